This is an optimization exercise on Yosys and OpenROAD, whose aim is small area and a short achievable clock period, not a production implementation.
At most, simulation tests tie the RTL to the original design; equivalence was not proved.
The runs stand in the order in which they began. Some may have run side by side, so a run need not build on the results above it, and the first need not be the original design.
The series may have gaps, and a smaller design here may also do less where the tests do not look.
Function not checked in runs 12, 14 to 16, 20 and 22: the RTL went through the layout flow alone.

===== flow/design.v =====
module counter #( parameter DATA_WIDTH = 10, 
                  parameter MAX_VAL    = {DATA_WIDTH{1'b0}} )
                ( clk, rst, out );
    input wire                      clk, rst;
    output reg [ DATA_WIDTH - 1:0 ] out;
    always @( posedge clk or posedge rst ) begin
        if ( ( rst ) )
            out <= {DATA_WIDTH{1'b0}};  
        else
            if ( out == MAX_VAL )
                out <= {DATA_WIDTH{1'b0}};  
            else
                out <= out + 1'b1;  
    end
endmodule
module counter_stop #( parameter DATA_WIDTH = 10, 
                       parameter MAX_VAL    = 8 )
                     ( clk, rst, out );
    input wire clk, rst;
    output reg [ DATA_WIDTH - 1:0 ] out;
    always @( posedge clk or posedge rst ) begin
        if ( rst )
            out <= {DATA_WIDTH{1'b0}};  
        else if ( out < MAX_VAL )
            out <= out + 1'b1;  
    end
endmodule
module decoder #( parameter DATA_WIDTH = 4,
                  parameter PORTS      = 14 )
                  ( count, out );
    input  wire [ DATA_WIDTH-1:0] count;
    output wire [ PORTS-1:0 ] out;
    genvar i;
    generate
        for (i = 0; i < PORTS; i = i + 1) begin : gen_decode
            assign out[i] = (count == i[ DATA_WIDTH-1:0 ] );
        end
    endgenerate
endmodule
module dff  #( parameter DATA_WIDTH = 12,
               parameter RESET_VAL  = {DATA_WIDTH{1'b0}} )
             ( clk, rst, en, d, q );
    input                           clk, rst, en;
    input      [ DATA_WIDTH-1:0 ]   d; 
    output reg [ DATA_WIDTH-1:0 ]   q;
    always @ ( posedge clk or posedge rst ) begin
        if ( rst )
            q <= RESET_VAL;
        else if (en)
            q <= d;
    end
endmodule
module mux2_1 #( parameter DATA_WIDTH = 10 )
               ( d0, d1, s, q );
    input                         s;
    input      [ DATA_WIDTH-1:0 ] d0, d1; 
    output reg [ DATA_WIDTH-1:0 ] q;
    always @( d0, d1, s )
        if( s == 0 )
            q = d0;
        else
            q = d1;
endmodule
module register #( parameter DATA_WIDTH = 12,
                   parameter N          = 14 )
                  ( clk, rst, enables, in_smpl, out_smpls );
    input wire                      clk, rst;
    input wire  [ N-1:0 ]           enables;
    input wire  [ DATA_WIDTH-1:0 ]  in_smpl; 
    output reg [ N*DATA_WIDTH-1:0 ]  out_smpls;
    genvar i;
    generate
        for ( i = 0; i < N; i = i + 1 ) begin : sample_regs
            always @(posedge clk or posedge rst ) begin
                if ( rst )
                    out_smpls[ i * DATA_WIDTH +: DATA_WIDTH ] 
                        <= {DATA_WIDTH{1'b0}};  
                else if ( enables[ i ] )
                    out_smpls[ i * DATA_WIDTH +: DATA_WIDTH ] 
                        <= in_smpl;
            end
        end
endgenerate
endmodule
module NOAA_Module( CLK, RESET, MODE, TN, SAMPLE, DONE, AVG_SD );
    input CLK, RESET, MODE;
    input [ 11:0 ] TN;
    output SAMPLE, DONE;
    output [ 11:0 ] AVG_SD;
    localparam TEMP_WIDTH       = 12;
    localparam N_SAMPLES        = 14;
    localparam MAX_IDX          = 4'b1101;
    localparam SUM_SQRD_WIDTH   = 28;
    localparam INIT_STDEV = 12'b010000000000;
    wire                                mode;
    wire [ 3:0 ]                        idx_reg;
    wire [ 3:0 ]                        num_smpls;
    wire [ N_SAMPLES-1:0 ]              temp_reg_ENs;
    wire [ N_SAMPLES*TEMP_WIDTH-1:0 ]   temps;
    reg  [ 15:0 ]                       sum;  
    wire [ TEMP_WIDTH-1:0 ]             avg;
    reg  [ SUM_SQRD_WIDTH-1:0 ]         sum_sqrd;  
    wire [ SUM_SQRD_WIDTH-1:0 ]         variance;
    wire [ TEMP_WIDTH-1:0 ]             stdev;
    wire [ TEMP_WIDTH-1:0 ]             stdev_q;
    wire [ TEMP_WIDTH-1:0 ]             avg_sd;
    integer                             i;
    dff     #( .DATA_WIDTH( 1 ), .RESET_VAL( 0 ) )
     mode_ff ( .clk( CLK    ),
               .rst( RESET  ),
               .en(  1'b1   ),
               .d(   MODE   ),
               .q(   mode   ) );
    counter_stop #( .DATA_WIDTH( 4 ), .MAX_VAL( N_SAMPLES ) )
        smpl_cntr ( .clk( CLK       ),
                    .rst( RESET     ),
                    .out( num_smpls ) );
    counter     #(  .DATA_WIDTH( 4 ), .MAX_VAL( MAX_IDX ) )
        idx_cntr (  .clk( CLK        ),
                    .rst( RESET      ),
                    .out( idx_reg    ) );
    decoder #( .DATA_WIDTH( 4 ), .PORTS( N_SAMPLES ) )
        dcdr ( .count( idx_reg      ),
               .out(   temp_reg_ENs ) );
    register #( .DATA_WIDTH( TEMP_WIDTH ), .N( N_SAMPLES ) )
        rgstr ( .clk(       CLK             ),
                .rst(       RESET           ),
                .enables(   temp_reg_ENs    ),
                .in_smpl(   TN              ),
                .out_smpls( temps           ) );
    always @(*) begin
        sum = 0;
        for (i = 0; i < N_SAMPLES; i = i + 1)
            sum = sum + temps[ i*TEMP_WIDTH +: TEMP_WIDTH ];
    end
    assign avg = ( num_smpls == 0 ) ? 0 : ( sum / num_smpls );
    always @(*) begin
        sum_sqrd = 0;
        for (i = 0; i < N_SAMPLES; i = i + 1)
            sum_sqrd = sum_sqrd 
                     + temps[ i*TEMP_WIDTH +: TEMP_WIDTH ] 
                     * temps[ i*TEMP_WIDTH +: TEMP_WIDTH ];
    end
    assign variance = ( num_smpls == 0 ) ? 0 : sum_sqrd / num_smpls - avg * avg;
    assign stdev = ( stdev_q == 0 ) ? 0 : ( ( variance / stdev_q ) + stdev_q ) / 2;
    dff     #( .DATA_WIDTH( TEMP_WIDTH ), .RESET_VAL( INIT_STDEV ) )
     stdev_ff( .clk( CLK        ),
               .rst( RESET      ),
               .en(  mode       ),
               .d(   stdev      ),
               .q(   stdev_q    ) );
    mux2_1 #( TEMP_WIDTH )
     out_mux( .s(  mode     ),
              .d0( avg      ),
              .d1( stdev    ),
              .q(  avg_sd   ) );
    assign SAMPLE = DONE;
    dff     #( .DATA_WIDTH( 1 ) )
     done_ff ( .clk( CLK            ),
               .rst( RESET          ),
               .en(  1'b1           ),
               .d(   num_smpls >= 1 ),
               .q(   DONE           ) );
    dff    #( .DATA_WIDTH( TEMP_WIDTH ) )
     out_ff ( .clk( CLK    ),
              .rst( RESET  ),
              .en(  1'b1   ),
              .d(   avg_sd ),
              .q(   AVG_SD ) );
endmodule

===== flow/run.sh =====
#!/bin/bash
# synth_recipe.tcl (not shown) runs the flow's synth.tcl, then flattens the netlist and writes it again
# the make line also repeats each setting of config.mk as NAME=value (left out here)
make -C /OpenROAD-flow-scripts/flow DESIGN_CONFIG=/design/flow/config.mk WORK_HOME=/design/flow/orfs CLKGATE_MAP_FILE= SYNTH_SCRIPT=/design/flow/synth_recipe.tcl finish

===== flow/config.mk =====
export PLATFORM = sky130hd
export DESIGN_NAME = NOAA_Module
export DESIGN_NICKNAME = NOAA_Module
export VERILOG_FILES = /design/flow/design.v
export SDC_FILE = /design/flow/constraint.sdc
export NUM_CORES = 4
export LEC_CHECK = 0
export CAP_MARGIN = 20
export CORE_MARGIN = 2
export CORE_UTILIZATION = 40
export SLEW_MARGIN = 20

===== flow/constraint.sdc =====
create_clock -name core_clock -period 250.0 [get_ports {CLK}]
set_input_delay 50.0000 -clock core_clock [delete_from_list [all_inputs] [get_ports {CLK}]]
set_output_delay 50.0000 -clock core_clock [all_outputs]
set_load 0.01 [all_outputs]

==> results of run 1 <==
cell type report:
type                    instances  area (sq um)  area share (%)
clock inverters                22           213           0.161
clock buffers                  38           886           0.670
inverters                    2714         10200            7.72
multi-input cells           12000        110000            82.8
well taps                    4160          5200            3.94
repair buffers                146          1140           0.863
flip-flops and latches        202          5060            3.82
diodes                          2          5.00         0.00378
layer usage:
| layer | track usage, % | part of all wire [%] |
|---|---|---|
| met1 | 34.0 | 44 |
| met2 | 40.9 | 46 |
| met3 | 3.70 | 6.5 |
| met4 | 6.48 | 3.0 |
| met5 | 0 | 0 |
registers in the layout, summed over array words and instances, names as in the netlist:
name,flops
rgstr.out_smpls,168
idx_cntr.out,4
smpl_cntr.out,4
mode_ff.q,1
done_ff.q,1
stdev_ff.q,12
out_ff.q,12
per-stage QoR:
stage          utilization [%]  instances
6_report                  42.0      19300
5_1_grt                   42.0      19300
4_1_cts                   42.0      19300
3_5_place_dp              41.7      19200
3_3_place_gp              41.7      19200
2_1_floorplan                -      15400
synthesized netlist by cell type, drive strengths merged (94+ instances only):
master,instances
o21ai,580
nand2b,167
nor4,124
inv,2710
nand4,125
clkbuf,386
and3,96
mux2i,105
o31ai,132
a21o,184
nor3,487
xor2,268
mux2,233
a31oi,127
nand2,1230
a21oi,755
or3,133
o21a,324
o211ai,94
nor2,1031
ha,1320
nand3,243
dfrtp,201
and2,546
xnor2,398
fa,1920
nor2b,147
or2,156
cell families (layout without fill, tap and decap cells):
logic type | count (synthesis) | count (layout) | synth area share (%)
multiplexers | 338 | 338 | 2.94
XOR/XNOR | 667 | 667 | 4.64
AO/OA/AOI/OAI | 3018 | 3018 | 16.3
buffers and inverters | 3172 | 2920 | 9.50
flip-flops | 202 | 202 | 4.00
AND/OR/NAND/NOR | 4729 | 4729 | 19.1
adder cells (fa/ha/maj) | 3248 | 3248 | 43.5
other | 1 | 25 | 0.00297
==> flow_summary_export.csv, run 1 <==
group,metric,value,unit
finish,drive_gt1_share,5.31,%
synthesis,post-synth-top-area-fraction,30.4,%
finish,fin_area,0.132,sq mm
grt,grt_max_degree,67,
placed_design,place_area,0.131,sq mm
hold_path,min_to,"smpl_cntr.out[2]",
hold_path,min-delay-start,"smpl_cntr.out[2]",
worst_setup_path,crit_top_cell,"o21a_1",
cts,cts.sinks,202,
worst_setup_path,reg2regPathDepth,942,
grt,grt_usage,24.9,%
grt,grt_overflow,0,
sta,fin_crit,204.40,ns
cts,postCtsHoldBufs,0,
job,max_cap_viol_count,0,
cts,htreeDepth,2,
worst_setup_path,critical-path-top-delay-family,"compound AO/OA/AOI/OAI gates",
synthesis,synthCells,15400,
worst_setup_path,cp_max_fo,39,
sta,finalHoldViolations,0,
sta,rsz0062_at_grt,"false",
cts,cts_made_buffers,34,
synthesis,synth_area,0.126,sq mm
die,rows,206,
routing,drt_iter0_markers,8394,
die,core,0.315,sq mm
sta,worst_slack,45.60,ns
synthesis,ys_seq_elements,202,
routing,drtAntennaViolNets,0,
placed_design,place_ws,48.58,ns
grt,antenna_found_initial,13,
synthesis,synth_top_cell_by_area,"fa_1",
die,die_h,566,um
cts,clock_latency,0.65,ns
worst_setup_path,path_class,"flip-flop to flip-flop",
synthesis,synthArstFlopShare,100,%
sta,setup_viol,0,
worst_setup_path,startpoint,"rgstr.out_smpls[19]",
finish,layout.nets,18400,
die,num_io_pins,29,
die,dieArea,0.321,sq mm
cts,postCtsSetupBuffers,0,
run_status,outcome,"complete, no violations",
worst_setup_path,r2r_slack,45.60,ns
worst_setup_path,required,250.53,ns
grt,grt_pass1_wl,629000,um
worst_setup_path,critPathBufInv,101,
synthesis,synth_edf_count,0,
worst_setup_path,crit_cells,863,
synthesis,synth_area_leaders,"fa_1 30%, ha_1 13%, inv_1 8.0%, dfrtp_1 4.0%, nand2_1 3.6%",
finish,nFillCells,31800,
cts,cts_root_buf,"clkbuf_16",
worst_setup_path,timing.rr.end,"out_ff.q[11]",
hold_path,hold_path_class,"flip-flop to flip-flop",
synthesis,syn_area_per_cell,8.22,sq um
routing,viasPerCell,5.57,
synthesis,yosysSeqAreaShare,4.00,%
synthesis,ys_types,155,
routing,drtPass1Iterations,6,
worst_setup_path,endpoint_kind,"flip-flop",
worst_setup_path,cp_data_arrival_time,204.92,ns
sta,drv_slew,0,
worst_setup_path,slowest_delay,0.82,ns
synthesis,ys.flop_type,"dfrtp_1",
cts,cts_tree,"built",
sta,max_slew_margin,21.8,%
sta,fmax,4.89,MHz
hold_path,hold-path-cell-count,2,
sta,tightestPinTransition,1.14,ns
routing,drc,0,
cts,path_clk_slew,0.06,ns
routing,wirelength,401000,um
finish,final_common_cell,"inv_1",
die,start_util,40.2,%
sta,tns,0,ns
sta,hold_slack,0.617,ns
sta,fin_crit_sh,81.8,%
sta,fin_worst_skew,0.0529,ns
cts,ctsResizeCount,0,
worst_setup_path,start_kind,"flip-flop",
grt,grt_pass1_vias,107000,
placed_design,hpwlAfterDp,341000,um
finish,areaGrowthSynthToFinish,4.62,%
finish,mostFrequentLayoutCells,"2686 x inv_1, 1920 x fa_1, 1320 x ha_1",
placed_design,gp_congestion,0.991,
worst_setup_path,cp-endpoint,"out_ff.q[11]",
synthesis,yosys_warnings,9,
placed_design,port-buffer-count,28,
cts,clockBufferDepth,3,
die,die_x,566,um
worst_setup_path,crit_slowest_cell,"dfrtp_1",
worst_setup_path,r2r_start,"rgstr.out_smpls[19]",
routing,avgRoutedWirePerCell,20.8,um
routing,vias,107000,
Power of run 1 is not shown: the default activity estimate is doubtful for this run.
==> inputs of run 2 (changes only) <==
==> flow/design.v (replaced) <==
module noaa_udiv #( parameter NW = 16, parameter DW = 4, parameter QW = 12 )
                  ( input [NW-1:0] num, input [DW-1:0] den, output [QW-1:0] quo );
    wire [DW-1:0] rem [0:QW];
    assign rem[QW] = num[NW-1:QW];
    genvar i;
    generate
        for (i = QW-1; i >= 0; i = i - 1) begin : row
            wire [DW:0] t = {rem[i+1], num[i]};
            wire [DW+1:0] d = {1'b0, t} - {2'b0, den};
            assign quo[i] = ~d[DW+1];
            assign rem[i] = d[DW+1] ? t[DW-1:0] : d[DW-1:0];
        end
    endgenerate
endmodule
module NOAA_Module( CLK, RESET, MODE, TN, SAMPLE, DONE, AVG_SD );
    input CLK, RESET, MODE;
    input [ 11:0 ] TN;
    output SAMPLE, DONE;
    output [ 11:0 ] AVG_SD;
    reg  [ 11:0 ] win [ 0:13 ];    
    reg  [ 3:0 ]  n;               
    reg  [ 15:0 ] s;               
    reg  [ 27:0 ] ss;              
    reg  [ 11:0 ] avg_r;           
    reg  [ 22:0 ] var_r;           
    reg           m;
    reg  [ 11:0 ] q;
    reg           done_r;
    reg  [ 11:0 ] out_r;
    integer i;
    wire          full  = ( n == 4'd14 );
    wire [ 3:0 ]  n_nx  = full ? 4'd14 : n + 4'd1;
    wire [ 11:0 ] old   = full ? win[13] : 12'd0;
    wire [ 15:0 ] s_nx  = s + TN - old;
    wire [ 27:0 ] ss_nx = ss + TN * TN - old * old;
    wire [ 11:0 ] avg_nx;
    wire [ 23:0 ] ssq_nx;
    noaa_udiv #( .NW( 16 ), .DW( 4 ), .QW( 12 ) ) div_s  ( .num( s_nx  ), .den( n_nx ), .quo( avg_nx ) );
    noaa_udiv #( .NW( 28 ), .DW( 4 ), .QW( 24 ) ) div_ss ( .num( ss_nx ), .den( n_nx ), .quo( ssq_nx ) );
    wire [ 23:0 ] var_nx = ssq_nx - avg_nx * avg_nx;
    wire [ 12:0 ] quo;
    wire [ 9:0 ]  dummy_hi;
    noaa_udiv #( .NW( 35 ), .DW( 12 ), .QW( 23 ) ) div_q ( .num( { 12'd0, var_r } ), .den( q ), .quo( {dummy_hi, quo} ) );
    wire [ 12:0 ] nsum = quo + { 1'b0, q };
    wire [ 11:0 ] sd   = ( q == 12'd0 ) ? 12'd0 : nsum[ 12:1 ];
    always @( posedge CLK ) begin
        win[0] <= TN;
        for ( i = 1; i < 14; i = i + 1 )
            win[i] <= win[i-1];
        avg_r <= avg_nx;
        var_r <= var_nx[ 22:0 ];
        out_r <= m ? sd : avg_r;
    end
    always @( posedge CLK or posedge RESET ) begin
        if ( RESET ) begin
            n      <= 4'd0;
            s      <= 16'd0;
            ss     <= 28'd0;
            m      <= 1'b0;
            q      <= 12'd1024;
            done_r <= 1'b0;
        end else begin
            n      <= n_nx;
            s      <= s_nx;
            ss     <= ss_nx;
            m      <= MODE;
            if ( m ) q <= sd;
            done_r <= ( n != 4'd0 );
        end
    end
    assign DONE   = done_r;
    assign SAMPLE = done_r;
    assign AVG_SD = out_r;
endmodule
==> flow_summary_export.csv, run 2 <==
group,metric,value,unit
run_status,outcome,"complete, no violations",
finish,mostFrequentLayoutCells,"835 x inv_1, 620 x ha_1, 393 x fa_1",
synthesis,ys_types,109,
sta,setup_viol,0,
placed_design,dp.cells,6235,
cts,cts.sinks,277,
synthesis,post_synth_and_or_nand_nor_area_fraction,12.4,%
routing,vias,32700,
finish,top_register,"win",
grt,antenna_found_initial,1,
grt,grt_usage,19.6,%
synthesis,synth_top_cell_by_area,"fa_1",
cts,postCtsHoldBufs,0,
finish,drive_gt1_share,5.33,%
finish,final-instance-count-excl-fill,6294,
sta,finalHoldViolations,0,
synthesis,syn_area_per_cell,8.63,sq um
sta,tightestPinTransition,1.09,ns
placed_design,port-buffer-count,28,
die,dieArea,0.107,sq mm
die,core,0.104,sq mm
finish,top_regs,"win: 168 flops, ss: 28 flops, var_r: 23 flops",
die,start_util,40.4,%
sta,drv_slew,0,
routing,drc,0,
synthesis,synth_edf_count,0,
sta,rsz0062_at_grt,"false",
grt,grt_max_degree,63,
cts,ctsResizeCount,0,
synthesis,ys.flop_type,"dfxtp_1",
synthesis,synthArstFlopShare,22.4,%
die,die_h,328,um
sta,hold_slack,0.322,ns
worst_setup_path,required,250.49,ns
worst_setup_path,crit_top_cell,"a21o_1",
placed_design,hpwlAfterDp,83000,um
worst_setup_path,cp_data_arrival_time,104.46,ns
cts,cts_root_buf,"clkbuf_16",
synthesis,ys_top_cells_by_count,"838 x inv_1, 620 x ha_1, 393 x fa_1",
sta,fmax,9.62,MHz
cts,clockBufferDepth,3,
grt,grt_pass1_vias,33100,
job,max_cap_viol_count,0,
sta,fin_crit_sh,41.6,%
placed_design,gp_congestion,0.894,
synthesis,synth-adder-area-share,37.3,%
synthesis,muxShareOfSynthArea,4.82,%
finish,n_antenna_cell,0,
synthesis,yosys.area_share.xor_xnor,6.41,%
finish,final_common_cell,"inv_1",
cts,cts_tree,"built",
synthesis,yosysSeqAreaShare,14.0,%
synthesis,synth_top_family_by_area,"adder cells",
synthesis,synth_area_leaders,"fa_1 19%, ha_1 18%, dfxtp_1 10%, inv_1 7.5%, a21o_1 4.1%",
cts,clock_latency,0.57,ns
synthesis,synthCells,4859,
finish,largest_reg_flops,168,
synthesis,synth_most_common_cell,"inv_1",
routing,drtAntennaViolNets,0,
die,num_io_pins,29,
die,die_x,328,um
routing,drt_iter0_markers,1713,
sta,fin_crit,103.96,ns
sta,max_slew_margin,27.0,%
synthesis,ys_seq_elements,277,
worst_setup_path,endpoint_kind,"flip-flop",
grt,grt_pass1_wl,172000,um
synthesis,post-synth-top-area-fraction,18.8,%
routing,avgRoutedWirePerCell,16.3,um
worst_setup_path,path_class,"input port to flip-flop",
routing,viasPerCell,5.19,
worst_setup_path,slowest_delay,0.83,ns
finish,layout.nets,5919,
grt,grt_overflow,0,
synthesis,synth_area,0.0419,sq mm
finish,areaGrowthSynthToFinish,7.62,%
routing,drtPass1Iterations,5,
synthesis,synth_compound_area_share,16.6,%
die,rows,118,
sta,fin_worst_skew,0.0266,ns
cts,path_clk_slew,0.06,ns
cts,cts_made_buffers,34,
finish,nFillCells,10200,
worst_setup_path,crit_slowest_cell,"clkdlybuf4s50_1",
cts,postCtsSetupBuffers,0,
routing,wirelength,103000,um
synthesis,yosys_warnings,5,
cts,htreeDepth,2,
worst_setup_path,start_kind,"input port",
sta,tns,0,ns
hold_path,hold_path_class,"flip-flop to flip-flop",
worst_setup_path,cp_max_fo,13,
==> run 2: cell count changes after synthesis, sizes merged, moves of 500 or more <==
| cell | before | now |
|---|---|---|
| fa | 1920 | 393 |
| ha | 1320 | 620 |
| nor2 | 1031 | 322 |
| a21oi | 755 | 255 |
| inv | 2710 | 848 |
| nand2 | 1230 | 307 |
==> run 2: worst max-delay path, delay by kind of cell <==
kind,cells,cell delay (ns)
adder cells (fa/ha/maj),36,12.41
multiplexers,13,4.55
buffers and inverters,20,3.45
AO/OA/AOI/OAI,111,24.76
AND/OR/NAND/NOR,36,8.90
XOR/XNOR,2,0.31
==> run 2: cell families (layout without fill, tap and decap cells) <==
group / count (synthesis) / in the layout
compound gates: 1057 / 1057
xor+xnor: 307 / 307
other cells: 1 / 5
simple gates: 1082 / 1082
buf+inv: 934 / 985
fa+ha+maj: 1013 / 1013
mux: 188 / 188
flops: 277 / 277
==> run 2: final cells by class <==
cell class              instances  area, sq um  area share, %
inverters                     856         3210           7.12
clock buffers                  40          925           2.05
flip-flops and latches        277         5860           13.0
repair buffers                 70          596           1.32
clock inverters                19          255          0.565
multi-input cells            3652        32600           72.1
well taps                    1380         1730           3.83
==> run 2: final timing paths <==
kind | cells after the start | slack (ns) | to | start
hold reg to reg | 0 | 0.32 | win[12][10] | win[11][10]
hold / removal | 0 | 0.32 | win[12][10] | win[11][10]
setup / recovery | 218 | 146.04 | var_r[21] | TN[4]
min in group asynchronous | 3 | 50.05 | s[0] | RESET
max in group asynchronous | 3 | 199.26 | s[15] | RESET
setup reg to reg | 363 | 171.37 | q[11] | q[1]
==> run 2: metrics by stage <==
stage	cell area [sq um]	setup slack, ns	utilization [%]
final	45100	146.04	43.5
after global routing	45100	140.92	43.5
after CTS	45100	146.18	43.5
after detailed placement	44000	145.66	42.4
after global placement	44000	147.11	42.4
after floorplan	42000	152.80	-
==> run 2: metal layers <==
layer  wire [um]  track usage [%]  vias up
met5           0                0        -
met4        2140             4.47        0
met3        3960             1.78      106
met2       46500             32.5      521
met1       50200             27.7    15700
li1            -                -    16300
Power of run 2 is left out: the tool's default activity adds up to more than one toggle a clock period on the data nets, which glitch-free logic cannot reach.
## Run 3: large edit since run 2, in outline
flow/design.v: 74 -> 4368 lines; modules unchanged: 0
  NOAA_Module: edited, 60 -> 4368 lines, shown in part
  removed: noaa_udiv
==> module NOAA_Module, changes in run 3, first 69 of 4352 lines <==
@@ -9,24 +9,4332 @@
     reg  [ 27:0 ] ss;              
     reg  [ 11:0 ] avg_r;           
     reg  [ 22:0 ] var_r;           
-    reg           m;
-    reg  [ 11:0 ] q;
+    reg           m;               
+    reg  [ 11:0 ] q;               
     reg           done_r;
     reg  [ 11:0 ] out_r;
     integer i;
     wire          full  = ( n == 4'd14 );
     wire [ 3:0 ]  n_nx  = full ? 4'd14 : n + 4'd1;
-    wire [ 11:0 ] old   = full ? win[13] : 12'd0;
-    wire [ 15:0 ] s_nx  = s + TN - old;
-    wire [ 27:0 ] ss_nx = ss + TN * TN - old * old;
+    wire [ 11:0 ] old   = full ? win[13] : 12'd0;    
+    wire [ 15:0 ] s_nx;
+    wire [ 27:0 ] ss_nx;
     wire [ 11:0 ] avg_nx;
     wire [ 23:0 ] ssq_nx;
-    noaa_udiv #( .NW( 16 ), .DW( 4 ), .QW( 12 ) ) div_s  ( .num( s_nx  ), .den( n_nx ), .quo( avg_nx ) );
-    noaa_udiv #( .NW( 28 ), .DW( 4 ), .QW( 24 ) ) div_ss ( .num( ss_nx ), .den( n_nx ), .quo( ssq_nx ) );
-    wire [ 23:0 ] var_nx = ssq_nx - avg_nx * avg_nx;
+    wire [ 22:0 ] var_nx;
     wire [ 12:0 ] quo;
-    wire [ 9:0 ]  dummy_hi;
-    noaa_udiv #( .NW( 35 ), .DW( 12 ), .QW( 23 ) ) div_q ( .num( { 12'd0, var_r } ), .den( q ), .quo( {dummy_hi, quo} ) );
+    wire g1;
+    wire g2;
+    wire g3;
+    wire g4;
+    wire g5;
+    wire g6;
+    wire g7;
+    wire g8;
+    wire g9;
+    wire g10;
+    wire g11;
+    wire g12;
+    wire g13;
+    wire g14;
+    wire s15;
+    wire c16;
+    wire s17;
+    wire c18;
+    wire s19;
+    wire c20;
+    wire s21;
+    wire c22;
+    wire s23;
+    wire c24;
+    wire s25;
+    wire c26;
+    wire s27;
+    wire c28;
+    wire s29;
+    wire c30;
+    wire s31;
+    wire c32;
+    wire s33;
+    wire c34;
+    wire s35;
+    wire c36;
+    wire s37;
+    wire c38;
+    wire s39;
+    wire c40;
+    wire s41;
==> flow_summary_export.csv, run 3 <==
group,metric,value,unit
cts,cts_tree,"built",
sta,tns,0,ns
routing,drtPass1Iterations,5,
routing,drtAntennaViolNets,0,
grt,grt_pass1_wl,109000,um
synthesis,ys_seq_elements,277,
cts,clock_latency,0.61,ns
die,num_io_pins,29,
die,core,0.0683,sq mm
finish,largest_reg_flops,168,
worst_setup_path,slowest_delay,0.84,ns
grt,grt_usage,19.2,%
worst_setup_path,startpoint,"TN[1]",
finish,drive_gt1_share,9.88,%
cts,clockBufferDepth,3,
cts,cts_made_buffers,29,
worst_setup_path,cp_max_fo,14,
sta,drv_slew,0,
die,dieArea,0.0709,sq mm
sta,rsz0062_at_grt,"false",
finish,mostFrequentLayoutCells,"529 x fa_1, 432 x inv_1, 249 x nand2_1",
routing,viasPerCell,5.24,
placed_design,port-buffer-count,28,
finish,final_common_cell,"fa_1",
grt,grt_overflow,0,
synthesis,syn_area_per_cell,10.5,sq um
job,max_cap_viol_count,0,
routing,drc,0,
die,start_util,40.3,%
finish,top_regs,"win: 168 flops, ss: 28 flops, var_r: 23 flops",
worst_setup_path,start_kind,"input port",
hold_path,min-delay-start,"win[5][1]",
routing,vias,18600,
worst_setup_path,cp_data_arrival_time,115.89,ns
sta,fin_worst_skew,0.0337,ns
routing,wirelength,64100,um
cts,path_clk_slew,0.06,ns
synthesis,yosysSeqAreaShare,21.3,%
grt,antenna_found_initial,2,
synthesis,synth_area_leaders,"fa_1 38%, dfxtp_1 16%, ha_1 6.4%, inv_1 5.9%, dfrtp_1 5.5%",
synthesis,synth_area,0.0275,sq mm
die,die_x,266,um
finish,top_register,"win",
sta,fmax,8.67,MHz
cts,postCtsHoldBufs,0,
synthesis,synth_edf_count,0,
die,rows,96,
grt,grt_pass1_vias,20400,
synthesis,synthCells,2632,
worst_setup_path,crit_top_cell,"fa_1",
sta,fin_crit_sh,46.1,%
cts,htreeDepth,1,
synthesis,post-synth-top-area-fraction,38.5,%
run_status,outcome,"complete, no violations",
synthesis,synth_top_cell_by_area,"fa_1",
synthesis,synthArstFlopShare,22.4,%
die,die_h,266,um
sta,tightestPinTransition,0.983,ns
placed_design,gp_congestion,0.871,
hold_path,hold_path_class,"flip-flop to flip-flop",
finish,areaGrowthSynthToFinish,8.51,%
synthesis,ys_types,114,
synthesis,ys_top_cells_by_count,"529 x fa_1, 433 x inv_1, 249 x nand2_1",
grt,grt_max_degree,63,
worst_setup_path,endpoint_kind,"flip-flop",
sta,setup_viol,0,
synthesis,yosys_warnings,2,
synthesis,ys.flop_type,"dfxtp_1",
cts,postCtsSetupBuffers,0,
sta,finalHoldViolations,0,
cts,ctsResizeCount,0,
cts,cts_root_buf,"clkbuf_16",
worst_setup_path,required,250.51,ns
sta,max_slew_margin,34.5,%
finish,nFillCells,6360,
worst_setup_path,r2r_start,"q[8]",
routing,avgRoutedWirePerCell,18.0,um
worst_setup_path,crit_slowest_cell,"clkdlybuf4s50_1",
routing,drt_iter0_markers,1229,
finish,layout.nets,3332,
cts,cts.sinks,277,
worst_setup_path,path_class,"input port to flip-flop",
sta,fin_crit,115.37,ns
placed_design,hpwlAfterDp,50500,um
synthesis,synth_most_common_cell,"fa_1",
## run 3: layout make-up
cell class                 instances  area, sq um  share of cell area (%)
clock inverter                    10          106                   0.356
sequential                       277         5860                    19.6
tap                              882         1100                    3.69
multi-input combinational       1831        19700                    65.9
inverter                         442         1670                    5.58
timing repair buffer              67          573                    1.92
clock buffer                      44          872                    2.92
antenna                            1         2.50                 0.00838
## run 3: critical path, delay by kind of cell
| family | cells | cell delay, ns |
|---|---|---|
| adders and majority gates | 116 | 42.25 |
| AOI/OAI and AO/OA | 46 | 9.22 |
| and+or+nand+nor | 34 | 6.59 |
| buffers and inverters | 35 | 3.61 |
| muxes | 12 | 3.58 |
| xor gates and xnor gates | 3 | 0.48 |
## run 3: cells by family after synthesis
family	share of synthesized area (%)
AO/OA/AOI/OAI	8.96
XOR/XNOR	0.614
adder cells (fa/ha/maj)	44.8
buffers and inverters	7.26
flip-flops	21.3
multiplexers	5.57
AND/OR/NAND/NOR	11.5
## run 3: worst paths after layout
kind / to / slack, ns / cells after the start
min: win[6][1] / 0.32 / 0
max: var_r[22] / 134.63 / 246
max in group asynchronous: q[1] / 199.28 / 3
max reg2reg: out_r[11] / 155.63 / 294
min reg2reg: win[6][1] / 0.32 / 0
min in group asynchronous: done_r / 50.01 / 3
## run 3: routing by layer
| layer | GRT usage [%] | share of wire [%] | up-vias |
|---|---|---|---|
| li1 | - | - | 8499 |
| met1 | 26.4 | 44 | 9544 |
| met2 | 31.6 | 48 | 455 |
| met3 | 2.33 | 4.7 | 111 |
| met4 | 6.39 | 3.5 | 0 |
| met5 | 0 | 0 | - |
## run 3: stage by stage
stage | hold WS [ns] | area (sq um) | utilization (%) | setup slack, ns | std cells
floorplan | 0.310 | 27500 | - | 139.32 | 2632
global placement | 0.310 | 28900 | 42.3 | 135.75 | 3499
detailed placement | 0.312 | 28900 | 42.3 | 133.80 | 3499
CTS | 0.325 | 29900 | 43.7 | 134.45 | 3553
global route | 0.326 | 29900 | 43.7 | 130.57 | 3553
finish | 0.323 | 29900 | 43.7 | 134.63 | 3554
Power of run 3 is left out for the same reason.
--- run 4: outline of the changes from run 3 ---
flow/design.v: 4368 -> 4446 lines; modules unchanged: 0
  NOAA_Module: edited, 4368 -> 4446 lines, shown in part
==> module NOAA_Module, changes in run 4, first 97 of 5156 lines <==
@@ -8,7 +8,7 @@
     reg  [ 15:0 ] s;               
     reg  [ 27:0 ] ss;              
     reg  [ 11:0 ] avg_r;           
-    reg  [ 22:0 ] var_r;           
+    reg  [ 23:0 ] ssq_r;           
     reg           m;               
     reg  [ 11:0 ] q;               
     reg           done_r;
@@ -21,7 +21,7 @@
     wire [ 27:0 ] ss_nx;
     wire [ 11:0 ] avg_nx;
     wire [ 23:0 ] ssq_nx;
-    wire [ 22:0 ] var_nx;
+    wire [ 22:0 ] var_c;           
     wire [ 12:0 ] quo;
     wire g1;
     wire g2;
@@ -659,18 +659,18 @@
     wire c634;
     wire s635;
     wire c636;
-    wire s637;
-    wire c638;
-    wire s639;
-    wire c640;
-    wire s641;
-    wire c642;
-    wire s643;
-    wire c644;
-    wire s645;
-    wire c646;
-    wire s647;
-    wire c648;
+    wire g637;
+    wire s638;
+    wire c639;
+    wire s640;
+    wire c641;
+    wire s642;
+    wire c643;
+    wire g644;
+    wire g645;
+    wire g646;
+    wire g647;
+    wire g648;
     wire s649;
     wire c650;
     wire s651;
@@ -679,525 +679,525 @@
     wire c654;
     wire s655;
     wire c656;
-    wire s657;
-    wire c658;
+    wire g657;
+    wire g658;
     wire s659;
     wire c660;
     wire s661;
     wire c662;
-    wire g663;
-    wire g664;
+    wire s663;
+    wire c664;
     wire g665;
     wire g666;
     wire g667;
     wire g668;
-    wire s669;
-    wire c670;
-    wire s671;
-    wire c672;
-    wire s673;
-    wire c674;
-    wire g675;
-    wire g676;
-    wire g677;
+    wire g669;
+    wire s670;
+    wire c671;
+    wire s672;
+    wire c673;
+    wire s674;
+    wire c675;
+    wire s676;
+    wire c677;
     wire g678;
     wire g679;
-    wire g680;
-    wire g681;
-    wire g682;
-    wire s683;
-    wire c684;
-    wire s685;
-    wire c686;
-    wire s687;
==> flow_summary_export.csv, run 4 <==
group,metric,value,unit
synthesis,synth_area,0.0276,sq mm
die,dieArea,0.0710,sq mm
cts,cts.sinks,277,
sta,fin_worst_skew,0.0159,ns
sta,fin_crit,109.45,ns
routing,drc,0,
finish,seq_area,0.00586,sq mm
cts,ctsResizeCount,0,
routing,wirelength,63800,um
sta,rsz0062_at_grt,"false",
hold_path,hold_path_class,"flip-flop to flip-flop",
worst_setup_path,cp-endpoint,"ssq_r[0]",
worst_setup_path,r2r_slack,147.89,ns
cts,cts_tree,"built",
sta,max_slew_margin,33.7,%
hold_path,hold-path-cell-count,0,
synthesis,synth_most_common_cell,"fa_1",
die,die_x,266,um
placed_design,place_ws,140.18,ns
synthesis,syn_area_per_cell,10.5,sq um
synthesis,synth_edf_count,0,
worst_setup_path,r2r_start,"avg_r[0]",
worst_setup_path,slowest_delay,0.89,ns
finish,layout.nets,3333,
job,max_cap_viol_count,0,
synthesis,yosys_warnings,2,
finish,mostFrequentLayoutCells,"527 x fa_1, 429 x inv_1, 323 x nand2_1",
cts,postCtsHoldBufs,0,
die,core,0.0683,sq mm
finish,top_register,"win",
cts,clock_latency,0.57,ns
cts,clockBufferDepth,3,
worst_setup_path,critical-path-top-delay-family,"adder cells",
grt,antenna_found_initial,0,
sta,tightestPinTransition,0.989,ns
sta,finalHoldViolations,0,
synthesis,ys_top_cells_by_count,"527 x fa_1, 433 x inv_1, 323 x nand2_1",
finish,multi_input_area,0.0197,sq mm
finish,top_regs,"win: 168 flops, ss: 28 flops, ssq_r: 23 flops",
synthesis,synth_top_cell_by_area,"fa_1",
sta,worst_slack,140.55,ns
die,rows,96,
synthesis,yosysSeqAreaShare,21.3,%
worst_setup_path,crit_cells,204,
cts,cts_root_buf,"clkbuf_16",
worst_setup_path,critPathBufInv,22,
finish,largest_reg_flops,168,
worst_setup_path,cp_max_fo,14,
sta,tns,0,ns
worst_setup_path,timing.rr.end,"q[11]",
placed_design,port-buffer-count,28,
grt,grt_pass1_wl,108000,um
worst_setup_path,reg2regPathDepth,327,
worst_setup_path,required,250.46,ns
sta,setup_viol,0,
worst_setup_path,startpoint,"TN[1]",
sta,fin_crit_sh,43.8,%
cts,postCtsSetupBuffers,0,
die,start_util,40.3,%
worst_setup_path,crit_slowest_cell,"clkdlybuf4s50_1",
routing,drtAntennaViolNets,0,
worst_setup_path,endpoint_kind,"flip-flop",
synthesis,synthArstFlopShare,22.4,%
worst_setup_path,cp_data_arrival_time,109.91,ns
finish,drive_gt1_share,9.70,%
placed_design,hpwlAfterDp,50500,um
routing,viasPerCell,5.19,
cts,htreeDepth,1,
routing,drt_iter0_markers,1048,
worst_setup_path,start_kind,"input port",
worst_setup_path,crit_top_cell,"fa_1",
die,num_io_pins,29,
cts,cts_made_buffers,30,
cts,path_clk_slew,0.07,ns
finish,nFillCells,6459,
routing,drtPass1Iterations,5,
worst_setup_path,path_class,"input port to flip-flop",
finish,final_common_cell,"fa_1",
synthesis,synth_area_leaders,"fa_1 38%, dfxtp_1 16%, ha_1 6.5%, inv_1 5.9%, dfrtp_1 5.5%",
placed_design,gp_congestion,0.858,
routing,avgRoutedWirePerCell,18.0,um
synthesis,synthCells,2628,
synthesis,ys.flop_type,"dfxtp_1",
synthesis,ys_types,122,
run_status,outcome,"complete, no violations",
die,die_h,266,um
synthesis,ys_seq_elements,277,
routing,vias,18400,
grt,grt_usage,18.9,%
grt,grt_max_degree,50,
finish,n_antenna_cell,0,
finish,areaGrowthSynthToFinish,8.72,%
sta,drv_slew,0,
grt,grt_pass1_vias,20300,
grt,grt_overflow,0,
sta,fmax,9.14,MHz
synthesis,post-synth-top-area-fraction,38.3,%
-- run 4: cell count changes after synthesis, moves of 6 or more --
| cell | previous run | this run |
|---|---|---|
| o21ai_0 | 79 | 72 |
| o31ai_1 | 12 | 6 |
| or3_1 | 15 | 8 |
| nor2_1 | 203 | 133 |
| or4_1 | 12 | 6 |
| o221a_2 | 8 | 1 |
| nand3_1 | 29 | 17 |
| mux2i_1 | 37 | 54 |
| nor3_1 | 13 | 22 |
| mux2_2 | 101 | 94 |
| nand2_1 | 249 | 323 |
-- run 4: layer usage --
layer | global-route usage, % | up-vias | part of all wire (%)
li1 | - | 8450 | -
met1 | 24.8 | 9467 | 43
met2 | 33.8 | 406 | 51
met3 | 1.61 | 116 | 3.3
met4 | 4.66 | 0 | 2.7
met5 | 0 | - | 0
-- run 4: cells by family after synthesis --
| group | after synthesis | synth area share (%) |
|---|---|---|
| buffers and inverters | 518 | 7.24 |
| AOI/OAI and AO/OA | 332 | 9.01 |
| xor gates and xnor gates | 21 | 0.745 |
| DFF | 277 | 21.3 |
| adders and majority gates | 670 | 44.8 |
| muxes | 153 | 6.07 |
| and+or+nand+nor | 657 | 10.9 |
-- run 4: layout make-up --
type | count | area share, %
clock inverters | 20 | 0.831
clock buffers | 35 | 2.81
inverters | 446 | 5.60
flip-flops and latches | 277 | 19.5
repair buffers | 60 | 1.74
well taps | 882 | 3.68
multi-input cells | 1833 | 65.8
-- run 4: how the worst min path moves through the flow --
stage               start    endpoint  slack, ns
6_report       win[12][9]  win[13][9]       0.32
4_1_cts         win[3][7]   win[4][7]       0.32
5_1_grt         win[9][9]  win[10][9]       0.33
3_5_place_dp    win[8][6]   win[9][6]       0.31
2_1_floorplan   win[9][0]  win[10][0]       0.31
3_3_place_gp   win[12][7]  win[13][7]       0.31
-- run 4: stage by stage --
step | cell area (sq um) | std cells | util (%) | hold slack [ns]
CTS | 30000 | 3553 | 43.8 | 0.322
finish | 30000 | 3553 | 43.8 | 0.321
global route | 30000 | 3553 | 43.8 | 0.328
detailed placement | 28900 | 3498 | 42.2 | 0.312
global placement | 28900 | 3498 | 42.2 | 0.310
floorplan | 27600 | 2628 | - | 0.310
-- run 4: worst register-to-register path: cells and delay by family, from the launching register on --
family	cells	cell delay [ns]
AOI/OAI and AO/OA	51	8.86
xor gates and xnor gates	2	0.57
adders and majority gates	201	79.28
buffers and inverters	31	4.48
DFF	1	0.54
muxes	1	0.22
and+or+nand+nor	41	8.11
Power of run 4 is left out for the same reason.
==> run 5: too many edits to list; what changed since run 4 <==
flow/design.v: 4446 -> 4969 lines; modules unchanged: 0
  NOAA_Module: edited, 4446 -> 4969 lines, shown in part
==> module NOAA_Module, changes in run 5, first 85 of 5151 lines <==
@@ -8,7 +8,7 @@
     reg  [ 15:0 ] s;               
     reg  [ 27:0 ] ss;              
     reg  [ 11:0 ] avg_r;           
-    reg  [ 23:0 ] ssq_r;           
+    reg  [ 25:0 ] e_r;             
     reg           m;               
     reg  [ 11:0 ] q;               
     reg           done_r;
@@ -20,9 +20,13 @@
     wire [ 15:0 ] s_nx;
     wire [ 27:0 ] ss_nx;
     wire [ 11:0 ] avg_nx;
-    wire [ 23:0 ] ssq_nx;
+    wire [ 3:0 ]  rs_nx;           
+    wire [ 25:0 ] e_nx;
     wire [ 22:0 ] var_c;           
     wire [ 12:0 ] quo;
+    wire [ 4:0 ]  m_lo  = { 1'b0, s_nx[ 3:0 ] } - { 1'b0, rs_nx };
+    wire [ 11:0 ] m_hi1 = s_nx[ 15:4 ] - 12'd1;
+    wire [ 15:0 ] m_nx  = { m_lo[4] ? m_hi1 : s_nx[ 15:4 ], m_lo[ 3:0 ] };
     wire g1;
     wire g2;
     wire g3;
@@ -898,12 +902,12 @@
     wire g873;
     wire g874;
     wire g875;
-    wire s876;
-    wire c877;
-    wire s878;
-    wire c879;
-    wire s880;
-    wire c881;
+    wire g876;
+    wire g877;
+    wire g878;
+    wire g879;
+    wire g880;
+    wire g881;
     wire g882;
     wire g883;
     wire g884;
@@ -912,12 +916,12 @@
     wire g887;
     wire g888;
     wire g889;
-    wire s890;
-    wire c891;
-    wire s892;
-    wire c893;
-    wire s894;
-    wire c895;
+    wire g890;
+    wire g891;
+    wire g892;
+    wire g893;
+    wire g894;
+    wire g895;
     wire g896;
     wire g897;
     wire g898;
@@ -926,12 +930,12 @@
     wire g901;
     wire g902;
     wire g903;
-    wire s904;
-    wire c905;
-    wire s906;
-    wire c907;
-    wire s908;
-    wire c909;
+    wire g904;
+    wire g905;
+    wire g906;
+    wire g907;
+    wire g908;
+    wire g909;
     wire g910;
     wire g911;
     wire g912;
@@ -940,12 +944,12 @@
     wire g915;
     wire g916;
     wire g917;
==> flow_summary_export.csv, run 5 <==
group,metric,value,unit
worst_setup_path,reg2regPathDepth,303,
routing,top_layer,"met5",
synthesis,synth_top_cell_by_area,"fa_1",
synthesis,yosysSeqAreaShare,19.2,%
sta,tightestPinTransition,1.00,ns
routing,drtPass1Iterations,7,
sta,drv_slew,0,
worst_setup_path,path_class,"flip-flop to flip-flop",
finish,nFillCells,7229,
cts,htreeDepth,1,
sta,fin_crit,94.00,ns
routing,drtAntennaViolNets,0,
cts,path_clk_slew,0.07,ns
synthesis,synthArstFlopShare,21.6,%
cts,ctsResizeCount,0,
die,rows,101,
placed_design,hpwlAfterDp,60000,um
worst_setup_path,crit_slowest_cell,"or4_1",
routing,vias,20500,
synthesis,synth_area_leaders,"fa_1 42%, dfxtp_1 14%, ha_1 5.8%, inv_1 5.6%, dfrtp_1 4.8%",
worst_setup_path,startpoint,"n[2]",
grt,grt_pass1_wl,124000,um
sta,tns,0,ns
synthesis,synthCells,2918,
routing,drt_iter0_markers,1374,
worst_setup_path,cp_data_arrival_time,94.49,ns
cts,cts_root_buf,"clkbuf_16",
die,dieArea,0.0788,sq mm
synthesis,syn_area_per_cell,10.5,sq um
worst_setup_path,slowest_delay,0.76,ns
die,die_h,281,um
grt,grt_overflow,0,
die,die_x,281,um
synthesis,post-synth-top-area-fraction,41.8,%
placed_design,port-buffer-count,28,
die,num_io_pins,29,
sta,fin_crit_sh,37.6,%
placed_design,gp_congestion,0.888,
routing,viasPerCell,5.21,
synthesis,synth_edf_count,0,
worst_setup_path,crit_top_cell,"fa_1",
synthesis,yosys_warnings,2,
worst_setup_path,r2r_start,"n[2]",
grt,antenna_found_initial,5,
hold_path,hold_path_class,"flip-flop to flip-flop",
job,max_cap_viol_count,0,
finish,top_register,"win",
finish,top_regs,"win: 168 flops, e_r: 26 flops, ss: 26 flops",
routing,drc,0,
worst_setup_path,cp_max_fo,24,
sta,fmax,10.6,MHz
sta,rsz0062_at_grt,"false",
routing,wirelength,74900,um
synthesis,synth_area,0.0306,sq mm
synthesis,ys_top_cells_by_count,"639 x fa_1, 459 x inv_1, 304 x nor2_1",
finish,largest_reg_flops,168,
finish,areaGrowthSynthToFinish,8.22,%
worst_setup_path,required,250.49,ns
finish,layout.nets,3734,
worst_setup_path,r2r_slack,156.01,ns
synthesis,synth_most_common_cell,"fa_1",
worst_setup_path,endpoint_kind,"flip-flop",
sta,finalHoldViolations,0,
finish,final_common_cell,"fa_1",
routing,avgRoutedWirePerCell,19.0,um
run_status,outcome,"complete, no violations",
grt,grt_max_degree,61,
cts,cts_made_buffers,28,
sta,fin_worst_skew,0.0213,ns
worst_setup_path,timing.rr.end,"q[11]",
routing,wl_met3,4510,um
cts,clock_latency,0.57,ns
finish,n_antenna_cell,0,
worst_setup_path,start_kind,"flip-flop",
cts,clockBufferDepth,3,
sta,max_slew_margin,33.2,%
die,core,0.0758,sq mm
finish,drive_gt1_share,10.3,%
grt,grt_pass1_vias,22100,
synthesis,ys_seq_elements,278,
routing,met2WireLength,34400,um
finish,mostFrequentLayoutCells,"639 x fa_1, 458 x inv_1, 304 x nor2_1",
die,start_util,40.4,%
cts,postCtsHoldBufs,0,
sta,setup_viol,0,
routing,wl_met1,34300,um
cts,cts_tree,"built",
sta,worst_slack,156.01,ns
placed_design,place_ws,156.17,ns
synthesis,ys.flop_type,"dfxtp_1",
cts,cts.sinks,278,
worst_setup_path,cp-endpoint,"q[11]",
cts,postCtsSetupBuffers,0,
grt,grt_usage,20.2,%
synthesis,ys_types,110,
run 5: cell count changes after synthesis, moves of 9 or more:
| cell | delta |
|---|---|
| fa_1 | +112 |
| nand3_1 | +9 |
| and2_1 | +11 |
| nor2_1 | +171 |
| nand2_1 | -87 |
| o31ai_1 | +10 |
| buf_2 | +14 |
| inv_1 | +26 |
| clkbuf_1 | +10 |
| o21ai_0 | -11 |
| mux2_2 | +12 |
| xnor2_1 | +15 |
run 5: stage by stage:
step                      util (%)  instances  hold slack (ns)  area [sq um]
after global placement        42.5       3887            0.310         32200
after CTS                     43.7       3939            0.322         33100
after detailed placement      42.5       3887            0.312         32200
after global routing          43.7       3939            0.326         33100
after floorplan                  -       2918            0.310         30600
final                         43.7       3939            0.318         33100
run 5: area by class of cell:
| type | instances | area (sq um) | share of cell area, % |
|---|---|---|---|
| Clock inverter | 19 | 159 | 0.480 |
| Sequential cell | 278 | 5870 | 17.7 |
| Tap cell | 978 | 1220 | 3.69 |
| Clock buffer | 33 | 772 | 2.33 |
| Timing Repair Buffer | 92 | 761 | 2.30 |
| Multi-Input combinational cell | 2068 | 22600 | 68.1 |
| Inverter | 471 | 1770 | 5.34 |
run 5: critical path, delay by kind of cell, from the launching register on:
kind                       cells  cell delay (ns)
adders and majority gates    187            72.39
and+or+nand+nor               39             7.99
AOI/OAI and AO/OA             40             6.91
buffers and inverters         32             4.47
muxes                          4             1.54
DFF                            1             0.34
xor gates and xnor gates       1             0.13
run 5: worst min path at each step:
stage | start | to | slack, ns | cells past startpoint
after floorplan | win[9][0] | win[10][0] | 0.31 | 0
after global placement | win[0][3] | win[1][3] | 0.31 | 0
after detailed placement | win[0][6] | win[1][6] | 0.31 | 0
after CTS | win[3][2] | win[4][2] | 0.32 | 0
after global routing | win[3][6] | win[4][6] | 0.33 | 0
final | win[3][2] | win[4][2] | 0.32 | 0
run 5: per-layer routing:
metal	track usage (%)	up-vias
met4	4.35	2
met2	32.2	581
met1	28.9	10600
li1	-	9291
met3	3.37	95
met5	0	-
run 5: kinds of logic (layout without fill, tap and decap cells):
group / Yosys count / count (layout) / share of synthesized area [%]
DFF: 278 / 278 / 19.2
muxes: 156 / 156 / 5.59
adders and majority gates: 780 / 780 / 47.6
and+or+nand+nor: 778 / 778 / 11.6
buffers and inverters: 572 / 615 / 7.19
xor gates and xnor gates: 36 / 36 / 1.03
AOI/OAI and AO/OA: 318 / 318 / 7.90
Power of run 5 is left out for the same reason.
## Run 6: large edit since run 5, in outline
flow/design.v: 4969 -> 5369 lines; modules unchanged: 0
  NOAA_Module: edited, 4969 -> 5369 lines, shown in part
==> module NOAA_Module, changes in run 6, first 105 of 2398 lines <==
@@ -1937,8 +1937,8 @@
     wire c1908;
     wire s1909;
     wire c1910;
-    wire s1911;
-    wire c1912;
+    wire g1911;
+    wire g1912;
     wire s1913;
     wire c1914;
     wire s1915;
@@ -1947,94 +1947,94 @@
     wire c1918;
     wire g1919;
     wire g1920;
-    wire g1921;
-    wire g1922;
-    wire g1923;
-    wire g1924;
-    wire g1925;
-    wire g1926;
+    wire s1921;
+    wire c1922;
+    wire s1923;
+    wire c1924;
+    wire s1925;
+    wire c1926;
     wire g1927;
     wire g1928;
     wire g1929;
-    wire s1930;
-    wire c1931;
-    wire s1932;
-    wire c1933;
-    wire s1934;
-    wire c1935;
-    wire s1936;
-    wire c1937;
-    wire s1938;
-    wire c1939;
-    wire s1940;
-    wire c1941;
-    wire s1942;
-    wire c1943;
-    wire s1944;
-    wire c1945;
+    wire g1930;
+    wire g1931;
+    wire g1932;
+    wire g1933;
+    wire g1934;
+    wire g1935;
+    wire g1936;
+    wire g1937;
+    wire g1938;
+    wire s1939;
+    wire c1940;
+    wire s1941;
+    wire c1942;
+    wire s1943;
+    wire c1944;
+    wire g1945;
     wire g1946;
-    wire g1947;
-    wire g1948;
-    wire g1949;
-    wire g1950;
-    wire g1951;
-    wire g1952;
-    wire g1953;
-    wire g1954;
+    wire s1947;
+    wire c1948;
+    wire s1949;
+    wire c1950;
+    wire s1951;
+    wire c1952;
+    wire s1953;
+    wire c1954;
     wire g1955;
     wire g1956;
-    wire g1957;
-    wire s1958;
-    wire c1959;
-    wire s1960;
-    wire c1961;
-    wire s1962;
-    wire c1963;
-    wire s1964;
-    wire c1965;
-    wire s1966;
-    wire c1967;
-    wire s1968;
-    wire c1969;
-    wire s1970;
-    wire c1971;
-    wire s1972;
-    wire c1973;
-    wire s1974;
-    wire c1975;
+    wire s1957;
+    wire c1958;
+    wire s1959;
+    wire c1960;
+    wire s1961;
==> flow_summary_export.csv, run 6 <==
group,metric,value,unit
sta,fin_crit_sh,36.2,%
sta,finalHoldViolations,0,
grt,grt_overflow,0,
worst_setup_path,r2r_start,"n[1]",
synthesis,synth_area_leaders,"fa_1 40%, dfxtp_1 14%, ha_1 6.8%, inv_1 6.0%, dfrtp_1 4.7%",
die,core,0.0775,sq mm
routing,viasPerCell,5.09,
cts,postCtsHoldBufs,0,
finish,top_register,"win",
synthesis,synth_top_cell_by_area,"fa_1",
sta,max_slew_margin,33.9,%
run_status,outcome,"complete, no violations",
placed_design,port-buffer-count,28,
synthesis,synthArstFlopShare,21.6,%
placed_design,place_ws,158.73,ns
sta,fin_crit,90.53,ns
sta,rsz0062_at_grt,"false",
die,start_util,40.4,%
synthesis,synth_most_common_cell,"fa_1",
hold_path,hold_path_class,"flip-flop to flip-flop",
finish,mostFrequentLayoutCells,"624 x fa_1, 503 x inv_1, 328 x nand2_1",
worst_setup_path,slowest_delay,0.81,ns
cts,clockBufferDepth,3,
worst_setup_path,critical-path-top-delay-family,"adder cells",
routing,vias,21300,
worst_setup_path,r2r_slack,160.91,ns
synthesis,ys_top_cells_by_count,"624 x fa_1, 504 x inv_1, 328 x nand2_1",
hold_path,hold-path-cell-count,0,
finish,drive_gt1_share,9.37,%
worst_setup_path,crit_slowest_cell,"clkdlybuf4s50_1",
worst_setup_path,reg2regPathDepth,316,
finish,nFillCells,7433,
grt,grt_pass1_vias,23100,
die,die_h,284,um
finish,final_common_cell,"fa_1",
die,rows,102,
finish,top_regs,"win: 168 flops, e_r: 26 flops, ss: 26 flops",
finish,largest_reg_flops,168,
grt,grt_pass1_wl,127000,um
synthesis,synthCells,3089,
worst_setup_path,cp_data_arrival_time,91.00,ns
sta,drv_slew,0,
worst_setup_path,critPathBufInv,29,
die,dieArea,0.0805,sq mm
worst_setup_path,crit_cells,142,
routing,avgRoutedWirePerCell,18.0,um
cts,postCtsSetupBuffers,0,
worst_setup_path,timing.rr.end,"out_r[11]",
cts,cts_root_buf,"clkbuf_16",
synthesis,ys_types,107,
sta,tns,0,ns
grt,antenna_found_initial,2,
finish,areaGrowthSynthToFinish,9.07,%
finish,layout.nets,3920,
sta,worst_slack,159.47,ns
cts,htreeDepth,2,
worst_setup_path,start_kind,"input port",
hold_path,min_to,"win[2][5]",
placed_design,hpwlAfterDp,61000,um
hold_path,min-delay-start,"win[1][5]",
die,die_x,284,um
routing,drtPass1Iterations,5,
synthesis,syn_area_per_cell,10.1,sq um
sta,setup_viol,0,
cts,cts_made_buffers,34,
worst_setup_path,cp_max_fo,23,
synthesis,synth_edf_count,0,
synthesis,post-synth-top-area-fraction,39.9,%
synthesis,yosys_warnings,2,
sta,tightestPinTransition,0.988,ns
cts,cts.sinks,278,
grt,grt_max_degree,61,
synthesis,yosysSeqAreaShare,18.8,%
cts,ctsResizeCount,0,
sta,fmax,11.0,MHz
cts,path_clk_slew,0.06,ns
placed_design,gp_congestion,0.876,
cts,cts_tree,"built",
routing,drc,0,
sta,fin_worst_skew,0.0193,ns
routing,drtAntennaViolNets,0,
synthesis,ys.flop_type,"dfxtp_1",
worst_setup_path,endpoint_kind,"flip-flop",
worst_setup_path,crit_top_cell,"fa_1",
job,max_cap_viol_count,0,
synthesis,ys_seq_elements,278,
synthesis,synth_area,0.0313,sq mm
routing,drt_iter0_markers,1308,
worst_setup_path,path_class,"input port to flip-flop",
cts,clock_latency,0.55,ns
routing,wirelength,75200,um
die,num_io_pins,29,
grt,grt_usage,19.8,%
worst_setup_path,required,250.47,ns
[run 6: cell count changes after synthesis, moves of 9 or more]
cell      before  now
nand2_1      236  328
inv_1        459  504
mux2_2       106   62
ha_1         141  170
o21ai_0       61   85
nor2_1       304  286
fa_1         639  624
mux2i_1       48   59
xnor2_1       24   34
clkbuf_1      72   81
nand3_1       26   17
[run 6: per-layer routing]
| layer | vias up | wire length (um) | GRT usage (%) |
|---|---|---|---|
| li1 | 9817 | - | - |
| met1 | 10900 | 33500 | 27.1 |
| met2 | 440 | 36800 | 33.5 |
| met3 | 110 | 2840 | 1.99 |
| met4 | 0 | 2110 | 5.41 |
| met5 | - | 0 | 0 |
[run 6: worst max path at each step]
stage / start / to
after CTS: TN[1] / e_r[25]
final: TN[1] / e_r[25]
after floorplan: TN[2] / e_r[25]
after global routing: n[1] / out_r[11]
after detailed placement: TN[1] / e_r[25]
after global placement: TN[1] / e_r[25]
[run 6: logic make-up (layout without fill, tap and decap cells)]
group           after synthesis  in the layout  share of synthesized area [%]
mux                         128            128                           4.47
buf+inv                     626            674                           7.71
xor+xnor                     52             52                           1.46
other cells                   0              1                              0
flops                       278            278                           18.8
compound gates              370            370                           8.70
fa+ha+maj                   794            794                           46.7
simple gates                841            841                           12.2
[run 6: layout make-up]
class | count | area [sq um] | share of cell area (%)
clock inverter | 15 | 176 | 0.517
timing repair buffer | 88 | 731 | 2.14
sequential | 278 | 5870 | 17.2
multi-input combinational | 2185 | 23000 | 67.5
antenna | 1 | 2.50 | 0.00733
tap | 1040 | 1300 | 3.81
inverter | 524 | 1970 | 5.79
clock buffer | 47 | 1030 | 3.03
[run 6: stage by stage]
| stage | util, % | area (sq um) | hold slack, ns | std cells |
|---|---|---|---|---|
| 2_1_floorplan | - | 31300 | 0.310 | 3089 |
| 3_3_place_gp | 42.5 | 32900 | 0.310 | 4115 |
| 3_5_place_dp | 42.5 | 32900 | 0.312 | 4115 |
| 4_1_cts | 44.0 | 34100 | 0.324 | 4177 |
| 5_1_grt | 44.0 | 34100 | 0.324 | 4177 |
| 6_report | 44.1 | 34100 | 0.323 | 4178 |
Power of run 6 is left out for the same reason.
==> inputs of run 7 (changes only) <==
==> flow/design.v: back to that of run 5 <==
==> flow/config.mk (replaced) <==
export PLATFORM = sky130hd
export DESIGN_NAME = NOAA_Module
export DESIGN_NICKNAME = NOAA_Module
export VERILOG_FILES = /design/flow/design.v
export SDC_FILE = /design/flow/constraint.sdc
export NUM_CORES = 4
export LEC_CHECK = 0
export CAP_MARGIN = 10
export CORE_MARGIN = 2
export CORE_UTILIZATION = 65
export PLACE_DENSITY = 0.75
export SLEW_MARGIN = 10
==> flow_summary_export.csv, run 7 <==
group,metric,value,unit
run_status,outcome,"complete, no violations",
synthesis,synth_edf_count,0,
grt,grt_max_degree,61,
cts,clock_latency,0.58,ns
routing,drt_iter0_markers,1543,
sta,fin_worst_skew,0.0149,ns
finish,top_register,"win",
cts,cts_made_buffers,29,
synthesis,syn_area_per_cell,10.5,sq um
routing,vias,21100,
cts,postCtsSetupBuffers,0,
finish,n_antenna_cell,0,
worst_setup_path,crit_top_cell,"fa_1",
worst_setup_path,slowest_delay,0.74,ns
routing,viasPerCell,5.94,
hold_path,hold_path_class,"flip-flop to flip-flop",
finish,final_common_cell,"fa_1",
job,max_cap_viol_count,0,
placed_design,port-buffer-count,28,
worst_setup_path,cp_max_fo,23,
sta,finalHoldViolations,0,
sta,fin_crit,94.66,ns
grt,grt_pass1_wl,124000,um
die,rows,79,
worst_setup_path,path_class,"flip-flop to flip-flop",
cts,clockBufferDepth,3,
synthesis,ys_top_cells_by_count,"639 x fa_1, 459 x inv_1, 304 x nor2_1",
finish,largest_reg_flops,168,
worst_setup_path,cp_data_arrival_time,95.14,ns
cts,cts.sinks,278,
synthesis,ys_seq_elements,278,
synthesis,ys_types,110,
placed_design,gp_congestion,0.960,
cts,cts_root_buf,"clkbuf_16",
grt,grt_pass1_vias,23200,
finish,nFillCells,3380,
worst_setup_path,required,250.48,ns
die,die_x,221,um
synthesis,ys.flop_type,"dfxtp_1",
finish,drive_gt1_share,9.93,%
cts,cts_tree,"built",
sta,fmax,10.6,MHz
routing,drtAntennaViolNets,0,
synthesis,yosysSeqAreaShare,19.2,%
finish,layout.nets,3722,
placed_design,hpwlAfterDp,60300,um
synthesis,synth_top_cell_by_area,"fa_1",
die,core,0.0466,sq mm
worst_setup_path,start_kind,"flip-flop",
finish,areaGrowthSynthToFinish,6.65,%
sta,tns,0,ns
die,num_io_pins,29,
finish,mostFrequentLayoutCells,"639 x fa_1, 458 x inv_1, 304 x nor2_1",
synthesis,synth_area,0.0306,sq mm
synthesis,synthCells,2918,
cts,ctsResizeCount,0,
sta,tightestPinTransition,1.22,ns
synthesis,post-synth-top-area-fraction,41.8,%
sta,drv_slew,0,
sta,max_slew_margin,18.4,%
worst_setup_path,crit_slowest_cell,"or4_1",
die,die_h,221,um
sta,rsz0062_at_grt,"false",
grt,grt_overflow,0,
routing,wirelength,75500,um
die,start_util,65.7,%
sta,setup_viol,0,
routing,avgRoutedWirePerCell,21.2,um
synthesis,synth_area_leaders,"fa_1 42%, dfxtp_1 14%, ha_1 5.8%, inv_1 5.6%, dfrtp_1 4.8%",
die,dieArea,0.0488,sq mm
finish,top_regs,"win: 168 flops, e_r: 26 flops, ss: 26 flops",
sta,fin_crit_sh,37.9,%
cts,htreeDepth,1,
routing,drc,0,
cts,path_clk_slew,0.07,ns
synthesis,synthArstFlopShare,21.6,%
grt,grt_usage,32.2,%
synthesis,yosys_warnings,2,
synthesis,synth_most_common_cell,"fa_1",
cts,postCtsHoldBufs,0,
grt,antenna_found_initial,1,
worst_setup_path,endpoint_kind,"flip-flop",
routing,drtPass1Iterations,5,
[run 7: worst max-delay path: cells and delay by family (launching register included)]
| kind | cells | cell delay [ns] |
|---|---|---|
| fa+ha+maj | 188 | 73.48 |
| simple gates | 39 | 8.16 |
| compound gates | 40 | 7.09 |
| buf+inv | 30 | 3.73 |
| mux | 4 | 1.53 |
| flops | 1 | 0.41 |
| xor+xnor | 1 | 0.14 |
[run 7: path summary, 6_finish.rpt]
kind,startpoint,endpoint,slack (ns),cells after the start
max in group asynchronous,RESET,q[1],199.34,3
worst max register to register,n[1],q[11],155.34,302
min in group asynchronous,RESET,s[2],50.00,3
worst min register to register,win[2][0],win[3][0],0.32,0
worst min-delay path,win[2][0],win[3][0],0.32,0
worst max-delay path,n[1],q[11],155.34,302
[run 7: metal layers]
metal | vias to the layer above | share of wire (%) | track usage [%]
li1 | 9262 | - | -
met1 | 10900 | 40 | 42.7
met2 | 761 | 50 | 54.7
met3 | 200 | 6.0 | 4.13
met4 | 2 | 4.4 | 12.3
met5 | - | 0.017 | 0
[run 7: kinds of logic (layout without fill, tap and decap cells)]
kind of cell,Yosys count,count (layout),share of synthesized area [%]
AOI/OAI and AO/OA,318,318,7.90
xor gates and xnor gates,36,36,1.03
adders and majority gates,780,780,47.6
buffers and inverters,572,604,7.19
DFF,278,278,19.2
muxes,156,156,5.59
and+or+nand+nor,778,778,11.6
[run 7: final cells by class]
cell class,count,area (sq um),share of cell area [%]
timing repair buffer,79,663,2.03
inverter,471,1770,5.42
clock buffer,36,825,2.53
sequential,278,5870,18.0
multi-input combinational,2068,22600,69.1
tap,607,759,2.33
clock inverter,18,196,0.602
[run 7: stage by stage]
| stage | setup WS, ns | hold WS, ns | instances | instance area, sq um | util, % |
|---|---|---|---|---|---|
| finish | 155.34 | 0.324 | 3557 | 32600 | 70.1 |
| floorplan | 157.95 | 0.310 | 2918 | 30600 | - |
| global placement | 158.46 | 0.310 | 3502 | 31600 | 67.9 |
| CTS | 155.71 | 0.324 | 3556 | 32600 | 70.1 |
| global route | 151.28 | 0.327 | 3557 | 32600 | 70.1 |
| detailed placement | 155.77 | 0.312 | 3502 | 31600 | 67.9 |
Power of run 7 is left out for the same reason.
--- run 8: outline of the changes from run 7 ---
flow/design.v: 4969 -> 5244 lines; modules unchanged: 0
  NOAA_Module: edited, 4969 -> 5244 lines, shown in part
==> module NOAA_Module, changes in run 8, first 47 of 6910 lines <==
@@ -3,12 +3,13 @@
     input [ 11:0 ] TN;
     output SAMPLE, DONE;
     output [ 11:0 ] AVG_SD;
+    localparam K = 9;
     reg  [ 11:0 ] win [ 0:13 ];    
     reg  [ 3:0 ]  n;               
     reg  [ 15:0 ] s;               
     reg  [ 27:0 ] ss;              
-    reg  [ 11:0 ] avg_r;           
-    reg  [ 25:0 ] e_r;             
+    reg  [ K-1:0 ] aq_r;           
+    reg  [ 3:0 ]  ar_r;            
     reg           m;               
     reg  [ 11:0 ] q;               
     reg           done_r;
@@ -19,14 +20,27 @@
     wire [ 11:0 ] old   = full ? win[13] : 12'd0;    
     wire [ 15:0 ] s_nx;
     wire [ 27:0 ] ss_nx;
-    wire [ 11:0 ] avg_nx;
-    wire [ 3:0 ]  rs_nx;           
-    wire [ 25:0 ] e_nx;
-    wire [ 22:0 ] var_c;           
-    wire [ 12:0 ] quo;
-    wire [ 4:0 ]  m_lo  = { 1'b0, s_nx[ 3:0 ] } - { 1'b0, rs_nx };
-    wire [ 11:0 ] m_hi1 = s_nx[ 15:4 ] - 12'd1;
-    wire [ 15:0 ] m_nx  = { m_lo[4] ? m_hi1 : s_nx[ 15:4 ], m_lo[ 3:0 ] };
+    wire [ K-1:0 ] aq_nx;
+    wire [ 3:0 ]  ar_nx;
+    wire [ 11:0 ] avg_c;
+    wire [ 23:0 ] a2_c;
+    wire [ 23:0 ] ssq_c;
+    reg  [ 3:0 ]  sh;
+    always @(*) begin
+        sh = 4'd0;
+        for ( i = 0; i < 12; i = i + 1 )
+            if ( q[i] ) sh = 4'd11 - i[3:0];
+    end
+    wire [ 11:0 ] d1   = sh[3] ? { q[3:0], 8'd0 } : sh[2] ? { q[7:0], 4'd0 } : q;
+    wire [ 11:0 ] d    = d1 << sh[1:0];
+    wire [ 14:0 ] dpos = { 3'b000, d };
+    wire [ 14:0 ] negd = -dpos;
+    wire [ 34:0 ] xs1  = sh[3] ? { 3'd0, ssq_c, 8'd0 } : sh[2] ? { 7'd0, ssq_c, 4'd0 } : { 11'd0, ssq_c };
+    wire [ 34:0 ] ys1  = sh[3] ? { 3'd0, a2_c, 8'd0 } : sh[2] ? { 7'd0, a2_c, 4'd0 } : { 11'd0, a2_c };
+    wire [ 34:0 ] xs   = xs1 << sh[1:0];
+    wire [ 34:0 ] ys   = ys1 << sh[1:0];
==> flow/config.mk (replaced) <==
export PLATFORM = sky130hd
export DESIGN_NAME = NOAA_Module
export DESIGN_NICKNAME = NOAA_Module
export VERILOG_FILES = /design/flow/design.v
export SDC_FILE = /design/flow/constraint.sdc
export NUM_CORES = 4
export LEC_CHECK = 0
export CAP_MARGIN = 20
export CORE_MARGIN = 2
export CORE_UTILIZATION = 40
export SLEW_MARGIN = 20
==> flow_summary_export.csv, run 8 <==
group,metric,value,unit
grt,grt_pass1_wl,175000,um
cts,clock_latency,0.56,ns
grt,grt_max_degree,75,
synthesis,yosys.area_share.xor_xnor,3.51,%
synthesis,synth_most_common_cell,"inv_1",
finish,layout.nets,4790,
synthesis,synthArstFlopShare,24.3,%
finish,drive_gt1_share,5.63,%
worst_setup_path,start_kind,"flip-flop",
worst_setup_path,required,250.46,ns
worst_setup_path,endpoint_kind,"flip-flop",
finish,final_util,42.9,%
worst_setup_path,cp_data_arrival_time,82.97,ns
grt,grt_overflow,0,
routing,viasPerCell,5.66,
die,start_util,40.2,%
grt,grt_usage,24.0,%
grt,met1_usage,32.0,%
grt,antenna_found_initial,0,
cts,cts_root_buf,"clkbuf_16",
grt,met2_usage,40.0,%
sta,tightestPinTransition,1.08,ns
grt,met3_usage,3.62,%
worst_setup_path,critPathBufInv,34,
sta,drv_slew,0,
die,die_h,304,um
synthesis,synth-adder-area-share,41.8,%
cts,clockBufferDepth,3,
worst_setup_path,cp_max_fo,23,
sta,fin_crit_sh,33.0,%
sta,setup_viol,0,
synthesis,synth_compound_area_share,15.5,%
placed_design,place_area,0.0376,sq mm
die,rows,110,
synthesis,synth_area,0.0361,sq mm
synthesis,synth_top_cell_by_area,"fa_1",
grt,grt_pass1_vias,29700,
placed_design,gp_congestion,0.979,
worst_setup_path,slowest_delay,0.80,ns
synthesis,ys_seq_elements,255,
sta,max_slew_margin,27.9,%
die,core,0.0897,sq mm
worst_setup_path,reg2regPathDepth,296,
finish,largest_reg_flops,168,
synthesis,syn_area_per_cell,8.94,sq um
finish,final_common_cell,"inv_1",
sta,hold_slack,0.320,ns
die,die_x,304,um
finish,fin_area,0.0385,sq mm
cts,postCtsHoldBufs,0,
synthesis,yosys_warnings,2,
sta,finalHoldViolations,0,
routing,drtAntennaViolNets,0,
hold_path,hold-path-cell-count,0,
routing,drc,0,
routing,wirelength,111000,um
sta,tns,0,ns
routing,drtPass1Iterations,6,
cts,htreeDepth,1,
synthesis,post_synth_and_or_nand_nor_area_fraction,11.8,%
cts,cts.sinks,255,
synthesis,ys_top_cells_by_count,"640 x inv_1, 617 x fa_1, 336 x a21oi_1",
synthesis,post-synth-top-area-fraction,34.2,%
cts,ctsResizeCount,0,
finish,areaGrowthSynthToFinish,6.67,%
die,dieArea,0.0926,sq mm
finish,top_register,"win",
sta,fmax,12.1,MHz
routing,avgRoutedWirePerCell,21.6,um
finish,top_regs,"win: 168 flops, ss: 28 flops, s: 16 flops",
routing,vias,29100,
finish,mostFrequentLayoutCells,"639 x inv_1, 617 x fa_1, 333 x a21oi_1",
worst_setup_path,critical-path-top-delay-family,"adder cells",
synthesis,synth_edf_count,0,
routing,drt_iter0_markers,2934,
finish,nFillCells,8910,
synthesis,synth_area_leaders,"fa_1 34%, dfxtp_1 11%, ha_1 7.5%, inv_1 6.7%, a21oi_1 4.7%",
grt,grt-busiest-layer,"met2",
worst_setup_path,path_class,"flip-flop to flip-flop",
cts,cts_tree,"built",
job,max_cap_viol_count,0,
synthesis,muxShareOfSynthArea,3.25,%
finish,seq_area,0.00542,sq mm
sta,fin_crit,82.51,ns
cts,path_clk_slew,0.07,ns
synthesis,ys.flop_type,"dfxtp_1",
sta,rsz0062_at_grt,"false",
finish,multi_input_area,0.0275,sq mm
synthesis,synthCells,4037,
worst_setup_path,crit_cells,296,
synthesis,yosysSeqAreaShare,15.0,%
synthesis,synth_top_family_by_area,"adder cells",
sta,fin_worst_skew,0.0165,ns
synthesis,ys_types,97,
die,num_io_pins,29,
cts,cts_made_buffers,25,
hold_path,hold_path_class,"flip-flop to flip-flop",
run_status,outcome,"complete, no violations",
worst_setup_path,crit_slowest_cell,"xnor2_1",
placed_design,hpwlAfterDp,85900,um
cts,postCtsSetupBuffers,0,
worst_setup_path,crit_top_cell,"fa_1",
placed_design,port-buffer-count,28,
-- run 8: worst paths after layout --
path	start	endpoint	slack, ns
max	n[1]	q[11]	167.49
min	win[2][2]	win[3][2]	0.32
max reg2reg	n[1]	q[11]	167.49
min reg2reg	win[2][2]	win[3][2]	0.32
max in group asynchronous	RESET	n[2]	199.33
min in group asynchronous	RESET	ss[21]	50.01
-- run 8: layout make-up --
cell class                 count  share of cell area [%]
clock inverter                16                   0.429
sequential                   255                    14.1
inverter                     643                    6.27
timing repair buffer         108                    2.29
antenna                        1                 0.00650
tap                         1176                    3.82
clock buffer                  30                    1.78
multi-input combinational   2908                    71.3
-- run 8: per-layer routing --
layer	wire length [um]	vias up	part of all wire, %
li1	-	13000	-
met1	45200	14400	41
met2	52000	1356	47
met3	9400	303	8.5
met4	4290	0	3.9
met5	0	-	0
-- run 8: cells by family (layout without fill, tap and decap cells) --
kind of cell             count (synthesis)  in the layout
adder cells (fa/ha/maj)                834            834
XOR/XNOR                               135            135
flip-flops                             255            255
buffers and inverters                  874            797
AND/OR/NAND/NOR                        912            912
multiplexers                           108            108
AO/OA/AOI/OAI                          919            919
other                                    0              1
-- run 8: stage by stage --
| step | setup WS (ns) | instances |
|---|---|---|
| after floorplan | 180.09 | 4037 |
| after global placement | 171.62 | 5090 |
| after detailed placement | 168.58 | 5090 |
| after CTS | 168.42 | 5136 |
| after global routing | 161.07 | 5136 |
| final | 167.49 | 5137 |
Power of run 8 is left out for the same reason.
--- run 9: outline of the changes from run 8 ---
flow/design.v: 5244 -> 5371 lines; modules unchanged: 0
  NOAA_Module: edited, 5244 -> 5371 lines, shown in part
==> module NOAA_Module, changes in run 9, first 55 of 9003 lines <==
@@ -3,13 +3,16 @@
     input [ 11:0 ] TN;
     output SAMPLE, DONE;
     output [ 11:0 ] AVG_SD;
-    localparam K = 9;
+    localparam K = 10;
+    localparam J = 4;
     reg  [ 11:0 ] win [ 0:13 ];    
     reg  [ 3:0 ]  n;               
     reg  [ 15:0 ] s;               
     reg  [ 27:0 ] ss;              
     reg  [ K-1:0 ] aq_r;           
     reg  [ 3:0 ]  ar_r;            
+    reg  [ J-1:0 ] sq_r;           
+    reg  [ 3:0 ]  sr_r;            
     reg           m;               
     reg  [ 11:0 ] q;               
     reg           done_r;
@@ -18,10 +21,13 @@
     wire          full  = ( n == 4'd14 );
     wire [ 3:0 ]  n_nx  = full ? 4'd14 : n + 4'd1;
     wire [ 11:0 ] old   = full ? win[13] : 12'd0;    
+    wire [ 15:0 ] s_m = s - old;   
     wire [ 15:0 ] s_nx;
     wire [ 27:0 ] ss_nx;
     wire [ K-1:0 ] aq_nx;
     wire [ 3:0 ]  ar_nx;
+    wire [ J-1:0 ] sq_nx;
+    wire [ 3:0 ]  sr_nx;
     wire [ 11:0 ] avg_c;
     wire [ 23:0 ] a2_c;
     wire [ 23:0 ] ssq_c;
@@ -41,6 +47,267 @@
     wire [ 34:0 ] ys   = ys1 << sh[1:0];
     wire [ 22:0 ] dp, dm;          
     wire [ 14:0 ] rs, rc;          
+    function [1:0] qsel( input [7:0] sc );
+        case ( sc )
+            8'd0: qsel = 2'b10;
+            8'd1: qsel = 2'b10;
+            8'd2: qsel = 2'b10;
+            8'd3: qsel = 2'b10;
+            8'd4: qsel = 2'b10;
+            8'd5: qsel = 2'b10;
+            8'd6: qsel = 2'b10;
+            8'd7: qsel = 2'b10;
+            8'd8: qsel = 2'b01;
+            8'd9: qsel = 2'b01;
+            8'd10: qsel = 2'b01;
+            8'd11: qsel = 2'b01;
+            8'd12: qsel = 2'b01;
+            8'd13: qsel = 2'b01;
+            8'd14: qsel = 2'b01;
+            8'd15: qsel = 2'b00;
+            8'd16: qsel = 2'b10;
removed: flow/run.sh
==> flow/flow/run.sh (new file) <==
#!/bin/bash
# Standard synthesis and layout; the layout's timing repair aims at a setup
# slack of 175 ns at the design's clock period (250 ns), i.e. it sizes and
# buffers the slowest paths towards an achieved period of 75 ns.
set -euo pipefail
bash standard.sh synth > synth.log 2>&1
bash standard.sh SETUP_SLACK_MARGIN=175 finish > layout.log 2>&1
==> flow/standard.sh (new file) <==
#!/bin/bash
# synth_recipe.tcl (not shown) runs the flow's synth.tcl, then flattens the netlist and writes it again
# the make line also repeats each setting of config.mk as NAME=value (left out here)
make -C /OpenROAD-flow-scripts/flow DESIGN_CONFIG=/design/flow/config.mk WORK_HOME=/design/flow/orfs CLKGATE_MAP_FILE= SYNTH_SCRIPT=/design/flow/synth_recipe.tcl "${@:-finish}"
==> flow_summary_export.csv, run 9 <==
group,metric,value,unit
run_status,outcome,"complete, no violations",
sta,max_slew_margin,28.6,%
worst_setup_path,required,250.46,ns
synthesis,post-synth-top-area-fraction,33.6,%
sta,fin_worst_skew,0.0267,ns
worst_setup_path,r2r_slack,179.82,ns
worst_setup_path,start_kind,"input port",
finish,top_register,"win",
synthesis,post_synth_and_or_nand_nor_area_fraction,11.1,%
sta,finalHoldViolations,0,
routing,avgRoutedWirePerCell,21.6,um
finish,final_common_cell,"inv_1",
finish,nFillCells,8807,
worst_setup_path,startpoint,"TN[1]",
finish,seq_area,0.00560,sq mm
die,die_h,305,um
synthesis,synthArstFlopShare,23.5,%
worst_setup_path,slowest_delay,0.88,ns
routing,wirelength,112000,um
worst_setup_path,crit_top_cell,"fa_1",
routing,drtAntennaViolNets,0,
cts,path_clk_slew,0.06,ns
synthesis,ys_types,103,
grt,grt_overflow,0,
cts,cts_root_buf,"clkbuf_16",
cts,htreeDepth,1,
sta,drv_slew,0,
job,max_cap_viol_count,0,
routing,drt_iter0_markers,2515,
grt,antenna_found_initial,1,
routing,drtPass1Iterations,8,
sta,fin_crit_sh,28.9,%
worst_setup_path,crit_slowest_cell,"clkdlybuf4s50_1",
worst_setup_path,cp_data_arrival_time,72.71,ns
finish,layout.nets,4832,
hold_path,min-delay-start,"win[12][9]",
synthesis,synth_top_cell_by_area,"fa_1",
sta,tightestPinTransition,1.06,ns
cts,clock_latency,0.58,ns
cts,cts_made_buffers,27,
worst_setup_path,path_class,"input port to flip-flop",
grt,grt_usage,24.2,%
synthesis,yosysSeqAreaShare,15.5,%
finish,areaGrowthSynthToFinish,8.06,%
finish,fin_area,0.0391,sq mm
synthesis,synthCells,4053,
synthesis,synth_compound_area_share,15.5,%
cts,cts_tree,"built",
finish,drive_gt1_share,6.57,%
placed_design,gp_congestion,0.995,
grt,grt_pass1_vias,29400,
placed_design,dp.cells,5127,
synthesis,synth_top_family_by_area,"adder cells",
finish,largest_reg_flops,168,
cts,clockBufferDepth,3,
placed_design,port-buffer-count,28,
synthesis,synth_most_common_cell,"inv_1",
cts,cts.sinks,264,
sta,tns,0,ns
synthesis,yosys_warnings,2,
sta,setup_viol,0,
finish,multi_input_area,0.0276,sq mm
hold_path,hold_path_class,"flip-flop to flip-flop",
synthesis,synth_edf_count,0,
sta,rsz0062_at_grt,"false",
worst_setup_path,endpoint_kind,"flip-flop",
die,rows,110,
synthesis,ys_seq_elements,264,
die,dieArea,0.0929,sq mm
die,die_x,305,um
routing,viasPerCell,5.57,
grt,grt_max_degree,90,
placed_design,hpwlAfterDp,86900,um
synthesis,syn_area_per_cell,8.93,sq um
sta,fin_crit,72.25,ns
synthesis,ys_top_cells_by_count,"687 x inv_1, 608 x fa_1, 360 x a21oi_1",
sta,hold_slack,0.310,ns
finish,top_regs,"win: 168 flops, ss: 28 flops, s: 16 flops",
sta,fmax,13.8,MHz
die,core,0.0899,sq mm
die,num_io_pins,29,
worst_setup_path,cp_max_fo,8,
synthesis,synth_area_leaders,"fa_1 34%, dfxtp_1 11%, ha_1 7.7%, inv_1 7.1%, a21oi_1 5.0%",
synthesis,synth-adder-area-share,41.4,%
finish,final-instance-count-excl-fill,5182,
synthesis,yosys.area_share.xor_xnor,3.80,%
routing,vias,28800,
synthesis,synth_area,0.0362,sq mm
die,start_util,40.3,%
synthesis,muxShareOfSynthArea,3.26,%
finish,mostFrequentLayoutCells,"685 x inv_1, 608 x fa_1, 357 x a21oi_1",
worst_setup_path,r2r_start,"n[1]",
grt,grt_pass1_wl,175000,um
placed_design,place_area,0.0378,sq mm
routing,drc,0,
synthesis,ys.flop_type,"dfxtp_1",
## run 9: final cells by class
cell class,count,share of cell area [%]
clock inverters,14,0.419
inverters,693,6.66
diodes,1,0.00640
well taps,1176,3.76
multi-input cells,2888,70.6
flip-flops and latches,264,14.3
clock buffers,35,1.94
repair buffers,111,2.31
## run 9: final timing paths
path                              end  cells after the start
max                           ar_r[3]                     79
min                        win[13][9]                      0
max reg2reg                     q[11]                    283
min reg2reg                win[13][9]                      0
max in group asynchronous      ss[10]                      3
min in group asynchronous       s[14]                      3
## run 9: per-layer routing
layer | track usage, % | wire [um] | vias up
li1 | - | - | 13100
met1 | 32.3 | 46100 | 14100
met2 | 38.7 | 50900 | 1284
met3 | 4.42 | 9560 | 317
met4 | 9.75 | 5190 | 2
met5 | 0.672 | 85 | -
## run 9: worst max-delay path: cells and delay by family
family | cells | cell delay, ns
adders and majority gates | 31 | 11.76
muxes | 9 | 2.38
and+or+nand+nor | 11 | 2.26
buffers and inverters | 10 | 1.77
AOI/OAI and AO/OA | 18 | 4.51
## run 9: logic make-up (layout without fill, tap and decap cells)
group                    count (synthesis)  count (layout)
AO/OA/AOI/OAI                          914             914
XOR/XNOR                               146             147
adder cells (fa/ha/maj)                832             832
buffers and inverters                  902             853
flip-flops                             264             264
multiplexers                           112             112
other                                    0               1
AND/OR/NAND/NOR                        883             883
## run 9: repair_timing
item,4_1_cts,5_1_grt
gates cloned,0,1
setup endpoints to repair,14,24
resized for setup,6,39
hold buffers,0,0
pin swaps,0,3
buffers inserted,0,4
## run 9: through the flow
step                      util, %  setup WS (ns)
after floorplan                 -         180.61
final                        43.5         177.75
after global placement       42.1         175.82
after detailed placement     42.1         173.76
after global routing         43.5         174.86
after CTS                    43.1         175.19
Power of run 9 is left out for the same reason.
==> inputs of run 10 (changes only) <==
==> flow/flow/run.sh (replaced) <==
#!/bin/bash
# Standard synthesis and layout; the layout's timing repair aims at a setup
# slack of 185 ns at the design's clock period (250 ns), i.e. it sizes and
# buffers the slowest paths towards an achieved period of 65 ns.
set -euo pipefail
bash standard.sh synth > synth.log 2>&1
bash standard.sh SETUP_SLACK_MARGIN=185 finish > layout.log 2>&1
==> flow_summary_export.csv, run 10 <==
group,metric,value,unit
synthesis,synth_area_leaders,"fa_1 34%, dfxtp_1 11%, ha_1 7.7%, inv_1 7.1%, a21oi_1 5.0%",
cts,path_clk_slew,0.09,ns
finish,drive_gt1_share,14.2,%
worst_setup_path,startpoint,"TN[5]",
grt,met3_usage,4.57,%
synthesis,yosysSeqAreaShare,15.5,%
worst_setup_path,slowest_delay,0.54,ns
worst_setup_path,cp_max_fo,5,
routing,drt_iter0_markers,2737,
grt,met1_usage,32.7,%
finish,final_common_cell,"inv_1",
cts,cts.sinks,264,
finish,final-instance-count-excl-fill,5316,
die,start_util,40.3,%
routing,wirelength,116000,um
grt,met2_usage,41.1,%
cts,cts_root_buf,"clkbuf_16",
sta,fmax,14.8,MHz
cts,cts_made_buffers,26,
sta,rsz0062_at_grt,"true",
grt,antenna_found_initial,3,
synthesis,ys.flop_type,"dfxtp_1",
synthesis,synthArstFlopShare,23.5,%
die,die_x,305,um
die,core,0.0899,sq mm
grt,grt_pass1_vias,29800,
placed_design,port-buffer-count,28,
routing,drtPass1Iterations,9,
placed_design,dp.cells,5122,
finish,mostFrequentLayoutCells,"655 x inv_1, 563 x fa_1, 330 x a21oi_1",
die,dieArea,0.0929,sq mm
job,max_cap_viol_count,0,
routing,vias,29500,
routing,drc,0,
synthesis,yosys_warnings,2,
die,die_h,305,um
sta,fin_crit_sh,26.9,%
sta,tightestPinTransition,1.28,ns
routing,avgRoutedWirePerCell,21.9,um
worst_setup_path,crit_top_cell,"fa_2",
sta,drv_slew,0,
finish,nFillCells,8652,
placed_design,place_ws,173.06,ns
synthesis,synthCells,4053,
run_status,outcome,"complete, no violations",
finish,areaGrowthSynthToFinish,14.1,%
cts,htreeDepth,1,
placed_design,gp_congestion,1.03,
finish,top_regs,"win: 168 flops, ss: 28 flops, s: 16 flops",
worst_setup_path,required,250.45,ns
worst_setup_path,endpoint_kind,"flip-flop",
grt,grt_usage,24.8,%
hold_path,min_to,"win[13][2]",
grt,grt_overflow,0,
worst_setup_path,reg2regPathDepth,292,
synthesis,synth_area,0.0362,sq mm
worst_setup_path,cp_data_arrival_time,67.81,ns
grt,grt_max_degree,74,
grt,grt-busiest-layer,"met2",
synthesis,synth_top_cell_by_area,"fa_1",
worst_setup_path,r2r_slack,188.09,ns
cts,cts_tree,"built",
sta,finalHoldViolations,0,
synthesis,synth_edf_count,0,
die,rows,110,
worst_setup_path,r2r_start,"s[1]",
sta,tns,0,ns
sta,setup_viol,0,
worst_setup_path,crit_slowest_cell,"fa_1",
synthesis,ys_types,103,
cts,clock_latency,0.58,ns
synthesis,ys_top_cells_by_count,"687 x inv_1, 608 x fa_1, 360 x a21oi_1",
routing,viasPerCell,5.56,
sta,fin_crit,67.36,ns
worst_setup_path,start_kind,"input port",
cts,postCtsHoldBufs,0,
hold_path,hold_path_class,"flip-flop to flip-flop",
cts,clockBufferDepth,3,
sta,worst_slack,182.64,ns
worst_setup_path,timing.rr.end,"q[11]",
grt,grt_pass1_wl,179000,um
hold_path,min-delay-start,"win[12][2]",
placed_design,hpwlAfterDp,87200,um
hold_path,hold-path-cell-count,0,
synthesis,synth_most_common_cell,"inv_1",
die,num_io_pins,29,
finish,layout.nets,4968,
routing,drtAntennaViolNets,0,
sta,max_slew_margin,13.6,%
synthesis,ys_seq_elements,264,
sta,fin_worst_skew,0.0328,ns
finish,largest_reg_flops,168,
synthesis,post-synth-top-area-fraction,33.6,%
worst_setup_path,path_class,"input port to flip-flop",
finish,top_register,"win",
synthesis,syn_area_per_cell,8.93,sq um
-- run 10: critical path: cells and delay by family --
kind	cells	cell delay (ns)
AOI/OAI and AO/OA	13	2.36
and+or+nand+nor	10	1.27
buffers and inverters	13	1.22
muxes	9	1.61
xor gates and xnor gates	1	0.16
adders and majority gates	33	11.16
-- run 10: logic make-up after synthesis --
group / count (synthesis) / synth area share, %
buffers and inverters: 902 / 9.53
adders and majority gates: 832 / 41.4
DFF: 264 / 15.5
AOI/OAI and AO/OA: 914 / 15.5
xor gates and xnor gates: 146 / 3.80
muxes: 112 / 3.26
and+or+nand+nor: 883 / 11.1
-- run 10: metal layers --
layer,part of all wire [%],vias to the layer above
li1,-,13400
met1,40,14600
met2,47,1297
met3,8.5,281
met4,4.1,4
met5,0.023,-
-- run 10: through the flow --
stage | hold slack (ns) | cell area (sq um) | util [%]
2_1_floorplan | 0.310 | 36500 | -
3_3_place_gp | 0.310 | 38100 | 42.4
3_5_place_dp | 0.312 | 38100 | 42.4
4_1_cts | 0.287 | 40200 | 44.8
5_1_grt | 0.322 | 41300 | 45.9
6_report | 0.300 | 41300 | 45.9
-- run 10: how the worst max path moves through the flow --
stage,end,cells past startpoint
after floorplan,ar_r[1],81
after global placement,q[11],283
after detailed placement,q[11],283
after CTS,ar_r[3],81
after global routing,ar_r[1],79
final,ar_r[3],79
-- run 10: timing repair --
action                                  4_1_cts  5_1_grt
endpoints found under the setup margin       37       36
cloned                                        1        4
buffers inserted                             75       67
pin swaps                                    50       59
resized for setup                           160      107
-- run 10: cell type report --
class / count / area, sq um / share of cell area (%)
Tap cell: 1176 / 1470 / 3.56
Antenna cell: 1 / 2.50 / 0.00606
Inverter: 693 / 2670 / 6.47
Timing Repair inverter: 1 / 5.00 / 0.0121
Sequential cell: 264 / 5600 / 13.6
Timing Repair Buffer: 247 / 2010 / 4.86
Clock buffer: 35 / 746 / 1.81
Multi-Input combinational cell: 2888 / 28700 / 69.4
Clock inverter: 11 / 131 / 0.318
Power of run 10 is left out for the same reason.
==> inputs of run 11 (changes only) <==
==> flow/run.sh (new file) <==
#!/bin/bash
# synth_recipe.tcl (not shown) runs the flow's synth.tcl, then flattens the netlist and writes it again
# the make line also repeats each setting of config.mk as NAME=value (left out here)
make -C /OpenROAD-flow-scripts/flow DESIGN_CONFIG=/design/flow/config.mk WORK_HOME=/design/flow/orfs CLKGATE_MAP_FILE= SYNTH_SCRIPT=/design/flow/synth_recipe.tcl finish
removed: flow/flow/run.sh
removed: flow/standard.sh
==> flow_summary_export.csv, run 11 <==
group,metric,value,unit
cts,postCtsSetupBuffers,0,
synthesis,ys_top_cells_by_count,"687 x inv_1, 608 x fa_1, 360 x a21oi_1",
worst_setup_path,crit_cells,283,
worst_setup_path,crit_top_cell,"a21oi_1",
cts,cts_root_buf,"clkbuf_16",
cts,ctsResizeCount,0,
finish,fin_area,0.0387,sq mm
worst_setup_path,crit_slowest_cell,"xnor2_2",
run_status,outcome,"complete, no violations",
routing,avgRoutedWirePerCell,21.5,um
worst_setup_path,cp-endpoint,"q[11]",
worst_setup_path,r2r_start,"n[1]",
worst_setup_path,timing.rr.end,"q[11]",
synthesis,ys_types,103,
finish,final-instance-count-excl-fill,5179,
worst_setup_path,critical-path-top-delay-family,"adder cells",
synthesis,synth_most_common_cell,"inv_1",
die,num_io_pins,29,
die,die_x,305,um
sta,tns,0,ns
cts,clock_latency,0.58,ns
sta,fin_crit,77.14,ns
synthesis,synth_top_cell_by_area,"fa_1",
die,rows,110,
cts,cts_made_buffers,27,
cts,clockBufferDepth,3,
sta,max_slew_margin,27.7,%
routing,wirelength,112000,um
finish,final_common_cell,"inv_1",
placed_design,hpwlAfterDp,86900,um
synthesis,synthCells,4053,
finish,seq_area,0.00560,sq mm
finish,nFillCells,8844,
worst_setup_path,slowest_delay,0.86,ns
synthesis,syn_area_per_cell,8.93,sq um
worst_setup_path,critPathBufInv,41,
job,max_cap_viol_count,0,
synthesis,yosysSeqAreaShare,15.5,%
die,start_util,40.3,%
worst_setup_path,start_kind,"flip-flop",
routing,drc,0,
grt,grt_usage,24.2,%
worst_setup_path,endpoint_kind,"flip-flop",
worst_setup_path,cp_max_fo,26,
sta,drv_slew,0,
sta,rsz0062_at_grt,"false",
synthesis,synth_edf_count,0,
sta,finalHoldViolations,0,
synthesis,post-synth-top-area-fraction,33.6,%
cts,htreeDepth,1,
hold_path,hold_path_class,"flip-flop to flip-flop",
sta,setup_viol,0,
finish,mostFrequentLayoutCells,"686 x inv_1, 608 x fa_1, 360 x a21oi_1",
synthesis,synth_area_leaders,"fa_1 34%, dfxtp_1 11%, ha_1 7.7%, inv_1 7.1%, a21oi_1 5.0%",
cts,cts.sinks,264,
synthesis,ys.flop_type,"dfxtp_1",
worst_setup_path,startpoint,"n[1]",
die,core,0.0899,sq mm
worst_setup_path,r2r_slack,172.86,ns
synthesis,ys_seq_elements,264,
finish,drive_gt1_share,5.65,%
cts,path_clk_slew,0.07,ns
finish,multi_input_area,0.0273,sq mm
synthesis,synthArstFlopShare,23.5,%
placed_design,gp_congestion,0.995,
routing,vias,28700,
placed_design,dp.cells,5127,
cts,postCtsHoldBufs,0,
finish,top_regs,"win: 168 flops, ss: 28 flops, s: 16 flops",
routing,viasPerCell,5.53,
grt,grt_overflow,0,
routing,drtPass1Iterations,6,
sta,fin_worst_skew,0.0285,ns
finish,largest_reg_flops,168,
sta,fin_crit_sh,30.9,%
grt,grt_pass1_wl,175000,um
worst_setup_path,cp_data_arrival_time,77.55,ns
synthesis,yosys_warnings,2,
routing,drt_iter0_markers,2796,
sta,fmax,13.0,MHz
cts,cts_tree,"built",
grt,antenna_found_initial,2,
grt,grt_max_degree,90,
worst_setup_path,path_class,"flip-flop to flip-flop",
die,dieArea,0.0929,sq mm
worst_setup_path,reg2regPathDepth,283,
finish,areaGrowthSynthToFinish,7.03,%
die,die_h,305,um
placed_design,port-buffer-count,28,
finish,top_register,"win",
finish,layout.nets,4827,
placed_design,place_area,0.0378,sq mm
grt,grt_pass1_vias,29300,
synthesis,synth_area,0.0362,sq mm
routing,drtAntennaViolNets,0,
worst_setup_path,required,250.41,ns
sta,tightestPinTransition,1.08,ns
[run 11: layer usage]
layer / GRT usage [%] / vias to the layer above / routed length, um
met2: 38.7 / 1204 / 50300
li1: - / 13100 / -
met5: 0.672 / - / 98
met4: 9.71 / 4 / 5210
met3: 4.52 / 293 / 8860
met1: 32.2 / 14100 / 47000
[run 11: how the worst min path moves through the flow]
stage                          start          to  slack, ns  cells after the start
after floorplan            win[9][0]  win[10][0]       0.31                      0
final                     win[12][9]  win[13][9]       0.31                      0
after global placement     win[1][5]   win[2][5]       0.31                      0
after detailed placement   win[3][9]   win[4][9]       0.31                      0
after global routing      win[6][10]  win[7][10]       0.33                      0
after CTS                 win[10][6]  win[11][6]       0.32                      0
[run 11: cells by family (layout without fill, tap and decap cells)]
kind of cell / count (synthesis) / count (layout) / share of synthesized area (%)
mux: 112 / 112 / 3.26
simple gates: 883 / 883 / 11.1
compound gates: 914 / 914 / 15.5
fa+ha+maj: 832 / 832 / 41.4
flops: 264 / 264 / 15.5
other cells: 0 / 3 / 0
xor+xnor: 146 / 146 / 3.80
buf+inv: 902 / 849 / 9.53
[run 11: layout make-up]
| cell class | count | share of cell area (%) |
|---|---|---|
| antenna | 3 | 0.0194 |
| clock buffer | 35 | 1.95 |
| clock inverter | 14 | 0.423 |
| inverter | 693 | 6.72 |
| multi-input combinational | 2887 | 70.4 |
| sequential | 264 | 14.5 |
| tap | 1176 | 3.80 |
| timing repair buffer | 107 | 2.26 |
[run 11: per-stage QoR]
step           util [%]  setup WS [ns]  hold slack (ns)
2_1_floorplan         -         180.61            0.310
4_1_cts            43.1         173.55            0.319
6_report           43.1         172.86            0.308
3_5_place_dp       42.1         173.76            0.312
5_1_grt            43.1         166.55            0.327
3_3_place_gp       42.1         175.82            0.310
Power of run 11 is left out for the same reason.
## Run 12: large edit since run 11, in outline
flow/design.v: 5371 -> 5553 lines; modules unchanged: 0
  NOAA_Module: edited, 5371 -> 5553 lines, shown in part
==> module NOAA_Module as of run 12, first 82 of 5553 lines <==
module NOAA_Module( CLK, RESET, MODE, TN, SAMPLE, DONE, AVG_SD );
    input CLK, RESET, MODE;
    input [ 11:0 ] TN;
    output SAMPLE, DONE;
    output [ 11:0 ] AVG_SD;
    reg  [ 11:0 ] win [ 0:13 ];    
    reg  [ 3:0 ]  n;               
    reg  [ 15:0 ] s;               
    reg  [ 27:0 ] ss;              
    reg  [ 11:0 ] avg_r;           
    reg  [ 25:0 ] e_r;             
    reg           m;               
    reg  [ 11:0 ] q;               
    reg           done_r;
    reg  [ 11:0 ] out_r;
    integer i;
    wire          full  = ( n == 4'd14 );
    wire [ 3:0 ]  n_nx  = full ? 4'd14 : n + 4'd1;
    wire [ 11:0 ] old   = full ? win[13] : 12'd0;    
    wire [ 15:0 ] s_nx;
    wire [ 27:0 ] ss_nx;
    wire [ 11:0 ] avg_nx;
    wire [ 3:0 ]  rs_nx;           
    wire [ 25:0 ] e_nx;
    wire [ 22:0 ] var_c;           
    wire [ 12:0 ] quo;
    wire [ 4:0 ]  m_lo  = { 1'b0, s_nx[ 3:0 ] } - { 1'b0, rs_nx };
    wire [ 11:0 ] m_hi1 = s_nx[ 15:4 ] - 12'd1;
    wire [ 15:0 ] m_nx  = { m_lo[4] ? m_hi1 : s_nx[ 15:4 ], m_lo[ 3:0 ] };
    wire g1;
    wire g2;
    wire g3;
    wire g4;
    wire g5;
    wire g6;
    wire g7;
    wire g8;
    wire g9;
    wire g10;
    wire g11;
    wire g12;
    wire g13;
    wire g14;
    wire s15;
    wire c16;
    wire s17;
    wire c18;
    wire s19;
    wire c20;
    wire s21;
    wire c22;
    wire s23;
    wire c24;
    wire s25;
    wire c26;
    wire s27;
    wire c28;
    wire s29;
    wire c30;
    wire s31;
    wire c32;
    wire s33;
    wire c34;
    wire s35;
    wire c36;
    wire s37;
    wire c38;
    wire s39;
    wire c40;
    wire s41;
    wire c42;
    wire s43;
    wire c44;
    wire s45;
    wire c46;
    wire s47;
    wire c48;
    wire s49;
    wire c50;
    wire s51;
    wire c52;
    wire s53;
removed: flow/run.sh
==> flow/flow/run.sh (new file) <==
#!/bin/bash
# Standard synthesis and layout; the layout's timing repair aims at a setup
# slack of 170 ns at the design's clock period (250 ns), i.e. it sizes and
# buffers the slowest paths towards an achieved period of 80 ns.
set -euo pipefail
bash standard.sh synth > synth.log 2>&1
bash standard.sh SETUP_SLACK_MARGIN=170 finish > layout.log 2>&1
==> flow/standard.sh (new file) <==
#!/bin/bash
# synth_recipe.tcl (not shown) runs the flow's synth.tcl, then flattens the netlist and writes it again
# the make line also repeats each setting of config.mk as NAME=value (left out here)
make -C /OpenROAD-flow-scripts/flow DESIGN_CONFIG=/design/flow/config.mk WORK_HOME=/design/flow/orfs CLKGATE_MAP_FILE= SYNTH_SCRIPT=/design/flow/synth_recipe.tcl "${@:-finish}"
==> flow_summary_export.csv, run 12 <==
group,metric,value,unit
die,rows,102,
worst_setup_path,start_kind,"input port",
finish,layout.nets,4087,
sta,fin_crit_sh,33.1,%
synthesis,syn_area_per_cell,10.1,sq um
synthesis,yosysSeqAreaShare,18.6,%
worst_setup_path,cp_data_arrival_time,83.27,ns
cts,path_clk_slew,0.07,ns
cts,cts.sinks,278,
worst_setup_path,crit_top_cell,"fa_2",
cts,cts_root_buf,"clkbuf_16",
sta,tightestPinTransition,1.05,ns
synthesis,post-synth-top-area-fraction,39.6,%
sta,hold_slack,0.322,ns
job,max_cap_viol_count,0,
run_status,outcome,"complete, no violations",
synthesis,synth_edf_count,0,
die,core,0.0777,sq mm
hold_path,hold_path_class,"flip-flop to flip-flop",
finish,top_regs,"win: 168 flops, e_r: 26 flops, ss: 26 flops",
grt,grt_overflow,0,
hold_path,min-delay-start,"win[6][2]",
synthesis,synthCells,3134,
finish,areaGrowthSynthToFinish,15.6,%
sta,finalHoldViolations,0,
grt,grt_max_degree,61,
die,dieArea,0.0810,sq mm
cts,cts_tree,"built",
sta,fin_crit,82.77,ns
worst_setup_path,cp_max_fo,6,
die,die_x,285,um
cts,htreeDepth,1,
die,die_h,285,um
worst_setup_path,startpoint,"TN[1]",
cts,clockBufferDepth,3,
routing,drtAntennaViolNets,0,
sta,max_slew_margin,30.1,%
worst_setup_path,required,250.50,ns
synthesis,synth_top_cell_by_area,"fa_1",
sta,drv_slew,0,
sta,fmax,12.1,MHz
synthesis,ys_seq_elements,278,
synthesis,synth_area_leaders,"fa_1 40%, dfxtp_1 14%, ha_1 6.7%, inv_1 5.9%, dfrtp_1 4.7%",
placed_design,gp_congestion,0.901,
synthesis,ys_types,108,
die,start_util,40.5,%
grt,antenna_found_initial,0,
grt,grt_pass1_vias,23700,
synthesis,ys_top_cells_by_count,"624 x fa_1, 499 x inv_1, 316 x nor2_1",
worst_setup_path,crit_slowest_cell,"fa_1",
grt,grt_pass1_wl,133000,um
cts,clock_latency,0.59,ns
sta,fin_worst_skew,0.0280,ns
placed_design,port-buffer-count,28,
routing,vias,22200,
sta,rsz0062_at_grt,"true",
routing,viasPerCell,5.11,
worst_setup_path,endpoint_kind,"flip-flop",
routing,drc,0,
finish,drive_gt1_share,22.7,%
worst_setup_path,r2r_start,"e_r[22]",
sta,tns,0,ns
worst_setup_path,slowest_delay,0.49,ns
worst_setup_path,path_class,"input port to flip-flop",
routing,drtPass1Iterations,5,
placed_design,hpwlAfterDp,62400,um
cts,cts_made_buffers,28,
synthesis,synth_area,0.0315,sq mm
finish,top_register,"win",
die,num_io_pins,29,
finish,nFillCells,7241,
synthesis,synth_most_common_cell,"fa_1",
routing,drt_iter0_markers,1058,
finish,mostFrequentLayoutCells,"456 x inv_1, 418 x fa_1, 295 x nor2_1",
synthesis,yosys_warnings,2,
finish,largest_reg_flops,168,
routing,avgRoutedWirePerCell,18.6,um
synthesis,ys.flop_type,"dfxtp_1",
sta,setup_viol,0,
routing,wirelength,80800,um
synthesis,synthArstFlopShare,21.6,%
finish,n_antenna_cell,0,
finish,final_common_cell,"inv_1",
grt,grt_usage,20.7,%
==> run 12: worst paths after layout <==
check / endpoint / slack [ns] / cells after the start
worst max register to register: out_r[11] / 172.71 / 321
min in group asynchronous: ss[5] / 50.01 / 3
worst max-delay path: e_r[25] / 167.23 / 143
max in group asynchronous: n[3] / 199.21 / 3
worst min-delay path: win[7][2] / 0.32 / 0
worst min register to register: win[7][2] / 0.32 / 0
==> run 12: final cells by class <==
cell class / instances / area, sq um / area share (%)
clock inverter: 19 / 158 / 0.433
sequential: 278 / 5880 / 16.1
multi-input combinational: 2241 / 24600 / 67.5
timing repair buffer: 215 / 1750 / 4.81
clock buffer: 33 / 739 / 2.03
tap: 1040 / 1300 / 3.57
inverter: 514 / 2010 / 5.51
==> run 12: worst max-delay path, delay by kind of cell <==
kind,cells,cell delay [ns]
buffers and inverters,28,1.91
adders and majority gates,75,25.46
xor gates and xnor gates,6,0.91
AOI/OAI and AO/OA,14,1.89
muxes,4,1.14
and+or+nand+nor,16,1.92
==> run 12: timing repair <==
action                     in CTS  in global routing
gates resized for setup       127                105
setup endpoints to repair      43                 35
setup buffers                 102                 38
hold buffers                    0                  0
pin swaps                      80                 97
gates cloned                    6                  1
==> run 12: per-layer routing <==
| metal | track usage [%] | part of all wire (%) |
|---|---|---|
| met1 | 28.5 | 44 |
| met2 | 35.0 | 49 |
| met3 | 1.93 | 3.8 |
| met4 | 5.41 | 3.0 |
| met5 | 0 | 0 |
==> run 12: through the flow <==
stage / worst slack, ns / util [%] / cell area, sq um / cells
2_1_floorplan: 166.00 / - / 32500 / 3134
3_3_place_gp: 163.32 / 43.4 / 33700 / 4141
3_5_place_dp: 162.69 / 43.4 / 33700 / 4141
4_1_cts: 167.22 / 46.1 / 35800 / 4301
5_1_grt: 166.07 / 46.9 / 36400 / 4340
6_report: 167.23 / 46.9 / 36400 / 4340
==> run 12: logic make-up (layout without fill, tap and decap cells) <==
logic type,Yosys count,in the layout,share of synthesized area (%)
AOI/OAI and AO/OA,403,403,9.53
xor gates and xnor gates,50,50,1.39
adders and majority gates,795,795,46.4
buffers and inverters,620,781,7.52
DFF,278,278,18.6
muxes,130,130,4.45
and+or+nand+nor,858,863,12.1
Power of run 12 is left out for the same reason.
==> inputs of run 13 (changes only) <==
==> flow/design.v: back to that of run 9 <==
==> flow/flow/run.sh (replaced) <==
#!/bin/bash
# Standard synthesis and layout; the layout's timing repair aims at a setup
# slack of 195 ns at the design's clock period (250 ns), i.e. it sizes and
# buffers the slowest paths towards an achieved period of 55 ns.
set -euo pipefail
bash standard.sh synth > synth.log 2>&1
bash standard.sh SETUP_SLACK_MARGIN=195 finish > layout.log 2>&1
==> flow_summary_export.csv, run 13 <==
group,metric,value,unit
synthesis,synth_area_leaders,"fa_1 34%, dfxtp_1 11%, ha_1 7.7%, inv_1 7.1%, a21oi_1 5.0%",
finish,n_antenna_cell,0,
finish,final_common_cell,"inv_1",
placed_design,hpwlAfterDp,89200,um
sta,hold_slack,0.314,ns
finish,top_register,"win",
finish,multi_input_area,0.0309,sq mm
synthesis,synth_area,0.0362,sq mm
die,rows,110,
synthesis,post-synth-top-area-fraction,33.6,%
finish,top_regs,"win: 168 flops, ss: 28 flops, s: 16 flops",
sta,rsz0062_at_grt,"true",
synthesis,yosysSeqAreaShare,15.5,%
placed_design,gp_congestion,1.01,
worst_setup_path,start_kind,"input port",
synthesis,ys_seq_elements,264,
cts,clock_latency,0.57,ns
routing,viasPerCell,5.61,
synthesis,ys_types,103,
sta,fmax,14.9,MHz
worst_setup_path,crit_slowest_cell,"fa_2",
cts,cts.sinks,264,
grt,grt_max_degree,74,
synthesis,syn_area_per_cell,8.93,sq um
routing,drt_iter0_markers,2897,
cts,clockBufferDepth,3,
sta,drv_slew,0,
finish,layout.nets,5228,
placed_design,port-buffer-count,28,
sta,max_slew_margin,19.0,%
finish,final_util,50.9,%
cts,htreeDepth,1,
routing,drtPass1Iterations,6,
die,start_util,40.3,%
worst_setup_path,cp_data_arrival_time,67.71,ns
finish,seq_area,0.00561,sq mm
cts,path_clk_slew,0.07,ns
sta,tns,0,ns
routing,wirelength,124000,um
finish,areaGrowthSynthToFinish,26.4,%
grt,grt_pass1_wl,190000,um
die,die_h,305,um
finish,nFillCells,8127,
sta,finalHoldViolations,0,
cts,cts_made_buffers,26,
grt,grt_pass1_vias,32000,
grt,antenna_found_initial,0,
sta,fin_crit_sh,26.9,%
worst_setup_path,critical-path-top-delay-family,"adder cells",
synthesis,synth_edf_count,0,
finish,fin_area,0.0457,sq mm
run_status,outcome,"complete, no violations",
synthesis,synth_most_common_cell,"inv_1",
worst_setup_path,required,250.45,ns
routing,vias,31300,
worst_setup_path,endpoint_kind,"flip-flop",
synthesis,synth_top_cell_by_area,"fa_1",
grt,grt_usage,26.3,%
worst_setup_path,path_class,"input port to flip-flop",
worst_setup_path,slowest_delay,0.54,ns
hold_path,hold_path_class,"flip-flop to flip-flop",
finish,largest_reg_flops,168,
grt,grt_overflow,0,
job,max_cap_viol_count,0,
synthesis,synthCells,4053,
sta,fin_crit,67.26,ns
routing,drtAntennaViolNets,0,
finish,drive_gt1_share,28.5,%
sta,tightestPinTransition,1.21,ns
synthesis,yosys_warnings,2,
worst_setup_path,cp_max_fo,6,
cts,cts_root_buf,"clkbuf_16",
synthesis,ys_top_cells_by_count,"687 x inv_1, 608 x fa_1, 360 x a21oi_1",
die,core,0.0899,sq mm
sta,fin_worst_skew,0.0188,ns
placed_design,place_area,0.0389,sq mm
routing,avgRoutedWirePerCell,22.3,um
synthesis,synthArstFlopShare,23.5,%
finish,mostFrequentLayoutCells,"609 x inv_1, 462 x fa_1, 411 x buf_4",
die,num_io_pins,29,
worst_setup_path,critPathBufInv,44,
worst_setup_path,r2r_slack,195.55,ns
sta,setup_viol,0,
die,die_x,305,um
worst_setup_path,crit_top_cell,"fa_2",
synthesis,ys.flop_type,"dfxtp_1",
cts,cts_tree,"built",
die,dieArea,0.0929,sq mm
routing,drc,0,
run 13: changes by cell type after synthesis, sizes merged, moves of 37 or more:
cell and delta:
inv +178, clkbuf +97, o22ai +97, xnor2 +74, ha +54, nor2 -68, a21oi +288, o21ai +111
nand3 +62, mux2 -37
run 13: area by class of cell:
type	instances	share of cell area, %
repair buffers	505	9.19
flip-flops and latches	264	12.3
multi-input cells	2891	67.5
inverters	693	5.87
clock buffers	31	1.58
clock inverters	16	0.350
well taps	1176	3.22
run 13: worst paths after layout:
kind                            cells past startpoint       from   endpoint
worst min register to register                      0  win[7][6]  win[8][6]
worst max-delay path                               88      TN[1]    sr_r[1]
worst min-delay path                                0  win[7][6]  win[8][6]
worst max register to register                    285       n[1]      q[11]
min in group asynchronous                           3      RESET      q[11]
max in group asynchronous                           3      RESET       n[2]
run 13: logic make-up after synthesis:
family                     Yosys count  synth area share [%]
AOI/OAI and AO/OA                  914                  15.5
DFF                                264                  15.5
buffers and inverters              902                  9.53
xor gates and xnor gates           146                  3.80
and+or+nand+nor                    883                  11.1
muxes                              112                  3.26
adders and majority gates          832                  41.4
run 13: through the flow:
step | instances | setup WS [ns]
floorplan | 4053 | 182.57
global placement | 5110 | 180.20
detailed placement | 5110 | 180.11
CTS | 5467 | 182.80
global route | 5576 | 182.20
finish | 5576 | 182.74
run 13: repair_timing:
item / 4_1_cts / 5_1_grt
cloned: 7 / 0
pin swaps: 240 / 237
endpoints found under the setup margin: 62 / 68
hold buffers: 0 / 0
gates resized for setup: 390 / 247
buffers inserted: 303 / 109
run 13: per-layer routing:
layer  GRT usage (%)  part of all wire (%)  vias to the layer above
met4            11.6                   5.5                        0
met1            34.7                    40                    15400
met5               0                     0                        -
met2            41.9                    45                     1595
met3            5.35                   9.9                      383
li1                -                     -                    13900
Power of run 13 is left out for the same reason.
==> inputs of run 14 (changes only) <==
--- a/flow/design.v
+++ b/flow/design.v
@@ -3,7 +3,7 @@
     input [ 11:0 ] TN;
     output SAMPLE, DONE;
     output [ 11:0 ] AVG_SD;
-    localparam K = 10;
+    localparam K = 9;
     localparam J = 4;
     reg  [ 11:0 ] win [ 0:13 ];    
     reg  [ 3:0 ]  n;               
@@ -1026,16 +1026,16 @@
     wire g716;
     wire g717;
     wire g718;
-    wire s719;
-    wire c720;
-    wire s721;
-    wire c722;
+    wire g719;
+    wire g720;
+    wire g721;
+    wire g722;
     wire s723;
     wire c724;
-    wire g725;
-    wire g726;
-    wire g727;
-    wire g728;
+    wire s725;
+    wire c726;
+    wire s727;
+    wire c728;
     wire g729;
     wire g730;
     wire g731;
@@ -1086,16 +1086,16 @@
     wire g776;
     wire g777;
     wire g778;
-    wire s779;
-    wire c780;
-    wire s781;
-    wire c782;
+    wire g779;
+    wire g780;
+    wire g781;
+    wire g782;
     wire s783;
     wire c784;
-    wire g785;
-    wire g786;
-    wire g787;
-    wire g788;
+    wire s785;
+    wire c786;
+    wire s787;
+    wire c788;
     wire g789;
     wire g790;
     wire g791;
@@ -3476,215 +3476,215 @@
     assign g714 = g712 ? s705 : g699;
     assign g715 = g712 ? s707 : g700;
     assign g716 = g712 ? s709 : g701;
-    assign g717 = ~(s_nx[2] ^ g587);
-    assign g718 = s_nx[2] | g587;
-    assign s719 = g713 ^ g588 ^ g718;
-    assign c720 = (g713 & g588) | (g718 & (g713 ^ g588));
-    assign s721 = g714 ^ g589 ^ c720;
-    assign c722 = (g714 & g589) | (c720 & (g714 ^ g589));
-    assign s723 = g715 ^ g590 ^ c722;
-    assign c724 = (g715 & g590) | (c722 & (g715 ^ g590));
-    assign g725 = ~(g716 ^ c724);
-    assign g726 = g716 | c724;
-    assign g727 = g726 ? g717 : s_nx[2];
-    assign g728 = g726 ? s719 : g713;
-    assign g729 = g726 ? s721 : g714;
-    assign g730 = g726 ? s723 : g715;
-    assign aq_nx = {g600, g614, g628, g642, g656, g670, g684, g698, g712, g726};
-    assign ar_nx = {g730, g729, g728, g727};
-    assign g731 = ~n_nx[0];
-    assign g732 = ~n_nx[1];
-    assign g733 = ~n_nx[2];
-    assign g734 = ~n_nx[3];
-    assign g735 = ~(ss_nx[23] ^ g731);
-    assign g736 = ss_nx[23] | g731;
-    assign s737 = ss_nx[24] ^ g732 ^ g736;
-    assign c738 = (ss_nx[24] & g732) | (g736 & (ss_nx[24] ^ g732));
-    assign s739 = ss_nx[25] ^ g733 ^ c738;
-    assign c740 = (ss_nx[25] & g733) | (c738 & (ss_nx[25] ^ g733));
-    assign s741 = ss_nx[26] ^ g734 ^ c740;
-    assign c742 = (ss_nx[26] & g734) | (c740 & (ss_nx[26] ^ g734));
-    assign g743 = ~(ss_nx[27] ^ c742);
-    assign g744 = ss_nx[27] | c742;
-    assign g745 = g744 ? g735 : ss_nx[23];
-    assign g746 = g744 ? s737 : ss_nx[24];
-    assign g747 = g744 ? s739 : ss_nx[25];
-    assign g748 = g744 ? s741 : ss_nx[26];
-    assign g749 = ~(ss_nx[22] ^ g731);
-    assign g750 = ss_nx[22] | g731;
-    assign s751 = g745 ^ g732 ^ g750;
-    assign c752 = (g745 & g732) | (g750 & (g745 ^ g732));
-    assign s753 = g746 ^ g733 ^ c752;
-    assign c754 = (g746 & g733) | (c752 & (g746 ^ g733));
-    assign s755 = g747 ^ g734 ^ c754;
-    assign c756 = (g747 & g734) | (c754 & (g747 ^ g734));
+    assign aq_nx = {g600, g614, g628, g642, g656, g670, g684, g698, g712};
+    assign ar_nx = {g716, g715, g714, g713};
+    assign g717 = ~n_nx[0];
+    assign g718 = ~n_nx[1];
+    assign g719 = ~n_nx[2];
+    assign g720 = ~n_nx[3];
+    assign g721 = ~(ss_nx[23] ^ g717);
+    assign g722 = ss_nx[23] | g717;
+    assign s723 = ss_nx[24] ^ g718 ^ g722;
+    assign c724 = (ss_nx[24] & g718) | (g722 & (ss_nx[24] ^ g718));
+    assign s725 = ss_nx[25] ^ g719 ^ c724;
+    assign c726 = (ss_nx[25] & g719) | (c724 & (ss_nx[25] ^ g719));
+    assign s727 = ss_nx[26] ^ g720 ^ c726;
+    assign c728 = (ss_nx[26] & g720) | (c726 & (ss_nx[26] ^ g720));
+    assign g729 = ~(ss_nx[27] ^ c728);
+    assign g730 = ss_nx[27] | c728;
+    assign g731 = g730 ? g721 : ss_nx[23];
+    assign g732 = g730 ? s723 : ss_nx[24];
+    assign g733 = g730 ? s725 : ss_nx[25];
+    assign g734 = g730 ? s727 : ss_nx[26];
+    assign g735 = ~(ss_nx[22] ^ g717);
+    assign g736 = ss_nx[22] | g717;
+    assign s737 = g731 ^ g718 ^ g736;
+    assign c738 = (g731 & g718) | (g736 & (g731 ^ g718));
+    assign s739 = g732 ^ g719 ^ c738;
+    assign c740 = (g732 & g719) | (c738 & (g732 ^ g719));
+    assign s741 = g733 ^ g720 ^ c740;
+    assign c742 = (g733 & g720) | (c740 & (g733 ^ g720));
+    assign g743 = ~(g734 ^ c742);
+    assign g744 = g734 | c742;
+    assign g745 = g744 ? g735 : ss_nx[22];
+    assign g746 = g744 ? s737 : g731;
+    assign g747 = g744 ? s739 : g732;
+    assign g748 = g744 ? s741 : g733;
+    assign g749 = ~(ss_nx[21] ^ g717);
+    assign g750 = ss_nx[21] | g717;
+    assign s751 = g745 ^ g718 ^ g750;
+    assign c752 = (g745 & g718) | (g750 & (g745 ^ g718));
+    assign s753 = g746 ^ g719 ^ c752;
+    assign c754 = (g746 & g719) | (c752 & (g746 ^ g719));
+    assign s755 = g747 ^ g720 ^ c754;
+    assign c756 = (g747 & g720) | (c754 & (g747 ^ g720));
     assign g757 = ~(g748 ^ c756);
     assign g758 = g748 | c756;
-    assign g759 = g758 ? g749 : ss_nx[22];
+    assign g759 = g758 ? g749 : ss_nx[21];
     assign g760 = g758 ? s751 : g745;
     assign g761 = g758 ? s753 : g746;
     assign g762 = g758 ? s755 : g747;
-    assign g763 = ~(ss_nx[21] ^ g731);
-    assign g764 = ss_nx[21] | g731;
-    assign s765 = g759 ^ g732 ^ g764;
-    assign c766 = (g759 & g732) | (g764 & (g759 ^ g732));
-    assign s767 = g760 ^ g733 ^ c766;
-    assign c768 = (g760 & g733) | (c766 & (g760 ^ g733));
-    assign s769 = g761 ^ g734 ^ c768;
-    assign c770 = (g761 & g734) | (c768 & (g761 ^ g734));
+    assign g763 = ~(ss_nx[20] ^ g717);
+    assign g764 = ss_nx[20] | g717;
+    assign s765 = g759 ^ g718 ^ g764;
+    assign c766 = (g759 & g718) | (g764 & (g759 ^ g718));
+    assign s767 = g760 ^ g719 ^ c766;
+    assign c768 = (g760 & g719) | (c766 & (g760 ^ g719));
+    assign s769 = g761 ^ g720 ^ c768;
+    assign c770 = (g761 & g720) | (c768 & (g761 ^ g720));
     assign g771 = ~(g762 ^ c770);
     assign g772 = g762 | c770;
-    assign g773 = g772 ? g763 : ss_nx[21];
+    assign g773 = g772 ? g763 : ss_nx[20];
     assign g774 = g772 ? s765 : g759;
     assign g775 = g772 ? s767 : g760;
     assign g776 = g772 ? s769 : g761;
-    assign g777 = ~(ss_nx[20] ^ g731);
-    assign g778 = ss_nx[20] | g731;
-    assign s779 = g773 ^ g732 ^ g778;
-    assign c780 = (g773 & g732) | (g778 & (g773 ^ g732));
-    assign s781 = g774 ^ g733 ^ c780;
-    assign c782 = (g774 & g733) | (c780 & (g774 ^ g733));
-    assign s783 = g775 ^ g734 ^ c782;
-    assign c784 = (g775 & g734) | (c782 & (g775 ^ g734));
-    assign g785 = ~(g776 ^ c784);
-    assign g786 = g776 | c784;
-    assign g787 = g786 ? g777 : ss_nx[20];
-    assign g788 = g786 ? s779 : g773;
-    assign g789 = g786 ? s781 : g774;
-    assign g790 = g786 ? s783 : g775;
-    assign sq_nx = {g744, g758, g772, g786};
-    assign sr_nx = {g790, g789, g788, g787};
-    assign g791 = ~n[0];
-    assign g792 = ~n[1];
-    assign g793 = ~n[2];
-    assign g794 = ~n[3];
-    assign g795 = ~(s[1] ^ g791);
-    assign g796 = s[1] | g791;
-    assign s797 = ar_r[0] ^ g792 ^ g796;
-    assign c798 = (ar_r[0] & g792) | (g796 & (ar_r[0] ^ g792));
-    assign s799 = ar_r[1] ^ g793 ^ c798;
-    assign c800 = (ar_r[1] & g793) | (c798 & (ar_r[1] ^ g793));
-    assign s801 = ar_r[2] ^ g794 ^ c800;
-    assign c802 = (ar_r[2] & g794) | (c800 & (ar_r[2] ^ g794));
-    assign g803 = ~(ar_r[3] ^ c802);
-    assign g804 = ar_r[3] | c802;
+    assign sq_nx = {g730, g744, g758, g772};
+    assign sr_nx = {g776, g775, g774, g773};
+    assign g777 = ~n[0];
+    assign g778 = ~n[1];
+    assign g779 = ~n[2];
+    assign g780 = ~n[3];
+    assign g781 = ~(s[2] ^ g777);
+    assign g782 = s[2] | g777;
+    assign s783 = ar_r[0] ^ g778 ^ g782;
+    assign c784 = (ar_r[0] & g778) | (g782 & (ar_r[0] ^ g778));
+    assign s785 = ar_r[1] ^ g779 ^ c784;
+    assign c786 = (ar_r[1] & g779) | (c784 & (ar_r[1] ^ g779));
+    assign s787 = ar_r[2] ^ g780 ^ c786;
+    assign c788 = (ar_r[2] & g780) | (c786 & (ar_r[2] ^ g780));
+    assign g789 = ~(ar_r[3] ^ c788);
+    assign g790 = ar_r[3] | c788;
+    assign g791 = g790 ? g781 : s[2];
+    assign g792 = g790 ? s783 : ar_r[0];
+    assign g793 = g790 ? s785 : ar_r[1];
+    assign g794 = g790 ? s787 : ar_r[2];
+    assign g795 = ~(s[1] ^ g777);
+    assign g796 = s[1] | g777;
+    assign s797 = g791 ^ g778 ^ g796;
+    assign c798 = (g791 & g778) | (g796 & (g791 ^ g778));
+    assign s799 = g792 ^ g779 ^ c798;
+    assign c800 = (g792 & g779) | (c798 & (g792 ^ g779));
+    assign s801 = g793 ^ g780 ^ c800;
+    assign c802 = (g793 & g780) | (c800 & (g793 ^ g780));
+    assign g803 = ~(g794 ^ c802);
+    assign g804 = g794 | c802;
     assign g805 = g804 ? g795 : s[1];
-    assign g806 = g804 ? s797 : ar_r[0];
-    assign g807 = g804 ? s799 : ar_r[1];
-    assign g808 = g804 ? s801 : ar_r[2];
-    assign g809 = ~(s[0] ^ g791);
-    assign g810 = s[0] | g791;
-    assign s811 = g805 ^ g792 ^ g810;
-    assign c812 = (g805 & g792) | (g810 & (g805 ^ g792));
-    assign s813 = g806 ^ g793 ^ c812;
-    assign c814 = (g806 & g793) | (c812 & (g806 ^ g793));
-    assign s815 = g807 ^ g794 ^ c814;
-    assign c816 = (g807 & g794) | (c814 & (g807 ^ g794));
+    assign g806 = g804 ? s797 : g791;
+    assign g807 = g804 ? s799 : g792;
+    assign g808 = g804 ? s801 : g793;
+    assign g809 = ~(s[0] ^ g777);
+    assign g810 = s[0] | g777;
+    assign s811 = g805 ^ g778 ^ g810;
+    assign c812 = (g805 & g778) | (g810 & (g805 ^ g778));
+    assign s813 = g806 ^ g779 ^ c812;
+    assign c814 = (g806 & g779) | (c812 & (g806 ^ g779));
+    assign s815 = g807 ^ g780 ^ c814;
+    assign c816 = (g807 & g780) | (c814 & (g807 ^ g780));
     assign g817 = ~(g808 ^ c816);
     assign g818 = g808 | c816;
-    assign avg_c = {aq_r[9], aq_r[8], aq_r[7], aq_r[6], aq_r[5], aq_r[4], aq_r[3], aq_r[2], aq_r[1], aq_r[0], g804, g818};
+    assign avg_c = {aq_r[8], aq_r[7], aq_r[6], aq_r[5], aq_r[4], aq_r[3], aq_r[2], aq_r[1], aq_r[0], g790, g804, g818};
     assign g819 = g818 & g804;
-    assign g820 = g818 & aq_r[0];
-    assign g821 = g818 & aq_r[1];
-    assign g822 = g818 & aq_r[2];
-    assign g823 = g818 & aq_r[3];
-    assign g824 = g818 & aq_r[4];
-    assign g825 = g818 & aq_r[5];
-    assign g826 = g818 & aq_r[6];
-    assign g827 = g818 & aq_r[7];
-    assign g828 = g818 & aq_r[8];
-    assign g829 = g818 & aq_r[9];
-    assign g830 = g804 & aq_r[0];
-    assign g831 = g804 & aq_r[1];
-    assign g832 = g804 & aq_r[2];
-    assign g833 = g804 & aq_r[3];
-    assign g834 = g804 & aq_r[4];
-    assign g835 = g804 & aq_r[5];
-    assign g836 = g804 & aq_r[6];
-    assign g837 = g804 & aq_r[7];
-    assign g838 = g804 & aq_r[8];
-    assign g839 = g804 & aq_r[9];
-    assign g840 = aq_r[0] & aq_r[1];
-    assign g841 = aq_r[0] & aq_r[2];
-    assign g842 = aq_r[0] & aq_r[3];
-    assign g843 = aq_r[0] & aq_r[4];
-    assign g844 = aq_r[0] & aq_r[5];
-    assign g845 = aq_r[0] & aq_r[6];
-    assign g846 = aq_r[0] & aq_r[7];
-    assign g847 = aq_r[0] & aq_r[8];
-    assign g848 = aq_r[0] & aq_r[9];
-    assign g849 = aq_r[1] & aq_r[2];
-    assign g850 = aq_r[1] & aq_r[3];
-    assign g851 = aq_r[1] & aq_r[4];
-    assign g852 = aq_r[1] & aq_r[5];
-    assign g853 = aq_r[1] & aq_r[6];
-    assign g854 = aq_r[1] & aq_r[7];
-    assign g855 = aq_r[1] & aq_r[8];
-    assign g856 = aq_r[1] & aq_r[9];
-    assign g857 = aq_r[2] & aq_r[3];
-    assign g858 = aq_r[2] & aq_r[4];
-    assign g859 = aq_r[2] & aq_r[5];
-    assign g860 = aq_r[2] & aq_r[6];
-    assign g861 = aq_r[2] & aq_r[7];
-    assign g862 = aq_r[2] & aq_r[8];
-    assign g863 = aq_r[2] & aq_r[9];
-    assign g864 = aq_r[3] & aq_r[4];
-    assign g865 = aq_r[3] & aq_r[5];
-    assign g866 = aq_r[3] & aq_r[6];
-    assign g867 = aq_r[3] & aq_r[7];
-    assign g868 = aq_r[3] & aq_r[8];
-    assign g869 = aq_r[3] & aq_r[9];
-    assign g870 = aq_r[4] & aq_r[5];
-    assign g871 = aq_r[4] & aq_r[6];
-    assign g872 = aq_r[4] & aq_r[7];
-    assign g873 = aq_r[4] & aq_r[8];
-    assign g874 = aq_r[4] & aq_r[9];
-    assign g875 = aq_r[5] & aq_r[6];
-    assign g876 = aq_r[5] & aq_r[7];
-    assign g877 = aq_r[5] & aq_r[8];
-    assign g878 = aq_r[5] & aq_r[9];
-    assign g879 = aq_r[6] & aq_r[7];
-    assign g880 = aq_r[6] & aq_r[8];
-    assign g881 = aq_r[6] & aq_r[9];
-    assign g882 = aq_r[7] & aq_r[8];
-    assign g883 = aq_r[7] & aq_r[9];
-    assign g884 = aq_r[8] & aq_r[9];
-    assign s885 = aq_r[0] ^ g830 ^ g821;
-    assign c886 = (aq_r[0] & g830) | (g821 & (aq_r[0] ^ g830));
-    assign s887 = aq_r[1] ^ g840 ^ g832;
-    assign c888 = (aq_r[1] & g840) | (g832 & (aq_r[1] ^ g840));
+    assign g820 = g818 & g790;
+    assign g821 = g818 & aq_r[0];
+    assign g822 = g818 & aq_r[1];
+    assign g823 = g818 & aq_r[2];
+    assign g824 = g818 & aq_r[3];
+    assign g825 = g818 & aq_r[4];
+    assign g826 = g818 & aq_r[5];
+    assign g827 = g818 & aq_r[6];
+    assign g828 = g818 & aq_r[7];
+    assign g829 = g818 & aq_r[8];
+    assign g830 = g804 & g790;
+    assign g831 = g804 & aq_r[0];
+    assign g832 = g804 & aq_r[1];
+    assign g833 = g804 & aq_r[2];
+    assign g834 = g804 & aq_r[3];
+    assign g835 = g804 & aq_r[4];
+    assign g836 = g804 & aq_r[5];
+    assign g837 = g804 & aq_r[6];
+    assign g838 = g804 & aq_r[7];
+    assign g839 = g804 & aq_r[8];
+    assign g840 = g790 & aq_r[0];
+    assign g841 = g790 & aq_r[1];
+    assign g842 = g790 & aq_r[2];
+    assign g843 = g790 & aq_r[3];
+    assign g844 = g790 & aq_r[4];
+    assign g845 = g790 & aq_r[5];
+    assign g846 = g790 & aq_r[6];
+    assign g847 = g790 & aq_r[7];
+    assign g848 = g790 & aq_r[8];
+    assign g849 = aq_r[0] & aq_r[1];
+    assign g850 = aq_r[0] & aq_r[2];
+    assign g851 = aq_r[0] & aq_r[3];
+    assign g852 = aq_r[0] & aq_r[4];
+    assign g853 = aq_r[0] & aq_r[5];
+    assign g854 = aq_r[0] & aq_r[6];
+    assign g855 = aq_r[0] & aq_r[7];
+    assign g856 = aq_r[0] & aq_r[8];
+    assign g857 = aq_r[1] & aq_r[2];
+    assign g858 = aq_r[1] & aq_r[3];
+    assign g859 = aq_r[1] & aq_r[4];
+    assign g860 = aq_r[1] & aq_r[5];
+    assign g861 = aq_r[1] & aq_r[6];
+    assign g862 = aq_r[1] & aq_r[7];
+    assign g863 = aq_r[1] & aq_r[8];
+    assign g864 = aq_r[2] & aq_r[3];
+    assign g865 = aq_r[2] & aq_r[4];
+    assign g866 = aq_r[2] & aq_r[5];
+    assign g867 = aq_r[2] & aq_r[6];
+    assign g868 = aq_r[2] & aq_r[7];
+    assign g869 = aq_r[2] & aq_r[8];
+    assign g870 = aq_r[3] & aq_r[4];
+    assign g871 = aq_r[3] & aq_r[5];
+    assign g872 = aq_r[3] & aq_r[6];
+    assign g873 = aq_r[3] & aq_r[7];
+    assign g874 = aq_r[3] & aq_r[8];
+    assign g875 = aq_r[4] & aq_r[5];
+    assign g876 = aq_r[4] & aq_r[6];
+    assign g877 = aq_r[4] & aq_r[7];
+    assign g878 = aq_r[4] & aq_r[8];
+    assign g879 = aq_r[5] & aq_r[6];
+    assign g880 = aq_r[5] & aq_r[7];
+    assign g881 = aq_r[5] & aq_r[8];
+    assign g882 = aq_r[6] & aq_r[7];
+    assign g883 = aq_r[6] & aq_r[8];
+    assign g884 = aq_r[7] & aq_r[8];
+    assign s885 = g790 ^ g830 ^ g821;
+    assign c886 = (g790 & g830) | (g821 & (g790 ^ g830));
+    assign s887 = aq_r[0] ^ g840 ^ g832;
+    assign c888 = (aq_r[0] & g840) | (g832 & (aq_r[0] ^ g840));
     assign s889 = g841 ^ g833 ^ g824;
     assign c890 = (g841 & g833) | (g824 & (g841 ^ g833));
-    assign s891 = aq_r[2] ^ g842 ^ g849;
-    assign c892 = (aq_r[2] & g842) | (g849 & (aq_r[2] ^ g842));
-    assign s893 = g843 ^ g850 ^ g835;
-    assign c894 = (g843 & g850) | (g835 & (g843 ^ g850));
-    assign s895 = aq_r[3] ^ g844 ^ g851;
-    assign c896 = (aq_r[3] & g844) | (g851 & (aq_r[3] ^ g844));
-    assign s897 = g857 ^ g836 ^ g827;
-    assign c898 = (g857 & g836) | (g827 & (g857 ^ g836));
-    assign s899 = g845 ^ g852 ^ g858;
-    assign c900 = (g845 & g852) | (g858 & (g845 ^ g852));
-    assign s901 = aq_r[4] ^ g846 ^ g853;
-    assign c902 = (aq_r[4] & g846) | (g853 & (aq_r[4] ^ g846));
-    assign s903 = g859 ^ g864 ^ g838;
-    assign c904 = (g859 & g864) | (g838 & (g859 ^ g864));
-    assign s905 = g847 ^ g854 ^ g860;
-    assign c906 = (g847 & g854) | (g860 & (g847 ^ g854));
-    assign s907 = aq_r[5] ^ g848 ^ g855;
-    assign c908 = (aq_r[5] & g848) | (g855 & (aq_r[5] ^ g848));
-    assign s909 = g861 ^ g866 ^ g870;
-    assign c910 = (g861 & g866) | (g870 & (g861 ^ g866));
+    assign s891 = aq_r[1] ^ g849 ^ g842;
+    assign c892 = (aq_r[1] & g849) | (g842 & (aq_r[1] ^ g849));
+    assign s893 = g850 ^ g843 ^ g835;
+    assign c894 = (g850 & g843) | (g835 & (g850 ^ g843));
+    assign s895 = aq_r[2] ^ g851 ^ g857;
+    assign c896 = (aq_r[2] & g851) | (g857 & (aq_r[2] ^ g851));
+    assign s897 = g844 ^ g836 ^ g827;
+    assign c898 = (g844 & g836) | (g827 & (g844 ^ g836));
+    assign s899 = g852 ^ g858 ^ g845;
+    assign c900 = (g852 & g858) | (g845 & (g852 ^ g858));
+    assign s901 = aq_r[3] ^ g853 ^ g859;
+    assign c902 = (aq_r[3] & g853) | (g859 & (aq_r[3] ^ g853));
+    assign s903 = g864 ^ g846 ^ g838;
+    assign c904 = (g864 & g846) | (g838 & (g864 ^ g846));
+    assign s905 = g854 ^ g860 ^ g865;
+    assign c906 = (g854 & g860) | (g865 & (g854 ^ g860));
+    assign s907 = aq_r[4] ^ g855 ^ g861;
+    assign c908 = (aq_r[4] & g855) | (g861 & (aq_r[4] ^ g855));
+    assign s909 = g866 ^ g870 ^ g848;
+    assign c910 = (g866 & g870) | (g848 & (g866 ^ g870));
     assign s911 = g856 ^ g862 ^ g867;
     assign c912 = (g856 & g862) | (g867 & (g856 ^ g862));
-    assign s913 = aq_r[6] ^ g863 ^ g868;
-    assign c914 = (aq_r[6] & g863) | (g868 & (aq_r[6] ^ g863));
+    assign s913 = aq_r[5] ^ g863 ^ g868;
+    assign c914 = (aq_r[5] & g863) | (g868 & (aq_r[5] ^ g863));
     assign s915 = g869 ^ g873 ^ g876;
     assign c916 = (g869 & g873) | (g876 & (g869 ^ g873));
-    assign s917 = aq_r[7] ^ g874 ^ g877;
-    assign c918 = (aq_r[7] & g874) | (g877 & (aq_r[7] ^ g874));
-    assign s919 = aq_r[8] ^ g881 ^ g882;
-    assign c920 = (aq_r[8] & g881) | (g882 & (aq_r[8] ^ g881));
+    assign s917 = aq_r[6] ^ g874 ^ g877;
+    assign c918 = (aq_r[6] & g874) | (g877 & (aq_r[6] ^ g874));
+    assign s919 = aq_r[7] ^ g881 ^ g882;
+    assign c920 = (aq_r[7] & g881) | (g882 & (aq_r[7] ^ g881));
     assign s921 = g831 ^ g822 ^ c886;
     assign c922 = (g831 & g822) | (c886 & (g831 ^ g822));
     assign s923 = s891 ^ g834 ^ g825;
@@ -3695,14 +3695,14 @@
     assign c928 = (s895 & c894) | (s897 & (s895 ^ c894));
     assign s929 = c896 ^ s899 ^ g837;
     assign c930 = (c896 & s899) | (g837 & (c896 ^ s899));
-    assign s931 = c900 ^ s901 ^ s903;
-    assign c932 = (c900 & s901) | (s903 & (c900 ^ s901));
-    assign s933 = g865 ^ c902 ^ s905;
-    assign c934 = (g865 & c902) | (s905 & (g865 ^ c902));
+    assign s931 = s901 ^ c900 ^ s903;
+    assign c932 = (s901 & c900) | (s903 & (s901 ^ c900));
+    assign s933 = c902 ^ s905 ^ g847;
+    assign c934 = (c902 & s905) | (g847 & (c902 ^ s905));
     assign s935 = c906 ^ s907 ^ s909;
     assign c936 = (c906 & s907) | (s909 & (c906 ^ s907));
-    assign s937 = g871 ^ c908 ^ c910;
-    assign c938 = (g871 & c908) | (c910 & (g871 ^ c908));
+    assign s937 = g871 ^ c908 ^ s911;
+    assign c938 = (g871 & c908) | (s911 & (g871 ^ c908));
     assign s939 = g872 ^ g875 ^ c912;
     assign c940 = (g872 & g875) | (c912 & (g872 ^ g875));
     assign s941 = g879 ^ c916 ^ s917;
@@ -3717,8 +3717,8 @@
     assign c950 = (c930 & s931) | (g829 & (c930 ^ s931));
     assign s951 = s933 ^ g839 ^ c904;
     assign c952 = (s933 & g839) | (c904 & (s933 ^ g839));
-    assign s953 = s911 ^ c936 ^ s937;
-    assign c954 = (s911 & c936) | (s937 & (s911 ^ c936));
+    assign s953 = s937 ^ c910 ^ c936;
+    assign c954 = (s937 & c910) | (c936 & (s937 ^ c910));
     assign s955 = s913 ^ c938 ^ s939;
     assign c956 = (s913 & c938) | (s939 & (s913 ^ c938));
     assign s957 = c914 ^ s915 ^ c940;
@@ -3777,16 +3777,16 @@
     assign c1010 = s963 & c962;
     assign s1011 = s953 ^ c964 ^ c1010;
     assign c1012 = (s953 & c964) | (c1010 & (s953 ^ c964));
-    assign s1013 = c954 ^ s955 ^ c1012;
-    assign c1014 = (c954 & s955) | (c1012 & (c954 ^ s955));
+    assign s1013 = s955 ^ c954 ^ c1012;
+    assign c1014 = (s955 & c954) | (c1012 & (s955 ^ c954));
     assign s1015 = c956 ^ s957 ^ c1014;
     assign c1016 = (c956 & s957) | (c1014 & (c956 ^ s957));
     assign g1017 = ~(s963 ^ c962);
     assign g1018 = s963 | c962;
     assign s1019 = s953 ^ c964 ^ g1018;
     assign c1020 = (s953 & c964) | (g1018 & (s953 ^ c964));
-    assign s1021 = c954 ^ s955 ^ c1020;
-    assign c1022 = (c954 & s955) | (c1020 & (c954 ^ s955));
+    assign s1021 = s955 ^ c954 ^ c1020;
+    assign c1022 = (s955 & c954) | (c1020 & (s955 ^ c954));
     assign s1023 = c956 ^ s957 ^ c1022;
     assign c1024 = (c956 & s957) | (c1022 & (c956 ^ s957));
     assign g1025 = g1008 ? g1017 : s1009;
@@ -3812,12 +3812,12 @@
     assign g1045 = g1029 ? c1041 : c1035;
     assign s1046 = g883 ^ c920;
     assign c1047 = g883 & c920;
-    assign s1048 = aq_r[9] ^ g884 ^ c1047;
-    assign c1049 = (aq_r[9] & g884) | (c1047 & (aq_r[9] ^ g884));
+    assign s1048 = aq_r[8] ^ g884 ^ c1047;
+    assign c1049 = (aq_r[8] & g884) | (c1047 & (aq_r[8] ^ g884));
     assign g1050 = ~(g883 ^ c920);
     assign g1051 = g883 | c920;
-    assign s1052 = aq_r[9] ^ g884 ^ g1051;
-    assign c1053 = (aq_r[9] & g884) | (g1051 & (aq_r[9] ^ g884));
+    assign s1052 = aq_r[8] ^ g884 ^ g1051;
+    assign c1053 = (aq_r[8] & g884) | (g1051 & (aq_r[8] ^ g884));
     assign g1054 = g1045 ? g1050 : s1046;
     assign g1055 = g1045 ? s1052 : s1048;
     assign g1056 = g1045 ? c1053 : c1049;
==> flow/flow/run.sh (replaced) <==
#!/bin/bash
# Standard synthesis and layout; the layout's timing repair aims at a setup
# slack of 187 ns at the design's clock period (250 ns), i.e. it sizes and
# buffers the slowest paths towards an achieved period of 63 ns.
set -euo pipefail
bash standard.sh synth > synth.log 2>&1
bash standard.sh SETUP_SLACK_MARGIN=187 finish > layout.log 2>&1
==> flow_summary_export.csv, run 14 <==
group,metric,value,unit
run_status,outcome,"complete, no violations",
synthesis,post-synth-top-area-fraction,34.0,%
worst_setup_path,path_class,"input port to flip-flop",
sta,finalHoldViolations,0,
worst_setup_path,slowest_delay,0.54,ns
finish,top_regs,"win: 168 flops, ss: 28 flops, s: 16 flops",
routing,vias,29000,
finish,mostFrequentLayoutCells,"634 x inv_1, 522 x fa_1, 341 x nand2_1",
cts,postCtsHoldBufs,0,
synthesis,synth_top_cell_by_area,"fa_1",
routing,drtAntennaViolNets,0,
worst_setup_path,crit_top_cell,"fa_2",
synthesis,ys_top_cells_by_count,"677 x inv_1, 607 x fa_1, 349 x nand2_1",
routing,wirelength,115000,um
finish,multi_input_area,0.0287,sq mm
die,num_io_pins,29,
finish,seq_area,0.00558,sq mm
finish,final_common_cell,"inv_1",
grt,grt_pass1_wl,177000,um
synthesis,ys_seq_elements,263,
routing,viasPerCell,5.52,
worst_setup_path,cp_data_arrival_time,66.74,ns
sta,rsz0062_at_grt,"true",
cts,clockBufferDepth,3,
synthesis,syn_area_per_cell,8.97,sq um
synthesis,synth_most_common_cell,"inv_1",
synthesis,yosys_warnings,2,
die,start_util,40.4,%
cts,cts_root_buf,"clkbuf_16",
finish,drive_gt1_share,17.0,%
synthesis,yosysSeqAreaShare,15.6,%
sta,drv_slew,0,
cts,htreeDepth,1,
synthesis,synthCells,3982,
grt,antenna_found_initial,1,
worst_setup_path,endpoint_kind,"flip-flop",
synthesis,ys.flop_type,"dfxtp_1",
grt,grt_overflow,0,
worst_setup_path,start_kind,"input port",
cts,cts.sinks,263,
synthesis,synth_edf_count,0,
cts,path_clk_slew,0.07,ns
sta,fin_worst_skew,0.0113,ns
cts,cts_made_buffers,27,
worst_setup_path,crit_slowest_cell,"fa_1",
synthesis,synthArstFlopShare,23.6,%
sta,fin_crit,66.28,ns
worst_setup_path,cp_max_fo,5,
synthesis,synth_area_leaders,"fa_1 34%, dfxtp_1 11%, ha_1 7.9%, inv_1 7.1%, a21oi_1 4.8%",
routing,drt_iter0_markers,2552,
finish,top_register,"win",
sta,setup_viol,0,
placed_design,hpwlAfterDp,85900,um
sta,tns,0,ns
synthesis,synth_area,0.0357,sq mm
sta,tightestPinTransition,1.04,ns
cts,clock_latency,0.57,ns
routing,drc,0,
routing,avgRoutedWirePerCell,21.8,um
die,dieArea,0.0917,sq mm
placed_design,port-buffer-count,28,
grt,grt_usage,25.2,%
finish,layout.nets,4914,
hold_path,hold_path_class,"flip-flop to flip-flop",
synthesis,ys_types,94,
placed_design,gp_congestion,1.03,
sta,max_slew_margin,30.8,%
routing,drtPass1Iterations,6,
die,rows,109,
grt,grt_pass1_vias,29300,
job,max_cap_viol_count,0,
worst_setup_path,required,250.45,ns
sta,fin_crit_sh,26.5,%
finish,largest_reg_flops,168,
cts,cts_tree,"built",
sta,fmax,15.1,MHz
die,die_h,303,um
die,core,0.0885,sq mm
finish,nFillCells,8405,
grt,grt_max_degree,83,
die,die_x,303,um
finish,areaGrowthSynthToFinish,15.8,%
run 14: cell count changes after synthesis, sizes merged, moves of 16 or more:
| cell | delta |
|---|---|
| nand3 | -22 |
| o21ai | -18 |
| and3 | +17 |
| nand2 | +20 |
| a21oi | -16 |
run 14: timing repair:
action | in CTS | in global routing
gates resized for setup | 157 | 159
hold endpoints to repair | 0 | 0
setup endpoints to repair | 38 | 36
setup buffers | 80 | 77
pin swaps | 69 | 106
gates cloned | 3 | 5
run 14: cell type report:
type | count | area share [%]
diodes | 2 | 0.0121
multi-input cells | 2837 | 69.3
inverters | 688 | 6.42
repair buffers | 250 | 5.04
well taps | 1165 | 3.52
clock inverters | 18 | 0.550
clock buffers | 32 | 1.70
flip-flops and latches | 263 | 13.5
run 14: metal layers:
layer  vias to the layer above  track usage [%]  routed length (um)  part of all wire, %
li1                      13100                -                   -                    -
met4                         0             9.35                5210                  4.5
met3                       300             4.53                9660                  8.4
met5                         -                0                   0                    0
met2                      1254             40.9               52900                   46
met1                     14300             33.8               47000                   41
run 14: worst max-delay path, delay by kind of cell:
family	cells	cell delay (ns)
buffers and inverters	11	1.21
and+or+nand+nor	10	1.52
adders and majority gates	29	9.89
xor gates and xnor gates	1	0.16
AOI/OAI and AO/OA	16	2.59
muxes	7	1.31
run 14: cell families (layout without fill, tap and decap cells):
group	count (synthesis)	in the layout	synth area share [%]
muxes	106	106	3.24
AOI/OAI and AO/OA	871	871	14.8
xor gates and xnor gates	148	154	3.94
and+or+nand+nor	874	874	11.0
buffers and inverters	888	988	9.43
adders and majority gates	832	832	41.9
DFF	263	263	15.6
other	0	2	0
run 14: worst paths after layout:
path	cells after the start	endpoint	slack, ns	startpoint
setup reg to reg	284	q[11]	189.96	n[0]
min in group asynchronous	3	m	50.03	RESET
setup / recovery	74	ar_r[3]	183.72	TN[6]
hold / removal	0	win[2][9]	0.32	win[1][9]
hold reg to reg	0	win[2][9]	0.32	win[1][9]
max in group asynchronous	3	n[2]	199.26	RESET
run 14: per-stage QoR:
stage	instance area [sq um]	worst slack [ns]	utilization (%)	hold slack (ns)	cells
after floorplan	36400	183.41	-	0.310	3982
after global placement	37900	180.42	42.8	0.310	5038
after detailed placement	37900	178.37	42.8	0.312	5038
after CTS	40200	183.66	45.4	0.323	5171
after global routing	41400	182.94	46.8	0.328	5253
final	41400	183.72	46.8	0.322	5255
Power of run 14 is left out for the same reason.
==> inputs of run 15 (changes only) <==
--- a/flow/design.v
+++ b/flow/design.v
@@ -3,8 +3,8 @@
     input [ 11:0 ] TN;
     output SAMPLE, DONE;
     output [ 11:0 ] AVG_SD;
-    localparam K = 9;
-    localparam J = 4;
+    localparam K = 7;
+    localparam J = 2;
     reg  [ 11:0 ] win [ 0:13 ];    
     reg  [ 3:0 ]  n;               
     reg  [ 15:0 ] s;               
@@ -998,30 +998,30 @@
     wire g688;
     wire g689;
     wire g690;
-    wire s691;
-    wire c692;
-    wire s693;
-    wire c694;
+    wire g691;
+    wire g692;
+    wire g693;
+    wire g694;
     wire s695;
     wire c696;
-    wire g697;
-    wire g698;
-    wire g699;
-    wire g700;
+    wire s697;
+    wire c698;
+    wire s699;
+    wire c700;
     wire g701;
     wire g702;
     wire g703;
     wire g704;
-    wire s705;
-    wire c706;
-    wire s707;
-    wire c708;
+    wire g705;
+    wire g706;
+    wire g707;
+    wire g708;
     wire s709;
     wire c710;
-    wire g711;
-    wire g712;
-    wire g713;
-    wire g714;
+    wire s711;
+    wire c712;
+    wire s713;
+    wire c714;
     wire g715;
     wire g716;
     wire g717;
@@ -1030,58 +1030,58 @@
     wire g720;
     wire g721;
     wire g722;
-    wire s723;
-    wire c724;
-    wire s725;
-    wire c726;
+    wire g723;
+    wire g724;
+    wire g725;
+    wire g726;
     wire s727;
     wire c728;
-    wire g729;
-    wire g730;
-    wire g731;
-    wire g732;
+    wire s729;
+    wire c730;
+    wire s731;
+    wire c732;
     wire g733;
     wire g734;
     wire g735;
     wire g736;
-    wire s737;
-    wire c738;
-    wire s739;
-    wire c740;
+    wire g737;
+    wire g738;
+    wire g739;
+    wire g740;
     wire s741;
     wire c742;
-    wire g743;
-    wire g744;
-    wire g745;
-    wire g746;
+    wire s743;
+    wire c744;
+    wire s745;
+    wire c746;
     wire g747;
     wire g748;
     wire g749;
     wire g750;
-    wire s751;
-    wire c752;
-    wire s753;
-    wire c754;
+    wire g751;
+    wire g752;
+    wire g753;
+    wire g754;
     wire s755;
     wire c756;
-    wire g757;
-    wire g758;
-    wire g759;
-    wire g760;
+    wire s757;
+    wire c758;
+    wire s759;
+    wire c760;
     wire g761;
     wire g762;
     wire g763;
     wire g764;
-    wire s765;
-    wire c766;
-    wire s767;
-    wire c768;
+    wire g765;
+    wire g766;
+    wire g767;
+    wire g768;
     wire s769;
     wire c770;
-    wire g771;
-    wire g772;
-    wire g773;
-    wire g774;
+    wire s771;
+    wire c772;
+    wire s773;
+    wire c774;
     wire g775;
     wire g776;
     wire g777;
@@ -1104,12 +1104,12 @@
     wire g794;
     wire g795;
     wire g796;
-    wire s797;
-    wire c798;
-    wire s799;
-    wire c800;
-    wire s801;
-    wire c802;
+    wire g797;
+    wire g798;
+    wire g799;
+    wire g800;
+    wire g801;
+    wire g802;
     wire g803;
     wire g804;
     wire g805;
@@ -1118,12 +1118,12 @@
     wire g808;
     wire g809;
     wire g810;
-    wire s811;
-    wire c812;
-    wire s813;
-    wire c814;
-    wire s815;
-    wire c816;
+    wire g811;
+    wire g812;
+    wire g813;
+    wire g814;
+    wire g815;
+    wire g816;
     wire g817;
     wire g818;
     wire g819;
@@ -1164,34 +1164,34 @@
     wire g854;
     wire g855;
     wire g856;
-    wire g857;
-    wire g858;
-    wire g859;
-    wire g860;
-    wire g861;
-    wire g862;
-    wire g863;
-    wire g864;
-    wire g865;
-    wire g866;
-    wire g867;
-    wire g868;
-    wire g869;
-    wire g870;
-    wire g871;
-    wire g872;
-    wire g873;
-    wire g874;
-    wire g875;
-    wire g876;
-    wire g877;
-    wire g878;
-    wire g879;
-    wire g880;
-    wire g881;
-    wire g882;
-    wire g883;
-    wire g884;
+    wire s857;
+    wire c858;
+    wire s859;
+    wire c860;
+    wire s861;
+    wire c862;
+    wire s863;
+    wire c864;
+    wire s865;
+    wire c866;
+    wire s867;
+    wire c868;
+    wire s869;
+    wire c870;
+    wire s871;
+    wire c872;
+    wire s873;
+    wire c874;
+    wire s875;
+    wire c876;
+    wire s877;
+    wire c878;
+    wire s879;
+    wire c880;
+    wire s881;
+    wire c882;
+    wire s883;
+    wire c884;
     wire s885;
     wire c886;
     wire s887;
@@ -1262,106 +1262,106 @@
     wire c952;
     wire s953;
     wire c954;
-    wire s955;
-    wire c956;
-    wire s957;
-    wire c958;
-    wire s959;
-    wire c960;
-    wire s961;
-    wire c962;
-    wire s963;
-    wire c964;
-    wire s965;
-    wire c966;
+    wire g955;
+    wire s956;
+    wire c957;
+    wire s958;
+    wire c959;
+    wire s960;
+    wire c961;
+    wire g962;
+    wire g963;
+    wire g964;
+    wire g965;
+    wire g966;
     wire s967;
     wire c968;
-    wire s969;
-    wire c970;
-    wire s971;
-    wire c972;
-    wire s973;
-    wire c974;
-    wire s975;
-    wire c976;
-    wire s977;
-    wire c978;
-    wire s979;
-    wire c980;
+    wire g969;
+    wire s970;
+    wire c971;
+    wire s972;
+    wire c973;
+    wire s974;
+    wire c975;
+    wire g976;
+    wire g977;
+    wire g978;
+    wire g979;
+    wire g980;
     wire s981;
     wire c982;
-    wire g983;
-    wire s984;
-    wire c985;
-    wire s986;
-    wire c987;
-    wire s988;
-    wire c989;
+    wire s983;
+    wire c984;
+    wire s985;
+    wire c986;
+    wire s987;
+    wire c988;
+    wire g989;
     wire g990;
-    wire g991;
-    wire g992;
-    wire g993;
-    wire g994;
+    wire s991;
+    wire c992;
+    wire s993;
+    wire c994;
     wire s995;
     wire c996;
     wire g997;
-    wire s998;
-    wire c999;
-    wire s1000;
-    wire c1001;
+    wire g998;
+    wire g999;
+    wire g1000;
+    wire g1001;
     wire s1002;
     wire c1003;
-    wire g1004;
-    wire g1005;
-    wire g1006;
-    wire g1007;
+    wire s1004;
+    wire c1005;
+    wire s1006;
+    wire c1007;
     wire g1008;
-    wire s1009;
-    wire c1010;
-    wire s1011;
-    wire c1012;
-    wire s1013;
-    wire c1014;
-    wire s1015;
-    wire c1016;
+    wire g1009;
+    wire s1010;
+    wire c1011;
+    wire s1012;
+    wire c1013;
+    wire g1014;
+    wire g1015;
+    wire g1016;
     wire g1017;
-    wire g1018;
-    wire s1019;
-    wire c1020;
-    wire s1021;
-    wire c1022;
-    wire s1023;
-    wire c1024;
-    wire g1025;
+    wire s1018;
+    wire c1019;
+    wire s1020;
+    wire c1021;
+    wire g1022;
+    wire g1023;
+    wire s1024;
+    wire c1025;
     wire g1026;
     wire g1027;
     wire g1028;
     wire g1029;
-    wire s1030;
-    wire c1031;
-    wire s1032;
-    wire c1033;
-    wire s1034;
-    wire c1035;
-    wire g1036;
-    wire g1037;
-    wire s1038;
-    wire c1039;
-    wire s1040;
-    wire c1041;
+    wire g1030;
+    wire g1031;
+    wire g1032;
+    wire g1033;
+    wire g1034;
+    wire s1035;
+    wire c1036;
+    wire s1037;
+    wire c1038;
+    wire s1039;
+    wire c1040;
+    wire g1041;
     wire g1042;
     wire g1043;
     wire g1044;
     wire g1045;
-    wire s1046;
-    wire c1047;
-    wire s1048;
-    wire c1049;
-    wire g1050;
-    wire g1051;
-    wire s1052;
-    wire c1053;
-    wire g1054;
+    wire g1046;
+    wire g1047;
+    wire g1048;
+    wire s1049;
+    wire c1050;
+    wire s1051;
+    wire c1052;
+    wire s1053;
+    wire c1054;
     wire g1055;
     wire g1056;
     wire g1057;
@@ -3448,661 +3448,661 @@
     assign g686 = g684 ? s677 : g671;
     assign g687 = g684 ? s679 : g672;
     assign g688 = g684 ? s681 : g673;
-    assign g689 = ~(s_nx[4] ^ g587);
-    assign g690 = s_nx[4] | g587;
-    assign s691 = g685 ^ g588 ^ g690;
-    assign c692 = (g685 & g588) | (g690 & (g685 ^ g588));
-    assign s693 = g686 ^ g589 ^ c692;
-    assign c694 = (g686 & g589) | (c692 & (g686 ^ g589));
-    assign s695 = g687 ^ g590 ^ c694;
-    assign c696 = (g687 & g590) | (c694 & (g687 ^ g590));
-    assign g697 = ~(g688 ^ c696);
-    assign g698 = g688 | c696;
-    assign g699 = g698 ? g689 : s_nx[4];
-    assign g700 = g698 ? s691 : g685;
-    assign g701 = g698 ? s693 : g686;
-    assign g702 = g698 ? s695 : g687;
-    assign g703 = ~(s_nx[3] ^ g587);
-    assign g704 = s_nx[3] | g587;
-    assign s705 = g699 ^ g588 ^ g704;
-    assign c706 = (g699 & g588) | (g704 & (g699 ^ g588));
-    assign s707 = g700 ^ g589 ^ c706;
-    assign c708 = (g700 & g589) | (c706 & (g700 ^ g589));
-    assign s709 = g701 ^ g590 ^ c708;
-    assign c710 = (g701 & g590) | (c708 & (g701 ^ g590));
-    assign g711 = ~(g702 ^ c710);
-    assign g712 = g702 | c710;
-    assign g713 = g712 ? g703 : s_nx[3];
-    assign g714 = g712 ? s705 : g699;
-    assign g715 = g712 ? s707 : g700;
-    assign g716 = g712 ? s709 : g701;
-    assign aq_nx = {g600, g614, g628, g642, g656, g670, g684, g698, g712};
-    assign ar_nx = {g716, g715, g714, g713};
-    assign g717 = ~n_nx[0];
-    assign g718 = ~n_nx[1];
-    assign g719 = ~n_nx[2];
-    assign g720 = ~n_nx[3];
-    assign g721 = ~(ss_nx[23] ^ g717);
-    assign g722 = ss_nx[23] | g717;
-    assign s723 = ss_nx[24] ^ g718 ^ g722;
-    assign c724 = (ss_nx[24] & g718) | (g722 & (ss_nx[24] ^ g718));
-    assign s725 = ss_nx[25] ^ g719 ^ c724;
-    assign c726 = (ss_nx[25] & g719) | (c724 & (ss_nx[25] ^ g719));
-    assign s727 = ss_nx[26] ^ g720 ^ c726;
-    assign c728 = (ss_nx[26] & g720) | (c726 & (ss_nx[26] ^ g720));
-    assign g729 = ~(ss_nx[27] ^ c728);
-    assign g730 = ss_nx[27] | c728;
-    assign g731 = g730 ? g721 : ss_nx[23];
-    assign g732 = g730 ? s723 : ss_nx[24];
-    assign g733 = g730 ? s725 : ss_nx[25];
-    assign g734 = g730 ? s727 : ss_nx[26];
-    assign g735 = ~(ss_nx[22] ^ g717);
-    assign g736 = ss_nx[22] | g717;
-    assign s737 = g731 ^ g718 ^ g736;
-    assign c738 = (g731 & g718) | (g736 & (g731 ^ g718));
-    assign s739 = g732 ^ g719 ^ c738;
-    assign c740 = (g732 & g719) | (c738 & (g732 ^ g719));
-    assign s741 = g733 ^ g720 ^ c740;
-    assign c742 = (g733 & g720) | (c740 & (g733 ^ g720));
-    assign g743 = ~(g734 ^ c742);
-    assign g744 = g734 | c742;
-    assign g745 = g744 ? g735 : ss_nx[22];
-    assign g746 = g744 ? s737 : g731;
-    assign g747 = g744 ? s739 : g732;
-    assign g748 = g744 ? s741 : g733;
-    assign g749 = ~(ss_nx[21] ^ g717);
-    assign g750 = ss_nx[21] | g717;
-    assign s751 = g745 ^ g718 ^ g750;
-    assign c752 = (g745 & g718) | (g750 & (g745 ^ g718));
-    assign s753 = g746 ^ g719 ^ c752;
-    assign c754 = (g746 & g719) | (c752 & (g746 ^ g719));
-    assign s755 = g747 ^ g720 ^ c754;
-    assign c756 = (g747 & g720) | (c754 & (g747 ^ g720));
-    assign g757 = ~(g748 ^ c756);
-    assign g758 = g748 | c756;
-    assign g759 = g758 ? g749 : ss_nx[21];
-    assign g760 = g758 ? s751 : g745;
-    assign g761 = g758 ? s753 : g746;
-    assign g762 = g758 ? s755 : g747;
-    assign g763 = ~(ss_nx[20] ^ g717);
-    assign g764 = ss_nx[20] | g717;
-    assign s765 = g759 ^ g718 ^ g764;
-    assign c766 = (g759 & g718) | (g764 & (g759 ^ g718));
-    assign s767 = g760 ^ g719 ^ c766;
-    assign c768 = (g760 & g719) | (c766 & (g760 ^ g719));
-    assign s769 = g761 ^ g720 ^ c768;
-    assign c770 = (g761 & g720) | (c768 & (g761 ^ g720));
-    assign g771 = ~(g762 ^ c770);
-    assign g772 = g762 | c770;
-    assign g773 = g772 ? g763 : ss_nx[20];
-    assign g774 = g772 ? s765 : g759;
-    assign g775 = g772 ? s767 : g760;
-    assign g776 = g772 ? s769 : g761;
-    assign sq_nx = {g730, g744, g758, g772};
-    assign sr_nx = {g776, g775, g774, g773};
-    assign g777 = ~n[0];
-    assign g778 = ~n[1];
-    assign g779 = ~n[2];
-    assign g780 = ~n[3];
-    assign g781 = ~(s[2] ^ g777);
-    assign g782 = s[2] | g777;
-    assign s783 = ar_r[0] ^ g778 ^ g782;
-    assign c784 = (ar_r[0] & g778) | (g782 & (ar_r[0] ^ g778));
-    assign s785 = ar_r[1] ^ g779 ^ c784;
-    assign c786 = (ar_r[1] & g779) | (c784 & (ar_r[1] ^ g779));
-    assign s787 = ar_r[2] ^ g780 ^ c786;
-    assign c788 = (ar_r[2] & g780) | (c786 & (ar_r[2] ^ g780));
-    assign g789 = ~(ar_r[3] ^ c788);
-    assign g790 = ar_r[3] | c788;
-    assign g791 = g790 ? g781 : s[2];
-    assign g792 = g790 ? s783 : ar_r[0];
-    assign g793 = g790 ? s785 : ar_r[1];
-    assign g794 = g790 ? s787 : ar_r[2];
-    assign g795 = ~(s[1] ^ g777);
-    assign g796 = s[1] | g777;
-    assign s797 = g791 ^ g778 ^ g796;
-    assign c798 = (g791 & g778) | (g796 & (g791 ^ g778));
-    assign s799 = g792 ^ g779 ^ c798;
-    assign c800 = (g792 & g779) | (c798 & (g792 ^ g779));
-    assign s801 = g793 ^ g780 ^ c800;
-    assign c802 = (g793 & g780) | (c800 & (g793 ^ g780));
-    assign g803 = ~(g794 ^ c802);
-    assign g804 = g794 | c802;
-    assign g805 = g804 ? g795 : s[1];
-    assign g806 = g804 ? s797 : g791;
-    assign g807 = g804 ? s799 : g792;
-    assign g808 = g804 ? s801 : g793;
-    assign g809 = ~(s[0] ^ g777);
-    assign g810 = s[0] | g777;
-    assign s811 = g805 ^ g778 ^ g810;
-    assign c812 = (g805 & g778) | (g810 & (g805 ^ g778));
-    assign s813 = g806 ^ g779 ^ c812;
-    assign c814 = (g806 & g779) | (c812 & (g806 ^ g779));
-    assign s815 = g807 ^ g780 ^ c814;
-    assign c816 = (g807 & g780) | (c814 & (g807 ^ g780));
-    assign g817 = ~(g808 ^ c816);
-    assign g818 = g808 | c816;
-    assign avg_c = {aq_r[8], aq_r[7], aq_r[6], aq_r[5], aq_r[4], aq_r[3], aq_r[2], aq_r[1], aq_r[0], g790, g804, g818};
-    assign g819 = g818 & g804;
-    assign g820 = g818 & g790;
-    assign g821 = g818 & aq_r[0];
-    assign g822 = g818 & aq_r[1];
-    assign g823 = g818 & aq_r[2];
-    assign g824 = g818 & aq_r[3];
-    assign g825 = g818 & aq_r[4];
-    assign g826 = g818 & aq_r[5];
-    assign g827 = g818 & aq_r[6];
-    assign g828 = g818 & aq_r[7];
-    assign g829 = g818 & aq_r[8];
-    assign g830 = g804 & g790;
-    assign g831 = g804 & aq_r[0];
-    assign g832 = g804 & aq_r[1];
-    assign g833 = g804 & aq_r[2];
-    assign g834 = g804 & aq_r[3];
-    assign g835 = g804 & aq_r[4];
-    assign g836 = g804 & aq_r[5];
-    assign g837 = g804 & aq_r[6];
-    assign g838 = g804 & aq_r[7];
-    assign g839 = g804 & aq_r[8];
-    assign g840 = g790 & aq_r[0];
-    assign g841 = g790 & aq_r[1];
-    assign g842 = g790 & aq_r[2];
-    assign g843 = g790 & aq_r[3];
-    assign g844 = g790 & aq_r[4];
-    assign g845 = g790 & aq_r[5];
-    assign g846 = g790 & aq_r[6];
-    assign g847 = g790 & aq_r[7];
-    assign g848 = g790 & aq_r[8];
-    assign g849 = aq_r[0] & aq_r[1];
-    assign g850 = aq_r[0] & aq_r[2];
-    assign g851 = aq_r[0] & aq_r[3];
-    assign g852 = aq_r[0] & aq_r[4];
-    assign g853 = aq_r[0] & aq_r[5];
-    assign g854 = aq_r[0] & aq_r[6];
-    assign g855 = aq_r[0] & aq_r[7];
-    assign g856 = aq_r[0] & aq_r[8];
-    assign g857 = aq_r[1] & aq_r[2];
-    assign g858 = aq_r[1] & aq_r[3];
-    assign g859 = aq_r[1] & aq_r[4];
-    assign g860 = aq_r[1] & aq_r[5];
-    assign g861 = aq_r[1] & aq_r[6];
-    assign g862 = aq_r[1] & aq_r[7];
-    assign g863 = aq_r[1] & aq_r[8];
-    assign g864 = aq_r[2] & aq_r[3];
-    assign g865 = aq_r[2] & aq_r[4];
-    assign g866 = aq_r[2] & aq_r[5];
-    assign g867 = aq_r[2] & aq_r[6];
-    assign g868 = aq_r[2] & aq_r[7];
-    assign g869 = aq_r[2] & aq_r[8];
-    assign g870 = aq_r[3] & aq_r[4];
-    assign g871 = aq_r[3] & aq_r[5];
-    assign g872 = aq_r[3] & aq_r[6];
-    assign g873 = aq_r[3] & aq_r[7];
-    assign g874 = aq_r[3] & aq_r[8];
-    assign g875 = aq_r[4] & aq_r[5];
-    assign g876 = aq_r[4] & aq_r[6];
-    assign g877 = aq_r[4] & aq_r[7];
-    assign g878 = aq_r[4] & aq_r[8];
-    assign g879 = aq_r[5] & aq_r[6];
-    assign g880 = aq_r[5] & aq_r[7];
-    assign g881 = aq_r[5] & aq_r[8];
-    assign g882 = aq_r[6] & aq_r[7];
-    assign g883 = aq_r[6] & aq_r[8];
-    assign g884 = aq_r[7] & aq_r[8];
-    assign s885 = g790 ^ g830 ^ g821;
-    assign c886 = (g790 & g830) | (g821 & (g790 ^ g830));
-    assign s887 = aq_r[0] ^ g840 ^ g832;
-    assign c888 = (aq_r[0] & g840) | (g832 & (aq_r[0] ^ g840));
-    assign s889 = g841 ^ g833 ^ g824;
-    assign c890 = (g841 & g833) | (g824 & (g841 ^ g833));
-    assign s891 = aq_r[1] ^ g849 ^ g842;
-    assign c892 = (aq_r[1] & g849) | (g842 & (aq_r[1] ^ g849));
-    assign s893 = g850 ^ g843 ^ g835;
-    assign c894 = (g850 & g843) | (g835 & (g850 ^ g843));
-    assign s895 = aq_r[2] ^ g851 ^ g857;
-    assign c896 = (aq_r[2] & g851) | (g857 & (aq_r[2] ^ g851));
-    assign s897 = g844 ^ g836 ^ g827;
-    assign c898 = (g844 & g836) | (g827 & (g844 ^ g836));
-    assign s899 = g852 ^ g858 ^ g845;
-    assign c900 = (g852 & g858) | (g845 & (g852 ^ g858));
-    assign s901 = aq_r[3] ^ g853 ^ g859;
-    assign c902 = (aq_r[3] & g853) | (g859 & (aq_r[3] ^ g853));
-    assign s903 = g864 ^ g846 ^ g838;
-    assign c904 = (g864 & g846) | (g838 & (g864 ^ g846));
-    assign s905 = g854 ^ g860 ^ g865;
-    assign c906 = (g854 & g860) | (g865 & (g854 ^ g860));
-    assign s907 = aq_r[4] ^ g855 ^ g861;
-    assign c908 = (aq_r[4] & g855) | (g861 & (aq_r[4] ^ g855));
-    assign s909 = g866 ^ g870 ^ g848;
-    assign c910 = (g866 & g870) | (g848 & (g866 ^ g870));
-    assign s911 = g856 ^ g862 ^ g867;
-    assign c912 = (g856 & g862) | (g867 & (g856 ^ g862));
-    assign s913 = aq_r[5] ^ g863 ^ g868;
-    assign c914 = (aq_r[5] & g863) | (g868 & (aq_r[5] ^ g863));
-    assign s915 = g869 ^ g873 ^ g876;
-    assign c916 = (g869 & g873) | (g876 & (g869 ^ g873));
-    assign s917 = aq_r[6] ^ g874 ^ g877;
-    assign c918 = (aq_r[6] & g874) | (g877 & (aq_r[6] ^ g874));
-    assign s919 = aq_r[7] ^ g881 ^ g882;
-    assign c920 = (aq_r[7] & g881) | (g882 & (aq_r[7] ^ g881));
-    assign s921 = g831 ^ g822 ^ c886;
-    assign c922 = (g831 & g822) | (c886 & (g831 ^ g822));
-    assign s923 = s891 ^ g834 ^ g825;
-    assign c924 = (s891 & g834) | (g825 & (s891 ^ g834));
-    assign s925 = c892 ^ s893 ^ g826;
-    assign c926 = (c892 & s893) | (g826 & (c892 ^ s893));
-    assign s927 = s895 ^ c894 ^ s897;
-    assign c928 = (s895 & c894) | (s897 & (s895 ^ c894));
-    assign s929 = c896 ^ s899 ^ g837;
-    assign c930 = (c896 & s899) | (g837 & (c896 ^ s899));
-    assign s931 = s901 ^ c900 ^ s903;
-    assign c932 = (s901 & c900) | (s903 & (s901 ^ c900));
-    assign s933 = c902 ^ s905 ^ g847;
-    assign c934 = (c902 & s905) | (g847 & (c902 ^ s905));
-    assign s935 = c906 ^ s907 ^ s909;
-    assign c936 = (c906 & s907) | (s909 & (c906 ^ s907));
-    assign s937 = g871 ^ c908 ^ s911;
-    assign c938 = (g871 & c908) | (s911 & (g871 ^ c908));
-    assign s939 = g872 ^ g875 ^ c912;
-    assign c940 = (g872 & g875) | (c912 & (g872 ^ g875));
-    assign s941 = g879 ^ c916 ^ s917;
-    assign c942 = (g879 & c916) | (s917 & (g879 ^ c916));
-    assign s943 = g878 ^ g880 ^ c918;
-    assign c944 = (g878 & g880) | (c918 & (g878 ^ g880));
-    assign s945 = s887 ^ g823 ^ c922;
-    assign c946 = (s887 & g823) | (c922 & (s887 ^ g823));
-    assign s947 = s929 ^ g828 ^ c898;
-    assign c948 = (s929 & g828) | (c898 & (s929 ^ g828));
-    assign s949 = c930 ^ s931 ^ g829;
-    assign c950 = (c930 & s931) | (g829 & (c930 ^ s931));
-    assign s951 = s933 ^ g839 ^ c904;
-    assign c952 = (s933 & g839) | (c904 & (s933 ^ g839));
-    assign s953 = s937 ^ c910 ^ c936;
-    assign c954 = (s937 & c910) | (c936 & (s937 ^ c910));
-    assign s955 = s913 ^ c938 ^ s939;
-    assign c956 = (s913 & c938) | (s939 & (s913 ^ c938));
-    assign s957 = c914 ^ s915 ^ c940;
-    assign c958 = (c914 & s915) | (c940 & (c914 ^ s915));
-    assign s959 = c888 ^ s889 ^ c946;
-    assign c960 = (c888 & s889) | (c946 & (c888 ^ s889));
-    assign s961 = s951 ^ c932 ^ c950;
-    assign c962 = (s951 & c932) | (c950 & (s951 ^ c932));
-    assign s963 = c934 ^ s935 ^ c952;
-    assign c964 = (c934 & s935) | (c952 & (c934 ^ s935));
-    assign s965 = c890 ^ s923 ^ c960;
-    assign c966 = (c890 & s923) | (c960 & (c890 ^ s923));
-    assign s967 = c924 ^ s925 ^ c966;
-    assign c968 = (c924 & s925) | (c966 & (c924 ^ s925));
-    assign s969 = c926 ^ s927 ^ c968;
-    assign c970 = (c926 & s927) | (c968 & (c926 ^ s927));
-    assign s971 = s947 ^ c928 ^ c970;
-    assign c972 = (s947 & c928) | (c970 & (s947 ^ c928));
-    assign s973 = s949 ^ c948 ^ c972;
-    assign c974 = (s949 & c948) | (c972 & (s949 ^ c948));
-    assign s975 = g804 ^ g819;
-    assign c976 = g804 & g819;
-    assign s977 = g820 ^ c976;
-    assign c978 = g820 & c976;
-    assign s979 = s885 ^ c978;
-    assign c980 = s885 & c978;
-    assign s981 = s921 ^ c980;
-    assign c982 = s921 & c980;
-    assign g983 = ~s945;
-    assign s984 = s959 ^ s945;
-    assign c985 = s959 & s945;
-    assign s986 = s965 ^ c985;
-    assign c987 = s965 & c985;
-    assign s988 = s967 ^ c987;
-    assign c989 = s967 & c987;
-    assign g990 = c982 ? g983 : s945;
-    assign g991 = c982 ? s984 : s959;
-    assign g992 = c982 ? s986 : s965;
-    assign g993 = c982 ? s988 : s967;
-    assign g994 = c982 ? c989 : 1'b0;
-    assign s995 = c974 ^ s961;
-    assign c996 = c974 & s961;
-    assign g997 = ~s969;
-    assign s998 = s971 ^ s969;
-    assign c999 = s971 & s969;
-    assign s1000 = s973 ^ c999;
-    assign c1001 = s973 & c999;
-    assign s1002 = c974 ^ s961 ^ c1001;
-    assign c1003 = (c974 & s961) | (c1001 & (c974 ^ s961));
-    assign g1004 = g994 ? g997 : s969;
-    assign g1005 = g994 ? s998 : s971;
-    assign g1006 = g994 ? s1000 : s973;
-    assign g1007 = g994 ? s1002 : s995;
-    assign g1008 = g994 ? c1003 : c996;
-    assign s1009 = s963 ^ c962;
-    assign c1010 = s963 & c962;
-    assign s1011 = s953 ^ c964 ^ c1010;
-    assign c1012 = (s953 & c964) | (c1010 & (s953 ^ c964));
-    assign s1013 = s955 ^ c954 ^ c1012;
-    assign c1014 = (s955 & c954) | (c1012 & (s955 ^ c954));
-    assign s1015 = c956 ^ s957 ^ c1014;
-    assign c1016 = (c956 & s957) | (c1014 & (c956 ^ s957));
-    assign g1017 = ~(s963 ^ c962);
-    assign g1018 = s963 | c962;
-    assign s1019 = s953 ^ c964 ^ g1018;
-    assign c1020 = (s953 & c964) | (g1018 & (s953 ^ c964));
-    assign s1021 = s955 ^ c954 ^ c1020;
-    assign c1022 = (s955 & c954) | (c1020 & (s955 ^ c954));
-    assign s1023 = c956 ^ s957 ^ c1022;
-    assign c1024 = (c956 & s957) | (c1022 & (c956 ^ s957));
-    assign g1025 = g1008 ? g1017 : s1009;
-    assign g1026 = g1008 ? s1019 : s1011;
-    assign g1027 = g1008 ? s1021 : s1013;
-    assign g1028 = g1008 ? s1023 : s1015;
-    assign g1029 = g1008 ? c1024 : c1016;
-    assign s1030 = s941 ^ c958;
-    assign c1031 = s941 & c958;
-    assign s1032 = c942 ^ s943 ^ c1031;
-    assign c1033 = (c942 & s943) | (c1031 & (c942 ^ s943));
-    assign s1034 = s919 ^ c944 ^ c1033;
-    assign c1035 = (s919 & c944) | (c1033 & (s919 ^ c944));
-    assign g1036 = ~(s941 ^ c958);
-    assign g1037 = s941 | c958;
-    assign s1038 = c942 ^ s943 ^ g1037;
-    assign c1039 = (c942 & s943) | (g1037 & (c942 ^ s943));
-    assign s1040 = s919 ^ c944 ^ c1039;
-    assign c1041 = (s919 & c944) | (c1039 & (s919 ^ c944));
-    assign g1042 = g1029 ? g1036 : s1030;
-    assign g1043 = g1029 ? s1038 : s1032;
-    assign g1044 = g1029 ? s1040 : s1034;
-    assign g1045 = g1029 ? c1041 : c1035;
-    assign s1046 = g883 ^ c920;
-    assign c1047 = g883 & c920;
-    assign s1048 = aq_r[8] ^ g884 ^ c1047;
-    assign c1049 = (aq_r[8] & g884) | (c1047 & (aq_r[8] ^ g884));
-    assign g1050 = ~(g883 ^ c920);
-    assign g1051 = g883 | c920;
-    assign s1052 = aq_r[8] ^ g884 ^ g1051;
-    assign c1053 = (aq_r[8] & g884) | (g1051 & (aq_r[8] ^ g884));
-    assign g1054 = g1045 ? g1050 : s1046;
-    assign g1055 = g1045 ? s1052 : s1048;
-    assign g1056 = g1045 ? c1053 : c1049;
-    assign a2_c = {g1056, g1055, g1054, g1044, g1043, g1042, g1028, g1027, g1026, g1025, g1007, g1006, g1005, g1004, g993, g992, g991, g990, s981, s979, s977, s975, 1'b0, g818};
-    assign g1057 = ~n[0];
-    assign g1058 = ~n[1];
-    assign g1059 = ~n[2];
-    assign g1060 = ~n[3];
-    assign g1061 = ~(ss[19] ^ g1057);
-    assign g1062 = ss[19] | g1057;
-    assign s1063 = sr_r[0] ^ g1058 ^ g1062;
-    assign c1064 = (sr_r[0] & g1058) | (g1062 & (sr_r[0] ^ g1058));
-    assign s1065 = sr_r[1] ^ g1059 ^ c1064;
-    assign c1066 = (sr_r[1] & g1059) | (c1064 & (sr_r[1] ^ g1059));
-    assign s1067 = sr_r[2] ^ g1060 ^ c1066;
-    assign c1068 = (sr_r[2] & g1060) | (c1066 & (sr_r[2] ^ g1060));
-    assign g1069 = ~(sr_r[3] ^ c1068);
-    assign g1070 = sr_r[3] | c1068;
+    assign aq_nx = {g600, g614, g628, g642, g656, g670, g684};
+    assign ar_nx = {g688, g687, g686, g685};
+    assign g689 = ~n_nx[0];
+    assign g690 = ~n_nx[1];
+    assign g691 = ~n_nx[2];
+    assign g692 = ~n_nx[3];
+    assign g693 = ~(ss_nx[23] ^ g689);
+    assign g694 = ss_nx[23] | g689;
+    assign s695 = ss_nx[24] ^ g690 ^ g694;
+    assign c696 = (ss_nx[24] & g690) | (g694 & (ss_nx[24] ^ g690));
+    assign s697 = ss_nx[25] ^ g691 ^ c696;
+    assign c698 = (ss_nx[25] & g691) | (c696 & (ss_nx[25] ^ g691));
+    assign s699 = ss_nx[26] ^ g692 ^ c698;
+    assign c700 = (ss_nx[26] & g692) | (c698 & (ss_nx[26] ^ g692));
+    assign g701 = ~(ss_nx[27] ^ c700);
+    assign g702 = ss_nx[27] | c700;
+    assign g703 = g702 ? g693 : ss_nx[23];
+    assign g704 = g702 ? s695 : ss_nx[24];
+    assign g705 = g702 ? s697 : ss_nx[25];
+    assign g706 = g702 ? s699 : ss_nx[26];
+    assign g707 = ~(ss_nx[22] ^ g689);
+    assign g708 = ss_nx[22] | g689;
+    assign s709 = g703 ^ g690 ^ g708;
+    assign c710 = (g703 & g690) | (g708 & (g703 ^ g690));
+    assign s711 = g704 ^ g691 ^ c710;
+    assign c712 = (g704 & g691) | (c710 & (g704 ^ g691));
+    assign s713 = g705 ^ g692 ^ c712;
+    assign c714 = (g705 & g692) | (c712 & (g705 ^ g692));
+    assign g715 = ~(g706 ^ c714);
+    assign g716 = g706 | c714;
+    assign g717 = g716 ? g707 : ss_nx[22];
+    assign g718 = g716 ? s709 : g703;
+    assign g719 = g716 ? s711 : g704;
+    assign g720 = g716 ? s713 : g705;
+    assign sq_nx = {g702, g716};
+    assign sr_nx = {g720, g719, g718, g717};
+    assign g721 = ~n[0];
+    assign g722 = ~n[1];
+    assign g723 = ~n[2];
+    assign g724 = ~n[3];
+    assign g725 = ~(s[4] ^ g721);
+    assign g726 = s[4] | g721;
+    assign s727 = ar_r[0] ^ g722 ^ g726;
+    assign c728 = (ar_r[0] & g722) | (g726 & (ar_r[0] ^ g722));
+    assign s729 = ar_r[1] ^ g723 ^ c728;
+    assign c730 = (ar_r[1] & g723) | (c728 & (ar_r[1] ^ g723));
+    assign s731 = ar_r[2] ^ g724 ^ c730;
+    assign c732 = (ar_r[2] & g724) | (c730 & (ar_r[2] ^ g724));
+    assign g733 = ~(ar_r[3] ^ c732);
+    assign g734 = ar_r[3] | c732;
+    assign g735 = g734 ? g725 : s[4];
+    assign g736 = g734 ? s727 : ar_r[0];
+    assign g737 = g734 ? s729 : ar_r[1];
+    assign g738 = g734 ? s731 : ar_r[2];
+    assign g739 = ~(s[3] ^ g721);
+    assign g740 = s[3] | g721;
+    assign s741 = g735 ^ g722 ^ g740;
+    assign c742 = (g735 & g722) | (g740 & (g735 ^ g722));
+    assign s743 = g736 ^ g723 ^ c742;
+    assign c744 = (g736 & g723) | (c742 & (g736 ^ g723));
+    assign s745 = g737 ^ g724 ^ c744;
+    assign c746 = (g737 & g724) | (c744 & (g737 ^ g724));
+    assign g747 = ~(g738 ^ c746);
+    assign g748 = g738 | c746;
+    assign g749 = g748 ? g739 : s[3];
+    assign g750 = g748 ? s741 : g735;
+    assign g751 = g748 ? s743 : g736;
+    assign g752 = g748 ? s745 : g737;
+    assign g753 = ~(s[2] ^ g721);
+    assign g754 = s[2] | g721;
+    assign s755 = g749 ^ g722 ^ g754;
+    assign c756 = (g749 & g722) | (g754 & (g749 ^ g722));
+    assign s757 = g750 ^ g723 ^ c756;
+    assign c758 = (g750 & g723) | (c756 & (g750 ^ g723));
+    assign s759 = g751 ^ g724 ^ c758;
+    assign c760 = (g751 & g724) | (c758 & (g751 ^ g724));
+    assign g761 = ~(g752 ^ c760);
+    assign g762 = g752 | c760;
+    assign g763 = g762 ? g753 : s[2];
+    assign g764 = g762 ? s755 : g749;
+    assign g765 = g762 ? s757 : g750;
+    assign g766 = g762 ? s759 : g751;
+    assign g767 = ~(s[1] ^ g721);
+    assign g768 = s[1] | g721;
+    assign s769 = g763 ^ g722 ^ g768;
+    assign c770 = (g763 & g722) | (g768 & (g763 ^ g722));
+    assign s771 = g764 ^ g723 ^ c770;
+    assign c772 = (g764 & g723) | (c770 & (g764 ^ g723));
+    assign s773 = g765 ^ g724 ^ c772;
+    assign c774 = (g765 & g724) | (c772 & (g765 ^ g724));
+    assign g775 = ~(g766 ^ c774);
+    assign g776 = g766 | c774;
+    assign g777 = g776 ? g767 : s[1];
+    assign g778 = g776 ? s769 : g763;
+    assign g779 = g776 ? s771 : g764;
+    assign g780 = g776 ? s773 : g765;
+    assign g781 = ~(s[0] ^ g721);
+    assign g782 = s[0] | g721;
+    assign s783 = g777 ^ g722 ^ g782;
+    assign c784 = (g777 & g722) | (g782 & (g777 ^ g722));
+    assign s785 = g778 ^ g723 ^ c784;
+    assign c786 = (g778 & g723) | (c784 & (g778 ^ g723));
+    assign s787 = g779 ^ g724 ^ c786;
+    assign c788 = (g779 & g724) | (c786 & (g779 ^ g724));
+    assign g789 = ~(g780 ^ c788);
+    assign g790 = g780 | c788;
+    assign avg_c = {aq_r[6], aq_r[5], aq_r[4], aq_r[3], aq_r[2], aq_r[1], aq_r[0], g734, g748, g762, g776, g790};
+    assign g791 = g790 & g776;
+    assign g792 = g790 & g762;
+    assign g793 = g790 & g748;
+    assign g794 = g790 & g734;
+    assign g795 = g790 & aq_r[0];
+    assign g796 = g790 & aq_r[1];
+    assign g797 = g790 & aq_r[2];
+    assign g798 = g790 & aq_r[3];
+    assign g799 = g790 & aq_r[4];
+    assign g800 = g790 & aq_r[5];
+    assign g801 = g790 & aq_r[6];
+    assign g802 = g776 & g762;
+    assign g803 = g776 & g748;
+    assign g804 = g776 & g734;
+    assign g805 = g776 & aq_r[0];
+    assign g806 = g776 & aq_r[1];
+    assign g807 = g776 & aq_r[2];
+    assign g808 = g776 & aq_r[3];
+    assign g809 = g776 & aq_r[4];
+    assign g810 = g776 & aq_r[5];
+    assign g811 = g776 & aq_r[6];
+    assign g812 = g762 & g748;
+    assign g813 = g762 & g734;
+    assign g814 = g762 & aq_r[0];
+    assign g815 = g762 & aq_r[1];
+    assign g816 = g762 & aq_r[2];
+    assign g817 = g762 & aq_r[3];
+    assign g818 = g762 & aq_r[4];
+    assign g819 = g762 & aq_r[5];
+    assign g820 = g762 & aq_r[6];
+    assign g821 = g748 & g734;
+    assign g822 = g748 & aq_r[0];
+    assign g823 = g748 & aq_r[1];
+    assign g824 = g748 & aq_r[2];
+    assign g825 = g748 & aq_r[3];
+    assign g826 = g748 & aq_r[4];
+    assign g827 = g748 & aq_r[5];
+    assign g828 = g748 & aq_r[6];
+    assign g829 = g734 & aq_r[0];
+    assign g830 = g734 & aq_r[1];
+    assign g831 = g734 & aq_r[2];
+    assign g832 = g734 & aq_r[3];
+    assign g833 = g734 & aq_r[4];
+    assign g834 = g734 & aq_r[5];
+    assign g835 = g734 & aq_r[6];
+    assign g836 = aq_r[0] & aq_r[1];
+    assign g837 = aq_r[0] & aq_r[2];
+    assign g838 = aq_r[0] & aq_r[3];
+    assign g839 = aq_r[0] & aq_r[4];
+    assign g840 = aq_r[0] & aq_r[5];
+    assign g841 = aq_r[0] & aq_r[6];
+    assign g842 = aq_r[1] & aq_r[2];
+    assign g843 = aq_r[1] & aq_r[3];
+    assign g844 = aq_r[1] & aq_r[4];
+    assign g845 = aq_r[1] & aq_r[5];
+    assign g846 = aq_r[1] & aq_r[6];
+    assign g847 = aq_r[2] & aq_r[3];
+    assign g848 = aq_r[2] & aq_r[4];
+    assign g849 = aq_r[2] & aq_r[5];
+    assign g850 = aq_r[2] & aq_r[6];
+    assign g851 = aq_r[3] & aq_r[4];
+    assign g852 = aq_r[3] & aq_r[5];
+    assign g853 = aq_r[3] & aq_r[6];
+    assign g854 = aq_r[4] & aq_r[5];
+    assign g855 = aq_r[4] & aq_r[6];
+    assign g856 = aq_r[5] & aq_r[6];
+    assign s857 = g762 ^ g802 ^ g793;
+    assign c858 = (g762 & g802) | (g793 & (g762 ^ g802));
+    assign s859 = g748 ^ g812 ^ g804;
+    assign c860 = (g748 & g812) | (g804 & (g748 ^ g812));
+    assign s861 = g813 ^ g805 ^ g796;
+    assign c862 = (g813 & g805) | (g796 & (g813 ^ g805));
+    assign s863 = g734 ^ g821 ^ g814;
+    assign c864 = (g734 & g821) | (g814 & (g734 ^ g821));
+    assign s865 = g822 ^ g815 ^ g807;
+    assign c866 = (g822 & g815) | (g807 & (g822 ^ g815));
+    assign s867 = aq_r[0] ^ g829 ^ g823;
+    assign c868 = (aq_r[0] & g829) | (g823 & (aq_r[0] ^ g829));
+    assign s869 = g816 ^ g808 ^ g799;
+    assign c870 = (g816 & g808) | (g799 & (g816 ^ g808));
+    assign s871 = g830 ^ g824 ^ g817;
+    assign c872 = (g830 & g824) | (g817 & (g830 ^ g824));
+    assign s873 = aq_r[1] ^ g836 ^ g831;
+    assign c874 = (aq_r[1] & g836) | (g831 & (aq_r[1] ^ g836));
+    assign s875 = g825 ^ g818 ^ g810;
+    assign c876 = (g825 & g818) | (g810 & (g825 ^ g818));
+    assign s877 = g837 ^ g832 ^ g826;
+    assign c878 = (g837 & g832) | (g826 & (g837 ^ g832));
+    assign s879 = aq_r[2] ^ g838 ^ g842;
+    assign c880 = (aq_r[2] & g838) | (g842 & (aq_r[2] ^ g838));
+    assign s881 = g833 ^ g827 ^ g820;
+    assign c882 = (g833 & g827) | (g820 & (g833 ^ g827));
+    assign s883 = g839 ^ g843 ^ g834;
+    assign c884 = (g839 & g843) | (g834 & (g839 ^ g843));
+    assign s885 = aq_r[3] ^ g840 ^ g844;
+    assign c886 = (aq_r[3] & g840) | (g844 & (aq_r[3] ^ g840));
+    assign s887 = g841 ^ g845 ^ g848;
+    assign c888 = (g841 & g845) | (g848 & (g841 ^ g845));
+    assign s889 = aq_r[4] ^ g846 ^ g849;
+    assign c890 = (aq_r[4] & g846) | (g849 & (aq_r[4] ^ g846));
+    assign s891 = aq_r[5] ^ g853 ^ g854;
+    assign c892 = (aq_r[5] & g853) | (g854 & (aq_r[5] ^ g853));
+    assign s893 = g803 ^ g794 ^ c858;
+    assign c894 = (g803 & g794) | (c858 & (g803 ^ g794));
+    assign s895 = s863 ^ g806 ^ g797;
+    assign c896 = (s863 & g806) | (g797 & (s863 ^ g806));
+    assign s897 = c864 ^ s865 ^ g798;
+    assign c898 = (c864 & s865) | (g798 & (c864 ^ s865));
+    assign s899 = s867 ^ c866 ^ s869;
+    assign c900 = (s867 & c866) | (s869 & (s867 ^ c866));
+    assign s901 = c868 ^ s871 ^ g809;
+    assign c902 = (c868 & s871) | (g809 & (c868 ^ s871));
+    assign s903 = s873 ^ c872 ^ s875;
+    assign c904 = (s873 & c872) | (s875 & (s873 ^ c872));
+    assign s905 = c874 ^ s877 ^ g819;
+    assign c906 = (c874 & s877) | (g819 & (c874 ^ s877));
+    assign s907 = s879 ^ c878 ^ s881;
+    assign c908 = (s879 & c878) | (s881 & (s879 ^ c878));
+    assign s909 = c880 ^ s883 ^ g828;
+    assign c910 = (c880 & s883) | (g828 & (c880 ^ s883));
+    assign s911 = g847 ^ s885 ^ g835;
+    assign c912 = (g847 & s885) | (g835 & (g847 ^ s885));
+    assign s913 = g851 ^ c888 ^ s889;
+    assign c914 = (g851 & c888) | (s889 & (g851 ^ c888));
+    assign s915 = g850 ^ g852 ^ c890;
+    assign c916 = (g850 & g852) | (c890 & (g850 ^ g852));
+    assign s917 = s859 ^ g795 ^ c894;
+    assign c918 = (s859 & g795) | (c894 & (s859 ^ g795));
+    assign s919 = s901 ^ g800 ^ c870;
+    assign c920 = (s901 & g800) | (c870 & (s901 ^ g800));
+    assign s921 = c902 ^ s903 ^ g801;
+    assign c922 = (c902 & s903) | (g801 & (c902 ^ s903));
+    assign s923 = s905 ^ g811 ^ c876;
+    assign c924 = (s905 & g811) | (c876 & (s905 ^ g811));
+    assign s925 = s909 ^ c882 ^ c908;
+    assign c926 = (s909 & c882) | (c908 & (s909 ^ c882));
+    assign s927 = c884 ^ s911 ^ c910;
+    assign c928 = (c884 & s911) | (c910 & (c884 ^ s911));
+    assign s929 = c886 ^ s887 ^ c912;
+    assign c930 = (c886 & s887) | (c912 & (c886 ^ s887));
+    assign s931 = c860 ^ s861 ^ c918;
+    assign c932 = (c860 & s861) | (c918 & (c860 ^ s861));
+    assign s933 = s923 ^ c904 ^ c922;
+    assign c934 = (s923 & c904) | (c922 & (s923 ^ c904));
+    assign s935 = c906 ^ s907 ^ c924;
+    assign c936 = (c906 & s907) | (c924 & (c906 ^ s907));
+    assign s937 = c862 ^ s895 ^ c932;
+    assign c938 = (c862 & s895) | (c932 & (c862 ^ s895));
+    assign s939 = c896 ^ s897 ^ c938;
+    assign c940 = (c896 & s897) | (c938 & (c896 ^ s897));
+    assign s941 = c898 ^ s899 ^ c940;
+    assign c942 = (c898 & s899) | (c940 & (c898 ^ s899));
+    assign s943 = s919 ^ c900 ^ c942;
+    assign c944 = (s919 & c900) | (c942 & (s919 ^ c900));
+    assign s945 = s921 ^ c920 ^ c944;
+    assign c946 = (s921 & c920) | (c944 & (s921 ^ c920));
+    assign s947 = g776 ^ g791;
+    assign c948 = g776 & g791;
+    assign s949 = g792 ^ c948;
+    assign c950 = g792 & c948;
+    assign s951 = s857 ^ c950;
+    assign c952 = s857 & c950;
+    assign s953 = s893 ^ c952;
+    assign c954 = s893 & c952;
+    assign g955 = ~s917;
+    assign s956 = s931 ^ s917;
+    assign c957 = s931 & s917;
+    assign s958 = s937 ^ c957;
+    assign c959 = s937 & c957;
+    assign s960 = s939 ^ c959;
+    assign c961 = s939 & c959;
+    assign g962 = c954 ? g955 : s917;
+    assign g963 = c954 ? s956 : s931;
+    assign g964 = c954 ? s958 : s937;
+    assign g965 = c954 ? s960 : s939;
+    assign g966 = c954 ? c961 : 1'b0;
+    assign s967 = c946 ^ s933;
+    assign c968 = c946 & s933;
+    assign g969 = ~s941;
+    assign s970 = s943 ^ s941;
+    assign c971 = s943 & s941;
+    assign s972 = s945 ^ c971;
+    assign c973 = s945 & c971;
+    assign s974 = c946 ^ s933 ^ c973;
+    assign c975 = (c946 & s933) | (c973 & (c946 ^ s933));
+    assign g976 = g966 ? g969 : s941;
+    assign g977 = g966 ? s970 : s943;
+    assign g978 = g966 ? s972 : s945;
+    assign g979 = g966 ? s974 : s967;
+    assign g980 = g966 ? c975 : c968;
+    assign s981 = s935 ^ c934;
+    assign c982 = s935 & c934;
+    assign s983 = s925 ^ c936 ^ c982;
+    assign c984 = (s925 & c936) | (c982 & (s925 ^ c936));
+    assign s985 = s927 ^ c926 ^ c984;
+    assign c986 = (s927 & c926) | (c984 & (s927 ^ c926));
+    assign s987 = s929 ^ c928 ^ c986;
+    assign c988 = (s929 & c928) | (c986 & (s929 ^ c928));
+    assign g989 = ~(s935 ^ c934);
+    assign g990 = s935 | c934;
+    assign s991 = s925 ^ c936 ^ g990;
+    assign c992 = (s925 & c936) | (g990 & (s925 ^ c936));
+    assign s993 = s927 ^ c926 ^ c992;
+    assign c994 = (s927 & c926) | (c992 & (s927 ^ c926));
+    assign s995 = s929 ^ c928 ^ c994;
+    assign c996 = (s929 & c928) | (c994 & (s929 ^ c928));
+    assign g997 = g980 ? g989 : s981;
+    assign g998 = g980 ? s991 : s983;
+    assign g999 = g980 ? s993 : s985;
+    assign g1000 = g980 ? s995 : s987;
+    assign g1001 = g980 ? c996 : c988;
+    assign s1002 = s913 ^ c930;
+    assign c1003 = s913 & c930;
+    assign s1004 = c914 ^ s915 ^ c1003;
+    assign c1005 = (c914 & s915) | (c1003 & (c914 ^ s915));
+    assign s1006 = s891 ^ c916 ^ c1005;
+    assign c1007 = (s891 & c916) | (c1005 & (s891 ^ c916));
+    assign g1008 = ~(s913 ^ c930);
+    assign g1009 = s913 | c930;
+    assign s1010 = c914 ^ s915 ^ g1009;
+    assign c1011 = (c914 & s915) | (g1009 & (c914 ^ s915));
+    assign s1012 = s891 ^ c916 ^ c1011;
+    assign c1013 = (s891 & c916) | (c1011 & (s891 ^ c916));
+    assign g1014 = g1001 ? g1008 : s1002;
+    assign g1015 = g1001 ? s1010 : s1004;
+    assign g1016 = g1001 ? s1012 : s1006;
+    assign g1017 = g1001 ? c1013 : c1007;
+    assign s1018 = g855 ^ c892;
+    assign c1019 = g855 & c892;
+    assign s1020 = aq_r[6] ^ g856 ^ c1019;
+    assign c1021 = (aq_r[6] & g856) | (c1019 & (aq_r[6] ^ g856));
+    assign g1022 = ~(g855 ^ c892);
+    assign g1023 = g855 | c892;
+    assign s1024 = aq_r[6] ^ g856 ^ g1023;
+    assign c1025 = (aq_r[6] & g856) | (g1023 & (aq_r[6] ^ g856));
+    assign g1026 = g1017 ? g1022 : s1018;
+    assign g1027 = g1017 ? s1024 : s1020;
+    assign g1028 = g1017 ? c1025 : c1021;
+    assign a2_c = {g1028, g1027, g1026, g1016, g1015, g1014, g1000, g999, g998, g997, g979, g978, g977, g976, g965, g964, g963, g962, s953, s951, s949, s947, 1'b0, g790};
+    assign g1029 = ~n[0];
+    assign g1030 = ~n[1];
+    assign g1031 = ~n[2];
+    assign g1032 = ~n[3];
+    assign g1033 = ~(ss[21] ^ g1029);
+    assign g1034 = ss[21] | g1029;
+    assign s1035 = sr_r[0] ^ g1030 ^ g1034;
+    assign c1036 = (sr_r[0] & g1030) | (g1034 & (sr_r[0] ^ g1030));
+    assign s1037 = sr_r[1] ^ g1031 ^ c1036;
+    assign c1038 = (sr_r[1] & g1031) | (c1036 & (sr_r[1] ^ g1031));
+    assign s1039 = sr_r[2] ^ g1032 ^ c1038;
+    assign c1040 = (sr_r[2] & g1032) | (c1038 & (sr_r[2] ^ g1032));
+    assign g1041 = ~(sr_r[3] ^ c1040);
+    assign g1042 = sr_r[3] | c1040;
+    assign g1043 = g1042 ? g1033 : ss[21];
+    assign g1044 = g1042 ? s1035 : sr_r[0];
+    assign g1045 = g1042 ? s1037 : sr_r[1];
+    assign g1046 = g1042 ? s1039 : sr_r[2];
+    assign g1047 = ~(ss[20] ^ g1029);
+    assign g1048 = ss[20] | g1029;
+    assign s1049 = g1043 ^ g1030 ^ g1048;
+    assign c1050 = (g1043 & g1030) | (g1048 & (g1043 ^ g1030));
+    assign s1051 = g1044 ^ g1031 ^ c1050;
+    assign c1052 = (g1044 & g1031) | (c1050 & (g1044 ^ g1031));
+    assign s1053 = g1045 ^ g1032 ^ c1052;
+    assign c1054 = (g1045 & g1032) | (c1052 & (g1045 ^ g1032));
+    assign g1055 = ~(g1046 ^ c1054);
+    assign g1056 = g1046 | c1054;
+    assign g1057 = g1056 ? g1047 : ss[20];
+    assign g1058 = g1056 ? s1049 : g1043;
+    assign g1059 = g1056 ? s1051 : g1044;
+    assign g1060 = g1056 ? s1053 : g1045;
+    assign g1061 = ~(ss[19] ^ g1029);
+    assign g1062 = ss[19] | g1029;
+    assign s1063 = g1057 ^ g1030 ^ g1062;
+    assign c1064 = (g1057 & g1030) | (g1062 & (g1057 ^ g1030));
+    assign s1065 = g1058 ^ g1031 ^ c1064;
+    assign c1066 = (g1058 & g1031) | (c1064 & (g1058 ^ g1031));
+    assign s1067 = g1059 ^ g1032 ^ c1066;
+    assign c1068 = (g1059 & g1032) | (c1066 & (g1059 ^ g1032));
+    assign g1069 = ~(g1060 ^ c1068);
+    assign g1070 = g1060 | c1068;
     assign g1071 = g1070 ? g1061 : ss[19];
-    assign g1072 = g1070 ? s1063 : sr_r[0];
-    assign g1073 = g1070 ? s1065 : sr_r[1];
-    assign g1074 = g1070 ? s1067 : sr_r[2];
-    assign g1075 = ~(ss[18] ^ g1057);
-    assign g1076 = ss[18] | g1057;
-    assign s1077 = g1071 ^ g1058 ^ g1076;
-    assign c1078 = (g1071 & g1058) | (g1076 & (g1071 ^ g1058));
-    assign s1079 = g1072 ^ g1059 ^ c1078;
-    assign c1080 = (g1072 & g1059) | (c1078 & (g1072 ^ g1059));
-    assign s1081 = g1073 ^ g1060 ^ c1080;
-    assign c1082 = (g1073 & g1060) | (c1080 & (g1073 ^ g1060));
+    assign g1072 = g1070 ? s1063 : g1057;
+    assign g1073 = g1070 ? s1065 : g1058;
+    assign g1074 = g1070 ? s1067 : g1059;
+    assign g1075 = ~(ss[18] ^ g1029);
+    assign g1076 = ss[18] | g1029;
+    assign s1077 = g1071 ^ g1030 ^ g1076;
+    assign c1078 = (g1071 & g1030) | (g1076 & (g1071 ^ g1030));
+    assign s1079 = g1072 ^ g1031 ^ c1078;
+    assign c1080 = (g1072 & g1031) | (c1078 & (g1072 ^ g1031));
+    assign s1081 = g1073 ^ g1032 ^ c1080;
+    assign c1082 = (g1073 & g1032) | (c1080 & (g1073 ^ g1032));
     assign g1083 = ~(g1074 ^ c1082);
     assign g1084 = g1074 | c1082;
     assign g1085 = g1084 ? g1075 : ss[18];
     assign g1086 = g1084 ? s1077 : g1071;
     assign g1087 = g1084 ? s1079 : g1072;
     assign g1088 = g1084 ? s1081 : g1073;
-    assign g1089 = ~(ss[17] ^ g1057);
-    assign g1090 = ss[17] | g1057;
-    assign s1091 = g1085 ^ g1058 ^ g1090;
-    assign c1092 = (g1085 & g1058) | (g1090 & (g1085 ^ g1058));
-    assign s1093 = g1086 ^ g1059 ^ c1092;
-    assign c1094 = (g1086 & g1059) | (c1092 & (g1086 ^ g1059));
-    assign s1095 = g1087 ^ g1060 ^ c1094;
-    assign c1096 = (g1087 & g1060) | (c1094 & (g1087 ^ g1060));
+    assign g1089 = ~(ss[17] ^ g1029);
+    assign g1090 = ss[17] | g1029;
+    assign s1091 = g1085 ^ g1030 ^ g1090;
+    assign c1092 = (g1085 & g1030) | (g1090 & (g1085 ^ g1030));
+    assign s1093 = g1086 ^ g1031 ^ c1092;
+    assign c1094 = (g1086 & g1031) | (c1092 & (g1086 ^ g1031));
+    assign s1095 = g1087 ^ g1032 ^ c1094;
+    assign c1096 = (g1087 & g1032) | (c1094 & (g1087 ^ g1032));
     assign g1097 = ~(g1088 ^ c1096);
     assign g1098 = g1088 | c1096;
     assign g1099 = g1098 ? g1089 : ss[17];
     assign g1100 = g1098 ? s1091 : g1085;
     assign g1101 = g1098 ? s1093 : g1086;
     assign g1102 = g1098 ? s1095 : g1087;
-    assign g1103 = ~(ss[16] ^ g1057);
-    assign g1104 = ss[16] | g1057;
-    assign s1105 = g1099 ^ g1058 ^ g1104;
-    assign c1106 = (g1099 & g1058) | (g1104 & (g1099 ^ g1058));
-    assign s1107 = g1100 ^ g1059 ^ c1106;
-    assign c1108 = (g1100 & g1059) | (c1106 & (g1100 ^ g1059));
-    assign s1109 = g1101 ^ g1060 ^ c1108;
-    assign c1110 = (g1101 & g1060) | (c1108 & (g1101 ^ g1060));
+    assign g1103 = ~(ss[16] ^ g1029);
+    assign g1104 = ss[16] | g1029;
+    assign s1105 = g1099 ^ g1030 ^ g1104;
+    assign c1106 = (g1099 & g1030) | (g1104 & (g1099 ^ g1030));
+    assign s1107 = g1100 ^ g1031 ^ c1106;
+    assign c1108 = (g1100 & g1031) | (c1106 & (g1100 ^ g1031));
+    assign s1109 = g1101 ^ g1032 ^ c1108;
+    assign c1110 = (g1101 & g1032) | (c1108 & (g1101 ^ g1032));
     assign g1111 = ~(g1102 ^ c1110);
     assign g1112 = g1102 | c1110;
     assign g1113 = g1112 ? g1103 : ss[16];
     assign g1114 = g1112 ? s1105 : g1099;
     assign g1115 = g1112 ? s1107 : g1100;
     assign g1116 = g1112 ? s1109 : g1101;
-    assign g1117 = ~(ss[15] ^ g1057);
-    assign g1118 = ss[15] | g1057;
-    assign s1119 = g1113 ^ g1058 ^ g1118;
-    assign c1120 = (g1113 & g1058) | (g1118 & (g1113 ^ g1058));
-    assign s1121 = g1114 ^ g1059 ^ c1120;
-    assign c1122 = (g1114 & g1059) | (c1120 & (g1114 ^ g1059));
-    assign s1123 = g1115 ^ g1060 ^ c1122;
-    assign c1124 = (g1115 & g1060) | (c1122 & (g1115 ^ g1060));
+    assign g1117 = ~(ss[15] ^ g1029);
+    assign g1118 = ss[15] | g1029;
+    assign s1119 = g1113 ^ g1030 ^ g1118;
+    assign c1120 = (g1113 & g1030) | (g1118 & (g1113 ^ g1030));
+    assign s1121 = g1114 ^ g1031 ^ c1120;
+    assign c1122 = (g1114 & g1031) | (c1120 & (g1114 ^ g1031));
+    assign s1123 = g1115 ^ g1032 ^ c1122;
+    assign c1124 = (g1115 & g1032) | (c1122 & (g1115 ^ g1032));
     assign g1125 = ~(g1116 ^ c1124);
     assign g1126 = g1116 | c1124;
     assign g1127 = g1126 ? g1117 : ss[15];
     assign g1128 = g1126 ? s1119 : g1113;
     assign g1129 = g1126 ? s1121 : g1114;
     assign g1130 = g1126 ? s1123 : g1115;
-    assign g1131 = ~(ss[14] ^ g1057);
-    assign g1132 = ss[14] | g1057;
-    assign s1133 = g1127 ^ g1058 ^ g1132;
-    assign c1134 = (g1127 & g1058) | (g1132 & (g1127 ^ g1058));
-    assign s1135 = g1128 ^ g1059 ^ c1134;
-    assign c1136 = (g1128 & g1059) | (c1134 & (g1128 ^ g1059));
-    assign s1137 = g1129 ^ g1060 ^ c1136;
-    assign c1138 = (g1129 & g1060) | (c1136 & (g1129 ^ g1060));
+    assign g1131 = ~(ss[14] ^ g1029);
+    assign g1132 = ss[14] | g1029;
+    assign s1133 = g1127 ^ g1030 ^ g1132;
+    assign c1134 = (g1127 & g1030) | (g1132 & (g1127 ^ g1030));
+    assign s1135 = g1128 ^ g1031 ^ c1134;
+    assign c1136 = (g1128 & g1031) | (c1134 & (g1128 ^ g1031));
+    assign s1137 = g1129 ^ g1032 ^ c1136;
+    assign c1138 = (g1129 & g1032) | (c1136 & (g1129 ^ g1032));
     assign g1139 = ~(g1130 ^ c1138);
     assign g1140 = g1130 | c1138;
     assign g1141 = g1140 ? g1131 : ss[14];
     assign g1142 = g1140 ? s1133 : g1127;
     assign g1143 = g1140 ? s1135 : g1128;
     assign g1144 = g1140 ? s1137 : g1129;
-    assign g1145 = ~(ss[13] ^ g1057);
-    assign g1146 = ss[13] | g1057;
-    assign s1147 = g1141 ^ g1058 ^ g1146;
-    assign c1148 = (g1141 & g1058) | (g1146 & (g1141 ^ g1058));
-    assign s1149 = g1142 ^ g1059 ^ c1148;
-    assign c1150 = (g1142 & g1059) | (c1148 & (g1142 ^ g1059));
-    assign s1151 = g1143 ^ g1060 ^ c1150;
-    assign c1152 = (g1143 & g1060) | (c1150 & (g1143 ^ g1060));
+    assign g1145 = ~(ss[13] ^ g1029);
+    assign g1146 = ss[13] | g1029;
+    assign s1147 = g1141 ^ g1030 ^ g1146;
+    assign c1148 = (g1141 & g1030) | (g1146 & (g1141 ^ g1030));
+    assign s1149 = g1142 ^ g1031 ^ c1148;
+    assign c1150 = (g1142 & g1031) | (c1148 & (g1142 ^ g1031));
+    assign s1151 = g1143 ^ g1032 ^ c1150;
+    assign c1152 = (g1143 & g1032) | (c1150 & (g1143 ^ g1032));
     assign g1153 = ~(g1144 ^ c1152);
     assign g1154 = g1144 | c1152;
     assign g1155 = g1154 ? g1145 : ss[13];
     assign g1156 = g1154 ? s1147 : g1141;
     assign g1157 = g1154 ? s1149 : g1142;
     assign g1158 = g1154 ? s1151 : g1143;
-    assign g1159 = ~(ss[12] ^ g1057);
-    assign g1160 = ss[12] | g1057;
-    assign s1161 = g1155 ^ g1058 ^ g1160;
-    assign c1162 = (g1155 & g1058) | (g1160 & (g1155 ^ g1058));
-    assign s1163 = g1156 ^ g1059 ^ c1162;
-    assign c1164 = (g1156 & g1059) | (c1162 & (g1156 ^ g1059));
-    assign s1165 = g1157 ^ g1060 ^ c1164;
-    assign c1166 = (g1157 & g1060) | (c1164 & (g1157 ^ g1060));
+    assign g1159 = ~(ss[12] ^ g1029);
+    assign g1160 = ss[12] | g1029;
+    assign s1161 = g1155 ^ g1030 ^ g1160;
+    assign c1162 = (g1155 & g1030) | (g1160 & (g1155 ^ g1030));
+    assign s1163 = g1156 ^ g1031 ^ c1162;
+    assign c1164 = (g1156 & g1031) | (c1162 & (g1156 ^ g1031));
+    assign s1165 = g1157 ^ g1032 ^ c1164;
+    assign c1166 = (g1157 & g1032) | (c1164 & (g1157 ^ g1032));
     assign g1167 = ~(g1158 ^ c1166);
     assign g1168 = g1158 | c1166;
     assign g1169 = g1168 ? g1159 : ss[12];
     assign g1170 = g1168 ? s1161 : g1155;
     assign g1171 = g1168 ? s1163 : g1156;
     assign g1172 = g1168 ? s1165 : g1157;
-    assign g1173 = ~(ss[11] ^ g1057);
-    assign g1174 = ss[11] | g1057;
-    assign s1175 = g1169 ^ g1058 ^ g1174;
-    assign c1176 = (g1169 & g1058) | (g1174 & (g1169 ^ g1058));
-    assign s1177 = g1170 ^ g1059 ^ c1176;
-    assign c1178 = (g1170 & g1059) | (c1176 & (g1170 ^ g1059));
-    assign s1179 = g1171 ^ g1060 ^ c1178;
-    assign c1180 = (g1171 & g1060) | (c1178 & (g1171 ^ g1060));
+    assign g1173 = ~(ss[11] ^ g1029);
+    assign g1174 = ss[11] | g1029;
+    assign s1175 = g1169 ^ g1030 ^ g1174;
+    assign c1176 = (g1169 & g1030) | (g1174 & (g1169 ^ g1030));
+    assign s1177 = g1170 ^ g1031 ^ c1176;
+    assign c1178 = (g1170 & g1031) | (c1176 & (g1170 ^ g1031));
+    assign s1179 = g1171 ^ g1032 ^ c1178;
+    assign c1180 = (g1171 & g1032) | (c1178 & (g1171 ^ g1032));
     assign g1181 = ~(g1172 ^ c1180);
     assign g1182 = g1172 | c1180;
     assign g1183 = g1182 ? g1173 : ss[11];
     assign g1184 = g1182 ? s1175 : g1169;
     assign g1185 = g1182 ? s1177 : g1170;
     assign g1186 = g1182 ? s1179 : g1171;
-    assign g1187 = ~(ss[10] ^ g1057);
-    assign g1188 = ss[10] | g1057;
-    assign s1189 = g1183 ^ g1058 ^ g1188;
-    assign c1190 = (g1183 & g1058) | (g1188 & (g1183 ^ g1058));
-    assign s1191 = g1184 ^ g1059 ^ c1190;
-    assign c1192 = (g1184 & g1059) | (c1190 & (g1184 ^ g1059));
-    assign s1193 = g1185 ^ g1060 ^ c1192;
-    assign c1194 = (g1185 & g1060) | (c1192 & (g1185 ^ g1060));
+    assign g1187 = ~(ss[10] ^ g1029);
+    assign g1188 = ss[10] | g1029;
+    assign s1189 = g1183 ^ g1030 ^ g1188;
+    assign c1190 = (g1183 & g1030) | (g1188 & (g1183 ^ g1030));
+    assign s1191 = g1184 ^ g1031 ^ c1190;
+    assign c1192 = (g1184 & g1031) | (c1190 & (g1184 ^ g1031));
+    assign s1193 = g1185 ^ g1032 ^ c1192;
+    assign c1194 = (g1185 & g1032) | (c1192 & (g1185 ^ g1032));
     assign g1195 = ~(g1186 ^ c1194);
     assign g1196 = g1186 | c1194;
     assign g1197 = g1196 ? g1187 : ss[10];
     assign g1198 = g1196 ? s1189 : g1183;
     assign g1199 = g1196 ? s1191 : g1184;
     assign g1200 = g1196 ? s1193 : g1185;
-    assign g1201 = ~(ss[9] ^ g1057);
-    assign g1202 = ss[9] | g1057;
-    assign s1203 = g1197 ^ g1058 ^ g1202;
-    assign c1204 = (g1197 & g1058) | (g1202 & (g1197 ^ g1058));
-    assign s1205 = g1198 ^ g1059 ^ c1204;
-    assign c1206 = (g1198 & g1059) | (c1204 & (g1198 ^ g1059));
-    assign s1207 = g1199 ^ g1060 ^ c1206;
-    assign c1208 = (g1199 & g1060) | (c1206 & (g1199 ^ g1060));
+    assign g1201 = ~(ss[9] ^ g1029);
+    assign g1202 = ss[9] | g1029;
+    assign s1203 = g1197 ^ g1030 ^ g1202;
+    assign c1204 = (g1197 & g1030) | (g1202 & (g1197 ^ g1030));
+    assign s1205 = g1198 ^ g1031 ^ c1204;
+    assign c1206 = (g1198 & g1031) | (c1204 & (g1198 ^ g1031));
+    assign s1207 = g1199 ^ g1032 ^ c1206;
+    assign c1208 = (g1199 & g1032) | (c1206 & (g1199 ^ g1032));
     assign g1209 = ~(g1200 ^ c1208);
     assign g1210 = g1200 | c1208;
     assign g1211 = g1210 ? g1201 : ss[9];
     assign g1212 = g1210 ? s1203 : g1197;
     assign g1213 = g1210 ? s1205 : g1198;
     assign g1214 = g1210 ? s1207 : g1199;
-    assign g1215 = ~(ss[8] ^ g1057);
-    assign g1216 = ss[8] | g1057;
-    assign s1217 = g1211 ^ g1058 ^ g1216;
-    assign c1218 = (g1211 & g1058) | (g1216 & (g1211 ^ g1058));
-    assign s1219 = g1212 ^ g1059 ^ c1218;
-    assign c1220 = (g1212 & g1059) | (c1218 & (g1212 ^ g1059));
-    assign s1221 = g1213 ^ g1060 ^ c1220;
-    assign c1222 = (g1213 & g1060) | (c1220 & (g1213 ^ g1060));
+    assign g1215 = ~(ss[8] ^ g1029);
+    assign g1216 = ss[8] | g1029;
+    assign s1217 = g1211 ^ g1030 ^ g1216;
+    assign c1218 = (g1211 & g1030) | (g1216 & (g1211 ^ g1030));
+    assign s1219 = g1212 ^ g1031 ^ c1218;
+    assign c1220 = (g1212 & g1031) | (c1218 & (g1212 ^ g1031));
+    assign s1221 = g1213 ^ g1032 ^ c1220;
+    assign c1222 = (g1213 & g1032) | (c1220 & (g1213 ^ g1032));
     assign g1223 = ~(g1214 ^ c1222);
     assign g1224 = g1214 | c1222;
     assign g1225 = g1224 ? g1215 : ss[8];
     assign g1226 = g1224 ? s1217 : g1211;
     assign g1227 = g1224 ? s1219 : g1212;
     assign g1228 = g1224 ? s1221 : g1213;
-    assign g1229 = ~(ss[7] ^ g1057);
-    assign g1230 = ss[7] | g1057;
-    assign s1231 = g1225 ^ g1058 ^ g1230;
-    assign c1232 = (g1225 & g1058) | (g1230 & (g1225 ^ g1058));
-    assign s1233 = g1226 ^ g1059 ^ c1232;
-    assign c1234 = (g1226 & g1059) | (c1232 & (g1226 ^ g1059));
-    assign s1235 = g1227 ^ g1060 ^ c1234;
-    assign c1236 = (g1227 & g1060) | (c1234 & (g1227 ^ g1060));
+    assign g1229 = ~(ss[7] ^ g1029);
+    assign g1230 = ss[7] | g1029;
+    assign s1231 = g1225 ^ g1030 ^ g1230;
+    assign c1232 = (g1225 & g1030) | (g1230 & (g1225 ^ g1030));
+    assign s1233 = g1226 ^ g1031 ^ c1232;
+    assign c1234 = (g1226 & g1031) | (c1232 & (g1226 ^ g1031));
+    assign s1235 = g1227 ^ g1032 ^ c1234;
+    assign c1236 = (g1227 & g1032) | (c1234 & (g1227 ^ g1032));
     assign g1237 = ~(g1228 ^ c1236);
     assign g1238 = g1228 | c1236;
     assign g1239 = g1238 ? g1229 : ss[7];
     assign g1240 = g1238 ? s1231 : g1225;
     assign g1241 = g1238 ? s1233 : g1226;
     assign g1242 = g1238 ? s1235 : g1227;
-    assign g1243 = ~(ss[6] ^ g1057);
-    assign g1244 = ss[6] | g1057;
-    assign s1245 = g1239 ^ g1058 ^ g1244;
-    assign c1246 = (g1239 & g1058) | (g1244 & (g1239 ^ g1058));
-    assign s1247 = g1240 ^ g1059 ^ c1246;
-    assign c1248 = (g1240 & g1059) | (c1246 & (g1240 ^ g1059));
-    assign s1249 = g1241 ^ g1060 ^ c1248;
-    assign c1250 = (g1241 & g1060) | (c1248 & (g1241 ^ g1060));
+    assign g1243 = ~(ss[6] ^ g1029);
+    assign g1244 = ss[6] | g1029;
+    assign s1245 = g1239 ^ g1030 ^ g1244;
+    assign c1246 = (g1239 & g1030) | (g1244 & (g1239 ^ g1030));
+    assign s1247 = g1240 ^ g1031 ^ c1246;
+    assign c1248 = (g1240 & g1031) | (c1246 & (g1240 ^ g1031));
+    assign s1249 = g1241 ^ g1032 ^ c1248;
+    assign c1250 = (g1241 & g1032) | (c1248 & (g1241 ^ g1032));
     assign g1251 = ~(g1242 ^ c1250);
     assign g1252 = g1242 | c1250;
     assign g1253 = g1252 ? g1243 : ss[6];
     assign g1254 = g1252 ? s1245 : g1239;
     assign g1255 = g1252 ? s1247 : g1240;
     assign g1256 = g1252 ? s1249 : g1241;
-    assign g1257 = ~(ss[5] ^ g1057);
-    assign g1258 = ss[5] | g1057;
-    assign s1259 = g1253 ^ g1058 ^ g1258;
-    assign c1260 = (g1253 & g1058) | (g1258 & (g1253 ^ g1058));
-    assign s1261 = g1254 ^ g1059 ^ c1260;
-    assign c1262 = (g1254 & g1059) | (c1260 & (g1254 ^ g1059));
-    assign s1263 = g1255 ^ g1060 ^ c1262;
-    assign c1264 = (g1255 & g1060) | (c1262 & (g1255 ^ g1060));
+    assign g1257 = ~(ss[5] ^ g1029);
+    assign g1258 = ss[5] | g1029;
+    assign s1259 = g1253 ^ g1030 ^ g1258;
+    assign c1260 = (g1253 & g1030) | (g1258 & (g1253 ^ g1030));
+    assign s1261 = g1254 ^ g1031 ^ c1260;
+    assign c1262 = (g1254 & g1031) | (c1260 & (g1254 ^ g1031));
+    assign s1263 = g1255 ^ g1032 ^ c1262;
+    assign c1264 = (g1255 & g1032) | (c1262 & (g1255 ^ g1032));
     assign g1265 = ~(g1256 ^ c1264);
     assign g1266 = g1256 | c1264;
     assign g1267 = g1266 ? g1257 : ss[5];
     assign g1268 = g1266 ? s1259 : g1253;
     assign g1269 = g1266 ? s1261 : g1254;
     assign g1270 = g1266 ? s1263 : g1255;
-    assign g1271 = ~(ss[4] ^ g1057);
-    assign g1272 = ss[4] | g1057;
-    assign s1273 = g1267 ^ g1058 ^ g1272;
-    assign c1274 = (g1267 & g1058) | (g1272 & (g1267 ^ g1058));
-    assign s1275 = g1268 ^ g1059 ^ c1274;
-    assign c1276 = (g1268 & g1059) | (c1274 & (g1268 ^ g1059));
-    assign s1277 = g1269 ^ g1060 ^ c1276;
-    assign c1278 = (g1269 & g1060) | (c1276 & (g1269 ^ g1060));
+    assign g1271 = ~(ss[4] ^ g1029);
+    assign g1272 = ss[4] | g1029;
+    assign s1273 = g1267 ^ g1030 ^ g1272;
+    assign c1274 = (g1267 & g1030) | (g1272 & (g1267 ^ g1030));
+    assign s1275 = g1268 ^ g1031 ^ c1274;
+    assign c1276 = (g1268 & g1031) | (c1274 & (g1268 ^ g1031));
+    assign s1277 = g1269 ^ g1032 ^ c1276;
+    assign c1278 = (g1269 & g1032) | (c1276 & (g1269 ^ g1032));
     assign g1279 = ~(g1270 ^ c1278);
     assign g1280 = g1270 | c1278;
     assign g1281 = g1280 ? g1271 : ss[4];
     assign g1282 = g1280 ? s1273 : g1267;
     assign g1283 = g1280 ? s1275 : g1268;
     assign g1284 = g1280 ? s1277 : g1269;
-    assign g1285 = ~(ss[3] ^ g1057);
-    assign g1286 = ss[3] | g1057;
-    assign s1287 = g1281 ^ g1058 ^ g1286;
-    assign c1288 = (g1281 & g1058) | (g1286 & (g1281 ^ g1058));
-    assign s1289 = g1282 ^ g1059 ^ c1288;
-    assign c1290 = (g1282 & g1059) | (c1288 & (g1282 ^ g1059));
-    assign s1291 = g1283 ^ g1060 ^ c1290;
-    assign c1292 = (g1283 & g1060) | (c1290 & (g1283 ^ g1060));
+    assign g1285 = ~(ss[3] ^ g1029);
+    assign g1286 = ss[3] | g1029;
+    assign s1287 = g1281 ^ g1030 ^ g1286;
+    assign c1288 = (g1281 & g1030) | (g1286 & (g1281 ^ g1030));
+    assign s1289 = g1282 ^ g1031 ^ c1288;
+    assign c1290 = (g1282 & g1031) | (c1288 & (g1282 ^ g1031));
+    assign s1291 = g1283 ^ g1032 ^ c1290;
+    assign c1292 = (g1283 & g1032) | (c1290 & (g1283 ^ g1032));
     assign g1293 = ~(g1284 ^ c1292);
     assign g1294 = g1284 | c1292;
     assign g1295 = g1294 ? g1285 : ss[3];
     assign g1296 = g1294 ? s1287 : g1281;
     assign g1297 = g1294 ? s1289 : g1282;
     assign g1298 = g1294 ? s1291 : g1283;
-    assign g1299 = ~(ss[2] ^ g1057);
-    assign g1300 = ss[2] | g1057;
-    assign s1301 = g1295 ^ g1058 ^ g1300;
-    assign c1302 = (g1295 & g1058) | (g1300 & (g1295 ^ g1058));
-    assign s1303 = g1296 ^ g1059 ^ c1302;
-    assign c1304 = (g1296 & g1059) | (c1302 & (g1296 ^ g1059));
-    assign s1305 = g1297 ^ g1060 ^ c1304;
-    assign c1306 = (g1297 & g1060) | (c1304 & (g1297 ^ g1060));
+    assign g1299 = ~(ss[2] ^ g1029);
+    assign g1300 = ss[2] | g1029;
+    assign s1301 = g1295 ^ g1030 ^ g1300;
+    assign c1302 = (g1295 & g1030) | (g1300 & (g1295 ^ g1030));
+    assign s1303 = g1296 ^ g1031 ^ c1302;
+    assign c1304 = (g1296 & g1031) | (c1302 & (g1296 ^ g1031));
+    assign s1305 = g1297 ^ g1032 ^ c1304;
+    assign c1306 = (g1297 & g1032) | (c1304 & (g1297 ^ g1032));
     assign g1307 = ~(g1298 ^ c1306);
     assign g1308 = g1298 | c1306;
     assign g1309 = g1308 ? g1299 : ss[2];
     assign g1310 = g1308 ? s1301 : g1295;
     assign g1311 = g1308 ? s1303 : g1296;
     assign g1312 = g1308 ? s1305 : g1297;
-    assign g1313 = ~(ss[1] ^ g1057);
-    assign g1314 = ss[1] | g1057;
-    assign s1315 = g1309 ^ g1058 ^ g1314;
-    assign c1316 = (g1309 & g1058) | (g1314 & (g1309 ^ g1058));
-    assign s1317 = g1310 ^ g1059 ^ c1316;
-    assign c1318 = (g1310 & g1059) | (c1316 & (g1310 ^ g1059));
-    assign s1319 = g1311 ^ g1060 ^ c1318;
-    assign c1320 = (g1311 & g1060) | (c1318 & (g1311 ^ g1060));
+    assign g1313 = ~(ss[1] ^ g1029);
+    assign g1314 = ss[1] | g1029;
+    assign s1315 = g1309 ^ g1030 ^ g1314;
+    assign c1316 = (g1309 & g1030) | (g1314 & (g1309 ^ g1030));
+    assign s1317 = g1310 ^ g1031 ^ c1316;
+    assign c1318 = (g1310 & g1031) | (c1316 & (g1310 ^ g1031));
+    assign s1319 = g1311 ^ g1032 ^ c1318;
+    assign c1320 = (g1311 & g1032) | (c1318 & (g1311 ^ g1032));
     assign g1321 = ~(g1312 ^ c1320);
     assign g1322 = g1312 | c1320;
     assign g1323 = g1322 ? g1313 : ss[1];
     assign g1324 = g1322 ? s1315 : g1309;
     assign g1325 = g1322 ? s1317 : g1310;
     assign g1326 = g1322 ? s1319 : g1311;
-    assign g1327 = ~(ss[0] ^ g1057);
-    assign g1328 = ss[0] | g1057;
-    assign s1329 = g1323 ^ g1058 ^ g1328;
-    assign c1330 = (g1323 & g1058) | (g1328 & (g1323 ^ g1058));
-    assign s1331 = g1324 ^ g1059 ^ c1330;
-    assign c1332 = (g1324 & g1059) | (c1330 & (g1324 ^ g1059));
-    assign s1333 = g1325 ^ g1060 ^ c1332;
-    assign c1334 = (g1325 & g1060) | (c1332 & (g1325 ^ g1060));
+    assign g1327 = ~(ss[0] ^ g1029);
+    assign g1328 = ss[0] | g1029;
+    assign s1329 = g1323 ^ g1030 ^ g1328;
+    assign c1330 = (g1323 & g1030) | (g1328 & (g1323 ^ g1030));
+    assign s1331 = g1324 ^ g1031 ^ c1330;
+    assign c1332 = (g1324 & g1031) | (c1330 & (g1324 ^ g1031));
+    assign s1333 = g1325 ^ g1032 ^ c1332;
+    assign c1334 = (g1325 & g1032) | (c1332 & (g1325 ^ g1032));
     assign g1335 = ~(g1326 ^ c1334);
     assign g1336 = g1326 | c1334;
-    assign ssq_c = {sq_r[3], sq_r[2], sq_r[1], sq_r[0], g1070, g1084, g1098, g1112, g1126, g1140, g1154, g1168, g1182, g1196, g1210, g1224, g1238, g1252, g1266, g1280, g1294, g1308, g1322, g1336};
+    assign ssq_c = {sq_r[1], sq_r[0], g1042, g1056, g1070, g1084, g1098, g1112, g1126, g1140, g1154, g1168, g1182, g1196, g1210, g1224, g1238, g1252, g1266, g1280, g1294, g1308, g1322, g1336};
     assign g1337 = ~ys[23];
     assign g1338 = ~ys[24];
     assign g1339 = ~ys[25];
==> flow/flow/run.sh (replaced) <==
#!/bin/bash
# Standard synthesis and layout; the layout's timing repair aims at a setup
# slack of 188 ns at the design's clock period (250 ns), i.e. it sizes and
# buffers the slowest paths towards an achieved period of 62 ns.
set -euo pipefail
bash standard.sh synth > synth.log 2>&1
bash standard.sh SETUP_SLACK_MARGIN=188 finish > layout.log 2>&1
==> flow_summary_export.csv, run 15 <==
group,metric,value,unit
finish,drive_gt1_share,20.8,%
die,die_h,306,um
finish,n_antenna_cell,0,
sta,fin_crit_sh,25.2,%
cts,path_clk_slew,0.07,ns
worst_setup_path,crit_top_cell,"fa_2",
grt,grt_max_degree,76,
synthesis,synth_area,0.0364,sq mm
synthesis,synth_area_leaders,"fa_1 33%, dfxtp_1 11%, ha_1 7.8%, inv_1 6.9%, a21oi_1 4.8%",
synthesis,yosys_warnings,2,
synthesis,ys_top_cells_by_count,"668 x inv_1, 605 x fa_1, 377 x nand2_1",
worst_setup_path,path_class,"input port to flip-flop",
sta,max_slew_margin,32.8,%
routing,drc,0,
routing,avgRoutedWirePerCell,21.1,um
placed_design,hpwlAfterDp,85500,um
synthesis,post-synth-top-area-fraction,33.2,%
synthesis,synth_most_common_cell,"inv_1",
routing,vias,30600,
finish,nFillCells,8460,
synthesis,yosysSeqAreaShare,15.1,%
sta,rsz0062_at_grt,"true",
cts,cts_made_buffers,25,
routing,wirelength,115000,um
worst_setup_path,cp-endpoint,"ar_r[3]",
die,core,0.0901,sq mm
cts,postCtsHoldBufs,0,
worst_setup_path,cp_data_arrival_time,63.42,ns
cts,clock_latency,0.59,ns
sta,fmax,15.9,MHz
routing,drt_iter0_markers,2843,
sta,drv_slew,0,
worst_setup_path,cp_max_fo,10,
cts,cts.sinks,259,
sta,fin_crit,62.96,ns
finish,top_register,"win",
synthesis,synthCells,4114,
die,num_io_pins,29,
worst_setup_path,required,250.47,ns
die,rows,110,
sta,tightestPinTransition,1.01,ns
worst_setup_path,timing.rr.end,"q[11]",
placed_design,port-buffer-count,28,
run_status,outcome,"complete, no violations",
worst_setup_path,start_kind,"input port",
grt,grt_pass1_vias,30900,
synthesis,syn_area_per_cell,8.86,sq um
die,die_x,306,um
routing,drtAntennaViolNets,0,
finish,largest_reg_flops,168,
finish,top_regs,"win: 168 flops, ss: 28 flops, s: 16 flops",
grt,grt_usage,24.4,%
sta,fin_worst_skew,0.0424,ns
finish,mostFrequentLayoutCells,"627 x inv_1, 499 x fa_1, 368 x nand2_1",
synthesis,ys.flop_type,"dfxtp_1",
finish,areaGrowthSynthToFinish,18.8,%
job,max_cap_viol_count,0,
die,dieArea,0.0936,sq mm
cts,clockBufferDepth,3,
worst_setup_path,startpoint,"TN[4]",
placed_design,gp_congestion,0.985,
sta,tns,0,ns
grt,grt_overflow,0,
sta,finalHoldViolations,0,
sta,setup_viol,0,
synthesis,ys_types,111,
synthesis,ys_seq_elements,259,
worst_setup_path,r2r_slack,190.49,ns
synthesis,synth_edf_count,0,
cts,cts_tree,"built",
finish,layout.nets,5131,
finish,final_common_cell,"inv_1",
worst_setup_path,reg2regPathDepth,300,
grt,grt_pass1_wl,180000,um
hold_path,hold_path_class,"flip-flop to flip-flop",
die,start_util,40.4,%
synthesis,synth_top_cell_by_area,"fa_1",
worst_setup_path,crit_slowest_cell,"fa_1",
cts,htreeDepth,1,
cts,cts_root_buf,"clkbuf_16",
worst_setup_path,r2r_start,"s[4]",
synthesis,synthArstFlopShare,23.9,%
grt,antenna_found_initial,1,
worst_setup_path,endpoint_kind,"flip-flop",
worst_setup_path,slowest_delay,0.62,ns
routing,drtPass1Iterations,6,
routing,viasPerCell,5.58,
run 15: changes by cell type in the layout (fill, tap and decap cells not counted), moves of 14 or more:
cell     previous run  this run
buf_4             207       323
o22ai_1           102       138
nand2_1           341       368
a31oi_1            41        15
a21oi_2            25        50
fa_1              522       499
fa_2               85       106
mux2i_1            49        69
a21oi_1           305       288
nor3_1             24        41
nand3_1            62        48
run 15: repair_timing:
action                     CTS  global route
setup endpoints to repair   35            35
pin swaps                  111           222
buffers inserted           166           118
gates resized for setup    206           211
cloned                       0             2
run 15: cell type report:
| class | instances | area (sq um) | area share, % |
|---|---|---|---|
| flip-flops and latches | 259 | 5500 | 12.7 |
| inverters | 675 | 2610 | 6.02 |
| repair buffers | 373 | 3050 | 7.04 |
| well taps | 1176 | 1470 | 3.40 |
| clock inverters | 16 | 176 | 0.408 |
| clock buffers | 30 | 694 | 1.60 |
| multi-input cells | 2950 | 29800 | 68.8 |
run 15: cell families after synthesis:
group / share of synthesized area (%)
buffers and inverters: 9.56
multiplexers: 3.35
flip-flops: 15.1
XOR/XNOR: 3.85
AND/OR/NAND/NOR: 11.5
AO/OA/AOI/OAI: 15.7
adder cells (fa/ha/maj): 41.0
run 15: worst min path at each step:
| stage | cells past startpoint | to | slack [ns] | start |
|---|---|---|---|---|
| 2_1_floorplan | 0 | win[10][0] | 0.31 | win[9][0] |
| 3_3_place_gp | 0 | win[3][0] | 0.31 | win[2][0] |
| 3_5_place_dp | 0 | win[7][11] | 0.31 | win[6][11] |
| 4_1_cts | 0 | win[13][9] | 0.32 | win[12][9] |
| 5_1_grt | 0 | win[3][7] | 0.33 | win[2][7] |
| 6_report | 0 | win[13][9] | 0.30 | win[12][9] |
run 15: per-stage QoR:
step / instances / hold slack [ns] / cell area (sq um) / util [%] / setup WS, ns
after floorplan: 4114 / 0.310 / 37400 / - / 186.88
after global placement: 5147 / 0.310 / 38500 / 42.7 / 178.22
after detailed placement: 5147 / 0.312 / 38500 / 42.7 / 175.82
after CTS: 5359 / 0.315 / 41600 / 46.1 / 186.91
after global routing: 5479 / 0.329 / 43300 / 48.0 / 186.56
final: 5479 / 0.302 / 43300 / 48.0 / 187.05
run 15: critical path, delay by kind of cell:
family	cells	cell delay, ns
XOR/XNOR	1	0.12
AO/OA/AOI/OAI	13	1.62
adder cells (fa/ha/maj)	19	6.56
multiplexers	7	1.45
buffers and inverters	26	2.84
AND/OR/NAND/NOR	5	0.78
run 15: routing by layer:
metal  GRT usage [%]  vias to the layer above  routed length, um
li1                -                    13800                  -
met1            32.5                    15100              46700
met2            40.6                     1404              54400
met3            3.94                      293               9500
met4            8.28                        0               4840
met5               0                        -                  0
Power of run 15 is left out for the same reason.
==> inputs of run 16 (changes only) <==
==> flow/design.v: back to that of run 14 <==
==> flow/flow/run.sh (replaced) <==
#!/bin/bash
# Standard synthesis and layout; the layout's timing repair aims at a setup
# slack of 183 ns at the design's clock period (250 ns), i.e. it sizes and
# buffers the slowest paths towards an achieved period of 67 ns.
set -euo pipefail
bash standard.sh synth > synth.log 2>&1
bash standard.sh SETUP_SLACK_MARGIN=183 finish > layout.log 2>&1
==> flow_summary_export.csv, run 16 <==
group,metric,value,unit
finish,mostFrequentLayoutCells,"661 x inv_1, 577 x fa_1, 345 x nand2_1",
cts,clock_latency,0.56,ns
die,num_io_pins,29,
sta,fin_worst_skew,0.0130,ns
synthesis,syn_area_per_cell,8.97,sq um
finish,drive_gt1_share,12.2,%
run_status,outcome,"complete, no violations",
routing,drtAntennaViolNets,0,
worst_setup_path,r2r_start,"s[2]",
worst_setup_path,r2r_slack,186.53,ns
sta,rsz0062_at_grt,"false",
synthesis,ys_seq_elements,263,
worst_setup_path,reg2regPathDepth,288,
die,rows,109,
placed_design,port-buffer-count,28,
grt,antenna_found_initial,1,
routing,drt_iter0_markers,2633,
synthesis,synth_most_common_cell,"inv_1",
finish,largest_reg_flops,168,
sta,finalHoldViolations,0,
placed_design,hpwlAfterDp,85100,um
routing,drc,0,
sta,tightestPinTransition,1.21,ns
synthesis,synthCells,3982,
worst_setup_path,cp_max_fo,7,
hold_path,hold_path_class,"flip-flop to flip-flop",
grt,grt_max_degree,76,
worst_setup_path,critical-path-top-delay-family,"adder cells",
die,core,0.0885,sq mm
synthesis,synth_edf_count,0,
worst_setup_path,slowest_delay,0.56,ns
grt,grt_pass1_vias,29200,
synthesis,synth_area,0.0357,sq mm
cts,cts.sinks,263,
finish,multi_input_area,0.0280,sq mm
cts,cts_made_buffers,25,
grt,grt_pass1_wl,174000,um
worst_setup_path,crit_slowest_cell,"fa_1",
synthesis,ys_types,94,
cts,htreeDepth,1,
sta,tns,0,ns
worst_setup_path,required,250.44,ns
grt,grt_overflow,0,
die,die_x,303,um
worst_setup_path,cp-endpoint,"ar_r[1]",
worst_setup_path,timing.rr.end,"q[11]",
synthesis,ys_top_cells_by_count,"677 x inv_1, 607 x fa_1, 349 x nand2_1",
finish,final_common_cell,"inv_1",
die,die_h,303,um
cts,path_clk_slew,0.07,ns
synthesis,yosys_warnings,2,
sta,setup_viol,0,
cts,cts_root_buf,"clkbuf_16",
cts,postCtsHoldBufs,0,
synthesis,yosysSeqAreaShare,15.6,%
sta,drv_slew,0,
routing,viasPerCell,5.56,
worst_setup_path,start_kind,"input port",
cts,clockBufferDepth,3,
die,dieArea,0.0917,sq mm
sta,max_slew_margin,18.7,%
die,start_util,40.4,%
finish,areaGrowthSynthToFinish,12.5,%
finish,seq_area,0.00558,sq mm
synthesis,synthArstFlopShare,23.6,%
synthesis,synth_top_cell_by_area,"fa_1",
worst_setup_path,crit_cells,77,
synthesis,synth_area_leaders,"fa_1 34%, dfxtp_1 11%, ha_1 7.9%, inv_1 7.1%, a21oi_1 4.8%",
sta,fin_crit,66.33,ns
finish,top_register,"win",
worst_setup_path,startpoint,"TN[1]",
routing,vias,28900,
job,max_cap_viol_count,0,
grt,grt_usage,24.7,%
worst_setup_path,crit_top_cell,"fa_2",
synthesis,ys.flop_type,"dfxtp_1",
routing,wirelength,112000,um
finish,top_regs,"win: 168 flops, ss: 28 flops, s: 16 flops",
finish,layout.nets,4860,
sta,fin_crit_sh,26.5,%
finish,nFillCells,8581,
worst_setup_path,endpoint_kind,"flip-flop",
routing,drtPass1Iterations,9,
synthesis,post-synth-top-area-fraction,34.0,%
sta,fmax,15.1,MHz
worst_setup_path,path_class,"input port to flip-flop",
placed_design,gp_congestion,1.01,
worst_setup_path,critPathBufInv,11,
worst_setup_path,cp_data_arrival_time,66.77,ns
cts,cts_tree,"built",
routing,avgRoutedWirePerCell,21.6,um
==> run 16: what timing repair did <==
item | CTS | global route
gates cloned | 2 | 0
setup buffers | 41 | 66
resized for setup | 100 | 119
pin swaps | 28 | 63
endpoints found under the setup margin | 30 | 34
==> run 16: metal layers <==
metal,track usage [%],share of wire [%],vias up
met4,8.93,4.3,0
met1,32.9,41,14300
met2,40.5,46,1272
met5,0,0,-
met3,4.31,8.8,290
li1,-,-,13000
==> run 16: how the worst min path moves through the flow <==
stage / from / end / slack [ns] / depth (start not counted)
after CTS: win[4][3] / win[5][3] / 0.32 / 0
after detailed placement: win[11][5] / win[12][5] / 0.31 / 0
after floorplan: win[9][0] / win[10][0] / 0.31 / 0
after global routing: win[1][0] / win[2][0] / 0.33 / 0
final: win[1][0] / win[2][0] / 0.32 / 0
after global placement: win[11][6] / win[12][6] / 0.31 / 0
==> run 16: logic make-up after synthesis <==
| group | Yosys count | share of synthesized area [%] |
|---|---|---|
| and+or+nand+nor | 874 | 11.0 |
| AOI/OAI and AO/OA | 871 | 14.8 |
| buffers and inverters | 888 | 9.43 |
| muxes | 106 | 3.24 |
| adders and majority gates | 832 | 41.9 |
| xor gates and xnor gates | 148 | 3.94 |
| DFF | 263 | 15.6 |
==> run 16: metrics by stage <==
step / setup WS [ns] / instance area [sq um] / instances / hold WS (ns) / util [%]
global placement: 175.65 / 37500 / 5042 / 0.310 / 42.4
finish: 183.67 / 40200 / 5196 / 0.325 / 45.4
floorplan: 183.01 / 36000 / 3982 / 0.310 / -
CTS: 183.02 / 39200 / 5129 / 0.324 / 44.3
global route: 182.67 / 40200 / 5195 / 0.325 / 45.4
detailed placement: 173.14 / 37600 / 5042 / 0.312 / 42.4
==> run 16: cell type report <==
type                       count  area share [%]
clock buffer                  29            1.64
tap                         1165            3.63
timing repair buffer         202            4.14
sequential                   263            13.9
multi-input combinational   2833            69.6
inverter                     688            6.57
clock inverter                15           0.538
antenna                        1         0.00622
Power of run 16 is left out for the same reason.
--- run 17: outline of the changes from run 16 ---
flow/design.v: 5371 -> 5361 lines; modules unchanged: 0
  NOAA_Module: edited, 5371 -> 5361 lines, shown in part
==> module NOAA_Module, changes in run 17, first 103 of 5473 lines <==
@@ -3,8 +3,8 @@
     input [ 11:0 ] TN;
     output SAMPLE, DONE;
     output [ 11:0 ] AVG_SD;
-    localparam K = 9;
-    localparam J = 4;
+    localparam K = 6;
+    localparam J = 1;
     reg  [ 11:0 ] win [ 0:13 ];    
     reg  [ 3:0 ]  n;               
     reg  [ 15:0 ] s;               
@@ -984,44 +984,44 @@
     wire g674;
     wire g675;
     wire g676;
-    wire s677;
-    wire c678;
-    wire s679;
-    wire c680;
+    wire g677;
+    wire g678;
+    wire g679;
+    wire g680;
     wire s681;
     wire c682;
-    wire g683;
-    wire g684;
-    wire g685;
-    wire g686;
+    wire s683;
+    wire c684;
+    wire s685;
+    wire c686;
     wire g687;
     wire g688;
     wire g689;
     wire g690;
-    wire s691;
-    wire c692;
-    wire s693;
-    wire c694;
+    wire g691;
+    wire g692;
+    wire g693;
+    wire g694;
     wire s695;
     wire c696;
-    wire g697;
-    wire g698;
-    wire g699;
-    wire g700;
+    wire s697;
+    wire c698;
+    wire s699;
+    wire c700;
     wire g701;
     wire g702;
     wire g703;
     wire g704;
-    wire s705;
-    wire c706;
-    wire s707;
-    wire c708;
+    wire g705;
+    wire g706;
+    wire g707;
+    wire g708;
     wire s709;
     wire c710;
-    wire g711;
-    wire g712;
-    wire g713;
-    wire g714;
+    wire s711;
+    wire c712;
+    wire s713;
+    wire c714;
     wire g715;
     wire g716;
     wire g717;
@@ -1072,12 +1072,12 @@
     wire g762;
     wire g763;
     wire g764;
-    wire s765;
-    wire c766;
-    wire s767;
-    wire c768;
-    wire s769;
-    wire c770;
+    wire g765;
+    wire g766;
+    wire g767;
+    wire g768;
+    wire g769;
+    wire g770;
     wire g771;
     wire g772;
     wire g773;
@@ -1090,12 +1090,12 @@
     wire g780;
     wire g781;
     wire g782;
removed: flow/flow/run.sh
removed: flow/standard.sh
==> flow/run.sh (new file) <==
#!/bin/bash
# synth_recipe.tcl (not shown) runs the flow's synth.tcl, then flattens the netlist and writes it again
# the make line also repeats each setting of config.mk as NAME=value (left out here)
make -C /OpenROAD-flow-scripts/flow DESIGN_CONFIG=/design/flow/config.mk WORK_HOME=/design/flow/orfs CLKGATE_MAP_FILE= SYNTH_SCRIPT=/design/flow/synth_recipe.tcl finish
--- a/flow/config.mk
+++ b/flow/config.mk
@@ -5,6 +5,7 @@
 export SDC_FILE = /design/flow/constraint.sdc
 export NUM_CORES = 4
 export LEC_CHECK = 0
+export ABC_AREA = 1
 export CAP_MARGIN = 20
 export CORE_MARGIN = 2
 export CORE_UTILIZATION = 40
==> flow_summary_export.csv, run 17 <==
group,metric,value,unit
finish,top_regs,"win: 168 flops, ss: 28 flops, s: 16 flops",
synthesis,yosys_warnings,2,
grt,grt_max_degree,77,
synthesis,ys_top_cells_by_count,"953 x inv_1, 782 x nand2_1, 604 x fa_1",
finish,mostFrequentLayoutCells,"951 x inv_1, 781 x nand2_1, 604 x fa_1",
die,die_h,296,um
synthesis,synth_edf_count,0,
worst_setup_path,cp_max_fo,24,
synthesis,post-synth-top-area-fraction,35.4,%
finish,areaGrowthSynthToFinish,6.84,%
worst_setup_path,path_class,"flip-flop to flip-flop",
sta,tightestPinTransition,1.12,ns
routing,drt_iter0_markers,2194,
synthesis,synth_most_common_cell,"inv_1",
cts,postCtsSetupBuffers,0,
sta,max_slew_margin,24.4,%
synthesis,synth-adder-area-share,43.8,%
synthesis,syn_area_per_cell,8.25,sq um
finish,layout.nets,4920,
hold_path,hold-path-cell-count,0,
worst_setup_path,cp_data_arrival_time,75.12,ns
synthesis,ys_types,46,
grt,grt_pass1_wl,154000,um
sta,finalHoldViolations,0,
finish,final_common_cell,"inv_1",
routing,wl_met1,40400,um
worst_setup_path,crit_slowest_cell,"fa_1",
grt,grt_usage,22.3,%
sta,fin_crit,74.73,ns
sta,tns,0,ns
sta,fin_crit_sh,29.9,%
worst_setup_path,r2r_start,"n[2]",
cts,clock_latency,0.54,ns
sta,fin_worst_skew,0.0113,ns
cts,htreeDepth,1,
grt,grt_overflow,0,
die,num_io_pins,29,
die,rows,107,
sta,rsz0062_at_grt,"false",
die,core,0.0849,sq mm
worst_setup_path,crit_top_cell,"inv_1",
synthesis,muxShareOfSynthArea,0.773,%
die,start_util,40.2,%
die,dieArea,0.0877,sq mm
routing,avgRoutedWirePerCell,18.2,um
hold_path,hold_path_class,"flip-flop to flip-flop",
cts,cts_tree,"built",
synthesis,synthCells,4141,
hold_path,min_to,"win[10][11]",
cts,cts_made_buffers,25,
worst_setup_path,slowest_delay,0.63,ns
finish,n_antenna_cell,0,
routing,vias,26900,
synthesis,synthArstFlopShare,24.6,%
cts,ctsResizeCount,0,
sta,fmax,13.4,MHz
synthesis,synth_top_family_by_area,"adder cells",
worst_setup_path,reg2regPathDepth,376,
synthesis,synth_top_cell_by_area,"fa_1",
routing,met2WireLength,44700,um
worst_setup_path,timing.rr.end,"q[11]",
routing,drtPass1Iterations,6,
cts,path_clk_slew,0.06,ns
finish,drive_gt1_share,5.87,%
cts,cts.sinks,252,
worst_setup_path,r2r_slack,175.28,ns
synthesis,synth_area_leaders,"fa_1 35%, dfxtp_1 11%, inv_1 10%, nand2_1 8.6%, ha_1 8.4%",
worst_setup_path,required,250.40,ns
die,die_x,296,um
finish,top_register,"win",
routing,viasPerCell,5.14,
sta,drv_slew,0,
hold_path,min-delay-start,"win[9][11]",
grt,grt_pass1_vias,27800,
worst_setup_path,endpoint_kind,"flip-flop",
cts,cts_root_buf,"clkbuf_16",
synthesis,synth_compound_area_share,10.8,%
finish,largest_reg_flops,168,
synthesis,post_synth_and_or_nand_nor_area_fraction,14.8,%
routing,wirelength,95200,um
placed_design,gp_congestion,0.972,
job,max_cap_viol_count,0,
routing,top_layer,"met4",
placed_design,hpwlAfterDp,75900,um
cts,postCtsHoldBufs,0,
routing,drtAntennaViolNets,0,
synthesis,yosys.area_share.xor_xnor,1.38,%
cts,clockBufferDepth,3,
synthesis,ys.flop_type,"dfxtp_1",
placed_design,port-buffer-count,28,
synthesis,yosysSeqAreaShare,15.7,%
sta,setup_viol,0,
grt,antenna_found_initial,1,
routing,wl_met3,6360,um
finish,nFillCells,8598,
synthesis,ys_seq_elements,252,
worst_setup_path,start_kind,"flip-flop",
routing,drc,0,
run_status,outcome,"complete, no violations",
synthesis,synth_area,0.0342,sq mm
-- run 17: layout make-up --
type	count	area [sq um]	area share, %
tap	1144	1430	3.92
clock inverter	14	151	0.415
sequential	252	5360	14.7
multi-input combinational	2733	24500	67.1
timing repair buffer	80	671	1.84
inverter	981	3680	10.1
clock buffer	31	698	1.91
-- run 17: cells by family after synthesis --
family	count (synthesis)
xor+xnor	54
simple gates	1186
compound gates	635
buf+inv	1156
flops	252
fa+ha+maj	832
mux	26
-- run 17: critical path, delay by kind of cell (launching register included) --
kind	cells	cell delay, ns
mux	1	0.29
fa+ha+maj	81	32.71
xor+xnor	4	0.54
simple gates	141	18.62
buf+inv	99	12.94
flops	1	0.34
compound gates	50	8.96
-- run 17: worst max-delay path by stage --
| stage | start | endpoint | slack, ns | cells past startpoint |
|---|---|---|---|---|
| after floorplan | TN[1] | ar_r[1] | 187.71 | 62 |
| after detailed placement | n[2] | q[11] | 175.74 | 376 |
| after global placement | n[2] | q[11] | 178.90 | 375 |
| final | n[2] | q[11] | 175.28 | 376 |
| after CTS | n[2] | q[11] | 175.68 | 376 |
| after global routing | n[2] | q[11] | 168.65 | 376 |
-- run 17: routing by layer --
metal	GRT usage (%)	up-vias
met3	3.04	246
met2	37.3	965
met4	7.87	0
met5	0	-
li1	-	12700
met1	29.6	13000
-- run 17: through the flow --
stage / utilization, % / hold slack, ns / cell area (sq um) / cells / setup WS (ns)
2_1_floorplan: - / 0.310 / 34200 / 4141 / 187.71
3_3_place_gp: 42.0 / 0.310 / 35600 / 5190 / 178.90
5_1_grt: 43.0 / 0.326 / 36500 / 5235 / 168.65
4_1_cts: 43.0 / 0.323 / 36500 / 5235 / 175.68
3_5_place_dp: 42.0 / 0.312 / 35600 / 5190 / 175.74
6_report: 43.0 / 0.321 / 36500 / 5235 / 175.28
Power of run 17 is left out for the same reason.
==> inputs of run 18 (changes only) <==
==> flow/flow/run.sh (new file) <==
#!/bin/bash
# Standard synthesis and layout; the layout's timing repair aims at a setup
# slack of 188 ns at the design's clock period (250 ns), i.e. it sizes and
# buffers the slowest paths towards an achieved period of 62 ns.
set -euo pipefail
bash standard.sh synth > synth.log 2>&1
bash standard.sh SETUP_SLACK_MARGIN=188 finish > layout.log 2>&1
==> flow/standard.sh (new file) <==
#!/bin/bash
# synth_recipe.tcl (not shown) runs the flow's synth.tcl, then flattens the netlist and writes it again
# the make line also repeats each setting of config.mk as NAME=value (left out here)
make -C /OpenROAD-flow-scripts/flow DESIGN_CONFIG=/design/flow/config.mk WORK_HOME=/design/flow/orfs CLKGATE_MAP_FILE= SYNTH_SCRIPT=/design/flow/synth_recipe.tcl "${@:-finish}"
removed: flow/run.sh
==> flow_summary_export.csv, run 18 <==
group,metric,value,unit
worst_setup_path,cp_data_arrival_time,61.79,ns
synthesis,ys.flop_type,"dfxtp_1",
sta,fin_worst_skew,0.0273,ns
routing,avgRoutedWirePerCell,18.2,um
sta,max_slew_margin,30.5,%
worst_setup_path,crit_slowest_cell,"fa_1",
placed_design,hpwlAfterDp,74700,um
grt,grt_max_degree,71,
synthesis,ys_seq_elements,252,
finish,mostFrequentLayoutCells,"906 x inv_1, 732 x nand2_1, 570 x fa_1",
synthesis,synthCells,4141,
synthesis,ys_top_cells_by_count,"953 x inv_1, 782 x nand2_1, 604 x fa_1",
finish,largest_reg_flops,168,
die,die_x,296,um
cts,clockBufferDepth,3,
routing,wirelength,98200,um
placed_design,place_ws,175.51,ns
worst_setup_path,path_class,"input port to flip-flop",
finish,top_regs,"win: 168 flops, ss: 28 flops, s: 16 flops",
die,rows,107,
hold_path,hold_path_class,"flip-flop to flip-flop",
sta,drv_slew,0,
synthesis,yosysSeqAreaShare,15.7,%
grt,grt_pass1_vias,28100,
synthesis,synth_area_leaders,"fa_1 35%, dfxtp_1 11%, inv_1 10%, nand2_1 8.6%, ha_1 8.4%",
synthesis,synth_most_common_cell,"inv_1",
cts,postCtsHoldBufs,0,
synthesis,syn_area_per_cell,8.25,sq um
synthesis,synthArstFlopShare,24.6,%
sta,rsz0062_at_grt,"false",
placed_design,gp_congestion,0.963,
worst_setup_path,slowest_delay,0.54,ns
sta,tightestPinTransition,1.03,ns
placed_design,port-buffer-count,28,
die,core,0.0849,sq mm
worst_setup_path,start_kind,"input port",
sta,fin_crit_sh,24.5,%
sta,fmax,16.3,MHz
worst_setup_path,endpoint_kind,"flip-flop",
synthesis,synth_area,0.0342,sq mm
routing,drc,0,
die,die_h,296,um
routing,drtAntennaViolNets,0,
cts,cts_made_buffers,25,
synthesis,ys_types,46,
cts,cts_root_buf,"clkbuf_16",
grt,grt_pass1_wl,156000,um
sta,finalHoldViolations,0,
job,max_cap_viol_count,0,
die,num_io_pins,29,
cts,htreeDepth,1,
finish,layout.nets,5086,
routing,vias,27800,
cts,path_clk_slew,0.06,ns
die,start_util,40.2,%
grt,grt_usage,22.7,%
finish,n_antenna_cell,0,
finish,areaGrowthSynthToFinish,13.5,%
synthesis,synth_edf_count,0,
run_status,outcome,"complete, no violations",
worst_setup_path,required,250.44,ns
finish,nFillCells,8302,
worst_setup_path,crit_top_cell,"fa_1",
die,dieArea,0.0877,sq mm
grt,grt_overflow,0,
synthesis,synth_top_cell_by_area,"fa_1",
sta,worst_slack,188.66,ns
worst_setup_path,cp_max_fo,8,
sta,setup_viol,0,
synthesis,post-synth-top-area-fraction,35.4,%
finish,final_common_cell,"inv_1",
synthesis,yosys_warnings,2,
routing,viasPerCell,5.14,
cts,cts.sinks,252,
finish,top_register,"win",
sta,fin_crit,61.34,ns
cts,cts_tree,"built",
finish,final_util,45.7,%
grt,antenna_found_initial,1,
routing,drt_iter0_markers,2237,
routing,drtPass1Iterations,6,
sta,tns,0,ns
cts,clock_latency,0.56,ns
finish,drive_gt1_share,14.2,%
==> run 18: cell counts after synthesis <==
Identical to the previous run, type by type.
==> run 18: worst paths after layout <==
check	startpoint	endpoint	slack (ns)	cells past startpoint
max	TN[1]	ar_r[3]	188.66	63
min	win[4][4]	win[5][4]	0.32	0
max reg2reg	n[0]	q[11]	190.93	364
min reg2reg	win[4][4]	win[5][4]	0.32	0
max in group asynchronous	RESET	n[1]	199.31	3
min in group asynchronous	RESET	q[11]	50.04	3
==> run 18: routing by layer <==
metal | vias up | global-route usage, % | wire length (um) | part of all wire [%]
met5 | - | 0 | 0 | 0
met2 | 1053 | 37.6 | 45900 | 47
met3 | 274 | 3.05 | 6440 | 6.6
met1 | 13400 | 30.1 | 41400 | 42
met4 | 0 | 8.56 | 4460 | 4.5
li1 | 13000 | - | - | -
==> run 18: kinds of logic after synthesis <==
| group | after synthesis | synth area share, % |
|---|---|---|
| compound gates | 635 | 10.8 |
| xor+xnor | 54 | 1.38 |
| fa+ha+maj | 832 | 43.8 |
| flops | 252 | 15.7 |
| mux | 26 | 0.773 |
| buf+inv | 1156 | 12.8 |
| simple gates | 1186 | 14.8 |
==> run 18: layout make-up <==
class                           instances  area [sq um]  area share [%]
Clock buffer                           33           696            1.79
Clock inverter                         11           126           0.326
Inverter                              981          3800            9.81
Multi-Input combinational cell       2733         25300            65.3
Sequential cell                       252          5360            13.8
Tap cell                             1144          1430            3.69
Timing Repair Buffer                  246          2050            5.30
==> run 18: critical path: cells and delay by family <==
kind	cells	cell delay, ns
fa+ha+maj	21	7.09
simple gates	11	0.99
buf+inv	16	1.65
compound gates	14	1.83
xor+xnor	1	0.20
==> run 18: through the flow <==
stage	hold WS (ns)	std cells	instance area, sq um
2_1_floorplan	0.310	4141	34200
3_3_place_gp	0.310	5189	35600
3_5_place_dp	0.312	5189	35600
4_1_cts	0.322	5290	37400
5_1_grt	0.325	5400	38800
6_report	0.322	5400	38800
==> run 18: repair_timing <==
action,in CTS,in global routing
cloned,2,0
pin swaps,16,114
endpoints found under the hold margin,0,0
resized for setup,123,160
endpoints found under the setup margin,29,29
buffers inserted,55,110
Power of run 18 is left out for the same reason.
==> inputs of run 19 (changes only) <==
==> flow/flow/run.sh (replaced) <==
#!/bin/bash
# Standard synthesis and layout; the layout's timing repair aims at a setup
# slack of 192 ns at the design's clock period (250 ns), i.e. it sizes and
# buffers the slowest paths towards an achieved period of 58 ns.
set -euo pipefail
bash standard.sh synth > synth.log 2>&1
bash standard.sh SETUP_SLACK_MARGIN=192 finish > layout.log 2>&1
==> flow_summary_export.csv, run 19 <==
group,metric,value,unit
worst_setup_path,r2r_slack,193.78,ns
finish,seq_area,0.00536,sq mm
cts,cts_tree,"built",
synthesis,synth_most_common_cell,"inv_1",
cts,cts_root_buf,"clkbuf_16",
worst_setup_path,endpoint_kind,"flip-flop",
grt,grt_overflow,0,
synthesis,ys_seq_elements,252,
synthesis,ys_top_cells_by_count,"953 x inv_1, 782 x nand2_1, 604 x fa_1",
sta,setup_viol,0,
cts,clockBufferDepth,3,
finish,largest_reg_flops,168,
worst_setup_path,cp_data_arrival_time,60.84,ns
sta,finalHoldViolations,0,
synthesis,yosys_warnings,2,
worst_setup_path,reg2regPathDepth,346,
finish,nFillCells,8093,
placed_design,hpwlAfterDp,74900,um
synthesis,synthArstFlopShare,24.6,%
worst_setup_path,required,250.45,ns
grt,grt_usage,22.9,%
finish,drive_gt1_share,23.9,%
worst_setup_path,slowest_delay,0.55,ns
finish,multi_input_area,0.0271,sq mm
worst_setup_path,path_class,"input port to flip-flop",
grt,grt_pass1_vias,28800,
placed_design,place_area,0.0359,sq mm
cts,cts.sinks,252,
synthesis,synthCells,4141,
synthesis,ys_types,46,
synthesis,synth_top_cell_by_area,"fa_1",
routing,drtPass1Iterations,6,
hold_path,hold-path-cell-count,0,
placed_design,gp_congestion,0.992,
sta,fin_crit,60.39,ns
die,dieArea,0.0877,sq mm
placed_design,place_ws,178.40,ns
worst_setup_path,r2r_start,"n[0]",
sta,fin_worst_skew,0.0162,ns
die,die_x,296,um
synthesis,ys.flop_type,"dfxtp_1",
finish,mostFrequentLayoutCells,"834 x inv_1, 711 x nand2_1, 518 x fa_1",
routing,avgRoutedWirePerCell,18.4,um
routing,drt_iter0_markers,2117,
grt,grt_max_degree,77,
die,core,0.0849,sq mm
cts,cts_made_buffers,24,
synthesis,synth_area_leaders,"fa_1 35%, dfxtp_1 11%, inv_1 10%, nand2_1 8.6%, ha_1 8.4%",
finish,top_register,"win",
sta,fin_crit_sh,24.2,%
die,start_util,40.2,%
cts,path_clk_slew,0.07,ns
cts,clock_latency,0.55,ns
finish,layout.nets,5216,
hold_path,hold_path_class,"flip-flop to flip-flop",
placed_design,dp.cells,5191,
grt,grt_pass1_wl,157000,um
finish,areaGrowthSynthToFinish,22.0,%
run_status,outcome,"complete, no violations",
die,die_h,296,um
sta,drv_slew,0,
routing,wirelength,102000,um
sta,tns,0,ns
grt,antenna_found_initial,2,
worst_setup_path,crit_slowest_cell,"fa_1",
sta,tightestPinTransition,1.06,ns
synthesis,post-synth-top-area-fraction,35.4,%
worst_setup_path,cp_max_fo,7,
sta,fmax,16.6,MHz
finish,top_regs,"win: 168 flops, ss: 28 flops, s: 16 flops",
finish,final-instance-count-excl-fill,5531,
job,max_cap_viol_count,0,
finish,final_common_cell,"inv_1",
placed_design,port-buffer-count,28,
die,rows,107,
finish,fin_area,0.0417,sq mm
synthesis,synth_edf_count,0,
sta,max_slew_margin,29.0,%
sta,rsz0062_at_grt,"true",
worst_setup_path,crit_top_cell,"fa_2",
cts,htreeDepth,1,
routing,viasPerCell,5.20,
worst_setup_path,timing.rr.end,"q[11]",
routing,vias,28800,
die,num_io_pins,29,
synthesis,syn_area_per_cell,8.25,sq um
synthesis,yosysSeqAreaShare,15.7,%
hold_path,min-delay-start,"win[1][9]",
cts,postCtsHoldBufs,0,
synthesis,synth_area,0.0342,sq mm
routing,drc,0,
finish,n_antenna_cell,0,
worst_setup_path,start_kind,"input port",
routing,drtAntennaViolNets,0,
hold_path,min_to,"win[2][9]",
sta,worst_slack,189.61,ns
[run 19: logic make-up (layout without fill, tap and decap cells)]
logic type               count (synthesis)  after routing  synth area share (%)
AND/OR/NAND/NOR                       1186           1186                  14.8
buffers and inverters                 1156           1402                  12.8
adder cells (fa/ha/maj)                832            832                  43.8
AO/OA/AOI/OAI                          635            635                  10.8
flip-flops                             252            252                  15.7
XOR/XNOR                                54             54                  1.38
multiplexers                            26             26                 0.773
[run 19: how the worst max path moves through the flow]
stage | start | slack (ns) | to | depth (start not counted)
final | TN[1] | 189.61 | aq_r[0] | 62
after global routing | TN[1] | 189.04 | ar_r[1] | 63
after CTS | TN[1] | 189.58 | ar_r[1] | 63
after detailed placement | n[2] | 178.40 | out_r[11] | 377
after global placement | n[2] | 181.48 | q[11] | 375
after floorplan | TN[1] | 189.30 | ar_r[3] | 61
[run 19: cell type report]
| type | count | area share (%) |
|---|---|---|
| Timing Repair Buffer | 377 | 7.59 |
| Tap cell | 1144 | 3.43 |
| Clock inverter | 14 | 0.402 |
| Clock buffer | 30 | 1.59 |
| Sequential cell | 252 | 12.9 |
| Inverter | 981 | 9.17 |
| Multi-Input combinational cell | 2733 | 65.0 |
[run 19: routing by layer]
layer | vias to the layer above | share of wire, % | wire [um] | GRT usage (%)
li1 | 13300 | - | - | -
met1 | 14000 | 40 | 41200 | 29.8
met2 | 1112 | 47 | 48300 | 38.1
met3 | 379 | 7.1 | 7230 | 3.37
met4 | 2 | 5.2 | 5330 | 9.36
met5 | - | 0.013 | 13 | 0
[run 19: critical path: cells and delay by family]
family                   cells  cell delay, ns
adder cells (fa/ha/maj)     21            6.79
buffers and inverters       17            1.10
XOR/XNOR                     1            0.23
AND/OR/NAND/NOR              9            0.92
AO/OA/AOI/OAI               14            1.76
[run 19: stage by stage]
stage               util (%)  hold WS [ns]
floorplan                  -         0.310
global placement        42.3         0.310
detailed placement      42.3         0.312
CTS                     45.8         0.324
global route            49.1         0.329
finish                  49.1         0.322
[run 19: repair_timing]
item / CTS / global route
pin swaps: 139 / 267
buffers inserted: 177 / 118
cloned: 1 / 0
endpoints found under the setup margin: 39 / 38
resized for setup: 222 / 442
Power of run 19 is left out for the same reason.
--- run 20: outline of the changes from run 19 ---
flow/design.v: 5361 -> 5447 lines; modules unchanged: 0
  NOAA_Module: edited, 5361 -> 5447 lines, shown in part
==> module NOAA_Module, changes in run 20, first 105 of 6500 lines <==
@@ -3,7 +3,7 @@
     input [ 11:0 ] TN;
     output SAMPLE, DONE;
     output [ 11:0 ] AVG_SD;
-    localparam K = 6;
+    localparam K = 5;
     localparam J = 1;
     reg  [ 11:0 ] win [ 0:13 ];    
     reg  [ 3:0 ]  n;               
@@ -854,36 +854,36 @@
     wire c544;
     wire s545;
     wire c546;
-    wire s547;
-    wire c548;
-    wire s549;
-    wire c550;
-    wire s551;
-    wire c552;
-    wire s553;
-    wire c554;
-    wire s555;
-    wire c556;
-    wire s557;
-    wire c558;
+    wire g547;
+    wire s548;
+    wire c549;
+    wire s550;
+    wire c551;
+    wire s552;
+    wire c553;
+    wire g554;
+    wire g555;
+    wire g556;
+    wire g557;
+    wire g558;
     wire s559;
     wire c560;
     wire s561;
     wire c562;
     wire s563;
     wire c564;
-    wire s565;
-    wire c566;
-    wire s567;
-    wire c568;
-    wire s569;
-    wire c570;
-    wire s571;
-    wire c572;
-    wire s573;
-    wire c574;
-    wire s575;
-    wire c576;
+    wire g565;
+    wire s566;
+    wire c567;
+    wire s568;
+    wire c569;
+    wire s570;
+    wire c571;
+    wire g572;
+    wire g573;
+    wire g574;
+    wire g575;
+    wire g576;
     wire s577;
     wire c578;
     wire s579;
@@ -892,48 +892,48 @@
     wire c582;
     wire s583;
     wire c584;
-    wire s585;
-    wire c586;
-    wire g587;
-    wire g588;
-    wire g589;
-    wire g590;
-    wire g591;
-    wire g592;
-    wire s593;
-    wire c594;
-    wire s595;
-    wire c596;
-    wire s597;
-    wire c598;
-    wire g599;
-    wire g600;
-    wire g601;
-    wire g602;
-    wire g603;
-    wire g604;
-    wire g605;
+    wire g585;
+    wire g586;
+    wire s587;
+    wire c588;
+    wire s589;
+    wire c590;
+    wire s591;
+    wire c592;
+    wire g593;
+    wire g594;
==> flow/flow/run.sh (replaced) <==
#!/bin/bash
# Standard synthesis and layout; the layout's timing repair aims at a setup
# slack of 190 ns at the design's clock period (250 ns), i.e. it sizes and
# buffers the slowest paths towards an achieved period of 60 ns.
set -euo pipefail
bash standard.sh synth > synth.log 2>&1
bash standard.sh SETUP_SLACK_MARGIN=190 finish > layout.log 2>&1
==> flow_summary_export.csv, run 20 <==
group,metric,value,unit
synthesis,ys_types,50,
die,die_x,297,um
routing,drtAntennaViolNets,0,
sta,rsz0062_at_grt,"false",
synthesis,synth_area,0.0343,sq mm
sta,setup_viol,0,
finish,final_common_cell,"inv_1",
die,num_io_pins,29,
worst_setup_path,timing.rr.end,"q[11]",
routing,avgRoutedWirePerCell,19.1,um
grt,grt_max_degree,83,
worst_setup_path,cp_data_arrival_time,59.94,ns
cts,cts_root_buf,"clkbuf_16",
worst_setup_path,cp-endpoint,"ar_r[3]",
finish,top_register,"win",
worst_setup_path,startpoint,"TN[1]",
synthesis,synthArstFlopShare,24.7,%
die,dieArea,0.0881,sq mm
run_status,outcome,"complete, no violations",
synthesis,ys_top_cells_by_count,"956 x inv_1, 821 x nand2_1, 601 x fa_1",
finish,largest_reg_flops,168,
routing,drt_iter0_markers,2539,
worst_setup_path,path_class,"input port to flip-flop",
die,rows,107,
worst_setup_path,cp_max_fo,7,
placed_design,place_area,0.0359,sq mm
worst_setup_path,start_kind,"input port",
cts,cts_tree,"built",
finish,layout.nets,5219,
worst_setup_path,reg2regPathDepth,355,
hold_path,hold_path_class,"flip-flop to flip-flop",
sta,tns,0,ns
finish,multi_input_area,0.0269,sq mm
sta,hold_slack,0.307,ns
grt,grt_pass1_vias,28800,
synthesis,yosys_warnings,2,
routing,drc,0,
finish,mostFrequentLayoutCells,"860 x inv_1, 750 x nand2_1, 541 x fa_1",
finish,drive_gt1_share,21.3,%
sta,fmax,16.8,MHz
synthesis,yosysSeqAreaShare,15.6,%
worst_setup_path,required,250.45,ns
worst_setup_path,r2r_slack,191.57,ns
grt,grt_usage,23.0,%
synthesis,syn_area_per_cell,8.20,sq um
worst_setup_path,r2r_start,"n[0]",
grt,antenna_found_initial,0,
die,core,0.0850,sq mm
sta,fin_crit,59.49,ns
sta,tightestPinTransition,1.08,ns
worst_setup_path,crit_slowest_cell,"fa_1",
sta,max_slew_margin,27.0,%
worst_setup_path,endpoint_kind,"flip-flop",
synthesis,synth_edf_count,0,
finish,top_regs,"win: 168 flops, ss: 28 flops, s: 16 flops",
sta,fin_crit_sh,23.8,%
finish,seq_area,0.00534,sq mm
die,start_util,40.3,%
die,die_h,297,um
routing,vias,28900,
worst_setup_path,slowest_delay,0.55,ns
sta,drv_slew,0,
job,max_cap_viol_count,0,
finish,nFillCells,7985,
routing,drtPass1Iterations,7,
synthesis,synth_most_common_cell,"inv_1",
routing,wirelength,105000,um
synthesis,ys.flop_type,"dfxtp_1",
placed_design,gp_congestion,0.977,
synthesis,synth_area_leaders,"fa_1 35%, dfxtp_1 11%, inv_1 10%, nand2_1 9.0%, ha_1 8.4%",
cts,htreeDepth,1,
cts,path_clk_slew,0.09,ns
placed_design,port-buffer-count,28,
synthesis,synthCells,4184,
finish,areaGrowthSynthToFinish,20.0,%
grt,grt_pass1_wl,160000,um
synthesis,synth_top_cell_by_area,"fa_1",
cts,clockBufferDepth,3,
cts,cts_made_buffers,24,
sta,finalHoldViolations,0,
finish,final_util,48.4,%
placed_design,hpwlAfterDp,78300,um
synthesis,post-synth-top-area-fraction,35.1,%
grt,grt_overflow,0,
routing,viasPerCell,5.22,
cts,clock_latency,0.57,ns
sta,fin_worst_skew,0.0289,ns
finish,fin_area,0.0412,sq mm
cts,cts.sinks,251,
synthesis,ys_seq_elements,251,
-- run 20: critical path: cells and delay by family --
kind | cells | cell delay (ns)
AO/OA/AOI/OAI | 12 | 1.54
XOR/XNOR | 1 | 0.20
adder cells (fa/ha/maj) | 17 | 5.63
buffers and inverters | 13 | 1.45
AND/OR/NAND/NOR | 11 | 1.07
-- run 20: cell type report --
type | count | area share (%)
multi-input cells | 2772 | 65.5
flip-flops and latches | 251 | 13.0
inverters | 990 | 9.34
repair buffers | 333 | 6.75
well taps | 1144 | 3.48
clock buffers | 31 | 1.64
clock inverters | 13 | 0.343
diodes | 1 | 0.00608
-- run 20: logic make-up after synthesis --
family                     synth area share [%]
buffers and inverters                      12.8
xor gates and xnor gates                   1.46
muxes                                     0.784
AOI/OAI and AO/OA                          10.9
adders and majority gates                  43.5
DFF                                        15.6
and+or+nand+nor                            15.0
-- run 20: worst min path at each step --
stage	slack (ns)	start	endpoint	depth (start not counted)
2_1_floorplan	0.31	win[9][0]	win[10][0]	0
3_3_place_gp	0.31	win[0][0]	win[1][0]	0
3_5_place_dp	0.31	win[1][9]	win[2][9]	0
4_1_cts	0.32	win[12][0]	win[13][0]	0
5_1_grt	0.33	win[5][7]	win[6][7]	0
6_report	0.31	win[12][0]	win[13][0]	0
-- run 20: routing by layer --
| metal | vias up | global-route usage, % | routed length (um) |
|---|---|---|---|
| met3 | 362 | 3.96 | 7060 |
| met2 | 1067 | 39.9 | 51700 |
| met5 | - | 0 | 0 |
| met4 | 0 | 9.34 | 5220 |
| li1 | 13300 | - | - |
| met1 | 14200 | 28.3 | 41500 |
-- run 20: repair_timing --
item / 4_1_cts / 5_1_grt
buffers inserted: 107 / 144
endpoints found under the setup margin: 29 / 29
gates cloned: 1 / 0
gates resized for setup: 185 / 417
pin swaps: 59 / 252
hold buffers: 0 / 0
-- run 20: per-stage QoR --
stage,setup WS [ns],cells
6_report,190.51,5535
5_1_grt,189.10,5534
4_1_cts,190.00,5390
3_5_place_dp,175.35,5238
3_3_place_gp,178.34,5238
2_1_floorplan,189.99,4184
Power of run 20 is left out for the same reason.
==> inputs of run 21 (changes only) <==
==> flow/design.v: back to that of run 17 <==
==> flow/flow/run.sh (replaced) <==
#!/bin/bash
# Standard synthesis and layout; the layout's timing repair aims at a setup
# slack of 188 ns at the design's clock period (250 ns), i.e. it sizes and
# buffers the slowest paths towards an achieved period of 62 ns.
set -euo pipefail
bash standard.sh synth > synth.log 2>&1
bash standard.sh SETUP_SLACK_MARGIN=188 finish > layout.log 2>&1
--- a/flow/config.mk
+++ b/flow/config.mk
@@ -9,4 +9,5 @@
 export CAP_MARGIN = 20
 export CORE_MARGIN = 2
 export CORE_UTILIZATION = 40
+export PLACE_DENSITY = 0.7
 export SLEW_MARGIN = 20
==> flow_summary_export.csv, run 21 <==
group,metric,value,unit
run_status,outcome,"complete, no violations",
finish,final_common_cell,"inv_1",
die,core,0.0849,sq mm
finish,mostFrequentLayoutCells,"907 x inv_1, 730 x nand2_1, 572 x fa_1",
sta,fmax,16.3,MHz
synthesis,synth_most_common_cell,"inv_1",
grt,grt_max_degree,77,
worst_setup_path,crit_top_cell,"fa_1",
cts,clock_latency,0.54,ns
finish,final_util,45.6,%
die,dieArea,0.0877,sq mm
placed_design,gp_congestion,0.947,
finish,n_antenna_cell,0,
grt,grt_pass1_wl,152000,um
synthesis,yosys_warnings,2,
die,num_io_pins,29,
routing,drtAntennaViolNets,0,
job,max_cap_viol_count,0,
synthesis,synth_top_cell_by_area,"fa_1",
worst_setup_path,timing.rr.end,"q[11]",
worst_setup_path,path_class,"input port to flip-flop",
placed_design,dp.cells,5187,
cts,cts_made_buffers,24,
sta,drv_slew,0,
routing,wirelength,97000,um
routing,drtPass1Iterations,7,
finish,drive_gt1_share,14.4,%
cts,cts.sinks,252,
worst_setup_path,r2r_slack,190.64,ns
synthesis,synthArstFlopShare,24.6,%
sta,max_slew_margin,30.8,%
hold_path,min-delay-start,"win[12][4]",
sta,fin_crit_sh,24.6,%
grt,grt_pass1_vias,28300,
finish,top_regs,"win: 168 flops, ss: 28 flops, s: 16 flops",
routing,met2WireLength,45200,um
worst_setup_path,crit_slowest_cell,"fa_1",
synthesis,yosysSeqAreaShare,15.7,%
routing,avgRoutedWirePerCell,18.0,um
finish,layout.nets,5080,
finish,top_register,"win",
sta,rsz0062_at_grt,"false",
cts,path_clk_slew,0.07,ns
synthesis,ys_seq_elements,252,
grt,grt_overflow,0,
die,rows,107,
routing,viasPerCell,5.24,
sta,fin_crit,61.41,ns
routing,wl_met1,38700,um
synthesis,ys_types,46,
synthesis,synthCells,4141,
cts,clockBufferDepth,3,
synthesis,synth_area,0.0342,sq mm
routing,top_layer,"met4",
finish,largest_reg_flops,168,
routing,vias,28300,
worst_setup_path,cp_max_fo,8,
sta,fin_worst_skew,0.0134,ns
routing,wl_met3,7960,um
placed_design,port-buffer-count,28,
hold_path,hold_path_class,"flip-flop to flip-flop",
synthesis,ys.flop_type,"dfxtp_1",
finish,areaGrowthSynthToFinish,13.3,%
worst_setup_path,reg2regPathDepth,360,
synthesis,synth_area_leaders,"fa_1 35%, dfxtp_1 11%, inv_1 10%, nand2_1 8.6%, ha_1 8.4%",
worst_setup_path,slowest_delay,0.54,ns
cts,htreeDepth,1,
routing,drt_iter0_markers,2373,
placed_design,hpwlAfterDp,73500,um
sta,setup_viol,0,
cts,cts_tree,"built",
worst_setup_path,required,250.46,ns
grt,antenna_found_initial,0,
worst_setup_path,endpoint_kind,"flip-flop",
sta,finalHoldViolations,0,
synthesis,ys_top_cells_by_count,"953 x inv_1, 782 x nand2_1, 604 x fa_1",
sta,tns,0,ns
cts,postCtsHoldBufs,0,
worst_setup_path,startpoint,"TN[1]",
die,start_util,40.2,%
cts,cts_root_buf,"clkbuf_16",
worst_setup_path,start_kind,"input port",
synthesis,post-synth-top-area-fraction,35.4,%
synthesis,syn_area_per_cell,8.25,sq um
worst_setup_path,r2r_start,"n[0]",
grt,grt_usage,21.9,%
synthesis,synth_edf_count,0,
worst_setup_path,cp_data_arrival_time,61.87,ns
routing,drc,0,
die,die_x,296,um
worst_setup_path,cp-endpoint,"ar_r[0]",
sta,tightestPinTransition,1.03,ns
die,die_h,296,um
finish,final-instance-count-excl-fill,5395,
-- run 21: cell count changes after synthesis, sizes merged, moves of 5 or more --
cell and delta:
o221ai +9, inv -6, nand2 -34, a22oi -6, a31oi +5, o21ai -13
clkbuf +6
-- run 21: metal layers --
layer / vias up / track usage, %
li1: 13000 / -
met1: 13600 / 28.3
met2: 1309 / 36.7
met3: 369 / 3.65
met4: 0 / 8.62
met5: - / 0
-- run 21: stage by stage --
| stage | hold slack [ns] | setup WS (ns) | cell area (sq um) |
|---|---|---|---|
| after floorplan | 0.310 | 188.02 | 34200 |
| after global placement | 0.310 | 179.21 | 35600 |
| after detailed placement | 0.312 | 175.82 | 35600 |
| after CTS | 0.324 | 188.02 | 37200 |
| after global routing | 0.331 | 187.25 | 38700 |
| final | 0.322 | 188.59 | 38700 |
-- run 21: what timing repair did --
item	4_1_cts	5_1_grt
resized for setup	123	168
pin swaps	14	121
endpoints found under the setup margin	29	29
setup buffers	51	112
gates cloned	1	0
-- run 21: worst max-delay path: cells and delay by family --
kind / cells / cell delay (ns)
buf+inv: 17 / 1.82
fa+ha+maj: 21 / 6.92
compound gates: 15 / 1.86
simple gates: 12 / 1.05
xor+xnor: 1 / 0.19
-- run 21: kinds of logic after synthesis --
logic type,count (synthesis),share of synthesized area [%]
flip-flops,252,15.7
XOR/XNOR,54,1.38
buffers and inverters,1156,12.8
multiplexers,26,0.773
AO/OA/AOI/OAI,635,10.8
AND/OR/NAND/NOR,1186,14.8
adder cells (fa/ha/maj),832,43.8
-- run 21: final cells by class --
class	count	area, sq um
fillers	8185	46200
multi-input cells	2733	25300
flip-flops and latches	252	5360
inverters	981	3800
repair buffers	241	1970
well taps	1144	1430
clock buffers	29	671
clock inverters	15	138
-- run 21: worst min-delay path by stage --
stage          cells past startpoint          to
4_1_cts                            0  win[13][3]
2_1_floorplan                      0  win[10][0]
6_report                           0  win[13][4]
3_5_place_dp                       0   win[1][2]
5_1_grt                            0   win[1][5]
3_3_place_gp                       0   win[8][0]
Power of run 21 is left out for the same reason.
--- run 22: outline of the changes from run 21 ---
flow/design.v: 5361 -> 5356 lines; modules unchanged: 0
  NOAA_Module: edited, 5361 -> 5356 lines, shown in part
==> module NOAA_Module, changes in run 22, first 105 of 6277 lines <==
@@ -3,7 +3,7 @@
     input [ 11:0 ] TN;
     output SAMPLE, DONE;
     output [ 11:0 ] AVG_SD;
-    localparam K = 6;
+    localparam K = 5;
     localparam J = 1;
     reg  [ 11:0 ] win [ 0:13 ];    
     reg  [ 3:0 ]  n;               
@@ -854,36 +854,36 @@
     wire c544;
     wire s545;
     wire c546;
-    wire s547;
-    wire c548;
-    wire s549;
-    wire c550;
-    wire s551;
-    wire c552;
-    wire s553;
-    wire c554;
-    wire s555;
-    wire c556;
-    wire s557;
-    wire c558;
+    wire g547;
+    wire s548;
+    wire c549;
+    wire s550;
+    wire c551;
+    wire s552;
+    wire c553;
+    wire g554;
+    wire g555;
+    wire g556;
+    wire g557;
+    wire g558;
     wire s559;
     wire c560;
     wire s561;
     wire c562;
     wire s563;
     wire c564;
-    wire s565;
-    wire c566;
-    wire s567;
-    wire c568;
-    wire s569;
-    wire c570;
-    wire s571;
-    wire c572;
-    wire s573;
-    wire c574;
-    wire s575;
-    wire c576;
+    wire g565;
+    wire s566;
+    wire c567;
+    wire s568;
+    wire c569;
+    wire s570;
+    wire c571;
+    wire g572;
+    wire g573;
+    wire g574;
+    wire g575;
+    wire g576;
     wire s577;
     wire c578;
     wire s579;
@@ -892,48 +892,48 @@
     wire c582;
     wire s583;
     wire c584;
-    wire s585;
-    wire c586;
-    wire g587;
-    wire g588;
-    wire g589;
-    wire g590;
-    wire g591;
-    wire g592;
-    wire s593;
-    wire c594;
-    wire s595;
-    wire c596;
-    wire s597;
-    wire c598;
-    wire g599;
-    wire g600;
-    wire g601;
-    wire g602;
-    wire g603;
-    wire g604;
-    wire g605;
+    wire g585;
+    wire g586;
+    wire s587;
+    wire c588;
+    wire s589;
+    wire c590;
+    wire s591;
+    wire c592;
+    wire g593;
+    wire g594;
--- a/flow/config.mk
+++ b/flow/config.mk
@@ -9,5 +9,4 @@
 export CAP_MARGIN = 20
 export CORE_MARGIN = 2
 export CORE_UTILIZATION = 40
-export PLACE_DENSITY = 0.7
 export SLEW_MARGIN = 20
==> flow_summary_export.csv, run 22 <==
group,metric,value,unit
run_status,outcome,"complete, no violations",
worst_setup_path,crit_top_cell,"fa_1",
finish,final_common_cell,"inv_1",
worst_setup_path,crit_slowest_cell,"fa_1",
die,start_util,40.4,%
sta,fmax,16.4,MHz
routing,drt_iter0_markers,2075,
synthesis,synth_compound_area_share,11.2,%
die,die_h,300,um
synthesis,synth_top_family_by_area,"adder cells",
cts,clockBufferDepth,3,
sta,setup_viol,0,
hold_path,hold_path_class,"flip-flop to flip-flop",
worst_setup_path,endpoint_kind,"flip-flop",
synthesis,ys_seq_elements,251,
worst_setup_path,required,250.45,ns
cts,cts_made_buffers,24,
synthesis,syn_area_per_cell,8.21,sq um
die,rows,108,
synthesis,synthCells,4272,
worst_setup_path,critical-path-top-delay-family,"adder cells",
routing,avgRoutedWirePerCell,17.9,um
die,core,0.0869,sq mm
sta,tns,0,ns
synthesis,synth_top_cell_by_area,"fa_1",
die,dieArea,0.0901,sq mm
synthesis,synth_area,0.0351,sq mm
worst_setup_path,start_kind,"input port",
synthesis,synth_area_leaders,"fa_1 34%, dfxtp_1 11%, inv_1 11%, ha_1 8.9%, nand2_1 8.2%",
sta,drv_slew,0,
synthesis,post-synth-top-area-fraction,33.6,%
sta,fin_crit,61.05,ns
die,die_x,300,um
worst_setup_path,slowest_delay,0.53,ns
synthesis,ys.flop_type,"dfxtp_1",
synthesis,synth_edf_count,0,
sta,rsz0062_at_grt,"false",
synthesis,ys_types,56,
placed_design,port-buffer-count,28,
routing,viasPerCell,5.11,
synthesis,synth-adder-area-share,42.5,%
worst_setup_path,cp_max_fo,14,
synthesis,synth_most_common_cell,"inv_1",
grt,grt_pass1_wl,156000,um
routing,drtPass1Iterations,6,
grt,grt_pass1_vias,28400,
sta,fin_worst_skew,0.0192,ns
routing,vias,28200,
cts,cts_root_buf,"clkbuf_16",
routing,wirelength,98900,um
worst_setup_path,path_class,"input port to flip-flop",
grt,grt_overflow,0,
routing,drtAntennaViolNets,0,
finish,n_antenna_cell,0,
finish,drive_gt1_share,13.4,%
synthesis,yosys_warnings,2,
sta,tightestPinTransition,1.02,ns
finish,top_register,"win",
placed_design,gp_congestion,0.934,
placed_design,hpwlAfterDp,76800,um
routing,drc,0,
synthesis,muxShareOfSynthArea,1.01,%
cts,cts_tree,"built",
cts,clock_latency,0.56,ns
cts,path_clk_slew,0.08,ns
synthesis,yosysSeqAreaShare,15.2,%
finish,mostFrequentLayoutCells,"945 x inv_1, 725 x nand2_1, 564 x fa_1",
grt,grt_usage,22.0,%
cts,cts.sinks,251,
finish,top_regs,"win: 168 flops, ss: 28 flops, s: 16 flops",
synthesis,post_synth_and_or_nand_nor_area_fraction,14.9,%
grt,grt_max_degree,77,
cts,htreeDepth,1,
job,max_cap_viol_count,0,
sta,max_slew_margin,31.9,%
synthesis,ys_top_cells_by_count,"984 x inv_1, 771 x nand2_1, 589 x fa_1",
finish,areaGrowthSynthToFinish,11.5,%
sta,finalHoldViolations,0,
finish,largest_reg_flops,168,
die,num_io_pins,29,
worst_setup_path,critPathBufInv,13,
grt,antenna_found_initial,2,
worst_setup_path,cp_data_arrival_time,61.50,ns
synthesis,yosys.area_share.xor_xnor,1.67,%
finish,layout.nets,5204,
sta,fin_crit_sh,24.4,%
synthesis,synthArstFlopShare,24.7,%
==> run 22: cell count changes after synthesis, moves of 14 or more <==
cell | before | now
ha_1 | 228 | 249
o221ai_1 | 15 | 1
nor2_1 | 135 | 158
clkbuf_8 | 0 | 15
fa_1 | 604 | 589
o21ai_0 | 217 | 265
clkbuf_1 | 162 | 137
o211ai_1 | 2 | 23
o22ai_1 | 270 | 250
inv_1 | 953 | 984
==> run 22: path summary, 6_finish.rpt <==
check,startpoint,end,slack [ns],cells after the start
min in group asynchronous,RESET,s[15],50.02,3
setup reg to reg,n[0],out_r[11],191.27,362
hold / removal,win[0][0],win[1][0],0.32,0
setup / recovery,TN[2],ar_r[3],188.95,53
hold reg to reg,win[0][0],win[1][0],0.32,0
max in group asynchronous,RESET,n[2],199.33,3
==> run 22: what timing repair did <==
action | 4_1_cts | 5_1_grt
endpoints found under the setup margin | 24 | 29
pin swaps | 13 | 98
resized for setup | 101 | 135
hold buffers | 0 | 0
setup buffers | 41 | 104
gates cloned | 0 | 3
==> run 22: area by class of cell <==
type,instances,area [sq um]
Clock buffer,36,706
Clock inverter,8,67.6
Fill cell,8576,47800
Inverter,1016,3940
Multi-Input combinational cell,2829,25700
Sequential cell,251,5340
Tap cell,1155,1450
Timing Repair Buffer,228,1870
Timing Repair inverter,1,5.00
==> run 22: metrics by stage <==
stage          area (sq um)  util [%]  worst slack (ns)  hold WS [ns]  cells
3_5_place_dp          36400      41.9            174.86         0.312   5332
5_1_grt               39100      45.0            187.48         0.332   5524
2_1_floorplan         35100         -            188.46         0.310   4272
4_1_cts               37800      43.5            188.03         0.325   5417
6_report              39100      45.0            188.95         0.322   5524
3_3_place_gp          36400      41.9            178.36         0.310   5332
==> run 22: per-layer routing <==
| metal | vias up | global-route usage (%) | wire, um |
|---|---|---|---|
| li1 | 13400 | - | - |
| met1 | 13700 | 29.6 | 42200 |
| met2 | 970 | 37.1 | 47800 |
| met3 | 184 | 2.61 | 6040 |
| met4 | 0 | 6.63 | 2910 |
| met5 | - | 0 | 0 |
==> run 22: logic make-up (layout without fill, tap and decap cells) <==
family | after synthesis | in the layout
AND/OR/NAND/NOR | 1204 | 1204
adder cells (fa/ha/maj) | 838 | 838
XOR/XNOR | 67 | 67
AO/OA/AOI/OAI | 685 | 685
buffers and inverters | 1192 | 1289
multiplexers | 35 | 35
flip-flops | 251 | 251
==> run 22: worst register-to-register path, delay by kind of cell, from the launching register on <==
family,cells,cell delay [ns]
mux,2,0.53
simple gates,121,11.02
xor+xnor,4,0.70
compound gates,52,6.32
fa+ha+maj,84,31.36
buf+inv,99,8.20
flops,1,0.43
Power of run 22 is left out for the same reason.

## port drivers added, routing unchanged
Ports are ideal in the flow. The routed layouts listed here were re-timed in OpenROAD. Step 1: set_driving_cell puts a clkbuf_16 on CLK and a buf_2 on each other input, an assumption about the parent block. Step 2 also shifts input and output timing later by t, the mid clock arrival at the registers, as if the neighbouring blocks saw the same clock. Slacks: ideal / step 1 / step 2; pairs: ideal / step 1.
run | t, ns | setup slack, ns | worst hold slack (ns) | worst register clock-pin slew, ns | worst data-port slew with drivers (ns)
run 1 | 0.724 | 45.603 / 45.603 / 45.603 | 0.617 / 0.617 / 0.617 | 0.10 / 0.10 | 0.03
run 2 | 0.621 | 146.037 / 146.067 / 145.446 | 0.322 / 0.322 / 0.322 | 0.07 / 0.07 | 0.03
run 3 | 0.641 | 134.629 / 134.649 / 134.009 | 0.323 / 0.323 / 0.323 | 0.08 / 0.08 | 0.03
run 4 | 0.617 | 140.549 / 140.578 / 139.961 | 0.321 / 0.321 / 0.321 | 0.07 / 0.07 | 0.03
run 5 | 0.630 | 156.005 / 156.005 / 156.005 | 0.318 / 0.318 / 0.318 | 0.07 / 0.07 | 0.03
run 6 | 0.599 | 159.470 / 159.501 / 158.902 | 0.323 / 0.323 / 0.323 | 0.07 / 0.07 | 0.03
run 7 | 0.637 | 155.341 / 155.341 / 155.341 | 0.324 / 0.324 / 0.324 | 0.08 / 0.08 | 0.04
run 8 | 0.606 | 167.491 / 167.491 / 167.491 | 0.320 / 0.320 / 0.320 | 0.08 / 0.08 | 0.07
run 9 | 0.622 | 177.749 / 177.783 / 177.161 | 0.310 / 0.310 / 0.310 | 0.07 / 0.07 | 0.03
run 10 | 0.621 | 182.638 / 182.673 / 182.052 | 0.300 / 0.300 / 0.300 | 0.09 / 0.09 | 0.06
run 11 | 0.623 | 172.859 / 172.859 / 172.859 | 0.308 / 0.308 / 0.308 | 0.07 / 0.07 | 0.03
run 12 | 0.625 | 167.230 / 167.227 / 166.602 | 0.322 / 0.322 / 0.322 | 0.07 / 0.07 | 0.07
run 13 | 0.620 | 182.738 / 182.733 / 182.113 | 0.314 / 0.314 / 0.314 | 0.07 / 0.07 | 0.06
run 14 | 0.622 | 183.716 / 183.729 / 183.107 | 0.322 / 0.322 / 0.322 | 0.07 / 0.07 | 0.06
run 15 | 0.631 | 187.045 / 187.045 / 186.414 | 0.302 / 0.302 / 0.302 | 0.08 / 0.08 | 0.06
run 16 | 0.605 | 183.669 / 183.657 / 183.052 | 0.325 / 0.325 / 0.325 | 0.07 / 0.07 | 0.07
run 17 | 0.590 | 175.275 / 175.275 / 175.275 | 0.321 / 0.321 / 0.321 | 0.07 / 0.07 | 0.04
run 18 | 0.599 | 188.657 / 188.687 / 188.088 | 0.322 / 0.322 / 0.322 | 0.08 / 0.08 | 0.04
run 19 | 0.597 | 189.607 / 189.628 / 189.031 | 0.322 / 0.322 / 0.322 | 0.07 / 0.07 | 0.05
run 20 | 0.605 | 190.506 / 190.538 / 189.933 | 0.307 / 0.307 / 0.307 | 0.09 / 0.09 | 0.04
run 21 | 0.585 | 188.589 / 188.613 / 188.028 | 0.322 / 0.322 / 0.322 | 0.08 / 0.08 | 0.04
run 22 | 0.606 | 188.950 / 188.982 / 188.376 | 0.322 / 0.322 / 0.322 | 0.08 / 0.08 | 0.04
After both steps setup and hold are still met in every run listed. For run 15, which loses most, drivers alone change the setup slack by 0.000 ns; drivers and shift together by -0.631 ns.
